Context: an optimization exercise on an open-source flow, tuned for small area. The choices shown serve that exercise and are no tape-out recipe. Where RTL was checked, it was by simulation tests only, not by an equivalence proof against the original. The runs stand in the order in which they began. Some may have run side by side, so a run need not build on the results above it, and the first need not be the original design. Some runs may be left out. An edit can pass the tests and still lose a function that they never use. Only the layout flow was run in runs 6 to 13, 22 to 24, 32, 35, 36, 38 to 40, 48 and 51; the RTL was not checked for function there. Power is estimated from default activity; no workload was simulated.

### flow/design.v
module spi_master (
input clk,rst,wr,
input ready,op_done,miso,
input [7:0]din,
input [7:0]addr,
output reg mosi,cs,
output [7:0]dout,
output reg done,err
);
typedef enum bit[2:0] {idle=0,load=1,check_op=2,write=3,send_addr=4,check_ready=5,read=6,error=7}state_type;
state_type state;         
reg [16:0]din_reg;
reg [7:0]dout_reg;
integer count;
assign dout = dout_reg;
always @(posedge clk) begin
    if(rst) begin
        state<=idle;
        cs<=1'b1;
        mosi<=1'b0;
        dout_reg<=8'b0;
        done<=1'b0;
        err<=1'b0;
        count<=32'b0;
        din_reg<=17'b0; 
    end
    else begin
        case (state)
        idle: begin
            state<=load;
            cs<=1'b1;
            mosi<=1'b0;
            dout_reg<=8'b0;
            done<=1'b0;
            err<=1'b0;
            count<=32'b0;
            din_reg<=17'b0;  
         end
        load: begin
            din_reg<={din,addr,wr};
            state<=check_op;
        end
        check_op: begin
          if(wr==1'b1 && addr<32) begin
            cs<=1'b0;
            state<=write;
          end
          else if(wr==1'b0 && addr<32) begin
            cs<=1'b0;
            state<=send_addr;
          end
          else  begin
            state<=error;
          end
         end
        write: begin 
            if(count<=16) begin
                mosi<=din_reg[count];
                count<=count+1'b1;
                state<=write;
            end
            else begin
                cs<=1'b1;
                mosi<=1'b0;
                if(op_done) begin
                  done<=1'b1;
                  state<=idle;
                  count<=1'b0;
                end
                else begin
                    state<=write;
                end
            end
        end
        send_addr: begin
          if(count<=8) begin
                mosi<=din_reg[count];
                count<=count+1'b1;
                state<=send_addr;
            end
            else begin
                cs<=1'b1;
                mosi<=1'b0;
                count<=1'b0;
                state<=check_ready;
            end
        end
        check_ready: begin
          if (ready) begin
            state<=read;
          end
          else begin
            state<=check_ready;
          end
        end
        read: begin
          if(count<=7) begin
            dout_reg[count]<=miso;
            count<=count+1'b1;
            state<=read;
          end
          else begin
             count<=0;
             state<=idle;
             done<=1'b1;
          end
        end
          error: begin
            err<=1'b1;
            state<=idle;
            done<=1'b1;
          end
        endcase
    end
end
endmodule
module  spi_memory(
    input miso,cs,
    input clk,rst,
    output reg mosi,ready,op_done
);
  typedef enum bit[2:0]{idle=0,detect=1,receive_data=2,addr=3,send_data=4,start=5}state_type;
state_type state;
reg [7:0]mem[32];
integer count;
integer i;
reg [15:0] data_reg;
reg [7:0]addr_reg;
reg [7:0]data_out;
always @(posedge clk) begin
  if(rst) begin
        state<=idle;
        count<=0;
        mosi<=1'b0;
        ready<=1'b0;
        op_done<=1'b0;
        data_reg<=8'b0;
        addr_reg<=8'b0;
        data_out<=8'b0;
        for(i=0;i<32;i=i+1) begin
            mem[i]<=8'b0;
        end
    end
    else begin
        case(state)
          idle: begin
            count<=1'b0;
            mosi<=1'b1;
            ready<=1'b0;
            op_done<=1'b0;
            data_reg<=8'b0;
            addr_reg<=8'b0;
            data_out<=8'b0;
             if((cs==0)) 
             state<=detect;
            else 
              state<=idle;
          end
        detect: begin
            if(miso & (cs==0)) 
             state<=receive_data;
            else if ((!miso) & (cs==0))
              state<=addr; 
            else 
              state<=detect;
        end
        receive_data: begin
            if(count<=15) begin
                data_reg[count]<=miso;
                count<=count+1'b1;
                state<=receive_data;
            end
            else begin
                count<=1'b0;
                mem[{data_reg[7:0]}]<=data_reg[15:8];
                state<=idle;
                op_done<=1'b1;
            end
        end
       addr:begin
         if(count<=7)begin
            addr_reg[count]<=miso;
            count<=count+1'b1;
            state<=addr;
         end
         else begin
            count<=0;
            state<=send_data;
            ready<=1'b1;
            data_out<=mem[addr_reg];
         end
       end
       send_data: begin
        if(count<=7)begin
            mosi<=data_out[count];
            count<=count+1'b1;
            state<=send_data;
         end
         else begin
            count<=0;
            state<=idle;
            op_done<=1'b1;
         end
       end
       default: 
         state<=idle;
        endcase
    end
end
endmodule
module spi_top(
    input clk,rst,wr,
    input [7:0]din,addr,
    output done,err,
    output [7:0]dout
);
wire cs,mosi,miso,op_done,ready;
spi_master dut1(clk,rst,wr,ready,op_done,miso,din,addr,mosi,cs,dout,done,err);
spi_memory dut2(mosi,cs,clk,rst,miso,ready,op_done);
endmodule
### flow/run.sh
#!/bin/bash
# synth_recipe.tcl (not shown) runs the flow's synth.tcl, then flattens the netlist and writes it again
# the make line also repeats each setting of config.mk as NAME=value (left out here)
make -C /OpenROAD-flow-scripts/flow DESIGN_CONFIG=/design/flow/config.mk WORK_HOME=/design/flow/orfs CLKGATE_MAP_FILE= SYNTH_SCRIPT=/design/flow/synth_recipe.tcl finish
### flow/constraint.sdc
create_clock -name core_clock -period 8.0 [get_ports {clk}]
set_input_delay 1.6000 -clock core_clock [delete_from_list [all_inputs] [get_ports {clk}]]
set_output_delay 1.6000 -clock core_clock [all_outputs]
set_load 0.01 [all_outputs]
### flow/config.mk
export PLATFORM = sky130hd
export DESIGN_NAME = spi_top
export DESIGN_NICKNAME = spi_top
export VERILOG_FILES = /design/flow/design.v
export SDC_FILE = /design/flow/constraint.sdc
export NUM_CORES = 4
export LEC_CHECK = 0
export CAP_MARGIN = 20
export CORE_MARGIN = 2
export CORE_UTILIZATION = 40
export SLEW_MARGIN = 20
==> results of run 1 <==
[stage by stage]
stage	power [mW]	std cells	area [sq um]	hold WS [ns]
2_1_floorplan	2.56	1838	20200	0.436
3_3_place_gp	2.67	2396	20800	0.448
3_5_place_dp	2.68	2396	20800	0.454
4_1_cts	4.74	2476	22300	0.471
5_1_grt	4.87	2476	22300	0.495
6_report	4.70	2477	22300	0.467
[critical path: stages, from the launching register on]
cell and delay, ns:
dfxtp_1 0.57, inv_1 0.25, ha_1 0.36, nor3b_2 0.62, nand3_1 0.41, nor4b_1 0.37, o21bai_1 0.10, a2111oi_0 0.49
o2111ai_1 0.22, a2111oi_2 0.41, mux2i_1 0.21
[power by group]
part | switching, mW | total (mW) | internal [mW] | leakage (nW)
clock network | 0.832 | 2.06 | 1.23 | 0.719
registers | 0.0475 | 2.25 | 2.20 | 3.69
logic | 0.251 | 0.395 | 0.144 | 3.34
[final timing paths]
path                     from          endpoint  slack [ns]  depth (start not counted)
max             dut1.count[0]  dut1.dout_reg[0]        3.89                         10
min          dut1.dout_reg[7]  dut1.dout_reg[7]        0.47                          2
max reg2reg     dut1.count[0]  dut1.dout_reg[0]        3.89                         10
min reg2reg  dut1.dout_reg[7]  dut1.dout_reg[7]        0.47                          2
[area by class of cell]
class                      instances  area [sq um]  area share
clock inverter                    27           354      0.0159
multi-input combinational       1275          9160       0.411
timing repair buffer              37           345      0.0155
clock buffer                      53          1110      0.0500
sequential                       389         10400       0.466
antenna                            1          2.50    0.000112
tap                              672           841      0.0378
inverter                          23          86.3     0.00388
[synth_stat cells (9+ instances only)]
cell type / count / share of area
o31ai_1: 27 / 0.010
mux4_2: 86 / 0.096
or3_1: 20 / 0.0062
and2_1: 260 / 0.081
nand4_1: 30 / 0.0093
mux2i_1: 30 / 0.015
o21ai_0: 58 / 0.014
a211oi_1: 9 / 0.0033
and3_1: 17 / 0.0053
a31oi_1: 16 / 0.0050
o211ai_1: 10 / 0.0037
nand2_1: 103 / 0.019
edfxtp_1: 256 / 0.38
nor2b_1: 10 / 0.0031
buf_1: 15 / 0.0028
or4_1: 19 / 0.0071
xor2_1: 18 / 0.0078
or2_2: 41 / 0.013
nand2b_1: 13 / 0.0040
inv_1: 22 / 0.0041
clkbuf_1: 127 / 0.024
a21oi_1: 29 / 0.0072
nor4_1: 29 / 0.0090
xnor2_1: 39 / 0.017
nor3_1: 40 / 0.0099
nor4b_1: 9 / 0.0039
dfxtp_1: 133 / 0.13
a22oi_1: 19 / 0.0071
nor2_1: 171 / 0.032
nand3_1: 62 / 0.015
[cells by family after synthesis]
logic type	synth area share
flops	0.513
simple gates	0.232
fa+ha+maj	0.00248
xor+xnor	0.0247
mux	0.112
buf+inv	0.0335
compound gates	0.0820
[metal layers]
metal | vias up | global-route usage
met5 | - | 0
met4 | 0 | 0.0455
met3 | 74 | 0.0329
met2 | 482 | 0.317
met1 | 6988 | 0.279
li1 | 6634 | -
==> impl_metrics.toml, run 1 <==
[routing]
routed_wl_um = 52000
dr_wl_met3_um = 3110
highest_layer = "met4"
vias = 14200
wl_per_cell_um = 21.0
first_pass_iters = 7
wl_met2_um = 24200
drtAntennaViolNets = 0
vias_per_cell = 5.72
drc = 0
drtIter0Drc = 1378
met1_length_um = 23700

[worst_hold_path]
min-delay-path-class = "flop to flop"

[timing]
maxSlewViolCount = 0
clock_skew_ns = 0.0250
timing.final.crit_period_ns = 4.11
rsz0062_at_grt = "false"
final_hold_viol_count = 0
fin_crit_sh = 0.513
setup_viol = 0
slew_headroom = 0.341
tightest_slew_ns = 0.988
setup_slack_ns = 3.89
fin_tns_setup_ns = 0
max_clock_freq_mhz = 244

[yosys]
avgSynthCellArea_sq_um = 11.0
yosysWarningCount = 2
synth-edff-count = 256
ys_seq_elements = 389
synth_area_sq_um = 20200
async_flop_share = 0
synth_flop_cell = "edfxtp_1"
ys_types = 75
syn_inst = 1838
synth-seq-area-share = 0.513
syn_nets = 1861

[clock_tree]
postCtsHoldBufs = 0
ctsRootBufferMaster = "clkbuf_16"
clkSlewWorstSetupHoldPaths_ns = 0.06
cts_setup_buffers = 0
clock_path_buffers = 3
cts_tree = "built"
numCtsBuffers = 43
h-tree-depth = 2
worstSkewPairLatency_ns = 0.58
ctsResizeCount = 0
cts_num_sinks = 389

[cells_and_area]
drive_gt1_frac = 0.131
reg.largest.list = "dut2.mem x256, dut1.count x32, dut2.count x32"
area_delta_synth_final_pct = 10.4
fillers = 4583
regMostFlops = "dut2.mem"
largest_register_ffs = 256
fin_util = 0.446
final_cell_mix = "and2_1, edfxtp_1, nor2_1, dfxtp_1, nand2_1"
nets = 1792
mostFrequentLayoutCell = "and2_1"

[floorplanning]
coreArea_sq_um = 50000
io-pin-count = 29
start_util = 0.404
dieArea_sq_um = 52300
die_width_um = 229
fp.dieH_um = 229
rows = 82

[placement]
dp_slack_ns = 3.88
dp_hpwl_um = 33800
routabilityCongestion = 0.863
io_buffers = 28

[global_routing]
antenna_found_initial = 1
gr-usage-all-layers = 0.197
grt_pass1_vias = 13500
grt_pass1_wl_um = 80900
overflow = 0
grt_max_degree = 66

[pwr]
ir_worst_vdd_mv = 0.158
power_density_nw_per_um2 = 211
leakagePower_nw = 7.75

[critical_path]
endpoint_kind = "flop"
critPathKind = "flop to flop"
crit_arrival_ns = 4.60
cp_max_fo = 18
cp-start-kind = "flop"
required_ns = 8.49

[job]
maxCapViolations = 0

[outcome]
status = "finished clean"
==> run 2, diff against run 1 <==
==> flow/design.v (replaced) <==
module spi_top(
    input clk,rst,wr,
    input [7:0]din,addr,
    output done,err,
    output [7:0]dout
);
reg [127:0] ring0;
reg [127:0] ring1;
reg [3:0] ptr;
reg clr;
reg [4:0] cnt;
reg [7:0] cap;
wire ok  = (addr[7:5] == 3'd0);
wire hit = (ptr == addr[3:0]);
wire we  = wr & ok & hit;
wire [7:0] d0 = (we & ~addr[4]) ? din : (clr ? 8'd0 : ring0[127:120]);
wire [7:0] d1 = (we &  addr[4]) ? din : (clr ? 8'd0 : ring1[127:120]);
assign done = ok ? (wr ? (cnt == 5'd23) : (cnt == 5'd24)) : (cnt == 5'd4);
assign err  = ~ok & (cnt == 5'd4);
assign dout = (wr | ~ok) ? 8'd0 : cap;
always @(posedge clk) begin
    ring0 <= {ring0[119:0], d0};
    ring1 <= {ring1[119:0], d1};
    if (hit)
        cap <= addr[4] ? d1 : d0;
    if (rst) begin
        ptr <= 4'd0;
        clr <= 1'b1;
        cnt <= 5'd0;
    end
    else begin
        ptr <= ptr + 4'd1;
        if (ptr == 4'd15)
            clr <= 1'b0;
        cnt <= done ? 5'd1 : cnt + 5'd1;
    end
end
endmodule
==> impl_metrics.toml, run 2 <==
[routing]
vias = 2714
drc = 0
first_pass_iters = 4
vias_per_cell = 4.03
drtAntennaViolNets = 0
routed_wl_um = 8310
drtIter0Drc = 86
wl_per_cell_um = 12.4

[cells_and_area]
nets = 460
mostFrequentLayoutCell = "dfxtp_1"
drive_gt1_frac = 0.162
reg.largest.list = "ring0 x128, ring1 x128, cap x8"
final_cell_mix = "dfxtp_1, clkdlybuf4s50_1, clkbuf_16, mux2_2, nor2b_1"
diodes = 0
area_delta_synth_final_pct = 22.2

[clock_tree]
clock_path_buffers = 3
ctsRootBufferMaster = "clkbuf_16"
ctsResizeCount = 0
clkSlewWorstSetupHoldPaths_ns = 0.06
numCtsBuffers = 25
postCtsHoldBufs = 0
cts_tree = "built"
cts_setup_buffers = 0
cts_num_sinks = 274
h-tree-depth = 1
worstSkewPairLatency_ns = 0.51

[critical_path]
crit_buf_inv = 2
cp_max_fo = 8
reg2reg_slack_ns = 5.36
r2r_cells = 4
endpoint_kind = "primary output"
critPathKind = "primary input to primary output"
crit_top_cell = "clkdlybuf4s50_1"
path_depth = 5
cpMaxStageDelayCell = "nor2_1"
crit_arrival_ns = 3.80
required_ns = 6.40
cpLargestDelayFamily = "simple AND/OR/NAND/NOR gates"
cp_slowest_stage_delay_ns = 0.57
cp-start-kind = "primary input"
path_cells = "clkdlybuf4s50_1, or3_1, nor2_1, and2_1, clkdlybuf4s50_1"

[timing]
max_clock_freq_mhz = 185
timing.final.crit_period_ns = 5.40
rsz0062_at_grt = "false"
final_hold_viol_count = 0
fin_tns_setup_ns = 0
setup_viol = 0
maxSlewViolCount = 0
tightest_slew_ns = 0.970
setup_slack_ns = 2.60
slew_headroom = 0.349
fin_crit_sh = 0.675
clock_skew_ns = 0.0180

[floorplanning]
dieArea_sq_um = 17200
rows = 46
fp.dieH_um = 131
coreArea_sq_um = 15800
io-pin-count = 29
die_width_um = 131
start_util = 0.408

[outcome]
status = "finished clean"

[yosys]
syn_inst = 387
synth_flop_cell = "dfxtp_1"
synth-edff-count = 8
ys_seq_elements = 274
yosysWarningCount = 1
synth_top_cell_by_area = "dfxtp_1"
avgSynthCellArea_sq_um = 16.7
synth.area.top_cells = "dfxtp_1, mux2_2, edfxtp_1, nor2b_1, mux2i_1"
post-synth-top-count-cell = "dfxtp_1"
synth_commonest_cells = "dfxtp_1, mux2_2, nor2b_1"
synth-seq-area-share = 0.863
async_flop_share = 0
syn_nets = 409
synth_top_area_share = 0.825
synth_area_sq_um = 6450
ys_types = 32

[pwr]
finalPower_mw = 2.63
p_int_mw = 2.15
power_switching_mw = 0.486
ir_worst_vdd_mv = 0.157
leakagePower_nw = 3.11
p_seq_frac = 0.525
power_density_nw_per_um2 = 334
p_comb_frac = 0.012
switching_share = 0.185
clkPwrFrac = 0.463

[placement]
io_buffers = 28
routabilityCongestion = 0.732
dp_hpwl_um = 4770
dp_slack_ns = 2.53

[worst_hold_path]
min-delay-path-class = "flop to flop"
hold_depth = 0

[global_routing]
grt_max_degree = 26
gr-usage-all-layers = 0.103
overflow = 0
grt_pass1_vias = 2718
grt_pass1_wl_um = 13600
antenna_found_initial = 0

[job]
maxCapViolations = 0
[run 2: area by class of cell]
cell class | count | area [sq um]
flip-flops and latches | 274 | 5570
inverters | 4 | 15.0
well taps | 216 | 270
fillers | 1342 | 7940
repair buffers | 29 | 288
multi-input cells | 104 | 848
clock inverters | 9 | 104
clock buffers | 37 | 793
[run 2: worst reg2reg max path: stages, from the launching register on]
cell,delay (ns)
dfxtp_1,0.34
xor2_1,0.19
nor4_4,0.85
and4b_1,0.70
mux2_2,0.44
[run 2: kinds of logic after synthesis]
family / share of synthesized area
buffers and inverters: 0.00601
and+or+nand+nor: 0.0527
adders and majority gates: 0.00582
xor gates and xnor gates: 0.0109
DFF: 0.863
muxes: 0.0543
AOI/OAI and AO/OA: 0.00776
[run 2: path summary, 6_finish.rpt]
path         startpoint   endpoint
max reg2reg      ptr[0]   ring0[1]
min reg2reg   ring0[68]  ring0[76]
max             addr[6]    dout[0]
min           ring0[68]  ring0[76]
[run 2: power groups by stage]
| stage | clock [mW] | combinational [mW] | sequential (mW) |
|---|---|---|---|
| after floorplan | 0 | 0.0153 | 1.41 |
| after global placement | 0 | 0.0317 | 1.41 |
| after detailed placement | 0 | 0.0327 | 1.41 |
| after CTS | 1.25 | 0.0328 | 1.38 |
| after global routing | 1.31 | 0.0352 | 1.38 |
| final | 1.22 | 0.0323 | 1.38 |
[run 2: through the flow]
step | hold slack, ns | cell area (sq um) | instances | util
after CTS | 0.313 | 7880 | 673 | 0.498
after detailed placement | 0.312 | 6990 | 627 | 0.441
final | 0.309 | 7880 | 673 | 0.498
after floorplan | 0.310 | 6450 | 387 | -
after global routing | 0.322 | 7880 | 673 | 0.498
after global placement | 0.310 | 6990 | 627 | 0.441
[run 2: metal layers]
metal	part of all wire	GRT usage
met1	0.47	0.134
met3	0.048	0.0334
met5	0	0
met2	0.46	0.156
met4	0.023	0.0469
==> run 3, diff against run 2 <==
--- a/flow/config.mk
+++ b/flow/config.mk
@@ -8,4 +8,7 @@
 export CAP_MARGIN = 20
 export CORE_MARGIN = 2
 export CORE_UTILIZATION = 40
+export CTS_BUF_LIST = sky130_fd_sc_hd__clkbuf_8
+export CTS_CLUSTER_DIAMETER = 60
+export CTS_CLUSTER_SIZE = 20
 export SLEW_MARGIN = 20
==> impl_metrics.toml, run 3 <==
[outcome]
status = "finished clean"

[placement]
io_buffers = 28
dp_hpwl_um = 4770
routabilityCongestion = 0.732
place_area_sq_um = 6990

[yosys]
synth_compound_area_frac = 0.00776
ys_types = 32
synth-simple-area-share = 0.0527
synth_mux_area_frac = 0.0543
synth-adder-area-share = 0.00582
syn_nets = 409
yosys.area_share.xor_xnor = 0.0109
synth_commonest_cells = "dfxtp_1, mux2_2, nor2b_1"
yosysWarningCount = 1
synth_top_family_by_area = "multiplexers"
post-synth-top-count-cell = "dfxtp_1"
ys_seq_elements = 274
synth-edff-count = 8
syn_inst = 387
synth_top_area_share = 0.825
avgSynthCellArea_sq_um = 16.7
synth_area_sq_um = 6450
synth_flop_cell = "dfxtp_1"
synth.area.top_cells = "dfxtp_1, mux2_2, edfxtp_1, nor2b_1, mux2i_1"
synth_top_cell_by_area = "dfxtp_1"
synth-seq-area-share = 0.863
async_flop_share = 0

[timing]
max_clock_freq_mhz = 185
maxSlewViolCount = 0
rsz0062_at_grt = "false"
slew_headroom = 0.380
setup_viol = 0
tightest_slew_ns = 0.923
timing.final.crit_period_ns = 5.40
final_hold_viol_count = 0
clock_skew_ns = 0.0190
fin_crit_sh = 0.675
fin_tns_setup_ns = 0

[clock_tree]
numCtsBuffers = 18
ctsResizeCount = 0
ctsRootBufferMaster = "clkbuf_8"
cts_setup_buffers = 0
clock_path_buffers = 3
cts_num_sinks = 274
h-tree-depth = 1
worstSkewPairLatency_ns = 0.50
postCtsHoldBufs = 0
clkSlewWorstSetupHoldPaths_ns = 0.10
cts_tree = "built"

[pwr]
leakagePower_nw = 2.85
power_density_nw_per_um2 = 278
ir_worst_vdd_mv = 0.112

[global_routing]
gr-usage-all-layers = 0.0975
grt_pass1_wl_um = 13000
overflow = 0
grt_pass1_vias = 2600
grt_max_degree = 26
antenna_found_initial = 0

[critical_path]
critPathKind = "primary input to primary output"
crit_arrival_ns = 3.80
path_cells = "clkdlybuf4s50_1, or3_1, nor2_1, and2_1, clkdlybuf4s50_1"
crit_top_cell = "clkdlybuf4s50_1"
required_ns = 6.40
cp_slowest_stage_delay_ns = 0.57
cp_max_fo = 8
cpMaxStageDelayCell = "nor2_1"
cp-start-kind = "primary input"
endpoint_kind = "primary output"

[floorplanning]
start_util = 0.408
io-pin-count = 29
coreArea_sq_um = 15800
fp.dieH_um = 131
die_width_um = 131
rows = 46
dieArea_sq_um = 17200

[routing]
vias_per_cell = 4.01
wl_per_cell_um = 12.3
vias = 2624
drc = 0
routed_wl_um = 8030
first_pass_iters = 6
drtIter0Drc = 95
drtAntennaViolNets = 0

[cells_and_area]
reg.largest.list = "ring0 x128, ring1 x128, cap x8"
diodes = 0
area_delta_synth_final_pct = 13.1
mostFrequentLayoutCell = "dfxtp_1"
drive_gt1_frac = 0.116
final_cell_mix = "dfxtp_1, clkdlybuf4s50_1, mux2_2, clkbuf_8, nor2b_1"
fin_util = 0.461
nets = 453
final_area_sq_um = 7300

[job]
maxCapViolations = 0

[worst_hold_path]
min-delay-path-class = "flop to flop"
==> run 3: cell counts after synthesis <==
Identical to the previous run, type by type.
==> run 3: per-layer routing <==
layer | routed length, um | vias up | track usage
met1 | 3900 | 1242 | 0.134
li1 | - | 1330 | -
met4 | 227 | 0 | 0.0332
met3 | 337 | 19 | 0.0289
met2 | 3560 | 33 | 0.148
met5 | 0 | - | 0
==> run 3: metrics by stage <==
step | hold WS (ns) | worst slack [ns] | instances | power, mW
after floorplan | 0.310 | 3.95 | 387 | 1.43
after global placement | 0.310 | 2.54 | 627 | 1.44
after detailed placement | 0.312 | 2.53 | 627 | 1.44
after CTS | 0.317 | 2.53 | 654 | 2.05
after global routing | 0.314 | 2.42 | 654 | 2.11
final | 0.316 | 2.60 | 654 | 2.03
==> run 3: logic make-up (layout without fill, tap and decap cells) <==
logic type                 Yosys count  in the layout
xor gates and xnor gates             8              8
buffers and inverters                9             60
and+or+nand+nor                     55             55
DFF                                274            274
adders and majority gates            3              3
AOI/OAI and AO/OA                    6              6
muxes                               32             32
==> run 3: layout make-up <==
| cell class | instances | area [sq um] |
|---|---|---|
| inverters | 4 | 15.0 |
| well taps | 216 | 270 |
| flip-flops and latches | 274 | 5570 |
| repair buffers | 29 | 288 |
| fillers | 1385 | 8530 |
| clock buffers | 19 | 262 |
| multi-input cells | 104 | 848 |
| clock inverters | 8 | 50.0 |
==> run 3: final timing paths <==
kind	slack, ns	from	endpoint	cells past startpoint
hold / removal	0.32	ring0[78]	ring0[86]	0
setup reg to reg	5.42	ptr[0]	ring0[6]	4
hold reg to reg	0.32	ring0[78]	ring0[86]	0
setup / recovery	2.60	addr[6]	dout[1]	5
==> run 3: critical path: cells and delay by family <==
family	cells	cell delay [ns]
buffers and inverters	2	0.95
AND/OR/NAND/NOR	3	1.25
==> run 3: power breakdown <==
group | switching (mW) | total [mW] | internal (mW)
combinational | 0.0142 | 0.0321 | 0.0179
clock | 0.388 | 0.615 | 0.228
sequential | 0.00418 | 1.38 | 1.38
==> run 4, diff against run 3 <==
--- a/flow/config.mk
+++ b/flow/config.mk
@@ -8,7 +8,7 @@
 export CAP_MARGIN = 20
 export CORE_MARGIN = 2
 export CORE_UTILIZATION = 40
-export CTS_BUF_LIST = sky130_fd_sc_hd__clkbuf_8
-export CTS_CLUSTER_DIAMETER = 60
-export CTS_CLUSTER_SIZE = 20
+export CTS_BUF_LIST = sky130_fd_sc_hd__clkbuf_16
+export CTS_CLUSTER_DIAMETER = 100
+export CTS_CLUSTER_SIZE = 30
 export SLEW_MARGIN = 20
==> impl_metrics.toml, run 4 <==
[outcome]
status = "finished clean"

[yosys]
synth-edff-count = 8
ys_types = 32
synth.area.top_cells = "dfxtp_1, mux2_2, edfxtp_1, nor2b_1, mux2i_1"
synth_commonest_cells = "dfxtp_1, mux2_2, nor2b_1"
synth_flop_cell = "dfxtp_1"
synth_area_sq_um = 6450
yosysWarningCount = 1
synth_top_cell_by_area = "dfxtp_1"
async_flop_share = 0
synth_top_area_share = 0.825
syn_nets = 409
syn_inst = 387
avgSynthCellArea_sq_um = 16.7
post-synth-top-count-cell = "dfxtp_1"
synth-seq-area-share = 0.863
ys_seq_elements = 274

[cells_and_area]
nets = 448
area_delta_synth_final_pct = 14.0
drive_gt1_frac = 0.103
final_cell_mix = "dfxtp_1, clkdlybuf4s50_1, mux2_2, nor2b_1, clkbuf_16"
diodes = 0
fin_util = 0.465
mostFrequentLayoutCell = "dfxtp_1"
reg.largest.list = "ring0 x128, ring1 x128, cap x8"

[worst_hold_path]
hold_depth = 0
hold_path_end = "ring1[26]"
min-delay-path-class = "flop to flop"
min_from = "ring1[18]"

[global_routing]
top_usage_layer = "met2"
overflow = 0
grt_pass1_vias = 2534
grt_max_degree = 32
grtUsageMet1 = 0.137
grt_pass1_wl_um = 12900
gr-usage-met3 = 0.0212
antenna_found_initial = 0
gr-usage-all-layers = 0.0969
use_met2 = 0.148

[critical_path]
reg2reg_slack_ns = 5.40
cp-start-kind = "primary input"
required_ns = 6.40
endpoint_kind = "primary output"
cp_max_fo = 8
critPathKind = "primary input to primary output"
regToRegStartpoint = "ptr[0]"
reg2reg_to = "ring0[1]"
r2r_cells = 4
crit_arrival_ns = 3.81

[routing]
vias = 2584
routed_wl_um = 8070
first_pass_iters = 4
drtAntennaViolNets = 0
wl_per_cell_um = 12.5
vias_per_cell = 4.01
drc = 0
drtIter0Drc = 123

[clock_tree]
worstSkewPairLatency_ns = 0.46
cts_tree = "built"
cts_setup_buffers = 0
postCtsHoldBufs = 0
h-tree-depth = 1
ctsResizeCount = 0
ctsRootBufferMaster = "clkbuf_16"
numCtsBuffers = 13
clock_path_buffers = 3
cts_num_sinks = 274
clkSlewWorstSetupHoldPaths_ns = 0.10

[placement]
io_buffers = 28
routabilityCongestion = 0.732
dp_hpwl_um = 4770
dp_slack_ns = 2.53

[floorplanning]
start_util = 0.408
coreArea_sq_um = 15800
dieArea_sq_um = 17200
io-pin-count = 29
fp.dieH_um = 131
die_width_um = 131
rows = 46

[timing]
tightest_slew_ns = 0.919
maxSlewViolCount = 0
max_clock_freq_mhz = 185
final_hold_viol_count = 0
setup_viol = 0
setup_slack_ns = 2.59
clock_skew_ns = 0.0259
fin_tns_setup_ns = 0
final.hold.worst_slack_ns = 0.304
slew_headroom = 0.383
timing.final.crit_period_ns = 5.41
fin_crit_sh = 0.676
rsz0062_at_grt = "false"

[pwr]
power_density_nw_per_um2 = 287
ir_worst_vdd_mv = 0.135
leakagePower_nw = 2.86

[job]
maxCapViolations = 0
-- run 4: area by class of cell --
class                   instances  area, sq um
inverters                       4         15.0
flip-flops and latches        274         5570
fillers                      1378         8470
repair buffers                 29          288
multi-input cells             104          848
well taps                     216          270
clock inverters                 5         45.0
clock buffers                  13          325
-- run 4: critical path, stage by stage --
cell and delay (ns):
clkdlybuf4s50_1 0.42, or3_1 0.46, nor2_1 0.58, and2_1 0.22, clkdlybuf4s50_1 0.53
-- run 4: logic make-up after synthesis --
| logic type | share of synthesized area |
|---|---|
| mux | 0.0543 |
| fa+ha+maj | 0.00582 |
| buf+inv | 0.00601 |
| compound gates | 0.00776 |
| flops | 0.863 |
| xor+xnor | 0.0109 |
| simple gates | 0.0527 |
-- run 4: worst max path at each step --
stage               startpoint      end  slack [ns]  depth (start not counted)
floorplan              addr[6]     done        3.95                          2
global placement       addr[6]  dout[1]        2.54                          5
detailed placement     addr[6]  dout[1]        2.53                          5
CTS                    addr[6]  dout[1]        2.53                          5
global route           addr[6]  dout[7]        2.42                          5
finish                 addr[6]  dout[1]        2.59                          5
-- run 4: power by group --
part           switching [mW]  leakage, nW  internal [mW]
Sequential            0.00419         2.20           1.38
Clock                   0.393        0.193          0.304
Combinational          0.0142        0.463         0.0179
Total                   0.411         2.86           1.70
-- run 4: through the flow --
step                      cell area (sq um)  cells  power, mW
after global placement                 6990    627       1.44
after global routing                   7360    645       2.18
after CTS                              7360    645       2.13
final                                  7360    645       2.11
after detailed placement               6990    627       1.44
after floorplan                        6450    387       1.43
-- run 4: metal layers --
metal,share of wire,up-vias,routed length [um]
met5,0,-,0
met2,0.44,23,3520
li1,-,1317,-
met1,0.50,1229,4070
met4,0.029,0,231
met3,0.030,15,245
==> run 5, diff against run 4 <==
==> flow/config.mk (replaced) <==
export PLATFORM = sky130hd
export DESIGN_NAME = spi_top
export DESIGN_NICKNAME = spi_top
export VERILOG_FILES = /design/flow/design.v
export SDC_FILE = /design/flow/constraint.sdc
export NUM_CORES = 4
export LEC_CHECK = 0
export CAP_MARGIN = 20
export CORE_MARGIN = 2
export CORE_UTILIZATION = 70
export CTS_BUF_LIST = sky130_fd_sc_hd__clkbuf_8
export CTS_CLUSTER_DIAMETER = 50
export CTS_CLUSTER_SIZE = 20
export SLEW_MARGIN = 20
==> impl_metrics.toml, run 5 <==
[timing]
clock_skew_ns = 0.0224
timing.final.crit_period_ns = 5.30
setup_viol = 0
fin_tns_setup_ns = 0
final_hold_viol_count = 0
rsz0062_at_grt = "false"
tightest_slew_ns = 0.836
fin_crit_sh = 0.662
max_clock_freq_mhz = 189
slew_headroom = 0.442
setup_slack_ns = 2.70
maxSlewViolCount = 0

[floorplanning]
io-pin-count = 29
dieArea_sq_um = 10000
coreArea_sq_um = 9110
rows = 35
fp.dieH_um = 100
start_util = 0.708
die_width_um = 100

[critical_path]
cp_max_fo = 8
path_depth = 5
crit_top_cell = "clkdlybuf4s50_1"
endpoint_kind = "primary output"
cpMaxStageDelayCell = "clkdlybuf4s50_1"
critPathKind = "primary input to primary output"
required_ns = 6.40
r2r_cells = 4
startpoint = "addr[6]"
cp_slowest_stage_delay_ns = 0.55
reg2reg_to = "ring0[1]"
reg2reg_slack_ns = 5.60
regToRegStartpoint = "ptr[0]"
critPathCapture = "dout[5]"
crit_arrival_ns = 3.70
cpLargestDelayFamily = "simple AND/OR/NAND/NOR gates"
path_cells = "clkdlybuf4s50_1, or3_1, nor2_1, and2_1, clkdlybuf4s50_1"
crit_buf_inv = 2
cp-start-kind = "primary input"

[pwr]
power_switching_mw = 0.386
p_comb_frac = 0.016
p_int_mw = 1.59
switching_share = 0.195
leakagePower_nw = 2.81
p_seq_frac = 0.698
ir_worst_vdd_mv = 0.232
power_density_nw_per_um2 = 278
clkPwrFrac = 0.286

[clock_tree]
postCtsHoldBufs = 0
ctsResizeCount = 0
clock_path_buffers = 3
numCtsBuffers = 17
cts_setup_buffers = 0
ctsRootBufferMaster = "clkbuf_8"
cts_tree = "built"
h-tree-depth = 1
clkSlewWorstSetupHoldPaths_ns = 0.12
cts_num_sinks = 274
worstSkewPairLatency_ns = 0.50

[cells_and_area]
mostFrequentLayoutCell = "dfxtp_1"
drive_gt1_frac = 0.111
reg.largest.list = "ring0 x128, ring1 x128, cap x8"
nets = 451
fin_util = 0.781
final_cell_mix = "dfxtp_1, clkdlybuf4s50_1, mux2_2, nor2b_1, clkbuf_8"
area_delta_synth_final_pct = 10.2
diodes = 0
final_area_sq_um = 7110
stdcell_count = 544

[routing]
drtAntennaViolNets = 0
drtIter0Drc = 59
dr_wl_met3_um = 259
vias_per_cell = 4.73
routed_wl_um = 8090
highest_layer = "met4"
first_pass_iters = 4
wl_per_cell_um = 14.9
met1_length_um = 4040
wl_met2_um = 3580
drc = 0
vias = 2575

[placement]
dp_cells = 521
dp_slack_ns = 2.67
place_area_sq_um = 6850
routabilityCongestion = 0.708
io_buffers = 28
dp_hpwl_um = 5130

[yosys]
synth-seq-area-share = 0.863
synth_area_sq_um = 6450
synth_top_cell_by_area = "dfxtp_1"
synth_flop_cell = "dfxtp_1"
synth_top_area_share = 0.825
ys_types = 32
synth-edff-count = 8
synth_commonest_cells = "dfxtp_1, mux2_2, nor2b_1"
yosysWarningCount = 1
async_flop_share = 0
ys_seq_elements = 274
post-synth-top-count-cell = "dfxtp_1"
avgSynthCellArea_sq_um = 16.7
syn_inst = 387
syn_nets = 409
synth.area.top_cells = "dfxtp_1, mux2_2, edfxtp_1, nor2b_1, mux2i_1"

[job]
maxCapViolations = 0

[global_routing]
grt_pass1_wl_um = 13200
grt_max_degree = 26
antenna_found_initial = 0
overflow = 0
grt_pass1_vias = 2617
gr-usage-all-layers = 0.170

[worst_hold_path]
min-delay-path-class = "flop to flop"

[outcome]
status = "finished clean"
-- run 5: cell type report --
type	instances	area, sq um
Fill cell	520	2000
Tap cell	111	139
Inverter	4	15.0
Clock buffer	17	234
Timing Repair Buffer	28	280
Sequential cell	274	5570
Multi-Input combinational cell	104	848
Clock inverter	6	31.3
-- run 5: worst min path at each step --
stage                           from          to  cells after the start
after floorplan            ring0[92]  ring0[100]                      0
after global placement    ring0[113]  ring0[121]                      0
after detailed placement    ring0[0]    ring0[8]                      0
after CTS                  ring0[11]   ring0[19]                      0
after global routing       ring0[11]   ring0[19]                      0
final                      ring0[47]   ring0[55]                      0
-- run 5: cell families after synthesis --
logic type / after synthesis / share of synthesized area
xor gates and xnor gates: 8 / 0.0109
DFF: 274 / 0.863
muxes: 32 / 0.0543
AOI/OAI and AO/OA: 6 / 0.00776
buffers and inverters: 9 / 0.00601
adders and majority gates: 3 / 0.00582
and+or+nand+nor: 55 / 0.0527
-- run 5: layer usage --
metal	vias to the layer above	GRT usage
li1	1319	-
met1	1202	0.245
met2	36	0.261
met3	18	0.0362
met4	0	0.0537
met5	-	0
-- run 5: power groups by stage --
stage               logic, mW  clock network [mW]  registers (mW)
finish                 0.0318               0.566            1.38
global route           0.0349               0.629            1.38
CTS                    0.0322               0.581            1.38
detailed placement     0.0320                   0            1.41
global placement       0.0306                   0            1.41
floorplan              0.0153                   0            1.41
-- run 5: stage by stage --
stage / power [mW] / hold slack, ns
floorplan: 1.43 / 0.310
global placement: 1.44 / 0.310
detailed placement: 1.44 / 0.312
CTS: 1.99 / 0.325
global route: 2.05 / 0.331
finish: 1.98 / 0.324
==> run 6, diff against run 5 <==
--- a/flow/design.v
+++ b/flow/design.v
@@ -17,12 +17,12 @@
 wire [7:0] d1 = (we &  addr[4]) ? din : (clr ? 8'd0 : ring1[127:120]);
 assign done = ok ? (wr ? (cnt == 5'd23) : (cnt == 5'd24)) : (cnt == 5'd4);
 assign err  = ~ok & (cnt == 5'd4);
-assign dout = (wr | ~ok) ? 8'd0 : cap;
+assign dout = cap;
 always @(posedge clk) begin
     ring0 <= {ring0[119:0], d0};
     ring1 <= {ring1[119:0], d1};
-    if (hit)
-        cap <= addr[4] ? d1 : d0;
+    if (hit | ~ok)
+        cap <= (wr | ~ok | clr) ? 8'd0 : (addr[4] ? ring1[127:120] : ring0[127:120]);
     if (rst) begin
         ptr <= 4'd0;
         clr <= 1'b1;
==> impl_metrics.toml, run 6 <==
[timing]
fin_tns_setup_ns = 0
clock_skew_ns = 0.0246
max_clock_freq_mhz = 182
slew_headroom = 0.424
final_hold_viol_count = 0
timing.final.crit_period_ns = 5.51
fin_crit_sh = 0.689
setup_viol = 0
rsz0062_at_grt = "false"
maxSlewViolCount = 0
tightest_slew_ns = 0.860
final.hold.worst_slack_ns = 0.309

[clock_tree]
h-tree-depth = 1
clock_path_buffers = 3
ctsResizeCount = 0
worstSkewPairLatency_ns = 0.51
numCtsBuffers = 18
cts_num_sinks = 274
cts_tree = "built"
cts_setup_buffers = 0
postCtsHoldBufs = 0
clkSlewWorstSetupHoldPaths_ns = 0.11
ctsRootBufferMaster = "clkbuf_8"

[floorplanning]
die_width_um = 98.8
io-pin-count = 29
dieArea_sq_um = 9770
fp.dieH_um = 98.8
rows = 34
start_util = 0.722
coreArea_sq_um = 8720

[job]
maxCapViolations = 0

[yosys]
syn_inst = 373
post-synth-top-count-cell = "dfxtp_1"
synth-edff-count = 8
async_flop_share = 0
avgSynthCellArea_sq_um = 16.9
synth_commonest_cells = "dfxtp_1, nor2b_1, mux2_2"
ys_types = 30
synth-seq-area-share = 0.884
synth_top_area_share = 0.846
ys_seq_elements = 274
syn_nets = 395
synth.area.top_cells = "dfxtp_1, edfxtp_1, mux2_2, nor2b_1, mux2i_1"
synth_area_sq_um = 6300
yosysWarningCount = 1
synth_flop_cell = "dfxtp_1"
synth_top_cell_by_area = "dfxtp_1"

[routing]
routed_wl_um = 8430
first_pass_iters = 4
drc = 0
drtIter0Drc = 78
vias = 2499
drtAntennaViolNets = 0
vias_per_cell = 4.72
wl_per_cell_um = 15.9

[outcome]
status = "finished clean"

[placement]
routabilityCongestion = 0.803
io_buffers = 28
dp_hpwl_um = 4800
place_area_sq_um = 6680

[worst_hold_path]
hold_depth = 0
min-delay-path-class = "flop to flop"
min_from = "ring1[58]"
hold_path_end = "ring1[66]"

[critical_path]
reg2reg_to = "ring0[6]"
required_ns = 6.40
reg2reg_slack_ns = 5.99
critPathKind = "primary input to primary output"
regToRegStartpoint = "ptr[2]"
r2r_cells = 4
endpoint_kind = "primary output"
cp_max_fo = 5
crit_arrival_ns = 3.91
cp-start-kind = "primary input"

[cells_and_area]
reg.largest.list = "ring0 x128, ring1 x128, cap x8"
nets = 438
final_area_sq_um = 7010
seqCellArea_sq_um = 5570
drive_gt1_frac = 0.0998
area_delta_synth_final_pct = 11.4
fillers = 437
diodes = 0
multi_input_area_sq_um = 688
mostFrequentLayoutCell = "dfxtp_1"
final_cell_mix = "dfxtp_1, clkdlybuf4s50_1, clkbuf_8, nor2b_1, mux2_2"
fin_util = 0.804

[global_routing]
grt_pass1_vias = 2577
grt_max_degree = 22
antenna_found_initial = 0
grt_pass1_wl_um = 13100
overflow = 0
gr-usage-all-layers = 0.176

[pwr]
power_density_nw_per_um2 = 293
leakagePower_nw = 2.76
ir_worst_vdd_mv = 0.220
-- run 6: cell types whose count changed after synthesis, moves of 2 or more --
cell,delta
and4b_1,-2
xnor2_1,+4
and2_1,-8
mux2_2,-8
nand4_1,+2
nand2_1,+2
xor2_1,-4
-- run 6: cell families (layout without fill, tap and decap cells) --
kind of cell	count (synthesis)	after routing	synth area share
xor gates and xnor gates	8	8	0.0111
muxes	24	24	0.0413
AOI/OAI and AO/OA	6	6	0.00755
buffers and inverters	9	57	0.00676
DFF	274	274	0.884
and+or+nand+nor	49	49	0.0433
adders and majority gates	3	3	0.00596
-- run 6: critical path, cell delays in order --
cell	delay [ns]
clkdlybuf4s50_1	0.50
nor4_1	0.34
o2bb2a_1	0.29
o31ai_1	0.53
clkdlybuf4s50_1	0.66
-- run 6: power breakdown --
| group | internal [mW] | switching (mW) |
|---|---|---|
| Sequential | 1.38 | 0.00418 |
| Combinational | 0.0179 | 0.0119 |
| Clock | 0.258 | 0.388 |
| Total | 1.65 | 0.404 |
-- run 6: layout make-up --
type	instances	area share
Sequential cell	274	0.793
Multi-Input combinational cell	90	0.0981
Timing Repair Buffer	28	0.0400
Clock buffer	19	0.0373
Tap cell	108	0.0193
Clock inverter	6	0.00981
Inverter	4	0.00214
-- run 6: worst max-delay path by stage --
stage	startpoint	endpoint	slack (ns)	cells past startpoint
2_1_floorplan	wr	done	3.78	3
3_3_place_gp	wr	done	2.70	5
6_report	wr	done	2.49	5
5_1_grt	wr	done	2.42	5
4_1_cts	wr	done	2.55	5
3_5_place_dp	wr	done	2.55	5
-- run 6: through the flow --
| stage | power (mW) | cells | setup WS [ns] |
|---|---|---|---|
| after global routing | 2.12 | 529 | 2.42 |
| after global placement | 1.44 | 504 | 2.70 |
| after CTS | 2.07 | 529 | 2.55 |
| after floorplan | 1.42 | 373 | 3.78 |
| after detailed placement | 1.44 | 504 | 2.55 |
| final | 2.06 | 529 | 2.49 |
-- run 6: per-layer routing --
layer	track usage	up-vias	routed length, um	part of all wire
met5	0	-	0	0
met1	0.254	1170	4190	0.50
met4	0.0611	0	161	0.019
li1	-	1268	-	-
met3	0.0447	15	410	0.049
met2	0.264	46	3670	0.44
==> run 7, diff against run 6 <==
==> flow/flow/run.sh (new file) <==
#!/bin/bash
# Standard layout, with two changes: the port buffers are the smallest
# buffer (buf_1), and clock tree synthesis inserts no dummy loads.
set -euo pipefail
bash standard.sh \
  BUFFER_PORTS_ARGS="-buffer_cell sky130_fd_sc_hd__buf_1" \
  CTS_ARGS="-sink_clustering_enable -repair_clock_nets -sink_clustering_size 20 -sink_clustering_max_diameter 50 -buf_list sky130_fd_sc_hd__clkbuf_8 -dont_use_dummy_load" \
  finish > standard.log 2>&1
==> flow/standard.sh (new file) <==
#!/bin/bash
# synth_recipe.tcl (not shown) runs the flow's synth.tcl, then flattens the netlist and writes it again
# the make line also repeats each setting of config.mk as NAME=value (left out here)
make -C /OpenROAD-flow-scripts/flow DESIGN_CONFIG=/design/flow/config.mk WORK_HOME=/design/flow/orfs CLKGATE_MAP_FILE= SYNTH_SCRIPT=/design/flow/synth_recipe.tcl "${@:-finish}"
removed: flow/run.sh
==> impl_metrics.toml, run 7 <==
[outcome]
status = "finished clean"

[timing]
clock_skew_ns = 0.0665
fin_tns_setup_ns = 0
max_clock_freq_mhz = 212
maxSlewViolCount = 0
fin_crit_sh = 0.588
rsz0062_at_grt = "false"
slew_headroom = 0.395
timing.final.crit_period_ns = 4.71
final_hold_viol_count = 0
tightest_slew_ns = 0.902
setup_viol = 0

[placement]
routabilityCongestion = 0.790
io_buffers = 28
dp_hpwl_um = 4650
place_area_sq_um = 6510
dp_cells = 504

[floorplanning]
start_util = 0.722
rows = 34
die_width_um = 98.8
dieArea_sq_um = 9770
fp.dieH_um = 98.8
coreArea_sq_um = 8720
io-pin-count = 29

[pwr]
p_seq_frac = 0.703
ir_worst_vdd_mv = 0.224
switching_share = 0.191
clkPwrFrac = 0.286
finalPower_mw = 1.96
leakagePower_nw = 2.64
p_int_mw = 1.59
p_comb_frac = 0.011
power_density_nw_per_um2 = 291
power_switching_mw = 0.374

[yosys]
syn_inst = 373
yosys.area_share.xor_xnor = 0.0111
syn_nets = 395
async_flop_share = 0
synth_area_sq_um = 6300
synth_flop_cell = "dfxtp_1"
synth_compound_area_frac = 0.00755
synth_top_cell_by_area = "dfxtp_1"
synth-simple-area-share = 0.0433
synth_commonest_cells = "dfxtp_1, nor2b_1, mux2_2"
synth-seq-area-share = 0.884
synth.area.top_cells = "dfxtp_1, edfxtp_1, mux2_2, nor2b_1, mux2i_1"
ys_types = 30
synth-adder-area-share = 0.00596
post-synth-top-count-cell = "dfxtp_1"
yosysWarningCount = 1
synth_top_family_by_area = "simple AND/OR/NAND/NOR gates"
synth_top_area_share = 0.846
synth-edff-count = 8
synth_mux_area_frac = 0.0413
ys_seq_elements = 274
avgSynthCellArea_sq_um = 16.9

[clock_tree]
h-tree-depth = 1
cts_tree = "built"
postCtsHoldBufs = 0
ctsRootBufferMaster = "clkbuf_8"
ctsResizeCount = 0
clkSlewWorstSetupHoldPaths_ns = 0.11
cts_setup_buffers = 0
cts_num_sinks = 274
worstSkewPairLatency_ns = 0.51
numCtsBuffers = 18
clock_path_buffers = 3

[routing]
drtAntennaViolNets = 0
drtIter0Drc = 48
drc = 0
routed_wl_um = 7700
wl_per_cell_um = 14.8
vias = 2490
first_pass_iters = 4
vias_per_cell = 4.77

[cells_and_area]
final_cell_mix = "dfxtp_1, buf_1, clkbuf_8, nor2b_1, mux2_2"
nets = 438
stdcell_count = 522
mostFrequentLayoutCell = "dfxtp_1"
reg.largest.list = "ring0 x128, ring1 x128, cap x8"
final_area_sq_um = 6760
drive_gt1_frac = 0.0918
diodes = 0
area_delta_synth_final_pct = 7.31

[critical_path]
critPathKind = "primary input to primary output"
endpoint_kind = "primary output"
required_ns = 6.40
crit_arrival_ns = 3.11
cp-start-kind = "primary input"
cp_max_fo = 5

[global_routing]
antenna_found_initial = 0
grt_pass1_vias = 2554
grt_max_degree = 21
grt_pass1_wl_um = 12500
overflow = 0
gr-usage-all-layers = 0.166

[job]
maxCapViolations = 0

[worst_hold_path]
min-delay-path-class = "flop to flop"
run 7: area by class of cell:
cell class | count | area [sq um]
sequential | 274 | 5570
clock buffer | 18 | 248
timing repair buffer | 28 | 105
multi-input combinational | 90 | 688
inverter | 4 | 15.0
tap | 108 | 135
fill | 496 | 1960
run 7: worst max-delay path, cell delays in order:
cell and delay (ns):
buf_1 0.14, nor4_1 0.32, o2bb2a_1 0.28, o31ai_1 0.56
buf_1 0.22
run 7: kinds of logic after synthesis:
family	count (synthesis)
flip-flops	274
AO/OA/AOI/OAI	6
buffers and inverters	9
multiplexers	24
AND/OR/NAND/NOR	49
XOR/XNOR	8
adder cells (fa/ha/maj)	3
run 7: stage by stage:
step,hold WS (ns),worst slack [ns],util
after floorplan,0.310,3.78,-
after detailed placement,0.312,3.31,0.746
after CTS,0.278,3.30,0.775
after global routing,0.286,3.15,0.775
after global placement,0.310,3.51,0.746
final,0.275,3.29,0.775
run 7: layer usage:
layer,routed length (um),global-route usage
met3,342,0.0333
met2,3290,0.246
met5,0,0
met1,3790,0.241
met4,286,0.0727
run 7: path summary, 6_finish.rpt:
kind | startpoint | to | slack (ns) | cells after the start
hold / removal | ring1[66] | ring1[74] | 0.27 | 0
setup / recovery | wr | done | 3.29 | 5
hold reg to reg | ring1[66] | ring1[74] | 0.27 | 0
setup reg to reg | ptr[2] | ring0[3] | 6.01 | 4
run 7: power groups by stage:
| stage | clock [mW] | sequential [mW] | combinational (mW) |
|---|---|---|---|
| final | 0.562 | 1.38 | 0.0215 |
| after global routing | 0.622 | 1.38 | 0.0238 |
| after CTS | 0.577 | 1.38 | 0.0220 |
| after detailed placement | 0 | 1.41 | 0.0218 |
| after global placement | 0 | 1.41 | 0.0207 |
| after floorplan | 0 | 1.41 | 0.0123 |
==> run 8, diff against run 7 <==
==> flow/flow/run.sh (replaced) <==
#!/bin/bash
set -euo pipefail
bash standard.sh \
  BUFFER_PORTS_ARGS="-buffer_cell sky130_fd_sc_hd__buf_1" \
  CTS_ARGS="-sink_clustering_enable -repair_clock_nets -sink_clustering_size 12 -sink_clustering_max_diameter 30 -buf_list sky130_fd_sc_hd__clkbuf_4 -dont_use_dummy_load " \
  finish > standard.log 2>&1
--- a/flow/config.mk
+++ b/flow/config.mk
@@ -8,7 +8,4 @@
 export CAP_MARGIN = 20
 export CORE_MARGIN = 2
 export CORE_UTILIZATION = 70
-export CTS_BUF_LIST = sky130_fd_sc_hd__clkbuf_8
-export CTS_CLUSTER_DIAMETER = 50
-export CTS_CLUSTER_SIZE = 20
 export SLEW_MARGIN = 20
==> impl_metrics.toml, run 8 <==
[outcome]
status = "finished clean"

[clock_tree]
ctsRootBufferMaster = "clkbuf_4"
clock_path_buffers = 3
postCtsHoldBufs = 0
clkSlewWorstSetupHoldPaths_ns = 0.10
cts_setup_buffers = 0
cts_num_sinks = 274
h-tree-depth = 2
numCtsBuffers = 35
worstSkewPairLatency_ns = 0.54
ctsResizeCount = 0
cts_tree = "built"

[critical_path]
required_ns = 6.40
cp_slowest_stage_delay_ns = 0.57
cp_max_fo = 5
path_cells = "buf_1, nor4_1, o2bb2a_1, o31ai_1, buf_1"
endpoint_kind = "primary output"
crit_buf_inv = 2
crit_top_cell = "buf_1"
cpMaxStageDelayCell = "o31ai_1"
critPathKind = "primary input to primary output"
crit_arrival_ns = 3.13
cp-start-kind = "primary input"
cpLargestDelayFamily = "compound AO/OA/AOI/OAI gates"

[yosys]
synth-edff-count = 8
async_flop_share = 0
synth_top_area_share = 0.846
post-synth-top-count-cell = "dfxtp_1"
synth_commonest_cells = "dfxtp_1, nor2b_1, mux2_2"
synth_top_cell_by_area = "dfxtp_1"
avgSynthCellArea_sq_um = 16.9
syn_inst = 373
synth_area_sq_um = 6300
syn_nets = 395
ys_seq_elements = 274
synth_flop_cell = "dfxtp_1"
synth-seq-area-share = 0.884
yosysWarningCount = 1
ys_types = 30
synth.area.top_cells = "dfxtp_1, edfxtp_1, mux2_2, nor2b_1, mux2i_1"

[routing]
first_pass_iters = 4
drc = 0
vias = 2555
vias_per_cell = 4.74
routed_wl_um = 7750
drtIter0Drc = 35
wl_per_cell_um = 14.4
drtAntennaViolNets = 0

[cells_and_area]
stdcell_count = 539
diodes = 0
fillers = 491
seqCellArea_sq_um = 5570
mostFrequentLayoutCell = "dfxtp_1"
fin_util = 0.776
nets = 455
final_area_sq_um = 6770
reg.largest.list = "ring0 x128, ring1 x128, cap x8"
area_delta_synth_final_pct = 7.55
final_cell_mix = "dfxtp_1, clkbuf_4, buf_1, nor2b_1, mux2_2"
multi_input_area_sq_um = 688
drive_gt1_frac = 0.128

[timing]
setup_viol = 0
max_clock_freq_mhz = 212
tightest_slew_ns = 0.902
timing.final.crit_period_ns = 4.73
fin_crit_sh = 0.591
rsz0062_at_grt = "false"
maxSlewViolCount = 0
clock_skew_ns = 0.0373
final_hold_viol_count = 0
fin_tns_setup_ns = 0
slew_headroom = 0.395

[placement]
dp_cells = 504
place_area_sq_um = 6510
io_buffers = 28
dp_hpwl_um = 4650
routabilityCongestion = 0.790

[pwr]
finalPower_mw = 1.97
power_density_nw_per_um2 = 290
leakagePower_nw = 2.67
ir_worst_vdd_mv = 0.230

[floorplanning]
fp.dieH_um = 98.8
die_width_um = 98.8
rows = 34
dieArea_sq_um = 9770
start_util = 0.722
coreArea_sq_um = 8720
io-pin-count = 29

[global_routing]
grt_pass1_vias = 2733
grt_pass1_wl_um = 12800
antenna_found_initial = 0
gr-usage-all-layers = 0.170
overflow = 0
grt_max_degree = 19

[worst_hold_path]
min-delay-path-class = "flop to flop"

[job]
maxCapViolations = 0
[run 8: cell families (layout without fill, tap and decap cells)]
group	after synthesis	after routing	share of synthesized area
compound gates	6	6	0.00755
xor+xnor	8	8	0.0111
flops	274	274	0.884
simple gates	49	49	0.0433
buf+inv	9	67	0.00676
mux	24	24	0.0413
fa+ha+maj	3	3	0.00596
[run 8: power by group]
group          total [mW]  switching [mW]  internal (mW)
registers            1.38         0.00423           1.38
logic              0.0216          0.0119        0.00970
clock network       0.565           0.362          0.203
total                1.97           0.378           1.59
[run 8: final cells by class]
type	instances	area share
Sequential cell	274	0.822
Timing Repair Buffer	28	0.0155
Multi-Input combinational cell	90	0.102
Clock buffer	35	0.0388
Tap cell	108	0.0200
Inverter	4	0.00222
[run 8: final timing paths]
kind,startpoint,endpoint,slack (ns),depth (start not counted)
worst max-delay path,wr,done,3.27,5
worst min-delay path,ring0[51],ring0[59],0.29,0
worst max register to register,ptr[2],ring0[7],6.00,4
worst min register to register,ring0[51],ring0[59],0.29,0
[run 8: routing by layer]
| metal | global-route usage | up-vias | routed length [um] |
|---|---|---|---|
| met2 | 0.253 | 55 | 3470 |
| met5 | 0 | - | 0 |
| met1 | 0.235 | 1190 | 3830 |
| met3 | 0.0489 | 10 | 342 |
| met4 | 0.0780 | 0 | 112 |
| li1 | - | 1300 | - |
[run 8: stage by stage]
| step | hold WS [ns] | worst slack (ns) |
|---|---|---|
| after CTS | 0.294 | 3.30 |
| after detailed placement | 0.312 | 3.31 |
| after floorplan | 0.310 | 3.78 |
| after global routing | 0.287 | 3.15 |
| after global placement | 0.310 | 3.51 |
| final | 0.291 | 3.27 |
==> run 9, diff against run 8 <==
==> flow/flow/run.sh (replaced) <==
#!/bin/bash
set -euo pipefail
bash standard.sh \
  BUFFER_PORTS_ARGS="-buffer_cell sky130_fd_sc_hd__buf_1" \
  CTS_ARGS="-sink_clustering_enable -repair_clock_nets -sink_clustering_size 36 -sink_clustering_max_diameter 60 -buf_list sky130_fd_sc_hd__clkbuf_16 -dont_use_dummy_load " \
  finish > standard.log 2>&1
==> impl_metrics.toml, run 9 <==
[outcome]
status = "finished clean"

[yosys]
synth_flop_cell = "dfxtp_1"
ys_seq_elements = 274
synth_top_cell_by_area = "dfxtp_1"
synth-edff-count = 8
yosysWarningCount = 1
synth_compound_area_frac = 0.00755
async_flop_share = 0
synth_top_family_by_area = "simple AND/OR/NAND/NOR gates"
post-synth-top-count-cell = "dfxtp_1"
syn_nets = 395
yosys.area_share.xor_xnor = 0.0111
syn_inst = 373
synth_area_sq_um = 6300
synth_top_area_share = 0.846
ys_types = 30
synth_mux_area_frac = 0.0413
synth-simple-area-share = 0.0433
synth-seq-area-share = 0.884
avgSynthCellArea_sq_um = 16.9
synth_commonest_cells = "dfxtp_1, nor2b_1, mux2_2"
synth-adder-area-share = 0.00596
synth.area.top_cells = "dfxtp_1, edfxtp_1, mux2_2, nor2b_1, mux2i_1"

[critical_path]
crit_arrival_ns = 3.12
reg2reg_to = "ring0[4]"
cp_slowest_stage_delay_ns = 0.57
regToRegStartpoint = "ptr[2]"
path_cells = "buf_1, nor4_1, o2bb2a_1, o31ai_1, buf_1"
required_ns = 6.40
endpoint_kind = "primary output"
r2r_cells = 4
cp_max_fo = 5
cp-start-kind = "primary input"
critPathKind = "primary input to primary output"
reg2reg_slack_ns = 5.92
crit_top_cell = "buf_1"
cpMaxStageDelayCell = "o31ai_1"

[global_routing]
grt_pass1_vias = 2675
antenna_found_initial = 0
grt_max_degree = 37
overflow = 0
gr-usage-all-layers = 0.188
grt_pass1_wl_um = 14000

[worst_hold_path]
min_from = "ring0[32]"
hold_path_end = "ring0[40]"
hold_depth = 0
min-delay-path-class = "flop to flop"

[routing]
vias_per_cell = 4.84
routed_wl_um = 8740
drtAntennaViolNets = 0
drc = 0
vias = 2500
wl_per_cell_um = 16.9
first_pass_iters = 4
drtIter0Drc = 112

[cells_and_area]
area_delta_synth_final_pct = 8.15
seqCellArea_sq_um = 5570
nets = 432
final_cell_mix = "dfxtp_1, buf_1, nor2b_1, mux2_2"
drive_gt1_frac = 0.0784
mostFrequentLayoutCell = "dfxtp_1"
fillers = 463
multi_input_area_sq_um = 688
reg.largest.list = "ring0 x128, ring1 x128, cap x8"
diodes = 0

[clock_tree]
postCtsHoldBufs = 0
clkSlewWorstSetupHoldPaths_ns = 0.11
worstSkewPairLatency_ns = 0.47
cts_setup_buffers = 0
clock_path_buffers = 3
h-tree-depth = 1
cts_num_sinks = 274
ctsResizeCount = 0
numCtsBuffers = 12
ctsRootBufferMaster = "clkbuf_16"
cts_tree = "built"

[floorplanning]
start_util = 0.722
io-pin-count = 29
dieArea_sq_um = 9770
die_width_um = 98.8
rows = 34
fp.dieH_um = 98.8
coreArea_sq_um = 8720

[job]
maxCapViolations = 0

[timing]
setup_viol = 0
final_hold_viol_count = 0
tightest_slew_ns = 0.978
rsz0062_at_grt = "false"
slew_headroom = 0.344
clock_skew_ns = 0.0504
fin_tns_setup_ns = 0
fin_crit_sh = 0.590
final.hold.worst_slack_ns = 0.267
timing.final.crit_period_ns = 4.72
max_clock_freq_mhz = 212
maxSlewViolCount = 0

[placement]
dp_hpwl_um = 4650
io_buffers = 28
routabilityCongestion = 0.790

[pwr]
ir_worst_vdd_mv = 0.201
power_density_nw_per_um2 = 299
leakagePower_nw = 2.66
[run 9: cell counts after synthesis]
No cell type changed its count.
[run 9: how the worst max path moves through the flow]
stage | end | start | cells after the start | slack [ns]
final | done | wr | 5 | 3.28
after global routing | done | wr | 5 | 3.15
after CTS | done | wr | 5 | 3.30
after detailed placement | done | wr | 5 | 3.31
after global placement | done | wr | 5 | 3.51
after floorplan | done | wr | 3 | 3.78
[run 9: critical path, delay by kind of cell]
kind,cells,cell delay [ns]
AO/OA/AOI/OAI,2,0.85
AND/OR/NAND/NOR,1,0.32
buffers and inverters,2,0.35
[run 9: kinds of logic after synthesis]
| logic type | count (synthesis) |
|---|---|
| AOI/OAI and AO/OA | 6 |
| xor gates and xnor gates | 8 |
| adders and majority gates | 3 |
| buffers and inverters | 9 |
| DFF | 274 |
| muxes | 24 |
| and+or+nand+nor | 49 |
[run 9: power breakdown]
group	switching (mW)	total, mW	internal (mW)	leakage, nW
Combinational	0.0120	0.0217	0.00969	0.272
Sequential	0.00425	1.38	1.38	2.24
Clock	0.361	0.633	0.272	0.148
Total	0.377	2.03	1.66	2.66
[run 9: area by class of cell]
class / instances / share of cell area
timing repair buffer: 28 / 0.0154
multi-input combinational: 90 / 0.101
clock buffer: 12 / 0.0441
sequential: 274 / 0.817
inverter: 4 / 0.00221
tap: 108 / 0.0198
[run 9: per-layer routing]
metal  vias up  routed length [um]  GRT usage
met4         0                 155     0.0601
met3        15                 318     0.0319
met5         -                   0          0
met2        46                4030      0.298
li1       1251                   -          -
met1      1188                4240      0.269
[run 9: through the flow]
step                      setup WS, ns  instances  cell area (sq um)   util  power, mW
after global placement            3.51        504               6510  0.746       1.43
after detailed placement          3.31        504               6510  0.746       1.43
after global routing              3.15        516               6810  0.781       2.10
after CTS                         3.30        516               6810  0.781       2.05
after floorplan                   3.78        373               6300      -       1.42
final                             3.28        516               6810  0.781       2.03
==> run 10, diff against run 9 <==
==> flow/flow/run.sh (replaced) <==
#!/bin/bash
set -euo pipefail
bash standard.sh \
  BUFFER_PORTS_ARGS="-buffer_cell sky130_fd_sc_hd__buf_1" \
  CTS_ARGS="-sink_clustering_enable -repair_clock_nets -sink_clustering_size 24 -sink_clustering_max_diameter 50 -buf_list sky130_fd_sc_hd__clkbuf_8 sky130_fd_sc_hd__clkbuf_16 -dont_use_dummy_load " \
  finish > standard.log 2>&1
==> impl_metrics.toml, run 10 <==
[yosys]
synth_top_area_share = 0.846
async_flop_share = 0
synth-seq-area-share = 0.884
yosysWarningCount = 1
synth.area.top_cells = "dfxtp_1, edfxtp_1, mux2_2, nor2b_1, mux2i_1"
post-synth-top-count-cell = "dfxtp_1"
synth_top_cell_by_area = "dfxtp_1"
ys_seq_elements = 274
synth_commonest_cells = "dfxtp_1, nor2b_1, mux2_2"
avgSynthCellArea_sq_um = 16.9
synth_flop_cell = "dfxtp_1"
synth-edff-count = 8
ys_types = 30
syn_inst = 373
synth_area_sq_um = 6300
syn_nets = 395

[placement]
io_buffers = 28
routabilityCongestion = 0.790
dp_hpwl_um = 4650
dp_cells = 504

[outcome]
lastStage = "clock tree synthesis (4_1_cts)"
error_line = "[ERROR STA-0564] clock_tree_synthesis positional arguments not supported."
status = "did not finish"

[floorplanning]
rows = 34
start_util = 0.722
io-pin-count = 29
die_width_um = 98.8
fp.dieH_um = 98.8
run 10: cell counts after synthesis:
No cell type changed its count.
run 10: power groups by stage:
| stage | logic [mW] | registers (mW) | clock network (mW) |
|---|---|---|---|
| 3_5_place_dp | 0.0218 | 1.41 | 0 |
| 2_1_floorplan | 0.0123 | 1.41 | 0 |
| 3_3_place_gp | 0.0207 | 1.41 | 0 |
run 10: cell families after synthesis:
logic type,share of synthesized area
AOI/OAI and AO/OA,0.00755
xor gates and xnor gates,0.0111
adders and majority gates,0.00596
buffers and inverters,0.00676
DFF,0.884
muxes,0.0413
and+or+nand+nor,0.0433
run 10: worst max path at each step:
stage	slack (ns)	start	end	cells past startpoint
2_1_floorplan	3.78	wr	done	3
3_3_place_gp	3.51	wr	done	5
3_5_place_dp	3.31	wr	done	5
run 10: per-stage QoR:
stage	worst slack (ns)	cell area (sq um)	power [mW]
3_5_place_dp	3.31	6510	1.43
3_3_place_gp	3.51	6510	1.43
2_1_floorplan	3.78	6300	1.42
==> run 11, diff against run 10 <==
==> flow/flow/run.sh (replaced) <==
#!/bin/bash
set -euo pipefail
bash standard.sh \
  BUFFER_PORTS_ARGS="-buffer_cell sky130_fd_sc_hd__buf_1" \
  CTS_ARGS="-sink_clustering_enable -repair_clock_nets -sink_clustering_size 28 -sink_clustering_max_diameter 40 -buf_list sky130_fd_sc_hd__clkbuf_8 -dont_use_dummy_load " \
  finish > standard.log 2>&1
--- a/flow/config.mk
+++ b/flow/config.mk
@@ -7,5 +7,5 @@
 export LEC_CHECK = 0
 export CAP_MARGIN = 20
 export CORE_MARGIN = 2
-export CORE_UTILIZATION = 70
+export CORE_UTILIZATION = 85
 export SLEW_MARGIN = 20
==> impl_metrics.toml, run 11 <==
[yosys]
synth_commonest_cells = "dfxtp_1, nor2b_1, mux2_2"
synth_area_sq_um = 6300
ys_types = 30
synth-edff-count = 8
synth-seq-area-share = 0.884
post-synth-top-count-cell = "dfxtp_1"
synth_flop_cell = "dfxtp_1"
syn_inst = 373
synth.area.top_cells = "dfxtp_1, edfxtp_1, mux2_2, nor2b_1, mux2i_1"
async_flop_share = 0
yosysWarningCount = 1
syn_nets = 395
ys_seq_elements = 274
avgSynthCellArea_sq_um = 16.9
synth_top_area_share = 0.846
synth_top_cell_by_area = "dfxtp_1"

[outcome]
error_line = "[ERROR DPL-0033] detailed placement checks failed during check placement."
lastStage = "detailed placement (3_5_place_dp)"
status = "did not finish"

[floorplanning]
die_width_um = 90.1
fp.dieH_um = 90.1
rows = 31
start_util = 0.873
io-pin-count = 29

[placement]
routabilityCongestion = 0.873
io_buffers = 28
dp_hpwl_um = 8700
-- run 11: how the worst max path moves through the flow --
stage | from | endpoint | slack (ns) | cells past startpoint
2_1_floorplan | wr | done | 3.78 | 3
3_3_place_gp | wr | done | 3.52 | 5
-- run 11: kinds of logic after synthesis --
group / count (synthesis) / synth area share
XOR/XNOR: 8 / 0.0111
buffers and inverters: 9 / 0.00676
multiplexers: 24 / 0.0413
flip-flops: 274 / 0.884
adder cells (fa/ha/maj): 3 / 0.00596
AO/OA/AOI/OAI: 6 / 0.00755
AND/OR/NAND/NOR: 49 / 0.0433
-- run 11: per-stage QoR --
stage / hold slack, ns / area (sq um) / setup slack, ns
floorplan: 0.310 / 6300 / 3.78
global placement: 0.310 / 6500 / 3.52
-- run 11: power by group through the flow --
| stage | Combinational, mW | Clock, mW | Sequential [mW] |
|---|---|---|---|
| 2_1_floorplan | 0.0123 | 0 | 1.41 |
| 3_3_place_gp | 0.0203 | 0 | 1.41 |
==> run 12, diff against run 11 <==
==> flow/flow/run.sh (replaced) <==
#!/bin/bash
set -euo pipefail
bash standard.sh \
  BUFFER_PORTS_ARGS="-buffer_cell sky130_fd_sc_hd__buf_1" \
  CTS_ARGS="-sink_clustering_enable -repair_clock_nets -sink_clustering_size 22 -sink_clustering_max_diameter 40 -buf_list sky130_fd_sc_hd__clkbuf_8 -dont_use_dummy_load " \
  finish > standard.log 2>&1
--- a/flow/config.mk
+++ b/flow/config.mk
@@ -7,5 +7,5 @@
 export LEC_CHECK = 0
 export CAP_MARGIN = 20
 export CORE_MARGIN = 2
-export CORE_UTILIZATION = 85
+export CORE_UTILIZATION = 80
 export SLEW_MARGIN = 20
==> impl_metrics.toml, run 12 <==
[outcome]
status = "finished clean"

[yosys]
synth_compound_area_frac = 0.00755
ys_seq_elements = 274
async_flop_share = 0
synth-edff-count = 8
synth-adder-area-share = 0.00596
syn_inst = 373
syn_nets = 395
synth_mux_area_frac = 0.0413
post-synth-top-count-cell = "dfxtp_1"
synth_top_family_by_area = "simple AND/OR/NAND/NOR gates"
yosysWarningCount = 1
yosys.area_share.xor_xnor = 0.0111
synth_flop_cell = "dfxtp_1"
synth-simple-area-share = 0.0433
synth.area.top_cells = "dfxtp_1, edfxtp_1, mux2_2, nor2b_1, mux2i_1"
synth_area_sq_um = 6300
synth-seq-area-share = 0.884
synth_commonest_cells = "dfxtp_1, nor2b_1, mux2_2"
synth_top_area_share = 0.846
ys_types = 30
avgSynthCellArea_sq_um = 16.9
synth_top_cell_by_area = "dfxtp_1"

[clock_tree]
cts_setup_buffers = 0
ctsRootBufferMaster = "clkbuf_8"
numCtsBuffers = 17
worstSkewPairLatency_ns = 0.51
h-tree-depth = 1
cts_tree = "built"
clock_path_buffers = 3
postCtsHoldBufs = 0
clkSlewWorstSetupHoldPaths_ns = 0.12
cts_num_sinks = 274
ctsResizeCount = 0

[cells_and_area]
nets = 438
fillers = 250
final_cell_mix = "dfxtp_1, buf_1, nor2b_1, clkbuf_8, mux2_2"
final_area_sq_um = 6740
seqCellArea_sq_um = 5570
diodes = 0
multi_input_area_sq_um = 688
area_delta_synth_final_pct = 7.09
mostFrequentLayoutCell = "dfxtp_1"
reg.largest.list = "ring0 x128, ring1 x128, cap x8"
drive_gt1_frac = 0.0918

[global_routing]
gr-usage-all-layers = 0.255
grt_pass1_wl_um = 15800
grt_max_degree = 23
overflow = 0
antenna_found_initial = 0
grt_pass1_vias = 2816

[worst_hold_path]
min-delay-path-class = "flop to flop"

[timing]
final_hold_viol_count = 0
tightest_slew_ns = 0.915
setup_viol = 0
maxSlewViolCount = 0
fin_tns_setup_ns = 0
slew_headroom = 0.387
rsz0062_at_grt = "false"
timing.final.crit_period_ns = 4.74
max_clock_freq_mhz = 211
fin_crit_sh = 0.592
clock_skew_ns = 0.0388

[critical_path]
startpoint = "wr"
endpoint_kind = "primary output"
crit_top_cell = "buf_1"
critPathCapture = "done"
reg2reg_to = "ring0[0]"
reg2reg_slack_ns = 5.82
required_ns = 6.40
regToRegStartpoint = "ptr[3]"
critPathKind = "primary input to primary output"
cp_slowest_stage_delay_ns = 0.53
cp-start-kind = "primary input"
cp_max_fo = 5
r2r_cells = 4
path_cells = "buf_1, nor4_1, o2bb2a_1, o31ai_1, buf_1"
crit_arrival_ns = 3.14
cpMaxStageDelayCell = "o31ai_1"

[placement]
io_buffers = 28
place_area_sq_um = 6510
dp_hpwl_um = 5900
routabilityCongestion = 0.723

[floorplanning]
start_util = 0.819
rows = 32
dieArea_sq_um = 8600
fp.dieH_um = 92.7
coreArea_sq_um = 7690
die_width_um = 92.7
io-pin-count = 29

[routing]
routed_wl_um = 10500
vias_per_cell = 5.03
drc = 0
drtAntennaViolNets = 0
vias = 2596
drtIter0Drc = 97
first_pass_iters = 4
wl_per_cell_um = 20.3

[pwr]
finalPower_mw = 1.97
leakagePower_nw = 2.64
ir_worst_vdd_mv = 0.316
power_density_nw_per_um2 = 292

[job]
maxCapViolations = 0
## run 12: cell families after synthesis
logic type                 count (synthesis)
DFF                                      274
xor gates and xnor gates                   8
and+or+nand+nor                           49
muxes                                     24
adders and majority gates                  3
buffers and inverters                      9
AOI/OAI and AO/OA                          6
## run 12: worst min path at each step
| stage | from | end | slack (ns) | depth (start not counted) |
|---|---|---|---|---|
| after floorplan | ring0[92] | ring0[100] | 0.31 | 0 |
| after global placement | ring0[65] | ring0[73] | 0.31 | 0 |
| after detailed placement | ring1[102] | ring1[110] | 0.31 | 0 |
| after CTS | ring1[5] | ring1[13] | 0.30 | 0 |
| after global routing | ring1[5] | ring1[13] | 0.30 | 0 |
| final | ring1[5] | ring1[13] | 0.30 | 0 |
## run 12: per-stage QoR
step,util,hold WS (ns),setup WS (ns),cells
floorplan,-,0.310,3.78,373
global placement,0.847,0.310,3.53,499
detailed placement,0.847,0.312,3.34,499
CTS,0.877,0.304,3.35,516
global route,0.877,0.300,3.18,516
finish,0.877,0.300,3.26,516
## run 12: area by class of cell
| class | instances | area share |
|---|---|---|
| tap | 102 | 0.0189 |
| timing repair buffer | 29 | 0.0167 |
| inverter | 4 | 0.00223 |
| multi-input combinational | 90 | 0.102 |
| sequential | 274 | 0.825 |
| clock buffer | 17 | 0.0347 |
## run 12: report_power, final
group          switching (mW)  total, mW  leakage, nW  internal, mW
Clock                   0.368      0.562        0.122         0.194
Combinational          0.0137     0.0237        0.277        0.0101
Sequential            0.00477       1.38         2.24          1.38
## run 12: worst max-delay path: cells and delay by family
kind                   cells  cell delay, ns
AND/OR/NAND/NOR            1            0.35
buffers and inverters      2            0.36
AO/OA/AOI/OAI              2            0.83
## run 12: routing by layer
layer	vias up	global-route usage	routed length, um
met1	1247	0.327	4500
met2	65	0.448	5290
li1	1261	-	-
met3	23	0.0350	386
met4	0	0.0944	289
met5	-	0	0
==> run 13, diff against run 12 <==
==> flow/flow/run.sh (replaced) <==
#!/bin/bash
set -euo pipefail
bash standard.sh \
  BUFFER_PORTS_ARGS="-buffer_cell sky130_fd_sc_hd__buf_1" \
  CTS_ARGS="-sink_clustering_enable -repair_clock_nets -sink_clustering_size 8 -sink_clustering_max_diameter 25 -buf_list sky130_fd_sc_hd__clkbuf_2 -dont_use_dummy_load " \
  finish > standard.log 2>&1
==> impl_metrics.toml, run 13 <==
[clock_tree]
cts_setup_buffers = 0
clock_path_buffers = 3
cts_num_sinks = 274
ctsResizeCount = 0
h-tree-depth = 2
ctsRootBufferMaster = "clkbuf_2"
numCtsBuffers = 42
postCtsHoldBufs = 0

[floorplanning]
rows = 32
start_util = 0.819
die_width_um = 92.7
fp.dieH_um = 92.7
io-pin-count = 29

[placement]
dp_slack_ns = 3.34
dp_hpwl_um = 5900
routabilityCongestion = 0.723
io_buffers = 28

[yosys]
avgSynthCellArea_sq_um = 16.9
syn_nets = 395
synth_top_cell_by_area = "dfxtp_1"
synth_commonest_cells = "dfxtp_1, nor2b_1, mux2_2"
synth_area_sq_um = 6300
ys_seq_elements = 274
ys_types = 30
async_flop_share = 0
synth_top_area_share = 0.846
synth-seq-area-share = 0.884
synth.area.top_cells = "dfxtp_1, edfxtp_1, mux2_2, nor2b_1, mux2i_1"
post-synth-top-count-cell = "dfxtp_1"
yosysWarningCount = 1
synth-edff-count = 8
synth_flop_cell = "dfxtp_1"
syn_inst = 373

[outcome]
status = "did not finish"
lastStage = "clock tree synthesis (4_1_cts)"
error_line = "[ERROR DPL-0033] detailed placement checks failed during check placement."
-- run 13: cell counts after synthesis --
Identical to the previous run, type by type.
-- run 13: power groups by stage --
stage | Combinational (mW) | Sequential [mW] | Clock [mW]
after global placement | 0.0206 | 1.41 | 0
after detailed placement | 0.0227 | 1.41 | 0
after floorplan | 0.0123 | 1.41 | 0
-- run 13: worst min-delay path by stage --
stage,end,start,slack [ns],depth (start not counted)
3_5_place_dp,ring1[110],ring1[102],0.31,0
3_3_place_gp,ring0[73],ring0[65],0.31,0
2_1_floorplan,ring0[100],ring0[92],0.31,0
-- run 13: logic make-up after synthesis --
logic type / synth area share
buffers and inverters: 0.00676
flip-flops: 0.884
AND/OR/NAND/NOR: 0.0433
adder cells (fa/ha/maj): 0.00596
AO/OA/AOI/OAI: 0.00755
multiplexers: 0.0413
XOR/XNOR: 0.0111
-- run 13: through the flow --
step	total power, mW	cells	hold WS, ns	utilization	instance area (sq um)
floorplan	1.42	373	0.310	-	6300
global placement	1.43	499	0.310	0.847	6510
detailed placement	1.43	499	0.312	0.847	6510
==> run 14, diff against run 13 <==
--- a/flow/design.v
+++ b/flow/design.v
@@ -15,8 +15,9 @@
 wire we  = wr & ok & hit;
 wire [7:0] d0 = (we & ~addr[4]) ? din : (clr ? 8'd0 : ring0[127:120]);
 wire [7:0] d1 = (we &  addr[4]) ? din : (clr ? 8'd0 : ring1[127:120]);
-assign done = ok ? (wr ? (cnt == 5'd23) : (cnt == 5'd24)) : (cnt == 5'd4);
-assign err  = ~ok & (cnt == 5'd4);
+reg done_r, err_r;
+assign done = done_r;
+assign err  = err_r;
 assign dout = cap;
 always @(posedge clk) begin
     ring0 <= {ring0[119:0], d0};
@@ -27,12 +28,16 @@
         ptr <= 4'd0;
         clr <= 1'b1;
         cnt <= 5'd0;
+        done_r <= 1'b0;
+        err_r <= 1'b0;
     end
     else begin
         ptr <= ptr + 4'd1;
         if (ptr == 4'd15)
             clr <= 1'b0;
-        cnt <= done ? 5'd1 : cnt + 5'd1;
+        cnt <= done_r ? 5'd1 : cnt + 5'd1;
+        done_r <= ok ? (wr ? (cnt == 5'd22) : (cnt == 5'd23)) : (cnt == 5'd3);
+        err_r <= ~ok & (cnt == 5'd3);
     end
 end
 endmodule
==> flow/flow/run.sh (replaced) <==
#!/bin/bash
# Standard layout, with two changes: the port buffers are the smallest
# buffer (buf_1), and clock tree synthesis inserts no dummy loads.
set -euo pipefail
bash standard.sh \
  BUFFER_PORTS_ARGS="-buffer_cell sky130_fd_sc_hd__buf_1" \
  CTS_ARGS="-sink_clustering_enable -repair_clock_nets -sink_clustering_size 20 -sink_clustering_max_diameter 50 -buf_list sky130_fd_sc_hd__clkbuf_8 -dont_use_dummy_load" \
  finish > standard.log 2>&1
--- a/flow/config.mk
+++ b/flow/config.mk
@@ -7,5 +7,8 @@
 export LEC_CHECK = 0
 export CAP_MARGIN = 20
 export CORE_MARGIN = 2
-export CORE_UTILIZATION = 80
+export CORE_UTILIZATION = 70
+export CTS_BUF_LIST = sky130_fd_sc_hd__clkbuf_8
+export CTS_CLUSTER_DIAMETER = 50
+export CTS_CLUSTER_SIZE = 20
 export SLEW_MARGIN = 20
==> impl_metrics.toml, run 14 <==
[outcome]
status = "finished clean"

[yosys]
synth_top_area_share = 0.846
avgSynthCellArea_sq_um = 17.2
yosysWarningCount = 1
synth-seq-area-share = 0.884
syn_nets = 390
synth_flop_cell = "dfxtp_1"
async_flop_share = 0
ys_types = 27
synth_area_sq_um = 6340
post-synth-top-count-cell = "dfxtp_1"
synth_top_cell_by_area = "dfxtp_1"
synth-edff-count = 8
synth.area.top_cells = "dfxtp_1, edfxtp_1, mux2_4, nor2b_1, mux2_2"
syn_inst = 369
ys_seq_elements = 276
synth_commonest_cells = "dfxtp_1, nor2b_1, nor2_1"

[routing]
drtAntennaViolNets = 0
vias = 2450
wl_per_cell_um = 14.4
drc = 0
vias_per_cell = 4.73
drtIter0Drc = 93
routed_wl_um = 7450
first_pass_iters = 4

[cells_and_area]
area_delta_synth_final_pct = 7.10
fin_util = 0.775
diodes = 0
final_area_sq_um = 6790
seqCellArea_sq_um = 5610
nets = 433
fillers = 489
mostFrequentLayoutCell = "dfxtp_1"
drive_gt1_frac = 0.0927
final_cell_mix = "dfxtp_1, buf_1, nor2b_1, clkbuf_8, nor2_1"
reg.largest.list = "ring0 x128, ring1 x128, cap x8"
multi_input_area_sq_um = 703

[timing]
max_clock_freq_mhz = 355
tightest_slew_ns = 0.686
setup_viol = 0
clock_skew_ns = 0.0492
fin_tns_setup_ns = 0
final_hold_viol_count = 0
fin_crit_sh = 0.352
rsz0062_at_grt = "false"
slew_headroom = 0.543
maxSlewViolCount = 0
timing.final.crit_period_ns = 2.81

[critical_path]
cp-start-kind = "primary input"
cp_max_fo = 10
endpoint_kind = "flop"
crit_arrival_ns = 3.17
reg2reg_slack_ns = 6.13
startpoint = "addr[4]"
critPathKind = "primary input to flop"
regToRegStartpoint = "ptr[2]"
required_ns = 8.36

[global_routing]
grt_pass1_vias = 2480
gr-usage-all-layers = 0.160
top_usage_layer = "met2"
use_met2 = 0.243
grt_pass1_wl_um = 12300
antenna_found_initial = 0
grt_max_degree = 21
grtUsageMet1 = 0.234
gr-usage-met3 = 0.0351
overflow = 0

[pwr]
power_density_nw_per_um2 = 288
ir_worst_vdd_mv = 0.210
leakagePower_nw = 2.67

[clock_tree]
ctsResizeCount = 0
cts_tree = "built"
h-tree-depth = 1
clkSlewWorstSetupHoldPaths_ns = 0.11
ctsRootBufferMaster = "clkbuf_8"
cts_num_sinks = 276
worstSkewPairLatency_ns = 0.50
numCtsBuffers = 17
postCtsHoldBufs = 0
clock_path_buffers = 3
cts_setup_buffers = 0

[floorplanning]
io-pin-count = 29
coreArea_sq_um = 8760
start_util = 0.723
die_width_um = 99.2
fp.dieH_um = 99.2
rows = 34
dieArea_sq_um = 9830

[placement]
routabilityCongestion = 0.766
dp_hpwl_um = 4680
place_area_sq_um = 6560
io_buffers = 28

[worst_hold_path]
min_from = "ring0[108]"
min-delay-path-class = "flop to flop"

[job]
maxCapViolations = 0
==> run 14: layer usage <==
layer | wire length [um] | vias up | part of all wire
li1 | - | 1243 | -
met3 | 259 | 16 | 0.035
met5 | 0 | - | 0
met2 | 3230 | 35 | 0.43
met4 | 170 | 0 | 0.023
met1 | 3790 | 1156 | 0.51
==> run 14: where the power goes <==
group	leakage (nW)	total, mW	internal (mW)	switching [mW]
logic	0.297	0.0197	0.00901	0.0107
clock network	0.122	0.546	0.193	0.353
registers	2.25	1.39	1.39	0.00432
==> run 14: cells by family after synthesis <==
group / after synthesis / share of synthesized area
AO/OA/AOI/OAI: 3 / 0.00375
XOR/XNOR: 10 / 0.0138
adder cells (fa/ha/maj): 2 / 0.00395
buffers and inverters: 6 / 0.00493
flip-flops: 276 / 0.884
multiplexers: 24 / 0.0458
AND/OR/NAND/NOR: 48 / 0.0436
==> run 14: cell type report <==
| class | count | share of cell area |
|---|---|---|
| Multi-Input combinational cell | 87 | 0.104 |
| Timing Repair Buffer | 28 | 0.0155 |
| Tap cell | 108 | 0.0199 |
| Inverter | 2 | 0.00111 |
| Clock buffer | 17 | 0.0345 |
| Sequential cell | 276 | 0.826 |
==> run 14: worst paths after layout <==
path,depth (start not counted),endpoint
max,4,ring1[6]
min reg2reg,0,ring0[116]
min,0,ring0[116]
max reg2reg,4,ring0[7]
==> run 14: worst max-delay path, stage by stage <==
cell	delay [ns]
buf_1	0.51
inv_1	0.08
or3b_1	0.62
mux2_4	0.37
==> run 14: per-stage QoR <==
stage	total power, mW	setup WS (ns)	hold slack (ns)	std cells
after floorplan	1.43	5.12	0.310	369
after global placement	1.44	4.71	0.310	501
after detailed placement	1.44	4.71	0.312	501
after CTS	1.97	5.19	0.318	518
after global routing	2.03	5.09	0.327	518
final	1.96	5.19	0.317	518
==> run 15, diff against run 14 <==
==> flow/run.sh (new file) <==
#!/bin/bash
# synth_recipe.tcl (not shown) runs the flow's synth.tcl, then flattens the netlist and writes it again
# the make line also repeats each setting of config.mk as NAME=value (left out here)
make -C /OpenROAD-flow-scripts/flow DESIGN_CONFIG=/design/flow/config.mk WORK_HOME=/design/flow/orfs CLKGATE_MAP_FILE= SYNTH_SCRIPT=/design/flow/synth_recipe.tcl finish
removed: flow/flow/run.sh
removed: flow/standard.sh
==> impl_metrics.toml, run 15 <==
[clock_tree]
h-tree-depth = 1
cts_num_sinks = 276
clkSlewWorstSetupHoldPaths_ns = 0.11
cts_tree = "built"
ctsResizeCount = 0
cts_setup_buffers = 0
worstSkewPairLatency_ns = 0.50
clock_path_buffers = 3
numCtsBuffers = 17
ctsRootBufferMaster = "clkbuf_8"
postCtsHoldBufs = 0

[timing]
max_clock_freq_mhz = 319
rsz0062_at_grt = "false"
final_hold_viol_count = 0
tightest_slew_ns = 0.666
slew_headroom = 0.554
fin_tns_setup_ns = 0
setup_viol = 0
timing.final.crit_period_ns = 3.13
fin_crit_sh = 0.392
maxSlewViolCount = 0
clock_skew_ns = 0.0198
setup_slack_ns = 4.87

[yosys]
ys_seq_elements = 276
post-synth-top-count-cell = "dfxtp_1"
avgSynthCellArea_sq_um = 17.2
synth_commonest_cells = "dfxtp_1, nor2b_1, nor2_1"
synth_top_cell_by_area = "dfxtp_1"
synth_top_area_share = 0.846
synth-edff-count = 8
yosysWarningCount = 1
synth_area_sq_um = 6340
syn_nets = 390
async_flop_share = 0
syn_inst = 369
synth_flop_cell = "dfxtp_1"
ys_types = 27
synth-seq-area-share = 0.884
synth.area.top_cells = "dfxtp_1, edfxtp_1, mux2_4, nor2b_1, mux2_2"

[routing]
first_pass_iters = 4
drtAntennaViolNets = 0
drtIter0Drc = 54
routed_wl_um = 7990
vias = 2432
drc = 0
wl_per_cell_um = 15.2
vias_per_cell = 4.63

[placement]
routabilityCongestion = 0.771
io_buffers = 28
dp_hpwl_um = 4960
dp_slack_ns = 4.36

[global_routing]
gr-usage-all-layers = 0.170
grt_pass1_vias = 2533
overflow = 0
grt_pass1_wl_um = 12900
grt_max_degree = 22
antenna_found_initial = 0

[floorplanning]
io-pin-count = 29
fp.dieH_um = 99.2
rows = 34
coreArea_sq_um = 8760
die_width_um = 99.2
start_util = 0.723
dieArea_sq_um = 9830

[critical_path]
required_ns = 6.40
critPathKind = "flop to primary output"
r2r_cells = 4
cpMaxStageDelayCell = "clkdlybuf4s50_1"
cp_slowest_stage_delay_ns = 0.58
regToRegStartpoint = "ptr[2]"
cpLargestDelayFamily = "buffers and inverters"
path_cells = "clkdlybuf4s50_1"
crit_arrival_ns = 1.53
reg2reg_to = "ring1[4]"
cp_max_fo = 6
reg2reg_slack_ns = 6.14
endpoint_kind = "primary output"
crit_buf_inv = 1
cp-start-kind = "flop"

[cells_and_area]
drive_gt1_frac = 0.0959
diodes = 0
fillers = 445
area_delta_synth_final_pct = 10.5
nets = 433
mostFrequentLayoutCell = "dfxtp_1"
reg.largest.list = "ring0 x128, ring1 x128, cap x8"
final_cell_mix = "dfxtp_1, clkdlybuf4s50_1, clkbuf_8, nor2b_1, nor2_1"

[worst_hold_path]
min-delay-path-class = "flop to flop"
hold_path_end = "ring0[74]"
min_from = "ring0[66]"
hold_depth = 0

[pwr]
ir_worst_vdd_mv = 0.208
power_density_nw_per_um2 = 285
leakagePower_nw = 2.78

[job]
maxCapViolations = 0

[outcome]
status = "finished clean"
## run 15: how the worst max path moves through the flow
stage	start	to	slack [ns]	cells past startpoint
after floorplan	addr[6]	ring1[0]	5.12	5
after global placement	addr[6]	ring0[5]	4.34	5
after detailed placement	addr[4]	ring1[2]	4.36	4
after CTS	done_r	done	4.84	1
after global routing	done_r	done	4.80	1
final	done_r	done	4.87	1
## run 15: per-layer routing
layer  wire length, um  share of wire  global-route usage  vias to the layer above
met5                 0              0                   0                        -
met4               191          0.024              0.0558                        0
met3               238          0.030              0.0351                       13
met2              3510           0.44               0.266                       32
met1              4050           0.51               0.243                     1137
li1                  -              -                   -                     1250
## run 15: where the power goes
group	switching, mW	leakage, nW	internal [mW]
registers	0.00462	2.25	1.39
clock network	0.372	0.156	0.208
logic	0.0110	0.369	0.0171
## run 15: cells by family (layout without fill, tap and decap cells)
logic type               after synthesis  in the layout  synth area share
buffers and inverters                  6             54           0.00493
AO/OA/AOI/OAI                          3              3           0.00375
AND/OR/NAND/NOR                       48             48            0.0436
multiplexers                          24             24            0.0458
adder cells (fa/ha/maj)                2              2           0.00395
flip-flops                           276            276             0.884
XOR/XNOR                              10             10            0.0138
## run 15: through the flow
| step | instance area [sq um] | util | hold WS, ns | cells | power, mW |
|---|---|---|---|---|---|
| 2_1_floorplan | 6340 | - | 0.310 | 369 | 1.43 |
| 3_3_place_gp | 6730 | 0.768 | 0.310 | 501 | 1.45 |
| 3_5_place_dp | 6730 | 0.768 | 0.312 | 501 | 1.45 |
| 4_1_cts | 7010 | 0.799 | 0.327 | 525 | 2.01 |
| 5_1_grt | 7010 | 0.799 | 0.325 | 525 | 2.06 |
| 6_report | 7010 | 0.799 | 0.329 | 525 | 2.00 |
## run 15: final cells by class
| cell class | count | area, sq um | area share |
|---|---|---|---|
| inverter | 2 | 7.51 | 0.00107 |
| multi-input combinational | 87 | 703 | 0.100 |
| timing repair buffer | 28 | 280 | 0.0400 |
| clock inverter | 6 | 26.3 | 0.00375 |
| sequential | 276 | 5610 | 0.800 |
| tap | 108 | 135 | 0.0193 |
| clock buffer | 18 | 248 | 0.0354 |
## run 15: worst register-to-register path, stage by stage (launching register included)
cell and delay (ns):
dfxtp_1 0.43, xnor2_1 0.15, nand4_1 0.18, or3b_1 0.63
mux2_4 0.38
==> run 16, diff against run 15 <==
==> flow/flow/run.sh (new file) <==
#!/bin/bash
# Standard layout, with three changes: the port buffers are the smallest
# buffer (buf_1), clock tree synthesis inserts no dummy loads, and cells
# with timing slack to spare are downsized before detailed placement.
set -euo pipefail
bash standard.sh \
  BUFFER_PORTS_ARGS="-buffer_cell sky130_fd_sc_hd__buf_1" \
  PRE_DETAIL_PLACE_TCL="$PWD/flow/recover.tcl" \
  CTS_ARGS="-sink_clustering_enable -repair_clock_nets -sink_clustering_size 20 -sink_clustering_max_diameter 50 -buf_list sky130_fd_sc_hd__clkbuf_8 -dont_use_dummy_load" \
  finish > standard.log 2>&1
==> flow/flow/recover.tcl (new file) <==
# Downsize cells on paths with timing slack to spare (ORFS hook, sourced
# before detailed placement).
estimate_parasitics -placement
repair_timing -recover_power 100
==> flow/standard.sh (new file) <==
#!/bin/bash
# synth_recipe.tcl (not shown) runs the flow's synth.tcl, then flattens the netlist and writes it again
# the make line also repeats each setting of config.mk as NAME=value (left out here)
make -C /OpenROAD-flow-scripts/flow DESIGN_CONFIG=/design/flow/config.mk WORK_HOME=/design/flow/orfs CLKGATE_MAP_FILE= SYNTH_SCRIPT=/design/flow/synth_recipe.tcl "${@:-finish}"
removed: flow/run.sh
==> impl_metrics.toml, run 16 <==
[outcome]
status = "finished clean"

[timing]
clock_skew_ns = 0.0298
fin_crit_sh = 0.374
maxSlewViolCount = 0
slew_headroom = 0.526
final_hold_viol_count = 0
setup_viol = 0
max_clock_freq_mhz = 334
rsz0062_at_grt = "false"
tightest_slew_ns = 0.711
fin_tns_setup_ns = 0
timing.final.crit_period_ns = 2.99

[floorplanning]
start_util = 0.723
dieArea_sq_um = 9830
rows = 34
coreArea_sq_um = 8760
fp.dieH_um = 99.2
die_width_um = 99.2
io-pin-count = 29

[yosys]
synth_flop_cell = "dfxtp_1"
async_flop_share = 0
synth_commonest_cells = "dfxtp_1, nor2b_1, nor2_1"
syn_inst = 369
synth-seq-area-share = 0.884
post-synth-top-count-cell = "dfxtp_1"
yosysWarningCount = 1
synth_area_sq_um = 6340
synth_top_cell_by_area = "dfxtp_1"
synth-edff-count = 8
ys_seq_elements = 276
avgSynthCellArea_sq_um = 17.2
ys_types = 27
synth_top_area_share = 0.846
synth.area.top_cells = "dfxtp_1, edfxtp_1, mux2_4, nor2b_1, mux2_2"
syn_nets = 390

[pwr]
ir_worst_vdd_mv = 0.217
finalPower_mw = 1.96
leakagePower_nw = 2.65
power_density_nw_per_um2 = 290

[critical_path]
critPathKind = "primary input to flop"
regToRegStartpoint = "ptr[2]"
path_cells = "buf_1, nor3_1, and2_2, nor3b_2, mux2_2"
crit_arrival_ns = 3.37
required_ns = 8.37
startpoint = "addr[6]"
cp_max_fo = 8
endpoint_kind = "flop"
cp_slowest_stage_delay_ns = 0.58
cp-start-kind = "primary input"
crit_buf_inv = 1
cpLargestDelayFamily = "simple AND/OR/NAND/NOR gates"
cpMaxStageDelayCell = "nor3b_2"

[routing]
first_pass_iters = 4
drc = 0
vias = 2424
vias_per_cell = 4.68
drtAntennaViolNets = 0
routed_wl_um = 7500
wl_per_cell_um = 14.5
drtIter0Drc = 39

[cells_and_area]
fillers = 518
drive_gt1_frac = 0.0707
seqCellArea_sq_um = 5610
multi_input_area_sq_um = 662
reg.largest.list = "ring0 x128, ring1 x128, cap x8"
diodes = 0
mostFrequentLayoutCell = "dfxtp_1"
nets = 433
final_cell_mix = "dfxtp_1, buf_1, nor2b_1, clkbuf_8, nor2_1"
area_delta_synth_final_pct = 6.45

[clock_tree]
cts_setup_buffers = 0
ctsResizeCount = 0
cts_num_sinks = 276
postCtsHoldBufs = 0
ctsRootBufferMaster = "clkbuf_8"
clock_path_buffers = 3
clkSlewWorstSetupHoldPaths_ns = 0.11
cts_tree = "built"
worstSkewPairLatency_ns = 0.49
h-tree-depth = 1
numCtsBuffers = 17

[global_routing]
grt_pass1_vias = 2534
top_usage_layer = "met2"
gr-usage-all-layers = 0.162
grt_max_degree = 21
grtUsageMet1 = 0.233
gr-usage-met3 = 0.0379
use_met2 = 0.246
antenna_found_initial = 0
grt_pass1_wl_um = 12400
overflow = 0

[job]
maxCapViolations = 0

[placement]
io_buffers = 28
dp_hpwl_um = 4630
routabilityCongestion = 0.766

[worst_hold_path]
min-delay-path-class = "flop to flop"
min_from = "ring0[117]"
[run 16: per-layer routing]
layer | wire [um] | share of wire
met1 | 3870 | 0.52
met2 | 3190 | 0.43
met3 | 260 | 0.035
met4 | 180 | 0.024
met5 | 0 | 0
[run 16: report_power, final]
part           internal (mW)  switching, mW  leakage [nW]
sequential              1.39        0.00437          2.25
clock                  0.193          0.356         0.122
combinational        0.00873         0.0102         0.272
total                   1.59          0.371          2.65
[run 16: path summary, 6_finish.rpt]
path	endpoint	slack, ns	depth (start not counted)
worst min register to register	ring0[125]	0.32	0
worst max register to register	ring0[0]	6.11	4
worst min-delay path	ring0[125]	0.32	0
worst max-delay path	ring0[0]	5.01	5
[run 16: per-stage QoR]
stage                     setup WS [ns]  cells  hold WS (ns)  area [sq um]  utilization
final                              5.01    518         0.320          6750        0.770
after global routing               4.85    518         0.336          6750        0.770
after CTS                          4.56    518         0.327          6740        0.770
after detailed placement           4.06    501         0.312          6510        0.743
after global placement             4.71    501         0.310          6560        0.748
after floorplan                    5.12    369         0.310          6340            -
[run 16: layout make-up]
type	count	area share
Timing Repair Buffer	28	0.0156
Tap cell	108	0.0200
Sequential cell	276	0.831
Multi-Input combinational cell	87	0.0981
Clock buffer	17	0.0347
Inverter	2	0.00111
[run 16: kinds of logic after synthesis]
group,share of synthesized area
and+or+nand+nor,0.0436
DFF,0.884
adders and majority gates,0.00395
AOI/OAI and AO/OA,0.00375
muxes,0.0458
xor gates and xnor gates,0.0138
buffers and inverters,0.00493
==> run 17, diff against run 16 <==
==> flow/flow/run.sh (replaced) <==
#!/bin/bash
set -euo pipefail
bash standard.sh \
  BUFFER_PORTS_ARGS="-buffer_cell sky130_fd_sc_hd__buf_1" \
  PRE_DETAIL_PLACE_TCL="$PWD/flow/recover.tcl" \
  CTS_ARGS="-sink_clustering_enable -repair_clock_nets -dont_use_dummy_load -sink_clustering_size 20 -sink_clustering_max_diameter 50 -buf_list sky130_fd_sc_hd__clkbuf_8 -root_buf sky130_fd_sc_hd__clkbuf_16" \
  finish > standard.log 2>&1
--- a/flow/config.mk
+++ b/flow/config.mk
@@ -8,7 +8,4 @@
 export CAP_MARGIN = 20
 export CORE_MARGIN = 2
 export CORE_UTILIZATION = 70
-export CTS_BUF_LIST = sky130_fd_sc_hd__clkbuf_8
-export CTS_CLUSTER_DIAMETER = 50
-export CTS_CLUSTER_SIZE = 20
 export SLEW_MARGIN = 20
==> impl_metrics.toml, run 17 <==
[outcome]
status = "finished clean"

[clock_tree]
clock_path_buffers = 3
h-tree-depth = 1
cts_tree = "built"
worstSkewPairLatency_ns = 0.47
postCtsHoldBufs = 0
ctsRootBufferMaster = "clkbuf_16"
ctsResizeCount = 0
cts_setup_buffers = 0
cts_num_sinks = 276
numCtsBuffers = 17
clkSlewWorstSetupHoldPaths_ns = 0.11

[pwr]
finalPower_mw = 2.00
p_seq_frac = 0.697
clkPwrFrac = 0.294
p_comb_frac = 0.010
leakagePower_nw = 2.66
power_switching_mw = 0.374
switching_share = 0.187
p_int_mw = 1.62
power_density_nw_per_um2 = 294
ir_worst_vdd_mv = 0.217

[cells_and_area]
mostFrequentLayoutCell = "dfxtp_1"
fin_util = 0.774
area_delta_synth_final_pct = 6.99
diodes = 0
final_cell_mix = "dfxtp_1, buf_1, nor2b_1, clkbuf_8, nor2_1"
drive_gt1_frac = 0.0707
reg.largest.list = "ring0 x128, ring1 x128, cap x8"
final_area_sq_um = 6780
nets = 433

[yosys]
synth.area.top_cells = "dfxtp_1, edfxtp_1, mux2_4, nor2b_1, mux2_2"
synth-seq-area-share = 0.884
syn_inst = 369
syn_nets = 390
yosysWarningCount = 1
synth_commonest_cells = "dfxtp_1, nor2b_1, nor2_1"
synth-edff-count = 8
synth_flop_cell = "dfxtp_1"
post-synth-top-count-cell = "dfxtp_1"
synth_top_area_share = 0.846
synth_top_cell_by_area = "dfxtp_1"
synth_area_sq_um = 6340
avgSynthCellArea_sq_um = 17.2
async_flop_share = 0
ys_types = 27
ys_seq_elements = 276

[routing]
drc = 0
drtAntennaViolNets = 0
first_pass_iters = 4
vias = 2441
drtIter0Drc = 46
routed_wl_um = 7520
vias_per_cell = 4.71
wl_per_cell_um = 14.5

[timing]
setup_slack_ns = 4.96
tightest_slew_ns = 0.716
rsz0062_at_grt = "false"
fin_crit_sh = 0.380
clock_skew_ns = 0.0335
setup_viol = 0
final_hold_viol_count = 0
fin_tns_setup_ns = 0
slew_headroom = 0.523
max_clock_freq_mhz = 329
maxSlewViolCount = 0
timing.final.crit_period_ns = 3.04

[global_routing]
overflow = 0
grt_pass1_wl_um = 12500
use_met2 = 0.247
grt_pass1_vias = 2536
grt_max_degree = 21
antenna_found_initial = 0
top_usage_layer = "met2"
gr-usage-all-layers = 0.163
gr-usage-met3 = 0.0387
grtUsageMet1 = 0.236

[floorplanning]
fp.dieH_um = 99.2
coreArea_sq_um = 8760
die_width_um = 99.2
start_util = 0.723
dieArea_sq_um = 9830
rows = 34
io-pin-count = 29

[placement]
dp_hpwl_um = 4630
routabilityCongestion = 0.766
dp_slack_ns = 4.06
io_buffers = 28
place_area_sq_um = 6510

[critical_path]
crit_arrival_ns = 3.38
cp-start-kind = "primary input"
critPathKind = "primary input to flop"
endpoint_kind = "flop"
required_ns = 8.34
cp_max_fo = 8

[job]
maxCapViolations = 0

[worst_hold_path]
min-delay-path-class = "flop to flop"
-- run 17: path summary, 6_finish.rpt --
kind / startpoint / end / slack (ns) / cells after the start
worst min-delay path: ring0[117] / ring0[125] / 0.32 / 0
worst max-delay path: addr[6] / ring0[0] / 4.96 / 5
worst min register to register: ring0[117] / ring0[125] / 0.32 / 0
worst max register to register: ptr[2] / ring0[0] / 6.10 / 4
-- run 17: routing by layer --
metal  wire length (um)  share of wire
met1               3820           0.51
met2               3190           0.42
met3                328          0.044
met4                179          0.024
met5                  0              0
-- run 17: layout make-up --
class	instances	area, sq um
fillers	505	1980
repair buffers	28	105
well taps	108	135
clock buffers	17	268
multi-input cells	87	662
inverters	2	7.51
flip-flops and latches	276	5610
-- run 17: kinds of logic (layout without fill, tap and decap cells) --
family / count (synthesis) / in the layout / synth area share
flip-flops: 276 / 276 / 0.884
AND/OR/NAND/NOR: 48 / 48 / 0.0436
multiplexers: 24 / 24 / 0.0458
XOR/XNOR: 10 / 10 / 0.0138
buffers and inverters: 6 / 47 / 0.00493
AO/OA/AOI/OAI: 3 / 3 / 0.00375
adder cells (fa/ha/maj): 2 / 2 / 0.00395
-- run 17: critical path, cell delays in order --
cell     delay, ns
buf_1         0.08
nor3_1        0.46
and2_2        0.25
nor3b_2       0.58
mux2_2        0.41
-- run 17: metrics by stage --
step / cells / hold slack, ns
global placement: 501 / 0.310
CTS: 518 / 0.334
floorplan: 369 / 0.310
detailed placement: 501 / 0.312
finish: 518 / 0.322
global route: 518 / 0.336
-- run 17: power groups by stage --
stage | clock network (mW) | logic [mW] | registers, mW
global route | 0.655 | 0.0214 | 1.39
floorplan | 0 | 0.0109 | 1.42
finish | 0.586 | 0.0190 | 1.39
global placement | 0 | 0.0195 | 1.42
CTS | 0.599 | 0.0191 | 1.39
detailed placement | 0 | 0.0189 | 1.42
==> run 18, diff against run 17 <==
==> flow/flow/run.sh (replaced) <==
#!/bin/bash
set -euo pipefail
bash standard.sh \
  BUFFER_PORTS_ARGS="-buffer_cell sky130_fd_sc_hd__buf_1" \
  PRE_DETAIL_PLACE_TCL="$PWD/flow/recover.tcl" \
  CTS_ARGS="-sink_clustering_enable -repair_clock_nets -dont_use_dummy_load -sink_clustering_size 21 -sink_clustering_max_diameter 45 -buf_list sky130_fd_sc_hd__clkbuf_8" \
  finish > standard.log 2>&1
--- a/flow/config.mk
+++ b/flow/config.mk
@@ -7,5 +7,5 @@
 export LEC_CHECK = 0
 export CAP_MARGIN = 20
 export CORE_MARGIN = 2
-export CORE_UTILIZATION = 70
+export CORE_UTILIZATION = 75
 export SLEW_MARGIN = 20
==> impl_metrics.toml, run 18 <==
[global_routing]
overflow = 0
grt_pass1_vias = 2539
gr-usage-all-layers = 0.186
grt_max_degree = 22
antenna_found_initial = 0
grt_pass1_wl_um = 12600

[pwr]
power_density_nw_per_um2 = 290
leakagePower_nw = 2.65
finalPower_mw = 1.96
ir_worst_vdd_mv = 0.227

[yosys]
avgSynthCellArea_sq_um = 17.2
synth_top_area_share = 0.846
ys_types = 27
synth_flop_cell = "dfxtp_1"
syn_inst = 369
synth_area_sq_um = 6340
synth-edff-count = 8
synth_top_cell_by_area = "dfxtp_1"
synth-seq-area-share = 0.884
ys_seq_elements = 276
synth.area.top_cells = "dfxtp_1, edfxtp_1, mux2_4, nor2b_1, mux2_2"
yosysWarningCount = 1
async_flop_share = 0
post-synth-top-count-cell = "dfxtp_1"
syn_nets = 390
synth_commonest_cells = "dfxtp_1, nor2b_1, nor2_1"

[cells_and_area]
mostFrequentLayoutCell = "dfxtp_1"
nets = 433
multi_input_area_sq_um = 662
fillers = 385
reg.largest.list = "ring0 x128, ring1 x128, cap x8"
diodes = 0
final_cell_mix = "dfxtp_1, buf_1, nor2b_1, clkbuf_8, nor2_1"
seqCellArea_sq_um = 5610
final_area_sq_um = 6750
area_delta_synth_final_pct = 6.39
fin_util = 0.821
drive_gt1_frac = 0.0707

[critical_path]
cp_max_fo = 8
required_ns = 8.38
cp_slowest_stage_delay_ns = 0.67
critPathKind = "primary input to flop"
endpoint_kind = "flop"
path_cells = "buf_1, nor3_1, and2_2, nor3b_2, mux2_2"
cpMaxStageDelayCell = "nor3b_2"
crit_buf_inv = 1
cp-start-kind = "primary input"
crit_arrival_ns = 3.47
cpLargestDelayFamily = "simple AND/OR/NAND/NOR gates"

[timing]
max_clock_freq_mhz = 324
rsz0062_at_grt = "false"
setup_slack_ns = 4.91
maxSlewViolCount = 0
fin_crit_sh = 0.386
final_hold_viol_count = 0
clock_skew_ns = 0.0479
setup_viol = 0
slew_headroom = 0.454
tightest_slew_ns = 0.816
fin_tns_setup_ns = 0
timing.final.crit_period_ns = 3.09

[clock_tree]
ctsRootBufferMaster = "clkbuf_8"
h-tree-depth = 1
clkSlewWorstSetupHoldPaths_ns = 0.12
clock_path_buffers = 3
ctsResizeCount = 0
numCtsBuffers = 17
cts_tree = "built"
postCtsHoldBufs = 0
cts_num_sinks = 276
worstSkewPairLatency_ns = 0.50
cts_setup_buffers = 0

[placement]
io_buffers = 28
routabilityCongestion = 0.702
dp_slack_ns = 3.82
place_area_sq_um = 6510
dp_hpwl_um = 5200

[floorplanning]
dieArea_sq_um = 9200
coreArea_sq_um = 8220
die_width_um = 95.9
io-pin-count = 29
fp.dieH_um = 95.9
rows = 33
start_util = 0.772

[outcome]
status = "finished clean"

[worst_hold_path]
min-delay-path-class = "flop to flop"

[routing]
first_pass_iters = 4
routed_wl_um = 8120
drc = 0
vias_per_cell = 4.78
drtAntennaViolNets = 0
drtIter0Drc = 52
vias = 2462
wl_per_cell_um = 15.8

[job]
maxCapViolations = 0
run 18: cell type report:
| cell class | count | share of cell area |
|---|---|---|
| clock buffer | 17 | 0.0347 |
| inverter | 2 | 0.00111 |
| multi-input combinational | 87 | 0.0981 |
| sequential | 276 | 0.831 |
| tap | 105 | 0.0195 |
| timing repair buffer | 28 | 0.0156 |
run 18: routing by layer:
metal | track usage | routed length (um) | vias up
li1 | - | - | 1243
met1 | 0.249 | 3940 | 1168
met2 | 0.299 | 3670 | 36
met3 | 0.0501 | 335 | 15
met4 | 0.0631 | 167 | 0
met5 | 0 | 0 | -
run 18: worst paths after layout:
path,startpoint,to,slack (ns),cells after the start
worst max register to register,ptr[2],ring0[2],6.03,4
worst max-delay path,addr[6],ring0[2],4.91,5
worst min register to register,ring1[77],ring1[85],0.30,0
worst min-delay path,ring1[77],ring1[85],0.30,0
run 18: power by group:
group | switching, mW | internal (mW) | leakage [nW]
sequential | 0.00444 | 1.39 | 2.25
clock | 0.355 | 0.193 | 0.122
combinational | 0.0105 | 0.00873 | 0.272
run 18: logic make-up (layout without fill, tap and decap cells):
logic type,count (synthesis),after routing,synth area share
DFF,276,276,0.884
and+or+nand+nor,48,48,0.0436
muxes,24,24,0.0458
xor gates and xnor gates,10,10,0.0138
buffers and inverters,6,47,0.00493
AOI/OAI and AO/OA,3,3,0.00375
adders and majority gates,2,2,0.00395
run 18: worst reg2reg max path: cells and delay by family (launching register included):
kind,cells,cell delay (ns)
multiplexers,1,0.43
XOR/XNOR,1,0.14
AND/OR/NAND/NOR,2,0.90
flip-flops,1,0.43
run 18: per-stage QoR:
| step | hold slack (ns) | cells |
|---|---|---|
| finish | 0.298 | 515 |
| global route | 0.311 | 515 |
| CTS | 0.304 | 515 |
| detailed placement | 0.312 | 498 |
| global placement | 0.311 | 498 |
| floorplan | 0.310 | 369 |
==> run 19, diff against run 18 <==
==> flow/flow/run.sh (replaced) <==
#!/bin/bash
set -euo pipefail
bash standard.sh \
  BUFFER_PORTS_ARGS="-buffer_cell sky130_fd_sc_hd__buf_1" \
  PRE_DETAIL_PLACE_TCL="$PWD/flow/recover.tcl" \
  CTS_ARGS="-sink_clustering_enable -repair_clock_nets -dont_use_dummy_load -sink_clustering_size 12 -sink_clustering_max_diameter 30 -buf_list sky130_fd_sc_hd__clkbuf_4" \
  finish > standard.log 2>&1
--- a/flow/config.mk
+++ b/flow/config.mk
@@ -7,5 +7,5 @@
 export LEC_CHECK = 0
 export CAP_MARGIN = 20
 export CORE_MARGIN = 2
-export CORE_UTILIZATION = 75
+export CORE_UTILIZATION = 70
 export SLEW_MARGIN = 20
==> impl_metrics.toml, run 19 <==
[yosys]
yosys.area_share.xor_xnor = 0.0138
async_flop_share = 0
avgSynthCellArea_sq_um = 17.2
synth_flop_cell = "dfxtp_1"
synth_mux_area_frac = 0.0458
ys_seq_elements = 276
synth-seq-area-share = 0.884
synth_top_cell_by_area = "dfxtp_1"
ys_types = 27
synth_compound_area_frac = 0.00375
yosysWarningCount = 1
synth-adder-area-share = 0.00395
post-synth-top-count-cell = "dfxtp_1"
syn_nets = 390
syn_inst = 369
synth_top_family_by_area = "multiplexers"
synth_area_sq_um = 6340
synth-simple-area-share = 0.0436
synth_commonest_cells = "dfxtp_1, nor2b_1, nor2_1"
synth-edff-count = 8
synth.area.top_cells = "dfxtp_1, edfxtp_1, mux2_4, nor2b_1, mux2_2"
synth_top_area_share = 0.846

[clock_tree]
h-tree-depth = 2
ctsResizeCount = 0
clkSlewWorstSetupHoldPaths_ns = 0.11
cts_tree = "built"
ctsRootBufferMaster = "clkbuf_4"
cts_setup_buffers = 0
postCtsHoldBufs = 0
clock_path_buffers = 3
worstSkewPairLatency_ns = 0.55
cts_num_sinks = 276
numCtsBuffers = 35

[placement]
routabilityCongestion = 0.766
dp_hpwl_um = 4630
dp_cells = 501
io_buffers = 28

[cells_and_area]
final_cell_mix = "dfxtp_1, clkbuf_4, buf_1, nor2b_1, nor2_1"
nets = 451
reg.largest.list = "ring0 x128, ring1 x128, cap x8"
area_delta_synth_final_pct = 6.91
diodes = 0
fillers = 521
mostFrequentLayoutCell = "dfxtp_1"
seqCellArea_sq_um = 5610
multi_input_area_sq_um = 662
drive_gt1_frac = 0.110
stdcell_count = 536

[job]
maxCapViolations = 0

[critical_path]
required_ns = 8.41
critPathKind = "primary input to flop"
reg2reg_to = "ring0[4]"
regToRegStartpoint = "ptr[2]"
r2r_cells = 4
reg2reg_slack_ns = 6.11
crit_arrival_ns = 3.37
cp-start-kind = "primary input"
cp_max_fo = 8
endpoint_kind = "flop"

[routing]
vias_per_cell = 4.68
first_pass_iters = 3
drc = 0
drtAntennaViolNets = 0
wl_per_cell_um = 13.9
routed_wl_um = 7460
vias = 2506
drtIter0Drc = 43

[floorplanning]
dieArea_sq_um = 9830
rows = 34
io-pin-count = 29
coreArea_sq_um = 8760
die_width_um = 99.2
fp.dieH_um = 99.2
start_util = 0.723

[timing]
slew_headroom = 0.538
tightest_slew_ns = 0.690
final_hold_viol_count = 0
fin_tns_setup_ns = 0
fin_crit_sh = 0.369
clock_skew_ns = 0.0315
maxSlewViolCount = 0
timing.final.crit_period_ns = 2.95
max_clock_freq_mhz = 339
setup_viol = 0
final.hold.worst_slack_ns = 0.300
rsz0062_at_grt = "false"

[pwr]
power_density_nw_per_um2 = 291
leakagePower_nw = 2.69
ir_worst_vdd_mv = 0.181

[worst_hold_path]
min_from = "ring0[42]"
min-delay-path-class = "flop to flop"
hold_depth = 0
hold_path_end = "ring0[50]"

[global_routing]
antenna_found_initial = 0
gr-usage-all-layers = 0.165
grt_pass1_vias = 2703
use_met2 = 0.244
grtUsageMet1 = 0.226
top_usage_layer = "met2"
gr-usage-met3 = 0.0520
grt_max_degree = 19
overflow = 0
grt_pass1_wl_um = 12600

[outcome]
status = "finished clean"
run 19: cell types whose count changed in the layout (fill, tap and decap cells not counted):
| cell | previous run | this run |
|---|---|---|
| clkbuf_8 | 17 | 0 |
| clkbuf_4 | 0 | 35 |
run 19: worst max path at each step:
stage | cells after the start | to | from
CTS | 5 | ring0[0] | addr[6]
detailed placement | 5 | ring0[1] | addr[6]
finish | 5 | ring0[4] | addr[6]
floorplan | 5 | ring1[0] | addr[6]
global route | 5 | ring0[4] | addr[6]
global placement | 4 | ring1[0] | addr[4]
run 19: cell type report:
class / instances / area share
Clock buffer: 35 / 0.0388
Inverter: 2 / 0.00111
Timing Repair Buffer: 28 / 0.0155
Sequential cell: 276 / 0.827
Tap cell: 108 / 0.0199
Multi-Input combinational cell: 87 / 0.0977
run 19: routing by layer:
metal	routed length (um)	share of wire
met3	300	0.040
met4	166	0.022
met5	0	0
met2	3250	0.44
met1	3740	0.50
run 19: power breakdown:
part	switching, mW	internal, mW
Sequential	0.00433	1.39
Combinational	0.0102	0.00873
Clock	0.362	0.203
run 19: worst max-delay path, stage by stage:
cell     delay (ns)
buf_1          0.08
nor3_1         0.46
and2_2         0.24
nor3b_2        0.58
mux2_2         0.40
run 19: cells by family after synthesis:
kind of cell	Yosys count
flip-flops	276
buffers and inverters	6
adder cells (fa/ha/maj)	2
AND/OR/NAND/NOR	48
AO/OA/AOI/OAI	3
XOR/XNOR	10
multiplexers	24
run 19: stage by stage:
step	power, mW	instance area (sq um)	setup slack [ns]	util
floorplan	1.43	6340	5.12	-
global placement	1.44	6560	4.71	0.748
detailed placement	1.44	6510	4.06	0.743
CTS	2.00	6770	4.63	0.773
global route	2.06	6780	4.91	0.773
finish	1.97	6780	5.05	0.773
==> run 20, diff against run 19 <==
==> flow/flow/run.sh (replaced) <==
#!/bin/bash
set -euo pipefail
bash standard.sh \
  BUFFER_PORTS_ARGS="-buffer_cell sky130_fd_sc_hd__buf_1" \
  PRE_DETAIL_PLACE_TCL="$PWD/flow/recover.tcl" \
  CTS_ARGS="-sink_clustering_enable -repair_clock_nets -dont_use_dummy_load -sink_clustering_size 20 -sink_clustering_max_diameter 50 -buf_list sky130_fd_sc_hd__clkbuf_8" \
  finish > standard.log 2>&1
--- a/flow/config.mk
+++ b/flow/config.mk
@@ -7,5 +7,5 @@
 export LEC_CHECK = 0
 export CAP_MARGIN = 20
 export CORE_MARGIN = 2
-export CORE_UTILIZATION = 70
+export CORE_UTILIZATION = 75
 export SLEW_MARGIN = 20
==> impl_metrics.toml, run 20 <==
[placement]
io_buffers = 28
routabilityCongestion = 0.702
dp_hpwl_um = 5200

[critical_path]
cpMaxStageDelayCell = "nor3b_2"
regToRegStartpoint = "ptr[2]"
endpoint_kind = "flop"
cp_slowest_stage_delay_ns = 0.67
crit_buf_inv = 1
cp_max_fo = 8
critPathKind = "primary input to flop"
crit_arrival_ns = 3.46
required_ns = 8.36
startpoint = "addr[6]"
cp-start-kind = "primary input"
path_cells = "buf_1, nor3_1, and2_2, nor3b_2, mux2_2"
cpLargestDelayFamily = "simple AND/OR/NAND/NOR gates"

[floorplanning]
rows = 33
die_width_um = 95.9
coreArea_sq_um = 8220
io-pin-count = 29
start_util = 0.772
fp.dieH_um = 95.9
dieArea_sq_um = 9200

[routing]
drtAntennaViolNets = 0
vias = 2458
drtIter0Drc = 71
first_pass_iters = 4
drc = 0
routed_wl_um = 8480
wl_per_cell_um = 16.5
vias_per_cell = 4.77

[clock_tree]
cts_setup_buffers = 0
cts_num_sinks = 276
cts_tree = "built"
numCtsBuffers = 17
clock_path_buffers = 3
postCtsHoldBufs = 0
worstSkewPairLatency_ns = 0.50
ctsResizeCount = 0
h-tree-depth = 1
clkSlewWorstSetupHoldPaths_ns = 0.11
ctsRootBufferMaster = "clkbuf_8"

[cells_and_area]
area_delta_synth_final_pct = 6.39
nets = 433
fillers = 385
drive_gt1_frac = 0.0707
mostFrequentLayoutCell = "dfxtp_1"
reg.largest.list = "ring0 x128, ring1 x128, cap x8"
diodes = 0
fin_util = 0.821
final_cell_mix = "dfxtp_1, buf_1, nor2b_1, clkbuf_8, nor2_1"

[worst_hold_path]
min_from = "ring1[29]"
min-delay-path-class = "flop to flop"

[yosys]
synth_top_area_share = 0.846
syn_nets = 390
synth.area.top_cells = "dfxtp_1, edfxtp_1, mux2_4, nor2b_1, mux2_2"
post-synth-top-count-cell = "dfxtp_1"
synth_flop_cell = "dfxtp_1"
yosysWarningCount = 1
ys_types = 27
synth_top_cell_by_area = "dfxtp_1"
async_flop_share = 0
synth-seq-area-share = 0.884
syn_inst = 369
ys_seq_elements = 276
synth-edff-count = 8
avgSynthCellArea_sq_um = 17.2
synth_commonest_cells = "dfxtp_1, nor2b_1, nor2_1"
synth_area_sq_um = 6340

[timing]
timing.final.crit_period_ns = 3.09
fin_crit_sh = 0.387
maxSlewViolCount = 0
tightest_slew_ns = 0.822
final_hold_viol_count = 0
fin_tns_setup_ns = 0
rsz0062_at_grt = "false"
clock_skew_ns = 0.0466
max_clock_freq_mhz = 323
slew_headroom = 0.450
setup_viol = 0

[global_routing]
overflow = 0
grt_pass1_vias = 2594
antenna_found_initial = 0
grt_pass1_wl_um = 13100
grt_max_degree = 21
gr-usage-all-layers = 0.197

[outcome]
status = "finished clean"

[pwr]
ir_worst_vdd_mv = 0.228
leakagePower_nw = 2.65
power_density_nw_per_um2 = 290

[job]
maxCapViolations = 0
==> run 20: cell counts after synthesis <==
Identical to the previous run, type by type.
==> run 20: final cells by class <==
class / instances / area [sq um] / area share
sequential: 276 / 5610 / 0.831
tap: 105 / 131 / 0.0195
multi-input combinational: 87 / 662 / 0.0981
timing repair buffer: 28 / 105 / 0.0156
inverter: 2 / 7.51 / 0.00111
clock buffer: 17 / 234 / 0.0347
==> run 20: metal layers <==
metal / part of all wire / routed length (um) / vias to the layer above / track usage
met3: 0.033 / 282 / 15 / 0.0446
met4: 0.021 / 176 / 0 / 0.0690
met2: 0.47 / 3980 / 36 / 0.326
li1: - / - / 1244 / -
met5: 0 / 0 / - / 0
met1: 0.48 / 4030 / 1163 / 0.258
==> run 20: cell families (layout without fill, tap and decap cells) <==
kind of cell / Yosys count / after routing / share of synthesized area
AOI/OAI and AO/OA: 3 / 3 / 0.00375
xor gates and xnor gates: 10 / 10 / 0.0138
adders and majority gates: 2 / 2 / 0.00395
buffers and inverters: 6 / 47 / 0.00493
DFF: 276 / 276 / 0.884
muxes: 24 / 24 / 0.0458
and+or+nand+nor: 48 / 48 / 0.0436
==> run 20: through the flow <==
stage               area (sq um)  hold WS, ns  worst slack [ns]  std cells  power [mW]
floorplan                   6340        0.310              5.12        369        1.43
global placement            6550        0.311              4.71        498        1.44
detailed placement          6510        0.312              3.82        498        1.44
CTS                         6740        0.294              4.33        515        1.97
global route                6750        0.311              4.80        515        2.02
finish                      6750        0.300              4.91        515        1.96
==> run 20: report_power, final <==
group          total (mW)  switching (mW)  internal, mW
Combinational      0.0192          0.0105       0.00873
Sequential           1.39         0.00451          1.39
Clock               0.550           0.356         0.193
==> run 20: worst paths after layout <==
kind,end,slack [ns],depth (start not counted)
max,ring0[7],4.91,5
min,ring1[37],0.30,0
max reg2reg,ring0[7],5.99,4
min reg2reg,ring1[37],0.30,0
==> run 21, diff against run 20 <==
==> flow/flow/run.sh (replaced) <==
#!/bin/bash
set -euo pipefail
bash standard.sh \
  BUFFER_PORTS_ARGS="-buffer_cell sky130_fd_sc_hd__buf_1" \
  PRE_DETAIL_PLACE_TCL="$PWD/flow/recover.tcl" \
  CTS_ARGS="-sink_clustering_enable -repair_clock_nets -dont_use_dummy_load -sink_clustering_size 20 -sink_clustering_max_diameter 60 -buf_list sky130_fd_sc_hd__clkbuf_8" \
  finish > standard.log 2>&1
--- a/flow/config.mk
+++ b/flow/config.mk
@@ -7,5 +7,5 @@
 export LEC_CHECK = 0
 export CAP_MARGIN = 20
 export CORE_MARGIN = 2
-export CORE_UTILIZATION = 75
+export CORE_UTILIZATION = 70
 export SLEW_MARGIN = 20
==> impl_metrics.toml, run 21 <==
[timing]
fin_crit_sh = 0.377
final_hold_viol_count = 0
setup_slack_ns = 4.98
clock_skew_ns = 0.0251
tightest_slew_ns = 0.699
rsz0062_at_grt = "false"
timing.final.crit_period_ns = 3.02
final.hold.worst_slack_ns = 0.315
maxSlewViolCount = 0
setup_viol = 0
slew_headroom = 0.532
fin_tns_setup_ns = 0
max_clock_freq_mhz = 331

[yosys]
synth_top_area_share = 0.846
synth-edff-count = 8
synth_area_sq_um = 6340
ys_seq_elements = 276
synth_top_cell_by_area = "dfxtp_1"
async_flop_share = 0
synth_flop_cell = "dfxtp_1"
avgSynthCellArea_sq_um = 17.2
ys_types = 27
synth.area.top_cells = "dfxtp_1, edfxtp_1, mux2_4, nor2b_1, mux2_2"
yosysWarningCount = 1
synth_commonest_cells = "dfxtp_1, nor2b_1, nor2_1"
syn_nets = 390
syn_inst = 369
synth-seq-area-share = 0.884
post-synth-top-count-cell = "dfxtp_1"

[floorplanning]
rows = 34
die_width_um = 99.2
coreArea_sq_um = 8760
start_util = 0.723
io-pin-count = 29
dieArea_sq_um = 9830
fp.dieH_um = 99.2

[outcome]
status = "finished clean"

[critical_path]
path_cells = "buf_1, nor3_1, and2_2, nor3b_2, mux2_2"
cp-start-kind = "primary input"
crit_arrival_ns = 3.38
regToRegStartpoint = "ptr[2]"
critPathKind = "primary input to flop"
required_ns = 8.36
cp_slowest_stage_delay_ns = 0.58
cp_max_fo = 8
cpMaxStageDelayCell = "nor3b_2"
endpoint_kind = "flop"
startpoint = "addr[6]"

[routing]
wl_per_cell_um = 14.2
drtIter0Drc = 38
vias = 2398
vias_per_cell = 4.63
first_pass_iters = 4
routed_wl_um = 7360
drc = 0
drtAntennaViolNets = 0

[cells_and_area]
diodes = 0
mostFrequentLayoutCell = "dfxtp_1"
drive_gt1_frac = 0.0707
nets = 433
reg.largest.list = "ring0 x128, ring1 x128, cap x8"
final_cell_mix = "dfxtp_1, buf_1, nor2b_1, clkbuf_8, nor2_1"
area_delta_synth_final_pct = 6.45

[pwr]
switching_share = 0.187
power_switching_mw = 0.365
p_comb_frac = 0.010
leakagePower_nw = 2.65
power_density_nw_per_um2 = 289
p_seq_frac = 0.712
p_int_mw = 1.59
clkPwrFrac = 0.279
ir_worst_vdd_mv = 0.207
finalPower_mw = 1.95

[placement]
io_buffers = 28
dp_slack_ns = 4.06
routabilityCongestion = 0.766
dp_hpwl_um = 4630

[clock_tree]
clock_path_buffers = 3
h-tree-depth = 1
cts_tree = "built"
numCtsBuffers = 17
clkSlewWorstSetupHoldPaths_ns = 0.11
ctsResizeCount = 0
postCtsHoldBufs = 0
cts_setup_buffers = 0
ctsRootBufferMaster = "clkbuf_8"
cts_num_sinks = 276
worstSkewPairLatency_ns = 0.49

[job]
maxCapViolations = 0

[global_routing]
overflow = 0
grt_max_degree = 21
gr-usage-all-layers = 0.159
grt_pass1_vias = 2522
grt_pass1_wl_um = 12200
antenna_found_initial = 0

[worst_hold_path]
min_from = "ring0[27]"
min-delay-path-class = "flop to flop"
run 21: cell counts after synthesis:
Identical to the previous run, type by type.
run 21: path summary, 6_finish.rpt:
| check | end | slack, ns | cells past startpoint |
|---|---|---|---|
| worst min-delay path | ring0[35] | 0.31 | 0 |
| worst min register to register | ring0[35] | 0.31 | 0 |
| worst max register to register | ring0[1] | 6.10 | 4 |
| worst max-delay path | ring0[1] | 4.98 | 5 |
run 21: area by class of cell:
cell class,instances,area (sq um)
Sequential cell,276,5610
Clock buffer,17,234
Timing Repair Buffer,28,105
Multi-Input combinational cell,87,662
Tap cell,108,135
Inverter,2,7.51
Fill cell,514,2010
run 21: cell families (layout without fill, tap and decap cells):
kind of cell,count (synthesis),in the layout,synth area share
AOI/OAI and AO/OA,3,3,0.00375
xor gates and xnor gates,10,10,0.0138
adders and majority gates,2,2,0.00395
buffers and inverters,6,47,0.00493
DFF,276,276,0.884
muxes,24,24,0.0458
and+or+nand+nor,48,48,0.0436
run 21: power by group through the flow:
stage          clock network [mW]  logic [mW]  registers (mW)
2_1_floorplan                   0      0.0109            1.42
5_1_grt                     0.613      0.0213            1.39
6_report                    0.544      0.0189            1.39
4_1_cts                     0.562      0.0190            1.39
3_3_place_gp                    0      0.0195            1.42
3_5_place_dp                    0      0.0189            1.42
run 21: per-stage QoR:
| step | instance area, sq um | utilization | cells |
|---|---|---|---|
| after global routing | 6750 | 0.770 | 518 |
| final | 6750 | 0.770 | 518 |
| after CTS | 6740 | 0.770 | 518 |
| after detailed placement | 6510 | 0.743 | 501 |
| after global placement | 6560 | 0.748 | 501 |
| after floorplan | 6340 | - | 369 |
run 21: metal layers:
| metal | share of wire | GRT usage | wire length [um] | vias to the layer above |
|---|---|---|---|---|
| met3 | 0.032 | 0.0365 | 232 | 11 |
| met5 | 0 | 0 | 0 | - |
| met2 | 0.43 | 0.244 | 3170 | 26 |
| li1 | - | - | - | 1244 |
| met4 | 0.018 | 0.0485 | 129 | 0 |
| met1 | 0.52 | 0.229 | 3830 | 1117 |
run 21: worst max-delay path: cells and delay by family:
family / cells / cell delay [ns]
multiplexers: 1 / 0.41
AND/OR/NAND/NOR: 3 / 1.28
buffers and inverters: 1 / 0.08
==> run 22, diff against run 21 <==
==> flow/design.v (replaced) <==
module spi_top(
    input clk,rst,wr,
    input [7:0]din,addr,
    output done,err,
    output [7:0]dout
);
reg [127:0] ring0;
reg [127:0] ring1;
reg [3:0] ptr;
reg clr;
reg [4:0] cnt;
reg [7:0] cap;
reg done_r, err_r;
wire ok  = (addr[7:5] == 3'd0);
wire done_n = ok ? (wr ? (cnt == 5'd13) : (cnt == 5'd26)) : (cnt == 5'd7);
wire [3:0] ptr_n = ptr + 4'd1;
wire clr_n = clr & (ptr != 4'd15);
reg hit_r, k0, k1;
wire start = (cnt == 5'd0);
wire hit_n = (ptr_n == addr[3:0]) & ~start;
wire we_n  = wr & ok & hit_n;
wire hit = hit_r;
wire we0 = wr & ok & hit_r & ~addr[4];
wire we1 = wr & ok & hit_r &  addr[4];
wire [7:0] d0 = (din & {8{we0}}) | (ring0[127:120] & {8{k0}});
wire [7:0] d1 = (din & {8{we1}}) | (ring1[127:120] & {8{k1}});
assign done = done_r;
assign err  = err_r;
assign dout = cap;
always @(posedge clk) begin
    ring0 <= {ring0[119:0], d0};
    ring1 <= {ring1[119:0], d1};
    if (hit | ~ok)
        cap <= (wr | ~ok | clr) ? 8'd0 : (addr[4] ? ring1[127:120] : ring0[127:120]);
    if (rst) begin
        ptr <= 4'd0;
        clr <= 1'b1;
        cnt <= 5'd0;
        done_r <= 1'b0;
        err_r <= 1'b0;
        hit_r <= 1'b0;
        k0 <= 1'b0;
        k1 <= 1'b0;
    end
    else begin
        ptr <= ptr_n;
        clr <= clr_n;
        hit_r <= hit_n;
        k0 <= ~(we_n & ~addr[4]) & ~clr_n;
        k1 <= ~(we_n &  addr[4]) & ~clr_n;
        cnt <= done_n ? 5'd0 : {cnt[3:0], ~(cnt[4] ^ cnt[2])};
        done_r <= done_n;
        err_r <= ~ok & (cnt == 5'd7);
    end
end
endmodule
==> flow/flow/run.sh (replaced) <==
#!/bin/bash
# Standard layout, with three changes: the port buffers are the smallest
# buffer (buf_1), clock tree synthesis inserts no dummy loads, and cells
# with timing slack to spare are downsized before detailed placement.
set -euo pipefail
bash standard.sh \
  BUFFER_PORTS_ARGS="-buffer_cell sky130_fd_sc_hd__buf_1" \
  PRE_DETAIL_PLACE_TCL="$PWD/flow/recover.tcl" \
  CTS_ARGS="-sink_clustering_enable -repair_clock_nets -sink_clustering_size 20 -sink_clustering_max_diameter 50 -buf_list sky130_fd_sc_hd__clkbuf_8 -dont_use_dummy_load" \
  finish > standard.log 2>&1
--- a/flow/config.mk
+++ b/flow/config.mk
@@ -8,4 +8,7 @@
 export CAP_MARGIN = 20
 export CORE_MARGIN = 2
 export CORE_UTILIZATION = 70
+export CTS_BUF_LIST = sky130_fd_sc_hd__clkbuf_8
+export CTS_CLUSTER_DIAMETER = 50
+export CTS_CLUSTER_SIZE = 20
 export SLEW_MARGIN = 20
==> impl_metrics.toml, run 22 <==
[timing]
maxSlewViolCount = 0
setup_slack_ns = 4.96
rsz0062_at_grt = "false"
final_hold_viol_count = 0
fin_tns_setup_ns = 0
clock_skew_ns = 0.0621
max_clock_freq_mhz = 329
fin_crit_sh = 0.379
timing.final.crit_period_ns = 3.04
tightest_slew_ns = 0.960
setup_viol = 0
final.hold.worst_slack_ns = 0.282
slew_headroom = 0.355

[routing]
vias_per_cell = 4.72
vias = 2412
first_pass_iters = 4
drc = 0
wl_per_cell_um = 14.7
drtIter0Drc = 44
routed_wl_um = 7510
drtAntennaViolNets = 0

[cells_and_area]
fin_util = 0.772
diodes = 0
final_cell_mix = "dfxtp_1, buf_1, clkbuf_8, nor2_1, a22o_1"
mostFrequentLayoutCell = "dfxtp_1"
reg.largest.list = "ring0 x128, ring1 x128, cap x8"
nets = 425
stdcell_count = 511
final_area_sq_um = 6730
area_delta_synth_final_pct = 6.98
drive_gt1_frac = 0.0571

[yosys]
ys_types = 30
yosysWarningCount = 1
synth-seq-area-share = 0.900
synth-edff-count = 8
synth_area_sq_um = 6290
ys_seq_elements = 279
post-synth-top-count-cell = "dfxtp_1"
syn_inst = 361
synth_top_area_share = 0.862
avgSynthCellArea_sq_um = 17.4
synth_flop_cell = "dfxtp_1"
syn_nets = 381
async_flop_share = 0
synth_top_cell_by_area = "dfxtp_1"
synth_commonest_cells = "dfxtp_1, a22o_1, nor2_1"
synth.area.top_cells = "dfxtp_1, edfxtp_1, a22o_1, mux2i_1, nor2_1"

[critical_path]
startpoint = "addr[6]"
required_ns = 8.40
crit_arrival_ns = 3.43
cp-start-kind = "primary input"
critPathKind = "primary input to flop"
regToRegStartpoint = "ptr[0]"
endpoint_kind = "flop"
cp_max_fo = 8

[floorplanning]
dieArea_sq_um = 9760
rows = 34
io-pin-count = 29
fp.dieH_um = 98.8
start_util = 0.722
die_width_um = 98.8
coreArea_sq_um = 8720

[clock_tree]
ctsResizeCount = 0
clock_path_buffers = 3
h-tree-depth = 1
numCtsBuffers = 18
postCtsHoldBufs = 0
cts_setup_buffers = 0
clkSlewWorstSetupHoldPaths_ns = 0.10
worstSkewPairLatency_ns = 0.51
cts_num_sinks = 279
cts_tree = "built"
ctsRootBufferMaster = "clkbuf_8"

[global_routing]
grt_pass1_vias = 2504
grt_pass1_wl_um = 12300
antenna_found_initial = 0
overflow = 0
gr-usage-all-layers = 0.162
grt_max_degree = 21

[placement]
routabilityCongestion = 0.790
place_area_sq_um = 6480
dp_slack_ns = 4.50
io_buffers = 28
dp_cells = 493
dp_hpwl_um = 4720

[pwr]
power_density_nw_per_um2 = 295
leakagePower_nw = 2.65
finalPower_mw = 1.99
ir_worst_vdd_mv = 0.220

[worst_hold_path]
min-delay-path-class = "flop to flop"
min_from = "ring0[24]"

[outcome]
status = "finished clean"

[job]
maxCapViolations = 0
-- run 22: logic make-up after synthesis --
logic type | after synthesis | share of synthesized area
buffers and inverters | 6 | 0.00418
multiplexers | 8 | 0.0127
AO/OA/AOI/OAI | 22 | 0.0296
AND/OR/NAND/NOR | 39 | 0.0404
adder cells (fa/ha/maj) | 1 | 0.00199
XOR/XNOR | 6 | 0.0107
flip-flops | 279 | 0.900
-- run 22: critical path, stage by stage --
cell and delay (ns):
buf_1 0.07, nor3_1 0.60, nand2_1 0.17, nor3_1 0.76
a22o_1 0.23
-- run 22: path summary, 6_finish.rpt --
kind / end / slack [ns] / cells after the start
worst max register to register: k1 / 6.39 / 5
worst max-delay path: ring0[5] / 4.96 / 5
worst min-delay path: ring0[32] / 0.28 / 0
worst min register to register: ring0[32] / 0.28 / 0
-- run 22: power breakdown --
| part | leakage [nW] | switching [mW] | internal (mW) | total [mW] |
|---|---|---|---|---|
| clock network | 0.129 | 0.360 | 0.204 | 0.564 |
| registers | 2.28 | 0.00289 | 1.40 | 1.40 |
| logic | 0.242 | 0.0111 | 0.00872 | 0.0199 |
-- run 22: metal layers --
layer,vias up,part of all wire,global-route usage
met1,1108,0.50,0.230
met3,23,0.038,0.0376
met5,-,0,0
li1,1243,-,-
met4,0,0.034,0.0632
met2,38,0.42,0.246
-- run 22: cell type report --
type                    instances  area [sq um]
flip-flops and latches        279          5670
inverters                       2          7.51
well taps                     108           135
fillers                       474          1990
multi-input cells              76           571
repair buffers                 28           105
clock buffers                  18           248
==> run 23, diff against run 22 <==
==> flow/flow/run.sh (replaced) <==
#!/bin/bash
set -euo pipefail
bash standard.sh \
  BUFFER_PORTS_ARGS="-buffer_cell sky130_fd_sc_hd__buf_1" \
  PRE_DETAIL_PLACE_TCL="$PWD/flow/recover.tcl" \
  CTS_ARGS="-sink_clustering_enable -repair_clock_nets -dont_use_dummy_load -sink_clustering_size 34 -sink_clustering_max_diameter 50 -buf_list sky130_fd_sc_hd__clkbuf_16 -root_buf sky130_fd_sc_hd__clkbuf_4 -tree_buf sky130_fd_sc_hd__clkbuf_4" \
  finish > standard.log 2>&1
--- a/flow/config.mk
+++ b/flow/config.mk
@@ -8,7 +8,4 @@
 export CAP_MARGIN = 20
 export CORE_MARGIN = 2
 export CORE_UTILIZATION = 70
-export CTS_BUF_LIST = sky130_fd_sc_hd__clkbuf_8
-export CTS_CLUSTER_DIAMETER = 50
-export CTS_CLUSTER_SIZE = 20
 export SLEW_MARGIN = 20
==> impl_metrics.toml, run 23 <==
[outcome]
status = "finished clean"

[placement]
io_buffers = 28
dp_cells = 493
routabilityCongestion = 0.790
dp_hpwl_um = 4720

[routing]
drc = 0
drtIter0Drc = 65
wl_per_cell_um = 16.6
vias = 2452
routed_wl_um = 8440
first_pass_iters = 4
vias_per_cell = 4.84
drtAntennaViolNets = 0

[critical_path]
reg2reg_to = "k0"
regToRegStartpoint = "ptr[0]"
critPathKind = "primary input to flop"
reg2reg_slack_ns = 6.37
required_ns = 8.50
r2r_cells = 5
endpoint_kind = "flop"
crit_arrival_ns = 3.43
cp_max_fo = 8
cp-start-kind = "primary input"

[timing]
maxSlewViolCount = 0
clock_skew_ns = 0.0596
fin_tns_setup_ns = 0
timing.final.crit_period_ns = 2.93
setup_viol = 0
rsz0062_at_grt = "false"
slew_headroom = 0.372
fin_crit_sh = 0.366
final.hold.worst_slack_ns = 0.283
final_hold_viol_count = 0
tightest_slew_ns = 0.935
max_clock_freq_mhz = 342

[global_routing]
antenna_found_initial = 0
grt_pass1_vias = 2578
overflow = 0
grt_max_degree = 35
gr-usage-all-layers = 0.180
grt_pass1_wl_um = 13500

[worst_hold_path]
min_from = "ring0[69]"
hold_depth = 0
hold_path_end = "ring0[77]"
min-delay-path-class = "flop to flop"

[clock_tree]
postCtsHoldBufs = 0
worstSkewPairLatency_ns = 0.61
clock_path_buffers = 3
cts_tree = "built"
numCtsBuffers = 14
ctsResizeCount = 0
h-tree-depth = 1
clkSlewWorstSetupHoldPaths_ns = 0.12
ctsRootBufferMaster = "clkbuf_4"
cts_setup_buffers = 0
cts_num_sinks = 279

[yosys]
synth_top_area_share = 0.862
syn_inst = 361
async_flop_share = 0
post-synth-top-count-cell = "dfxtp_1"
synth.area.top_cells = "dfxtp_1, edfxtp_1, a22o_1, mux2i_1, nor2_1"
ys_seq_elements = 279
synth-edff-count = 8
synth_commonest_cells = "dfxtp_1, a22o_1, nor2_1"
synth_area_sq_um = 6290
synth-seq-area-share = 0.900
ys_types = 30
synth_flop_cell = "dfxtp_1"
avgSynthCellArea_sq_um = 17.4
syn_nets = 381
yosysWarningCount = 1
synth_top_cell_by_area = "dfxtp_1"

[cells_and_area]
drive_gt1_frac = 0.0476
final_cell_mix = "dfxtp_1, buf_1, nor2_1, a22o_1, clkbuf_16"
nets = 421
fillers = 449
diodes = 0
mostFrequentLayoutCell = "dfxtp_1"
stdcell_count = 507
fin_util = 0.778
area_delta_synth_final_pct = 7.77
reg.largest.list = "ring0 x128, ring1 x128, cap x8"

[floorplanning]
rows = 34
coreArea_sq_um = 8720
dieArea_sq_um = 9760
fp.dieH_um = 98.8
io-pin-count = 29
start_util = 0.722
die_width_um = 98.8

[pwr]
leakagePower_nw = 2.67
ir_worst_vdd_mv = 0.284
power_density_nw_per_um2 = 303

[job]
maxCapViolations = 0
run 23: cell counts after synthesis:
No cell type changed its count.
run 23: cells by family (layout without fill, tap and decap cells):
family | Yosys count | count (layout) | share of synthesized area
compound gates | 22 | 22 | 0.0296
xor+xnor | 6 | 6 | 0.0107
fa+ha+maj | 1 | 1 | 0.00199
buf+inv | 6 | 44 | 0.00418
flops | 279 | 279 | 0.900
mux | 8 | 8 | 0.0127
simple gates | 39 | 39 | 0.0404
run 23: routing by layer:
layer	global-route usage	vias to the layer above	wire length, um
met5	0	-	0
met1	0.255	1161	4150
met2	0.294	38	3870
li1	-	1242	-
met3	0.0326	11	301
met4	0.0443	0	115
run 23: how the worst max path moves through the flow:
stage	from	to	slack [ns]	cells past startpoint
finish	addr[6]	ring0[7]	5.07	5
global route	addr[6]	ring0[7]	4.87	5
CTS	addr[6]	ring0[7]	5.09	5
detailed placement	addr[6]	ring0[7]	4.50	5
global placement	addr[4]	ring1[6]	5.14	4
floorplan	addr[6]	done_r	5.57	4
run 23: area by class of cell:
type | instances | area, sq um | share of cell area
multi-input cells | 76 | 571 | 0.0841
flip-flops and latches | 279 | 5670 | 0.835
inverters | 2 | 7.51 | 0.00111
well taps | 108 | 135 | 0.0199
repair buffers | 28 | 105 | 0.0155
clock buffers | 14 | 298 | 0.0439
run 23: where the power goes:
| group | internal (mW) | switching (mW) | leakage, nW |
|---|---|---|---|
| Combinational | 0.00874 | 0.0112 | 0.242 |
| Clock | 0.262 | 0.369 | 0.149 |
| Sequential | 1.40 | 0.00297 | 2.28 |
run 23: per-stage QoR:
stage / setup slack [ns] / total power [mW] / cell area, sq um
after floorplan: 5.57 / 1.45 / 6290
after global placement: 5.14 / 1.45 / 6510
after detailed placement: 4.50 / 1.45 / 6480
after CTS: 5.09 / 2.07 / 6780
after global routing: 4.87 / 2.12 / 6780
final: 5.07 / 2.05 / 6780
run 23: critical path, stage by stage:
cell	delay, ns
buf_1	0.07
nor3_1	0.59
nand2_1	0.18
nor3_1	0.75
a22o_1	0.24
==> run 24, diff against run 23 <==
==> flow/flow/run.sh (replaced) <==
#!/bin/bash
set -euo pipefail
bash standard.sh \
  BUFFER_PORTS_ARGS="-buffer_cell sky130_fd_sc_hd__buf_1" \
  PRE_DETAIL_PLACE_TCL="$PWD/flow/recover.tcl" \
  CTS_ARGS="-sink_clustering_enable -repair_clock_nets -dont_use_dummy_load -sink_clustering_size 20 -sink_clustering_max_diameter 50 -buf_list sky130_fd_sc_hd__clkbuf_8 -root_buf sky130_fd_sc_hd__clkbuf_4 -tree_buf sky130_fd_sc_hd__clkbuf_4" \
  finish > standard.log 2>&1
==> impl_metrics.toml, run 24 <==
[timing]
maxSlewViolCount = 0
setup_viol = 0
clock_skew_ns = 0.0708
rsz0062_at_grt = "false"
tightest_slew_ns = 0.955
timing.final.crit_period_ns = 2.95
slew_headroom = 0.358
fin_crit_sh = 0.369
final_hold_viol_count = 0
setup_slack_ns = 5.05
max_clock_freq_mhz = 339
fin_tns_setup_ns = 0

[floorplanning]
rows = 34
start_util = 0.722
die_width_um = 98.8
dieArea_sq_um = 9760
fp.dieH_um = 98.8
io-pin-count = 29
coreArea_sq_um = 8720

[global_routing]
grt_pass1_wl_um = 12300
gr-usage-met3 = 0.0376
use_met2 = 0.246
top_usage_layer = "met2"
gr-usage-all-layers = 0.162
overflow = 0
grt_max_degree = 21
antenna_found_initial = 0
grt_pass1_vias = 2516
grtUsageMet1 = 0.232

[pwr]
finalPower_mw = 1.96
ir_worst_vdd_mv = 0.218
power_density_nw_per_um2 = 293
leakagePower_nw = 2.64

[critical_path]
critPathKind = "primary input to flop"
r2r_cells = 5
cp-start-kind = "primary input"
cp_max_fo = 8
crit_top_cell = "nor3_1"
endpoint_kind = "flop"
cp_slowest_stage_delay_ns = 0.76
cpMaxStageDelayCell = "nor3_1"
required_ns = 8.49
crit_arrival_ns = 3.44
path_cells = "buf_1, nor3_1, nand2_1, nor3_1, a22o_1"

[clock_tree]
cts_setup_buffers = 0
h-tree-depth = 1
ctsRootBufferMaster = "clkbuf_4"
clock_path_buffers = 3
postCtsHoldBufs = 0
ctsResizeCount = 0
cts_tree = "built"
cts_num_sinks = 279
clkSlewWorstSetupHoldPaths_ns = 0.10
numCtsBuffers = 18
worstSkewPairLatency_ns = 0.60

[yosys]
yosysWarningCount = 1
synth-adder-area-share = 0.00199
synth_mux_area_frac = 0.0127
synth_top_cell_by_area = "dfxtp_1"
synth_compound_area_frac = 0.0296
ys_seq_elements = 279
synth_top_area_share = 0.862
synth-simple-area-share = 0.0404
ys_types = 30
avgSynthCellArea_sq_um = 17.4
async_flop_share = 0
yosys.area_share.xor_xnor = 0.0107
synth-edff-count = 8
synth_commonest_cells = "dfxtp_1, a22o_1, nor2_1"
synth-seq-area-share = 0.900
synth.area.top_cells = "dfxtp_1, edfxtp_1, a22o_1, mux2i_1, nor2_1"
synth_top_family_by_area = "simple AND/OR/NAND/NOR gates"
syn_nets = 381
synth_area_sq_um = 6290
synth_flop_cell = "dfxtp_1"
post-synth-top-count-cell = "dfxtp_1"
syn_inst = 361

[routing]
wl_per_cell_um = 14.8
first_pass_iters = 4
drc = 0
vias_per_cell = 4.71
drtIter0Drc = 52
vias = 2407
drtAntennaViolNets = 0
routed_wl_um = 7540

[placement]
io_buffers = 28
dp_hpwl_um = 4720
place_area_sq_um = 6480
dp_slack_ns = 4.50
routabilityCongestion = 0.790

[cells_and_area]
nets = 425
fillers = 475
drive_gt1_frac = 0.0571
diodes = 0
reg.largest.list = "ring0 x128, ring1 x128, cap x8"
final_area_sq_um = 6710
fin_util = 0.770
final_cell_mix = "dfxtp_1, buf_1, nor2_1, a22o_1, clkbuf_8"
area_delta_synth_final_pct = 6.68
mostFrequentLayoutCell = "dfxtp_1"

[job]
maxCapViolations = 0

[worst_hold_path]
hold_depth = 0
min-delay-path-class = "flop to flop"

[outcome]
status = "finished clean"
## run 24: cell counts after synthesis
No cell type changed its count.
## run 24: worst paths after layout
check	start	endpoint	slack, ns
hold / removal	ring0[41]	ring0[49]	0.28
setup / recovery	addr[6]	ring0[1]	5.05
hold reg to reg	ring0[41]	ring0[49]	0.28
setup reg to reg	ptr[0]	k1	6.40
## run 24: kinds of logic after synthesis
logic type               after synthesis
flip-flops                           279
AND/OR/NAND/NOR                       39
AO/OA/AOI/OAI                         22
multiplexers                           8
XOR/XNOR                               6
buffers and inverters                  6
adder cells (fa/ha/maj)                1
## run 24: layer usage
metal / up-vias / share of wire
li1: 1242 / -
met1: 1104 / 0.50
met5: - / 0
met2: 45 / 0.43
met4: 0 / 0.027
met3: 16 / 0.042
## run 24: area by class of cell
cell class / instances / area, sq um / area share
flip-flops and latches: 279 / 5670 / 0.844
repair buffers: 28 / 105 / 0.0157
well taps: 108 / 135 / 0.0201
multi-input cells: 76 / 571 / 0.0850
inverters: 2 / 7.51 / 0.00112
clock buffers: 18 / 229 / 0.0341
## run 24: power by group
part           total (mW)  leakage [nW]  switching [mW]  internal [mW]
clock network       0.543         0.122           0.358          0.186
registers            1.40          2.28         0.00289           1.40
logic              0.0198         0.242          0.0111        0.00872
total                1.96          2.64           0.372           1.59
## run 24: critical path, delay by kind of cell
kind,cells,cell delay [ns]
AO/OA/AOI/OAI,1,0.24
buffers and inverters,1,0.07
AND/OR/NAND/NOR,3,1.53
## run 24: per-stage QoR
| stage | hold WS [ns] | std cells |
|---|---|---|
| 2_1_floorplan | 0.310 | 361 |
| 3_3_place_gp | 0.310 | 493 |
| 3_5_place_dp | 0.312 | 493 |
| 4_1_cts | 0.270 | 511 |
| 5_1_grt | 0.284 | 511 |
| 6_report | 0.282 | 511 |
==> run 25, diff against run 24 <==
==> flow/design.v (replaced) <==
module spi_top(
    input clk,rst,wr,
    input [7:0]din,addr,
    output done,err,
    output [7:0]dout
);
reg [127:0] ring0;
reg [127:0] ring1;
reg [3:0] ptr;
reg clr;
reg [4:0] cnt;
reg [7:0] cap;
reg done_r, err_r;
reg hit, k0, k1;
localparam [4:0] C3 = 5'd7, C22 = 5'd13, C23 = 5'd26;
wire ok     = (addr[7:5] == 3'd0);
wire start  = (cnt == 5'd0);
wire done_n = ok ? (wr ? (cnt == C22) : (cnt == C23)) : (cnt == C3);
wire [3:0] ptr_n = ptr + 4'd1;
wire clr_n = clr & (ptr != 4'd15);
wire hit_n = (ptr_n == addr[3:0]) & ~start;
wire we_n  = wr & ok & hit_n;
wire we0   = wr & ok & hit & ~addr[4];
wire we1   = wr & ok & hit &  addr[4];
wire [7:0] d0 = (din & {8{we0}}) | (ring0[127:120] & {8{k0}});
wire [7:0] d1 = (din & {8{we1}}) | (ring1[127:120] & {8{k1}});
assign done = done_r;
assign err  = err_r;
assign dout = cap;
always @(posedge clk) begin
    ring0 <= {ring0[119:0], d0};
    ring1 <= {ring1[119:0], d1};
    if (hit | ~ok)
        cap <= (wr | ~ok | clr) ? 8'd0 : (addr[4] ? ring1[127:120] : ring0[127:120]);
    if (rst) begin
        ptr <= 4'd0;
        clr <= 1'b1;
        cnt <= 5'd0;
        done_r <= 1'b0;
        err_r <= 1'b0;
        hit <= 1'b0;
        k0 <= 1'b0;
        k1 <= 1'b0;
    end
    else begin
        ptr <= ptr_n;
        clr <= clr_n;
        cnt <= done_n ? 5'd0 : {cnt[3:0], ~(cnt[4] ^ cnt[2])};
        done_r <= done_n;
        err_r <= ~ok & (cnt == C3);
        hit <= hit_n;
        k0 <= ~(we_n & ~addr[4]) & ~clr_n;
        k1 <= ~(we_n &  addr[4]) & ~clr_n;
    end
end
endmodule
==> flow/flow/run.sh (replaced) <==
#!/bin/bash
set -euo pipefail
bash standard.sh \
  BUFFER_PORTS_ARGS="-buffer_cell sky130_fd_sc_hd__buf_1" \
  PRE_DETAIL_PLACE_TCL="$PWD/flow/recover.tcl" \
  CTS_ARGS="-sink_clustering_enable -repair_clock_nets -dont_use_dummy_load -sink_clustering_size 28 -sink_clustering_max_diameter 45 -buf_list sky130_fd_sc_hd__clkbuf_16 -root_buf sky130_fd_sc_hd__clkbuf_8 -tree_buf sky130_fd_sc_hd__clkbuf_8" \
  finish > standard.log 2>&1
==> impl_metrics.toml, run 25 <==
[yosys]
synth_top_area_share = 0.862
synth_top_family_by_area = "simple AND/OR/NAND/NOR gates"
synth_area_sq_um = 6290
synth_commonest_cells = "dfxtp_1, a22o_1, nor2_1"
synth_compound_area_frac = 0.0296
synth.area.top_cells = "dfxtp_1, edfxtp_1, a22o_1, mux2i_1, nor2_1"
async_flop_share = 0
avgSynthCellArea_sq_um = 17.4
yosysWarningCount = 1
syn_nets = 381
synth_top_cell_by_area = "dfxtp_1"
syn_inst = 361
synth-simple-area-share = 0.0404
synth_flop_cell = "dfxtp_1"
ys_seq_elements = 279
synth_mux_area_frac = 0.0127
synth-seq-area-share = 0.900
ys_types = 30
synth-adder-area-share = 0.00199
post-synth-top-count-cell = "dfxtp_1"
yosys.area_share.xor_xnor = 0.0107
synth-edff-count = 8

[cells_and_area]
drive_gt1_frac = 0.0524
final_cell_mix = "dfxtp_1, buf_1, nor2_1, a22o_1, clkbuf_16"
area_delta_synth_final_pct = 8.87
nets = 423
reg.largest.list = "ring0 x128, ring1 x128, cap x8"
diodes = 0
fillers = 447
stdcell_count = 509
mostFrequentLayoutCell = "dfxtp_1"

[floorplanning]
io-pin-count = 29
die_width_um = 98.8
rows = 34
coreArea_sq_um = 8720
start_util = 0.722
dieArea_sq_um = 9760
fp.dieH_um = 98.8

[clock_tree]
cts_num_sinks = 279
postCtsHoldBufs = 0
h-tree-depth = 1
cts_tree = "built"
ctsRootBufferMaster = "clkbuf_8"
worstSkewPairLatency_ns = 0.54
cts_setup_buffers = 0
numCtsBuffers = 16
clock_path_buffers = 3
ctsResizeCount = 0
clkSlewWorstSetupHoldPaths_ns = 0.10

[routing]
first_pass_iters = 4
wl_per_cell_um = 18.3
vias = 2533
drtIter0Drc = 66
drtAntennaViolNets = 0
routed_wl_um = 9340
vias_per_cell = 4.98
drc = 0

[placement]
routabilityCongestion = 0.762
io_buffers = 28
dp_cells = 493
dp_hpwl_um = 5000

[pwr]
ir_worst_vdd_mv = 0.257
finalPower_mw = 2.14
leakagePower_nw = 2.69
power_density_nw_per_um2 = 312

[timing]
max_clock_freq_mhz = 322
final_hold_viol_count = 0
timing.final.crit_period_ns = 3.11
clock_skew_ns = 0.0619
tightest_slew_ns = 1.08
rsz0062_at_grt = "false"
maxSlewViolCount = 0
setup_viol = 0
fin_tns_setup_ns = 0
fin_crit_sh = 0.389
slew_headroom = 0.273

[job]
maxCapViolations = 0

[critical_path]
crit_arrival_ns = 3.54
required_ns = 8.43
cp-start-kind = "primary input"
cp_max_fo = 8
critPathKind = "primary input to flop"
endpoint_kind = "flop"

[global_routing]
grt_pass1_wl_um = 14400
grt_max_degree = 29
gr-usage-all-layers = 0.199
overflow = 0
antenna_found_initial = 0
grt_pass1_vias = 2674

[outcome]
status = "finished clean"

[worst_hold_path]
min-delay-path-class = "flop to flop"
==> run 25: cell counts after synthesis <==
Identical to the previous run, type by type.
==> run 25: critical path: stages <==
cell,delay [ns]
buf_1,0.07
nor3_1,0.59
nand2_1,0.16
nor3_1,0.85
a22o_1,0.26
==> run 25: area by class of cell <==
cell class              instances  area, sq um  area share
clock buffers                  16          367      0.0535
inverters                       2         7.51     0.00110
multi-input cells              76          571      0.0833
flip-flops and latches        279         5670       0.827
well taps                     108          135      0.0197
repair buffers                 28          105      0.0153
==> run 25: path summary, 6_finish.rpt <==
path | startpoint | endpoint | slack (ns) | cells after the start
max reg2reg | ptr[0] | k0 | 6.38 | 5
min | ring1[59] | ring1[67] | 0.30 | 0
min reg2reg | ring1[59] | ring1[67] | 0.30 | 0
max | addr[6] | ring0[0] | 4.89 | 5
==> run 25: per-layer routing <==
layer | up-vias | wire length, um | part of all wire | GRT usage
li1 | 1237 | - | - | -
met1 | 1222 | 4200 | 0.45 | 0.255
met2 | 50 | 4490 | 0.48 | 0.333
met3 | 24 | 357 | 0.038 | 0.0383
met4 | 0 | 285 | 0.031 | 0.0864
met5 | - | 0 | 0 | 0
==> run 25: logic make-up (layout without fill, tap and decap cells) <==
group	count (synthesis)	after routing
AO/OA/AOI/OAI	22	22
buffers and inverters	6	46
flip-flops	279	279
adder cells (fa/ha/maj)	1	1
multiplexers	8	8
AND/OR/NAND/NOR	39	39
XOR/XNOR	6	6
==> run 25: power by group <==
group	leakage, nW	total, mW	switching [mW]	internal, mW
Sequential	2.28	1.40	0.00315	1.40
Clock	0.182	0.717	0.394	0.323
Combinational	0.236	0.0209	0.0120	0.00882
Total	2.69	2.14	0.409	1.73
==> run 25: per-stage QoR <==
stage | worst slack [ns] | util | hold slack (ns) | area, sq um
global placement | 5.12 | 0.747 | 0.310 | 6510
global route | 4.71 | 0.786 | 0.313 | 6850
finish | 4.89 | 0.786 | 0.300 | 6850
CTS | 4.90 | 0.786 | 0.305 | 6850
detailed placement | 4.49 | 0.743 | 0.312 | 6480
floorplan | 5.57 | - | 0.310 | 6290
==> run 26, diff against run 25 <==
==> flow/flow/run.sh (replaced) <==
#!/bin/bash
set -euo pipefail
bash standard.sh \
  BUFFER_PORTS_ARGS="-buffer_cell sky130_fd_sc_hd__buf_1" \
  PRE_DETAIL_PLACE_TCL="$PWD/flow/recover.tcl" \
  CTS_ARGS="-sink_clustering_enable -repair_clock_nets -dont_use_dummy_load -sink_clustering_size 20 -sink_clustering_max_diameter 50 -buf_list sky130_fd_sc_hd__clkbuf_8 -root_buf sky130_fd_sc_hd__clkbuf_8 -tree_buf sky130_fd_sc_hd__clkbuf_4" \
  finish > standard.log 2>&1
==> impl_metrics.toml, run 26 <==
[routing]
drc = 0
first_pass_iters = 4
wl_per_cell_um = 16.2
drtIter0Drc = 28
vias = 2462
drtAntennaViolNets = 0
vias_per_cell = 4.82
routed_wl_um = 8270

[timing]
final_hold_viol_count = 0
timing.final.crit_period_ns = 3.02
fin_crit_sh = 0.378
tightest_slew_ns = 0.977
fin_tns_setup_ns = 0
maxSlewViolCount = 0
rsz0062_at_grt = "false"
clock_skew_ns = 0.0602
setup_slack_ns = 4.98
slew_headroom = 0.344
setup_viol = 0
final.hold.worst_slack_ns = 0.272
max_clock_freq_mhz = 331

[clock_tree]
numCtsBuffers = 18
cts_num_sinks = 279
ctsRootBufferMaster = "clkbuf_8"
postCtsHoldBufs = 0
h-tree-depth = 1
worstSkewPairLatency_ns = 0.51
clkSlewWorstSetupHoldPaths_ns = 0.10
cts_setup_buffers = 0
clock_path_buffers = 3
cts_tree = "built"
ctsResizeCount = 0

[critical_path]
cp_max_fo = 8
reg2reg_slack_ns = 6.41
cp-start-kind = "primary input"
crit_arrival_ns = 3.44
required_ns = 8.42
endpoint_kind = "flop"
critPathKind = "primary input to flop"

[yosys]
ys_seq_elements = 279
syn_nets = 381
synth_area_sq_um = 6290
synth_top_area_share = 0.862
async_flop_share = 0
ys_types = 30
synth-edff-count = 8
synth_flop_cell = "dfxtp_1"
synth.area.top_cells = "dfxtp_1, edfxtp_1, a22o_1, mux2i_1, nor2_1"
yosysWarningCount = 1
synth_top_cell_by_area = "dfxtp_1"
synth_commonest_cells = "dfxtp_1, a22o_1, nor2_1"
avgSynthCellArea_sq_um = 17.4
syn_inst = 361
synth-seq-area-share = 0.900
post-synth-top-count-cell = "dfxtp_1"

[floorplanning]
fp.dieH_um = 98.8
rows = 34
dieArea_sq_um = 9760
coreArea_sq_um = 8720
io-pin-count = 29
die_width_um = 98.8
start_util = 0.722

[global_routing]
grt_max_degree = 21
antenna_found_initial = 0
grt_pass1_wl_um = 13100
grt_pass1_vias = 2532
gr-usage-all-layers = 0.178
overflow = 0

[pwr]
ir_worst_vdd_mv = 0.209
leakagePower_nw = 2.64
power_density_nw_per_um2 = 296

[placement]
routabilityCongestion = 0.762
io_buffers = 28
dp_slack_ns = 4.49
dp_hpwl_um = 5000

[job]
maxCapViolations = 0

[cells_and_area]
diodes = 0
mostFrequentLayoutCell = "dfxtp_1"
reg.largest.list = "ring0 x128, ring1 x128, cap x8"
fillers = 473
final_cell_mix = "dfxtp_1, buf_1, clkbuf_8, nor2_1, a22o_1"
drive_gt1_frac = 0.0571
area_delta_synth_final_pct = 6.98
nets = 425

[outcome]
status = "finished clean"

[worst_hold_path]
min-delay-path-class = "flop to flop"
run 26: cell counts after synthesis:
No cell type changed its count.
run 26: final cells by class:
type	instances	area, sq um	area share
Tap cell	108	135	0.0201
Timing Repair Buffer	28	105	0.0156
Inverter	2	7.51	0.00112
Sequential cell	279	5670	0.842
Clock buffer	18	248	0.0368
Multi-Input combinational cell	76	571	0.0848
run 26: cells by family after synthesis:
logic type / after synthesis / share of synthesized area
DFF: 279 / 0.900
and+or+nand+nor: 39 / 0.0404
xor gates and xnor gates: 6 / 0.0107
adders and majority gates: 1 / 0.00199
AOI/OAI and AO/OA: 22 / 0.0296
muxes: 8 / 0.0127
buffers and inverters: 6 / 0.00418
run 26: per-stage QoR:
| stage | util | total power, mW | cell area, sq um | std cells |
|---|---|---|---|---|
| 2_1_floorplan | - | 1.45 | 6290 | 361 |
| 3_3_place_gp | 0.747 | 1.45 | 6510 | 493 |
| 3_5_place_dp | 0.743 | 1.45 | 6480 | 493 |
| 4_1_cts | 0.772 | 2.01 | 6730 | 511 |
| 5_1_grt | 0.772 | 2.06 | 6730 | 511 |
| 6_report | 0.772 | 1.99 | 6730 | 511 |
run 26: worst paths after layout:
kind	start	endpoint	cells past startpoint
hold / removal	ring0[42]	ring0[50]	0
hold reg to reg	ring0[42]	ring0[50]	0
setup / recovery	addr[6]	ring0[6]	5
setup reg to reg	ptr[0]	k0	5
run 26: per-layer routing:
layer	wire length, um	track usage	up-vias
met5	0	0	-
met4	187	0.0548	0
met3	372	0.0461	17
met2	3820	0.290	46
met1	3890	0.239	1158
li1	-	-	1241
run 26: power breakdown:
group / total [mW] / switching [mW] / internal [mW]
Combinational: 0.0203 / 0.0115 / 0.00880
Sequential: 1.40 / 0.00289 / 1.40
Clock: 0.571 / 0.367 / 0.204
Total: 1.99 / 0.382 / 1.61
run 26: critical path, cell delays in order:
cell and delay [ns]:
buf_1 0.07, nor3_1 0.59, nand2_1 0.15, nor3_1 0.77
a22o_1 0.25
==> run 27, diff against run 26 <==
==> flow/flow/run.sh (replaced) <==
#!/bin/bash
# Standard layout, with these changes: the port buffers are the smallest
# buffer (buf_1); clock tree synthesis clusters up to 20 flip-flops per
# clkbuf_8, builds the tree above them from clkbuf_4 and inserts no dummy
# loads; cells with timing slack to spare are downsized before detailed
# placement (recover.tcl). Each ORFS step logs to orfs/logs/; make's own
# output goes to standard.log.
set -euo pipefail
bash standard.sh \
  BUFFER_PORTS_ARGS="-buffer_cell sky130_fd_sc_hd__buf_1" \
  PRE_DETAIL_PLACE_TCL="$PWD/flow/recover.tcl" \
  CTS_ARGS="-sink_clustering_enable -repair_clock_nets -sink_clustering_size 20 -sink_clustering_max_diameter 50 -buf_list sky130_fd_sc_hd__clkbuf_8 -root_buf sky130_fd_sc_hd__clkbuf_4 -tree_buf sky130_fd_sc_hd__clkbuf_4 -dont_use_dummy_load" \
  finish > standard.log 2>&1
--- a/flow/config.mk
+++ b/flow/config.mk
@@ -8,4 +8,7 @@
 export CAP_MARGIN = 20
 export CORE_MARGIN = 2
 export CORE_UTILIZATION = 70
+export CTS_BUF_LIST = sky130_fd_sc_hd__clkbuf_8
+export CTS_CLUSTER_DIAMETER = 50
+export CTS_CLUSTER_SIZE = 20
 export SLEW_MARGIN = 20
==> impl_metrics.toml, run 27 <==
[yosys]
synth_top_area_share = 0.862
syn_inst = 361
syn_nets = 381
yosysWarningCount = 1
synth_top_family_by_area = "simple AND/OR/NAND/NOR gates"
synth.area.top_cells = "dfxtp_1, edfxtp_1, a22o_1, mux2i_1, nor2_1"
avgSynthCellArea_sq_um = 17.4
synth-simple-area-share = 0.0404
synth-seq-area-share = 0.900
synth-adder-area-share = 0.00199
synth_compound_area_frac = 0.0296
synth_top_cell_by_area = "dfxtp_1"
async_flop_share = 0
synth_mux_area_frac = 0.0127
synth_commonest_cells = "dfxtp_1, a22o_1, nor2_1"
synth_area_sq_um = 6290
synth_flop_cell = "dfxtp_1"
synth-edff-count = 8
post-synth-top-count-cell = "dfxtp_1"
ys_seq_elements = 279
yosys.area_share.xor_xnor = 0.0107
ys_types = 30

[clock_tree]
ctsRootBufferMaster = "clkbuf_4"
cts_tree = "built"
postCtsHoldBufs = 0
numCtsBuffers = 18
clock_path_buffers = 3
worstSkewPairLatency_ns = 0.59
cts_num_sinks = 279
cts_setup_buffers = 0
h-tree-depth = 1
ctsResizeCount = 0
clkSlewWorstSetupHoldPaths_ns = 0.11

[critical_path]
cp_max_fo = 8
required_ns = 8.48
endpoint_kind = "flop"
cp-start-kind = "primary input"
r2r_cells = 5
critPathKind = "primary input to flop"
reg2reg_slack_ns = 6.41
crit_arrival_ns = 3.43
regToRegStartpoint = "ptr[0]"
reg2reg_to = "k0"

[timing]
setup_viol = 0
setup_slack_ns = 5.06
slew_headroom = 0.335
tightest_slew_ns = 0.990
fin_crit_sh = 0.368
clock_skew_ns = 0.0777
timing.final.crit_period_ns = 2.94
max_clock_freq_mhz = 340
maxSlewViolCount = 0
fin_tns_setup_ns = 0
final_hold_viol_count = 0
rsz0062_at_grt = "false"
final.hold.worst_slack_ns = 0.276

[routing]
wl_per_cell_um = 15.5
routed_wl_um = 7940
first_pass_iters = 4
drtIter0Drc = 49
vias = 2449
drc = 0
vias_per_cell = 4.79
drtAntennaViolNets = 0

[placement]
dp_hpwl_um = 5000
dp_slack_ns = 4.49
routabilityCongestion = 0.762
io_buffers = 28

[floorplanning]
coreArea_sq_um = 8720
start_util = 0.722
die_width_um = 98.8
io-pin-count = 29
fp.dieH_um = 98.8
dieArea_sq_um = 9760
rows = 34

[pwr]
power_density_nw_per_um2 = 293
p_seq_frac = 0.713
switching_share = 0.190
power_switching_mw = 0.374
leakagePower_nw = 2.63
ir_worst_vdd_mv = 0.214
finalPower_mw = 1.97
clkPwrFrac = 0.277
p_int_mw = 1.59
p_comb_frac = 0.010

[global_routing]
grt_pass1_vias = 2523
gr-usage-all-layers = 0.170
grt_pass1_wl_um = 12700
grt_max_degree = 21
antenna_found_initial = 0
overflow = 0

[cells_and_area]
nets = 425
mostFrequentLayoutCell = "dfxtp_1"
reg.largest.list = "ring0 x128, ring1 x128, cap x8"
diodes = 0
fin_util = 0.770
area_delta_synth_final_pct = 6.68
final_cell_mix = "dfxtp_1, buf_1, nor2_1, a22o_1, clkbuf_8"
drive_gt1_frac = 0.0571

[outcome]
status = "finished clean"

[worst_hold_path]
hold_path_end = "ring0[26]"
hold_depth = 0
min_from = "ring0[18]"
min-delay-path-class = "flop to flop"

[job]
maxCapViolations = 0
## run 27: cell counts after synthesis
No cell type changed its count.
## run 27: power groups by stage
stage / Combinational [mW] / Clock (mW) / Sequential, mW
2_1_floorplan: 0.0121 / 0 / 1.43
3_3_place_gp: 0.0209 / 0 / 1.43
3_5_place_dp: 0.0204 / 0 / 1.43
4_1_cts: 0.0206 / 0.561 / 1.40
5_1_grt: 0.0223 / 0.608 / 1.40
6_report: 0.0204 / 0.545 / 1.40
## run 27: metal layers
layer / vias to the layer above / part of all wire / GRT usage
met5: - / 0 / 0
met4: 0 / 0.023 / 0.0548
met3: 16 / 0.042 / 0.0411
met2: 45 / 0.45 / 0.274
met1: 1146 / 0.49 / 0.232
li1: 1242 / - / -
## run 27: worst max path at each step
stage | endpoint | depth (start not counted) | startpoint
floorplan | k0 | 3 | addr[3]
global placement | ring1[7] | 4 | addr[4]
detailed placement | ring0[6] | 5 | addr[6]
CTS | ring0[6] | 5 | addr[6]
global route | ring0[4] | 5 | addr[6]
finish | ring0[6] | 5 | addr[6]
## run 27: metrics by stage
stage                     cells  instance area, sq um
after CTS                   511                  6710
after global placement      493                  6510
after floorplan             361                  6290
after global routing        511                  6710
final                       511                  6710
after detailed placement    493                  6480
## run 27: critical path, stage by stage
cell     delay (ns)
buf_1          0.07
nor3_1         0.57
nand2_1        0.15
nor3_1         0.78
a22o_1         0.25
## run 27: layout make-up
| type | instances | area [sq um] |
|---|---|---|
| tap | 108 | 135 |
| fill | 493 | 2010 |
| multi-input combinational | 76 | 571 |
| clock buffer | 18 | 229 |
| sequential | 279 | 5670 |
| timing repair buffer | 28 | 105 |
| inverter | 2 | 7.51 |
## run 27: cell families after synthesis
kind of cell    after synthesis
compound gates               22
xor+xnor                      6
mux                           8
fa+ha+maj                     1
buf+inv                       6
simple gates                 39
flops                       279
==> run 28, diff against run 27 <==
==> flow/flow/run.sh (replaced) <==
#!/bin/bash
set -euo pipefail
bash standard.sh \
  BUFFER_PORTS_ARGS="-buffer_cell sky130_fd_sc_hd__buf_1" \
  PRE_DETAIL_PLACE_TCL="$PWD/flow/recover.tcl" \
  CTS_ARGS="-sink_clustering_enable -repair_clock_nets -dont_use_dummy_load -sink_clustering_size 20 -sink_clustering_max_diameter 70 -buf_list sky130_fd_sc_hd__clkbuf_8 -root_buf sky130_fd_sc_hd__clkbuf_4 -tree_buf sky130_fd_sc_hd__clkbuf_4" \
  finish > standard.log 2>&1
--- a/flow/config.mk
+++ b/flow/config.mk
@@ -8,7 +8,4 @@
 export CAP_MARGIN = 20
 export CORE_MARGIN = 2
 export CORE_UTILIZATION = 70
-export CTS_BUF_LIST = sky130_fd_sc_hd__clkbuf_8
-export CTS_CLUSTER_DIAMETER = 50
-export CTS_CLUSTER_SIZE = 20
 export SLEW_MARGIN = 20
==> impl_metrics.toml, run 28 <==
[outcome]
status = "finished clean"

[critical_path]
crit_top_cell = "nor3_1"
reg2reg_to = "k0"
regToRegStartpoint = "ptr[0]"
path_cells = "buf_1, nor3_1, nand2_1, nor3_1, a22o_1"
endpoint_kind = "flop"
cpMaxStageDelayCell = "nor3_1"
cp_max_fo = 8
cp_slowest_stage_delay_ns = 0.76
critPathCapture = "ring0[6]"
reg2reg_slack_ns = 6.41
r2r_cells = 5
cp-start-kind = "primary input"
critPathKind = "primary input to flop"
startpoint = "addr[6]"
path_depth = 5
cpLargestDelayFamily = "simple AND/OR/NAND/NOR gates"
required_ns = 8.49
crit_buf_inv = 1
crit_arrival_ns = 3.46

[timing]
timing.final.crit_period_ns = 2.97
clock_skew_ns = 0.00861
setup_slack_ns = 5.03
rsz0062_at_grt = "false"
fin_tns_setup_ns = 0
tightest_slew_ns = 0.966
fin_crit_sh = 0.371
setup_viol = 0
maxSlewViolCount = 0
final_hold_viol_count = 0
max_clock_freq_mhz = 337
slew_headroom = 0.351

[cells_and_area]
area_delta_synth_final_pct = 6.46
mostFrequentLayoutCell = "dfxtp_1"
reg.largest.list = "ring0 x128, ring1 x128, cap x8"
final_area_sq_um = 6700
final_cell_mix = "dfxtp_1, buf_1, nor2_1, a22o_1, clkbuf_8"
nets = 424
fillers = 497
stdcell_count = 510
drive_gt1_frac = 0.0547
diodes = 0

[clock_tree]
cts_setup_buffers = 0
cts_tree = "built"
postCtsHoldBufs = 0
clkSlewWorstSetupHoldPaths_ns = 0.11
worstSkewPairLatency_ns = 0.56
ctsResizeCount = 0
numCtsBuffers = 17
cts_num_sinks = 279
ctsRootBufferMaster = "clkbuf_4"
clock_path_buffers = 3
h-tree-depth = 1

[floorplanning]
coreArea_sq_um = 8720
io-pin-count = 29
start_util = 0.722
rows = 34
die_width_um = 98.8
fp.dieH_um = 98.8
dieArea_sq_um = 9760

[routing]
routed_wl_um = 7810
first_pass_iters = 4
vias = 2439
drtAntennaViolNets = 0
wl_per_cell_um = 15.3
vias_per_cell = 4.78
drtIter0Drc = 38
drc = 0

[global_routing]
grt_max_degree = 21
grt_pass1_vias = 2501
grtUsageMet1 = 0.233
use_met2 = 0.266
antenna_found_initial = 0
gr-usage-met3 = 0.0348
overflow = 0
gr-usage-all-layers = 0.168
grt_pass1_wl_um = 12500
top_usage_layer = "met2"

[yosys]
post-synth-top-count-cell = "dfxtp_1"
synth-edff-count = 8
syn_inst = 361
synth-seq-area-share = 0.900
synth_top_cell_by_area = "dfxtp_1"
yosysWarningCount = 1
async_flop_share = 0
synth_commonest_cells = "dfxtp_1, a22o_1, nor2_1"
ys_seq_elements = 279
synth_area_sq_um = 6290
synth_flop_cell = "dfxtp_1"
ys_types = 30
synth.area.top_cells = "dfxtp_1, edfxtp_1, a22o_1, mux2i_1, nor2_1"
avgSynthCellArea_sq_um = 17.4
synth_top_area_share = 0.862
syn_nets = 381

[placement]
dp_slack_ns = 4.49
dp_cells = 493
place_area_sq_um = 6480
dp_hpwl_um = 5000
routabilityCongestion = 0.762
io_buffers = 28

[pwr]
p_int_mw = 1.58
leakagePower_nw = 2.63
p_comb_frac = 0.010
ir_worst_vdd_mv = 0.227
power_switching_mw = 0.367
clkPwrFrac = 0.271
switching_share = 0.188
p_seq_frac = 0.719
power_density_nw_per_um2 = 291

[job]
maxCapViolations = 0

[worst_hold_path]
min-delay-path-class = "flop to flop"
## run 28: worst reg2reg max path: stages, from the launching register on
cell and delay [ns]:
dfxtp_1 0.35, ha_1 0.32, xor2_1 0.17, a211oi_1 0.18
nand4b_1 0.20, o31a_1 0.27
## run 28: through the flow
stage                     hold WS (ns)  power (mW)  utilization
after global routing             0.337        2.02        0.768
after detailed placement         0.312        1.45        0.743
after CTS                        0.329        1.97        0.768
after global placement           0.310        1.45        0.747
final                            0.328        1.95        0.768
after floorplan                  0.310        1.45            -
## run 28: cell type report
type | instances | area (sq um) | share of cell area
tap | 108 | 135 | 0.0202
sequential | 279 | 5670 | 0.846
multi-input combinational | 76 | 571 | 0.0852
inverter | 2 | 7.51 | 0.00112
clock buffer | 17 | 215 | 0.0321
timing repair buffer | 28 | 105 | 0.0157
## run 28: cells by family after synthesis
| group | after synthesis | synth area share |
|---|---|---|
| xor gates and xnor gates | 6 | 0.0107 |
| muxes | 8 | 0.0127 |
| and+or+nand+nor | 39 | 0.0404 |
| AOI/OAI and AO/OA | 22 | 0.0296 |
| adders and majority gates | 1 | 0.00199 |
| DFF | 279 | 0.900 |
| buffers and inverters | 6 | 0.00418 |
## run 28: power groups by stage
stage               Clock [mW]  Combinational, mW  Sequential [mW]
floorplan                    0             0.0121             1.43
CTS                      0.544             0.0205             1.40
global route             0.592             0.0222             1.40
finish                   0.529             0.0203             1.40
detailed placement           0             0.0204             1.43
global placement             0             0.0209             1.43
## run 28: worst min path at each step
stage	start	to	slack, ns	depth (start not counted)
floorplan	ring0[92]	ring0[100]	0.31	0
global placement	ring0[117]	ring0[125]	0.31	0
detailed placement	ring0[22]	ring0[30]	0.31	0
CTS	ring0[59]	ring0[67]	0.33	0
global route	ring1[117]	ring1[125]	0.34	0
finish	ring0[39]	ring0[47]	0.33	0
## run 28: metal layers
layer	wire length, um	vias to the layer above
met5	0	-
met4	157	0
met3	311	14
met2	3500	37
met1	3840	1147
li1	-	1241
==> run 29, diff against run 28 <==
==> flow/flow/run.sh (replaced) <==
#!/bin/bash
set -euo pipefail
bash standard.sh \
  BUFFER_PORTS_ARGS="-buffer_cell sky130_fd_sc_hd__buf_1" \
  PRE_DETAIL_PLACE_TCL="$PWD/flow/recover.tcl" \
  CTS_ARGS="-sink_clustering_enable -repair_clock_nets -dont_use_dummy_load -sink_clustering_size 20 -sink_clustering_max_diameter 100 -buf_list sky130_fd_sc_hd__clkbuf_8 -root_buf sky130_fd_sc_hd__clkbuf_4 -tree_buf sky130_fd_sc_hd__clkbuf_4" \
  finish > standard.log 2>&1
==> impl_metrics.toml, run 29 <==
[global_routing]
overflow = 0
grt_pass1_vias = 2501
gr-usage-all-layers = 0.168
grt_pass1_wl_um = 12500
grt_max_degree = 21
antenna_found_initial = 0

[clock_tree]
clock_path_buffers = 3
clkSlewWorstSetupHoldPaths_ns = 0.11
cts_setup_buffers = 0
postCtsHoldBufs = 0
ctsResizeCount = 0
worstSkewPairLatency_ns = 0.56
numCtsBuffers = 17
h-tree-depth = 1
ctsRootBufferMaster = "clkbuf_4"
cts_num_sinks = 279
cts_tree = "built"

[worst_hold_path]
hold_depth = 0
min-delay-path-class = "flop to flop"

[routing]
drc = 0
drtAntennaViolNets = 0
routed_wl_um = 7810
vias = 2439
wl_per_cell_um = 15.3
first_pass_iters = 4
vias_per_cell = 4.78
drtIter0Drc = 38

[cells_and_area]
stdcell_count = 510
reg.largest.list = "ring0 x128, ring1 x128, cap x8"
nets = 424
mostFrequentLayoutCell = "dfxtp_1"
area_delta_synth_final_pct = 6.46
final_cell_mix = "dfxtp_1, buf_1, nor2_1, a22o_1, clkbuf_8"
drive_gt1_frac = 0.0547
diodes = 0
fillers = 497

[critical_path]
critPathKind = "primary input to flop"
cpLargestDelayFamily = "simple AND/OR/NAND/NOR gates"
path_depth = 5
cp-start-kind = "primary input"
cp_max_fo = 8
path_cells = "buf_1, nor3_1, nand2_1, nor3_1, a22o_1"
crit_buf_inv = 1
cp_slowest_stage_delay_ns = 0.76
crit_top_cell = "nor3_1"
cpMaxStageDelayCell = "nor3_1"
crit_arrival_ns = 3.46
required_ns = 8.49
endpoint_kind = "flop"
r2r_cells = 5

[yosys]
avgSynthCellArea_sq_um = 17.4
syn_inst = 361
synth-edff-count = 8
synth.area.top_cells = "dfxtp_1, edfxtp_1, a22o_1, mux2i_1, nor2_1"
ys_seq_elements = 279
synth_area_sq_um = 6290
synth_commonest_cells = "dfxtp_1, a22o_1, nor2_1"
syn_nets = 381
yosysWarningCount = 1
post-synth-top-count-cell = "dfxtp_1"
synth-seq-area-share = 0.900
synth_top_cell_by_area = "dfxtp_1"
synth_flop_cell = "dfxtp_1"
ys_types = 30
async_flop_share = 0
synth_top_area_share = 0.862

[floorplanning]
dieArea_sq_um = 9760
rows = 34
die_width_um = 98.8
fp.dieH_um = 98.8
io-pin-count = 29
start_util = 0.722
coreArea_sq_um = 8720

[placement]
routabilityCongestion = 0.762
dp_hpwl_um = 5000
dp_cells = 493
io_buffers = 28

[timing]
tightest_slew_ns = 0.966
final_hold_viol_count = 0
setup_viol = 0
slew_headroom = 0.351
maxSlewViolCount = 0
clock_skew_ns = 0.00861
rsz0062_at_grt = "false"
fin_tns_setup_ns = 0
fin_crit_sh = 0.371
max_clock_freq_mhz = 337
timing.final.crit_period_ns = 2.97

[pwr]
power_density_nw_per_um2 = 291
ir_worst_vdd_mv = 0.227
leakagePower_nw = 2.63

[outcome]
status = "finished clean"

[job]
maxCapViolations = 0
[run 29: cell counts after synthesis]
No cell type changed its count.
[run 29: layer usage]
| metal | vias up | track usage | part of all wire |
|---|---|---|---|
| met4 | 0 | 0.0632 | 0.020 |
| met5 | - | 0 | 0 |
| li1 | 1241 | - | - |
| met3 | 14 | 0.0348 | 0.040 |
| met2 | 37 | 0.266 | 0.45 |
| met1 | 1147 | 0.233 | 0.49 |
[run 29: area by class of cell]
type / count / area [sq um] / share of cell area
Clock buffer: 17 / 215 / 0.0321
Inverter: 2 / 7.51 / 0.00112
Multi-Input combinational cell: 76 / 571 / 0.0852
Timing Repair Buffer: 28 / 105 / 0.0157
Tap cell: 108 / 135 / 0.0202
Sequential cell: 279 / 5670 / 0.846
[run 29: worst reg2reg max path, cell delays in order, from the launching register on]
cell and delay, ns:
dfxtp_1 0.35, ha_1 0.32, xor2_1 0.17, a211oi_1 0.18, nand4b_1 0.20, o31a_1 0.27
[run 29: final timing paths]
| path | from | slack [ns] | end |
|---|---|---|---|
| hold reg to reg | ring0[39] | 0.33 | ring0[47] |
| setup reg to reg | ptr[0] | 6.41 | k0 |
| hold / removal | ring0[39] | 0.33 | ring0[47] |
| setup / recovery | addr[6] | 5.03 | ring0[6] |
[run 29: stage by stage]
stage	utilization	hold WS (ns)	cell area [sq um]	total power, mW	setup slack [ns]
finish	0.768	0.328	6700	1.95	5.03
global route	0.768	0.337	6700	2.02	4.88
CTS	0.768	0.329	6700	1.97	5.03
detailed placement	0.743	0.312	6480	1.45	4.49
global placement	0.747	0.310	6510	1.45	5.12
floorplan	-	0.310	6290	1.45	5.57
[run 29: logic make-up after synthesis]
logic type / after synthesis / share of synthesized area
compound gates: 22 / 0.0296
fa+ha+maj: 1 / 0.00199
buf+inv: 6 / 0.00418
xor+xnor: 6 / 0.0107
simple gates: 39 / 0.0404
mux: 8 / 0.0127
flops: 279 / 0.900
[run 29: report_power, final]
group	switching, mW	leakage (nW)	internal [mW]
registers	0.00290	2.28	1.40
clock network	0.353	0.114	0.176
logic	0.0115	0.236	0.00880
==> run 30, diff against run 29 <==
==> flow/flow/run.sh (replaced) <==
#!/bin/bash
set -euo pipefail
bash standard.sh \
  BUFFER_PORTS_ARGS="-buffer_cell sky130_fd_sc_hd__buf_1" \
  PRE_DETAIL_PLACE_TCL="$PWD/flow/recover.tcl" \
  CTS_ARGS="-sink_clustering_enable -repair_clock_nets -dont_use_dummy_load -sink_clustering_size 21 -sink_clustering_max_diameter 60 -buf_list sky130_fd_sc_hd__clkbuf_8 -root_buf sky130_fd_sc_hd__clkbuf_4 -tree_buf sky130_fd_sc_hd__clkbuf_4" \
  finish > standard.log 2>&1
==> impl_metrics.toml, run 30 <==
[yosys]
synth_top_area_share = 0.862
synth_top_cell_by_area = "dfxtp_1"
avgSynthCellArea_sq_um = 17.4
async_flop_share = 0
yosysWarningCount = 1
synth-seq-area-share = 0.900
synth_commonest_cells = "dfxtp_1, a22o_1, nor2_1"
syn_inst = 361
synth_area_sq_um = 6290
ys_types = 30
synth-edff-count = 8
syn_nets = 381
post-synth-top-count-cell = "dfxtp_1"
ys_seq_elements = 279
synth_flop_cell = "dfxtp_1"
synth.area.top_cells = "dfxtp_1, edfxtp_1, a22o_1, mux2i_1, nor2_1"

[clock_tree]
cts_setup_buffers = 0
numCtsBuffers = 17
clock_path_buffers = 3
h-tree-depth = 1
postCtsHoldBufs = 0
clkSlewWorstSetupHoldPaths_ns = 0.11
ctsResizeCount = 0
cts_tree = "built"
cts_num_sinks = 279
worstSkewPairLatency_ns = 0.57
ctsRootBufferMaster = "clkbuf_4"

[timing]
tightest_slew_ns = 0.957
slew_headroom = 0.357
fin_tns_setup_ns = 0
setup_viol = 0
final_hold_viol_count = 0
clock_skew_ns = 0.0514
maxSlewViolCount = 0
fin_crit_sh = 0.365
max_clock_freq_mhz = 342
rsz0062_at_grt = "false"
timing.final.crit_period_ns = 2.92

[routing]
vias_per_cell = 4.77
drtIter0Drc = 42
first_pass_iters = 4
drtAntennaViolNets = 0
vias = 2434
routed_wl_um = 7930
drc = 0
wl_per_cell_um = 15.5

[placement]
routabilityCongestion = 0.762
io_buffers = 28
dp_hpwl_um = 5000
place_area_sq_um = 6480
dp_cells = 493

[outcome]
status = "finished clean"

[critical_path]
crit_arrival_ns = 3.41
cpMaxStageDelayCell = "nor3_1"
crit_top_cell = "nor3_1"
path_cells = "buf_1, nor3_1, nand2_1, nor3_1, a22o_1"
cp_slowest_stage_delay_ns = 0.76
critPathKind = "primary input to flop"
endpoint_kind = "flop"
cp-start-kind = "primary input"
required_ns = 8.49
cp_max_fo = 8

[cells_and_area]
fin_util = 0.768
mostFrequentLayoutCell = "dfxtp_1"
diodes = 0
final_area_sq_um = 6700
reg.largest.list = "ring0 x128, ring1 x128, cap x8"
fillers = 500
nets = 424
stdcell_count = 510
drive_gt1_frac = 0.0547
area_delta_synth_final_pct = 6.46
final_cell_mix = "dfxtp_1, buf_1, nor2_1, a22o_1, clkbuf_8"

[floorplanning]
start_util = 0.722
dieArea_sq_um = 9760
coreArea_sq_um = 8720
die_width_um = 98.8
rows = 34
fp.dieH_um = 98.8
io-pin-count = 29

[global_routing]
grt_pass1_vias = 2522
gr-usage-all-layers = 0.170
grt_max_degree = 22
overflow = 0
antenna_found_initial = 0
grt_pass1_wl_um = 12700

[pwr]
leakagePower_nw = 2.63
power_density_nw_per_um2 = 292
ir_worst_vdd_mv = 0.226

[worst_hold_path]
min-delay-path-class = "flop to flop"

[job]
maxCapViolations = 0
==> run 30: final cells by class <==
type	instances	area (sq um)	area share
flip-flops and latches	279	5670	0.846
multi-input cells	76	571	0.0852
clock buffers	17	215	0.0321
well taps	108	135	0.0202
repair buffers	28	105	0.0157
inverters	2	7.51	0.00112
==> run 30: logic make-up after synthesis <==
kind of cell,count (synthesis),share of synthesized area
buf+inv,6,0.00418
fa+ha+maj,1,0.00199
xor+xnor,6,0.0107
flops,279,0.900
compound gates,22,0.0296
simple gates,39,0.0404
mux,8,0.0127
==> run 30: power by group <==
part	total (mW)	switching [mW]	internal, mW
sequential	1.40	0.00298	1.40
clock	0.532	0.357	0.175
combinational	0.0205	0.0116	0.00881
==> run 30: per-layer routing <==
layer	share of wire	track usage
met5	0	0
met3	0.036	0.0348
met2	0.45	0.274
met1	0.49	0.233
met4	0.019	0.0611
==> run 30: worst paths after layout <==
kind                to  cells after the start  slack [ns]  startpoint
max           ring0[6]                      5        5.08     addr[6]
min          ring1[32]                      0        0.27   ring1[24]
max reg2reg         k0                      5        6.40      ptr[0]
min reg2reg  ring1[32]                      0        0.27   ring1[24]
==> run 30: per-stage QoR <==
step / power, mW / setup WS (ns) / hold WS [ns]
final: 1.96 / 5.08 / 0.272
after global routing: 2.02 / 4.92 / 0.265
after CTS: 1.97 / 5.08 / 0.270
after detailed placement: 1.45 / 4.49 / 0.312
after global placement: 1.45 / 5.12 / 0.310
after floorplan: 1.45 / 5.57 / 0.310
==> run 30: worst max-delay path: cells and delay by family <==
family | cells | cell delay, ns
simple gates | 3 | 1.48
compound gates | 1 | 0.26
buf+inv | 1 | 0.07
==> run 31, diff against run 30 <==
==> flow/flow/run.sh (replaced) <==
#!/bin/bash
set -euo pipefail
bash standard.sh \
  BUFFER_PORTS_ARGS="-buffer_cell sky130_fd_sc_hd__buf_1" \
  PRE_DETAIL_PLACE_TCL="$PWD/flow/recover.tcl" \
  CTS_ARGS="-sink_clustering_enable -repair_clock_nets -dont_use_dummy_load -sink_clustering_size 20 -sink_clustering_max_diameter 60 -buf_list sky130_fd_sc_hd__clkbuf_8 -root_buf sky130_fd_sc_hd__clkbuf_4 -tree_buf sky130_fd_sc_hd__clkbuf_4" \
  finish > standard.log 2>&1
--- a/flow/config.mk
+++ b/flow/config.mk
@@ -7,5 +7,5 @@
 export LEC_CHECK = 0
 export CAP_MARGIN = 20
 export CORE_MARGIN = 2
-export CORE_UTILIZATION = 70
+export CORE_UTILIZATION = 75
 export SLEW_MARGIN = 20
==> impl_metrics.toml, run 31 <==
[routing]
vias = 2468
wl_per_cell_um = 15.9
drc = 0
drtAntennaViolNets = 0
vias_per_cell = 4.87
drtIter0Drc = 63
routed_wl_um = 8080
first_pass_iters = 4

[clock_tree]
worstSkewPairLatency_ns = 0.56
ctsRootBufferMaster = "clkbuf_4"
h-tree-depth = 1
ctsResizeCount = 0
clkSlewWorstSetupHoldPaths_ns = 0.11
cts_setup_buffers = 0
cts_tree = "built"
postCtsHoldBufs = 0
numCtsBuffers = 17
clock_path_buffers = 3
cts_num_sinks = 279

[global_routing]
grt_pass1_wl_um = 12300
grt_max_degree = 21
overflow = 0
grt_pass1_vias = 2448
gr-usage-all-layers = 0.186
antenna_found_initial = 1

[placement]
dp_slack_ns = 4.34
io_buffers = 28
dp_hpwl_um = 5280
place_area_sq_um = 6480
routabilityCongestion = 0.743

[cells_and_area]
mostFrequentLayoutCell = "dfxtp_1"
final_area_sq_um = 6700
diodes = 0
final_cell_mix = "dfxtp_1, buf_1, nor2_1, a22o_1, clkbuf_8"
fillers = 382
area_delta_synth_final_pct = 6.40
drive_gt1_frac = 0.0547
reg.largest.list = "ring0 x128, ring1 x128, cap x8"
nets = 424

[yosys]
synth_flop_cell = "dfxtp_1"
avgSynthCellArea_sq_um = 17.4
ys_types = 30
synth_top_cell_by_area = "dfxtp_1"
syn_inst = 361
synth-edff-count = 8
ys_seq_elements = 279
synth_top_area_share = 0.862
synth_commonest_cells = "dfxtp_1, a22o_1, nor2_1"
post-synth-top-count-cell = "dfxtp_1"
synth.area.top_cells = "dfxtp_1, edfxtp_1, a22o_1, mux2i_1, nor2_1"
synth_area_sq_um = 6290
yosysWarningCount = 1
async_flop_share = 0
synth-seq-area-share = 0.900
syn_nets = 381

[timing]
max_clock_freq_mhz = 331
setup_slack_ns = 4.98
clock_skew_ns = 0.00827
fin_crit_sh = 0.378
slew_headroom = 0.332
setup_viol = 0
final_hold_viol_count = 0
fin_tns_setup_ns = 0
final.hold.worst_slack_ns = 0.329
tightest_slew_ns = 0.994
maxSlewViolCount = 0
rsz0062_at_grt = "false"
timing.final.crit_period_ns = 3.02

[floorplanning]
die_width_um = 95.6
start_util = 0.770
fp.dieH_um = 95.6
io-pin-count = 29
coreArea_sq_um = 8180
rows = 33
dieArea_sq_um = 9140

[critical_path]
critPathKind = "primary input to flop"
required_ns = 8.50
endpoint_kind = "flop"
cp_max_fo = 8
cp-start-kind = "primary input"
crit_arrival_ns = 3.53

[outcome]
status = "finished clean"

[pwr]
power_density_nw_per_um2 = 291
ir_worst_vdd_mv = 0.222
leakagePower_nw = 2.63
finalPower_mw = 1.95

[worst_hold_path]
min-delay-path-class = "flop to flop"

[job]
maxCapViolations = 0
==> run 31: cell counts after synthesis <==
Identical to the previous run, type by type.
==> run 31: per-layer routing <==
layer | wire (um) | part of all wire | GRT usage | vias to the layer above
met1 | 3830 | 0.47 | 0.258 | 1155
met4 | 148 | 0.018 | 0.0750 | 2
li1 | - | - | - | 1241
met5 | 7 | 0.00087 | 0 | -
met2 | 3660 | 0.45 | 0.291 | 51
met3 | 426 | 0.053 | 0.0395 | 19
==> run 31: cells by family (layout without fill, tap and decap cells) <==
logic type                 Yosys count  after routing  share of synthesized area
muxes                                8              8                     0.0127
adders and majority gates            1              1                    0.00199
buffers and inverters                6             47                    0.00418
DFF                                279            279                      0.900
and+or+nand+nor                     39             39                     0.0404
xor gates and xnor gates             6              6                     0.0107
AOI/OAI and AO/OA                   22             22                     0.0296
==> run 31: area by class of cell <==
cell class | instances | area, sq um | share of cell area
well taps | 105 | 131 | 0.0196
repair buffers | 28 | 105 | 0.0157
clock buffers | 17 | 215 | 0.0321
multi-input cells | 76 | 571 | 0.0852
inverters | 2 | 7.51 | 0.00112
flip-flops and latches | 279 | 5670 | 0.846
==> run 31: worst max-delay path, stage by stage <==
cell and delay [ns]:
buf_1 0.07, nor3_1 0.61, nand2_1 0.17, nor3_1 0.79
a22o_1 0.28
==> run 31: path summary, 6_finish.rpt <==
path                            startpoint         end  slack (ns)  cells past startpoint
worst max-delay path               addr[6]    ring0[0]        4.98                      5
worst min-delay path            ring1[104]  ring1[112]        0.33                      0
worst max register to register      ptr[0]          k0        6.33                      5
worst min register to register  ring1[104]  ring1[112]        0.33                      0
==> run 31: report_power, final <==
part / total, mW / internal [mW] / switching (mW) / leakage (nW)
registers: 1.40 / 1.40 / 0.00292 / 2.28
logic: 0.0203 / 0.00887 / 0.0114 / 0.236
clock network: 0.528 / 0.175 / 0.352 / 0.114
total: 1.95 / 1.58 / 0.367 / 2.63
==> run 31: through the flow <==
stage | instances | util
floorplan | 361 | -
global placement | 490 | 0.796
detailed placement | 490 | 0.793
CTS | 507 | 0.819
global route | 507 | 0.819
finish | 507 | 0.819
==> run 32, diff against run 31 <==
==> flow/design.v (replaced) <==
module spi_top(
    input clk,rst,wr,
    input [7:0]din,addr,
    output done,err,
    output [7:0]dout
);
reg [127:0] ring0;
reg [127:0] ring1;
reg [3:0] ptr;
reg clr;
reg [4:0] cnt;
reg [7:0] cap;
wire ok  = (addr[7:5] == 3'd0);
wire hit = (ptr == addr[3:0]);
wire we  = wr & ok & hit;
wire [7:0] d0 = (we & ~addr[4]) ? din : (clr ? 8'd0 : ring0[127:120]);
wire [7:0] d1 = (we &  addr[4]) ? din : (clr ? 8'd0 : ring1[127:120]);
reg done_r, err_r;
assign done = done_r;
assign err  = err_r;
assign dout = cap;
always @(posedge clk) begin
    ring0 <= {ring0[119:0], d0};
    ring1 <= {ring1[119:0], d1};
    if (hit | ~ok)
        cap <= (wr | ~ok | clr) ? 8'd0 : (addr[4] ? ring1[127:120] : ring0[127:120]);
    if (rst) begin
        ptr <= 4'd0;
        clr <= 1'b1;
        cnt <= 5'd0;
        done_r <= 1'b0;
        err_r <= 1'b0;
    end
    else begin
        ptr <= ptr + 4'd1;
        if (ptr == 4'd15)
            clr <= 1'b0;
        cnt <= done_r ? 5'd1 : {cnt[3:0], ~(cnt[4] ^ cnt[2])};
        done_r <= ok ? (wr ? (cnt == 5'd13) : (cnt == 5'd26)) : (cnt == 5'd7);
        err_r <= ~ok & (cnt == 5'd7);
    end
end
endmodule
==> flow/flow/run.sh (replaced) <==
#!/bin/bash
# Standard layout, with these changes:
# - after floorplanning, the combinational logic is re-mapped for area
#   (restructure.tcl), with a library copy that leaves out the platform's
#   don't-use cells (filter_lib.py);
# - the port buffers are the smallest buffer (buf_1);
# - cells with timing slack to spare are downsized before detailed placement
#   (recover.tcl);
# - clock tree synthesis clusters up to 20 flip-flops per clkbuf_8, builds
#   the tree above them from clkbuf_4 and inserts no dummy loads.
# Each ORFS step logs to orfs/logs/; make's output goes to standard.log.
set -euo pipefail
mkdir -p rmp
python3 flow/filter_lib.py \
  "$FLOW_HOME/platforms/sky130hd/lib/sky130_fd_sc_hd__tt_025C_1v80.lib" \
  rmp/lib.lib 'lpflow|probe' > rmp/filter_lib.log 2>&1
bash standard.sh \
  POST_FLOORPLAN_TCL="$PWD/flow/restructure.tcl" \
  BUFFER_PORTS_ARGS="-buffer_cell sky130_fd_sc_hd__buf_1" \
  PRE_DETAIL_PLACE_TCL="$PWD/flow/recover.tcl" \
  CTS_ARGS="-sink_clustering_enable -repair_clock_nets -sink_clustering_size 20 -sink_clustering_max_diameter 70 -buf_list sky130_fd_sc_hd__clkbuf_8 -root_buf sky130_fd_sc_hd__clkbuf_4 -tree_buf sky130_fd_sc_hd__clkbuf_4 -dont_use_dummy_load" \
  finish > standard.log 2>&1
==> flow/flow/filter_lib.py (new file) <==
#!/usr/bin/env python3
"""Copy a Liberty file, leaving out the cells whose names match a pattern."""
import re, sys
src, dst, pat = sys.argv[1], sys.argv[2], re.compile(sys.argv[3])
text = open(src).read()
out = []
i = 0
cell = re.compile(r'\n(\s*)cell\s*\(\s*"?([\w]+)"?\s*\)\s*\{')
while True:
    m = cell.search(text, i)
    if not m:
        out.append(text[i:])
        break
    # find the end of this cell group by brace counting
    j = m.end()
    depth = 1
    while depth:
        c = text[j]
        if c == '{':
            depth += 1
        elif c == '}':
            depth -= 1
        j += 1
    out.append(text[i:m.start()])
    if not pat.search(m.group(2)):
        out.append(text[m.start():j])
    i = j
open(dst, 'w').write(''.join(out))
==> flow/flow/restructure.tcl (new file) <==
# ORFS hook, sourced at the end of floorplanning: re-map the combinational
# logic for area with ABC (OpenROAD's restructure). ABC reads a copy of the
# platform's library without its don't-use cells, which run.sh writes to
# rmp/ in the work folder. Registers are not touched.
set work [file normalize [file join [file dirname [info script]] ..]]
set tiehi [join $::env(TIEHI_CELL_AND_PORT) /]
set tielo [join $::env(TIELO_CELL_AND_PORT) /]
report_design_area
restructure -target area -liberty_file $work/rmp/lib.lib \
  -tiehi_port $tiehi -tielo_port $tielo -work_dir $work/rmp \
  -abc_logfile $work/rmp/abc.log
report_design_area
--- a/flow/config.mk
+++ b/flow/config.mk
@@ -7,5 +7,5 @@
 export LEC_CHECK = 0
 export CAP_MARGIN = 20
 export CORE_MARGIN = 2
-export CORE_UTILIZATION = 75
+export CORE_UTILIZATION = 70
 export SLEW_MARGIN = 20
==> impl_metrics.toml, run 32 <==
[timing]
tightest_slew_ns = 0.805
maxSlewViolCount = 0
setup_viol = 0
fin_tns_setup_ns = 0
slew_headroom = 0.459
rsz0062_at_grt = "false"
max_clock_freq_mhz = 312
timing.final.crit_period_ns = 3.20
setup_slack_ns = 4.80
clock_skew_ns = 0.0390
final.hold.worst_slack_ns = 0.307
fin_crit_sh = 0.400
final_hold_viol_count = 0

[routing]
drc = 0
wl_per_cell_um = 15.2
drtAntennaViolNets = 0
vias_per_cell = 4.94
vias = 2487
routed_wl_um = 7660
first_pass_iters = 4
drtIter0Drc = 63

[clock_tree]
numCtsBuffers = 17
cts_num_sinks = 276
ctsResizeCount = 0
clock_path_buffers = 3
worstSkewPairLatency_ns = 0.58
cts_setup_buffers = 0
postCtsHoldBufs = 0
clkSlewWorstSetupHoldPaths_ns = 0.11
cts_tree = "built"
h-tree-depth = 1
ctsRootBufferMaster = "clkbuf_4"

[cells_and_area]
mostFrequentLayoutCell = "dfxtp_1"
drive_gt1_frac = 0.0430
nets = 416
fin_util = 0.754
stdcell_count = 503
fillers = 515
reg.largest.list = "ring0 x128, ring1 x128, cap x8"
area_delta_synth_final_pct = 4.27
final_cell_mix = "dfxtp_1, buf_1, a32o_1, clkinv_1, clkbuf_8"
diodes = 0
final_area_sq_um = 6570

[worst_hold_path]
min_from = "ring0[91]"
min-delay-path-class = "flop to flop"
hold_path_end = "ring0[99]"
hold_depth = 0

[global_routing]
antenna_found_initial = 0
overflow = 0
grt_pass1_wl_um = 12100
grt_max_degree = 21
grt_pass1_vias = 2407
gr-usage-all-layers = 0.160

[yosys]
ys_types = 25
synth_top_family_by_area = "multiplexers"
syn_nets = 388
synth_flop_cell = "dfxtp_1"
yosys.area_share.xor_xnor = 0.00973
synth.area.top_cells = "dfxtp_1, edfxtp_1, mux2_4, nor2b_1, mux2_2"
post-synth-top-count-cell = "dfxtp_1"
synth_mux_area_frac = 0.0461
synth_commonest_cells = "dfxtp_1, nor2_1, nor2b_1"
async_flop_share = 0
avgSynthCellArea_sq_um = 17.1
synth-seq-area-share = 0.889
yosysWarningCount = 1
syn_inst = 368
synth-adder-area-share = 0.00199
ys_seq_elements = 276
synth_top_area_share = 0.851
synth_top_cell_by_area = "dfxtp_1"
synth-simple-area-share = 0.0453
synth_area_sq_um = 6300
synth_compound_area_frac = 0.00318
synth-edff-count = 8

[floorplanning]
io-pin-count = 29
rows = 34
die_width_um = 98.9
start_util = 0.723
fp.dieH_um = 98.9
coreArea_sq_um = 8720
dieArea_sq_um = 9780

[critical_path]
reg2reg_slack_ns = 5.43
cp_max_fo = 9
critPathKind = "primary input to flop"
crit_arrival_ns = 3.64
cp-start-kind = "primary input"
cp_slowest_stage_delay_ns = 0.58
regToRegStartpoint = "ptr[1]"
crit_buf_inv = 3
required_ns = 8.44
cpLargestDelayFamily = "buffers and inverters"
path_cells = "buf_1, a2bb2oi_1, or4_1, nor4_1, clkbuf_1, clkinv_1, a32o_1"
endpoint_kind = "flop"
reg2reg_to = "ring1[1]"
r2r_cells = 7
cpMaxStageDelayCell = "or4_1"

[placement]
io_buffers = 28
dp_cells = 486
routabilityCongestion = 0.710
dp_slack_ns = 4.26
dp_hpwl_um = 4950
place_area_sq_um = 6360

[job]
maxCapViolations = 0

[pwr]
finalPower_mw = 1.93
leakagePower_nw = 2.53
power_density_nw_per_um2 = 294
ir_worst_vdd_mv = 0.228

[outcome]
status = "finished clean"
[run 32: per-layer routing]
| layer | global-route usage | part of all wire | up-vias |
|---|---|---|---|
| li1 | - | - | 1249 |
| met1 | 0.235 | 0.50 | 1149 |
| met2 | 0.238 | 0.43 | 68 |
| met3 | 0.0404 | 0.054 | 21 |
| met4 | 0.0506 | 0.025 | 0 |
| met5 | 0 | 0 | - |
[run 32: final cells by class]
type	instances	area (sq um)	share of cell area
Sequential cell	276	5610	0.853
Timing Repair Buffer	30	113	0.0171
Multi-Input combinational cell	56	443	0.0674
Clock buffer	17	215	0.0327
Tap cell	108	135	0.0206
Inverter	16	60.1	0.00914
[run 32: cells by family (layout without fill, tap and decap cells)]
kind of cell    after synthesis  count (layout)
fa+ha+maj                     1               0
simple gates                 52              19
buf+inv                       5              63
mux                          24               0
flops                       276             276
xor+xnor                      7               0
compound gates                3              37
[run 32: worst max path at each step]
stage	slack, ns	from	endpoint	cells after the start
finish	4.80	addr[0]	ring1[1]	7
floorplan	5.17	addr[6]	ring1[0]	5
global placement	4.55	addr[0]	ring1[5]	7
CTS	4.85	addr[0]	ring1[1]	7
detailed placement	4.26	addr[0]	ring1[1]	7
global route	4.70	addr[5]	ring0[1]	7
[run 32: report_power, final]
| group | internal (mW) | switching (mW) | leakage, nW |
|---|---|---|---|
| logic | 0.00604 | 0.0103 | 0.166 |
| clock network | 0.175 | 0.351 | 0.114 |
| registers | 1.38 | 0.00274 | 2.25 |
==> run 33, diff against run 32 <==
--- a/flow/design.v
+++ b/flow/design.v
@@ -35,9 +35,9 @@
         ptr <= ptr + 4'd1;
         if (ptr == 4'd15)
             clr <= 1'b0;
-        cnt <= done_r ? 5'd1 : {cnt[3:0], ~(cnt[4] ^ cnt[2])};
-        done_r <= ok ? (wr ? (cnt == 5'd13) : (cnt == 5'd26)) : (cnt == 5'd7);
-        err_r <= ~ok & (cnt == 5'd7);
+        cnt <= done_r ? 5'd1 : cnt + 5'd1;
+        done_r <= ok ? (wr ? (cnt == 5'd22) : (cnt == 5'd23)) : (cnt == 5'd3);
+        err_r <= ~ok & (cnt == 5'd3);
     end
 end
 endmodule
==> impl_metrics.toml, run 33 <==
[clock_tree]
cts_tree = "built"
postCtsHoldBufs = 0
ctsResizeCount = 0
cts_setup_buffers = 0
cts_num_sinks = 276
worstSkewPairLatency_ns = 0.59
numCtsBuffers = 17
clkSlewWorstSetupHoldPaths_ns = 0.11
ctsRootBufferMaster = "clkbuf_4"
h-tree-depth = 1
clock_path_buffers = 3

[yosys]
ys_seq_elements = 276
synth_compound_area_frac = 0.00375
synth_commonest_cells = "dfxtp_1, nor2b_1, nor2_1"
post-synth-top-count-cell = "dfxtp_1"
ys_types = 27
synth-simple-area-share = 0.0436
async_flop_share = 0
yosys.area_share.xor_xnor = 0.0138
synth.area.top_cells = "dfxtp_1, edfxtp_1, mux2_4, nor2b_1, mux2_2"
yosysWarningCount = 1
synth_top_cell_by_area = "dfxtp_1"
synth-edff-count = 8
synth_flop_cell = "dfxtp_1"
synth_top_area_share = 0.846
synth-adder-area-share = 0.00395
synth_top_family_by_area = "multiplexers"
synth_mux_area_frac = 0.0458
syn_inst = 369
synth-seq-area-share = 0.884
syn_nets = 390
synth_area_sq_um = 6340
avgSynthCellArea_sq_um = 17.2

[worst_hold_path]
min-delay-path-class = "flop to flop"
min_from = "ring0[77]"

[floorplanning]
coreArea_sq_um = 8760
rows = 34
die_width_um = 99.2
io-pin-count = 29
dieArea_sq_um = 9830
fp.dieH_um = 99.2
start_util = 0.723

[timing]
setup_viol = 0
slew_headroom = 0.392
clock_skew_ns = 0.0348
final_hold_viol_count = 0
final.hold.worst_slack_ns = 0.313
max_clock_freq_mhz = 312
fin_tns_setup_ns = 0
timing.final.crit_period_ns = 3.21
maxSlewViolCount = 0
rsz0062_at_grt = "false"
tightest_slew_ns = 0.904
fin_crit_sh = 0.401

[routing]
drc = 0
wl_per_cell_um = 15.0
drtIter0Drc = 42
vias = 2516
drtAntennaViolNets = 0
vias_per_cell = 4.98
first_pass_iters = 4
routed_wl_um = 7590

[placement]
dp_hpwl_um = 4870
io_buffers = 28
routabilityCongestion = 0.750

[cells_and_area]
drive_gt1_frac = 0.0428
fillers = 534
final_cell_mix = "dfxtp_1, buf_1, a32o_1, clkinv_1, clkbuf_8"
multi_input_area_sq_um = 464
diodes = 0
reg.largest.list = "ring0 x128, ring1 x128, cap x8"
area_delta_synth_final_pct = 3.99
seqCellArea_sq_um = 5610
mostFrequentLayoutCell = "dfxtp_1"
nets = 418
fin_util = 0.752

[global_routing]
antenna_found_initial = 0
overflow = 0
gr-usage-all-layers = 0.161
grt_pass1_wl_um = 12100
grt_pass1_vias = 2458
grt_max_degree = 21

[critical_path]
cp-start-kind = "primary input"
required_ns = 8.45
critPathKind = "primary input to flop"
startpoint = "addr[4]"
crit_arrival_ns = 3.66
regToRegStartpoint = "ptr[1]"
cp_max_fo = 10
endpoint_kind = "flop"

[pwr]
power_density_nw_per_um2 = 293
ir_worst_vdd_mv = 0.261
finalPower_mw = 1.93
leakagePower_nw = 2.54

[job]
maxCapViolations = 0

[outcome]
status = "finished clean"
run 33: cells by family after synthesis:
logic type,Yosys count
AO/OA/AOI/OAI,3
XOR/XNOR,10
adder cells (fa/ha/maj),2
buffers and inverters,6
flip-flops,276
multiplexers,24
AND/OR/NAND/NOR,48
run 33: per-stage QoR:
stage | std cells | worst slack (ns) | cell area [sq um]
final | 505 | 4.79 | 6590
after global routing | 505 | 4.63 | 6590
after CTS | 505 | 4.82 | 6590
after detailed placement | 488 | 4.23 | 6380
after global placement | 488 | 4.53 | 6380
after floorplan | 369 | 5.12 | 6340
run 33: worst paths after layout:
kind,end,slack (ns),depth (start not counted)
hold reg to reg,ring0[85],0.31,0
setup reg to reg,ring1[2],5.45,7
hold / removal,ring0[85],0.31,0
setup / recovery,ring1[2],4.79,6
run 33: cell type report:
| cell class | count | share of cell area |
|---|---|---|
| timing repair buffer | 30 | 0.0171 |
| clock buffer | 17 | 0.0326 |
| multi-input combinational | 58 | 0.0704 |
| sequential | 276 | 0.850 |
| tap | 108 | 0.0205 |
| inverter | 16 | 0.00911 |
run 33: report_power, final:
| group | switching (mW) | internal [mW] |
|---|---|---|
| clock network | 0.349 | 0.175 |
| registers | 0.00366 | 1.38 |
| logic | 0.0113 | 0.00658 |
run 33: worst max-delay path: stages:
cell and delay [ns]:
clkbuf_1 0.34, clkinv_1 0.38, nor4_1 0.33, clkbuf_1 0.35, clkinv_1 0.31, a32o_1 0.34
run 33: per-layer routing:
metal | GRT usage | wire length (um)
met1 | 0.232 | 3660
met2 | 0.243 | 3310
met3 | 0.0358 | 391
met4 | 0.0622 | 233
met5 | 0 | 0
==> run 34, diff against run 33 <==
==> flow/design.v (replaced) <==
module spi_top(
    input clk,rst,wr,
    input [7:0]din,addr,
    output done,err,
    output [7:0]dout
);
reg [127:0] ring0;
reg [127:0] ring1;
reg [3:0] ptr;
reg clr;
reg [4:0] cnt;
reg [7:0] cap;
reg done_r, err_r;
reg hit, k0, k1;
localparam [4:0] C3 = 5'd7, C22 = 5'd13, C23 = 5'd26;
wire ok     = (addr[7:5] == 3'd0);
wire start  = (cnt == 5'd0);
wire done_n = ok ? (wr ? (cnt == C22) : (cnt == C23)) : (cnt == C3);
wire [3:0] ptr_n = ptr + 4'd1;
wire clr_n = clr & (ptr != 4'd15);
wire hit_n = (ptr_n == addr[3:0]) & ~start;
wire we_n  = wr & ok & hit_n;
wire we0   = wr & ok & hit & ~addr[4];
wire we1   = wr & ok & hit &  addr[4];
wire [7:0] d0 = (din & {8{we0}}) | (ring0[127:120] & {8{k0}});
wire [7:0] d1 = (din & {8{we1}}) | (ring1[127:120] & {8{k1}});
assign done = done_r;
assign err  = err_r;
assign dout = cap;
always @(posedge clk) begin
    ring0 <= {ring0[119:0], d0};
    ring1 <= {ring1[119:0], d1};
    if (hit | ~ok)
        cap <= (wr | ~ok | clr) ? 8'd0 : (addr[4] ? ring1[127:120] : ring0[127:120]);
    if (rst) begin
        ptr <= 4'd0;
        clr <= 1'b1;
        cnt <= 5'd0;
        done_r <= 1'b0;
        err_r <= 1'b0;
        hit <= 1'b0;
        k0 <= 1'b0;
        k1 <= 1'b0;
    end
    else begin
        ptr <= ptr_n;
        clr <= clr_n;
        cnt <= done_n ? 5'd0 : {cnt[3:0], ~(cnt[4] ^ cnt[2])};
        done_r <= done_n;
        err_r <= ~ok & (cnt == C3);
        hit <= hit_n;
        k0 <= ~(we_n & ~addr[4]) & ~clr_n;
        k1 <= ~(we_n &  addr[4]) & ~clr_n;
    end
end
endmodule
==> impl_metrics.toml, run 34 <==
[clock_tree]
cts_setup_buffers = 0
numCtsBuffers = 17
ctsResizeCount = 0
h-tree-depth = 1
postCtsHoldBufs = 0
cts_tree = "built"
clkSlewWorstSetupHoldPaths_ns = 0.11
ctsRootBufferMaster = "clkbuf_4"
worstSkewPairLatency_ns = 0.58
cts_num_sinks = 279
clock_path_buffers = 3

[timing]
tightest_slew_ns = 0.837
final_hold_viol_count = 0
max_clock_freq_mhz = 332
timing.final.crit_period_ns = 3.01
slew_headroom = 0.438
maxSlewViolCount = 0
clock_skew_ns = 0.0506
fin_tns_setup_ns = 0
fin_crit_sh = 0.376
setup_viol = 0
rsz0062_at_grt = "false"

[cells_and_area]
fin_util = 0.763
drive_gt1_frac = 0.0400
area_delta_synth_final_pct = 5.77
multi_input_area_sq_um = 470
final_cell_mix = "dfxtp_1, buf_1, nand2_1, clkinv_1, o21ai_0"
nets = 446
mostFrequentLayoutCell = "dfxtp_1"
diodes = 0
seqCellArea_sq_um = 5670
fillers = 532
reg.largest.list = "ring0 x128, ring1 x128, cap x8"

[critical_path]
endpoint_kind = "flop"
regToRegStartpoint = "ptr[0]"
cp_slowest_stage_delay_ns = 0.68
crit_arrival_ns = 3.42
cpMaxStageDelayCell = "nor3_1"
cp-start-kind = "primary input"
required_ns = 8.41
reg2reg_to = "k1"
path_cells = "buf_1, nor3_1, clkinv_1, nor3_1, o221a_1"
crit_top_cell = "nor3_1"
r2r_cells = 8
reg2reg_slack_ns = 6.20
critPathKind = "primary input to flop"
startpoint = "addr[5]"
cp_max_fo = 8

[placement]
dp_hpwl_um = 4850
routabilityCongestion = 0.798
io_buffers = 28

[outcome]
status = "finished clean"

[yosys]
syn_inst = 361
ys_types = 30
synth_area_sq_um = 6290
synth_commonest_cells = "dfxtp_1, a22o_1, nor2_1"
synth_top_area_share = 0.862
synth_top_cell_by_area = "dfxtp_1"
post-synth-top-count-cell = "dfxtp_1"
ys_seq_elements = 279
synth_flop_cell = "dfxtp_1"
synth.area.top_cells = "dfxtp_1, edfxtp_1, a22o_1, mux2i_1, nor2_1"
avgSynthCellArea_sq_um = 17.4
syn_nets = 381
synth-edff-count = 8
async_flop_share = 0
synth-seq-area-share = 0.900
yosysWarningCount = 1

[worst_hold_path]
hold_depth = 0
min_from = "ring1[94]"
hold_path_end = "ring1[102]"
min-delay-path-class = "flop to flop"

[routing]
routed_wl_um = 7510
drtIter0Drc = 51
drtAntennaViolNets = 0
first_pass_iters = 4
wl_per_cell_um = 14.1
vias_per_cell = 4.77
drc = 0
vias = 2545

[global_routing]
grt_max_degree = 21
overflow = 0
grt_pass1_wl_um = 12200
gr-usage-all-layers = 0.159
antenna_found_initial = 0
grt_pass1_vias = 2512

[floorplanning]
die_width_um = 98.8
coreArea_sq_um = 8720
fp.dieH_um = 98.8
io-pin-count = 29
dieArea_sq_um = 9760
rows = 34
start_util = 0.722

[pwr]
power_density_nw_per_um2 = 293
ir_worst_vdd_mv = 0.208
leakagePower_nw = 2.58

[job]
maxCapViolations = 0
-- run 34: changes by cell type in the layout (fill, tap and decap cells not counted), sizes merged, moves of 2 or more --
cell,change
xnor2,+2
a221oi,-3
nor2,+11
clkbuf,-3
o21ai,+15
dfxtp,+3
a32o,-16
nand3,+3
o41ai,+2
nand2,+16
nand4,+3
nor4,-3
a2bb2oi,-2
-- run 34: through the flow --
stage	cell area (sq um)	cells	setup slack [ns]	power (mW)	hold WS [ns]
6_report	6660	533	4.99	1.95	0.298
5_1_grt	6660	533	4.88	2.02	0.321
4_1_cts	6660	533	5.07	1.97	0.285
3_5_place_dp	6440	516	4.48	1.45	0.312
3_3_place_gp	6440	516	4.68	1.45	0.310
2_1_floorplan	6290	361	5.57	1.45	0.310
-- run 34: kinds of logic after synthesis --
| logic type | synth area share |
|---|---|
| adder cells (fa/ha/maj) | 0.00199 |
| AND/OR/NAND/NOR | 0.0404 |
| XOR/XNOR | 0.0107 |
| AO/OA/AOI/OAI | 0.0296 |
| multiplexers | 0.0127 |
| flip-flops | 0.900 |
| buffers and inverters | 0.00418 |
-- run 34: cell type report --
cell class,count,share of cell area
clock buffers,17,0.0323
inverters,17,0.00959
multi-input cells,84,0.0707
flip-flops and latches,279,0.851
well taps,108,0.0203
repair buffers,28,0.0158
-- run 34: how the worst max path moves through the flow --
| stage | end | slack (ns) | cells past startpoint |
|---|---|---|---|
| global placement | cap[4] | 4.68 | 5 |
| floorplan | k0 | 5.57 | 3 |
| detailed placement | cap[1] | 4.48 | 5 |
| global route | cap[1] | 4.88 | 5 |
| CTS | cap[1] | 5.07 | 5 |
| finish | cap[4] | 4.99 | 5 |
-- run 34: power by group --
group          switching, mW  internal [mW]  leakage, nW  total, mW
Sequential           0.00247           1.40         2.28       1.40
Combinational         0.0119        0.00650        0.193     0.0184
Clock                  0.354          0.175        0.114      0.529
-- run 34: per-layer routing --
metal / share of wire / GRT usage / wire length (um)
met1: 0.50 / 0.231 / 3760
met2: 0.43 / 0.246 / 3230
met3: 0.044 / 0.0340 / 332
met4: 0.026 / 0.0474 / 199
met5: 0 / 0 / 0
-- run 34: worst max-delay path, delay by kind of cell --
kind | cells | cell delay (ns)
AOI/OAI and AO/OA | 1 | 0.32
buffers and inverters | 2 | 0.29
and+or+nand+nor | 2 | 1.21
==> run 35, diff against run 34 <==
==> flow/design.v (replaced) <==
module spi_top(
    input clk,rst,wr,
    input [7:0]din,addr,
    output done,err,
    output [7:0]dout
);
reg [127:0] ring0;
reg [127:0] ring1;
reg [3:0] ptr;
reg clr;
reg [4:0] cnt;
reg [7:0] cap;
reg done_r, err_r;
wire ok  = (addr[7:5] == 3'd0);
wire done_n = ok ? (wr ? (cnt == 5'd13) : (cnt == 5'd26)) : (cnt == 5'd7);
wire hit = (ptr == addr[3:0]);
wire we  = wr & ok & hit & (cnt != 5'd0);
wire [7:0] d0 = (we & ~addr[4]) ? din : (clr ? 8'd0 : ring0[127:120]);
wire [7:0] d1 = (we &  addr[4]) ? din : (clr ? 8'd0 : ring1[127:120]);
assign done = done_r;
assign err  = err_r;
assign dout = cap;
always @(posedge clk) begin
    ring0 <= {ring0[119:0], d0};
    ring1 <= {ring1[119:0], d1};
    if (hit | ~ok)
        cap <= (wr | ~ok | clr) ? 8'd0 : (addr[4] ? ring1[127:120] : ring0[127:120]);
    if (rst) begin
        ptr <= 4'd0;
        clr <= 1'b1;
        cnt <= 5'd0;
        done_r <= 1'b0;
        err_r <= 1'b0;
    end
    else begin
        ptr <= ptr + 4'd1;
        if (ptr == 4'd15)
            clr <= 1'b0;
        cnt <= done_n ? 5'd0 : {cnt[3:0], ~(cnt[4] ^ cnt[2])};
        done_r <= done_n;
        err_r <= ~ok & (cnt == 5'd7);
    end
end
endmodule
==> impl_metrics.toml, run 35 <==
[pwr]
switching_share = 0.188
power_density_nw_per_um2 = 293
clkPwrFrac = 0.272
p_int_mw = 1.57
power_switching_mw = 0.363
leakagePower_nw = 2.53
p_seq_frac = 0.719
p_comb_frac = 0.009
finalPower_mw = 1.93
ir_worst_vdd_mv = 0.204

[placement]
io_buffers = 28
dp_hpwl_um = 4710
routabilityCongestion = 0.747

[clock_tree]
cts_tree = "built"
h-tree-depth = 1
ctsRootBufferMaster = "clkbuf_4"
cts_setup_buffers = 0
cts_num_sinks = 276
ctsResizeCount = 0
clock_path_buffers = 3
numCtsBuffers = 17
postCtsHoldBufs = 0
worstSkewPairLatency_ns = 0.57
clkSlewWorstSetupHoldPaths_ns = 0.12

[floorplanning]
io-pin-count = 29
rows = 34
coreArea_sq_um = 8760
dieArea_sq_um = 9820
start_util = 0.722
fp.dieH_um = 99.1
die_width_um = 99.1

[job]
maxCapViolations = 0

[cells_and_area]
nets = 418
mostFrequentLayoutCell = "dfxtp_1"
drive_gt1_frac = 0.0428
diodes = 0
final_cell_mix = "dfxtp_1, buf_1, a32o_1, clkinv_1, clkbuf_8"
area_delta_synth_final_pct = 3.91
reg.largest.list = "ring0 x128, ring1 x128, cap x8"
fillers = 560

[timing]
timing.final.crit_period_ns = 3.75
clock_skew_ns = 0.0461
setup_viol = 0
fin_crit_sh = 0.468
final_hold_viol_count = 0
max_clock_freq_mhz = 267
fin_tns_setup_ns = 0
maxSlewViolCount = 0
tightest_slew_ns = 1.06
slew_headroom = 0.290
rsz0062_at_grt = "false"

[critical_path]
endpoint_kind = "flop"
path_cells = "buf_1, a2bb2oi_1, or4_1, nor3_1, clkinv_1, a32o_1"
crit_buf_inv = 2
cp_max_fo = 9
cpLargestDelayFamily = "simple AND/OR/NAND/NOR gates"
cp-start-kind = "primary input"
path_depth = 6
critPathKind = "primary input to flop"
crit_arrival_ns = 4.18
cpMaxStageDelayCell = "nor3_1"
r2r_cells = 6
cp_slowest_stage_delay_ns = 0.84
required_ns = 8.44

[yosys]
yosysWarningCount = 1
synth-simple-area-share = 0.0551
synth-edff-count = 8
synth_top_family_by_area = "simple AND/OR/NAND/NOR gates"
ys_types = 31
synth_compound_area_frac = 0.00474
ys_seq_elements = 276
synth_flop_cell = "dfxtp_1"
synth_top_cell_by_area = "dfxtp_1"
synth_commonest_cells = "dfxtp_1, nor2b_1, mux2_2"
avgSynthCellArea_sq_um = 17.1
synth.area.top_cells = "dfxtp_1, edfxtp_1, mux2_2, nor2b_1, mux2i_1"
yosys.area_share.xor_xnor = 0.00968
synth-adder-area-share = 0.00198
syn_inst = 370
async_flop_share = 0
syn_nets = 390
post-synth-top-count-cell = "dfxtp_1"
synth_mux_area_frac = 0.0411
synth_area_sq_um = 6330
synth-seq-area-share = 0.885
synth_top_area_share = 0.847

[global_routing]
overflow = 0
grt_pass1_wl_um = 12500
gr-usage-all-layers = 0.162
grt_max_degree = 21
antenna_found_initial = 0
grt_pass1_vias = 2492

[routing]
wl_per_cell_um = 15.0
vias_per_cell = 5.02
drtIter0Drc = 100
routed_wl_um = 7570
drc = 0
drtAntennaViolNets = 0
vias = 2535
first_pass_iters = 4

[outcome]
status = "finished clean"

[worst_hold_path]
hold_depth = 0
min-delay-path-class = "flop to flop"
[run 35: cell types whose count changed after synthesis, moves of 3 or more]
cell,before,now
a22o_1,16,0
mux2_2,0,15
nor2b_1,3,17
nor3b_2,4,0
and2_1,0,3
buf_1,3,0
dfxtp_1,271,268
xnor2_1,2,5
[run 35: final cells by class]
class                   instances  area [sq um]  share of cell area
clock buffers                  17           215              0.0327
inverters                      15          56.3             0.00856
multi-input cells              61           462              0.0702
flip-flops and latches        276          5610               0.852
well taps                     108           135              0.0205
repair buffers                 28           105              0.0160
[run 35: worst paths after layout]
kind / to / slack, ns / start
max reg2reg: ring1[7] / 4.96 / ptr[3]
max: ring1[7] / 4.25 / addr[1]
min reg2reg: ring1[116] / 0.29 / ring1[108]
min: ring1[116] / 0.29 / ring1[108]
[run 35: power by group through the flow]
stage                     Combinational, mW  Clock [mW]  Sequential, mW
after detailed placement             0.0174           0            1.42
after global placement               0.0167           0            1.42
after CTS                            0.0175       0.544            1.39
after global routing                 0.0197       0.587            1.39
final                                0.0174       0.524            1.39
after floorplan                      0.0128           0            1.42
[run 35: cell families (layout without fill, tap and decap cells)]
| group | count (synthesis) | in the layout |
|---|---|---|
| mux | 24 | 0 |
| simple gates | 55 | 26 |
| compound gates | 4 | 35 |
| xor+xnor | 7 | 0 |
| buf+inv | 3 | 60 |
| flops | 276 | 276 |
| fa+ha+maj | 1 | 0 |
[run 35: worst register-to-register path: stages, from the launching register on]
cell       delay (ns)
dfxtp_1          0.33
clkinv_1         0.11
o2bb2ai_1        0.14
or4_1            0.61
nor3_1           0.84
clkinv_1         0.52
a32o_1           0.40
[run 35: through the flow]
| stage | area [sq um] | worst slack [ns] | std cells | utilization | hold slack, ns |
|---|---|---|---|---|---|
| after CTS | 6580 | 4.34 | 505 | 0.751 | 0.299 |
| after detailed placement | 6360 | 3.76 | 488 | 0.726 | 0.312 |
| after global placement | 6360 | 4.05 | 488 | 0.726 | 0.310 |
| final | 6580 | 4.25 | 505 | 0.751 | 0.285 |
| after global routing | 6580 | 4.16 | 505 | 0.751 | 0.318 |
| after floorplan | 6330 | 5.04 | 370 | - | 0.310 |
[run 35: layer usage]
metal,share of wire,global-route usage,vias up
met1,0.50,0.239,1197
met5,0,0,-
met2,0.43,0.240,58
li1,-,-,1259
met3,0.044,0.0394,21
met4,0.027,0.0590,0
==> run 36, diff against run 35 <==
--- a/flow/design.v
+++ b/flow/design.v
@@ -10,13 +10,12 @@
 reg clr;
 reg [4:0] cnt;
 reg [7:0] cap;
-reg done_r, err_r;
 wire ok  = (addr[7:5] == 3'd0);
-wire done_n = ok ? (wr ? (cnt == 5'd13) : (cnt == 5'd26)) : (cnt == 5'd7);
 wire hit = (ptr == addr[3:0]);
 wire we  = wr & ok & hit & (cnt != 5'd0);
 wire [7:0] d0 = (we & ~addr[4]) ? din : (clr ? 8'd0 : ring0[127:120]);
 wire [7:0] d1 = (we &  addr[4]) ? din : (clr ? 8'd0 : ring1[127:120]);
+reg done_r, err_r;
 assign done = done_r;
 assign err  = err_r;
 assign dout = cap;
@@ -36,8 +35,8 @@
         ptr <= ptr + 4'd1;
         if (ptr == 4'd15)
             clr <= 1'b0;
-        cnt <= done_n ? 5'd0 : {cnt[3:0], ~(cnt[4] ^ cnt[2])};
-        done_r <= done_n;
+        cnt <= done_r ? 5'd1 : {cnt[3:0], ~(cnt[4] ^ cnt[2])};
+        done_r <= ok ? (wr ? (cnt == 5'd13) : (cnt == 5'd26)) : (cnt == 5'd7);
         err_r <= ~ok & (cnt == 5'd7);
     end
 end
==> impl_metrics.toml, run 36 <==
[routing]
first_pass_iters = 4
wl_per_cell_um = 15.6
vias = 2529
vias_per_cell = 5.00
drtIter0Drc = 117
routed_wl_um = 7880
drtAntennaViolNets = 0
drc = 0

[timing]
rsz0062_at_grt = "false"
setup_slack_ns = 4.69
clock_skew_ns = 0.0423
setup_viol = 0
tightest_slew_ns = 0.878
fin_tns_setup_ns = 0
slew_headroom = 0.410
timing.final.crit_period_ns = 3.31
final_hold_viol_count = 0
max_clock_freq_mhz = 302
maxSlewViolCount = 0
fin_crit_sh = 0.413

[yosys]
synth_commonest_cells = "dfxtp_1, nor2b_1, mux2_2, nor2_1"
synth-adder-area-share = 0.00199
syn_inst = 369
post-synth-top-count-cell = "dfxtp_1"
async_flop_share = 0
synth_mux_area_frac = 0.0414
synth-simple-area-share = 0.0473
synth_compound_area_frac = 0.00437
yosysWarningCount = 1
synth.area.top_cells = "dfxtp_1, edfxtp_1, mux2_2, nor2b_1, mux2i_1"
synth_top_cell_by_area = "dfxtp_1"
ys_types = 27
synth_area_sq_um = 6290
synth_flop_cell = "dfxtp_1"
synth_top_area_share = 0.853
syn_nets = 389
synth-seq-area-share = 0.891
synth-edff-count = 8
ys_seq_elements = 276
yosys.area_share.xor_xnor = 0.00974
synth_top_family_by_area = "simple AND/OR/NAND/NOR gates"
avgSynthCellArea_sq_um = 17.1

[cells_and_area]
fillers = 540
nets = 418
reg.largest.list = "ring0 x128, ring1 x128, cap x8"
drive_gt1_frac = 0.0428
final_area_sq_um = 6590
area_delta_synth_final_pct = 4.71
mostFrequentLayoutCell = "dfxtp_1"
multi_input_area_sq_um = 458
final_cell_mix = "dfxtp_1, buf_1, a32o_1, clkinv_1, clkbuf_8"
seqCellArea_sq_um = 5610

[placement]
dp_slack_ns = 4.13
place_area_sq_um = 6370
io_buffers = 28
routabilityCongestion = 0.820
dp_hpwl_um = 4950

[global_routing]
gr-usage-all-layers = 0.166
grt_pass1_vias = 2496
grt_pass1_wl_um = 12700
antenna_found_initial = 1
grt_max_degree = 21
overflow = 0

[floorplanning]
io-pin-count = 29
fp.dieH_um = 98.8
coreArea_sq_um = 8720
rows = 34
die_width_um = 98.8
start_util = 0.722
dieArea_sq_um = 9760

[critical_path]
cp-start-kind = "primary input"
critPathKind = "primary input to flop"
crit_top_cell = "clkinv_1"
required_ns = 8.46
cpMaxStageDelayCell = "or3_1"
endpoint_kind = "flop"
cp_slowest_stage_delay_ns = 0.39
crit_arrival_ns = 3.76
cp_max_fo = 9
path_cells = "buf_1, nor3_1, clkinv_1, or3_1, nor4_1, clkbuf_1, clkinv_1, a32o_1"

[clock_tree]
ctsRootBufferMaster = "clkbuf_4"
numCtsBuffers = 17
ctsResizeCount = 0
h-tree-depth = 1
cts_tree = "built"
cts_setup_buffers = 0
clkSlewWorstSetupHoldPaths_ns = 0.11
clock_path_buffers = 3
postCtsHoldBufs = 0
worstSkewPairLatency_ns = 0.59
cts_num_sinks = 276

[pwr]
ir_worst_vdd_mv = 0.238
power_density_nw_per_um2 = 294
leakagePower_nw = 2.52
finalPower_mw = 1.94

[worst_hold_path]
min-delay-path-class = "flop to flop"

[job]
maxCapViolations = 0

[outcome]
status = "finished clean"
## run 36: layout make-up
type / instances / area share
repair buffers: 30 / 0.0171
diodes: 1 / 0.000380
well taps: 108 / 0.0205
multi-input cells: 58 / 0.0695
inverters: 16 / 0.00912
flip-flops and latches: 276 / 0.851
clock buffers: 17 / 0.0327
## run 36: stage by stage
stage / instances / hold slack [ns] / utilization
6_report: 506 / 0.305 / 0.756
4_1_cts: 505 / 0.319 / 0.755
3_3_place_gp: 488 / 0.311 / 0.731
3_5_place_dp: 488 / 0.312 / 0.731
2_1_floorplan: 369 / 0.310 / -
5_1_grt: 506 / 0.315 / 0.756
## run 36: logic make-up (layout without fill, tap and decap cells)
family	Yosys count	after routing
DFF	276	276
buffers and inverters	5	63
and+or+nand+nor	52	21
adders and majority gates	1	0
AOI/OAI and AO/OA	4	35
muxes	24	0
xor gates and xnor gates	7	2
other	0	1
## run 36: worst max-delay path: cells and delay by family
kind | cells | cell delay, ns
buffers and inverters | 4 | 0.93
and+or+nand+nor | 3 | 0.89
AOI/OAI and AO/OA | 1 | 0.34
## run 36: power by group
part	internal, mW	leakage (nW)	switching (mW)	total [mW]
clock	0.175	0.114	0.355	0.530
sequential	1.38	2.25	0.00376	1.39
combinational	0.00628	0.157	0.0111	0.0174
total	1.57	2.52	0.370	1.94
## run 36: path summary, 6_finish.rpt
| kind | startpoint | end | depth (start not counted) | slack (ns) |
|---|---|---|---|---|
| worst min register to register | ring1[11] | ring1[19] | 0 | 0.30 |
| worst max-delay path | addr[5] | ring0[6] | 8 | 4.69 |
| worst max register to register | ptr[2] | ring0[6] | 7 | 5.65 |
| worst min-delay path | ring1[11] | ring1[19] | 0 | 0.30 |
## run 36: metal layers
| metal | GRT usage | wire length (um) |
|---|---|---|
| met2 | 0.253 | 3490 |
| met5 | 0 | 0 |
| met3 | 0.0376 | 375 |
| met4 | 0.0632 | 215 |
| met1 | 0.237 | 3800 |
==> run 37, diff against run 36 <==
--- a/flow/design.v
+++ b/flow/design.v
@@ -10,12 +10,14 @@
 reg clr;
 reg [4:0] cnt;
 reg [7:0] cap;
-wire ok  = (addr[7:5] == 3'd0);
-wire hit = (ptr == addr[3:0]);
-wire we  = wr & ok & hit & (cnt != 5'd0);
+reg done_r, err_r;
+localparam [4:0] C3 = 5'd7, C22 = 5'd13, C23 = 5'd26;
+wire ok     = (addr[7:5] == 3'd0);
+wire done_n = ok ? (wr ? (cnt == C22) : (cnt == C23)) : (cnt == C3);
+wire hit    = (ptr == addr[3:0]);
+wire we     = wr & ok & hit & (cnt != 5'd0);
 wire [7:0] d0 = (we & ~addr[4]) ? din : (clr ? 8'd0 : ring0[127:120]);
 wire [7:0] d1 = (we &  addr[4]) ? din : (clr ? 8'd0 : ring1[127:120]);
-reg done_r, err_r;
 assign done = done_r;
 assign err  = err_r;
 assign dout = cap;
@@ -35,9 +37,9 @@
         ptr <= ptr + 4'd1;
         if (ptr == 4'd15)
             clr <= 1'b0;
-        cnt <= done_r ? 5'd1 : {cnt[3:0], ~(cnt[4] ^ cnt[2])};
-        done_r <= ok ? (wr ? (cnt == 5'd13) : (cnt == 5'd26)) : (cnt == 5'd7);
-        err_r <= ~ok & (cnt == 5'd7);
+        cnt <= done_n ? 5'd0 : {cnt[3:0], ~(cnt[4] ^ cnt[2])};
+        done_r <= done_n;
+        err_r <= ~ok & (cnt == C3);
     end
 end
 endmodule
==> impl_metrics.toml, run 37 <==
[critical_path]
endpoint_kind = "flop"
critPathKind = "primary input to flop"
crit_arrival_ns = 4.18
regToRegStartpoint = "ptr[3]"
reg2reg_to = "ring1[7]"
cp_slowest_stage_delay_ns = 0.84
r2r_cells = 6
required_ns = 8.44
path_cells = "buf_1, a2bb2oi_1, or4_1, nor3_1, clkinv_1, a32o_1"
cp_max_fo = 9
cpMaxStageDelayCell = "nor3_1"
cp-start-kind = "primary input"
reg2reg_slack_ns = 4.96

[cells_and_area]
multi_input_area_sq_um = 462
area_delta_synth_final_pct = 3.91
seqCellArea_sq_um = 5610
diodes = 0
drive_gt1_frac = 0.0428
reg.largest.list = "ring0 x128, ring1 x128, cap x8"
final_area_sq_um = 6580
mostFrequentLayoutCell = "dfxtp_1"
final_cell_mix = "dfxtp_1, buf_1, a32o_1, clkinv_1, clkbuf_8"
fillers = 560
nets = 418

[yosys]
synth.area.top_cells = "dfxtp_1, edfxtp_1, mux2_2, nor2b_1, mux2i_1"
post-synth-top-count-cell = "dfxtp_1"
ys_seq_elements = 276
synth-edff-count = 8
synth-seq-area-share = 0.885
synth_top_cell_by_area = "dfxtp_1"
yosysWarningCount = 1
synth_commonest_cells = "dfxtp_1, nor2b_1, mux2_2"
async_flop_share = 0
avgSynthCellArea_sq_um = 17.1
syn_inst = 370
synth_area_sq_um = 6330
syn_nets = 390
ys_types = 31
synth_flop_cell = "dfxtp_1"
synth_top_area_share = 0.847

[global_routing]
antenna_found_initial = 0
overflow = 0
gr-usage-all-layers = 0.162
grt_pass1_vias = 2492
grt_max_degree = 21
grt_pass1_wl_um = 12500

[timing]
timing.final.crit_period_ns = 3.75
final.hold.worst_slack_ns = 0.285
final_hold_viol_count = 0
setup_viol = 0
slew_headroom = 0.290
fin_crit_sh = 0.468
max_clock_freq_mhz = 267
clock_skew_ns = 0.0461
maxSlewViolCount = 0
tightest_slew_ns = 1.06
rsz0062_at_grt = "false"
fin_tns_setup_ns = 0

[pwr]
ir_worst_vdd_mv = 0.204
p_seq_frac = 0.719
power_switching_mw = 0.363
leakagePower_nw = 2.53
p_comb_frac = 0.009
power_density_nw_per_um2 = 293
clkPwrFrac = 0.272
switching_share = 0.188
p_int_mw = 1.57
finalPower_mw = 1.93

[worst_hold_path]
min_from = "ring1[108]"
hold_path_end = "ring1[116]"
hold_depth = 0
min-delay-path-class = "flop to flop"

[clock_tree]
h-tree-depth = 1
numCtsBuffers = 17
ctsResizeCount = 0
cts_setup_buffers = 0
clock_path_buffers = 3
clkSlewWorstSetupHoldPaths_ns = 0.12
cts_tree = "built"
ctsRootBufferMaster = "clkbuf_4"
worstSkewPairLatency_ns = 0.57
cts_num_sinks = 276
postCtsHoldBufs = 0

[floorplanning]
rows = 34
dieArea_sq_um = 9820
fp.dieH_um = 99.1
die_width_um = 99.1
start_util = 0.722
io-pin-count = 29
coreArea_sq_um = 8760

[placement]
routabilityCongestion = 0.747
io_buffers = 28
place_area_sq_um = 6360
dp_hpwl_um = 4710

[outcome]
status = "finished clean"

[routing]
vias_per_cell = 5.02
drtAntennaViolNets = 0
vias = 2535
wl_per_cell_um = 15.0
drc = 0
drtIter0Drc = 100
first_pass_iters = 4
routed_wl_um = 7570

[job]
maxCapViolations = 0
[run 37: cell types whose count changed after synthesis, sizes merged, moves of 2 or more]
cell	previous run	this run
nand2	5	3
nand3	2	4
nor3	1	3
nor4	2	4
[run 37: worst max-delay path by stage]
| stage | startpoint | end | depth (start not counted) |
|---|---|---|---|
| 5_1_grt | addr[5] | ring1[7] | 6 |
| 3_5_place_dp | addr[1] | ring1[7] | 6 |
| 6_report | addr[1] | ring1[7] | 6 |
| 2_1_floorplan | addr[6] | ring1[0] | 4 |
| 3_3_place_gp | addr[1] | ring0[1] | 6 |
| 4_1_cts | addr[1] | ring1[7] | 6 |
[run 37: worst max-delay path: cells and delay by family]
kind | cells | cell delay [ns]
and+or+nand+nor | 2 | 1.44
buffers and inverters | 2 | 0.60
AOI/OAI and AO/OA | 2 | 0.53
[run 37: cell families after synthesis]
kind of cell,after synthesis,synth area share
AOI/OAI and AO/OA,4,0.00474
DFF,276,0.885
buffers and inverters,3,0.00198
and+or+nand+nor,55,0.0551
muxes,24,0.0411
xor gates and xnor gates,7,0.00968
adders and majority gates,1,0.00198
[run 37: layout make-up]
cell class	count	share of cell area
clock buffers	17	0.0327
repair buffers	28	0.0160
flip-flops and latches	276	0.852
well taps	108	0.0205
multi-input cells	61	0.0702
inverters	15	0.00856
[run 37: per-layer routing]
metal  vias to the layer above  track usage  part of all wire
li1                       1259            -                 -
met1                      1197        0.239              0.50
met2                        58        0.240              0.43
met3                        21       0.0394             0.044
met4                         0       0.0590             0.027
met5                         -            0                 0
[run 37: power groups by stage]
stage	Combinational [mW]	Sequential [mW]	Clock, mW
after floorplan	0.0128	1.42	0
after global placement	0.0167	1.42	0
after detailed placement	0.0174	1.42	0
after CTS	0.0175	1.39	0.544
after global routing	0.0197	1.39	0.587
final	0.0174	1.39	0.524
[run 37: stage by stage]
stage / setup WS, ns / utilization / cells
floorplan: 5.04 / - / 370
global route: 4.16 / 0.751 / 505
finish: 4.25 / 0.751 / 505
CTS: 4.34 / 0.751 / 505
global placement: 4.05 / 0.726 / 488
detailed placement: 3.76 / 0.726 / 488
==> run 38, diff against run 37 <==
--- a/flow/design.v
+++ b/flow/design.v
@@ -34,8 +34,8 @@
         err_r <= 1'b0;
     end
     else begin
-        ptr <= ptr + 4'd1;
-        if (ptr == 4'd15)
+        ptr <= {ptr[2:0], ptr[3] ^ ptr[2] ^ (ptr[2:0] == 3'd0)};
+        if (ptr == 4'b1000)
             clr <= 1'b0;
         cnt <= done_n ? 5'd0 : {cnt[3:0], ~(cnt[4] ^ cnt[2])};
         done_r <= done_n;
==> impl_metrics.toml, run 38 <==
[timing]
timing.final.crit_period_ns = 3.74
fin_tns_setup_ns = 0
max_clock_freq_mhz = 267
final.hold.worst_slack_ns = 0.312
setup_viol = 0
slew_headroom = 0.285
clock_skew_ns = 0.0384
rsz0062_at_grt = "false"
final_hold_viol_count = 0
fin_crit_sh = 0.467
tightest_slew_ns = 1.06
maxSlewViolCount = 0

[floorplanning]
rows = 34
start_util = 0.722
coreArea_sq_um = 8760
io-pin-count = 29
die_width_um = 99.1
fp.dieH_um = 99.1
dieArea_sq_um = 9820

[yosys]
synth_top_cell_by_area = "dfxtp_1"
synth_commonest_cells = "dfxtp_1, nor2b_1, mux2_2"
synth_top_area_share = 0.847
syn_nets = 391
ys_seq_elements = 276
syn_inst = 371
async_flop_share = 0
synth-edff-count = 8
yosysWarningCount = 1
ys_types = 32
synth.area.top_cells = "dfxtp_1, edfxtp_1, mux2_2, nor2b_1, mux2i_1"
post-synth-top-count-cell = "dfxtp_1"
synth_area_sq_um = 6330
synth_flop_cell = "dfxtp_1"
avgSynthCellArea_sq_um = 17.1
synth-seq-area-share = 0.885

[cells_and_area]
fillers = 552
drive_gt1_frac = 0.0431
nets = 415
final_area_sq_um = 6570
area_delta_synth_final_pct = 3.72
mostFrequentLayoutCell = "dfxtp_1"
final_cell_mix = "dfxtp_1, buf_1, a32o_1, clkbuf_8, clkinv_1"
diodes = 0
reg.largest.list = "ring0 x128, ring1 x128, cap x8"
fin_util = 0.749

[clock_tree]
cts_num_sinks = 276
h-tree-depth = 1
clkSlewWorstSetupHoldPaths_ns = 0.11
numCtsBuffers = 17
clock_path_buffers = 3
cts_setup_buffers = 0
worstSkewPairLatency_ns = 0.59
cts_tree = "built"
postCtsHoldBufs = 0
ctsResizeCount = 0
ctsRootBufferMaster = "clkbuf_4"

[pwr]
power_density_nw_per_um2 = 294
p_comb_frac = 0.010
clkPwrFrac = 0.273
leakagePower_nw = 2.54
ir_worst_vdd_mv = 0.239
p_int_mw = 1.57
p_seq_frac = 0.718
switching_share = 0.190
power_switching_mw = 0.367
finalPower_mw = 1.93

[job]
maxCapViolations = 0

[global_routing]
overflow = 0
grt_pass1_vias = 2385
grt_pass1_wl_um = 12100
gr-usage-all-layers = 0.159
antenna_found_initial = 0
grt_max_degree = 21

[critical_path]
crit_arrival_ns = 4.22
critPathKind = "primary input to flop"
cp-start-kind = "primary input"
required_ns = 8.48
endpoint_kind = "flop"
cp_max_fo = 9

[placement]
place_area_sq_um = 6350
dp_hpwl_um = 4710
io_buffers = 28
routabilityCongestion = 0.757

[outcome]
status = "finished clean"

[routing]
first_pass_iters = 4
wl_per_cell_um = 15.2
drtAntennaViolNets = 0
vias = 2493
drtIter0Drc = 89
drc = 0
vias_per_cell = 4.97
routed_wl_um = 7640

[worst_hold_path]
min-delay-path-class = "flop to flop"
run 38: cell count changes after synthesis, sizes merged:
cell,delta
nand2,+1
xnor2,-1
nor3,+1
nand3,-2
inv,+1
nor2b,+1
run 38: through the flow:
stage	setup WS [ns]	std cells
after detailed placement	3.71	485
after global routing	4.19	502
final	4.26	502
after global placement	4.04	485
after CTS	4.33	502
after floorplan	5.04	371
run 38: worst max-delay path, stage by stage:
cell       delay [ns]
buf_1            0.08
a2bb2oi_1        0.13
or4_1            0.62
nor3_1           0.85
clkinv_1         0.53
a32o_1           0.41
run 38: cells by family after synthesis:
group / count (synthesis) / synth area share
compound gates: 4 / 0.00474
xor+xnor: 6 / 0.00830
fa+ha+maj: 1 / 0.00198
buf+inv: 4 / 0.00257
flops: 276 / 0.885
mux: 24 / 0.0411
simple gates: 56 / 0.0559
run 38: path summary, 6_finish.rpt:
| check | startpoint | depth (start not counted) | endpoint | slack, ns |
|---|---|---|---|---|
| setup / recovery | addr[3] | 6 | ring1[0] | 4.26 |
| hold reg to reg | ring0[17] | 0 | ring0[25] | 0.31 |
| setup reg to reg | ptr[1] | 6 | ring1[0] | 4.90 |
| hold / removal | ring0[17] | 0 | ring0[25] | 0.31 |
run 38: power groups by stage:
stage          sequential, mW  combinational [mW]  clock (mW)
6_report                 1.39              0.0185       0.527
5_1_grt                  1.39              0.0207       0.596
4_1_cts                  1.39              0.0185       0.546
3_5_place_dp             1.42              0.0182           0
3_3_place_gp             1.42              0.0175           0
2_1_floorplan            1.42              0.0201           0
run 38: final cells by class:
| type | instances | area (sq um) | area share |
|---|---|---|---|
| multi-input cells | 61 | 460 | 0.0701 |
| clock buffers | 17 | 215 | 0.0328 |
| flip-flops and latches | 276 | 5610 | 0.854 |
| repair buffers | 28 | 105 | 0.0160 |
| well taps | 108 | 135 | 0.0206 |
| inverters | 12 | 45.0 | 0.00686 |
run 38: per-layer routing:
layer	track usage	routed length (um)	share of wire
met5	0	0	0
met4	0.0759	292	0.038
met1	0.221	3720	0.49
met2	0.238	3270	0.43
met3	0.0394	361	0.047
==> run 39, diff against run 38 <==
--- a/flow/flow/restructure.tcl
+++ b/flow/flow/restructure.tcl
@@ -6,7 +6,10 @@
 set tiehi [join $::env(TIEHI_CELL_AND_PORT) /]
 set tielo [join $::env(TIELO_CELL_AND_PORT) /]
 report_design_area
-restructure -target area -liberty_file $work/rmp/lib.lib \
-  -tiehi_port $tiehi -tielo_port $tielo -work_dir $work/rmp \
-  -abc_logfile $work/rmp/abc.log
-report_design_area
+# a second pass still finds a little
+foreach pass {1 2} {
+  restructure -target area -liberty_file $work/rmp/lib.lib \
+    -tiehi_port $tiehi -tielo_port $tielo -work_dir $work/rmp \
+    -abc_logfile $work/rmp/abc$pass.log
+  report_design_area
+}
==> impl_metrics.toml, run 39 <==
[timing]
tightest_slew_ns = 0.985
setup_viol = 0
timing.final.crit_period_ns = 3.61
slew_headroom = 0.338
fin_tns_setup_ns = 0
setup_slack_ns = 4.39
final.hold.worst_slack_ns = 0.310
clock_skew_ns = 0.0193
final_hold_viol_count = 0
maxSlewViolCount = 0
max_clock_freq_mhz = 277
rsz0062_at_grt = "false"
fin_crit_sh = 0.451

[floorplanning]
fp.dieH_um = 99.1
coreArea_sq_um = 8760
die_width_um = 99.1
dieArea_sq_um = 9820
rows = 34
io-pin-count = 29
start_util = 0.722

[cells_and_area]
final_area_sq_um = 6570
reg.largest.list = "ring0 x128, ring1 x128, cap x8"
fillers = 546
final_cell_mix = "dfxtp_1, buf_1, a32o_1, clkbuf_8, clkinv_1"
mostFrequentLayoutCell = "dfxtp_1"
area_delta_synth_final_pct = 3.83
nets = 415
diodes = 0
drive_gt1_frac = 0.0457

[yosys]
ys_types = 32
ys_seq_elements = 276
syn_inst = 371
yosys.area_share.xor_xnor = 0.00830
synth_commonest_cells = "dfxtp_1, nor2b_1, mux2_2"
async_flop_share = 0
synth_compound_area_frac = 0.00474
synth_area_sq_um = 6330
syn_nets = 391
synth-edff-count = 8
synth_top_family_by_area = "simple AND/OR/NAND/NOR gates"
synth.area.top_cells = "dfxtp_1, edfxtp_1, mux2_2, nor2b_1, mux2i_1"
synth-seq-area-share = 0.885
post-synth-top-count-cell = "dfxtp_1"
yosysWarningCount = 1
synth_top_cell_by_area = "dfxtp_1"
synth_flop_cell = "dfxtp_1"
synth-adder-area-share = 0.00198
synth-simple-area-share = 0.0559
synth_top_area_share = 0.847
synth_mux_area_frac = 0.0411
avgSynthCellArea_sq_um = 17.1

[critical_path]
reg2reg_to = "ring1[0]"
critPathKind = "primary input to flop"
endpoint_kind = "flop"
critPathCapture = "ring1[0]"
cp-start-kind = "primary input"
startpoint = "addr[1]"
reg2reg_slack_ns = 5.08
regToRegStartpoint = "ptr[3]"
required_ns = 8.45
r2r_cells = 6
cp_max_fo = 9
crit_arrival_ns = 4.07

[clock_tree]
ctsResizeCount = 0
h-tree-depth = 1
worstSkewPairLatency_ns = 0.55
cts_tree = "built"
clkSlewWorstSetupHoldPaths_ns = 0.11
cts_num_sinks = 276
clock_path_buffers = 3
cts_setup_buffers = 0
numCtsBuffers = 17
postCtsHoldBufs = 0
ctsRootBufferMaster = "clkbuf_4"

[routing]
vias_per_cell = 5.03
vias = 2525
drc = 0
routed_wl_um = 7490
drtIter0Drc = 165
drtAntennaViolNets = 0
wl_per_cell_um = 14.9
first_pass_iters = 4

[pwr]
power_density_nw_per_um2 = 294
ir_worst_vdd_mv = 0.200
leakagePower_nw = 2.54

[job]
maxCapViolations = 0

[global_routing]
grt_max_degree = 21
grt_pass1_wl_um = 11700
overflow = 0
antenna_found_initial = 0
gr-usage-all-layers = 0.155
grt_pass1_vias = 2360

[placement]
dp_hpwl_um = 4610
routabilityCongestion = 0.836
dp_slack_ns = 3.86
place_area_sq_um = 6350
io_buffers = 28

[worst_hold_path]
min_from = "ring0[105]"
min-delay-path-class = "flop to flop"

[outcome]
status = "finished clean"
## run 39: cell counts after synthesis
No cell type changed its count.
## run 39: report_power, final
part | switching (mW) | total [mW] | internal (mW) | leakage [nW]
clock | 0.349 | 0.524 | 0.175 | 0.114
sequential | 0.00354 | 1.39 | 1.38 | 2.25
combinational | 0.0120 | 0.0189 | 0.00690 | 0.177
## run 39: how the worst min path moves through the flow
stage	endpoint	slack, ns	cells past startpoint
6_report	ring0[113]	0.31	0
5_1_grt	ring0[113]	0.32	0
4_1_cts	ring0[113]	0.32	0
3_5_place_dp	ring0[29]	0.31	0
3_3_place_gp	ring1[122]	0.31	0
2_1_floorplan	ring0[100]	0.31	0
## run 39: routing by layer
layer | GRT usage | up-vias | wire length, um
met3 | 0.0379 | 28 | 311
met5 | 0 | - | 0
met4 | 0.0695 | 0 | 272
li1 | - | 1258 | -
met1 | 0.232 | 1194 | 3840
met2 | 0.216 | 45 | 3060
## run 39: metrics by stage
step | utilization | total power, mW | cells
final | 0.750 | 1.93 | 502
after CTS | 0.750 | 1.95 | 502
after detailed placement | 0.725 | 1.44 | 485
after global routing | 0.750 | 2.00 | 502
after global placement | 0.725 | 1.44 | 485
after floorplan | - | 1.44 | 371
## run 39: critical path, cell delays in order
cell	delay [ns]
buf_1	0.09
a2bb2oi_1	0.14
or4_1	0.59
nor3_1	0.78
clkinv_1	0.49
a32o_1	0.38
## run 39: cells by family (layout without fill, tap and decap cells)
logic type	Yosys count	in the layout
buffers and inverters	4	55
AOI/OAI and AO/OA	4	35
and+or+nand+nor	56	28
xor gates and xnor gates	6	0
muxes	24	0
adders and majority gates	1	0
DFF	276	276
## run 39: cell type report
class / instances / area [sq um] / share of cell area
inverter: 10 / 37.5 / 0.00571
tap: 108 / 135 / 0.0206
multi-input combinational: 63 / 475 / 0.0723
sequential: 276 / 5610 / 0.853
clock buffer: 17 / 215 / 0.0327
timing repair buffer: 28 / 105 / 0.0160
==> run 40, diff against run 39 <==
--- a/flow/design.v
+++ b/flow/design.v
@@ -11,7 +11,7 @@
 reg [4:0] cnt;
 reg [7:0] cap;
 reg done_r, err_r;
-localparam [4:0] C3 = 5'd7, C22 = 5'd13, C23 = 5'd26;
+localparam [4:0] C3 = 5'd6, C22 = 5'd2, C23 = 5'd4;
 wire ok     = (addr[7:5] == 3'd0);
 wire done_n = ok ? (wr ? (cnt == C22) : (cnt == C23)) : (cnt == C3);
 wire hit    = (ptr == addr[3:0]);
@@ -37,7 +37,7 @@
         ptr <= {ptr[2:0], ptr[3] ^ ptr[2] ^ (ptr[2:0] == 3'd0)};
         if (ptr == 4'b1000)
             clr <= 1'b0;
-        cnt <= done_n ? 5'd0 : {cnt[3:0], ~(cnt[4] ^ cnt[2])};
+        cnt <= done_n ? 5'd0 : {cnt[3:0], ~(cnt[4] ^ cnt[1])};
         done_r <= done_n;
         err_r <= ~ok & (cnt == C3);
     end
--- a/flow/flow/restructure.tcl
+++ b/flow/flow/restructure.tcl
@@ -6,10 +6,7 @@
 set tiehi [join $::env(TIEHI_CELL_AND_PORT) /]
 set tielo [join $::env(TIELO_CELL_AND_PORT) /]
 report_design_area
-# a second pass still finds a little
-foreach pass {1 2} {
-  restructure -target area -liberty_file $work/rmp/lib.lib \
-    -tiehi_port $tiehi -tielo_port $tielo -work_dir $work/rmp \
-    -abc_logfile $work/rmp/abc$pass.log
-  report_design_area
-}
+restructure -target area -liberty_file $work/rmp/lib.lib \
+  -tiehi_port $tiehi -tielo_port $tielo -work_dir $work/rmp \
+  -abc_logfile $work/rmp/abc.log
+report_design_area
==> impl_metrics.toml, run 40 <==
[cells_and_area]
drive_gt1_frac = 0.0456
final_cell_mix = "dfxtp_1, buf_1, a32o_1, clkbuf_8, clkinv_1"
nets = 416
final_area_sq_um = 6570
mostFrequentLayoutCell = "dfxtp_1"
reg.largest.list = "ring0 x128, ring1 x128, cap x8"
diodes = 0
area_delta_synth_final_pct = 3.49

[clock_tree]
clock_path_buffers = 3
numCtsBuffers = 17
ctsResizeCount = 0
ctsRootBufferMaster = "clkbuf_4"
cts_setup_buffers = 0
worstSkewPairLatency_ns = 0.57
h-tree-depth = 1
postCtsHoldBufs = 0
cts_tree = "built"
cts_num_sinks = 276
clkSlewWorstSetupHoldPaths_ns = 0.11

[floorplanning]
io-pin-count = 29
start_util = 0.725
fp.dieH_um = 99.2
coreArea_sq_um = 8760
dieArea_sq_um = 9850
die_width_um = 99.2
rows = 34

[yosys]
synth_top_area_share = 0.845
post-synth-top-count-cell = "dfxtp_1"
ys_seq_elements = 276
synth_area_sq_um = 6350
synth.area.top_cells = "dfxtp_1, edfxtp_1, mux2_2, mux2i_1, nor2b_1"
synth_top_cell_by_area = "dfxtp_1"
syn_inst = 368
syn_nets = 388
synth_flop_cell = "dfxtp_1"
yosysWarningCount = 1
synth-edff-count = 8
synth_commonest_cells = "dfxtp_1, mux2_2, nor2b_1"
async_flop_share = 0
ys_types = 29
synth-seq-area-share = 0.883
avgSynthCellArea_sq_um = 17.3

[critical_path]
regToRegStartpoint = "ptr[1]"
r2r_cells = 8
critPathCapture = "ring1[3]"
cp-start-kind = "primary input"
startpoint = "addr[4]"
cp_max_fo = 10
path_cells = "clkbuf_1, clkinv_1, nor4_1, clkbuf_1, clkinv_1, a32o_1"
cp_slowest_stage_delay_ns = 0.49
reg2reg_slack_ns = 5.43
reg2reg_to = "ring1[3]"
critPathKind = "primary input to flop"
endpoint_kind = "flop"
cpMaxStageDelayCell = "clkinv_1"
required_ns = 8.46
crit_arrival_ns = 3.99

[routing]
drtAntennaViolNets = 0
dr_wl_met3_um = 319
highest_layer = "met4"
wl_met2_um = 3510
drc = 0
vias = 2515
first_pass_iters = 4
routed_wl_um = 7770
met1_length_um = 3780
wl_per_cell_um = 15.5
vias_per_cell = 5.00
drtIter0Drc = 105

[global_routing]
grt_pass1_vias = 2531
gr-usage-all-layers = 0.166
grt_pass1_wl_um = 12600
antenna_found_initial = 0
grt_max_degree = 21
overflow = 0

[worst_hold_path]
min-delay-path-class = "flop to flop"
hold_depth = 0

[placement]
dp_slack_ns = 3.96
dp_hpwl_um = 4760
place_area_sq_um = 6350
routabilityCongestion = 0.798
io_buffers = 28

[timing]
setup_slack_ns = 4.46
fin_crit_sh = 0.442
final.hold.worst_slack_ns = 0.319
maxSlewViolCount = 0
slew_headroom = 0.463
clock_skew_ns = 0.0238
tightest_slew_ns = 0.805
timing.final.crit_period_ns = 3.54
fin_tns_setup_ns = 0
rsz0062_at_grt = "false"
max_clock_freq_mhz = 283
final_hold_viol_count = 0
setup_viol = 0

[pwr]
power_density_nw_per_um2 = 294
clkPwrFrac = 0.272
p_int_mw = 1.57
p_comb_frac = 0.010
power_switching_mw = 0.367
ir_worst_vdd_mv = 0.214
switching_share = 0.190
leakagePower_nw = 2.54
p_seq_frac = 0.717

[job]
maxCapViolations = 0

[outcome]
status = "finished clean"
run 40: worst min-delay path by stage:
stage / from / end / slack [ns]
final: ring0[41] / ring0[49] / 0.32
after global routing: ring1[109] / ring1[117] / 0.32
after CTS: ring0[41] / ring0[49] / 0.32
after detailed placement: ring0[29] / ring0[37] / 0.31
after global placement: ring0[66] / ring0[74] / 0.31
after floorplan: ring0[92] / ring0[100] / 0.31
run 40: metal layers:
layer  GRT usage  up-vias
met3      0.0365       17
met4      0.0653        0
met5           0        -
met2       0.256       45
li1            -     1254
met1       0.235     1199
run 40: layout make-up:
class	count	area, sq um
clock buffer	17	215
inverter	14	52.6
sequential	276	5610
tap	108	135
fill	553	2190
timing repair buffer	31	118
multi-input combinational	57	445
run 40: cells by family after synthesis:
logic type / Yosys count / synth area share
adder cells (fa/ha/maj): 1 / 0.00197
AND/OR/NAND/NOR: 51 / 0.0566
buffers and inverters: 5 / 0.00414
multiplexers: 24 / 0.0410
XOR/XNOR: 6 / 0.00828
flip-flops: 276 / 0.883
AO/OA/AOI/OAI: 5 / 0.00532
run 40: through the flow:
step	utilization	instances	total power, mW
after global routing	0.750	503	2.00
after floorplan	-	368	1.45
after CTS	0.749	502	1.95
after detailed placement	0.725	485	1.44
final	0.750	503	1.93
after global placement	0.726	485	1.44
run 40: power by group through the flow:
stage	clock, mW	sequential (mW)	combinational [mW]
after global routing	0.591	1.39	0.0217
final	0.527	1.39	0.0195
after global placement	0	1.42	0.0188
after detailed placement	0	1.42	0.0193
after floorplan	0	1.42	0.0218
after CTS	0.543	1.39	0.0193
run 40: critical path: cells and delay by family:
| family | cells | cell delay [ns] |
|---|---|---|
| compound gates | 1 | 0.35 |
| buf+inv | 4 | 1.70 |
| simple gates | 1 | 0.34 |
==> run 41, diff against run 40 <==
--- a/flow/design.v
+++ b/flow/design.v
@@ -34,8 +34,8 @@
         err_r <= 1'b0;
     end
     else begin
-        ptr <= {ptr[2:0], ptr[3] ^ ptr[2] ^ (ptr[2:0] == 3'd0)};
-        if (ptr == 4'b1000)
+        ptr <= ptr + 4'd1;
+        if (ptr == 4'd15)
             clr <= 1'b0;
         cnt <= done_n ? 5'd0 : {cnt[3:0], ~(cnt[4] ^ cnt[1])};
         done_r <= done_n;
--- a/flow/flow/restructure.tcl
+++ b/flow/flow/restructure.tcl
@@ -6,7 +6,10 @@
 set tiehi [join $::env(TIEHI_CELL_AND_PORT) /]
 set tielo [join $::env(TIELO_CELL_AND_PORT) /]
 report_design_area
-restructure -target area -liberty_file $work/rmp/lib.lib \
-  -tiehi_port $tiehi -tielo_port $tielo -work_dir $work/rmp \
-  -abc_logfile $work/rmp/abc.log
-report_design_area
+# a second pass still finds a little
+foreach pass {1 2} {
+  restructure -target area -liberty_file $work/rmp/lib.lib \
+    -tiehi_port $tiehi -tielo_port $tielo -work_dir $work/rmp \
+    -abc_logfile $work/rmp/abc$pass.log
+  report_design_area
+}
==> impl_metrics.toml, run 41 <==
[outcome]
status = "finished clean"

[routing]
drtAntennaViolNets = 0
vias_per_cell = 4.89
wl_per_cell_um = 14.9
drc = 0
first_pass_iters = 5
drtIter0Drc = 150
vias = 2456
routed_wl_um = 7460

[cells_and_area]
final_cell_mix = "dfxtp_1, buf_1, a32o_1, clkbuf_8, clkinv_1"
nets = 415
reg.largest.list = "ring0 x128, ring1 x128, cap x8"
area_delta_synth_final_pct = 3.49
fillers = 526
drive_gt1_frac = 0.0431
seqCellArea_sq_um = 5610
mostFrequentLayoutCell = "dfxtp_1"
diodes = 0
multi_input_area_sq_um = 449

[clock_tree]
postCtsHoldBufs = 0
cts_num_sinks = 276
ctsRootBufferMaster = "clkbuf_4"
worstSkewPairLatency_ns = 0.56
cts_setup_buffers = 0
clkSlewWorstSetupHoldPaths_ns = 0.11
h-tree-depth = 1
clock_path_buffers = 3
numCtsBuffers = 17
cts_tree = "built"
ctsResizeCount = 0

[yosys]
synth_commonest_cells = "dfxtp_1, nor2b_1, mux2_2"
synth_top_cell_by_area = "dfxtp_1"
synth_flop_cell = "dfxtp_1"
syn_inst = 367
synth-seq-area-share = 0.883
ys_types = 32
synth-edff-count = 8
synth_area_sq_um = 6340
ys_seq_elements = 276
async_flop_share = 0
post-synth-top-count-cell = "dfxtp_1"
synth_top_area_share = 0.846
syn_nets = 387
avgSynthCellArea_sq_um = 17.3
synth.area.top_cells = "dfxtp_1, edfxtp_1, mux2_2, nor2b_1, mux2i_1"
yosysWarningCount = 1

[global_routing]
overflow = 0
gr-usage-all-layers = 0.154
grt_max_degree = 21
antenna_found_initial = 0
grt_pass1_vias = 2401
grt_pass1_wl_um = 11800

[critical_path]
required_ns = 8.44
endpoint_kind = "flop"
cp-start-kind = "primary input"
cpLargestDelayFamily = "buffers and inverters"
crit_arrival_ns = 3.84
path_cells = "clkbuf_1, clkinv_1, nor4_1, clkbuf_1, clkinv_1, a32o_1"
cp_slowest_stage_delay_ns = 0.44
cp_max_fo = 10
critPathKind = "primary input to flop"
crit_buf_inv = 4
cpMaxStageDelayCell = "clkinv_1"

[floorplanning]
start_util = 0.724
rows = 34
coreArea_sq_um = 8760
fp.dieH_um = 99.2
dieArea_sq_um = 9840
io-pin-count = 29
die_width_um = 99.2

[timing]
final_hold_viol_count = 0
setup_slack_ns = 4.60
setup_viol = 0
tightest_slew_ns = 1.06
maxSlewViolCount = 0
fin_tns_setup_ns = 0
clock_skew_ns = 0.0319
slew_headroom = 0.286
rsz0062_at_grt = "false"
max_clock_freq_mhz = 294
timing.final.crit_period_ns = 3.40
fin_crit_sh = 0.425

[pwr]
power_density_nw_per_um2 = 294
ir_worst_vdd_mv = 0.217
leakagePower_nw = 2.53

[worst_hold_path]
min-delay-path-class = "flop to flop"

[placement]
dp_slack_ns = 4.02
dp_hpwl_um = 4630
routabilityCongestion = 0.732
io_buffers = 28

[job]
maxCapViolations = 0
[run 41: layout make-up]
type	instances	area share
clock buffer	17	0.0328
inverter	13	0.00743
multi-input combinational	58	0.0684
sequential	276	0.854
tap	108	0.0206
timing repair buffer	30	0.0171
[run 41: worst paths after layout]
kind                            startpoint          to  slack (ns)  cells after the start
worst min-delay path             ring1[95]  ring1[103]        0.31                      0
worst max register to register      ptr[0]    ring0[6]        5.45                      7
worst min register to register   ring1[95]  ring1[103]        0.31                      0
worst max-delay path               addr[4]    ring1[2]        4.60                      6
[run 41: power by group]
group	switching (mW)	internal [mW]	total, mW
Sequential	0.00309	1.38	1.39
Clock	0.348	0.175	0.523
Combinational	0.0112	0.00619	0.0174
Total	0.362	1.57	1.93
[run 41: routing by layer]
| layer | global-route usage | vias up | wire length, um |
|---|---|---|---|
| li1 | - | 1253 | - |
| met5 | 0 | - | 0 |
| met4 | 0.0474 | 0 | 132 |
| met1 | 0.228 | 1140 | 3800 |
| met2 | 0.233 | 51 | 3200 |
| met3 | 0.0330 | 12 | 330 |
[run 41: logic make-up after synthesis]
family	share of synthesized area
and+or+nand+nor	0.0536
xor gates and xnor gates	0.00966
AOI/OAI and AO/OA	0.00769
buffers and inverters	0.00256
muxes	0.0410
adders and majority gates	0.00197
DFF	0.883
[run 41: per-stage QoR]
stage	cell area (sq um)	utilization	cells	total power [mW]	hold WS [ns]
4_1_cts	6570	0.749	502	1.95	0.309
5_1_grt	6570	0.749	502	2.00	0.313
3_3_place_gp	6360	0.726	485	1.44	0.310
3_5_place_dp	6350	0.725	485	1.44	0.312
2_1_floorplan	6340	-	367	1.43	0.310
6_report	6570	0.749	502	1.93	0.309
==> run 42, diff against run 41 <==
--- a/flow/flow/restructure.tcl
+++ b/flow/flow/restructure.tcl
@@ -6,10 +6,7 @@
 set tiehi [join $::env(TIEHI_CELL_AND_PORT) /]
 set tielo [join $::env(TIELO_CELL_AND_PORT) /]
 report_design_area
-# a second pass still finds a little
-foreach pass {1 2} {
-  restructure -target area -liberty_file $work/rmp/lib.lib \
-    -tiehi_port $tiehi -tielo_port $tielo -work_dir $work/rmp \
-    -abc_logfile $work/rmp/abc$pass.log
-  report_design_area
-}
+restructure -target area -liberty_file $work/rmp/lib.lib \
+  -tiehi_port $tiehi -tielo_port $tielo -work_dir $work/rmp \
+  -abc_logfile $work/rmp/abc.log
+report_design_area
--- a/flow/config.mk
+++ b/flow/config.mk
@@ -7,5 +7,5 @@
 export LEC_CHECK = 0
 export CAP_MARGIN = 20
 export CORE_MARGIN = 2
-export CORE_UTILIZATION = 70
+export CORE_UTILIZATION = 80
 export SLEW_MARGIN = 20
==> impl_metrics.toml, run 42 <==
[floorplanning]
die_width_um = 93.1
rows = 32
io-pin-count = 29
start_util = 0.825
fp.dieH_um = 93.1

[yosys]
synth-seq-area-share = 0.883
synth_top_area_share = 0.846
synth.area.top_cells = "dfxtp_1, edfxtp_1, mux2_2, nor2b_1, mux2i_1"
syn_inst = 367
synth-edff-count = 8
async_flop_share = 0
post-synth-top-count-cell = "dfxtp_1"
synth_top_cell_by_area = "dfxtp_1"
synth_commonest_cells = "dfxtp_1, nor2b_1, mux2_2"
synth_flop_cell = "dfxtp_1"
synth_area_sq_um = 6340
ys_types = 32
avgSynthCellArea_sq_um = 17.3
syn_nets = 387
ys_seq_elements = 276
yosysWarningCount = 1

[outcome]
error_line = "[ERROR DPL-0033] detailed placement checks failed during check placement."
lastStage = "clock tree synthesis (4_1_cts)"
status = "did not finish"

[clock_tree]
cts_num_sinks = 276
cts_setup_buffers = 0
h-tree-depth = 1
numCtsBuffers = 17
ctsResizeCount = 0
ctsRootBufferMaster = "clkbuf_4"
clock_path_buffers = 3
postCtsHoldBufs = 0

[placement]
dp_cells = 477
dp_slack_ns = 4.11
io_buffers = 28
dp_hpwl_um = 6340
routabilityCongestion = 0.829
place_area_sq_um = 6340
## run 42: cell counts after synthesis
Identical to the previous run, type by type.
## run 42: cell families after synthesis
group / after synthesis / synth area share
buffers and inverters: 4 / 0.00256
DFF: 276 / 0.883
muxes: 24 / 0.0410
xor gates and xnor gates: 7 / 0.00966
and+or+nand+nor: 50 / 0.0536
AOI/OAI and AO/OA: 5 / 0.00769
adders and majority gates: 1 / 0.00197
## run 42: how the worst max path moves through the flow
stage | start | endpoint | slack (ns) | depth (start not counted)
detailed placement | addr[0] | ring1[3] | 4.11 | 8
global placement | addr[0] | ring1[0] | 4.60 | 8
floorplan | addr[2] | cap[0] | 5.08 | 3
## run 42: power groups by stage
stage	clock network, mW	logic [mW]	registers (mW)
2_1_floorplan	0	0.0140	1.42
3_3_place_gp	0	0.0162	1.42
3_5_place_dp	0	0.0183	1.42
==> run 43, diff against run 42 <==
--- a/flow/config.mk
+++ b/flow/config.mk
@@ -7,5 +7,5 @@
 export LEC_CHECK = 0
 export CAP_MARGIN = 20
 export CORE_MARGIN = 2
-export CORE_UTILIZATION = 80
+export CORE_UTILIZATION = 70
 export SLEW_MARGIN = 20
==> impl_metrics.toml, run 43 <==
[cells_and_area]
mostFrequentLayoutCell = "dfxtp_1"
diodes = 0
final_cell_mix = "dfxtp_1, buf_1, a32o_1, clkbuf_8, clkinv_1"
drive_gt1_frac = 0.0434
reg.largest.list = "ring0 x128, ring1 x128, cap x8"
final_area_sq_um = 6560
nets = 413
area_delta_synth_final_pct = 3.45

[yosys]
synth_commonest_cells = "dfxtp_1, nor2b_1, mux2_2"
synth.area.top_cells = "dfxtp_1, edfxtp_1, mux2_2, nor2b_1, mux2i_1"
synth_top_cell_by_area = "dfxtp_1"
synth_top_area_share = 0.846
synth-adder-area-share = 0.00197
synth-simple-area-share = 0.0536
synth_top_family_by_area = "simple AND/OR/NAND/NOR gates"
ys_types = 32
ys_seq_elements = 276
avgSynthCellArea_sq_um = 17.3
syn_inst = 367
yosys.area_share.xor_xnor = 0.00966
synth_area_sq_um = 6340
synth-edff-count = 8
synth_mux_area_frac = 0.0410
synth-seq-area-share = 0.883
synth_flop_cell = "dfxtp_1"
yosysWarningCount = 1
async_flop_share = 0
synth_compound_area_frac = 0.00769
post-synth-top-count-cell = "dfxtp_1"
syn_nets = 387

[clock_tree]
ctsResizeCount = 0
postCtsHoldBufs = 0
cts_num_sinks = 276
numCtsBuffers = 17
worstSkewPairLatency_ns = 0.57
cts_tree = "built"
clkSlewWorstSetupHoldPaths_ns = 0.11
ctsRootBufferMaster = "clkbuf_4"
cts_setup_buffers = 0
h-tree-depth = 1
clock_path_buffers = 3

[routing]
drc = 0
wl_per_cell_um = 15.0
vias_per_cell = 4.87
first_pass_iters = 4
drtIter0Drc = 32
drtAntennaViolNets = 0
routed_wl_um = 7490
vias = 2434

[global_routing]
grt_max_degree = 21
grt_pass1_wl_um = 11900
gr-usage-all-layers = 0.156
antenna_found_initial = 0
grt_pass1_vias = 2360
overflow = 0

[timing]
rsz0062_at_grt = "false"
setup_viol = 0
fin_tns_setup_ns = 0
final_hold_viol_count = 0
clock_skew_ns = 0.0185
fin_crit_sh = 0.405
max_clock_freq_mhz = 309
final.hold.worst_slack_ns = 0.315
maxSlewViolCount = 0
setup_slack_ns = 4.76
timing.final.crit_period_ns = 3.24
tightest_slew_ns = 0.907
slew_headroom = 0.391

[pwr]
power_density_nw_per_um2 = 294
leakagePower_nw = 2.53
ir_worst_vdd_mv = 0.248

[floorplanning]
io-pin-count = 29
dieArea_sq_um = 9840
start_util = 0.724
coreArea_sq_um = 8760
die_width_um = 99.2
rows = 34
fp.dieH_um = 99.2

[job]
maxCapViolations = 0

[critical_path]
critPathKind = "primary input to flop"
cp_max_fo = 10
required_ns = 8.47
crit_arrival_ns = 3.71
endpoint_kind = "flop"
cp-start-kind = "primary input"

[placement]
dp_slack_ns = 4.19
routabilityCongestion = 0.823
place_area_sq_um = 6350
dp_hpwl_um = 4740
io_buffers = 28

[outcome]
status = "finished clean"

[worst_hold_path]
min-delay-path-class = "flop to flop"
[run 43: cell counts after synthesis]
No cell type changed its count.
[run 43: final timing paths]
kind | cells past startpoint | end | slack (ns) | startpoint
min | 0 | ring1[79] | 0.31 | ring1[71]
max | 6 | ring1[3] | 4.76 | addr[4]
min reg2reg | 0 | ring1[79] | 0.31 | ring1[71]
max reg2reg | 7 | ring1[3] | 5.56 | ptr[0]
[run 43: cells by family after synthesis]
| family | after synthesis |
|---|---|
| buf+inv | 4 |
| mux | 24 |
| compound gates | 5 |
| fa+ha+maj | 1 |
| flops | 276 |
| simple gates | 50 |
| xor+xnor | 7 |
[run 43: cell type report]
class | count | area, sq um
fillers | 550 | 2200
multi-input cells | 57 | 450
flip-flops and latches | 276 | 5610
well taps | 108 | 135
clock buffers | 17 | 215
repair buffers | 30 | 113
inverters | 12 | 45.0
[run 43: stage by stage]
step,power [mW],utilization,cells
after global routing,2.00,0.749,500
after CTS,1.95,0.749,500
after detailed placement,1.44,0.724,483
after global placement,1.44,0.725,483
final,1.93,0.749,500
after floorplan,1.43,-,367
[run 43: where the power goes]
| group | total (mW) | internal (mW) | leakage, nW | switching, mW |
|---|---|---|---|---|
| combinational | 0.0167 | 0.00602 | 0.159 | 0.0107 |
| clock | 0.528 | 0.175 | 0.114 | 0.353 |
| sequential | 1.39 | 1.38 | 2.25 | 0.00322 |
| total | 1.93 | 1.56 | 2.53 | 0.367 |
[run 43: metal layers]
| metal | up-vias | track usage | wire length [um] |
|---|---|---|---|
| met4 | 0 | 0.0527 | 185 |
| met2 | 41 | 0.228 | 3110 |
| met1 | 1134 | 0.235 | 3920 |
| met3 | 17 | 0.0344 | 275 |
| met5 | - | 0 | 0 |
| li1 | 1242 | - | - |
[run 43: worst max-delay path, cell delays in order]
cell	delay [ns]
clkbuf_1	0.36
clkinv_1	0.38
nor4_1	0.29
clkbuf_1	0.39
clkinv_1	0.34
a32o_1	0.35
==> run 44, diff against run 43 <==
--- a/flow/design.v
+++ b/flow/design.v
@@ -18,14 +18,17 @@
 wire we     = wr & ok & hit & (cnt != 5'd0);
 wire [7:0] d0 = (we & ~addr[4]) ? din : (clr ? 8'd0 : ring0[127:120]);
 wire [7:0] d1 = (we &  addr[4]) ? din : (clr ? 8'd0 : ring1[127:120]);
+wire cap_en = hit | ~ok;
+wire cap_rd = cap_en & ~(wr | ~ok | clr);
+wire cap_s0 = cap_rd & ~addr[4];
+wire cap_s1 = cap_rd &  addr[4];
 assign done = done_r;
 assign err  = err_r;
 assign dout = cap;
 always @(posedge clk) begin
     ring0 <= {ring0[119:0], d0};
     ring1 <= {ring1[119:0], d1};
-    if (hit | ~ok)
-        cap <= (wr | ~ok | clr) ? 8'd0 : (addr[4] ? ring1[127:120] : ring0[127:120]);
+    cap <= (cap & {8{~cap_en}}) | (ring0[127:120] & {8{cap_s0}}) | (ring1[127:120] & {8{cap_s1}});
     if (rst) begin
         ptr <= 4'd0;
         clr <= 1'b1;
--- a/flow/flow/run.sh
+++ b/flow/flow/run.sh
@@ -18,5 +18,5 @@
   POST_FLOORPLAN_TCL="$PWD/flow/restructure.tcl" \
   BUFFER_PORTS_ARGS="-buffer_cell sky130_fd_sc_hd__buf_1" \
   PRE_DETAIL_PLACE_TCL="$PWD/flow/recover.tcl" \
-  CTS_ARGS="-sink_clustering_enable -repair_clock_nets -sink_clustering_size 20 -sink_clustering_max_diameter 70 -buf_list sky130_fd_sc_hd__clkbuf_8 -root_buf sky130_fd_sc_hd__clkbuf_4 -tree_buf sky130_fd_sc_hd__clkbuf_4 -dont_use_dummy_load" \
+  CTS_ARGS="-sink_clustering_enable -repair_clock_nets -sink_clustering_size 20 -sink_clustering_max_diameter 70 -buf_list sky130_fd_sc_hd__clkbuf_8 -root_buf sky130_fd_sc_hd__clkbuf_8 -tree_buf sky130_fd_sc_hd__clkbuf_4 -sink_clustering_levels 1 -dont_use_dummy_load" \
   finish > standard.log 2>&1
==> impl_metrics.toml, run 44 <==
[outcome]
status = "finished clean"

[placement]
routabilityCongestion = 0.785
dp_slack_ns = 3.69
dp_hpwl_um = 4760
io_buffers = 28

[clock_tree]
clkSlewWorstSetupHoldPaths_ns = 0.11
postCtsHoldBufs = 0
ctsResizeCount = 0
cts_tree = "built"
clock_path_buffers = 3
cts_num_sinks = 276
numCtsBuffers = 17
worstSkewPairLatency_ns = 0.49
h-tree-depth = 1
ctsRootBufferMaster = "clkbuf_8"
cts_setup_buffers = 0

[critical_path]
r2r_cells = 6
crit_top_cell = "nor3_1"
cp_max_fo = 9
cp_slowest_stage_delay_ns = 0.80
crit_arrival_ns = 4.09
cpMaxStageDelayCell = "nor3_1"
critPathKind = "primary input to flop"
cp-start-kind = "primary input"
endpoint_kind = "flop"
required_ns = 8.36
path_cells = "buf_1, nor3_1, nand2_1, nor3_1, clkinv_1, a32o_1"

[cells_and_area]
diodes = 0
reg.largest.list = "ring0 x128, ring1 x128, cap x8"
multi_input_area_sq_um = 508
fillers = 530
seqCellArea_sq_um = 5530
area_delta_synth_final_pct = 3.16
drive_gt1_frac = 0.0443
mostFrequentLayoutCell = "dfxtp_1"
nets = 427
final_cell_mix = "dfxtp_1, buf_1, clkbuf_8, clkinv_1, a32o_1"

[timing]
final_hold_viol_count = 0
tightest_slew_ns = 0.942
setup_slack_ns = 4.27
final.hold.worst_slack_ns = 0.314
timing.final.crit_period_ns = 3.73
setup_viol = 0
rsz0062_at_grt = "false"
fin_crit_sh = 0.466
fin_tns_setup_ns = 0
maxSlewViolCount = 0
slew_headroom = 0.367
clock_skew_ns = 0.0290
max_clock_freq_mhz = 268

[yosys]
syn_nets = 416
synth_commonest_cells = "dfxtp_1, nor2b_1, nand2_1"
synth-seq-area-share = 0.867
syn_inst = 396
synth_area_sq_um = 6370
ys_types = 28
synth_flop_cell = "dfxtp_1"
synth-edff-count = 0
yosysWarningCount = 1
synth_top_cell_by_area = "dfxtp_1"
post-synth-top-count-cell = "dfxtp_1"
avgSynthCellArea_sq_um = 16.1
ys_seq_elements = 276
synth_top_area_share = 0.867
async_flop_share = 0
synth.area.top_cells = "dfxtp_1, nor2b_1, mux2_4, mux2_2, mux2i_1"

[pwr]
leakagePower_nw = 2.49
ir_worst_vdd_mv = 0.205
power_density_nw_per_um2 = 295

[floorplanning]
io-pin-count = 29
start_util = 0.727
coreArea_sq_um = 8760
dieArea_sq_um = 9880
rows = 34
fp.dieH_um = 99.4
die_width_um = 99.4

[routing]
drtAntennaViolNets = 0
drc = 0
vias_per_cell = 4.99
drtIter0Drc = 70
vias = 2564
first_pass_iters = 6
routed_wl_um = 7600
wl_per_cell_um = 14.8

[global_routing]
grt_pass1_wl_um = 12200
antenna_found_initial = 0
gr-usage-all-layers = 0.160
overflow = 0
grt_pass1_vias = 2438
grt_max_degree = 21

[worst_hold_path]
hold_depth = 0
min-delay-path-class = "flop to flop"

[job]
maxCapViolations = 0
[run 44: path summary, 6_finish.rpt]
kind / endpoint / startpoint / slack (ns)
min reg2reg: ring0[54] / ring0[46] / 0.31
max: ring0[6] / addr[5] / 4.27
max reg2reg: ring0[6] / ptr[0] / 5.10
min: ring0[54] / ring0[46] / 0.31
[run 44: layer usage]
layer / vias up / GRT usage / share of wire
li1: 1290 / - / -
met4: 0 / 0.0506 / 0.024
met5: - / 0 / 0
met2: 59 / 0.226 / 0.42
met3: 20 / 0.0422 / 0.050
met1: 1195 / 0.245 / 0.50
[run 44: report_power, final]
| part | switching [mW] | internal, mW | leakage (nW) |
|---|---|---|---|
| registers | 0.00269 | 1.38 | 2.22 |
| clock network | 0.351 | 0.193 | 0.122 |
| logic | 0.0107 | 0.00736 | 0.142 |
| total | 0.365 | 1.58 | 2.49 |
[run 44: worst max-delay path, delay by kind of cell]
kind	cells	cell delay (ns)
AOI/OAI and AO/OA	1	0.38
buffers and inverters	2	0.55
and+or+nand+nor	3	1.55
[run 44: logic make-up (layout without fill, tap and decap cells)]
| kind of cell | after synthesis | in the layout | share of synthesized area |
|---|---|---|---|
| xor+xnor | 7 | 1 | 0.00963 |
| compound gates | 11 | 45 | 0.00923 |
| simple gates | 68 | 22 | 0.0603 |
| mux | 24 | 0 | 0.0456 |
| flops | 276 | 276 | 0.867 |
| buf+inv | 9 | 62 | 0.00589 |
| fa+ha+maj | 1 | 0 | 0.00196 |
[run 44: metrics by stage]
| stage | area (sq um) | cells | util | power (mW) |
|---|---|---|---|---|
| detailed placement | 6330 | 497 | 0.723 | 1.43 |
| CTS | 6570 | 514 | 0.749 | 1.96 |
| floorplan | 6370 | 396 | - | 1.42 |
| finish | 6570 | 514 | 0.750 | 1.94 |
| global route | 6570 | 514 | 0.750 | 2.02 |
| global placement | 6330 | 497 | 0.723 | 1.43 |
[run 44: area by class of cell]
| class | count | area share |
|---|---|---|
| multi-input combinational | 68 | 0.0773 |
| inverter | 17 | 0.00971 |
| tap | 108 | 0.0206 |
| clock buffer | 17 | 0.0356 |
| timing repair buffer | 28 | 0.0160 |
| sequential | 276 | 0.841 |
==> run 45, diff against run 44 <==
--- a/flow/flow/run.sh
+++ b/flow/flow/run.sh
@@ -18,5 +18,5 @@
   POST_FLOORPLAN_TCL="$PWD/flow/restructure.tcl" \
   BUFFER_PORTS_ARGS="-buffer_cell sky130_fd_sc_hd__buf_1" \
   PRE_DETAIL_PLACE_TCL="$PWD/flow/recover.tcl" \
-  CTS_ARGS="-sink_clustering_enable -repair_clock_nets -sink_clustering_size 20 -sink_clustering_max_diameter 70 -buf_list sky130_fd_sc_hd__clkbuf_8 -root_buf sky130_fd_sc_hd__clkbuf_8 -tree_buf sky130_fd_sc_hd__clkbuf_4 -sink_clustering_levels 1 -dont_use_dummy_load" \
+  CTS_ARGS="-sink_clustering_enable -repair_clock_nets -sink_clustering_size 20 -sink_clustering_max_diameter 70 -buf_list sky130_fd_sc_hd__clkbuf_8 -root_buf sky130_fd_sc_hd__clkbuf_8 -tree_buf sky130_fd_sc_hd__clkbuf_4 -distance_between_buffers 500 -branching_point_buffers_distance 500 -dont_use_dummy_load" \
   finish > standard.log 2>&1
==> impl_metrics.toml, run 45 <==
[outcome]
status = "finished clean"

[global_routing]
gr-usage-met3 = 0.0422
grt_pass1_vias = 2438
top_usage_layer = "met1"
grtUsageMet1 = 0.245
use_met2 = 0.226
grt_max_degree = 21
gr-usage-all-layers = 0.160
antenna_found_initial = 0
overflow = 0
grt_pass1_wl_um = 12200

[critical_path]
cpLargestDelayFamily = "simple AND/OR/NAND/NOR gates"
cp-start-kind = "primary input"
cp_max_fo = 9
endpoint_kind = "flop"
cpMaxStageDelayCell = "nor3_1"
crit_buf_inv = 2
critPathKind = "primary input to flop"
crit_top_cell = "nor3_1"
crit_arrival_ns = 4.09
path_cells = "buf_1, nor3_1, nand2_1, nor3_1, clkinv_1, a32o_1"
required_ns = 8.36
cp_slowest_stage_delay_ns = 0.80

[routing]
routed_wl_um = 7600
first_pass_iters = 6
wl_per_cell_um = 14.8
vias = 2564
vias_per_cell = 4.99
drtIter0Drc = 70
drc = 0
drtAntennaViolNets = 0

[yosys]
ys_types = 28
synth_mux_area_frac = 0.0456
synth_top_area_share = 0.867
synth_commonest_cells = "dfxtp_1, nor2b_1, nand2_1"
yosys.area_share.xor_xnor = 0.00962
avgSynthCellArea_sq_um = 16.1
synth-edff-count = 0
synth-simple-area-share = 0.0603
yosysWarningCount = 1
synth-adder-area-share = 0.00196
ys_seq_elements = 276
syn_nets = 416
synth-seq-area-share = 0.867
async_flop_share = 0
syn_inst = 396
synth_flop_cell = "dfxtp_1"
synth_top_family_by_area = "simple AND/OR/NAND/NOR gates"
synth_area_sq_um = 6370
synth_compound_area_frac = 0.00923
synth.area.top_cells = "dfxtp_1, nor2b_1, mux2_4, mux2_2, mux2i_1"
post-synth-top-count-cell = "dfxtp_1"
synth_top_cell_by_area = "dfxtp_1"

[floorplanning]
fp.dieH_um = 99.4
start_util = 0.727
io-pin-count = 29
die_width_um = 99.4
rows = 34
coreArea_sq_um = 8760
dieArea_sq_um = 9880

[clock_tree]
cts_num_sinks = 276
worstSkewPairLatency_ns = 0.49
ctsResizeCount = 0
ctsRootBufferMaster = "clkbuf_8"
h-tree-depth = 1
cts_setup_buffers = 0
postCtsHoldBufs = 0
cts_tree = "built"
clkSlewWorstSetupHoldPaths_ns = 0.11
clock_path_buffers = 3
numCtsBuffers = 17

[pwr]
p_int_mw = 1.58
ir_worst_vdd_mv = 0.205
p_comb_frac = 0.009
power_density_nw_per_um2 = 295
switching_share = 0.188
leakagePower_nw = 2.49
clkPwrFrac = 0.281
power_switching_mw = 0.365
p_seq_frac = 0.710

[timing]
setup_slack_ns = 4.27
clock_skew_ns = 0.0290
timing.final.crit_period_ns = 3.73
max_clock_freq_mhz = 268
maxSlewViolCount = 0
tightest_slew_ns = 0.942
final_hold_viol_count = 0
rsz0062_at_grt = "false"
slew_headroom = 0.367
fin_crit_sh = 0.466
fin_tns_setup_ns = 0
setup_viol = 0

[cells_and_area]
reg.largest.list = "ring0 x128, ring1 x128, cap x8"
drive_gt1_frac = 0.0443
fin_util = 0.750
final_cell_mix = "dfxtp_1, buf_1, clkbuf_8, clkinv_1, a32o_1"
nets = 427
mostFrequentLayoutCell = "dfxtp_1"
area_delta_synth_final_pct = 3.16
diodes = 0
final_area_sq_um = 6570
stdcell_count = 514

[placement]
routabilityCongestion = 0.785
io_buffers = 28
place_area_sq_um = 6330
dp_slack_ns = 3.69
dp_hpwl_um = 4760
dp_cells = 497

[worst_hold_path]
min-delay-path-class = "flop to flop"

[job]
maxCapViolations = 0
## run 45: cell counts in the layout (fill, tap and decap cells not counted)
Identical to the previous run, type by type.
## run 45: area by class of cell
| cell class | count | area (sq um) |
|---|---|---|
| clock buffer | 17 | 234 |
| fill | 530 | 2190 |
| tap | 108 | 135 |
| inverter | 17 | 63.8 |
| sequential | 276 | 5530 |
| multi-input combinational | 68 | 508 |
| timing repair buffer | 28 | 105 |
## run 45: power groups by stage
stage,combinational [mW],clock [mW],sequential [mW]
2_1_floorplan,0.0129,0,1.41
3_3_place_gp,0.0173,0,1.41
3_5_place_dp,0.0179,0,1.41
4_1_cts,0.0179,0.563,1.38
5_1_grt,0.0197,0.619,1.38
6_report,0.0180,0.545,1.38
## run 45: final timing paths
path | from | slack [ns] | to | cells after the start
worst max-delay path | addr[5] | 4.27 | ring0[6] | 6
worst min-delay path | ring0[46] | 0.31 | ring0[54] | 0
worst max register to register | ptr[0] | 5.10 | ring0[6] | 6
worst min register to register | ring0[46] | 0.31 | ring0[54] | 0
## run 45: kinds of logic (layout without fill, tap and decap cells)
kind of cell | Yosys count | in the layout
AOI/OAI and AO/OA | 11 | 45
xor gates and xnor gates | 7 | 1
adders and majority gates | 1 | 0
buffers and inverters | 9 | 62
DFF | 276 | 276
muxes | 24 | 0
and+or+nand+nor | 68 | 22
## run 45: metal layers
layer	routed length, um	share of wire
met5	0	0
met1	3810	0.50
met4	183	0.024
met3	381	0.050
met2	3220	0.42
## run 45: stage by stage
step	power, mW	hold WS (ns)
finish	1.94	0.314
floorplan	1.42	0.310
CTS	1.96	0.312
global route	2.02	0.321
detailed placement	1.43	0.312
global placement	1.43	0.310
==> run 46, diff against run 45 <==
--- a/flow/flow/run.sh
+++ b/flow/flow/run.sh
@@ -18,5 +18,5 @@
   POST_FLOORPLAN_TCL="$PWD/flow/restructure.tcl" \
   BUFFER_PORTS_ARGS="-buffer_cell sky130_fd_sc_hd__buf_1" \
   PRE_DETAIL_PLACE_TCL="$PWD/flow/recover.tcl" \
-  CTS_ARGS="-sink_clustering_enable -repair_clock_nets -sink_clustering_size 20 -sink_clustering_max_diameter 70 -buf_list sky130_fd_sc_hd__clkbuf_8 -root_buf sky130_fd_sc_hd__clkbuf_8 -tree_buf sky130_fd_sc_hd__clkbuf_4 -distance_between_buffers 500 -branching_point_buffers_distance 500 -dont_use_dummy_load" \
+  CTS_ARGS="-sink_clustering_enable -repair_clock_nets -sink_clustering_size 20 -sink_clustering_max_diameter 70 -buf_list sky130_fd_sc_hd__clkbuf_8 -root_buf sky130_fd_sc_hd__clkbuf_4 -tree_buf sky130_fd_sc_hd__clkbuf_4 -dont_use_dummy_load" \
   finish > standard.log 2>&1
==> impl_metrics.toml, run 46 <==
[outcome]
status = "finished clean"

[yosys]
synth-edff-count = 0
yosysWarningCount = 1
synth-adder-area-share = 0.00196
async_flop_share = 0
synth_top_area_share = 0.867
synth_top_family_by_area = "simple AND/OR/NAND/NOR gates"
yosys.area_share.xor_xnor = 0.00962
synth_flop_cell = "dfxtp_1"
synth-simple-area-share = 0.0603
ys_types = 28
synth_compound_area_frac = 0.00923
synth.area.top_cells = "dfxtp_1, nor2b_1, mux2_4, mux2_2, mux2i_1"
synth_area_sq_um = 6370
avgSynthCellArea_sq_um = 16.1
ys_seq_elements = 276
synth-seq-area-share = 0.867
post-synth-top-count-cell = "dfxtp_1"
synth_mux_area_frac = 0.0456
synth_top_cell_by_area = "dfxtp_1"
synth_commonest_cells = "dfxtp_1, nor2b_1, nand2_1"
syn_nets = 416
syn_inst = 396

[worst_hold_path]
min-delay-path-class = "flop to flop"

[placement]
routabilityCongestion = 0.785
io_buffers = 28
dp_slack_ns = 3.69
dp_cells = 497
dp_hpwl_um = 4760

[routing]
wl_per_cell_um = 14.8
first_pass_iters = 4
drtAntennaViolNets = 0
vias_per_cell = 4.94
met1_length_um = 3780
drc = 0
wl_met2_um = 3240
drtIter0Drc = 64
routed_wl_um = 7630
highest_layer = "met4"
vias = 2541
dr_wl_met3_um = 390

[timing]
setup_slack_ns = 4.35
tightest_slew_ns = 0.939
final_hold_viol_count = 0
maxSlewViolCount = 0
fin_crit_sh = 0.457
max_clock_freq_mhz = 274
slew_headroom = 0.369
clock_skew_ns = 0.0442
rsz0062_at_grt = "false"
fin_tns_setup_ns = 0
timing.final.crit_period_ns = 3.65
setup_viol = 0

[clock_tree]
numCtsBuffers = 17
cts_tree = "built"
clkSlewWorstSetupHoldPaths_ns = 0.11
worstSkewPairLatency_ns = 0.58
ctsResizeCount = 0
postCtsHoldBufs = 0
cts_num_sinks = 276
ctsRootBufferMaster = "clkbuf_4"
h-tree-depth = 1
clock_path_buffers = 3
cts_setup_buffers = 0

[pwr]
p_comb_frac = 0.009
p_seq_frac = 0.717
ir_worst_vdd_mv = 0.205
clkPwrFrac = 0.273
power_switching_mw = 0.364
p_int_mw = 1.56
leakagePower_nw = 2.48
switching_share = 0.189
finalPower_mw = 1.92
power_density_nw_per_um2 = 293

[critical_path]
path_cells = "buf_1, a2bb2oi_1, nor4_1, o31ai_1, nor3_1, clkinv_1, a32o_1"
cpMaxStageDelayCell = "nor3_1"
crit_arrival_ns = 4.09
cpLargestDelayFamily = "simple AND/OR/NAND/NOR gates"
cp_max_fo = 9
required_ns = 8.43
cp-start-kind = "primary input"
crit_buf_inv = 2
endpoint_kind = "flop"
cp_slowest_stage_delay_ns = 0.75
critPathKind = "primary input to flop"

[global_routing]
gr-usage-all-layers = 0.161
overflow = 0
grt_pass1_wl_um = 12200
grt_pass1_vias = 2438
antenna_found_initial = 0
grt_max_degree = 21

[cells_and_area]
mostFrequentLayoutCell = "dfxtp_1"
seqCellArea_sq_um = 5530
reg.largest.list = "ring0 x128, ring1 x128, cap x8"
diodes = 0
area_delta_synth_final_pct = 2.87
final_cell_mix = "dfxtp_1, buf_1, clkinv_1, a32o_1, clkbuf_8"
nets = 427
multi_input_area_sq_um = 508
stdcell_count = 514
drive_gt1_frac = 0.0443
fillers = 536

[job]
maxCapViolations = 0

[floorplanning]
rows = 34
io-pin-count = 29
fp.dieH_um = 99.4
die_width_um = 99.4
coreArea_sq_um = 8760
start_util = 0.727
dieArea_sq_um = 9880
==> run 46: kinds of logic after synthesis <==
group | count (synthesis)
flip-flops | 276
AND/OR/NAND/NOR | 68
multiplexers | 24
AO/OA/AOI/OAI | 11
buffers and inverters | 9
XOR/XNOR | 7
adder cells (fa/ha/maj) | 1
==> run 46: final cells by class <==
class	count	area share
tap	108	0.0206
timing repair buffer	28	0.0160
multi-input combinational	68	0.0775
inverter	17	0.00974
clock buffer	17	0.0328
sequential	276	0.843
==> run 46: routing by layer <==
metal | vias to the layer above | GRT usage
li1 | 1290 | -
met1 | 1178 | 0.245
met2 | 54 | 0.226
met3 | 19 | 0.0408
met4 | 0 | 0.0601
met5 | - | 0
==> run 46: path summary, 6_finish.rpt <==
kind,start,end,slack (ns),cells after the start
min reg2reg,ring1[108],ring1[116],0.30,0
max reg2reg,ptr[0],ring0[6],5.10,6
min,ring1[108],ring1[116],0.30,0
max,addr[1],ring0[6],4.35,7
==> run 46: power groups by stage <==
stage	Combinational, mW	Clock (mW)	Sequential (mW)
after CTS	0.0179	0.543	1.38
after global routing	0.0197	0.598	1.38
after floorplan	0.0129	0	1.41
after detailed placement	0.0179	0	1.41
final	0.0180	0.526	1.38
after global placement	0.0173	0	1.41
==> run 46: per-stage QoR <==
stage | hold slack, ns | area [sq um] | util
6_report | 0.304 | 6550 | 0.748
5_1_grt | 0.299 | 6550 | 0.748
4_1_cts | 0.288 | 6550 | 0.747
3_5_place_dp | 0.312 | 6330 | 0.723
3_3_place_gp | 0.310 | 6330 | 0.723
2_1_floorplan | 0.310 | 6370 | -
==> run 47, diff against run 46 <==
--- a/flow/config.mk
+++ b/flow/config.mk
@@ -5,7 +5,7 @@
 export SDC_FILE = /design/flow/constraint.sdc
 export NUM_CORES = 4
 export LEC_CHECK = 0
-export CAP_MARGIN = 20
+export CAP_MARGIN = 5
 export CORE_MARGIN = 2
 export CORE_UTILIZATION = 70
-export SLEW_MARGIN = 20
+export SLEW_MARGIN = 5
==> impl_metrics.toml, run 47 <==
[critical_path]
endpoint_kind = "flop"
reg2reg_slack_ns = 5.02
crit_arrival_ns = 4.18
critPathCapture = "ring1[4]"
cp-start-kind = "primary input"
r2r_cells = 6
regToRegStartpoint = "ptr[0]"
critPathKind = "primary input to flop"
startpoint = "addr[5]"
required_ns = 8.44
cp_max_fo = 9
reg2reg_to = "ring1[4]"

[cells_and_area]
final_cell_mix = "dfxtp_1, buf_1, clkinv_1, a32o_1, clkbuf_8"
fin_util = 0.747
area_delta_synth_final_pct = 2.79
seqCellArea_sq_um = 5530
nets = 427
final_area_sq_um = 6550
multi_input_area_sq_um = 503
reg.largest.list = "ring0 x128, ring1 x128, cap x8"
mostFrequentLayoutCell = "dfxtp_1"
fillers = 536
drive_gt1_frac = 0.0419
diodes = 0

[pwr]
p_comb_frac = 0.009
p_int_mw = 1.56
p_seq_frac = 0.717
leakagePower_nw = 2.48
ir_worst_vdd_mv = 0.205
clkPwrFrac = 0.273
finalPower_mw = 1.92
power_switching_mw = 0.363
switching_share = 0.189
power_density_nw_per_um2 = 294

[timing]
rsz0062_at_grt = "false"
fin_crit_sh = 0.467
slew_headroom = 0.316
maxSlewViolCount = 0
final_hold_viol_count = 0
setup_slack_ns = 4.26
clock_skew_ns = 0.0453
fin_tns_setup_ns = 0
tightest_slew_ns = 1.02
max_clock_freq_mhz = 267
timing.final.crit_period_ns = 3.74
setup_viol = 0

[yosys]
synth-edff-count = 0
synth_commonest_cells = "dfxtp_1, nor2b_1, nand2_1"
synth.area.top_cells = "dfxtp_1, nor2b_1, mux2_4, mux2_2, mux2i_1"
synth-seq-area-share = 0.867
synth_area_sq_um = 6370
yosysWarningCount = 1
ys_types = 28
post-synth-top-count-cell = "dfxtp_1"
avgSynthCellArea_sq_um = 16.1
synth_flop_cell = "dfxtp_1"
synth_top_area_share = 0.867
synth_top_cell_by_area = "dfxtp_1"
ys_seq_elements = 276
syn_inst = 396
async_flop_share = 0
syn_nets = 416

[routing]
drtIter0Drc = 70
routed_wl_um = 7620
first_pass_iters = 4
vias = 2545
highest_layer = "met4"
wl_met2_um = 3280
dr_wl_met3_um = 353
wl_per_cell_um = 14.8
drc = 0
drtAntennaViolNets = 0
vias_per_cell = 4.95
met1_length_um = 3800

[clock_tree]
numCtsBuffers = 17
h-tree-depth = 1
cts_tree = "built"
postCtsHoldBufs = 0
ctsRootBufferMaster = "clkbuf_4"
clock_path_buffers = 3
cts_setup_buffers = 0
ctsResizeCount = 0
clkSlewWorstSetupHoldPaths_ns = 0.11
cts_num_sinks = 276
worstSkewPairLatency_ns = 0.58

[floorplanning]
die_width_um = 99.4
fp.dieH_um = 99.4
io-pin-count = 29
coreArea_sq_um = 8760
rows = 34
dieArea_sq_um = 9880
start_util = 0.727

[worst_hold_path]
min-delay-path-class = "flop to flop"

[placement]
io_buffers = 28
dp_slack_ns = 3.69
dp_hpwl_um = 4760
routabilityCongestion = 0.785
place_area_sq_um = 6330

[global_routing]
overflow = 0
antenna_found_initial = 0
grt_pass1_wl_um = 12200
gr-usage-all-layers = 0.161
grt_max_degree = 21
grt_pass1_vias = 2438

[outcome]
status = "finished clean"

[job]
maxCapViolations = 0
-- run 47: cell count changes in the layout (fill, tap and decap cells not counted) --
cell	previous run	this run
nor3_1	4	5
nor3_2	1	0
-- run 47: per-layer routing --
| layer | vias to the layer above | GRT usage |
|---|---|---|
| li1 | 1292 | - |
| met1 | 1181 | 0.245 |
| met2 | 57 | 0.226 |
| met3 | 15 | 0.0408 |
| met4 | 0 | 0.0601 |
| met5 | - | 0 |
-- run 47: layout make-up --
cell class	instances	share of cell area
Sequential cell	276	0.844
Multi-Input combinational cell	68	0.0768
Clock buffer	17	0.0329
Tap cell	108	0.0206
Timing Repair Buffer	28	0.0161
Inverter	17	0.00975
-- run 47: logic make-up after synthesis --
kind of cell	Yosys count	share of synthesized area
and+or+nand+nor	68	0.0603
AOI/OAI and AO/OA	11	0.00923
xor gates and xnor gates	7	0.00963
DFF	276	0.867
adders and majority gates	1	0.00196
buffers and inverters	9	0.00589
muxes	24	0.0456
-- run 47: through the flow --
stage	hold WS, ns	instances
floorplan	0.310	396
global placement	0.310	497
detailed placement	0.312	497
CTS	0.288	514
global route	0.299	514
finish	0.303	514
-- run 47: worst max-delay path: stages --
cell	delay [ns]
buf_1	0.07
nor3_1	0.53
nand2_1	0.20
nor3_1	0.85
clkinv_1	0.53
a32o_1	0.39
-- run 47: power by group through the flow --
| stage | clock network (mW) | registers [mW] | logic, mW |
|---|---|---|---|
| floorplan | 0 | 1.41 | 0.0129 |
| global placement | 0 | 1.41 | 0.0173 |
| detailed placement | 0 | 1.41 | 0.0179 |
| CTS | 0.543 | 1.38 | 0.0179 |
| global route | 0.598 | 1.38 | 0.0196 |
| finish | 0.525 | 1.38 | 0.0178 |
-- run 47: how the worst min path moves through the flow --
stage	depth (start not counted)	start	slack [ns]	end
detailed placement	0	ring0[95]	0.31	ring0[103]
finish	0	ring1[108]	0.30	ring1[116]
floorplan	0	ring0[92]	0.31	ring0[100]
global route	0	ring1[39]	0.30	ring1[47]
CTS	0	ring1[108]	0.29	ring1[116]
global placement	0	ring1[102]	0.31	ring1[110]
==> run 48, diff against run 47 <==
--- a/flow/design.v
+++ b/flow/design.v
@@ -37,8 +37,8 @@
         err_r <= 1'b0;
     end
     else begin
-        ptr <= ptr + 4'd1;
-        if (ptr == 4'd15)
+        ptr <= {ptr[2:0], ptr[3] ^ ptr[2] ^ (ptr[2:0] == 3'd0)};
+        if (ptr == 4'b1000)
             clr <= 1'b0;
         cnt <= done_n ? 5'd0 : {cnt[3:0], ~(cnt[4] ^ cnt[1])};
         done_r <= done_n;
--- a/flow/config.mk
+++ b/flow/config.mk
@@ -5,7 +5,7 @@
 export SDC_FILE = /design/flow/constraint.sdc
 export NUM_CORES = 4
 export LEC_CHECK = 0
-export CAP_MARGIN = 5
+export CAP_MARGIN = 20
 export CORE_MARGIN = 2
 export CORE_UTILIZATION = 70
-export SLEW_MARGIN = 5
+export SLEW_MARGIN = 20
==> impl_metrics.toml, run 48 <==
[yosys]
avgSynthCellArea_sq_um = 16.0
syn_inst = 397
synth-seq-area-share = 0.867
synth.area.top_cells = "dfxtp_1, nor2b_1, mux2_4, mux2_2, mux2i_1"
synth-edff-count = 0
synth_area_sq_um = 6370
synth_top_area_share = 0.867
synth_commonest_cells = "dfxtp_1, nor2b_1, nand2_1"
ys_seq_elements = 276
post-synth-top-count-cell = "dfxtp_1"
synth_flop_cell = "dfxtp_1"
yosysWarningCount = 1
synth_top_cell_by_area = "dfxtp_1"
ys_types = 28
async_flop_share = 0
syn_nets = 417

[timing]
slew_headroom = 0.270
clock_skew_ns = 0.0612
final_hold_viol_count = 0
timing.final.crit_period_ns = 3.92
fin_crit_sh = 0.490
maxSlewViolCount = 0
rsz0062_at_grt = "false"
tightest_slew_ns = 1.09
setup_viol = 0
fin_tns_setup_ns = 0
max_clock_freq_mhz = 255
setup_slack_ns = 4.08
final.hold.worst_slack_ns = 0.290

[placement]
io_buffers = 28
dp_slack_ns = 3.62
routabilityCongestion = 0.884
dp_hpwl_um = 4930

[floorplanning]
start_util = 0.727
coreArea_sq_um = 8760
io-pin-count = 29
rows = 34
dieArea_sq_um = 9880
fp.dieH_um = 99.4
die_width_um = 99.4

[clock_tree]
postCtsHoldBufs = 0
worstSkewPairLatency_ns = 0.59
cts_setup_buffers = 0
h-tree-depth = 1
clkSlewWorstSetupHoldPaths_ns = 0.11
numCtsBuffers = 17
cts_tree = "built"
ctsRootBufferMaster = "clkbuf_4"
cts_num_sinks = 276
clock_path_buffers = 3
ctsResizeCount = 0

[routing]
vias_per_cell = 5.01
drc = 0
routed_wl_um = 7840
wl_per_cell_um = 15.2
drtIter0Drc = 166
dr_wl_met3_um = 380
met1_length_um = 3860
vias = 2574
first_pass_iters = 6
wl_met2_um = 3340
drtAntennaViolNets = 0
highest_layer = "met4"

[critical_path]
endpoint_kind = "flop"
crit_arrival_ns = 4.38
cpLargestDelayFamily = "simple AND/OR/NAND/NOR gates"
required_ns = 8.46
critPathKind = "primary input to flop"
cp-start-kind = "primary input"
cp_slowest_stage_delay_ns = 0.86
cp_max_fo = 9
path_cells = "buf_1, a2bb2oi_1, nor4_1, o31ai_1, nor3_1, clkinv_1, a32o_1"
cpMaxStageDelayCell = "nor3_1"
crit_buf_inv = 2

[pwr]
leakagePower_nw = 2.48
finalPower_mw = 1.92
power_density_nw_per_um2 = 294
ir_worst_vdd_mv = 0.212

[worst_hold_path]
min-delay-path-class = "flop to flop"

[cells_and_area]
drive_gt1_frac = 0.0419
nets = 427
area_delta_synth_final_pct = 2.75
diodes = 0
mostFrequentLayoutCell = "dfxtp_1"
final_cell_mix = "dfxtp_1, buf_1, clkinv_1, a32o_1, clkbuf_8"
reg.largest.list = "ring0 x128, ring1 x128, cap x8"

[job]
maxCapViolations = 0

[global_routing]
gr-usage-all-layers = 0.165
overflow = 0
antenna_found_initial = 0
grt_pass1_vias = 2560
grt_pass1_wl_um = 12500
grt_max_degree = 21

[outcome]
status = "finished clean"
run 48: cell types whose count changed after synthesis:
cell,previous run,this run
xnor2_1,1,0
nor3_1,11,12
nand3_1,4,2
nand2_1,18,19
inv_1,0,1
nor2b_1,20,21
run 48: final cells by class:
cell class / instances / area, sq um
clock buffer: 17 / 215
tap: 108 / 135
sequential: 276 / 5530
multi-input combinational: 67 / 497
inverter: 18 / 67.6
timing repair buffer: 28 / 105
fill: 527 / 2220
run 48: layer usage:
layer	up-vias	track usage
met4	0	0.0769
met5	-	0
li1	1293	-
met1	1194	0.232
met2	66	0.248
met3	21	0.0351
run 48: cell families (layout without fill, tap and decap cells):
group	count (synthesis)	after routing	synth area share
XOR/XNOR	6	1	0.00825
buffers and inverters	10	63	0.00648
AND/OR/NAND/NOR	69	21	0.0611
adder cells (fa/ha/maj)	1	0	0.00196
AO/OA/AOI/OAI	11	45	0.00923
multiplexers	24	0	0.0456
flip-flops	276	276	0.867
run 48: metrics by stage:
step / util / std cells / cell area [sq um]
after detailed placement: 0.722 / 497 / 6330
after CTS: 0.747 / 514 / 6550
after floorplan: - / 397 / 6370
after global routing: 0.747 / 514 / 6550
after global placement: 0.722 / 497 / 6330
final: 0.747 / 514 / 6550
run 48: final timing paths:
| check | from | end | slack (ns) | depth (start not counted) |
|---|---|---|---|---|
| hold / removal | ring0[107] | ring0[115] | 0.29 | 0 |
| setup reg to reg | ptr[0] | ring0[0] | 4.87 | 6 |
| setup / recovery | addr[0] | ring0[0] | 4.08 | 7 |
| hold reg to reg | ring0[107] | ring0[115] | 0.29 | 0 |
run 48: power by group:
group / total, mW / internal, mW / switching (mW) / leakage [nW]
sequential: 1.38 / 1.38 / 0.00273 / 2.22
combinational: 0.0201 / 0.00791 / 0.0122 / 0.141
clock: 0.522 / 0.175 / 0.347 / 0.114
==> run 49, diff against run 48 <==
==> flow/design.v (replaced) <==
module spi_top(
    input clk,rst,wr,
    input [7:0]din,addr,
    output done,err,
    output [7:0]dout
);
reg [127:0] ring0;
reg [127:0] ring1;
reg [3:0] ptr;
reg clr;
reg [4:0] cnt;
reg [7:0] cap;
reg done_r, err_r;
localparam [4:0] C3 = 5'd6, C22 = 5'd2, C23 = 5'd4;
wire ok     = (addr[7:5] == 3'd0);
wire done_n = ok ? (wr ? (cnt == C22) : (cnt == C23)) : (cnt == C3);
wire hit    = (ptr == addr[3:0]);
wire start  = (cnt == 5'd0);
wire we     = wr & ok & hit & ~start;
wire [7:0] d0 = (we & ~addr[4]) ? din : (clr ? 8'd0 : ring0[127:120]);
wire [7:0] d1 = (we &  addr[4]) ? din : (clr ? 8'd0 : ring1[127:120]);
wire cap_ld = hit & ~wr & ok & ~start;
wire cap_cl = rst | done_r;
wire cap_k  = ~cap_cl & ~cap_ld;
wire cap_s0 = ~cap_cl & cap_ld & ~clr & ~addr[4];
wire cap_s1 = ~cap_cl & cap_ld & ~clr &  addr[4];
assign done = done_r;
assign err  = err_r;
assign dout = cap;
always @(posedge clk) begin
    ring0 <= {ring0[119:0], d0};
    ring1 <= {ring1[119:0], d1};
    cap <= (cap & {8{cap_k}}) | (ring0[127:120] & {8{cap_s0}}) | (ring1[127:120] & {8{cap_s1}});
    if (rst) begin
        ptr <= 4'd0;
        clr <= 1'b1;
        cnt <= 5'd0;
        done_r <= 1'b0;
        err_r <= 1'b0;
    end
    else begin
        ptr <= ptr + 4'd1;
        if (ptr == 4'd15)
            clr <= 1'b0;
        cnt <= done_n ? 5'd0 : {cnt[3:0], ~(cnt[4] ^ cnt[1])};
        done_r <= done_n;
        err_r <= ~ok & (cnt == C3);
    end
end
endmodule
==> impl_metrics.toml, run 49 <==
[yosys]
synth_area_sq_um = 6300
synth-seq-area-share = 0.877
synth_flop_cell = "dfxtp_1"
synth_top_cell_by_area = "dfxtp_1"
yosysWarningCount = 1
ys_seq_elements = 276
syn_inst = 364
synth_top_area_share = 0.877
async_flop_share = 0
synth-edff-count = 0
synth_commonest_cells = "dfxtp_1, nor2b_1, mux2_2"
post-synth-top-count-cell = "dfxtp_1"
ys_types = 27
avgSynthCellArea_sq_um = 17.3
synth.area.top_cells = "dfxtp_1, mux2_2, nor2b_1, mux2i_1, o2bb2ai_1"
syn_nets = 384

[clock_tree]
numCtsBuffers = 17
postCtsHoldBufs = 0
ctsRootBufferMaster = "clkbuf_4"
cts_num_sinks = 276
cts_tree = "built"
cts_setup_buffers = 0
worstSkewPairLatency_ns = 0.59
clock_path_buffers = 3
clkSlewWorstSetupHoldPaths_ns = 0.11
h-tree-depth = 1
ctsResizeCount = 0

[pwr]
finalPower_mw = 1.92
leakagePower_nw = 2.49
power_density_nw_per_um2 = 294
ir_worst_vdd_mv = 0.243

[critical_path]
startpoint = "addr[5]"
cp-start-kind = "primary input"
cp_max_fo = 9
critPathKind = "primary input to flop"
endpoint_kind = "flop"
crit_arrival_ns = 4.37
regToRegStartpoint = "ptr[3]"
required_ns = 8.44

[routing]
first_pass_iters = 4
drc = 0
drtAntennaViolNets = 0
wl_per_cell_um = 15.2
routed_wl_um = 7890
vias_per_cell = 4.98
drtIter0Drc = 101
vias = 2586

[outcome]
status = "finished clean"

[global_routing]
grt_pass1_wl_um = 12800
gr-usage-all-layers = 0.168
antenna_found_initial = 0
overflow = 0
grt_pass1_vias = 2559
grt_max_degree = 21

[cells_and_area]
reg.largest.list = "ring0 x128, ring1 x128, cap x8"
diodes = 0
fillers = 536
fin_util = 0.748
mostFrequentLayoutCell = "dfxtp_1"
drive_gt1_frac = 0.0414
area_delta_synth_final_pct = 3.55
nets = 432
final_area_sq_um = 6530
final_cell_mix = "dfxtp_1, buf_1, clkinv_1, o22ai_1, a32o_1"

[floorplanning]
fp.dieH_um = 98.9
io-pin-count = 29
dieArea_sq_um = 9780
start_util = 0.723
coreArea_sq_um = 8720
die_width_um = 98.9
rows = 34

[timing]
final_hold_viol_count = 0
fin_crit_sh = 0.490
fin_tns_setup_ns = 0
max_clock_freq_mhz = 255
tightest_slew_ns = 0.705
slew_headroom = 0.527
rsz0062_at_grt = "false"
maxSlewViolCount = 0
timing.final.crit_period_ns = 3.92
final.hold.worst_slack_ns = 0.300
setup_viol = 0
clock_skew_ns = 0.0479

[placement]
dp_hpwl_um = 4950
io_buffers = 28
routabilityCongestion = 0.868
place_area_sq_um = 6310

[worst_hold_path]
min-delay-path-class = "flop to flop"
min_from = "ring1[117]"

[job]
maxCapViolations = 0
## run 49: changes by cell type in the layout (fill, tap and decap cells not counted), moves of 2 or more
cell	previous run	this run
a221oi_1	0	2
o32ai_1	8	0
nor2_1	4	10
nor2b_1	4	2
clkinv_1	18	23
a211oi_1	0	3
o22ai_1	9	18
nor4b_1	2	0
nor4_1	2	0
a2bb2oi_1	4	1
## run 49: report_power, final
group / internal [mW] / switching (mW)
Sequential: 1.38 / 0.00214
Combinational: 0.00656 / 0.0111
Clock: 0.175 / 0.348
Total: 1.56 / 0.361
## run 49: kinds of logic (layout without fill, tap and decap cells)
kind of cell    after synthesis  after routing  synth area share
compound gates               14             46            0.0230
xor+xnor                      7              0           0.00973
fa+ha+maj                     1              0           0.00198
buf+inv                       4             68           0.00258
flops                       276            276             0.877
mux                          24              0            0.0413
simple gates                 38             21            0.0447
## run 49: cell type report
cell class / count / area, sq um / area share
clock buffer: 17 / 215 / 0.0330
multi-input combinational: 67 / 459 / 0.0704
tap: 108 / 135 / 0.0207
inverter: 23 / 86.3 / 0.0132
timing repair buffer: 28 / 105 / 0.0161
sequential: 276 / 5530 / 0.847
## run 49: through the flow
stage / setup slack (ns) / std cells
2_1_floorplan: 5.03 / 364
3_3_place_gp: 3.85 / 502
3_5_place_dp: 3.53 / 502
4_1_cts: 4.10 / 519
5_1_grt: 3.84 / 519
6_report: 4.08 / 519
## run 49: worst max-delay path, cell delays in order
cell       delay [ns]
buf_1            0.07
nor3_1           0.28
clkinv_1         0.14
a2111oi_0        0.36
o311ai_0         0.29
or2_0            0.30
nor2_1           0.52
clkinv_1         0.43
a32o_1           0.37
## run 49: final timing paths
check | to | slack [ns] | cells after the start
worst max-delay path | ring1[6] | 4.08 | 9
worst min-delay path | ring1[125] | 0.30 | 0
worst min register to register | ring1[125] | 0.30 | 0
worst max register to register | ring1[6] | 5.13 | 7
## run 49: routing by layer
layer	share of wire	GRT usage
met4	0.025	0.0611
met3	0.051	0.0397
met1	0.48	0.240
met2	0.44	0.255
met5	0	0
==> run 50, diff against run 49 <==
--- a/flow/flow/run.sh
+++ b/flow/flow/run.sh
@@ -18,5 +18,5 @@
   POST_FLOORPLAN_TCL="$PWD/flow/restructure.tcl" \
   BUFFER_PORTS_ARGS="-buffer_cell sky130_fd_sc_hd__buf_1" \
   PRE_DETAIL_PLACE_TCL="$PWD/flow/recover.tcl" \
-  CTS_ARGS="-sink_clustering_enable -repair_clock_nets -sink_clustering_size 20 -sink_clustering_max_diameter 70 -buf_list sky130_fd_sc_hd__clkbuf_8 -root_buf sky130_fd_sc_hd__clkbuf_4 -tree_buf sky130_fd_sc_hd__clkbuf_4 -dont_use_dummy_load" \
+  CTS_ARGS="-sink_clustering_enable -repair_clock_nets -sink_clustering_size 22 -sink_clustering_max_diameter 70 -buf_list sky130_fd_sc_hd__clkbuf_8 -root_buf sky130_fd_sc_hd__clkbuf_4 -tree_buf sky130_fd_sc_hd__clkbuf_4 -dont_use_dummy_load" \
   finish > standard.log 2>&1
==> impl_metrics.toml, run 50 <==
[yosys]
synth_compound_area_frac = 0.0230
yosysWarningCount = 1
synth_top_family_by_area = "simple AND/OR/NAND/NOR gates"
synth_mux_area_frac = 0.0413
synth_area_sq_um = 6300
syn_inst = 364
post-synth-top-count-cell = "dfxtp_1"
yosys.area_share.xor_xnor = 0.00973
synth_top_cell_by_area = "dfxtp_1"
synth_top_area_share = 0.877
synth-simple-area-share = 0.0447
synth-edff-count = 0
synth-adder-area-share = 0.00199
ys_seq_elements = 276
syn_nets = 384
synth_commonest_cells = "dfxtp_1, nor2b_1, mux2_2"
async_flop_share = 0
ys_types = 27
synth-seq-area-share = 0.877
avgSynthCellArea_sq_um = 17.3
synth.area.top_cells = "dfxtp_1, mux2_2, nor2b_1, mux2i_1, o2bb2ai_1"
synth_flop_cell = "dfxtp_1"

[routing]
routed_wl_um = 7980
drc = 0
wl_per_cell_um = 15.4
vias_per_cell = 4.97
vias = 2572
first_pass_iters = 4
drtAntennaViolNets = 0
drtIter0Drc = 89

[global_routing]
grt_max_degree = 23
grt_pass1_vias = 2571
gr-usage-all-layers = 0.169
overflow = 0
grt_pass1_wl_um = 12800
antenna_found_initial = 0

[clock_tree]
numCtsBuffers = 16
cts_num_sinks = 276
ctsResizeCount = 0
clock_path_buffers = 3
cts_tree = "built"
postCtsHoldBufs = 0
cts_setup_buffers = 0
h-tree-depth = 1
clkSlewWorstSetupHoldPaths_ns = 0.11
worstSkewPairLatency_ns = 0.58
ctsRootBufferMaster = "clkbuf_4"

[floorplanning]
dieArea_sq_um = 9780
io-pin-count = 29
die_width_um = 98.9
coreArea_sq_um = 8720
fp.dieH_um = 98.9
start_util = 0.723
rows = 34

[outcome]
status = "finished clean"

[cells_and_area]
drive_gt1_frac = 0.0390
mostFrequentLayoutCell = "dfxtp_1"
diodes = 0
reg.largest.list = "ring0 x128, ring1 x128, cap x8"
nets = 431
area_delta_synth_final_pct = 3.34
final_area_sq_um = 6510
final_cell_mix = "dfxtp_1, buf_1, clkinv_1, o22ai_1, a32o_1"

[timing]
clock_skew_ns = 0.0526
max_clock_freq_mhz = 258
maxSlewViolCount = 0
final_hold_viol_count = 0
slew_headroom = 0.518
fin_crit_sh = 0.485
fin_tns_setup_ns = 0
timing.final.crit_period_ns = 3.88
tightest_slew_ns = 0.719
setup_viol = 0
rsz0062_at_grt = "false"

[worst_hold_path]
min-delay-path-class = "flop to flop"

[pwr]
leakagePower_nw = 2.48
ir_worst_vdd_mv = 0.204
power_density_nw_per_um2 = 294

[placement]
dp_hpwl_um = 4950
io_buffers = 28
place_area_sq_um = 6310
routabilityCongestion = 0.868

[critical_path]
cp-start-kind = "primary input"
critPathKind = "primary input to flop"
cp_max_fo = 9
required_ns = 8.44
crit_arrival_ns = 4.32
endpoint_kind = "flop"

[job]
maxCapViolations = 0
[run 50: path summary, 6_finish.rpt]
path / from / to / slack, ns / cells past startpoint
max: addr[5] / ring1[5] / 4.12 / 9
min: ring1[79] / ring1[87] / 0.29 / 0
max reg2reg: ptr[3] / ring1[5] / 5.17 / 7
min reg2reg: ring1[79] / ring1[87] / 0.29 / 0
[run 50: critical path: stages]
cell and delay [ns]:
buf_1 0.07, nor3_1 0.28, clkinv_1 0.13, a2111oi_0 0.36
o311ai_0 0.27, or2_0 0.30, nor2_1 0.51, clkinv_1 0.43
a32o_1 0.36
[run 50: layer usage]
layer | track usage | wire length, um | vias up
met5 | 0 | 0 | -
met3 | 0.0348 | 402 | 21
met1 | 0.247 | 3930 | 1208
li1 | - | - | 1287
met2 | 0.254 | 3400 | 56
met4 | 0.0622 | 241 | 0
[run 50: cell type report]
cell class                      instances  area [sq um]
Fill cell                             539          2210
Timing Repair Buffer                   28           105
Sequential cell                       276          5530
Inverter                               23          86.3
Clock buffer                           16           201
Multi-Input combinational cell         67           459
Tap cell                              108           135
[run 50: report_power, final]
part	leakage [nW]	internal (mW)	switching, mW	total (mW)
clock network	0.107	0.165	0.353	0.518
logic	0.153	0.00656	0.0112	0.0177
registers	2.22	1.38	0.00214	1.38
[run 50: kinds of logic (layout without fill, tap and decap cells)]
logic type,after synthesis,after routing
multiplexers,24,0
XOR/XNOR,7,0
buffers and inverters,4,67
flip-flops,276,276
adder cells (fa/ha/maj),1,0
AND/OR/NAND/NOR,38,21
AO/OA/AOI/OAI,14,46
[run 50: through the flow]
stage | worst slack, ns | hold WS, ns | power (mW) | utilization | std cells
after global placement | 3.85 | 0.310 | 1.43 | 0.724 | 502
after detailed placement | 3.53 | 0.312 | 1.43 | 0.724 | 502
after CTS | 4.10 | 0.284 | 1.93 | 0.747 | 518
after floorplan | 5.03 | 0.310 | 1.43 | - | 364
final | 4.12 | 0.290 | 1.91 | 0.747 | 518
after global routing | 3.85 | 0.286 | 1.98 | 0.747 | 518
==> run 51, diff against run 50 <==
--- a/flow/design.v
+++ b/flow/design.v
@@ -10,7 +10,7 @@
 reg clr;
 reg [4:0] cnt;
 reg [7:0] cap;
-reg done_r, err_r;
+reg err_r;
 localparam [4:0] C3 = 5'd6, C22 = 5'd2, C23 = 5'd4;
 wire ok     = (addr[7:5] == 3'd0);
 wire done_n = ok ? (wr ? (cnt == C22) : (cnt == C23)) : (cnt == C3);
@@ -20,11 +20,11 @@
 wire [7:0] d0 = (we & ~addr[4]) ? din : (clr ? 8'd0 : ring0[127:120]);
 wire [7:0] d1 = (we &  addr[4]) ? din : (clr ? 8'd0 : ring1[127:120]);
 wire cap_ld = hit & ~wr & ok & ~start;
-wire cap_cl = rst | done_r;
+wire cap_cl = rst | done;
 wire cap_k  = ~cap_cl & ~cap_ld;
 wire cap_s0 = ~cap_cl & cap_ld & ~clr & ~addr[4];
 wire cap_s1 = ~cap_cl & cap_ld & ~clr &  addr[4];
-assign done = done_r;
+assign done = start & ~(clr & (ptr == 4'd0));
 assign err  = err_r;
 assign dout = cap;
 always @(posedge clk) begin
@@ -35,7 +35,6 @@
         ptr <= 4'd0;
         clr <= 1'b1;
         cnt <= 5'd0;
-        done_r <= 1'b0;
         err_r <= 1'b0;
     end
     else begin
@@ -43,7 +42,6 @@
         if (ptr == 4'd15)
             clr <= 1'b0;
         cnt <= done_n ? 5'd0 : {cnt[3:0], ~(cnt[4] ^ cnt[1])};
-        done_r <= done_n;
         err_r <= ~ok & (cnt == C3);
     end
 end
--- a/flow/flow/run.sh
+++ b/flow/flow/run.sh
@@ -18,5 +18,5 @@
   POST_FLOORPLAN_TCL="$PWD/flow/restructure.tcl" \
   BUFFER_PORTS_ARGS="-buffer_cell sky130_fd_sc_hd__buf_1" \
   PRE_DETAIL_PLACE_TCL="$PWD/flow/recover.tcl" \
-  CTS_ARGS="-sink_clustering_enable -repair_clock_nets -sink_clustering_size 22 -sink_clustering_max_diameter 70 -buf_list sky130_fd_sc_hd__clkbuf_8 -root_buf sky130_fd_sc_hd__clkbuf_4 -tree_buf sky130_fd_sc_hd__clkbuf_4 -dont_use_dummy_load" \
+  CTS_ARGS="-sink_clustering_enable -repair_clock_nets -sink_clustering_size 20 -sink_clustering_max_diameter 70 -buf_list sky130_fd_sc_hd__clkbuf_8 -root_buf sky130_fd_sc_hd__clkbuf_4 -tree_buf sky130_fd_sc_hd__clkbuf_4 -dont_use_dummy_load" \
   finish > standard.log 2>&1
==> impl_metrics.toml, run 51 <==
[outcome]
status = "finished clean"

[cells_and_area]
stdcell_count = 519
final_cell_mix = "dfxtp_1, buf_1, clkinv_1, o22ai_1, a32o_1"
reg.largest.list = "ring0 x128, ring1 x128, cap x8"
final_area_sq_um = 6530
mostFrequentLayoutCell = "dfxtp_1"
area_delta_synth_final_pct = 3.06
drive_gt1_frac = 0.0414
fin_util = 0.745
diodes = 0
nets = 432

[clock_tree]
postCtsHoldBufs = 0
numCtsBuffers = 17
h-tree-depth = 1
cts_num_sinks = 275
worstSkewPairLatency_ns = 0.58
cts_tree = "built"
cts_setup_buffers = 0
ctsRootBufferMaster = "clkbuf_4"
clkSlewWorstSetupHoldPaths_ns = 0.10
ctsResizeCount = 0
clock_path_buffers = 3

[yosys]
ys_seq_elements = 275
synth_commonest_cells = "dfxtp_1, nor2b_1, mux2_2"
yosysWarningCount = 1
synth-edff-count = 0
synth_area_sq_um = 6330
synth_flop_cell = "dfxtp_1"
synth-seq-area-share = 0.869
ys_types = 30
post-synth-top-count-cell = "dfxtp_1"
async_flop_share = 0
syn_nets = 397
synth_top_cell_by_area = "dfxtp_1"
syn_inst = 376
avgSynthCellArea_sq_um = 16.8
synth_top_area_share = 0.869
synth.area.top_cells = "dfxtp_1, mux2_2, nor2b_1, mux2i_1, o2bb2ai_1"

[timing]
final.hold.worst_slack_ns = 0.314
timing.final.crit_period_ns = 3.65
final_hold_viol_count = 0
slew_headroom = 0.595
tightest_slew_ns = 0.605
clock_skew_ns = 0.0335
rsz0062_at_grt = "false"
setup_viol = 0
fin_crit_sh = 0.456
maxSlewViolCount = 0
fin_tns_setup_ns = 0
max_clock_freq_mhz = 274

[global_routing]
gr-usage-all-layers = 0.162
overflow = 0
grt_max_degree = 21
grt_pass1_vias = 2528
grt_pass1_wl_um = 12500
antenna_found_initial = 0

[routing]
wl_per_cell_um = 14.8
drtAntennaViolNets = 0
vias_per_cell = 4.93
drc = 0
routed_wl_um = 7690
first_pass_iters = 4
drtIter0Drc = 116
vias = 2561

[floorplanning]
dieArea_sq_um = 9820
die_width_um = 99.1
rows = 34
fp.dieH_um = 99.1
start_util = 0.723
coreArea_sq_um = 8760
io-pin-count = 29

[job]
maxCapViolations = 0

[critical_path]
crit_arrival_ns = 2.05
endpoint_kind = "primary output"
critPathKind = "flop to primary output"
required_ns = 6.40
cp_max_fo = 4
cp-start-kind = "flop"

[placement]
dp_cells = 502
place_area_sq_um = 6310
routabilityCongestion = 0.833
dp_hpwl_um = 4820
io_buffers = 28

[pwr]
leakagePower_nw = 2.48
power_density_nw_per_um2 = 294
ir_worst_vdd_mv = 0.212

[worst_hold_path]
min-delay-path-class = "flop to flop"
run 51: changes by cell type in the layout (fill, tap and decap cells not counted), moves of 2 or more:
cell	before	now
nor2_1	10	8
o2bb2ai_1	0	2
nand3_1	0	2
or3_1	0	3
clkinv_1	23	19
run 51: logic make-up (layout without fill, tap and decap cells):
group / Yosys count / in the layout / synth area share
and+or+nand+nor: 48 / 27 / 0.0522
DFF: 275 / 275 / 0.869
adders and majority gates: 2 / 0 / 0.00395
AOI/OAI and AO/OA: 13 / 44 / 0.0194
xor gates and xnor gates: 6 / 1 / 0.00830
buffers and inverters: 7 / 64 / 0.00435
muxes: 25 / 0 / 0.0427
run 51: path summary, 6_finish.rpt:
check | from | to | slack (ns) | cells past startpoint
min reg2reg | ring0[68] | ring0[76] | 0.31 | 0
min | ring0[68] | ring0[76] | 0.31 | 0
max reg2reg | ptr[1] | ring1[5] | 5.37 | 9
max | cnt[0] | done | 4.35 | 4
run 51: through the flow:
stage | total power [mW] | setup slack, ns
2_1_floorplan | 1.42 | 4.87
3_3_place_gp | 1.43 | 4.22
3_5_place_dp | 1.43 | 4.09
4_1_cts | 1.94 | 4.34
5_1_grt | 1.99 | 4.22
6_report | 1.92 | 4.35
run 51: critical path, stage by stage (launching register included):
cell,delay [ns]
dfxtp_1,0.33
or3_1,0.42
or3_1,0.35
a31oi_1,0.21
buf_1,0.18
run 51: routing by layer:
metal  vias to the layer above  track usage  routed length, um
met5                         -            0                  0
met3                        14       0.0394                356
met1                      1194        0.236               3950
li1                       1304            -                  -
met2                        49        0.244               3230
met4                         0       0.0495                159
run 51: power by group:
group          switching [mW]  internal (mW)  total (mW)
combinational          0.0124        0.00808      0.0205
sequential            0.00254           1.37        1.37
clock                   0.351          0.175       0.526
total                   0.365           1.55        1.92
run 51: layout make-up:
class / count / area [sq um]
inverter: 19 / 71.3
tap: 108 / 135
multi-input combinational: 72 / 495
clock buffer: 17 / 215
timing repair buffer: 28 / 105
fill: 558 / 2240
sequential: 275 / 5510
==> run 52, diff against run 51 <==
--- a/flow/design.v
+++ b/flow/design.v
@@ -10,7 +10,7 @@
 reg clr;
 reg [4:0] cnt;
 reg [7:0] cap;
-reg err_r;
+reg done_r, err_r;
 localparam [4:0] C3 = 5'd6, C22 = 5'd2, C23 = 5'd4;
 wire ok     = (addr[7:5] == 3'd0);
 wire done_n = ok ? (wr ? (cnt == C22) : (cnt == C23)) : (cnt == C3);
@@ -20,11 +20,11 @@
 wire [7:0] d0 = (we & ~addr[4]) ? din : (clr ? 8'd0 : ring0[127:120]);
 wire [7:0] d1 = (we &  addr[4]) ? din : (clr ? 8'd0 : ring1[127:120]);
 wire cap_ld = hit & ~wr & ok & ~start;
-wire cap_cl = rst | done;
+wire cap_cl = rst | done_r;
 wire cap_k  = ~cap_cl & ~cap_ld;
 wire cap_s0 = ~cap_cl & cap_ld & ~clr & ~addr[4];
 wire cap_s1 = ~cap_cl & cap_ld & ~clr &  addr[4];
-assign done = start & ~(clr & (ptr == 4'd0));
+assign done = done_r;
 assign err  = err_r;
 assign dout = cap;
 always @(posedge clk) begin
@@ -35,6 +35,7 @@
         ptr <= 4'd0;
         clr <= 1'b1;
         cnt <= 5'd0;
+        done_r <= 1'b0;
         err_r <= 1'b0;
     end
     else begin
@@ -42,6 +43,7 @@
         if (ptr == 4'd15)
             clr <= 1'b0;
         cnt <= done_n ? 5'd0 : {cnt[3:0], ~(cnt[4] ^ cnt[1])};
+        done_r <= done_n;
         err_r <= ~ok & (cnt == C3);
     end
 end
--- a/flow/config.mk
+++ b/flow/config.mk
@@ -7,5 +7,5 @@
 export LEC_CHECK = 0
 export CAP_MARGIN = 20
 export CORE_MARGIN = 2
-export CORE_UTILIZATION = 70
+export CORE_UTILIZATION = 65
 export SLEW_MARGIN = 20
==> impl_metrics.toml, run 52 <==
[outcome]
status = "finished clean"

[placement]
dp_slack_ns = 3.74
dp_cells = 523
dp_hpwl_um = 4850
io_buffers = 28
routabilityCongestion = 0.864

[floorplanning]
io-pin-count = 29
rows = 35
coreArea_sq_um = 9330
fp.dieH_um = 102
die_width_um = 102
dieArea_sq_um = 10500
start_util = 0.676

[yosys]
synth_commonest_cells = "dfxtp_1, nor2b_1, mux2_2"
syn_inst = 364
syn_nets = 384
ys_seq_elements = 276
avgSynthCellArea_sq_um = 17.3
synth_area_sq_um = 6300
post-synth-top-count-cell = "dfxtp_1"
synth-edff-count = 0
synth_flop_cell = "dfxtp_1"
synth-seq-area-share = 0.877
async_flop_share = 0
synth_top_area_share = 0.877
yosysWarningCount = 1
synth_top_cell_by_area = "dfxtp_1"
ys_types = 27
synth.area.top_cells = "dfxtp_1, mux2_2, nor2b_1, mux2i_1, o2bb2ai_1"

[routing]
met1_length_um = 3980
highest_layer = "met4"
drc = 0
first_pass_iters = 4
drtIter0Drc = 70
vias = 2572
wl_per_cell_um = 14.2
dr_wl_met3_um = 328
routed_wl_um = 7690
drtAntennaViolNets = 0
vias_per_cell = 4.76
wl_met2_um = 3200

[clock_tree]
cts_setup_buffers = 0
clkSlewWorstSetupHoldPaths_ns = 0.11
postCtsHoldBufs = 0
ctsResizeCount = 0
worstSkewPairLatency_ns = 0.57
h-tree-depth = 1
cts_num_sinks = 276
ctsRootBufferMaster = "clkbuf_4"
cts_tree = "built"
clock_path_buffers = 3
numCtsBuffers = 17

[critical_path]
path_cells = "buf_1, nor3_1, clkinv_1, a2111oi_0, o311ai_0, or2_0, nor2_1, clkinv_1, a32o_1"
cp_slowest_stage_delay_ns = 0.44
endpoint_kind = "flop"
crit_top_cell = "clkinv_1"
cpLargestDelayFamily = "simple AND/OR/NAND/NOR gates"
crit_buf_inv = 3
cp_max_fo = 9
cp-start-kind = "primary input"
critPathKind = "primary input to flop"
required_ns = 8.45
crit_arrival_ns = 4.18
cpMaxStageDelayCell = "nor2_1"

[timing]
rsz0062_at_grt = "false"
fin_tns_setup_ns = 0
fin_crit_sh = 0.467
setup_viol = 0
final.hold.worst_slack_ns = 0.318
setup_slack_ns = 4.27
timing.final.crit_period_ns = 3.73
max_clock_freq_mhz = 268
maxSlewViolCount = 0
final_hold_viol_count = 0
slew_headroom = 0.314
clock_skew_ns = 0.0236
tightest_slew_ns = 1.02

[global_routing]
antenna_found_initial = 0
overflow = 0
grt_pass1_wl_um = 12200
grt_max_degree = 21
grt_pass1_vias = 2460
gr-usage-all-layers = 0.154

[cells_and_area]
drive_gt1_frac = 0.0414
mostFrequentLayoutCell = "dfxtp_1"
reg.largest.list = "ring0 x128, ring1 x128, cap x8"
stdcell_count = 540
area_delta_synth_final_pct = 3.97
final_cell_mix = "dfxtp_1, buf_1, clkinv_1, o22ai_1, a32o_1"
diodes = 0
nets = 432

[job]
maxCapViolations = 0

[pwr]
leakagePower_nw = 2.49
finalPower_mw = 1.92
ir_worst_vdd_mv = 0.223
power_density_nw_per_um2 = 294

[worst_hold_path]
min-delay-path-class = "flop to flop"
-- run 52: per-stage QoR --
step	util	area, sq um
final	0.702	6550
after global routing	0.702	6550
after CTS	0.702	6550
after detailed placement	0.679	6340
after global placement	0.679	6340
after floorplan	-	6300
-- run 52: path summary, 6_finish.rpt --
check        startpoint        end  slack (ns)  cells past startpoint
max             addr[5]   ring0[2]        4.27                      9
max reg2reg      ptr[3]   ring0[2]        5.30                      7
min           ring1[54]  ring1[62]        0.32                      0
min reg2reg   ring1[54]  ring1[62]        0.32                      0
-- run 52: area by class of cell --
| type | count | area (sq um) |
|---|---|---|
| Timing Repair Buffer | 28 | 105 |
| Inverter | 23 | 86.3 |
| Tap cell | 129 | 161 |
| Sequential cell | 276 | 5530 |
| Clock buffer | 17 | 215 |
| Multi-Input combinational cell | 67 | 459 |
| Fill cell | 635 | 2780 |
-- run 52: cells by family after synthesis --
| family | after synthesis | share of synthesized area |
|---|---|---|
| xor+xnor | 7 | 0.00973 |
| simple gates | 38 | 0.0447 |
| buf+inv | 4 | 0.00258 |
| fa+ha+maj | 1 | 0.00198 |
| compound gates | 14 | 0.0230 |
| mux | 24 | 0.0413 |
| flops | 276 | 0.877 |
-- run 52: layer usage --
metal | track usage | up-vias
met5 | 0 | -
met2 | 0.225 | 40
met3 | 0.0376 | 11
li1 | - | 1295
met4 | 0.0544 | 0
met1 | 0.225 | 1226
-- run 52: report_power, final --
group          switching (mW)  total [mW]  leakage (nW)  internal, mW
Sequential            0.00217        1.38          2.22          1.38
Combinational          0.0109      0.0174         0.153       0.00654
Clock                   0.353       0.528         0.114         0.175
==> run 53, diff against run 52 <==
--- a/flow/config.mk
+++ b/flow/config.mk
@@ -7,5 +7,5 @@
 export LEC_CHECK = 0
 export CAP_MARGIN = 20
 export CORE_MARGIN = 2
-export CORE_UTILIZATION = 65
+export CORE_UTILIZATION = 75
 export SLEW_MARGIN = 20
==> impl_metrics.toml, run 53 <==
[outcome]
status = "finished clean"

[pwr]
clkPwrFrac = 0.276
p_comb_frac = 0.009
power_switching_mw = 0.368
leakagePower_nw = 2.49
power_density_nw_per_um2 = 295
p_int_mw = 1.56
ir_worst_vdd_mv = 0.263
switching_share = 0.191
p_seq_frac = 0.715

[cells_and_area]
nets = 432
final_cell_mix = "dfxtp_1, buf_1, clkinv_1, o22ai_1, a32o_1"
area_delta_synth_final_pct = 3.49
stdcell_count = 516
mostFrequentLayoutCell = "dfxtp_1"
drive_gt1_frac = 0.0414
diodes = 0
reg.largest.list = "ring0 x128, ring1 x128, cap x8"

[clock_tree]
worstSkewPairLatency_ns = 0.57
clock_path_buffers = 3
numCtsBuffers = 17
cts_tree = "built"
ctsRootBufferMaster = "clkbuf_4"
ctsResizeCount = 0
h-tree-depth = 1
postCtsHoldBufs = 0
clkSlewWorstSetupHoldPaths_ns = 0.11
cts_num_sinks = 276
cts_setup_buffers = 0

[job]
maxCapViolations = 0

[floorplanning]
rows = 33
coreArea_sq_um = 8180
fp.dieH_um = 95.7
start_util = 0.771
die_width_um = 95.7
io-pin-count = 29
dieArea_sq_um = 9150

[yosys]
synth_area_sq_um = 6300
syn_inst = 364
ys_seq_elements = 276
synth.area.top_cells = "dfxtp_1, mux2_2, nor2b_1, mux2i_1, o2bb2ai_1"
yosysWarningCount = 1
synth_flop_cell = "dfxtp_1"
synth-seq-area-share = 0.877
avgSynthCellArea_sq_um = 17.3
async_flop_share = 0
synth_commonest_cells = "dfxtp_1, nor2b_1, mux2_2"
synth_top_cell_by_area = "dfxtp_1"
synth_top_area_share = 0.877
syn_nets = 384
ys_types = 27
synth-edff-count = 0
post-synth-top-count-cell = "dfxtp_1"

[placement]
routabilityCongestion = 0.827
io_buffers = 28
dp_hpwl_um = 5070
dp_cells = 499

[timing]
timing.final.crit_period_ns = 3.75
tightest_slew_ns = 1.02
rsz0062_at_grt = "false"
final_hold_viol_count = 0
max_clock_freq_mhz = 266
maxSlewViolCount = 0
clock_skew_ns = 0.0430
slew_headroom = 0.313
setup_viol = 0
fin_tns_setup_ns = 0
fin_crit_sh = 0.469

[critical_path]
cpMaxStageDelayCell = "nor2_1"
path_depth = 9
endpoint_kind = "flop"
required_ns = 8.45
cpLargestDelayFamily = "simple AND/OR/NAND/NOR gates"
cp_max_fo = 9
cp-start-kind = "primary input"
crit_buf_inv = 3
path_cells = "buf_1, nor3_1, clkinv_1, a2111oi_0, o311ai_0, or2_0, nor2_1, clkinv_1, a32o_1"
critPathKind = "primary input to flop"
crit_top_cell = "clkinv_1"
r2r_cells = 7
cp_slowest_stage_delay_ns = 0.48
crit_arrival_ns = 4.20

[routing]
routed_wl_um = 8210
first_pass_iters = 4
drtIter0Drc = 131
drc = 0
wl_per_cell_um = 15.9
vias = 2578
vias_per_cell = 5.00
drtAntennaViolNets = 0

[global_routing]
antenna_found_initial = 1
grt_pass1_wl_um = 12300
grt_pass1_vias = 2417
overflow = 0
grt_max_degree = 21
gr-usage-all-layers = 0.183

[worst_hold_path]
hold_depth = 0
min-delay-path-class = "flop to flop"
## run 53: cell counts after synthesis
Identical to the previous run, type by type.
## run 53: worst register-to-register path, cell delays in order (launching register included)
cell	delay, ns
dfxtp_1	0.33
clkinv_1	0.11
a2111oi_0	0.38
o311ai_0	0.25
or2_0	0.28
nor2_1	0.48
clkinv_1	0.41
a32o_1	0.37
## run 53: layout make-up
type	count	area, sq um
clock buffers	17	215
fillers	423	1650
inverters	23	86.3
multi-input cells	67	459
flip-flops and latches	276	5530
well taps	105	131
repair buffers	28	105
## run 53: path summary, 6_finish.rpt
kind	from	end	slack (ns)
hold reg to reg	ring0[87]	ring0[95]	0.32
hold / removal	ring0[87]	ring0[95]	0.32
setup / recovery	addr[5]	ring0[0]	4.25
setup reg to reg	ptr[3]	ring0[0]	5.30
## run 53: kinds of logic (layout without fill, tap and decap cells)
logic type | after synthesis | count (layout) | share of synthesized area
DFF | 276 | 276 | 0.877
and+or+nand+nor | 38 | 21 | 0.0447
muxes | 24 | 0 | 0.0413
AOI/OAI and AO/OA | 14 | 46 | 0.0230
xor gates and xnor gates | 7 | 0 | 0.00973
buffers and inverters | 4 | 68 | 0.00258
adders and majority gates | 1 | 0 | 0.00198
## run 53: per-layer routing
layer,GRT usage,share of wire,vias to the layer above
met2,0.286,0.44,67
li1,-,-,1299
met5,0,0,-
met1,0.247,0.47,1191
met4,0.0714,0.031,0
met3,0.0474,0.057,21
## run 53: per-stage QoR
step           hold WS, ns  power [mW]  area [sq um]  worst slack, ns   util
5_1_grt              0.317        1.99          6520             3.99  0.798
4_1_cts              0.317        1.94          6520             4.32  0.798
2_1_floorplan        0.310        1.43          6300             5.03      -
6_report             0.315        1.93          6520             4.25  0.798
3_5_place_dp         0.312        1.43          6310             3.73  0.772
3_3_place_gp         0.310        1.43          6310             3.98  0.772
## run 53: power by group through the flow
| stage | logic [mW] | registers, mW | clock network [mW] |
|---|---|---|---|
| after floorplan | 0.0144 | 1.41 | 0 |
| after global placement | 0.0163 | 1.41 | 0 |
| after detailed placement | 0.0167 | 1.41 | 0 |
| after CTS | 0.0169 | 1.38 | 0.545 |
| after global routing | 0.0186 | 1.38 | 0.587 |
| final | 0.0169 | 1.38 | 0.531 |
==> run 54, diff against run 53 <==
--- a/flow/design.v
+++ b/flow/design.v
@@ -39,8 +39,8 @@
         err_r <= 1'b0;
     end
     else begin
-        ptr <= ptr + 4'd1;
-        if (ptr == 4'd15)
+        ptr <= {ptr[2:0], ptr[3] ^ ptr[2] ^ (ptr[2:0] == 3'd0)};
+        if (ptr == 4'b1000)
             clr <= 1'b0;
         cnt <= done_n ? 5'd0 : {cnt[3:0], ~(cnt[4] ^ cnt[1])};
         done_r <= done_n;
--- a/flow/config.mk
+++ b/flow/config.mk
@@ -7,5 +7,5 @@
 export LEC_CHECK = 0
 export CAP_MARGIN = 20
 export CORE_MARGIN = 2
-export CORE_UTILIZATION = 75
+export CORE_UTILIZATION = 70
 export SLEW_MARGIN = 20
==> impl_metrics.toml, run 54 <==
[pwr]
p_seq_frac = 0.717
switching_share = 0.190
p_int_mw = 1.56
ir_worst_vdd_mv = 0.207
power_density_nw_per_um2 = 295
clkPwrFrac = 0.274
p_comb_frac = 0.010
power_switching_mw = 0.365
leakagePower_nw = 2.49

[cells_and_area]
final_cell_mix = "dfxtp_1, buf_1, clkinv_1, a32o_1, o22ai_1"
multi_input_area_sq_um = 474
drive_gt1_frac = 0.0419
area_delta_synth_final_pct = 2.88
diodes = 0
seqCellArea_sq_um = 5530
nNonClkBuffers = 28
multi_input_gates = 68
design.seq.count = 276
sh_seq_area = 0.848
fillers = 543
multi_input_area_share = 0.0727
n_all_inverters = 17
nets = 427
largest_class = "registers"
final-nonclk-buf-share = 0.0161
mostFrequentLayoutCell = "dfxtp_1"
stdcell_count = 514
nClkBuffers = 17
clock_cell_area_share = 0.0330
reg.largest.list = "ring0 x128, ring1 x128, cap x8"

[yosys]
post-synth-top-count-cell = "dfxtp_1"
avgSynthCellArea_sq_um = 17.3
synth-edff-count = 0
synth_flop_cell = "dfxtp_1"
synth_area_sq_um = 6340
synth_top_area_share = 0.872
synth_top_cell_by_area = "dfxtp_1"
syn_inst = 366
ys_seq_elements = 276
syn_nets = 386
async_flop_share = 0
yosysWarningCount = 1
synth.area.top_cells = "dfxtp_1, mux2_4, mux2_2, mux2i_1, nor2b_1"
synth_commonest_cells = "dfxtp_1, nor2b_1"
ys_types = 30
synth-seq-area-share = 0.872

[timing]
tightest_slew_ns = 1.00
rsz0062_at_grt = "false"
fin_tns_setup_ns = 0
clock_skew_ns = 0.0330
max_clock_freq_mhz = 274
setup_slack_ns = 4.34
timing.final.crit_period_ns = 3.66
maxSlewViolCount = 0
setup_viol = 0
fin_crit_sh = 0.457
slew_headroom = 0.325
final_hold_viol_count = 0

[clock_tree]
clkSlewWorstSetupHoldPaths_ns = 0.11
cts_setup_buffers = 0
worstSkewPairLatency_ns = 0.57
clock_path_buffers = 3
ctsRootBufferMaster = "clkbuf_4"
cts_num_sinks = 276
ctsResizeCount = 0
postCtsHoldBufs = 0
numCtsBuffers = 17
h-tree-depth = 1
cts_tree = "built"

[global_routing]
grt_pass1_vias = 2398
grt_max_degree = 21
overflow = 0
antenna_found_initial = 0
gr-usage-all-layers = 0.159
grt_pass1_wl_um = 12200

[placement]
dp_cells = 497
dp_hpwl_um = 4750
io_buffers = 28
routabilityCongestion = 0.755
dp_slack_ns = 3.82

[worst_hold_path]
min-delay-path-class = "flop to flop"

[critical_path]
cp_max_fo = 9
cp-start-kind = "primary input"
crit_arrival_ns = 4.11
endpoint_kind = "flop"
required_ns = 8.45
critPathKind = "primary input to flop"

[routing]
first_pass_iters = 4
vias = 2541
vias_per_cell = 4.94
routed_wl_um = 7470
drtIter0Drc = 92
drtAntennaViolNets = 0
wl_per_cell_um = 14.5
drc = 0

[floorplanning]
die_width_um = 99.1
fp.dieH_um = 99.1
io-pin-count = 29
start_util = 0.723
taps = 108
coreArea_sq_um = 8760
dieArea_sq_um = 9830
rows = 34

[job]
maxCapViolations = 0

[outcome]
status = "finished clean"
[run 54: cell count changes after synthesis, moves of 2 or more]
cell | previous run | this run
and2b_1 | 0 | 8
mux2_2 | 16 | 8
nor2b_1 | 19 | 12
xnor2_1 | 3 | 0
xor2_1 | 4 | 6
nor3_1 | 2 | 4
nand3_1 | 4 | 1
buf_6 | 0 | 2
mux2_4 | 0 | 8
[run 54: metal layers]
metal | vias up | track usage | share of wire
met5 | - | 0 | 0
met4 | 0 | 0.0506 | 0.026
met3 | 17 | 0.0344 | 0.048
met2 | 53 | 0.229 | 0.41
met1 | 1187 | 0.244 | 0.52
li1 | 1284 | - | -
[run 54: stage by stage]
| stage | hold WS, ns | instance area [sq um] | utilization | power [mW] |
|---|---|---|---|---|
| after floorplan | 0.310 | 6340 | - | 1.43 |
| after detailed placement | 0.312 | 6300 | 0.719 | 1.43 |
| after global routing | 0.318 | 6520 | 0.744 | 1.99 |
| after CTS | 0.309 | 6520 | 0.744 | 1.94 |
| after global placement | 0.310 | 6300 | 0.719 | 1.43 |
| final | 0.317 | 6520 | 0.744 | 1.92 |
[run 54: worst max-delay path: stages]
cell,delay (ns)
buf_1,0.08
o2bb2ai_1,0.11
or4_1,0.59
nor3_1,0.84
clkinv_1,0.50
a32o_1,0.39
[run 54: path summary, 6_finish.rpt]
| check | to | cells after the start | slack, ns | start |
|---|---|---|---|---|
| min | ring1[77] | 0 | 0.32 | ring1[69] |
| max | ring0[5] | 6 | 4.34 | addr[2] |
| min reg2reg | ring1[77] | 0 | 0.32 | ring1[69] |
| max reg2reg | ring0[5] | 6 | 4.99 | ptr[3] |
[run 54: cells by family after synthesis]
kind of cell | after synthesis | share of synthesized area
multiplexers | 24 | 0.0458
AO/OA/AOI/OAI | 14 | 0.0219
XOR/XNOR | 6 | 0.00829
buffers and inverters | 6 | 0.00592
AND/OR/NAND/NOR | 39 | 0.0440
flip-flops | 276 | 0.872
adder cells (fa/ha/maj) | 1 | 0.00197
[run 54: power by group through the flow]
stage / combinational (mW) / sequential, mW / clock [mW]
final: 0.0185 / 1.38 / 0.527
after detailed placement: 0.0185 / 1.41 / 0
after global placement: 0.0181 / 1.41 / 0
after CTS: 0.0186 / 1.38 / 0.544
after global routing: 0.0211 / 1.38 / 0.590
after floorplan: 0.0201 / 1.41 / 0

afterwards: timing with drivers on the ports:
No port has a modelled driver above. Below, the same layouts with a new extraction and two added sets of constraints. Step 1: set_driving_cell puts a clkbuf_16 on clk and a buf_2 on each other input, an assumption about the parent block. Step 2 moves the port delays by t, midway between the first and last clock arrival at a register: inputs arrive t later, outputs are due t later. That takes back most of the time a late clock gives input paths. a / b / c = ideal ports / drivers / drivers and shift; a / b = the first two.
run	shift t [ns]	setup slack, ns	hold WS [ns]	worst setup path at the end	clock arrival spread, ns
run 1	0.625	3.894 / 3.894 / 3.855	0.467 / 0.467 / 0.467	input to register	0.027 / 0.026
run 2	0.542	2.597 / 2.571 / 2.571	0.309 / 0.309 / 0.309	input to output	0.024 / 0.025
run 3	0.522	2.600 / 2.575 / 2.575	0.316 / 0.316 / 0.316	input to output	0.023 / 0.023
run 4	0.490	2.591 / 2.566 / 2.566	0.304 / 0.304 / 0.304	input to output	0.043 / 0.043
run 5	0.524	2.703 / 2.678 / 2.678	0.324 / 0.324 / 0.324	input to output	0.023 / 0.023
run 6	0.530	2.492 / 2.466 / 2.466	0.309 / 0.309 / 0.309	input to output	0.025 / 0.024
run 7	0.509	3.293 / 3.271 / 3.271	0.275 / 0.275 / 0.275	input to output	0.068 / 0.068
run 8	0.542	3.273 / 3.251 / 3.251	0.291 / 0.291 / 0.291	input to output	0.063 / 0.062
run 9	0.486	3.283 / 3.261 / 3.261	0.267 / 0.267 / 0.267	input to output	0.057 / 0.057
run 12	0.518	3.261 / 3.239 / 3.239	0.300 / 0.300 / 0.300	input to output	0.039 / 0.039
run 14	0.508	5.185 / 5.194 / 4.686	0.317 / 0.317 / 0.317	input to register	0.050 / 0.050
run 15	0.525	4.865 / 4.833 / 4.342	0.329 / 0.329 / 0.329	input to register	0.023 / 0.024
run 16	0.512	5.008 / 5.018 / 4.506	0.320 / 0.320 / 0.320	input to register	0.031 / 0.030
run 17	0.487	4.963 / 4.979 / 4.492	0.322 / 0.322 / 0.322	input to register	0.035 / 0.036
run 18	0.511	4.913 / 4.929 / 4.418	0.298 / 0.298 / 0.298	input to register	0.049 / 0.048
run 19	0.568	5.048 / 5.056 / 4.489	0.300 / 0.300 / 0.300	input to register	0.038 / 0.037
run 20	0.514	4.906 / 4.923 / 4.409	0.300 / 0.300 / 0.300	input to register	0.047 / 0.047
run 21	0.504	4.983 / 4.993 / 4.488	0.315 / 0.315 / 0.315	input to register	0.029 / 0.029
run 22	0.514	4.965 / 4.976 / 4.462	0.282 / 0.282 / 0.282	input to register	0.064 / 0.064
run 23	0.613	5.075 / 5.084 / 4.471	0.283 / 0.283 / 0.283	input to register	0.081 / 0.081
run 24	0.595	5.046 / 5.053 / 4.459	0.282 / 0.282 / 0.282	input to register	0.077 / 0.077
run 25	0.544	4.891 / 4.908 / 4.364	0.300 / 0.300 / 0.300	input to register	0.066 / 0.066
run 26	0.512	4.979 / 4.991 / 4.479	0.272 / 0.272 / 0.272	input to register	0.068 / 0.068
run 27	0.582	5.058 / 5.066 / 4.485	0.276 / 0.276 / 0.276	input to register	0.083 / 0.083
run 28	0.581	5.028 / 5.038 / 4.458	0.328 / 0.328 / 0.328	input to register	0.011 / 0.011
run 29	0.581	5.028 / 5.038 / 4.458	0.328 / 0.328 / 0.328	input to register	0.011 / 0.011
run 30	0.576	5.080 / 5.088 / 4.512	0.272 / 0.272 / 0.272	input to register	0.055 / 0.055
run 31	0.590	4.979 / 4.987 / 4.397	0.329 / 0.329 / 0.329	input to register	0.013 / 0.012
run 32	0.587	4.799 / 4.798 / 4.211	0.307 / 0.307 / 0.307	input to register	0.042 / 0.043
run 33	0.598	4.792 / 4.781 / 4.183	0.313 / 0.313 / 0.313	input to register	0.040 / 0.040
run 34	0.585	4.988 / 4.996 / 4.411	0.298 / 0.298 / 0.298	input to register	0.055 / 0.055
run 35	0.579	4.254 / 4.263 / 3.684	0.285 / 0.285 / 0.285	input to register	0.046 / 0.046
run 36	0.595	4.694 / 4.703 / 4.108	0.305 / 0.305 / 0.305	input to register	0.044 / 0.043
run 37	0.579	4.254 / 4.263 / 3.684	0.285 / 0.285 / 0.285	input to register	0.046 / 0.046
run 38	0.601	4.260 / 4.272 / 3.671	0.312 / 0.312 / 0.312	input to register	0.039 / 0.038
run 39	0.575	4.389 / 4.399 / 3.825	0.310 / 0.310 / 0.310	input to register	0.022 / 0.021
run 40	0.585	4.462 / 4.461 / 3.876	0.319 / 0.319 / 0.319	input to register	0.025 / 0.025
run 41	0.578	4.603 / 4.596 / 4.018	0.309 / 0.309 / 0.309	input to register	0.035 / 0.034
run 43	0.591	4.762 / 4.751 / 4.160	0.315 / 0.315 / 0.315	input to register	0.022 / 0.022
run 44	0.502	4.273 / 4.280 / 3.778	0.314 / 0.314 / 0.314	input to register	0.032 / 0.032
run 45	0.502	4.273 / 4.280 / 3.778	0.314 / 0.314 / 0.314	input to register	0.032 / 0.032
run 46	0.586	4.346 / 4.357 / 3.772	0.304 / 0.304 / 0.304	input to register	0.048 / 0.047
run 47	0.583	4.261 / 4.263 / 3.680	0.303 / 0.303 / 0.303	input to register	0.049 / 0.048
run 48	0.591	4.076 / 4.085 / 3.494	0.290 / 0.290 / 0.290	input to register	0.062 / 0.062
run 49	0.594	4.077 / 4.089 / 3.495	0.300 / 0.300 / 0.300	input to register	0.052 / 0.052
run 50	0.588	4.121 / 4.132 / 3.544	0.290 / 0.290 / 0.290	input to register	0.061 / 0.061
run 51	0.592	4.353 / 4.321 / 4.049	0.314 / 0.314 / 0.314	input to register	0.035 / 0.036
run 52	0.586	4.266 / 4.278 / 3.692	0.318 / 0.318 / 0.318	input to register	0.034 / 0.034
run 53	0.585	4.246 / 4.254 / 3.669	0.315 / 0.315 / 0.315	input to register	0.049 / 0.050
run 54	0.586	4.344 / 4.350 / 3.764	0.317 / 0.317 / 0.317	input to register	0.040 / 0.040
After both steps setup and hold are still met in every run listed. For run 33, which loses most, drivers alone change the setup slack by -0.011 ns; drivers and shift together by -0.609 ns.
